Source: an optimization exercise on an open RTL-to-GDS flow (aim: small area, a short achievable clock period and few clock cycles). Production flows keep margins and buffers that such runs may drop.
Function was checked by simulation only, so behaviour that the tests miss may differ from the original.
Runs are listed by start time; runs that overlapped did not see each other's results, and the first one shown may already differ from the original design.
Some runs may be left out. An edit can pass the tests and still lose a function that they never use.
Power and IR drop assume default switching activity.

--- run.sh ---
#!/bin/bash
# synth_recipe.tcl (not shown) runs the flow's synth.tcl, then flattens the netlist and writes it again
# the make line also repeats each setting of config.mk as NAME=value (left out here)
make -C /OpenROAD-flow-scripts/flow DESIGN_CONFIG=/design/flow/config.mk WORK_HOME=/design/flow/orfs CLKGATE_MAP_FILE= SYNTH_SCRIPT=/design/flow/synth_recipe.tcl finish
--- config.mk ---
export PLATFORM = sky130hd
export DESIGN_NAME = RSA
export DESIGN_NICKNAME = RSA
export VERILOG_FILES = /design/flow/design.v
export SDC_FILE = /design/flow/constraint.sdc
export NUM_CORES = 8
export LEC_CHECK = 0
export CAP_MARGIN = 20
export CORE_MARGIN = 2
export CORE_UTILIZATION = 40
export SLEW_MARGIN = 20
export SYNTH_MEMORY_MAX_BITS = 8192
--- constraint.sdc ---
create_clock -name core_clock -period 14.0 [get_ports {CLK}]
set_input_delay 2.8000 -clock core_clock [delete_from_list [all_inputs] [get_ports {CLK}]]
set_output_delay 2.8000 -clock core_clock [all_outputs]
set_load 0.01 [all_outputs]
--- design.v ---
module RSA ( key_in, mod_in, data_in, data_out, key_ready, mod_ready, data_ready, resetn, CLK, finish, key_end, mod_end, data_out_ready,state );   
   input           CLK, resetn;
   input [31:0]    key_in, mod_in, data_in;
   input           key_ready, mod_ready, data_ready;
   output          finish;
   output [31:0]   data_out;
   output          key_end, mod_end, data_out_ready;
   output [2:0] state;
   reg [1023:0]    Krg;
   wire [4:0]      count;
   wire [1:0]      InOutMem;
   wire [2:0]      state;
   wire [31:0]     w_data, d_out, r_data_m, r_data_s, r_data0, r_data1, d_in;
   wire [30:16]    MBCon;
   wire [8:0]      MemCon_m, MemCon_s, MemCon0, MemCon1, MemCon_i, MemCon_o;
   wire            MemSel;
   wire [1:0]      DSel;
   wire            v, sign;
   wire            ENKey;
   wire            key_bit;
   parameter       INIT     = 3'h1;
   parameter       IDLE     = 3'h2;
   parameter       KEY_GET  = 3'h3;
   parameter       MOD_GET  = 3'h4;
   parameter       DATA_GET = 3'h5;
   parameter       DATA_OUT = 3'h6;
   parameter       EnCRYPT  = 3'h7;
   always @(posedge CLK) begin
      if (resetn == 1'b0)                  
    Krg <= 1024'h0;
      else if (state == KEY_GET)     
    Krg <= {key_in, Krg[1023:32]};
      else if (ENKey == 1'b1)       
        Krg <= {Krg[1022:0], Krg[1023]}; 
   end
   assign key_bit = Krg[1023]; 
   assign data_out = r_data_m;           
   function [31:0] mux2_1_32;
      input [31:0] a, b;
      input Sel;
      case (Sel)
        1'b0: mux2_1_32 = a;
        1'b1: mux2_1_32 = b;
      endcase
   endfunction  
   function [8:0] mux3_1_9;
      input [8:0] a, b, c, d;
      input [2:0] Sel;
      case (Sel)
        3'b000: mux3_1_9 = a;
        3'b100: mux3_1_9 = b;
    3'b010: mux3_1_9 = c;
    3'b110: mux3_1_9 = c;
    3'b001: mux3_1_9 = d;
    3'b101: mux3_1_9 = d;
        default: mux3_1_9 = a;
      endcase
   endfunction  
   function [31:0] mux3_1_32;
      input [31:0] a, b, c;
      input [1:0] Sel;
      case (Sel)
        2'b00: mux3_1_32 = a;
        2'b01: mux3_1_32 = b;
        2'b10: mux3_1_32 = c;
        default: mux3_1_32 = a;
      endcase
   endfunction  
   assign d_in = (state == MOD_GET) ? mod_in : data_in;
   assign w_data = mux3_1_32(d_out, r_data_m, d_in, DSel);
   assign v = r_data_s[0];
   RSA_MultiplicationBlock  MULT_BLK     (CLK, resetn, MBCon, r_data_m, r_data_s, d_out, sign);
   RSA_SequencerBlock       SEQ_BLK    
     (CLK, resetn, 1'b1, key_ready, mod_ready, data_ready, key_bit, sign, v, MBCon, MemCon_m, MemCon_s, ENKey, MemSel, DSel, count, InOutMem, state, finish, key_end, mod_end, data_out_ready);
   assign MemCon_i = (state == MOD_GET) ? {2'b11, 2'b10, count}:{2'b11, 2'b01, count};
   assign MemCon_o = {2'b01, 2'b00, count};
   assign MemCon0 = mux3_1_9(MemCon_m, MemCon_s, MemCon_i, MemCon_o, {MemSel, InOutMem});
   assign MemCon1 = mux3_1_9(MemCon_s, MemCon_m, MemCon_i, MemCon_o, {MemSel, InOutMem});
   assign r_data_m = mux2_1_32(r_data0, r_data1, MemSel);
   assign r_data_s = mux2_1_32(r_data1, r_data0, MemSel);
   RSA_Memory MEM0 (r_data0, CLK, ~MemCon0[7], ~MemCon0[8], MemCon0[6:0], w_data);
   RSA_Memory MEM1 (r_data1, CLK, ~MemCon1[7], ~MemCon1[8], MemCon1[6:0], w_data);
endmodule  
module RSA_Memory ( Q, CLK, CEN, WEN, A, D);   
   input         CLK;
   input  [31:0] D;          
   input  [6:0]  A;          
   input     CEN, WEN;   
   output [31:0] Q;          
   reg [31:0]    mem [0:127];
   reg [31:0]    Q;
   wire      MemW, MemR;   
   assign MemW = (WEN == 0) & (CEN == 0);
   assign MemR = (WEN == 1) & (CEN == 0);
   always @(posedge CLK) begin
      if (MemW) begin
     mem[A] <= D;
      end
      else if (MemR)
    Q <= mem[A];
   end
endmodule  
module RSA_SequencerBlock (CLK, resetn, enable, key_ready, mod_ready, data_ready, key_bit, sign, v, MBCon, MemCon_m, MemCon_s, EnKey, MemSel, DSel, count, InOutMem, state, finish, key_end, mod_end, data_out_ready);
   input          CLK, resetn, enable, key_ready, mod_ready, data_ready;   
   input          key_bit;
   input      sign;
   input      v;
   output [30:16] MBCon;
   output [8:0]   MemCon_m, MemCon_s;
   output     EnKey;
   output     MemSel;
   output [1:0]   DSel;
   output [4:0]   count;
   output [1:0]   InOutMem;
   output [2:0]   state;
   output     finish, key_end, mod_end, data_out_ready;
   wire [30:0]    Con, Con_MM, Con_MR, Con_IN, Con_C, Con_O;  
   wire [9:0]     i;
   wire [4:0]     j, jj, jp1;
   wire       Cy_mr, Cy_m, Cy_r, sign;
   wire       Hlt_MM, Hlt_MR, Hlt_IN, Hlt_C, Hlt_O;  
   wire       Start_MM, Start_MR, Start_IN, Start_C, Start_O;  
   wire [6:0]     ad_m, ad_s;
   wire [11:0]    Pc;
   wire       Pc_MM, Fin, Hlt;
   reg        exp, msb, s;
   reg [4:0]      count;
   reg        Rst, key_endrg, data_out_readyrg, mod_endrg, Start;
   reg        key_endrg_tmp, mod_endrg_tmp;
   reg [1:0]      InOutMem;
   reg [2:0]      state;
   parameter       INIT     = 3'h1;   
   parameter       IDLE     = 3'h2; 
   parameter       KEY_GET  = 3'h3; 
   parameter       MOD_GET  = 3'h4;  
   parameter       DATA_GET = 3'h5; 
   parameter       DATA_OUT = 3'h6; 
   parameter       ENCRYPT  = 3'h7; 
   always @(posedge CLK) begin
      if (resetn == 1'b0) begin 
         state <= INIT; 
         Rst <= 1'b0;         
         data_out_readyrg <= 1'b0;
         key_endrg <= 1'b0;
         mod_endrg <= 1'b0;
         key_endrg_tmp <= 1'b0;
         mod_endrg_tmp <= 1'b0;
         count <= 5'b00000;
         InOutMem <= 2'b00;
         Start <= 1'b0;                                 
      end
      else if (enable == 1'b1) begin                    
     case(state)                                        
           INIT:                                        
         if (key_ready ==  1'b1)
           state <= KEY_GET; 
         else if (mod_ready == 1'b1) begin
           state <= MOD_GET;
           InOutMem <= 2'b10;                              
         end
       KEY_GET: begin                     
          if (count == 5'b11111) begin    
             state <= IDLE;                   
             key_endrg <= 1'b1;               
             key_endrg_tmp <= 1'b1;           
             count <= 5'b00000;               
          end
          else 
            count <= count + 1;               
       end
       MOD_GET: begin                   
          if (count == 5'b11111) begin  
            state <= IDLE;                 
            mod_endrg <= 1'b1;             
            mod_endrg_tmp <= 1'b1;         
            InOutMem <= 2'b00;             
            count <= 5'b00000;             
          end
          else
        count <= count + 1;             
       end
       DATA_GET: begin                  
          if (count == 5'b11111) begin  
         state <= ENCRYPT;              
         InOutMem <= 2'b00;             
         count <= 5'b00000;             
         Start <= 1'b1;                 
          end
          else
        count <= count + 1;              
       end
       ENCRYPT: begin                
          if (Hlt == 1'b1) begin     
         state <= DATA_OUT;          
         data_out_readyrg <= 1'b1;   
         InOutMem <= 2'b01;          
         count <= 5'b00000;          
          end
          else
        Start <= 1'b0;               
       end
       DATA_OUT: begin                        
          if (data_out_readyrg == 1'b1) begin 
         data_out_readyrg <= 1'b0;            
         count <= count + 1;                  
          end
          else if (count == 5'b11111) begin  
         state <= IDLE;                       
         InOutMem <= 2'b00;                   
         count <= 5'b00000;                   
         Rst <= 1'b1;                         
          end
          else
        count <= count + 1;                   
       end
       IDLE: begin                           
          if (key_ready == 1'b1) begin      
             state <= KEY_GET;                  
             data_out_readyrg <= 1'b0;          
             key_endrg_tmp <= 1'b0;             
             mod_endrg_tmp <= 1'b0;             
             Rst <= 1'b0;                       
          end
          else if (mod_ready == 1'b1) begin 
            state <= MOD_GET;                  
            InOutMem <= 2'b10;                 
            data_out_readyrg <= 1'b0;          
            key_endrg_tmp <= 1'b0;             
            mod_endrg_tmp <= 1'b0;             
            Rst <= 1'b0;                      
          end
          else if (mod_endrg == 1'b1 && key_endrg == 1'b1 && data_ready == 1'b1) begin  
            state <= DATA_GET;              
            InOutMem <= 2'b10;               
            data_out_readyrg <= 1'b0;                  
            key_endrg_tmp <= 1'b0;              
            mod_endrg_tmp <= 1'b0;              
            Rst <= 1'b0;                     
          end
          else begin                   
            data_out_readyrg <= 1'b0;                  
            key_endrg_tmp <= 1'b0;              
            mod_endrg_tmp <= 1'b0;              
            Rst <= 1'b0;                       
          end 
       end 
       default: state <= IDLE;          
     endcase
     end 
   end 
   assign finish = ~(state == INIT || state == IDLE);
   assign key_end = key_endrg_tmp;
   assign mod_end = mod_endrg_tmp;
   assign data_out_ready = data_out_readyrg;
   always @(posedge CLK) begin       
     if (resetn == 1'b0)                
       s <= 1'b0;                     
     else if (Pc[0] == 1'b1)          
       s <= 1'b0;                     
     else if (Hlt_MM == 1'b1)         
       s <= ~((sign ^ v) ^ s);       
   end
   assign MemSel = s | Pc[3];         
   always @(posedge CLK) begin       
     if (resetn == 1'b0)                
       exp <= 1'b0;                   
     else if (Pc[0] == 1'b1)          
       exp <= 1'b0;                   
     else if (Pc[4] == 1'b1)          
       exp <= key_bit;                
   end
   always @(posedge CLK) begin       
     if (resetn == 1'b0)                
       msb <= 1'b0;                   
     else if (Pc[0] == 1'b1)          
       msb <= 1'b0;                   
     else if (Pc[7] == 1'b1)          
       msb <= exp;                    
   end
   function [30:0] mux5_1;           
      input [30:0] a, b, c, d, e;
      input [4:0] Sel;
      case (Sel)
    5'b00000: mux5_1 = 31'b0000000000000000000000000000000;
    5'b00001: mux5_1 = a;                      
    5'b00010: mux5_1 = b;                      
    5'b00100: mux5_1 = c;                      
    5'b01000: mux5_1 = d;                      
    5'b10000: mux5_1 = e;                      
    default: mux5_1 = 31'b0000000000000000000000000000000;
      endcase
   endfunction 
   assign Pc_MM = Pc[5] | Pc[6] | Pc[10];
   assign Con = mux5_1(Con_MM, Con_MR, Con_IN, Con_C, Con_O,
                       {Pc[9], Pc[3], Pc[1], Pc[2], Pc_MM});
   assign Fin = Hlt_MM | Hlt_MR | Hlt_IN | Hlt_C | Hlt_O | Start;
   RSA_MemoryAddressController MEM_CON      (i[4:0], j, jj, jp1, Pc[5], Con[5:0], ad_m, ad_s);
   RSA_LoopController          LOOP_CON     (CLK, resetn, Con[11:6], {Pc[8],Pc[0]}, i, j, jj, jp1, Cy_mr, Cy_m, Cy_r);
   RSA_ModExpSequencer         MODEXP_SEQ   (CLK, resetn, Rst, msb, exp, Cy_mr, Fin, Pc);
   RSA_StartGen               START_MM     (CLK, resetn, Rst, Hlt_MM, Pc_MM, Start_MM);   
   RSA_MontMultSequencer       MONTMULT_SEQ (CLK, resetn, Start_MM, i, Cy_m, Pc[5], Con_MM, Hlt_MM);
   RSA_StartGen               START_MR     (CLK, resetn, Rst, Hlt_MR, Pc[2], Start_MR);
   RSA_MontRedcSequencer       MONTREDC_SEQ (CLK, resetn, Start_MR, i, sign, Cy_m, Cy_mr, Con_MR, Hlt_MR);
   RSA_StartGen                START_IN     (CLK, resetn, Rst, Hlt_IN, Pc[1], Start_IN);
   RSA_InvNSequencer           INVN_SEQ     (CLK, resetn, Start_IN, Cy_r, Con_IN, Hlt_IN);
   RSA_StartGen                START_C      (CLK, resetn, Rst, Hlt_C, Pc[3], Start_C);
   RSA_CpSequencer             Cp_SEQ       (CLK, resetn, Start_C, Cy_m, Con_C, Hlt_C);
   RSA_StartGen                START_O      (CLK, resetn, Rst, Hlt_O, Pc[9], Start_O);
   RSA_OneSequencer            ONE_SEQ      (CLK, resetn, Start_O, Cy_m, Con_O, Hlt_O);
   assign MBCon = Con[30:16];
   assign MemCon_m = {Con[15:14], ad_m};
   assign MemCon_s = {Con[13:12], ad_s};
   assign Hlt = Pc[11];
   assign DSel = {Pc[0], Pc[3]};
   assign EnKey = Pc[8];
endmodule  
module RSA_StartGen (CLK, resetn, Rst, Hlt, Pc, Start);
   input  CLK, resetn, Rst, Hlt, Pc;
   output Start;
   reg    rgt;
   always @(posedge CLK) begin       
     if (resetn == 1'b0)                
       rgt <= 1'b0;                   
     else if (Rst == 1'b1)            
       rgt <= 1'b0;                   
     else if (Hlt == 1'b1)            
       rgt <= 1'b0;                   
     else
       rgt <= rgt | Pc;           
   end
   assign Start = ~rgt & Pc;           
endmodule  
module RSA_ModExpSequencer (CLK, resetn, Rst, Msb, Exp, Cy_mr, Fin, pc);
   input         CLK, resetn, Rst;
   input     Msb, Exp;
   input         Cy_mr;
   input     Fin;    
   output [11:0] pc;
   reg    [11:0] pc;
   always @(posedge CLK) begin                   
     if (resetn == 1'b0)                            
       pc <= 12'b000000000001;
     else if (Rst == 1'b1)
       pc <= 12'b000000000001;
     else if (pc[0])
       if (Fin == 1) pc <= {pc[10:0],1'b0};       
       else       pc <= pc;                       
     else if (pc[1] || pc[2] || pc[3] || pc[9] || pc[10])  
       if (Fin == 1) pc <= {pc[10:0],1'b0};       
       else          pc <= pc;                    
     else if (pc[4])
       if (Msb == 1) pc <= {pc[10:0],1'b0};       
       else          pc <= 12'b000010000000;      
     else if (pc[5])
       if (Fin == 1) 
     if (Exp == 1) pc <= {pc[10:0],1'b0};     
     else          pc <= 12'b000100000000;    
       else            pc <= pc;                  
     else if (pc[6])
       if (Fin == 1) pc <= 12'b000100000000;      
       else          pc <= pc;                    
     else if (pc[8])
       if (Cy_mr == 1) pc <= {pc[10:0],1'b0};     
       else            pc <= 12'b000000010000;    
     else
       pc <= {pc[10:0],1'b0};                     
   end
endmodule  
module RSA_MontMultSequencer (CLK, resetn, Start, i, Cy_m, Sel, Con, Hlt);
   input         CLK, resetn, Start;
   input  [9:0]  i;        
   input     Cy_m, Sel;     
   output [30:0] Con;
   output    Hlt;
   reg    [27:0] pc;
   wire      zero;
   assign zero = ~(|(i ^ 10'b0000000000));
   always @(posedge CLK) begin
     if (resetn == 1'b0)
       pc <= 28'b0000000000000000000000000000;
     else if(Start == 1'b1)
       pc <= 28'b0000000000000000000000000001;
     else if (pc[1])
       pc <= 28'b0000000000000000000000001000;       
     else if (pc[5])
       if (zero == 1'b1)
     pc <= {pc[26:0],1'b0};                      
       else 
     pc <= 28'b0000000000000000000100000000;     
     else if (pc[7])
       if (Cy_m == 1'b1)
     pc <= 28'b0000000000000001000000000000;     
       else
     pc <= 28'b0000000000000000000001000000;     
     else if (pc[9])
       pc <= 28'b0000000000000000100000000000;
     else if (pc[11])
       if (Cy_m == 1'b1)
     pc <= {pc[26:0],1'b0};                      
       else
     pc <= 28'b0000000000000000010000000000;     
     else if (pc[17])
       if (Cy_m == 1'b1)
     pc <= {pc[26:0],1'b0};                      
       else
     pc <= 28'b0000000000010000000000000000;     
     else if (pc[21])
       if (Cy_m == 1'b1)
     pc <= {pc[26:0],1'b0};                      
       else
     pc <= 28'b0000000000000000000000000100;     
     else if (pc[23])
       pc <= 28'b0010000000000000000000000000;       
     else if (pc[25])
       if (Cy_m == 1'b1)
     pc <= {pc[26:0],1'b0};                      
       else
     pc <= 28'b0000010000000000000000000000;     
     else
       pc <= {pc[26:0],1'b0};
   end
   function [30:0] decoder;
      input [27:0] pc;
      input Sel, zero;
      case(pc)
    28'b0000000000000000000000000001: if (Sel == 1'b0) decoder = {15'b010100000000000, 4'b0100, 6'b010100, 6'b001000};  
                                     else             decoder = {15'b010100000000000, 4'b0100, 6'b010100, 6'b100000};  
    28'b0000000000000000000000000010: decoder = {15'b000010100001000, 4'b0111, 6'b000000, 6'b000101};  
    28'b0000000000000000000000000100: decoder = {15'b000000000000000, 4'b0101, 6'b000000, 6'b000000};  
    28'b0000000000000000000000001000: if (zero == 1'b1) decoder = {15'b010110000000000, 4'b0100, 6'b000000, 6'b011000};  
                                      else              decoder = {15'b011010000000000, 4'b0100, 6'b000000, 6'b011000};  
    28'b0000000000000000000000010000: decoder = {15'b000110100100000, 4'b0100, 6'b000000, 6'b000000};  
    28'b0000000000000000000000100000: if (Sel == 1'b0) decoder = {15'b000010000000000, 4'b0111, 6'b000100, 6'b001100};  
                                     else              decoder = {15'b000010000000000, 4'b0111, 6'b000100, 6'b100100};  
    28'b0000000000000000000001000000: decoder = {15'b000100100000000, 4'b0000, 6'b000000, 6'b000000};  
    28'b0000000000000000000010000000: decoder = {15'b100000000000000, 4'b0111, 6'b001000, 6'b101000};  
    28'b0000000000000000000100000000: if (Sel == 1'b0) decoder = {15'b000000000000000, 4'b0101, 6'b000000, 6'b001000};  
                                     else              decoder = {15'b000000000000000, 4'b0101, 6'b000000, 6'b100000};  
    28'b0000000000000000001000000000: decoder = {15'b001000100000000, 4'b0001, 6'b000000, 6'b000110};  
    28'b0000000000000000010000000000: decoder = {15'b000000100000000, 4'b0001, 6'b000000, 6'b000110};  
    28'b0000000000000000100000000000: decoder = {15'b101000000000000, 4'b0111, 6'b001000, 6'b101000};  
    28'b0000000000000001000000000000: decoder = {15'b000000000001000, 4'b1101, 6'b000100, 6'b110100};  
    28'b0000000000000010000000000000: decoder = {15'b010010001100000, 4'b0101, 6'b000000, 6'b010000};  
    28'b0000000000000100000000000000: decoder = {15'b011000100000000, 4'b0001, 6'b000000, 6'b000110};  
    28'b0000000000001000000000000000: decoder = {15'b101000000000000, 4'b0100, 6'b001000, 6'b111000};  
    28'b0000000000010000000000000000: decoder = {15'b000000100000000, 4'b0001, 6'b000000, 6'b000110};  
    28'b0000000000100000000000000000: decoder = {15'b101000000000000, 4'b0111, 6'b001000, 6'b111111};  
    28'b0000000001000000000000000000: decoder = {15'b000000000000000, 4'b0101, 6'b000100, 6'b110101};  
    28'b0000000010000000000000000000: decoder = {15'b001010101000000, 4'b0000, 6'b000000, 6'b000000};  
    28'b0000000100000000000000000000: if (Sel == 1'b0) decoder = {15'b100000000000000, 4'b0111, 6'b000000, 6'b001111};  
                                     else              decoder = {15'b100000000000000, 4'b0111, 6'b000000, 6'b100111};  
    28'b0000001000000000000000000000: decoder = {15'b100000100011000, 4'b0011, 6'b100101, 6'b000101};  
    28'b0000010000000000000000000000: decoder = {15'b000000000000000, 4'b0101, 6'b000000, 6'b010000};  
    28'b0000100000000000000000000000: decoder = {15'b001010101000001, 4'b0000, 6'b000000, 6'b000000};  
    28'b0001000000000000000000000000: decoder = {15'b001010001000000, 4'b0100, 6'b000000, 6'b111000};  
    28'b0010000000000000000000000000: decoder = {15'b100000100000001, 4'b1101, 6'b001000, 6'b100110};  
    28'b0100000000000000000000000000: decoder = {15'b000000000000000, 4'b0001, 6'b010100, 6'b000101};  
    28'b0100000000000000000000000000: decoder = {15'b000000000000000, 4'b0000, 6'b000000, 6'b000000};  
    default: decoder = 31'b0000000000000000000000000000000;
      endcase
   endfunction
   assign Con = decoder(pc, Sel, zero);
   assign Hlt = pc[27];
endmodule  
module RSA_MontRedcSequencer (CLK, resetn, Start, i, sign, Cy_m, Cy_mr, Con, Hlt);
   input         CLK, resetn, Start;
   input  [9:0]  i;  
   input     sign;   
   input     Cy_m, Cy_mr;     
   output [30:0] Con;
   output    Hlt;
   reg    [10:0] pc;
   reg      op;
   wire     a;
   wire  [32:0] Contmp;
   assign a = ~(op ^ sign);
   always @(posedge CLK) begin
     if (resetn == 1'b0)
       op <= 1'b0;
     else if(Contmp[31] == 1'b1)
       op <= 1'b0;
     else if (Contmp[32] == 1'b1)
       op <= a;
   end
   always @(posedge CLK) begin
     if (resetn == 1'b0)
       pc <= 11'b00000000000;
     else if (Start == 1'b1)
       pc <= 11'b00000000001;
     else if (pc[2])
       if (op == 1'b0)
     pc <= {pc[9:0],1'b0};         
       else
     pc <= 11'b00000010000;        
     else if (pc[3] || pc[4])  
       pc <= 11'b00000100000;          
     else if (pc[5]) begin
       if (Cy_m == 1'b1) 
     pc <= {pc[9:0],1'b0};         
       else 
     pc <= 10'b0000000100;         
     end
     else if (pc[6]) begin
       if (Cy_mr == 1'b1)
     if (a == 1'b0)
       pc <= {pc[9:0],1'b0};       
     else
       pc <= 11'b10000000000;      
       else
     pc <= 11'b00000000100;        
     end
     else if (pc[9]) begin
       if (Cy_m == 1'b1)
     pc <= {pc[9:0],1'b0};         
       else
     pc <= 11'b00010000000;        
     end
     else
       pc <= {pc[9:0],1'b0};           
   end
   function [32:0] decoder;
      input [10:0] pc;
      input a;
      case(pc)
    11'b00000000001: decoder = {2'b01, 15'b010101010000000, 4'b0000, 6'b010100, 6'b000000};  
    11'b00000000010: decoder = {2'b10, 15'b100000000010000, 4'b0101, 6'b000000, 6'b010001};  
    11'b00000000100: decoder = {2'b00, 15'b000000000000000, 4'b0101, 6'b000000, 6'b010001};  
    11'b00000001000: decoder = {2'b00, 15'b001010101000000, 4'b0000, 6'b000000, 6'b000000};  
    11'b00000010000: decoder = {2'b00, 15'b001010101010001, 4'b0000, 6'b000000, 6'b000000};  
    11'b00000100000: decoder = {2'b00, 15'b100000000000010, 4'b1111, 6'b001000, 6'b001001};  
    11'b00001000000:
      if (a == 1'b0)
        decoder = {2'b10, 15'b010000000000000, 4'b0000, 6'b100101, 6'b000000};  
      else
        decoder = {2'b10, 15'b100000000010000, 4'b0000, 6'b100101, 6'b000000};  
    11'b00010000000: decoder = {2'b00, 15'b000000000000000, 4'b0101, 6'b000000, 6'b010001};  
    11'b00100000000: decoder = {2'b00, 15'b001010101000000, 4'b0000, 6'b000000, 6'b000000};  
    11'b01000000000: decoder = {2'b00, 15'b100000000000000, 4'b1111, 6'b001000, 6'b001001};  
    11'b10000000000: decoder = {2'b00, 15'b000000000000000, 4'b0000, 6'b010100, 6'b000000};  
    default: decoder = 33'b000000000000000000000000000000000;
      endcase
   endfunction
   assign Contmp = decoder(pc, a);
   assign Con = Contmp[30:0];
   assign Hlt = pc[10];
endmodule  
module RSA_InvNSequencer (CLK, resetn, Start, Cy_r, Con, Hlt);
   input         CLK, resetn, Start;
   input     Cy_r;     
   output [30:0] Con;
   output    Hlt;
   reg    [6:0] pc;
   always @(posedge CLK) begin
     if (resetn == 1'b0)
       pc <= 7'b0000000;
     else if (Start == 1'b1)
       pc <= 7'b0000001;
     else if (pc[3])
       if (Cy_r == 1'b1) pc <= {pc[5:0],1'b0};    
       else              pc <=  7'b0000100;       
     else
       pc <= {pc[5:0],1'b0};    
   end
   function [30:0] decoder;  
      input [6:0] pc;
      case(pc)
    7'b0000001: decoder = {15'b010100000000000, 4'b0100, 6'b010100, 6'b010000};  
    7'b0000010: decoder = {15'b000010100000000, 4'b0001, 6'b100001, 6'b000010};  
    7'b0000100: decoder = {15'b000010101100100, 4'b0000, 6'b000000, 6'b000000};  
    7'b0001000: decoder = {15'b000010100100100, 4'b1101, 6'b100001, 6'b011010};  
    7'b0010000: decoder = {15'b000000000000000, 4'b0100, 6'b000000, 6'b011000};  
    7'b0100000: decoder = {15'b100110101010001, 4'b0000, 6'b000000, 6'b000000};  
    7'b1000000: decoder = {15'b000000000000000, 4'b1111, 6'b010100, 6'b011011};  
    default: decoder = 31'b0000000000000000000000000000000;
      endcase
   endfunction
   assign Con = decoder(pc);
   assign Hlt = pc[6];
endmodule  
module RSA_CpSequencer (CLK, resetn, Start, Cy_m, Con, Hlt);
   input         CLK, resetn, Start;
   input         Cy_m;
   output [30:0] Con;
   output        Hlt;
   reg    [3:0] pc;
   always @(posedge CLK) begin
     if (resetn == 1'b0)
       pc <= 4'b0000;
     else if (Start == 1'b1)
       pc <= 4'b0001;
     else if (pc[2])
       if (Cy_m == 1'b1) pc <= {pc[2:0],1'b0};
       else              pc <= 4'b0010;
     else 
       pc <= {pc[2:0],1'b0};   
   end
   function [30:0] decoder;
      input [3:0] pc;
      case(pc)
    4'b0001: decoder = {15'b000000000000000, 4'b0000, 6'b010100, 6'b000000};  
    4'b0010: decoder = {15'b000000000000000, 4'b0100, 6'b000000, 6'b001000};  
    4'b0100: decoder = {15'b000000000000000, 4'b0011, 6'b101000, 6'b000000};  
    4'b1000: decoder = {15'b000000000000000, 4'b0000, 6'b010100, 6'b000000};  
    default: decoder = 31'b0000000000000000000000000000000;
      endcase
   endfunction
   assign Con = decoder(pc);
   assign Hlt = pc[3];
endmodule  
module RSA_OneSequencer (CLK, resetn, Start, Cy_m, Con, Hlt);
   input         CLK, resetn, Start;
   input         Cy_m;
   output [30:0] Con;
   output        Hlt;
   reg    [4:0] pc;
   always @(posedge CLK) begin
     if (resetn == 1'b0)
       pc <= 5'b00000;
     else if (Start == 1'b1) 
       pc <= 5'b00001;
     else if (pc[3])
       if (Cy_m == 1'b1) pc <= {pc[3:0],1'b0};
       else              pc <= pc;
     else 
       pc <= {pc[3:0],1'b0};   
   end
   function [30:0] decoder;
      input [4:0] pc;
      case(pc)
    5'b00001: decoder = {15'b100000000010000, 4'b0000, 6'b000100, 6'b000000};  
    5'b00010: decoder = {15'b000000000001000, 4'b1100, 6'b001000, 6'b001000};  
    5'b00100: decoder = {15'b010000000000000, 4'b0000, 6'b000000, 6'b000000};  
    5'b01000: decoder = {15'b000000000001000, 4'b1100, 6'b001000, 6'b001000};  
    5'b10000: decoder = {15'b000000000000000, 4'b0000, 6'b000000, 6'b000000};  
    default: decoder = 31'b0000000000000000000000000000000;
      endcase
   endfunction
   assign Con = decoder(pc);
   assign Hlt = pc[4];
endmodule  
module RSA_LoopController (CLK, resetn, Con, Pc, i, j, jj, jp1, Cy_mr, Cy_m, Cy_r);
   input        CLK, resetn; 
   input  [5:0] Con;
   input  [1:0] Pc;
   output [9:0] i;
   output [4:0] j, jj, jp1;
   output   Cy_mr, Cy_m, Cy_r;
   reg [9:0]    i, i_me;
   reg [4:0]    j, jj;
   wire [9:0]   add_in;
   wire [10:0]  q;
   function [9:0] mux3_1;
      input [4:0] a;
      input [9:0] b, c;
      input [1:0] Sel;
      case (Sel)
        2'b00: mux3_1 = {5'b00000, a};
        2'b01: mux3_1 = b;
    2'b10: mux3_1 = c;
    default: mux3_1 = c;
      endcase
   endfunction
   assign add_in = mux3_1(j, i, i_me, {Pc[1], Con[0]});      
   assign q = add_in + 10'b0000000001;
   assign Cy_r = q[5];
   assign Cy_m = q[5];
   assign Cy_mr = q[10];           
   always @(posedge CLK) begin
     if (resetn == 1'b0)
       i <= 10'b0000000000;
     else if (Con[4] == 1'b1)
       i <= 10'b0000000000;
     else if (Con[5] == 1'b1)
       i <= q;
   end
   always @(posedge CLK) begin
     if (resetn == 1'b0)
       j <= 5'b00000;
     else if (Con[2] == 1'b1)
       j <= 5'b00000;
     else if (Con[3] == 1'b1)
       j <= q[4:0];
   end
   always @(posedge CLK) begin
     if (resetn == 1'b0)
       jj <= 5'b00000;
     else if (Con[3] == 1'b1)
       jj <= j;
   end
   always @(posedge CLK) begin
     if (resetn == 1'b0)
       i_me <= 10'b0000000000;
     else if (Pc[0] == 1'b1)
       i_me <= 10'b0000000000;
     else if (Pc[1] == 1'b1)
       i_me <= q;      
   end
   assign jp1 = q[4:0];
endmodule  
module RSA_MemoryAddressController (i, j, jj, jp1, Sel, Con, ad_m, ad_s);
   input  [4:0] i, j, jj, jp1;
   input    Sel;
   input  [5:0] Con;
   output [6:0] ad_m;
   output [6:0] ad_s;
   function [6:0] adg_m;
      input [4:0] i, j, jp1;
      input [2:0] Con;
      input Sel;
      case (Con)
        3'b000: adg_m = {2'b00, i};     
        3'b001: adg_m = {2'b01, j};     
        3'b010: adg_m = {2'b10, j};     
    3'b011: adg_m = 7'b1100000;     
        3'b100: adg_m = {2'b00, j};     
        3'b101: adg_m = (Sel == 1'b0)? {2'b01, jp1} : {2'b00, jp1};   
        3'b110: adg_m = 7'b1100011;     
        3'b111: adg_m = {2'b10, jp1};   
        default: adg_m = 7'b0000000;
      endcase
   endfunction
   assign ad_m = adg_m(i, j, jp1, Con[5:3], Sel);
   function [6:0] adg_s;
      input [4:0] i, j, jj, jp1;
      input [2:0] Con;
      case (Con)
        3'b000: adg_s = {2'b00, j};     
        3'b001: adg_s = {2'b01, j};     
        3'b010: adg_s = {2'b10, j};     
    3'b011: adg_s = 7'b1100000;     
        3'b100: adg_s = 7'b1100001;     
        3'b101: adg_s = 7'b1100010;     
        3'b110: adg_s = {2'b00, jp1};   
        3'b111: adg_s = {2'b00, jj};    
        default: adg_s = 7'b0000000;
      endcase
   endfunction
   assign ad_s = adg_s(i, j, jj, jp1, Con[2:0]);
endmodule  
module RSA_MultiplicationBlock (CLK, resetn, Con, d_in0, d_in1, d_out, sign);
   input          CLK, resetn;
   input  [30:16] Con;             
   input  [31:0]  d_in0, d_in1;    
   output [31:0]  d_out;           
   output         sign;            
   wire [31:0]  c, x, y;
   wire [32:0]  z;
   wire [31:0]  regc_in, regx_in, regy_in, regz_out;
   wire [63:0]  q;
   function [31:0] mux4_1;
      input [31:0] a, b, c, d;
      input [1:0] Sel;
      case (Sel)
        2'b00: mux4_1 = a;
        2'b01: mux4_1 = b;
        2'b10: mux4_1 = c;
    2'b11: mux4_1 = d;
      endcase
   endfunction  
   function [31:0] mux3_1;
      input [31:0] a, b, c;
      input [1:0] Sel;
      case (Sel)
        2'b00: mux3_1 = a;
        2'b01: mux3_1 = b;
        2'b10: mux3_1 = c;
        default: mux3_1 = a;
      endcase
   endfunction  
   function [31:0] mux2_1;
      input [31:0] a, b;
      input Sel;
      case (Sel)
        1'b0: mux2_1 = a;
        1'b1: mux2_1 = b;
      endcase
   endfunction  
   function [32:0] mux2_1_shift;
      input [31:0] a;
      input Sel;
      case (Sel)
        1'b0: mux2_1_shift = {1'b0,a};      
        1'b1: mux2_1_shift = {a,1'b0};       
      endcase
   endfunction  
   function  [31:0] exor;
      input [31:0] d;
      input Inv;
      integer i;
      for (i = 0; i <= 31; i = i + 1) begin
        exor[i] = d[i] ^ Inv;
      end
   endfunction  
   assign regx_in = mux4_1(d_in0, q[31:0], 32'h00000001, d_in1, Con[22:21]);
   assign d_out = mux2_1(q[31:0], c, Con[19]);
   assign regc_in = mux2_1(q[63:32], 32'h00000001, Con[20]);
   assign regy_in = mux2_1(exor(d_in0, Con[16]), q[31:0], Con[18]);
   assign z = mux2_1_shift(regz_out, Con[17]);
   assign sign = c[0];
   RSA_Register32 REG_C (CLK, resetn, Con[30], Con[29], regc_in, c);
   RSA_Register32 REG_Z (CLK, resetn, Con[28], Con[27], d_in1, regz_out);
   RSA_Register32 REG_X (CLK, resetn, Con[26], Con[25], regx_in, x);
   RSA_Register32 REG_Y (CLK, resetn, Con[24], Con[23], regy_in, y);
   RSA_ArithCore ArithCore (x, y, z, c, q);
endmodule  
module RSA_Register32 (CLK, resetn, enable, Rst, d, q);
   input  CLK, resetn, enable, Rst;
   input  [31:0] d;
   output [31:0] q;
   reg    [31:0] q;
   always @(posedge CLK) begin
     if (resetn == 1'b0)
       q <= 32'h00000000;
     else if (Rst == 1'b1)
       q <= 32'h00000000;
     else if (enable == 1'b1)
       q <= d;
   end
endmodule  
module RSA_ArithCore (x, y, z, c, q);
   input  [31:0] x, y, c;
   input  [32:0] z;
   output [63:0] q;
   assign q = z + c + x * y;
endmodule  
==> results of run 1 <==
## final cells by class
cell class                 instances  area share [%]
clock buffer                    1216            5.46
tap                            13700            3.65
sequential                      9531            58.5
clock inverter                   577            1.26
antenna                           99          0.0530
inverter                        1000           0.804
multi-input combinational      16800            27.7
timing repair buffer            1343            2.61
## worst max path at each step
stage                          startpoint                    to  cells after the start  slack [ns]
2_1_floorplan    SEQ_BLK.MODEXP_SEQ.pc[5]       MEM0.mem[0][17]                     42       -3.54
3_3_place_gp   SEQ_BLK.MONTREDC_SEQ.pc[7]  MULT_BLK.REG_C.q[30]                     55        0.13
3_5_place_dp   SEQ_BLK.MONTREDC_SEQ.pc[7]  MULT_BLK.REG_C.q[30]                     54        0.43
4_1_cts        SEQ_BLK.MONTREDC_SEQ.pc[7]  MULT_BLK.REG_C.q[30]                     54        0.29
5_1_grt        SEQ_BLK.MONTREDC_SEQ.pc[7]  MULT_BLK.REG_C.q[28]                     53        0.03
6_report       SEQ_BLK.MONTREDC_SEQ.pc[7]  MULT_BLK.REG_C.q[28]                     54        0.70
## per-stage QoR
stage	total power, mW	hold WS, ns	setup TNS, ns
5_1_grt	80.4	0.417	0
4_1_cts	78.0	0.405	0
2_1_floorplan	43.4	0.416	-9975.75
6_report	78.9	0.424	0
3_3_place_gp	52.3	0.449	0
3_5_place_dp	52.4	0.462	0
## cells by family (layout without fill, tap and decap cells)
| family | Yosys count | in the layout | synth area share [%] |
|---|---|---|---|
| muxes | 2651 | 2651 | 6.97 |
| AOI/OAI and AO/OA | 6387 | 6387 | 11.3 |
| other | 0 | 99 | 0 |
| adders and majority gates | 1239 | 1239 | 5.46 |
| DFF | 9531 | 9531 | 66.4 |
| and+or+nand+nor | 6344 | 6344 | 6.49 |
| buffers and inverters | 3153 | 4136 | 3.05 |
| xor gates and xnor gates | 158 | 158 | 0.336 |
## worst reg2reg max path: cells and delay by family, from the launching register on
family                     cells  cell delay [ns]
and+or+nand+nor                9             1.85
buffers and inverters         11             1.21
AOI/OAI and AO/OA             22             4.75
xor gates and xnor gates       2             0.35
DFF                            1             0.32
adders and majority gates     10             4.69
## placed cells by master, fill, tap and decap left out, types with 130 or more instances in the layout
master,count
clkinv_2,190
and2_1,284
clkbuf_1,215
a222oi_1,182
buf_4,1049
o21ai_0,471
edfxtp_1,8256
dfxtp_1,1242
a221oi_1,597
nand2_1,3093
inv_1,996
o2bb2ai_1,408
a22oi_1,412
mux2_2,685
clkdlybuf4s50_1,139
fa_1,931
buf_12,130
nor3_1,141
clkbuf_16,973
nand3_1,376
o22ai_1,227
a221o_1,414
a21oi_1,1326
nor2_1,1596
ha_1,307
a211oi_1,1373
nor2_4,274
clkinv_1,204
mux2i_1,1820
## power by group
part / internal, mW / switching [mW]
logic: 4.88 / 13.6
registers: 32.9 / 1.45
clock network: 14.6 / 11.5
total: 52.4 / 26.5
## routing by layer
metal | GRT usage, % | vias up | part of all wire, % | routed length, um
met4 | 13.4 | 66 | 5.6 | 87100
met2 | 42.4 | 20400 | 42 | 663000
met1 | 39.9 | 144000 | 38 | 594000
li1 | - | 113000 | - | -
met5 | 0 | - | 0.044 | 685
met3 | 9.57 | 3443 | 14 | 224000
## what timing repair did
item / 4_1_cts / 5_1_grt
buffers inserted: 0 / 0
hold buffers: 0 / 0
setup endpoints to repair: 0 / 89
gates resized for setup: 0 / 9
==> results.py, run 1 <==
metrics = {
    "yosys": {
        "ys_types": 104,
        "ys_seq_area_share_pct": 66.4,
        "ys_ff_latch": 9531,
        "synth.most_common_cell": "edfxtp_1",
        "yosys_most_used_dff": "edfxtp_1",
        "yosysWarnings": 14,
        "netlist_area_um2": 412000,
        "syn_area_per_cell_um2": 14.0,
        "synth_common_cells": "8,256 x edfxtp_1, 3,135 x nand2_1, 1,876 x nor2_1",
        "synth_enable_flop_cells": 8256,
        "async_flop_share_pct": 0,
        "synth_area_leaders": "edfxtp_1 60%, dfxtp_1 6.2%, fa_1 4.5%",
        "yosys.area.top_type": "edfxtp_1",
        "netlist.area_leader.share_pct": 60.2,
        "synth_cells": 29500,
    },
    "finish": {
        "reg_top3": "MEM0.mem x4096, MEM1.mem x4096, Krg x1024",
        "fin_area_um2": 468000,
        "utilization_pct": 45.6,
        "multi_input_area_um2": 129000,
        "nets": 31000,
        "regArea_um2": 273000,
        "layout-drive-gt1-share_pct": 13.0,
        "finalNonFillerCells": 44200,
        "fill_cells": 90400,
        "area_growth_pct": 13.6,
    },
    "place": {
        "placed_cells": 42300,
        "pre_cts_slack_ns": 0.431,
        "hpwl_mm": 941,
        "placed_area_um2": 435000,
        "place.gp.congestion": 0.954,
        "port_buffers": 139,
    },
    "power": {
        "power.density_nw_per_um2": 169,
        "irDropWorstVdd_mv": 0.160,
        "p_leak_nw": 154,
    },
    "routing": {
        "vias_per_cell": 6.36,
        "drtAntennaViolNets": 0,
        "drt_wl_total_mm": 1570,
        "avgRoutedWirePerCell_um": 35.5,
        "drc": 0,
        "vias": 281000,
        "first_pass_iters": 9,
        "drtIter0Drc": 44600,
    },
    "critical_path": {
        "arrival_ns": 14.34,
        "path_common_cell": "fa_1",
        "crit_path_max_incr_delay_ns": 0.56,
        "timing.rr.end": "MULT_BLK.REG_C.q[28]",
        "path_max_fanout": 5,
        "required_ns": 15.04,
        "worst_setup_path_end_kind": "flip-flop",
        "cp_slowest_cell": "fa_1",
        "critPathTopFamily": "compound AO/OA/AOI/OAI gates",
        "rrSetupSlack_ns": 0.70,
        "regToRegStartpoint": "SEQ_BLK.MONTREDC_SEQ.pc[7]",
        "critPathKind": "flip-flop to flip-flop",
        "path_buf_inv": 11,
        "worstRegToRegCells": 54,
        "setup.worst_path.start_class": "flip-flop",
    },
    "die": {
        "rows": 372,
        "die_y_mm": 1.02,
        "die_w_mm": 1.02,
        "dieArea_um2": 1040000,
        "coreArea_um2": 1030000,
        "io_pins": 140,
        "initial_core_util_pct": 40.1,
    },
    "sta": {
        "finalCritPeriodShare_pct": 95.0,
        "fin_ws_ns": 0.701,
        "slew-limit-headroom_pct": 4.64,
        "setup_viol": 0,
        "fmax_mhz": 75.2,
        "hold_viol": 0,
        "skew_ns": 0.242,
        "rsz0062_at_grt": "no",
        "worst_pin_slew_ns": 1.43,
        "min_period_ns": 13.30,
        "drv_slew": 0,
    },
    "grt": {
        "grt-ovfl-total": 0,
        "antenna_found_initial": 149,
        "grt_pass1_vias": 265000,
        "grt_pass1_wl_mm": 2160,
        "grt_usage_pct": 29.2,
        "grt_max_degree": 243,
    },
    "clock_network": {
        "h-tree-depth": 6,
        "clock-sinks": 9531,
        "path_clk_slew_ns": 0.06,
        "cts_root_buf": "clkbuf_16",
        "cts_tree": "yes",
        "cts_buffers": 968,
        "clk_latency_ns": 1.40,
        "clockBufferDepth": 5,
    },
    "worst_hold_path": {
        "holdCritStartpoint": "Krg[103]",
        "hold_end": "Krg[71]",
        "hold_class": "flip-flop to flip-flop",
        "holdPathStages": 2,
    },
    "status": {
        "status": "no timing/DRC/antenna violations",
    },
    "run": {
        "timing.max_cap.violations": 0,
    },
}
Testbench counts, summed over its fixed seeds: cycles 29,961,241.
==> run 2, diff against run 1 <==
==> design.v (replaced) <==
module RSA ( key_in, mod_in, data_in, data_out, key_ready, mod_ready, data_ready, resetn, CLK, finish, key_end, mod_end, data_out_ready,state );
   input           CLK, resetn;
   input [31:0]    key_in, mod_in, data_in;
   input           key_ready, mod_ready, data_ready;
   output          finish;
   output [31:0]   data_out;
   output          key_end, mod_end, data_out_ready;
   output [2:0]    state;
   localparam [2:0] INIT     = 3'h1;
   localparam [2:0] IDLE     = 3'h2;
   localparam [2:0] KEY_GET  = 3'h3;
   localparam [2:0] MOD_GET  = 3'h4;
   localparam [2:0] DATA_GET = 3'h5;
   localparam [2:0] DATA_OUT = 3'h6;
   localparam [2:0] ENCRYPT  = 3'h7;
   localparam [3:0] EG_IDLE = 4'd0;
   localparam [3:0] EG_INIT = 4'd1;    
   localparam [3:0] EG_WS1  = 4'd2;    
   localparam [3:0] EG_WS2  = 4'd3;    
   localparam [3:0] EG_PRE  = 4'd4;    
   localparam [3:0] EG_RUN  = 4'd5;    
   localparam [3:0] EG_RES  = 4'd6;    
   localparam [3:0] EG_NEXT = 4'd7;    
   localparam [3:0] EG_DONE = 4'd8;
   localparam [3:0] PH_DBLA  = 4'd0;
   localparam [3:0] PH_SQ    = 4'd1;
   localparam [3:0] PH_CONV  = 4'd2;
   localparam [3:0] PH_RED   = 4'd3;
   localparam [3:0] PH_DBLB  = 4'd4;
   localparam [3:0] PH_LOOP  = 4'd5;
   localparam [3:0] PH_FINAL = 4'd6;
   localparam [3:0] PH_FRED  = 4'd7;
   localparam [3:0] PH_END   = 4'd8;
   localparam [1:0] SRC_A   = 2'd0;
   localparam [1:0] SRC_X   = 2'd1;
   localparam [1:0] SRC_ONE = 2'd2;
   reg [2:0]  st, st_n;
   reg [4:0]  cnt;
   reg        fin_r, kend_r, mend_r, dor_r, keyok, modok;
   reg [3:0]  eg;
   wire       eng_start = (st == DATA_GET) && (cnt == 5'd31);
   always @(*) begin
      st_n = st;
      case (st)
        INIT, IDLE:
          if (key_ready) st_n = KEY_GET;
          else if (mod_ready) st_n = MOD_GET;
          else if (st == IDLE && keyok && modok && data_ready) st_n = DATA_GET;
        KEY_GET, MOD_GET:
          if (cnt == 5'd31) st_n = IDLE;
        DATA_GET:
          if (cnt == 5'd31) st_n = ENCRYPT;
        ENCRYPT:
          if (eg == EG_DONE) st_n = DATA_OUT;
        DATA_OUT:
          if (!dor_r && cnt == 5'd31) st_n = IDLE;
        default: st_n = IDLE;
      endcase
   end
   always @(posedge CLK) begin
      if (resetn == 1'b0) begin
         st     <= INIT;
         fin_r  <= 1'b0;
         cnt    <= 5'd0;
         kend_r <= 1'b0;
         mend_r <= 1'b0;
         dor_r  <= 1'b0;
         keyok  <= 1'b0;
         modok  <= 1'b0;
      end
      else begin
         st    <= st_n;
         fin_r <= !(st_n == INIT || st_n == IDLE);
         kend_r <= (st == KEY_GET) && (cnt == 5'd31);
         mend_r <= (st == MOD_GET) && (cnt == 5'd31);
         if (st == KEY_GET && cnt == 5'd31) keyok <= 1'b1;
         if (st == MOD_GET && cnt == 5'd31) modok <= 1'b1;
         case (st)
           KEY_GET, MOD_GET, DATA_GET: cnt <= cnt + 5'd1;
           ENCRYPT: begin
              cnt <= 5'd0;
              if (eg == EG_DONE) dor_r <= 1'b1;
           end
           DATA_OUT: begin
              dor_r <= 1'b0;
              cnt <= cnt + 5'd1;
           end
           default: cnt <= 5'd0;
         endcase
      end
   end
   assign state          = st;
   assign finish         = fin_r;
   assign key_end        = kend_r;
   assign mod_end        = mend_r;
   assign data_out_ready = dor_r;
   reg [1023:0] E;           
   reg [1023:0] N;           
   reg [1027:0] X;           
   reg [1024:0] A;           
   reg [1025:0] S, C;        
   reg          cin;         
   reg [3:0]    Np;          
   reg [4:0]    topw_idx;    
   reg [4:0]    topw_msb;    
   reg          mexam;
   reg [4:0]    mexam_idx;
   assign data_out = A[31:0];
   reg [3:0]    phase;
   reg [1:0]    src;
   reg [10:0]   dcnt;
   reg [2:0]    sqcnt;
   reg [4:0]    wcnt;
   reg          wsdbl, bor, pmsb, ge;
   reg [8:0]    di;
   reg [3:0]    a_reg;
   reg          res_first;
   reg [10:0]   ebits;
   reg          scan_act, found, first, sqd, mld;
   localparam integer W = 1030;
   wire [W-1:0] Sx = {4'b0, S};
   wire [W-1:0] Cx = {4'b0, C};
   wire [W-1:0] Bx = {5'b0, A};
   wire [W-1:0] Nx = {6'b0, N};
   wire [3:0] P  = a_reg * A[3:0];
   wire [3:0] T  = S[3:0] + C[3:0] + P + {3'b0, cin};
   wire [3:0] q  = T * Np;
   wire [W-1:0] r2 = a_reg[0] ? Bx        : {W{1'b0}};
   wire [W-1:0] r3 = a_reg[1] ? (Bx << 1) : {W{1'b0}};
   wire [W-1:0] r4 = a_reg[2] ? (Bx << 2) : {W{1'b0}};
   wire [W-1:0] r5 = a_reg[3] ? (Bx << 3) : {W{1'b0}};
   wire [W-1:0] n0 = q[0] ? Nx        : {W{1'b0}};
   wire [W-1:0] n1 = q[1] ? (Nx << 1) : {W{1'b0}};
   wire [W-1:0] n2 = q[2] ? (Nx << 2) : {W{1'b0}};
   wire [W-1:0] n3 = q[3] ? (Nx << 3) : {W{1'b0}};
   wire [W-1:0] s1a = Sx ^ Cx ^ r2;
   wire [W-1:0] c1a = {((Sx & Cx) | (Sx & r2) | (Cx & r2)), cin} ;
   wire [W-1:0] s1b = r3 ^ r4 ^ r5;
   wire [W-1:0] c1b = {((r3 & r4) | (r3 & r5) | (r4 & r5)), 1'b0};
   wire [W-1:0] s2  = s1a ^ c1a ^ s1b;
   wire [W-1:0] c2  = {((s1a & c1a) | (s1a & s1b) | (c1a & s1b)), 1'b0};
   wire [W-1:0] e0  = s2 ^ c2 ^ c1b;
   wire [W-1:0] e1  = {((s2 & c2) | (s2 & c1b) | (c2 & c1b)), 1'b0};
   wire [W-1:0] s4  = e0 ^ e1 ^ n0;
   wire [W-1:0] c4  = {((e0 & e1) | (e0 & n0) | (e1 & n0)), 1'b0};
   wire [W-1:0] s5  = n1 ^ n2 ^ n3;
   wire [W-1:0] c5  = {((n1 & n2) | (n1 & n3) | (n2 & n3)), 1'b0};
   wire [W-1:0] s6  = s4 ^ c4 ^ s5;
   wire [W-1:0] c6  = {((s4 & c4) | (s4 & s5) | (c4 & s5)), 1'b0};
   wire [W-1:0] s7  = s6 ^ c6 ^ c5;
   wire [W-1:0] c7  = {((s6 & c6) | (s6 & c5) | (c6 & c5)), 1'b0};
   wire [1025:0] S_mm   = s7[W-1:4];
   wire [1025:0] C_mm   = c7[W-1:4];
   wire          cin_mm = |{s7[3:0], c7[3:0]};
   wire [1026:0] rc;
   wire [1025:0] rsum;
   wire [1025:0] C_res;
   wire [128:0]  cbound;
   genvar gp;
   generate
      for (gp = 0; gp < 1026; gp = gp + 1) begin : g_res
         wire ci;
         if (gp == 0) begin : g_c0
            assign ci = cin;
         end else if (gp % 8 == 0) begin : g_cb
            assign ci = 1'b0;
         end else begin : g_cr
            assign ci = rc[gp];
         end
         assign rsum[gp]  = S[gp] ^ C[gp] ^ ci;
         assign rc[gp+1]  = (S[gp] & C[gp]) | (S[gp] & ci) | (C[gp] & ci);
         if (gp % 8 == 0 && gp > 0) begin : g_cout
            assign C_res[gp] = rc[gp];
            assign cbound[gp/8] = C[gp];
         end else begin : g_cz
            assign C_res[gp] = 1'b0;
         end
      end
   endgenerate
   assign rc[0] = 1'b0;
   assign cbound[0] = 1'b0;
   wire c_zero = ~|cbound;
   wire [1027:0] Aext = {3'b0, A};
   wire [4*512-1:0] lv0;
   genvar gl, gi;
   generate
      for (gi = 0; gi < 512; gi = gi + 1) begin : g_leaf
         if (gi < 257) begin : g_l
            assign lv0[4*gi +: 4] = Aext[4*gi +: 4];
         end else begin : g_z
            assign lv0[4*gi +: 4] = 4'b0;
         end
      end
   endgenerate
   wire [4*256-1:0] lv1;
   wire [4*128-1:0] lv2;
   wire [4*64-1:0]  lv3;
   wire [4*32-1:0]  lv4;
   wire [4*16-1:0]  lv5;
   wire [4*8-1:0]   lv6;
   wire [4*4-1:0]   lv7;
   wire [4*2-1:0]   lv8;
   wire [3:0]       lv9;
   generate
      for (gi = 0; gi < 256; gi = gi + 1) begin : g_t1
         assign lv1[4*gi +: 4] = di[0] ? lv0[4*(2*gi+1) +: 4] : lv0[4*(2*gi) +: 4];
      end
      for (gi = 0; gi < 128; gi = gi + 1) begin : g_t2
         assign lv2[4*gi +: 4] = di[1] ? lv1[4*(2*gi+1) +: 4] : lv1[4*(2*gi) +: 4];
      end
      for (gi = 0; gi < 64; gi = gi + 1) begin : g_t3
         assign lv3[4*gi +: 4] = di[2] ? lv2[4*(2*gi+1) +: 4] : lv2[4*(2*gi) +: 4];
      end
      for (gi = 0; gi < 32; gi = gi + 1) begin : g_t4
         assign lv4[4*gi +: 4] = di[3] ? lv3[4*(2*gi+1) +: 4] : lv3[4*(2*gi) +: 4];
      end
      for (gi = 0; gi < 16; gi = gi + 1) begin : g_t5
         assign lv5[4*gi +: 4] = di[4] ? lv4[4*(2*gi+1) +: 4] : lv4[4*(2*gi) +: 4];
      end
      for (gi = 0; gi < 8; gi = gi + 1) begin : g_t6
         assign lv6[4*gi +: 4] = di[5] ? lv5[4*(2*gi+1) +: 4] : lv5[4*(2*gi) +: 4];
      end
      for (gi = 0; gi < 4; gi = gi + 1) begin : g_t7
         assign lv7[4*gi +: 4] = di[6] ? lv6[4*(2*gi+1) +: 4] : lv6[4*(2*gi) +: 4];
      end
      for (gi = 0; gi < 2; gi = gi + 1) begin : g_t8
         assign lv8[4*gi +: 4] = di[7] ? lv7[4*(2*gi+1) +: 4] : lv7[4*(2*gi) +: 4];
      end
   endgenerate
   assign lv9 = di[8] ? lv8[7:4] : lv8[3:0];
   wire [3:0] dig_next = (src == SRC_A) ? lv9 :
                         (src == SRC_X) ? X[3:0] :
                         ((di == 9'd0) ? 4'd1 : 4'd0);
   wire [31:0] aw  = A[31:0];
   wire [31:0] nw  = N[31:0];
   wire [31:0] opa = wsdbl ? {aw[30:0], pmsb} : aw;
   wire [32:0] dif = {1'b0, opa} - {1'b0, nw} - {32'b0, bor};
   wire        bout = dif[32];
   wire [31:0] initw = (wcnt == topw_idx) ? (32'd1 << topw_msb) : 32'd0;
   wire [11:0] m_dbl = 12'd1036 - {2'b0, topw_idx, 5'b0} - {7'b0, topw_msb};
   wire [31:0] ntop = N[1023:992];
   reg  [4:0]  ntop_msb;
   integer k;
   always @(*) begin
      ntop_msb = 5'd0;
      for (k = 0; k < 32; k = k + 1)
        if (ntop[k]) ntop_msb = k[4:0];
   end
   reg [3:0] np_f;
   always @(*) begin
      case (ntop[3:0])
        4'd1:  np_f = 4'd15;
        4'd3:  np_f = 4'd5;
        4'd5:  np_f = 4'd3;
        4'd7:  np_f = 4'd9;
        4'd9:  np_f = 4'd7;
        4'd11: np_f = 4'd13;
        4'd13: np_f = 4'd11;
        4'd15: np_f = 4'd1;
        default: np_f = 4'd0;
      endcase
   end
   wire etop = E[1023];
   reg rotE_cmd;        
   reg copyX;           
   always @(posedge CLK) begin
      if (resetn == 1'b0) begin
         eg <= EG_IDLE;
         scan_act <= 1'b0;
         rotE_cmd <= 1'b0;
         copyX <= 1'b0;
      end
      else begin
         rotE_cmd <= 1'b0;
         copyX <= 1'b0;
         if (eng_start) begin
            ebits <= 11'd0;
            scan_act <= 1'b1;
            found <= 1'b0;
         end
         else if (scan_act) begin
            if (etop) begin
               found <= 1'b1;
               scan_act <= 1'b0;
            end
            else if (ebits[10]) begin
               scan_act <= 1'b0;
            end
            else
              ebits <= ebits + 11'd1;
         end
         else if (rotE_cmd)
           ebits <= ebits + 11'd1;
         case (eg)
           EG_IDLE: begin
              if (eng_start) begin
                 eg <= EG_INIT;
                 wcnt <= 5'd0;
                 phase <= PH_DBLA;
                 dcnt <= m_dbl[10:0];
                 first <= 1'b1;
                 sqd <= 1'b0;
                 mld <= 1'b0;
              end
           end
           EG_INIT: begin
              wcnt <= wcnt + 5'd1;
              if (wcnt == 5'd31) eg <= EG_NEXT;
           end
           EG_WS1: begin
              wcnt <= wcnt + 5'd1;
              bor <= bout;
              pmsb <= aw[31];
              if (wcnt == 5'd31) begin
                 ge <= (wsdbl ? aw[31] : A[1024]) | ~bout;
                 eg <= EG_WS2;
                 bor <= 1'b0;
                 pmsb <= 1'b0;
              end
           end
           EG_WS2: begin
              wcnt <= wcnt + 5'd1;
              bor <= bout;
              pmsb <= aw[31];
              if (wcnt == 5'd31) eg <= EG_NEXT;
           end
           EG_PRE: begin
              di <= di + 9'd1;
              eg <= EG_RUN;
           end
           EG_RUN: begin
              di <= di + 9'd1;
              if (di == 9'd257) begin
                 eg <= EG_RES;
                 res_first <= 1'b1;
              end
           end
           EG_RES: begin
              res_first <= 1'b0;
              if (!res_first && c_zero) eg <= EG_NEXT;
           end
           EG_NEXT: begin
              case (phase)
                PH_DBLA:
                  if (dcnt != 11'd0) begin
                     dcnt <= dcnt - 11'd1;
                     wsdbl <= 1'b1;
                     wcnt <= 5'd0; bor <= 1'b0; pmsb <= 1'b0;
                     eg <= EG_WS1;
                  end
                  else begin
                     phase <= PH_SQ;
                     sqcnt <= 3'd7;
                  end
                PH_SQ:
                  if (sqcnt != 3'd0) begin
                     sqcnt <= sqcnt - 3'd1;
                     src <= SRC_A;
                     di <= 9'd0;
                     eg <= EG_PRE;
                  end
                  else begin
                     phase <= PH_CONV;
                  end
                PH_CONV: begin
                   src <= SRC_X;
                   di <= 9'd0;
                   eg <= EG_PRE;
                   phase <= PH_RED;
                end
                PH_RED: begin
                   wsdbl <= 1'b0;
                   wcnt <= 5'd0; bor <= 1'b0; pmsb <= 1'b0;
                   eg <= EG_WS1;
                   phase <= PH_DBLB;
                   dcnt <= 11'd4;
                end
                PH_DBLB:
                  if (dcnt != 11'd0) begin
                     dcnt <= dcnt - 11'd1;
                     wsdbl <= 1'b1;
                     wcnt <= 5'd0; bor <= 1'b0; pmsb <= 1'b0;
                     eg <= EG_WS1;
                  end
                  else begin
                     copyX <= 1'b1;
                     phase <= PH_LOOP;
                  end
                PH_LOOP:
                  if (scan_act || copyX) begin
                  end
                  else if (!found) begin
                     phase <= PH_FINAL;
                  end
                  else if (first) begin
                     first <= 1'b0;
                     rotE_cmd <= 1'b1;
                  end
                  else if (rotE_cmd) begin
                  end
                  else if (ebits[10]) begin
                     phase <= PH_FINAL;
                  end
                  else if (!sqd) begin
                     sqd <= 1'b1;
                     src <= SRC_A;
                     di <= 9'd0;
                     eg <= EG_PRE;
                  end
                  else if (etop && !mld) begin
                     mld <= 1'b1;
                     src <= SRC_X;
                     di <= 9'd0;
                     eg <= EG_PRE;
                  end
                  else begin
                     sqd <= 1'b0;
                     mld <= 1'b0;
                     rotE_cmd <= 1'b1;
                  end
                PH_FINAL: begin
                   src <= SRC_ONE;
                   di <= 9'd0;
                   eg <= EG_PRE;
                   phase <= PH_FRED;
                end
                PH_FRED: begin
                   wsdbl <= 1'b0;
                   wcnt <= 5'd0; bor <= 1'b0; pmsb <= 1'b0;
                   eg <= EG_WS1;
                   phase <= PH_END;
                end
                PH_END: eg <= EG_DONE;
                default: ;
              endcase
           end
           EG_DONE: eg <= EG_IDLE;
           default: eg <= EG_IDLE;
         endcase
      end
   end
   wire wordop = (eg == EG_INIT) || (eg == EG_WS1) || (eg == EG_WS2) ||
                 (st == DATA_OUT && !dor_r);
   wire [31:0] topword = (eg == EG_INIT) ? initw :
                         (eg == EG_WS2)  ? (ge ? dif[31:0] : opa) : aw;
   always @(posedge CLK) begin
      if (st == KEY_GET)
        E <= {key_in, E[1023:32]};
      else if ((scan_act && !etop && !ebits[10]) || rotE_cmd)
        E <= {E[1022:0], E[1023]};
      if (st == MOD_GET)
        N <= {mod_in, N[1023:32]};
      else if (eg == EG_WS1 || eg == EG_WS2)
        N <= {N[31:0], N[1023:32]};
      mexam <= (st == MOD_GET);
      mexam_idx <= cnt;
      if (mexam) begin
         if (mexam_idx == 5'd0) begin
            Np <= np_f;
            topw_idx <= 5'd0;
            topw_msb <= ntop_msb;
         end
         else if (ntop != 32'd0) begin
            topw_idx <= mexam_idx;
            topw_msb <= ntop_msb;
         end
      end
      if (st == DATA_GET)
        X <= {4'b0, data_in, X[1023:32]};
      else if (copyX)
        X <= {3'b0, A};
      else if (src == SRC_X && (eg == EG_PRE || (eg == EG_RUN && di != 9'd257)))
        X <= {X[3:0], X[1027:4]};
      if (eg == EG_RES)
        A <= rsum[1024:0];
      else if (wordop) begin
         A[1023:0] <= {topword, A[1023:32]};
         if (eg == EG_INIT || eg == EG_WS2) A[1024] <= 1'b0;
      end
      if (eg == EG_RES) begin
         S <= rsum;
         C <= C_res;
      end
      else if (eg == EG_PRE) begin
         S <= 1026'd0;
         C <= 1026'd0;
      end
      else begin
         S <= S_mm;
         C <= C_mm;
      end
      cin <= (eg == EG_RUN) ? cin_mm : 1'b0;
      a_reg <= dig_next;
   end
endmodule
==> run 2 against run 1 <==
Against the previous run:
- still clean on timing, DRC and antenna
- first-iteration DRC count down 27%
- critical path depth down 32
- via count up 18%
- worst hold slack worse by 0.069 ns
- cell count up 42%
- die area up 22%
- fmax up 61%
- core utilization down 2.0 points
- sequential cell count down 3278
- area after synthesis up 22%
- synthesized cell count up 56%
- critical path type unchanged
- largest cell class is now multi-input combinational cells
==> results.py, run 2 <==
metrics = {
    "clock_network": {
        "cts_root_buf": "clkbuf_16",
        "clock-sinks": 6253,
        "h-tree-depth": 6,
        "path_clk_slew_ns": 0.06,
        "post_cts_buffers": 0,
        "cts_buffers": 765,
        "ctsResizeCount": 0,
        "clockBufferDepth": 5,
        "clk_latency_ns": 1.20,
        "postCtsHoldBufs": 0,
        "cts_tree": "yes",
    },
    "grt": {
        "grt_pass1_vias": 365000,
        "grt_max_degree": 255,
        "antenna_found_initial": 135,
        "grt-ovfl-total": 0,
        "grt_pass1_wl_mm": 2460,
        "grt_usage_pct": 26.1,
    },
    "routing": {
        "avgRoutedWirePerCell_um": 26.2,
        "vias": 332000,
        "drt_wl_total_mm": 1640,
        "drtAntennaViolNets": 0,
        "drtIter0Drc": 32500,
        "first_pass_iters": 6,
        "vias_per_cell": 5.29,
        "drc": 0,
    },
    "die": {
        "die_w_mm": 1.12,
        "rows": 411,
        "dieArea_um2": 1260000,
        "io_pins": 140,
        "coreArea_um2": 1250000,
        "die_y_mm": 1.12,
        "initial_core_util_pct": 40.0,
    },
    "yosys": {
        "synth_cells": 46000,
        "synth_common_cells": "10,700 x nand2_1, 9,095 x fa_1, 7,068 x and2_1",
        "yosysWarnings": 1,
        "async_flop_share_pct": 0,
        "synth.most_common_cell": "nand2_1",
        "yosys_most_used_dff": "edfxtp_1",
        "ys_seq_area_share_pct": 33.3,
        "ys_types": 78,
        "synth_area_leaders": "fa_1 36%, edfxtp_1 25%, and2_1 8.8%",
        "ys_ff_latch": 6253,
        "yosys.area.top_type": "fa_1",
        "netlist.area_leader.share_pct": 36.4,
        "syn_area_per_cell_um2": 10.9,
        "synth_enable_flop_cells": 4165,
        "netlist_area_um2": 501000,
    },
    "sta": {
        "slew-limit-headroom_pct": 16.5,
        "worst_pin_slew_ns": 1.24,
        "fin_setup_tns_ns": 0,
        "min_period_ns": 8.25,
        "rsz0062_at_grt": "no",
        "finalCritPeriodShare_pct": 58.9,
        "fmax_mhz": 121,
        "setup_viol": 0,
        "drv_slew": 0,
        "skew_ns": 0.104,
        "hold_viol": 0,
    },
    "finish": {
        "layout_commonest_cell": "nand2_1",
        "nets": 54600,
        "reg_top3": "X x1028, C x1026, S x1026",
        "layout-drive-gt1-share_pct": 4.24,
        "fin_area_um2": 545000,
        "final_cell_mix": "10,700 x nand2_1, 9,095 x fa_1, 7,065 x and2_1, 6,782 x inv_1, 4,165 x edfxtp_1",
        "top_register": "X",
        "largest_reg_flops": 1028,
        "area_growth_pct": 8.91,
    },
    "critical_path": {
        "path_max_fanout": 116,
        "worstRegToRegCells": 22,
        "arrival_ns": 9.24,
        "worst_setup_path_end_kind": "flip-flop",
        "setup.worst_path.start_class": "flip-flop",
        "required_ns": 14.99,
        "critPathKind": "flip-flop to flip-flop",
    },
    "place": {
        "port_buffers": 139,
        "placed_area_um2": 519000,
        "place.gp.congestion": 0.911,
        "hpwl_mm": 1140,
    },
    "worst_hold_path": {
        "holdPathStages": 0,
        "hold_class": "flip-flop to flip-flop",
    },
    "status": {
        "status": "no timing/DRC/antenna violations",
    },
    "run": {
        "timing.max_cap.violations": 0,
    },
}
==> run 2: cell count changes after synthesis, sizes merged, moves of 695 or more <==
cell	change
a21oi	-1233
mux2i	-751
nor2	-1731
inv	+5785
dfxtp	+813
o21ai	+695
and2	+6781
fa	+8164
edfxtp	-4091
nand2	+7565
buf	-710
a211oi	-1374
==> run 2: final cells by class <==
type                       instances  area [um^2]
clock inverter                   387         4770
sequential                      6253       167000
tap                            16700        20900
inverter                        6783        25500
timing repair buffer             557         5560
antenna                           84          210
multi-input combinational      30800       300000
clock buffer                    1040        21100
fill                          117000       705000
==> run 2: cell families (layout without fill, tap and decap cells) <==
| logic type | after synthesis | after routing | share of synthesized area, % |
|---|---|---|---|
| DFF | 6253 | 6253 | 33.3 |
| buffers and inverters | 8916 | 8767 | 6.74 |
| muxes | 1380 | 1380 | 3.45 |
| xor gates and xnor gates | 82 | 82 | 0.145 |
| and+or+nand+nor | 18100 | 18100 | 17.3 |
| adders and majority gates | 9338 | 9338 | 37.0 |
| other | 0 | 84 | 0 |
| AOI/OAI and AO/OA | 1879 | 1879 | 2.11 |
==> run 2: worst paths after layout <==
kind,from,to,slack (ns)
max,A[0],S[719],5.75
min,cnt[4],mexam_idx[4],0.35
max reg2reg,A[0],S[719],5.75
min reg2reg,cnt[4],mexam_idx[4],0.35
==> run 2: per-stage QoR <==
stage	instances	worst slack [ns]	utilization, %	hold WS (ns)
after floorplan	46000	-36.86	-	0.337
after global placement	61100	5.75	41.5	0.344
after detailed placement	61100	5.76	41.5	0.345
after CTS	62600	5.77	43.6	0.355
after global routing	62600	5.71	43.6	0.360
final	62700	5.75	43.6	0.355
==> run 2: layer usage <==
metal | up-vias | track usage, % | part of all wire (%)
li1 | 138000 | - | -
met1 | 176000 | 35.3 | 40
met2 | 14800 | 40.5 | 45
met3 | 3189 | 5.98 | 9.4
met4 | 40 | 11.6 | 5.0
met5 | - | 0 | 0.019
==> run 2: worst max-delay path, stage by stage, from the launching register on <==
cell      delay, ns
edfxtp_1       0.73
and2_1         0.27
fa_1           0.43
ha_1           0.32
fa_1           0.48
and2_1         0.19
ha_1           0.28
ha_1           0.33
ha_4           0.16
xor2_1         0.16
xnor2_1        0.20
xnor2_1        0.16
xnor2_1        0.18
xnor2_4        0.47
buf_16         0.23
buf_12         0.44
buf_12         0.53
and2_1         0.28
fa_1           0.44
fa_1           0.60
inv_1          0.09
fa_1           0.49
o22ai_1        0.07
Testbench counts for the RTL of run 2, summed over its fixed seeds: cycles 1,706,047.
Power of run 2 is left out: the tool's default activity adds up to more than one toggle a clock period on the data nets, which glitch-free logic cannot reach.
==> run 3, diff against run 2 <==
--- a/design.v
+++ b/design.v
@@ -15,21 +15,21 @@
    localparam [2:0] ENCRYPT  = 3'h7;
    localparam [3:0] EG_IDLE = 4'd0;
    localparam [3:0] EG_INIT = 4'd1;    
-   localparam [3:0] EG_WS1  = 4'd2;    
-   localparam [3:0] EG_WS2  = 4'd3;    
-   localparam [3:0] EG_PRE  = 4'd4;    
-   localparam [3:0] EG_RUN  = 4'd5;    
-   localparam [3:0] EG_RES  = 4'd6;    
-   localparam [3:0] EG_NEXT = 4'd7;    
-   localparam [3:0] EG_DONE = 4'd8;
+   localparam [3:0] EG_WS   = 4'd2;    
+   localparam [3:0] EG_PRE1 = 4'd4;    
+   localparam [3:0] EG_PRE2 = 4'd5;    
+   localparam [3:0] EG_RUN  = 4'd6;    
+   localparam [3:0] EG_RES  = 4'd7;    
+   localparam [3:0] EG_NEXT = 4'd8;    
+   localparam [3:0] EG_DONE = 4'd9;
    localparam [3:0] PH_DBLA  = 4'd0;
    localparam [3:0] PH_SQ    = 4'd1;
    localparam [3:0] PH_CONV  = 4'd2;
-   localparam [3:0] PH_RED   = 4'd3;
+   localparam [3:0] PH_FIX1  = 4'd3;
    localparam [3:0] PH_DBLB  = 4'd4;
    localparam [3:0] PH_LOOP  = 4'd5;
    localparam [3:0] PH_FINAL = 4'd6;
-   localparam [3:0] PH_FRED  = 4'd7;
+   localparam [3:0] PH_FFIX  = 4'd7;
    localparam [3:0] PH_END   = 4'd8;
    localparam [1:0] SRC_A   = 2'd0;
    localparam [1:0] SRC_X   = 2'd1;
@@ -98,91 +98,143 @@
    reg [1023:0] N;           
    reg [1027:0] X;           
    reg [1024:0] A;           
-   reg [1025:0] S, C;        
-   reg          cin;         
+   reg [1026:0] nS, nC;      
    reg [3:0]    Np;          
    reg [4:0]    topw_idx;    
    reg [4:0]    topw_msb;    
    reg          mexam;
    reg [4:0]    mexam_idx;
-   assign data_out = A[31:0];
+   reg [31:0]   dout_r;
+   assign data_out = dout_r;
    reg [3:0]    phase;
    reg [1:0]    src;
    reg [10:0]   dcnt;
    reg [2:0]    sqcnt;
    reg [4:0]    wcnt;
-   reg          wsdbl, bor, pmsb, ge;
-   reg [8:0]    di;
-   reg [3:0]    a_reg;
+   reg          wsdbl, cy, pmsb;
+   reg [8:0]    di;          
+   reg [3:0]    a_pre;       
+   reg [3:0]    a_reg;       
+   reg          a_regm;      
+   reg [5:0]    PL;          
+   reg [2:0]    cin;         
    reg          res_first;
    reg [10:0]   ebits;
    reg          scan_act, found, first, sqd, mld;
-   localparam integer W = 1030;
-   wire [W-1:0] Sx = {4'b0, S};
-   wire [W-1:0] Cx = {4'b0, C};
-   wire [W-1:0] Bx = {5'b0, A};
-   wire [W-1:0] Nx = {6'b0, N};
-   wire [3:0] P  = a_reg * A[3:0];
-   wire [3:0] T  = S[3:0] + C[3:0] + P + {3'b0, cin};
-   wire [3:0] q  = T * Np;
-   wire [W-1:0] r2 = a_reg[0] ? Bx        : {W{1'b0}};
-   wire [W-1:0] r3 = a_reg[1] ? (Bx << 1) : {W{1'b0}};
-   wire [W-1:0] r4 = a_reg[2] ? (Bx << 2) : {W{1'b0}};
-   wire [W-1:0] r5 = a_reg[3] ? (Bx << 3) : {W{1'b0}};
-   wire [W-1:0] n0 = q[0] ? Nx        : {W{1'b0}};
-   wire [W-1:0] n1 = q[1] ? (Nx << 1) : {W{1'b0}};
-   wire [W-1:0] n2 = q[2] ? (Nx << 2) : {W{1'b0}};
-   wire [W-1:0] n3 = q[3] ? (Nx << 3) : {W{1'b0}};
-   wire [W-1:0] s1a = Sx ^ Cx ^ r2;
-   wire [W-1:0] c1a = {((Sx & Cx) | (Sx & r2) | (Cx & r2)), cin} ;
-   wire [W-1:0] s1b = r3 ^ r4 ^ r5;
-   wire [W-1:0] c1b = {((r3 & r4) | (r3 & r5) | (r4 & r5)), 1'b0};
-   wire [W-1:0] s2  = s1a ^ c1a ^ s1b;
-   wire [W-1:0] c2  = {((s1a & c1a) | (s1a & s1b) | (c1a & s1b)), 1'b0};
-   wire [W-1:0] e0  = s2 ^ c2 ^ c1b;
-   wire [W-1:0] e1  = {((s2 & c2) | (s2 & c1b) | (c2 & c1b)), 1'b0};
-   wire [W-1:0] s4  = e0 ^ e1 ^ n0;
-   wire [W-1:0] c4  = {((e0 & e1) | (e0 & n0) | (e1 & n0)), 1'b0};
-   wire [W-1:0] s5  = n1 ^ n2 ^ n3;
-   wire [W-1:0] c5  = {((n1 & n2) | (n1 & n3) | (n2 & n3)), 1'b0};
-   wire [W-1:0] s6  = s4 ^ c4 ^ s5;
-   wire [W-1:0] c6  = {((s4 & c4) | (s4 & s5) | (c4 & s5)), 1'b0};
-   wire [W-1:0] s7  = s6 ^ c6 ^ c5;
-   wire [W-1:0] c7  = {((s6 & c6) | (s6 & c5) | (c6 & c5)), 1'b0};
-   wire [1025:0] S_mm   = s7[W-1:4];
-   wire [1025:0] C_mm   = c7[W-1:4];
-   wire          cin_mm = |{s7[3:0], c7[3:0]};
-   wire [1026:0] rc;
-   wire [1025:0] rsum;
-   wire [1025:0] C_res;
+   function [2:0] booth;
+      input b2, b1, b0;
+      begin
+         booth[2] = b2 & ~(b1 & b0);
+         booth[1] = b1 ^ b0;
+         booth[0] = (b2 & ~b1 & ~b0) | (~b2 & b1 & b0);
+      end
+   endfunction
+   function [5:0] lowcols;
+      input [5:0] sel;      
+      input [3:0] m;
+      reg [3:0] r0;
+      reg [1:0] r1;
+      begin
+         r0[0] = (sel[1] & m[0]) ^ sel[2];
+         r0[1] = ((sel[1] & m[1]) | (sel[0] & m[0])) ^ sel[2];
+         r0[2] = ((sel[1] & m[2]) | (sel[0] & m[1])) ^ sel[2];
+         r0[3] = ((sel[1] & m[3]) | (sel[0] & m[2])) ^ sel[2];
+         r1[0] = (sel[4] & m[0]) ^ sel[5];
+         r1[1] = ((sel[4] & m[1]) | (sel[3] & m[0])) ^ sel[5];
+         lowcols = {2'b0, r0} + {2'b0, r1, 2'b0} + {5'b0, sel[2]} + {3'b0, sel[5], 2'b0};
+      end
+   endfunction
+   localparam integer W = 1031;
+   wire [2:0] sa0 = booth(a_reg[1], a_reg[0], a_regm);
+   wire [2:0] sa1 = booth(a_reg[3], a_reg[2], a_reg[1]);
+   wire [6:0] e_lo = {3'b0, ~nS[3:0]} + {3'b0, ~nC[3:0]} + {1'b0, PL} + {4'b0, cin};
+   wire [3:0] t_lo = e_lo[3:0];
+   reg  [5:0] qsel;
+   reg  [5:0] qz;
+   reg  [3:0] qv;
+   reg  [5:0] qs_t [0:15];
+   reg  [5:0] qz_t [0:15];
+   integer ti;
+   always @(*) begin
+      for (ti = 0; ti < 16; ti = ti + 1) begin
+         qv = ti[3:0] * Np;
+         qs_t[ti] = {booth(qv[3], qv[2], qv[1]), booth(qv[1], qv[0], 1'b0)};
+         qz_t[ti] = lowcols(qs_t[ti], N[3:0]);
+      end
+      qsel = qs_t[t_lo];
+      qz   = qz_t[t_lo];
+   end
+   wire [6:0] l_sum = e_lo + {1'b0, qz};
+   wire [2:0] c4 = l_sum[6:4];         
+   wire [W-1:0] Bx  = {{(W-1025){A[1024]}}, A};
+   wire [W-1:0] Nx  = {{(W-1024){1'b0}}, N};
+   wire [W-1:0] na0 = ~((({W{sa0[1]}} & Bx) | ({W{sa0[0]}} & {Bx[W-2:0], 1'b0})) ^ {W{sa0[2]}});
+   wire [W-1:0] na1 = ~((({W{sa1[1]}} & {Bx[W-3:0], 2'b0}) | ({W{sa1[0]}} & {Bx[W-4:0], 3'b0})) ^ {W{sa1[2]}});
+   wire [W-1:0] nq0 = ~((({W{qsel[1]}} & Nx) | ({W{qsel[0]}} & {Nx[W-2:0], 1'b0})) ^ {W{qsel[2]}});
+   wire [W-1:0] nq1 = ~((({W{qsel[4]}} & {Nx[W-3:0], 2'b0}) | ({W{qsel[3]}} & {Nx[W-4:0], 3'b0})) ^ {W{qsel[5]}});
+   wire [1:0] s_t = ~nS[1026:1025];
+   wire [1:0] c_t = ~nC[1026:1025];
+   wire ext_s = |{s_t, c_t};
+   wire ext_c = &{s_t, c_t};
+   wire [W-1:0] nSx = {{(W-1027){~ext_s}}, nS};
+   wire [W-1:0] nCx = {{(W-1027){~ext_c}}, nC};
+   wire [1030:0] cs_s1, cs_c1;
+   rsa_fav #(1027) cs_f1_4 (nSx[1030:4], nCx[1030:4], na0[1030:4], cs_s1[1030:4], cs_c1[1030:4]);
+   wire [1030:0] cs_s2, cs_c2;
+   rsa_haiv #(1) cs_h2_4 (cs_s1[4], na1[4], cs_s2[4:4], cs_c2[4:4]);
+   rsa_fav #(1026) cs_f2_5 (cs_s1[1030:5], cs_c1[1029:4], na1[1030:5], cs_s2[1030:5], cs_c2[1030:5]);
+   wire [1030:0] cs_s3, cs_c3;
+   rsa_haiv #(1) cs_h3_4 (cs_s2[4], nq0[4], cs_s3[4:4], cs_c3[4:4]);
+   rsa_fav #(1026) cs_f3_5 (cs_s2[1030:5], cs_c2[1029:4], nq0[1030:5], cs_s3[1030:5], cs_c3[1030:5]);
+   wire [1030:0] cs_s4, cs_c4;
+   rsa_haiv #(1) cs_h4_4 (cs_s3[4], nq1[4], cs_s4[4:4], cs_c4[4:4]);
+   rsa_fav #(1026) cs_f4_5 (cs_s3[1030:5], cs_c3[1029:4], nq1[1030:5], cs_s4[1030:5], cs_c4[1030:5]);
+   wire [1030:0] ncsa_s = {cs_s4[1030:4], {4{1'b1}}};
+   wire [1030:0] ncsa_c = {cs_c4[1029:4], {5{1'b1}}};
+   wire [1026:0] nS_mm = ncsa_s[W-1:4];
+   wire [1026:0] nC_mm = ncsa_c[W-1:4];
+   wire [5:0] sp0 = {booth(a_pre[3], a_pre[2], a_pre[1]),
+                     booth(a_pre[1], a_pre[0], (eg == EG_PRE2) ? 1'b0 : a_reg[3])};
+   wire [5:0] pl_nx = lowcols(sp0, A[3:0]);
+   wire [9:0] rs0 = {2'b0, ~nS[7:0]} + {2'b0, ~nC[7:0]} + {7'b0, cin};
+   wire [1027:0] nrc;
+   wire [1026:0] nrsum;
+   wire [1026:0] nC_res;
    wire [128:0]  cbound;
    genvar gp;
    generate
-      for (gp = 0; gp < 1026; gp = gp + 1) begin : g_res
+      for (gp = 0; gp < 1027; gp = gp + 1) begin : g_res
          wire ci;
-         if (gp == 0) begin : g_c0
-            assign ci = cin;
-         end else if (gp % 8 == 0) begin : g_cb
-            assign ci = 1'b0;
-         end else begin : g_cr
-            assign ci = rc[gp];
+         if (gp < 8) begin : g_b0
+            assign nrsum[gp] = ~rs0[gp];
+            assign nrc[gp+1] = 1'b1;
+         end else begin : g_bk
+            if (gp % 8 == 0) begin : g_cb
+               assign ci = 1'b1;
+            end else begin : g_cr
+               assign ci = nrc[gp];
+            end
+            rsa_fa FA (nS[gp], nC[gp], ci, nrsum[gp], nrc[gp+1]);
          end
-         assign rsum[gp]  = S[gp] ^ C[gp] ^ ci;
-         assign rc[gp+1]  = (S[gp] & C[gp]) | (S[gp] & ci) | (C[gp] & ci);
-         if (gp % 8 == 0 && gp > 0) begin : g_cout
-            assign C_res[gp] = rc[gp];
-            assign cbound[gp/8] = C[gp];
+         if (gp == 8 || gp == 9) begin : g_c8
+            assign nC_res[gp] = ~rs0[gp];
+            if (gp == 8) begin : g_cb8
+               assign cbound[1] = ~nC[8];
+            end
+         end else if (gp % 8 == 0 && gp > 0) begin : g_cout
+            assign nC_res[gp] = nrc[gp];
+            assign cbound[gp/8] = ~nC[gp];
          end else begin : g_cz
-            assign C_res[gp] = 1'b0;
+            assign nC_res[gp] = 1'b1;
          end
       end
    endgenerate
-   assign rc[0] = 1'b0;
+   assign nrc[0] = 1'b1;
    assign cbound[0] = 1'b0;
    wire c_zero = ~|cbound;
-   wire [1027:0] Aext = {3'b0, A};
+   wire [1027:0] Aext = {{3{A[1024]}}, A};
    wire [4*512-1:0] lv0;
-   genvar gl, gi;
+   genvar gi;
    generate
       for (gi = 0; gi < 512; gi = gi + 1) begin : g_leaf
          if (gi < 257) begin : g_l
@@ -228,14 +280,19 @@
       end
    endgenerate
    assign lv9 = di[8] ? lv8[7:4] : lv8[3:0];
-   wire [3:0] dig_next = (src == SRC_A) ? lv9 :
-                         (src == SRC_X) ? X[3:0] :
-                         ((di == 9'd0) ? 4'd1 : 4'd0);
-   wire [31:0] aw  = A[31:0];
-   wire [31:0] nw  = N[31:0];
-   wire [31:0] opa = wsdbl ? {aw[30:0], pmsb} : aw;
-   wire [32:0] dif = {1'b0, opa} - {1'b0, nw} - {32'b0, bor};
-   wire        bout = dif[32];
+   wire [3:0] dig_fetch = (src == SRC_A) ? lv9 :
+                          (src == SRC_X) ? X[3:0] :
+                          ((di == 9'd0) ? 4'd1 : 4'd0);
+   wire fetch = (eg == EG_PRE1) || (eg == EG_PRE2) || (eg == EG_RUN);
+   wire        sgn  = A[1024];
+   wire [31:0] aw   = A[31:0];
+   wire [31:0] nw   = N[31:0];
+   wire        wsub = wsdbl & ~sgn;
+   wire        wadd = sgn;
+   wire [31:0] opa  = wsdbl ? {aw[30:0], pmsb} : aw;
+   wire [31:0] opn  = wsub ? ~nw : (wadd ? nw : 32'd0);
+   wire [32:0] wsum = {1'b0, opa} + {1'b0, opn} + {32'b0, cy};
+   wire        wsgn = (wsdbl ? aw[31] : sgn) ^ wsub ^ wsum[32];
    wire [31:0] initw = (wcnt == topw_idx) ? (32'd1 << topw_msb) : 32'd0;
    wire [11:0] m_dbl = 12'd1036 - {2'b0, topw_idx, 5'b0} - {7'b0, topw_msb};
    wire [31:0] ntop = N[1023:992];
@@ -307,30 +364,23 @@
               wcnt <= wcnt + 5'd1;
               if (wcnt == 5'd31) eg <= EG_NEXT;
            end
-           EG_WS1: begin
-              wcnt <= wcnt + 5'd1;
-              bor <= bout;
-              pmsb <= aw[31];
-              if (wcnt == 5'd31) begin
-                 ge <= (wsdbl ? aw[31] : A[1024]) | ~bout;
-                 eg <= EG_WS2;
-                 bor <= 1'b0;
-                 pmsb <= 1'b0;
-              end
-           end
-           EG_WS2: begin
+           EG_WS: begin
               wcnt <= wcnt + 5'd1;
-              bor <= bout;
+              cy <= wsum[32];
               pmsb <= aw[31];
               if (wcnt == 5'd31) eg <= EG_NEXT;
            end
-           EG_PRE: begin
+           EG_PRE1: begin
+              di <= di + 9'd1;
+              eg <= EG_PRE2;
+           end
+           EG_PRE2: begin
               di <= di + 9'd1;
               eg <= EG_RUN;
            end
            EG_RUN: begin
               di <= di + 9'd1;
-              if (di == 9'd257) begin
+              if (di == 9'd258) begin
                  eg <= EG_RES;
                  res_first <= 1'b1;
               end
@@ -345,8 +395,9 @@
                   if (dcnt != 11'd0) begin
                      dcnt <= dcnt - 11'd1;
                      wsdbl <= 1'b1;
-                     wcnt <= 5'd0; bor <= 1'b0; pmsb <= 1'b0;
-                     eg <= EG_WS1;
+                     wcnt <= 5'd0; pmsb <= 1'b0;
+                     cy <= ~A[1024];
+                     eg <= EG_WS;
                   end
                   else begin
                      phase <= PH_SQ;
@@ -357,7 +408,7 @@
                      sqcnt <= sqcnt - 3'd1;
                      src <= SRC_A;
                      di <= 9'd0;
-                     eg <= EG_PRE;
+                     eg <= EG_PRE1;
                   end
                   else begin
                      phase <= PH_CONV;
@@ -365,13 +416,13 @@
                 PH_CONV: begin
                    src <= SRC_X;
                    di <= 9'd0;
-                   eg <= EG_PRE;
-                   phase <= PH_RED;
+                   eg <= EG_PRE1;
+                   phase <= PH_FIX1;
                 end
-                PH_RED: begin
+                PH_FIX1: begin
                    wsdbl <= 1'b0;
-                   wcnt <= 5'd0; bor <= 1'b0; pmsb <= 1'b0;
-                   eg <= EG_WS1;
+                   wcnt <= 5'd0; pmsb <= 1'b0; cy <= 1'b0;
+                   eg <= EG_WS;
                    phase <= PH_DBLB;
                    dcnt <= 11'd4;
                 end
@@ -379,8 +430,9 @@
                   if (dcnt != 11'd0) begin
                      dcnt <= dcnt - 11'd1;
                      wsdbl <= 1'b1;
-                     wcnt <= 5'd0; bor <= 1'b0; pmsb <= 1'b0;
-                     eg <= EG_WS1;
+                     wcnt <= 5'd0; pmsb <= 1'b0;
+                     cy <= ~A[1024];
+                     eg <= EG_WS;
                   end
                   else begin
                      copyX <= 1'b1;
@@ -405,13 +457,13 @@
                      sqd <= 1'b1;
                      src <= SRC_A;
                      di <= 9'd0;
-                     eg <= EG_PRE;
+                     eg <= EG_PRE1;
                   end
                   else if (etop && !mld) begin
                      mld <= 1'b1;
                      src <= SRC_X;
                      di <= 9'd0;
-                     eg <= EG_PRE;
+                     eg <= EG_PRE1;
                   end
                   else begin
                      sqd <= 1'b0;
@@ -421,13 +473,13 @@
                 PH_FINAL: begin
                    src <= SRC_ONE;
                    di <= 9'd0;
-                   eg <= EG_PRE;
-                   phase <= PH_FRED;
+                   eg <= EG_PRE1;
+                   phase <= PH_FFIX;
                 end
-                PH_FRED: begin
+                PH_FFIX: begin
                    wsdbl <= 1'b0;
-                   wcnt <= 5'd0; bor <= 1'b0; pmsb <= 1'b0;
-                   eg <= EG_WS1;
+                   wcnt <= 5'd0; pmsb <= 1'b0; cy <= 1'b0;
+                   eg <= EG_WS;
                    phase <= PH_END;
                 end
                 PH_END: eg <= EG_DONE;
@@ -439,18 +491,19 @@
          endcase
       end
    end
-   wire wordop = (eg == EG_INIT) || (eg == EG_WS1) || (eg == EG_WS2) ||
-                 (st == DATA_OUT && !dor_r);
+   wire wordop = (eg == EG_INIT) || (eg == EG_WS) ||
+                 (st == DATA_OUT && cnt != 5'd31);
    wire [31:0] topword = (eg == EG_INIT) ? initw :
-                         (eg == EG_WS2)  ? (ge ? dif[31:0] : opa) : aw;
+                         (eg == EG_WS)   ? wsum[31:0] : aw;
    always @(posedge CLK) begin
+      dout_r <= A[31:0];
       if (st == KEY_GET)
         E <= {key_in, E[1023:32]};
       else if ((scan_act && !etop && !ebits[10]) || rotE_cmd)
         E <= {E[1022:0], E[1023]};
       if (st == MOD_GET)
         N <= {mod_in, N[1023:32]};
-      else if (eg == EG_WS1 || eg == EG_WS2)
+      else if (eg == EG_WS)
         N <= {N[31:0], N[1023:32]};
       mexam <= (st == MOD_GET);
       mexam_idx <= cnt;
@@ -468,28 +521,62 @@
       if (st == DATA_GET)
         X <= {4'b0, data_in, X[1023:32]};
       else if (copyX)
-        X <= {3'b0, A};
-      else if (src == SRC_X && (eg == EG_PRE || (eg == EG_RUN && di != 9'd257)))
+        X <= {{3{A[1024]}}, A};
+      else if (src == SRC_X && fetch && di < 9'd257)
         X <= {X[3:0], X[1027:4]};
       if (eg == EG_RES)
-        A <= rsum[1024:0];
+        A <= ~nrsum[1024:0];
       else if (wordop) begin
          A[1023:0] <= {topword, A[1023:32]};
-         if (eg == EG_INIT || eg == EG_WS2) A[1024] <= 1'b0;
+         if (eg == EG_INIT) A[1024] <= 1'b0;
+         if (eg == EG_WS && wcnt == 5'd31) A[1024] <= wsgn;
       end
       if (eg == EG_RES) begin
-         S <= rsum;
-         C <= C_res;
+         nS <= nrsum;
+         nC <= nC_res;
       end
-      else if (eg == EG_PRE) begin
-         S <= 1026'd0;
-         C <= 1026'd0;
+      else if (eg == EG_PRE2) begin
+         nS <= {1027{1'b1}};
+         nC <= {1027{1'b1}};
       end
       else begin
-         S <= S_mm;
-         C <= C_mm;
+         nS <= nS_mm;
+         nC <= nC_mm;
       end
-      cin <= (eg == EG_RUN) ? cin_mm : 1'b0;
-      a_reg <= dig_next;
+      a_pre  <= dig_fetch;
+      a_reg  <= a_pre;
+      a_regm <= (eg == EG_PRE2) ? 1'b0 : a_reg[3];
+      PL     <= pl_nx;
+      cin    <= (eg == EG_RUN) ? c4 : 3'd0;
    end
 endmodule
+module rsa_fa (a, b, c, s, co);
+   input  a, b, c;
+   output s, co;
+   assign s  = a ^ b ^ c;
+   assign co = (a & b) | (a & c) | (b & c);
+endmodule
+module rsa_hai (a, b, s, co);
+   input  a, b;
+   output s, co;
+   assign s  = ~(a ^ b);
+   assign co = a | b;
+endmodule
+module rsa_fav (a, b, c, s, co);
+   parameter integer W = 8;
+   input  [W-1:0] a, b, c;
+   output [W-1:0] s, co;
+   genvar i;
+   generate
+      for (i = 0; i < W; i = i + 1) begin : g
+         rsa_fa FA (a[i], b[i], c[i], s[i], co[i]);
+      end
+   endgenerate
+endmodule
+module rsa_haiv (a, b, s, co);
+   parameter integer W = 8;
+   input  [W-1:0] a, b;
+   output [W-1:0] s, co;
+   assign s  = ~(a ^ b);
+   assign co = a | b;
+endmodule
--- a/config.mk
+++ b/config.mk
@@ -9,4 +9,5 @@
 export CORE_MARGIN = 2
 export CORE_UTILIZATION = 40
 export SLEW_MARGIN = 20
+export SYNTH_HIERARCHICAL = 1
 export SYNTH_MEMORY_MAX_BITS = 8192
==> run 3 against run 2 <==
Against the previous run:
- clock skew fell by 0.014 ns
- highest routed layer unchanged
- core utilization rose by 0.19 points
- still clean on timing, DRC and antenna
- via count fell by 11%
==> results.py, run 3 <==
metrics = {
    "yosys": {
        "synth_cells": 34800,
        "synth_common_cells": "5,257 x nand2_1, 5,142 x fa_1, 4,187 x xnor2_1",
        "synth_enable_flop_cells": 4164,
        "synth.most_common_cell": "nand2_1",
        "netlist_area_um2": 422000,
        "synth_area_leaders": "edfxtp_1 30%, fa_1 24%, dfxtp_1 10%",
        "ys_types": 83,
        "ys_ff_latch": 6298,
        "ys_seq_area_share_pct": 39.8,
        "async_flop_share_pct": 0,
        "netlist.area_leader.share_pct": 29.6,
        "yosys.area.top_type": "edfxtp_1",
        "yosysWarnings": 9,
        "yosys_most_used_dff": "edfxtp_1",
        "syn_area_per_cell_um2": 12.1,
    },
    "routing": {
        "first_pass_iters": 7,
        "drtIter0Drc": 40100,
        "drt_wl_total_mm": 1520,
        "drc": 0,
        "avgRoutedWirePerCell_um": 31.3,
        "vias_per_cell": 6.12,
        "vias": 296000,
        "drtAntennaViolNets": 0,
    },
    "critical_path": {
        "path_common_cell": "fa_1",
        "path_max_fanout": 121,
        "arrival_ns": 8.90,
        "crit_path_max_incr_delay_ns": 1.02,
        "critPathKind": "flip-flop to flip-flop",
        "setup.worst_path.start_class": "flip-flop",
        "worst_setup_path_end_kind": "flip-flop",
        "required_ns": 15.03,
        "cp_slowest_cell": "fa_1",
        "path_cells": "inv_1 > fa_1 > inv_1 > fa_1 > ha_1 > fa_1 > nand2_1 > nor2_1 > a211oi_1 > o221ai_4 > buf_4 > buf_12 > buf_4 > a22oi_1 > xnor2_1 > fa_1 > o22a_1",
    },
    "sta": {
        "hold_viol": 0,
        "rsz0062_at_grt": "no",
        "setup_viol": 0,
        "fmax_mhz": 127,
        "skew_ns": 0.0904,
        "drv_slew": 0,
        "min_period_ns": 7.87,
        "slew-limit-headroom_pct": 9.76,
        "worst_pin_slew_ns": 1.35,
        "fin_setup_tns_ns": 0,
        "finalCritPeriodShare_pct": 56.2,
    },
    "place": {
        "port_buffers": 139,
        "hpwl_mm": 1000,
        "place.gp.congestion": 0.929,
    },
    "finish": {
        "final_cell_mix": "5,257 x nand2_1, 5,142 x fa_1, 4,186 x xnor2_1, 4,164 x edfxtp_1, 4,122 x a22oi_1",
        "layout-drive-gt1-share_pct": 6.02,
        "fill_cells": 96600,
        "top_register": "X",
        "largest_reg_flops": 1028,
        "reg_top3": "X x1028, nS x1027, nC x1026",
        "area_growth_pct": 9.29,
        "layout_commonest_cell": "nand2_1",
        "nets": 38900,
    },
    "die": {
        "die_y_mm": 1.03,
        "die_w_mm": 1.03,
        "rows": 377,
        "initial_core_util_pct": 40.1,
        "coreArea_um2": 1050000,
        "io_pins": 140,
        "dieArea_um2": 1060000,
    },
    "run": {
        "timing.max_cap.violations": 0,
    },
    "worst_hold_path": {
        "hold_class": "flip-flop to flip-flop",
    },
    "clock_network": {
        "path_clk_slew_ns": 0.07,
        "h-tree-depth": 6,
        "cts_tree": "yes",
        "cts_buffers": 746,
        "clk_latency_ns": 1.22,
        "postCtsHoldBufs": 0,
        "ctsResizeCount": 0,
        "clock-sinks": 6298,
        "cts_root_buf": "clkbuf_16",
        "clockBufferDepth": 5,
        "post_cts_buffers": 0,
    },
    "grt": {
        "grt-ovfl-total": 0,
        "grt_usage_pct": 27.9,
        "grt_pass1_wl_mm": 2210,
        "grt_pass1_vias": 307000,
        "grt_max_degree": 246,
        "antenna_found_initial": 119,
    },
    "status": {
        "status": "no timing/DRC/antenna violations",
    },
}
==> run 3: routing by layer <==
layer  routed length (um)  vias up  GRT usage [%]  part of all wire (%)
li1                     -   120000              -                     -
met1               578000   154000           36.9                    38
met2               664000    18700           41.5                    44
met3               183000     3536           8.51                    12
met4                90500       72           14.5                   6.0
met5                  777        -          0.152                 0.051
==> run 3: path summary, 6_finish.rpt <==
| kind | cells after the start | slack (ns) | endpoint | startpoint |
|---|---|---|---|---|
| max reg2reg | 17 | 6.13 | nS[947] | cin[2] |
| min | 0 | 0.38 | mexam_idx[3] | cnt[3] |
| min reg2reg | 0 | 0.38 | mexam_idx[3] | cnt[3] |
| max | 17 | 6.13 | nS[947] | cin[2] |
==> run 3: Yosys stat by module (local to each module, per instance), a selection <==
module	area, um^2	flops+latches	cells
RSA	319000	6298	29600
rsa_fa	20.0	0	1
==> run 3: logic make-up after synthesis <==
logic type,synth area share (%)
DFF,39.8
AOI/OAI and AO/OA,12.7
and+or+nand+nor,6.71
other,0.000889
buffers and inverters,2.78
xor gates and xnor gates,8.81
adders and majority gates,24.9
muxes,4.37
==> run 3: critical path, delay by kind of cell, from the launching register on <==
kind,cells,cell delay (ns)
adders and majority gates,5,2.61
buffers and inverters,5,2.07
AOI/OAI and AO/OA,4,0.97
and+or+nand+nor,2,0.79
DFF,1,0.36
xor gates and xnor gates,1,0.26
==> run 3: final cells by class <==
cell class / count / area [um^2] / area share (%)
multi-input combinational: 25600 / 243000 / 52.7
sequential: 6298 / 168000 / 36.4
clock buffer: 977 / 20400 / 4.42
tap: 14000 / 17500 / 3.80
timing repair buffer: 627 / 6370 / 1.38
clock inverter: 421 / 4490 / 0.974
inverter: 255 / 972 / 0.211
antenna: 154 / 385 / 0.0836
==> run 3: metrics by stage <==
| stage | setup slack, ns | hold slack (ns) | utilization, % | instances | instance area [um^2] |
|---|---|---|---|---|---|
| 4_1_cts | 6.37 | 0.386 | 43.8 | 48200 | 461000 |
| 6_report | 6.13 | 0.384 | 43.8 | 48400 | 461000 |
| 3_5_place_dp | 6.40 | 0.377 | 41.4 | 46800 | 436000 |
| 2_1_floorplan | -37.01 | 0.342 | - | 34900 | 423000 |
| 3_3_place_gp | 6.58 | 0.373 | 41.4 | 46800 | 436000 |
| 5_1_grt | 5.99 | 0.389 | 43.8 | 48300 | 461000 |
Testbench counts for the RTL of run 3, summed over its fixed seeds: cycles 1,705,681.
Power of run 3 is left out for the same reason.
==> run 4, diff against run 3 <==
==> flow/run.sh (new file) <==
#!/bin/bash
# Layout flow: the standard ORFS flow (standard.sh), run with a setup
# repair margin aimed well below the 14 ns clock, so that repair_timing
# keeps sizing and buffering the critical paths (on the worst 5 % of the
# endpoints) after the 14 ns constraint is met.  The constraints, the
# synthesis and every step are the standard ones.
set -euo pipefail
bash standard.sh SETUP_SLACK_MARGIN=9.3 TNS_END_PERCENT=5 finish > standard_flow.log 2>&1
==> standard.sh (new file) <==
#!/bin/bash
# synth_recipe.tcl (not shown) runs the flow's synth.tcl, then flattens the netlist and writes it again
# the make line also repeats each setting of config.mk as NAME=value (left out here)
make -C /OpenROAD-flow-scripts/flow DESIGN_CONFIG=/design/flow/config.mk WORK_HOME=/design/flow/orfs CLKGATE_MAP_FILE= SYNTH_SCRIPT=/design/flow/synth_recipe.tcl "${@:-finish}"
removed: run.sh
==> run 4 against run 3 <==
Against the previous run:
- via count rose by 3.3%
- sequential cell count unchanged
- non-clock buffer count is 410 higher
- die area stayed put
- wire length up 8.3%
- still clean
- first-iteration DRC count rose by 12%
- fmax grew 42%
==> results.py, run 4 <==
metrics = {
    "critical_path": {
        "timing.rr.end": "X[901]",
        "critPathKind": "flip-flop to flip-flop",
        "worst_setup_path_end_kind": "flip-flop",
        "setup.worst_path.start_class": "flip-flop",
        "arrival_ns": 6.42,
        "required_ns": 14.88,
        "regToRegStartpoint": "st[0]",
        "rrSetupSlack_ns": 8.46,
        "path_max_fanout": 188,
        "worstRegToRegCells": 8,
    },
    "place": {
        "port_buffers": 139,
        "place.gp.congestion": 0.929,
        "placed_cells": 46800,
        "hpwl_mm": 1000,
        "placed_area_um2": 436000,
    },
    "yosys": {
        "synth_cells": 34800,
        "syn_area_per_cell_um2": 12.1,
        "ys_seq_area_share_pct": 39.8,
        "synth.most_common_cell": "nand2_1",
        "yosysWarnings": 9,
        "synth_enable_flop_cells": 4164,
        "synth_area_leaders": "edfxtp_1 30%, fa_1 24%, dfxtp_1 10%",
        "yosys_most_used_dff": "edfxtp_1",
        "ys_ff_latch": 6298,
        "netlist.area_leader.share_pct": 29.6,
        "ys_types": 83,
        "netlist_area_um2": 422000,
        "yosys.area.top_type": "edfxtp_1",
        "async_flop_share_pct": 0,
        "synth_common_cells": "5,257 x nand2_1, 5,142 x fa_1, 4,187 x xnor2_1",
    },
    "clock_network": {
        "clockBufferDepth": 5,
        "path_clk_slew_ns": 0.06,
        "clock-sinks": 6298,
        "h-tree-depth": 6,
        "cts_tree": "yes",
        "cts_buffers": 746,
        "postCtsHoldBufs": 0,
        "clk_latency_ns": 1.23,
        "cts_root_buf": "clkbuf_16",
    },
    "sta": {
        "fmax_mhz": 180,
        "fin_setup_tns_ns": 0,
        "drv_slew": 0,
        "min_period_ns": 5.54,
        "rsz0062_at_grt": "yes",
        "finalCritPeriodShare_pct": 39.6,
        "hold_viol": 0,
        "setup_viol": 0,
        "worst_pin_slew_ns": 1.40,
        "slew-limit-headroom_pct": 6.78,
        "skew_ns": 0.0941,
    },
    "finish": {
        "final_cell_mix": "5,253 x nand2_1, 5,137 x fa_1, 4,164 x edfxtp_1, 4,108 x xnor2_1, 3,957 x a22oi_1",
        "nets": 39400,
        "regArea_um2": 168000,
        "utilization_pct": 44.9,
        "area_growth_pct": 12.1,
        "multi_input_area_um2": 245000,
        "largest_reg_flops": 1028,
        "layout_commonest_cell": "nand2_1",
        "layout-drive-gt1-share_pct": 8.05,
        "fin_area_um2": 473000,
        "fill_cells": 95400,
        "reg_top3": "X x1028, nS x1027, nC x1026",
        "top_register": "X",
        "finalNonFillerCells": 48800,
    },
    "worst_hold_path": {
        "hold_class": "flip-flop to flip-flop",
        "hold_end": "mexam_idx[3]",
        "holdPathStages": 0,
        "holdCritStartpoint": "cnt[3]",
    },
    "die": {
        "dieArea_um2": 1060000,
        "io_pins": 140,
        "die_y_mm": 1.03,
        "initial_core_util_pct": 40.1,
        "die_w_mm": 1.03,
        "rows": 377,
        "coreArea_um2": 1050000,
    },
    "grt": {
        "grt_pass1_wl_mm": 2310,
        "grt_usage_pct": 29.6,
        "grt_max_degree": 246,
        "grt_pass1_vias": 313000,
        "grt-ovfl-total": 0,
        "antenna_found_initial": 129,
    },
    "routing": {
        "drtAntennaViolNets": 0,
        "avgRoutedWirePerCell_um": 33.6,
        "drt_wl_total_mm": 1640,
        "vias": 306000,
        "drc": 0,
        "vias_per_cell": 6.26,
        "drtIter0Drc": 44800,
        "first_pass_iters": 10,
    },
    "run": {
        "timing.max_cap.violations": 0,
    },
    "status": {
        "status": "no timing/DRC/antenna violations",
    },
}
## run 4: cell counts after synthesis
No cell type changed its count.
## run 4: per-layer routing
layer | vias up | GRT usage [%] | share of wire [%]
met5 | - | 0.300 | 0.096
met4 | 80 | 16.8 | 6.8
met3 | 4518 | 10.3 | 14
met1 | 158000 | 38.5 | 37
met2 | 22000 | 43.0 | 43
li1 | 121000 | - | -
## run 4: how the worst max path moves through the flow
stage                 from       end  slack, ns  cells past startpoint
floorplan           cnt[0]      A[0]     -37.01                      4
global placement    cin[2]   nS[532]       6.58                     19
detailed placement  cin[2]   nS[492]       6.40                     17
CTS                 cin[2]    nS[58]       8.66                     18
global route        cin[2]  nS[1007]       8.47                     22
finish               st[0]    X[901]       8.46                      8
## run 4: through the flow
| step | setup WS (ns) | hold WS, ns |
|---|---|---|
| floorplan | -37.01 | 0.342 |
| global placement | 6.58 | 0.373 |
| detailed placement | 6.40 | 0.377 |
| CTS | 8.66 | 0.386 |
| global route | 8.47 | 0.389 |
| finish | 8.46 | 0.384 |
## run 4: cells by family (layout without fill, tap and decap cells)
family	count (synthesis)	in the layout	synth area share [%]
xor+xnor	4243	4243	8.81
simple gates	6768	6774	6.71
buf+inv	2975	2694	2.78
flops	6298	6298	39.8
compound gates	7745	7746	12.7
fa+ha+maj	5297	5297	24.9
other cells	1	338	0.000889
mux	1432	1432	4.37
## run 4: per-module statistics from Yosys, one instance, submodules excluded, a selection
| module | times used | cell area [um^2] | cells |
|---|---|---|---|
| RSA | 1 | 319000 | 29600 |
| rsa_fa | 5124 | 20.0 | 1 |
## run 4: area by class of cell
class,count,share of cell area (%)
Antenna cell,210,0.111
Clock buffer,977,4.31
Clock inverter,421,0.950
Inverter,255,0.214
Multi-Input combinational cell,25600,51.8
Sequential cell,6298,35.5
Tap cell,14000,3.71
Timing Repair Buffer,1037,3.42
Timing Repair inverter,4,0.00846
## run 4: critical path: stages, from the launching register on
cell	delay [ns]
dfxtp_1	0.39
buf_4	0.40
nor2b_2	0.64
and2_4	0.69
buf_4	0.81
buf_12	0.45
buf_4	0.79
nand2_1	0.29
o21ai_0	0.26
## run 4: what timing repair did
| item | CTS | global route |
|---|---|---|
| setup buffers | 104 | 95 |
| endpoints found under the setup margin | 5349 | 4543 |
| pin swaps | 102 | 190 |
| gates resized for setup | 519 | 344 |
| cloned | 149 | 72 |
Power of run 4 is left out for the same reason.
==> run 5, diff against run 4 <==
--- a/design.v
+++ b/design.v
@@ -13,15 +13,24 @@
    localparam [2:0] DATA_GET = 3'h5;
    localparam [2:0] DATA_OUT = 3'h6;
    localparam [2:0] ENCRYPT  = 3'h7;
-   localparam [3:0] EG_IDLE = 4'd0;
-   localparam [3:0] EG_INIT = 4'd1;    
-   localparam [3:0] EG_WS   = 4'd2;    
-   localparam [3:0] EG_PRE1 = 4'd4;    
-   localparam [3:0] EG_PRE2 = 4'd5;    
-   localparam [3:0] EG_RUN  = 4'd6;    
-   localparam [3:0] EG_RES  = 4'd7;    
-   localparam [3:0] EG_NEXT = 4'd8;    
-   localparam [3:0] EG_DONE = 4'd9;
+   localparam integer I_IDLE = 0;
+   localparam integer I_INIT = 1;      
+   localparam integer I_WS   = 2;      
+   localparam integer I_PRE1 = 3;      
+   localparam integer I_PRE2 = 4;      
+   localparam integer I_RUN  = 5;      
+   localparam integer I_RES  = 6;      
+   localparam integer I_NEXT = 7;      
+   localparam integer I_DONE = 8;
+   localparam [8:0] EG_IDLE = 9'b000000001;
+   localparam [8:0] EG_INIT = 9'b000000010;
+   localparam [8:0] EG_WS   = 9'b000000100;
+   localparam [8:0] EG_PRE1 = 9'b000001000;
+   localparam [8:0] EG_PRE2 = 9'b000010000;
+   localparam [8:0] EG_RUN  = 9'b000100000;
+   localparam [8:0] EG_RES  = 9'b001000000;
+   localparam [8:0] EG_NEXT = 9'b010000000;
+   localparam [8:0] EG_DONE = 9'b100000000;
    localparam [3:0] PH_DBLA  = 4'd0;
    localparam [3:0] PH_SQ    = 4'd1;
    localparam [3:0] PH_CONV  = 4'd2;
@@ -37,7 +46,8 @@
    reg [2:0]  st, st_n;
    reg [4:0]  cnt;
    reg        fin_r, kend_r, mend_r, dor_r, keyok, modok;
-   reg [3:0]  eg;
+   reg [8:0]  eg;
+   reg        st_key, st_mod, st_dget, st_dout;    
    wire       eng_start = (st == DATA_GET) && (cnt == 5'd31);
    always @(*) begin
       st_n = st;
@@ -51,7 +61,7 @@
         DATA_GET:
           if (cnt == 5'd31) st_n = ENCRYPT;
         ENCRYPT:
-          if (eg == EG_DONE) st_n = DATA_OUT;
+          if (eg[I_DONE]) st_n = DATA_OUT;
         DATA_OUT:
           if (!dor_r && cnt == 5'd31) st_n = IDLE;
         default: st_n = IDLE;
@@ -60,6 +70,10 @@
    always @(posedge CLK) begin
       if (resetn == 1'b0) begin
          st     <= INIT;
+         st_key <= 1'b0;
+         st_mod <= 1'b0;
+         st_dget <= 1'b0;
+         st_dout <= 1'b0;
          fin_r  <= 1'b0;
          cnt    <= 5'd0;
          kend_r <= 1'b0;
@@ -70,6 +84,10 @@
       end
       else begin
          st    <= st_n;
+         st_key  <= (st_n == KEY_GET);
+         st_mod  <= (st_n == MOD_GET);
+         st_dget <= (st_n == DATA_GET);
+         st_dout <= (st_n == DATA_OUT);
          fin_r <= !(st_n == INIT || st_n == IDLE);
          kend_r <= (st == KEY_GET) && (cnt == 5'd31);
          mend_r <= (st == MOD_GET) && (cnt == 5'd31);
@@ -79,7 +97,7 @@
            KEY_GET, MOD_GET, DATA_GET: cnt <= cnt + 5'd1;
            ENCRYPT: begin
               cnt <= 5'd0;
-              if (eg == EG_DONE) dor_r <= 1'b1;
+              if (eg[I_DONE]) dor_r <= 1'b1;
            end
            DATA_OUT: begin
               dor_r <= 1'b0;
@@ -113,10 +131,13 @@
    reg [4:0]    wcnt;
    reg          wsdbl, cy, pmsb;
    reg [8:0]    di;          
+   reg [63:0]   blk;         
+   reg [4:0]    bs;          
+   reg          xrot;        
    reg [3:0]    a_pre;       
-   reg [3:0]    a_reg;       
-   reg          a_regm;      
-   reg [5:0]    PL;          
+   reg          a_top;       
+   reg [5:0]    asel;        
+   reg [6:0]    elo;         
    reg [2:0]    cin;         
    reg          res_first;
    reg [10:0]   ebits;
@@ -145,27 +166,33 @@
       end
    endfunction
    localparam integer W = 1031;
-   wire [2:0] sa0 = booth(a_reg[1], a_reg[0], a_regm);
-   wire [2:0] sa1 = booth(a_reg[3], a_reg[2], a_reg[1]);
-   wire [6:0] e_lo = {3'b0, ~nS[3:0]} + {3'b0, ~nC[3:0]} + {1'b0, PL} + {4'b0, cin};
-   wire [3:0] t_lo = e_lo[3:0];
-   reg  [5:0] qsel;
-   reg  [5:0] qz;
+   wire [2:0] sa0 = asel[2:0];
+   wire [2:0] sa1 = asel[5:3];
+   wire [3:0] t_lo = elo[3:0];
+   reg  [5:0] qtab [0:15];
+   reg  [1:0] ktab [0:15];
    reg  [3:0] qv;
-   reg  [5:0] qs_t [0:15];
-   reg  [5:0] qz_t [0:15];
+   reg  [5:0] qtab_nx [0:15];
+   reg  [6:0] kv;
+   reg  [1:0] ktab_nx [0:15];
    integer ti;
    always @(*) begin
       for (ti = 0; ti < 16; ti = ti + 1) begin
          qv = ti[3:0] * Np;
-         qs_t[ti] = {booth(qv[3], qv[2], qv[1]), booth(qv[1], qv[0], 1'b0)};
-         qz_t[ti] = lowcols(qs_t[ti], N[3:0]);
+         qtab_nx[ti] = {booth(qv[3], qv[2], qv[1]), booth(qv[1], qv[0], 1'b0)};
+         kv = {3'b0, ti[3:0]} + {1'b0, lowcols(qtab_nx[ti], N[3:0])};
+         ktab_nx[ti] = kv[5:4];
       end
-      qsel = qs_t[t_lo];
-      qz   = qz_t[t_lo];
    end
-   wire [6:0] l_sum = e_lo + {1'b0, qz};
-   wire [2:0] c4 = l_sum[6:4];         
+   always @(posedge CLK) begin
+      if (eng_start)
+        for (ti = 0; ti < 16; ti = ti + 1) begin
+           qtab[ti] <= qtab_nx[ti];
+           ktab[ti] <= ktab_nx[ti];
+        end
+   end
+   wire [5:0] qsel = qtab[t_lo];
+   wire [2:0] c4 = elo[6:4] + {1'b0, ktab[t_lo]};
    wire [W-1:0] Bx  = {{(W-1025){A[1024]}}, A};
    wire [W-1:0] Nx  = {{(W-1024){1'b0}}, N};
    wire [W-1:0] na0 = ~((({W{sa0[1]}} & Bx) | ({W{sa0[0]}} & {Bx[W-2:0], 1'b0})) ^ {W{sa0[2]}});
@@ -194,8 +221,10 @@
    wire [1026:0] nS_mm = ncsa_s[W-1:4];
    wire [1026:0] nC_mm = ncsa_c[W-1:4];
    wire [5:0] sp0 = {booth(a_pre[3], a_pre[2], a_pre[1]),
-                     booth(a_pre[1], a_pre[0], (eg == EG_PRE2) ? 1'b0 : a_reg[3])};
+                     booth(a_pre[1], a_pre[0], eg[I_PRE2] ? 1'b0 : a_top)};
    wire [5:0] pl_nx = lowcols(sp0, A[3:0]);
+   wire [6:0] elo_nx = eg[I_PRE2] ? {1'b0, pl_nx} :
+                       ({3'b0, ~nS_mm[3:0]} + {3'b0, ~nC_mm[3:0]} + {1'b0, pl_nx} + {4'b0, c4});
    wire [9:0] rs0 = {2'b0, ~nS[7:0]} + {2'b0, ~nC[7:0]} + {7'b0, cin};
    wire [1027:0] nrc;
    wire [1026:0] nrsum;
@@ -232,58 +261,61 @@
    assign nrc[0] = 1'b1;
    assign cbound[0] = 1'b0;
    wire c_zero = ~|cbound;
-   wire [1027:0] Aext = {{3{A[1024]}}, A};
-   wire [4*512-1:0] lv0;
+   wire [1087:0] Aext = {{63{A[1024]}}, A};
+   wire [8:0] di_p2 = di + 9'd2;
+   wire [4:0] bsel = bs;
+   wire [64*32-1:0] bl0;
    genvar gi;
    generate
-      for (gi = 0; gi < 512; gi = gi + 1) begin : g_leaf
-         if (gi < 257) begin : g_l
-            assign lv0[4*gi +: 4] = Aext[4*gi +: 4];
+      for (gi = 0; gi < 32; gi = gi + 1) begin : g_bl
+         if (gi < 17) begin : g_l
+            assign bl0[64*gi +: 64] = Aext[64*gi +: 64];
          end else begin : g_z
-            assign lv0[4*gi +: 4] = 4'b0;
+            assign bl0[64*gi +: 64] = 64'd0;
          end
       end
    endgenerate
-   wire [4*256-1:0] lv1;
-   wire [4*128-1:0] lv2;
-   wire [4*64-1:0]  lv3;
-   wire [4*32-1:0]  lv4;
-   wire [4*16-1:0]  lv5;
-   wire [4*8-1:0]   lv6;
-   wire [4*4-1:0]   lv7;
-   wire [4*2-1:0]   lv8;
-   wire [3:0]       lv9;
+   wire [64*16-1:0] bl1;
+   wire [64*8-1:0]  bl2;
+   wire [64*4-1:0]  bl3;
+   wire [64*2-1:0]  bl4;
+   wire [63:0]      bl5;
    generate
-      for (gi = 0; gi < 256; gi = gi + 1) begin : g_t1
-         assign lv1[4*gi +: 4] = di[0] ? lv0[4*(2*gi+1) +: 4] : lv0[4*(2*gi) +: 4];
-      end
-      for (gi = 0; gi < 128; gi = gi + 1) begin : g_t2
-         assign lv2[4*gi +: 4] = di[1] ? lv1[4*(2*gi+1) +: 4] : lv1[4*(2*gi) +: 4];
+      for (gi = 0; gi < 16; gi = gi + 1) begin : g_b1
+         assign bl1[64*gi +: 64] = bsel[0] ? bl0[64*(2*gi+1) +: 64] : bl0[64*(2*gi) +: 64];
       end
-      for (gi = 0; gi < 64; gi = gi + 1) begin : g_t3
-         assign lv3[4*gi +: 4] = di[2] ? lv2[4*(2*gi+1) +: 4] : lv2[4*(2*gi) +: 4];
+      for (gi = 0; gi < 8; gi = gi + 1) begin : g_b2
+         assign bl2[64*gi +: 64] = bsel[1] ? bl1[64*(2*gi+1) +: 64] : bl1[64*(2*gi) +: 64];
       end
-      for (gi = 0; gi < 32; gi = gi + 1) begin : g_t4
-         assign lv4[4*gi +: 4] = di[3] ? lv3[4*(2*gi+1) +: 4] : lv3[4*(2*gi) +: 4];
+      for (gi = 0; gi < 4; gi = gi + 1) begin : g_b3
+         assign bl3[64*gi +: 64] = bsel[2] ? bl2[64*(2*gi+1) +: 64] : bl2[64*(2*gi) +: 64];
       end
-      for (gi = 0; gi < 16; gi = gi + 1) begin : g_t5
-         assign lv5[4*gi +: 4] = di[4] ? lv4[4*(2*gi+1) +: 4] : lv4[4*(2*gi) +: 4];
+      for (gi = 0; gi < 2; gi = gi + 1) begin : g_b4
+         assign bl4[64*gi +: 64] = bsel[3] ? bl3[64*(2*gi+1) +: 64] : bl3[64*(2*gi) +: 64];
       end
-      for (gi = 0; gi < 8; gi = gi + 1) begin : g_t6
-         assign lv6[4*gi +: 4] = di[5] ? lv5[4*(2*gi+1) +: 4] : lv5[4*(2*gi) +: 4];
+   endgenerate
+   assign bl5 = bsel[4] ? bl4[127:64] : bl4[63:0];
+   wire [4*8-1:0] dg1;
+   wire [4*4-1:0] dg2;
+   wire [4*2-1:0] dg3;
+   wire [3:0]     dg4;
+   generate
+      for (gi = 0; gi < 8; gi = gi + 1) begin : g_d1
+         assign dg1[4*gi +: 4] = di[0] ? blk[4*(2*gi+1) +: 4] : blk[4*(2*gi) +: 4];
       end
-      for (gi = 0; gi < 4; gi = gi + 1) begin : g_t7
-         assign lv7[4*gi +: 4] = di[6] ? lv6[4*(2*gi+1) +: 4] : lv6[4*(2*gi) +: 4];
+      for (gi = 0; gi < 4; gi = gi + 1) begin : g_d2
+         assign dg2[4*gi +: 4] = di[1] ? dg1[4*(2*gi+1) +: 4] : dg1[4*(2*gi) +: 4];
       end
-      for (gi = 0; gi < 2; gi = gi + 1) begin : g_t8
-         assign lv8[4*gi +: 4] = di[7] ? lv7[4*(2*gi+1) +: 4] : lv7[4*(2*gi) +: 4];
+      for (gi = 0; gi < 2; gi = gi + 1) begin : g_d3
+         assign dg3[4*gi +: 4] = di[2] ? dg2[4*(2*gi+1) +: 4] : dg2[4*(2*gi) +: 4];
       end
    endgenerate
-   assign lv9 = di[8] ? lv8[7:4] : lv8[3:0];
+   assign dg4 = di[3] ? dg3[7:4] : dg3[3:0];
+   wire [3:0] lv9 = dg4;
    wire [3:0] dig_fetch = (src == SRC_A) ? lv9 :
                           (src == SRC_X) ? X[3:0] :
                           ((di == 9'd0) ? 4'd1 : 4'd0);
-   wire fetch = (eg == EG_PRE1) || (eg == EG_PRE2) || (eg == EG_RUN);
+   wire fetch = eg[I_PRE1] | eg[I_PRE2] | eg[I_RUN];
    wire        sgn  = A[1024];
    wire [31:0] aw   = A[31:0];
    wire [31:0] nw   = N[31:0];
@@ -326,10 +358,13 @@
          scan_act <= 1'b0;
          rotE_cmd <= 1'b0;
          copyX <= 1'b0;
+         xrot <= 1'b0;
       end
       else begin
          rotE_cmd <= 1'b0;
          copyX <= 1'b0;
+         if (eg[I_NEXT]) xrot <= 1'b0;
+         if (eg[I_RUN] && di == 9'd256) xrot <= 1'b0;
          if (eng_start) begin
             ebits <= 11'd0;
             scan_act <= 1'b1;
@@ -348,8 +383,8 @@
          end
          else if (rotE_cmd)
            ebits <= ebits + 11'd1;
-         case (eg)
-           EG_IDLE: begin
+         case (1'b1)
+           eg[I_IDLE]: begin
               if (eng_start) begin
                  eg <= EG_INIT;
                  wcnt <= 5'd0;
@@ -360,36 +395,36 @@
                  mld <= 1'b0;
               end
            end
-           EG_INIT: begin
+           eg[I_INIT]: begin
               wcnt <= wcnt + 5'd1;
               if (wcnt == 5'd31) eg <= EG_NEXT;
            end
-           EG_WS: begin
+           eg[I_WS]: begin
               wcnt <= wcnt + 5'd1;
               cy <= wsum[32];
               pmsb <= aw[31];
               if (wcnt == 5'd31) eg <= EG_NEXT;
            end
-           EG_PRE1: begin
+           eg[I_PRE1]: begin
               di <= di + 9'd1;
               eg <= EG_PRE2;
            end
-           EG_PRE2: begin
+           eg[I_PRE2]: begin
               di <= di + 9'd1;
               eg <= EG_RUN;
            end
-           EG_RUN: begin
+           eg[I_RUN]: begin
               di <= di + 9'd1;
               if (di == 9'd258) begin
                  eg <= EG_RES;
                  res_first <= 1'b1;
               end
            end
-           EG_RES: begin
+           eg[I_RES]: begin
               res_first <= 1'b0;
               if (!res_first && c_zero) eg <= EG_NEXT;
            end
-           EG_NEXT: begin
+           eg[I_NEXT]: begin
               case (phase)
                 PH_DBLA:
                   if (dcnt != 11'd0) begin
@@ -415,6 +450,7 @@
                   end
                 PH_CONV: begin
                    src <= SRC_X;
+                   xrot <= 1'b1;
                    di <= 9'd0;
                    eg <= EG_PRE1;
                    phase <= PH_FIX1;
@@ -462,6 +498,7 @@
                   else if (etop && !mld) begin
                      mld <= 1'b1;
                      src <= SRC_X;
+                     xrot <= 1'b1;
                      di <= 9'd0;
                      eg <= EG_PRE1;
                   end
@@ -486,26 +523,25 @@
                 default: ;
               endcase
            end
-           EG_DONE: eg <= EG_IDLE;
+           eg[I_DONE]: eg <= EG_IDLE;
            default: eg <= EG_IDLE;
          endcase
       end
    end
-   wire wordop = (eg == EG_INIT) || (eg == EG_WS) ||
-                 (st == DATA_OUT && cnt != 5'd31);
-   wire [31:0] topword = (eg == EG_INIT) ? initw :
-                         (eg == EG_WS)   ? wsum[31:0] : aw;
+   wire wordop = eg[I_INIT] | eg[I_WS] | (st_dout & (cnt != 5'd31));
+   wire [31:0] topword = eg[I_INIT] ? initw :
+                         eg[I_WS]   ? wsum[31:0] : aw;
    always @(posedge CLK) begin
       dout_r <= A[31:0];
-      if (st == KEY_GET)
+      if (st_key)
         E <= {key_in, E[1023:32]};
       else if ((scan_act && !etop && !ebits[10]) || rotE_cmd)
         E <= {E[1022:0], E[1023]};
-      if (st == MOD_GET)
+      if (st_mod)
         N <= {mod_in, N[1023:32]};
-      else if (eg == EG_WS)
+      else if (eg[I_WS])
         N <= {N[31:0], N[1023:32]};
-      mexam <= (st == MOD_GET);
+      mexam <= st_mod;
       mexam_idx <= cnt;
       if (mexam) begin
          if (mexam_idx == 5'd0) begin
@@ -518,24 +554,24 @@
             topw_msb <= ntop_msb;
          end
       end
-      if (st == DATA_GET)
+      if (st_dget)
         X <= {4'b0, data_in, X[1023:32]};
       else if (copyX)
         X <= {{3{A[1024]}}, A};
-      else if (src == SRC_X && fetch && di < 9'd257)
+      else if (xrot)
         X <= {X[3:0], X[1027:4]};
-      if (eg == EG_RES)
+      if (eg[I_RES])
         A <= ~nrsum[1024:0];
       else if (wordop) begin
          A[1023:0] <= {topword, A[1023:32]};
-         if (eg == EG_INIT) A[1024] <= 1'b0;
-         if (eg == EG_WS && wcnt == 5'd31) A[1024] <= wsgn;
+         if (eg[I_INIT]) A[1024] <= 1'b0;
+         if (eg[I_WS] && wcnt == 5'd31) A[1024] <= wsgn;
       end
-      if (eg == EG_RES) begin
+      if (eg[I_RES]) begin
          nS <= nrsum;
          nC <= nC_res;
       end
-      else if (eg == EG_PRE2) begin
+      else if (eg[I_PRE2]) begin
          nS <= {1027{1'b1}};
          nC <= {1027{1'b1}};
       end
@@ -543,11 +579,13 @@
          nS <= nS_mm;
          nC <= nC_mm;
       end
-      a_pre  <= dig_fetch;
-      a_reg  <= a_pre;
-      a_regm <= (eg == EG_PRE2) ? 1'b0 : a_reg[3];
-      PL     <= pl_nx;
-      cin    <= (eg == EG_RUN) ? c4 : 3'd0;
+      blk   <= bl5;
+      bs    <= fetch ? di_p2[8:4] : 5'd0;
+      a_pre <= dig_fetch;
+      a_top <= a_pre[3];
+      asel  <= sp0;
+      elo   <= elo_nx;
+      cin   <= eg[I_RUN] ? c4 : 3'd0;
    end
 endmodule
 module rsa_fa (a, b, c, s, co);
==> flow/run.sh (replaced) <==
#!/bin/bash
# Layout flow: the standard ORFS flow (standard.sh), run with a setup
# repair margin aimed well below the 14 ns clock, so that repair_timing
# keeps sizing and buffering the critical paths after the 14 ns
# constraint is met.  The constraints, the synthesis and every step are
# the standard ones.
set -euo pipefail
bash standard.sh SETUP_SLACK_MARGIN=9.3 TNS_END_PERCENT=100 finish > standard_flow.log 2>&1
==> run 5 against run 4 <==
Against the previous run:
- synthesized cell count down 6.1%
- setup slack better by 0.53 ns
- area after synthesis up 0.83%
- first-iteration DRC count up 2.0%
- sequential cell count up 144
==> results.py, run 5 <==
metrics = {
    "die": {
        "io_pins": 140,
        "rows": 378,
        "coreArea_um2": 1060000,
        "die_y_mm": 1.04,
        "initial_core_util_pct": 40.1,
        "dieArea_um2": 1070000,
        "die_w_mm": 1.04,
    },
    "sta": {
        "worst_pin_slew_ns": 1.36,
        "slew-limit-headroom_pct": 7.08,
        "hold_viol": 0,
        "rsz0062_at_grt": "yes",
        "fmax_mhz": 200,
        "drv_slew": 0,
        "setup_viol": 0,
        "fin_setup_tns_ns": 0,
        "skew_ns": 0.124,
        "min_period_ns": 5.01,
        "finalCritPeriodShare_pct": 35.8,
    },
    "critical_path": {
        "path_max_fanout": 131,
        "critPathKind": "flip-flop to flip-flop",
        "path_cells": "clkbuf_8 > or2_4 > buf_16 > buf_12 > buf_6 > o22a_1",
        "crit_path_max_incr_delay_ns": 0.73,
        "worstRegToRegCells": 6,
        "worst_setup_path_end_kind": "flip-flop",
        "timing.rr.end": "nC[392]",
        "required_ns": 15.12,
        "critPathTopFamily": "buffers and inverters",
        "rrSetupSlack_ns": 8.99,
        "regToRegStartpoint": "eg[4]",
        "arrival_ns": 6.12,
        "path_buf_inv": 4,
        "setup.worst_path.start_class": "flip-flop",
        "cp_slowest_cell": "dfxtp_4",
    },
    "run": {
        "timing.max_cap.violations": 0,
    },
    "place": {
        "port_buffers": 139,
        "place.gp.congestion": 0.979,
        "hpwl_mm": 1120,
    },
    "yosys": {
        "netlist.area_leader.share_pct": 29.8,
        "async_flop_share_pct": 0,
        "netlist_area_um2": 426000,
        "ys_types": 79,
        "synth_cells": 32700,
        "yosysWarnings": 11,
        "synth_common_cells": "5,146 x fa_1, 4,226 x edfxtp_1, 4,112 x a22oi_1",
        "synth_enable_flop_cells": 4226,
        "syn_area_per_cell_um2": 13.0,
        "synth.most_common_cell": "fa_1",
        "yosys_most_used_dff": "edfxtp_1",
        "synth_area_leaders": "edfxtp_1 30%, fa_1 24%, dfxtp_1 10%",
        "ys_seq_area_share_pct": 40.2,
        "ys_ff_latch": 6442,
        "yosys.area.top_type": "edfxtp_1",
    },
    "clock_network": {
        "clockBufferDepth": 5,
        "clock-sinks": 6442,
        "clk_latency_ns": 1.23,
        "h-tree-depth": 6,
        "cts_buffers": 764,
        "cts_tree": "yes",
        "path_clk_slew_ns": 0.06,
        "cts_root_buf": "clkbuf_16",
    },
    "worst_hold_path": {
        "holdPathStages": 0,
        "holdCritStartpoint": "cnt[4]",
        "hold_end": "mexam_idx[4]",
        "hold_class": "flip-flop to flip-flop",
    },
    "finish": {
        "largest_reg_flops": 1028,
        "top_register": "X",
        "nets": 37100,
        "final_cell_mix": "5,133 x fa_1, 4,226 x edfxtp_1, 4,108 x a22oi_1, 2,187 x dfxtp_1, 2,133 x xnor2_1",
        "layout-drive-gt1-share_pct": 10.4,
        "reg_top3": "X x1028, nS x1027, nC x1026",
        "layout_commonest_cell": "fa_1",
        "fill_cells": 95000,
        "area_growth_pct": 10.7,
    },
    "routing": {
        "drtAntennaViolNets": 0,
        "drtIter0Drc": 45700,
        "drc": 0,
        "vias": 302000,
        "vias_per_cell": 6.47,
        "avgRoutedWirePerCell_um": 37.3,
        "drt_wl_total_mm": 1740,
        "first_pass_iters": 9,
    },
    "grt": {
        "grt_max_degree": 220,
        "grt-ovfl-total": 0,
        "grt_pass1_wl_mm": 2420,
        "antenna_found_initial": 302,
        "grt_usage_pct": 31.3,
        "grt_pass1_vias": 304000,
    },
    "status": {
        "status": "no timing/DRC/antenna violations",
    },
}
## run 5: cell count changes after synthesis, moves of 137 or more
cell,before,now
xor2_1,55,2097
o21ai_0,2095,1121
xnor2_1,4187,2135
clkbuf_1,2100,1945
mux2_2,69,1108
nand2b_1,931,25
nor2_1,321,1148
nand2_1,5257,1192
a31oi_1,169,15
a21oi_1,135,1093
o22a_1,993,1130
or3_1,12,909
## run 5: area by class of cell
| type | count | area, um^2 | share of cell area [%] |
|---|---|---|---|
| Sequential cell | 6442 | 171000 | 36.4 |
| Timing Repair Buffer | 843 | 11800 | 2.50 |
| Clock inverter | 324 | 3530 | 0.748 |
| Timing Repair inverter | 2 | 17.5 | 0.00372 |
| Multi-Input combinational cell | 23400 | 244000 | 51.7 |
| Inverter | 218 | 842 | 0.179 |
| Antenna cell | 280 | 701 | 0.149 |
| Clock buffer | 1103 | 21800 | 4.62 |
| Tap cell | 14100 | 17600 | 3.73 |
## run 5: logic make-up after synthesis
group | Yosys count | share of synthesized area [%]
compound gates | 7724 | 12.6
other cells | 2 | 0.00176
mux | 2500 | 7.22
xor+xnor | 4232 | 8.71
flops | 6442 | 40.2
fa+ha+maj | 5299 | 24.7
buf+inv | 2930 | 2.73
simple gates | 3524 | 3.79
## run 5: Yosys stat by module (local to each module, per instance), a selection
module	copies in the design	flops+latches
rsa_fa	5124	0
RSA	1	6442
## run 5: worst max-delay path by stage
stage                     startpoint       to  slack (ns)  cells after the start
final                          eg[4]  nC[392]        8.99                      6
after global routing         asel[0]   elo[5]        8.95                     17
after CTS                    asel[0]  nC[454]        9.07                     12
after detailed placement      elo[3]  nC[453]        7.28                     14
after global placement        elo[3]  nC[517]        7.34                     14
after floorplan                eg[2]     N[0]        5.53                      3
## run 5: routing by layer
layer / track usage, % / wire, um
met1: 40.5 / 636000
met2: 44.6 / 734000
met3: 12.9 / 259000
met4: 16.8 / 111000
met5: 0.159 / 1900
## run 5: per-stage QoR
stage	setup slack [ns]	utilization (%)	cell area, um^2	instances	hold slack [ns]
after global placement	7.34	41.5	439000	44800	0.345
after floorplan	5.53	-	426000	32800	0.337
after global routing	8.95	44.4	471000	46400	0.359
final	8.99	44.4	471000	46700	0.357
after detailed placement	7.28	41.5	439000	44800	0.348
after CTS	9.07	44.3	469000	46400	0.358
## run 5: repair_timing
action                     4_1_cts  5_1_grt
pin swaps                       33        4
buffers inserted                64       14
cloned                          65       29
hold buffers                     0        0
setup endpoints to repair     3446     1707
gates resized for setup        419      122
## run 5: worst register-to-register path: stages (launching register included)
cell and delay [ns]:
dfxtp_4 0.73, clkbuf_8 0.70, or2_4 0.66, buf_16 0.58, buf_12 0.71, buf_6 1.14
o22a_1 0.42
Testbench counts for the RTL of run 5, summed over its fixed seeds: cycles 1,705,681.
Power of run 5 is not shown: the default activity estimate is doubtful for this run.
==> run 6, diff against run 5 <==
--- a/design.v
+++ b/design.v
@@ -16,7 +16,6 @@
    localparam integer I_IDLE = 0;
    localparam integer I_INIT = 1;      
    localparam integer I_WS   = 2;      
-   localparam integer I_PRE1 = 3;      
    localparam integer I_PRE2 = 4;      
    localparam integer I_RUN  = 5;      
    localparam integer I_RES  = 6;      
@@ -25,7 +24,6 @@
    localparam [8:0] EG_IDLE = 9'b000000001;
    localparam [8:0] EG_INIT = 9'b000000010;
    localparam [8:0] EG_WS   = 9'b000000100;
-   localparam [8:0] EG_PRE1 = 9'b000001000;
    localparam [8:0] EG_PRE2 = 9'b000010000;
    localparam [8:0] EG_RUN  = 9'b000100000;
    localparam [8:0] EG_RES  = 9'b001000000;
@@ -34,7 +32,7 @@
    localparam [3:0] PH_DBLA  = 4'd0;
    localparam [3:0] PH_SQ    = 4'd1;
    localparam [3:0] PH_CONV  = 4'd2;
-   localparam [3:0] PH_FIX1  = 4'd3;
+   localparam [3:0] PH_COPY  = 4'd3;
    localparam [3:0] PH_DBLB  = 4'd4;
    localparam [3:0] PH_LOOP  = 4'd5;
    localparam [3:0] PH_FINAL = 4'd6;
@@ -137,11 +135,11 @@
    reg [3:0]    a_pre;       
    reg          a_top;       
    reg [5:0]    asel;        
+   reg [5:0]    pl_pre;      
    reg [6:0]    elo;         
    reg [2:0]    cin;         
-   reg          res_first;
    reg [10:0]   ebits;
-   reg          scan_act, found, first, sqd, mld;
+   reg          scan_act, found, cbit;
    function [2:0] booth;
       input b2, b1, b0;
       begin
@@ -222,14 +220,14 @@
    wire [1026:0] nC_mm = ncsa_c[W-1:4];
    wire [5:0] sp0 = {booth(a_pre[3], a_pre[2], a_pre[1]),
                      booth(a_pre[1], a_pre[0], eg[I_PRE2] ? 1'b0 : a_top)};
-   wire [5:0] pl_nx = lowcols(sp0, A[3:0]);
+   wire [5:0] pl_nx = pl_pre;
    wire [6:0] elo_nx = eg[I_PRE2] ? {1'b0, pl_nx} :
                        ({3'b0, ~nS_mm[3:0]} + {3'b0, ~nC_mm[3:0]} + {1'b0, pl_nx} + {4'b0, c4});
    wire [9:0] rs0 = {2'b0, ~nS[7:0]} + {2'b0, ~nC[7:0]} + {7'b0, cin};
    wire [1027:0] nrc;
+   wire [128:0]  cbound;
    wire [1026:0] nrsum;
    wire [1026:0] nC_res;
-   wire [128:0]  cbound;
    genvar gp;
    generate
       for (gp = 0; gp < 1027; gp = gp + 1) begin : g_res
@@ -259,8 +257,10 @@
       end
    endgenerate
    assign nrc[0] = 1'b1;
-   assign cbound[0] = 1'b0;
+   assign cbound[0] = ~nC[9];
    wire c_zero = ~|cbound;
+   reg  res_first;      
+   wire nx = eg[I_NEXT] | (eg[I_RES] & c_zero & ~res_first);
    wire [1087:0] Aext = {{63{A[1024]}}, A};
    wire [8:0] di_p2 = di + 9'd2;
    wire [4:0] bsel = bs;
@@ -315,7 +315,10 @@
    wire [3:0] dig_fetch = (src == SRC_A) ? lv9 :
                           (src == SRC_X) ? X[3:0] :
                           ((di == 9'd0) ? 4'd1 : 4'd0);
-   wire fetch = eg[I_PRE1] | eg[I_PRE2] | eg[I_RUN];
+   wire fetch = eg[I_PRE2] | eg[I_RUN];
+   wire [3:0] dig_f = nx ? dig0 : dig_fetch;
+   wire [5:0] spf = {booth(dig_f[3], dig_f[2], dig_f[1]),
+                     booth(dig_f[1], dig_f[0], nx ? 1'b0 : a_pre[3])};
    wire        sgn  = A[1024];
    wire [31:0] aw   = A[31:0];
    wire [31:0] nw   = N[31:0];
@@ -350,49 +353,128 @@
       endcase
    end
    wire etop = E[1023];
-   reg rotE_cmd;        
    reg copyX;           
+   reg        n_mm;         
+   reg [1:0]  n_src;        
+   reg        n_ws;         
+   reg        n_wsdbl;      
+   reg        n_rot;        
+   reg        n_copy;       
+   reg        n_done;
+   reg [3:0]  n_phase;
+   reg [10:0] n_dcnt;
+   reg [2:0]  n_sqcnt;
+   reg        n_cbit;
+   always @(*) begin
+      n_mm = 1'b0; n_src = SRC_A; n_ws = 1'b0; n_wsdbl = 1'b1;
+      n_rot = 1'b0; n_copy = 1'b0; n_done = 1'b0;
+      n_phase = phase; n_dcnt = dcnt; n_sqcnt = sqcnt; n_cbit = cbit;
+      case (phase)
+        PH_DBLA:
+          if (dcnt != 11'd0) begin
+             n_dcnt = dcnt - 11'd1;
+             n_ws = 1'b1;
+          end
+          else begin
+             n_phase = PH_SQ;
+             n_sqcnt = 3'd6;
+             n_mm = 1'b1;
+          end
+        PH_SQ:
+          if (sqcnt != 3'd0) begin
+             n_sqcnt = sqcnt - 3'd1;
+             n_mm = 1'b1;
+          end
+          else begin
+             n_phase = PH_DBLB;
+             n_dcnt = 11'd3;
+             n_ws = 1'b1;
+          end
+        PH_DBLB:
+          if (dcnt != 11'd0) begin
+             n_dcnt = dcnt - 11'd1;
+             n_ws = 1'b1;
+          end
+          else begin
+             n_phase = PH_COPY;
+             n_mm = 1'b1;
+             n_src = SRC_X;
+          end
+        PH_COPY: begin
+           n_copy = 1'b1;
+           n_phase = PH_LOOP;
+        end
+        PH_LOOP:
+          if (scan_act || copyX) begin
+          end
+          else if (!found) begin
+             n_phase = PH_FFIX;
+             n_mm = 1'b1;
+             n_src = SRC_ONE;
+          end
+          else if (cbit) begin
+             n_cbit = 1'b0;
+             n_mm = 1'b1;
+             n_src = SRC_X;
+          end
+          else if (ebits[10]) begin
+             n_phase = PH_FFIX;
+             n_mm = 1'b1;
+             n_src = SRC_ONE;
+          end
+          else begin
+             n_cbit = etop;
+             n_rot = 1'b1;
+             n_mm = 1'b1;
+          end
+        PH_FFIX: begin
+           n_ws = 1'b1;
+           n_wsdbl = 1'b0;
+           n_phase = PH_END;
+        end
+        PH_END: n_done = 1'b1;
+        default: ;
+      endcase
+   end
+   wire start_x = nx & n_mm & (n_src == SRC_X);
+   wire [3:0] dig0 = (n_src == SRC_A) ? A[3:0] :
+                     (n_src == SRC_X) ? X[3:0] : 4'd1;
+   wire rotE = (scan_act & ~ebits[10]) | (nx & n_rot);
    always @(posedge CLK) begin
       if (resetn == 1'b0) begin
          eg <= EG_IDLE;
          scan_act <= 1'b0;
-         rotE_cmd <= 1'b0;
          copyX <= 1'b0;
          xrot <= 1'b0;
       end
       else begin
-         rotE_cmd <= 1'b0;
          copyX <= 1'b0;
-         if (eg[I_NEXT]) xrot <= 1'b0;
          if (eg[I_RUN] && di == 9'd256) xrot <= 1'b0;
          if (eng_start) begin
             ebits <= 11'd0;
             scan_act <= 1'b1;
             found <= 1'b0;
          end
-         else if (scan_act) begin
-            if (etop) begin
-               found <= 1'b1;
-               scan_act <= 1'b0;
+         else begin
+            if (rotE) ebits <= ebits + 11'd1;
+            if (scan_act) begin
+               if (ebits[10])
+                 scan_act <= 1'b0;
+               else if (etop) begin
+                  found <= 1'b1;
+                  scan_act <= 1'b0;
+               end
             end
-            else if (ebits[10]) begin
-               scan_act <= 1'b0;
-            end
-            else
-              ebits <= ebits + 11'd1;
          end
-         else if (rotE_cmd)
-           ebits <= ebits + 11'd1;
          case (1'b1)
            eg[I_IDLE]: begin
               if (eng_start) begin
+                 copyX <= 1'b1;
                  eg <= EG_INIT;
                  wcnt <= 5'd0;
                  phase <= PH_DBLA;
                  dcnt <= m_dbl[10:0];
-                 first <= 1'b1;
-                 sqd <= 1'b0;
-                 mld <= 1'b0;
+                 cbit <= 1'b0;
               end
            end
            eg[I_INIT]: begin
@@ -405,10 +487,6 @@
               pmsb <= aw[31];
               if (wcnt == 5'd31) eg <= EG_NEXT;
            end
-           eg[I_PRE1]: begin
-              di <= di + 9'd1;
-              eg <= EG_PRE2;
-           end
            eg[I_PRE2]: begin
               di <= di + 9'd1;
               eg <= EG_RUN;
@@ -420,122 +498,44 @@
                  res_first <= 1'b1;
               end
            end
-           eg[I_RES]: begin
-              res_first <= 1'b0;
-              if (!res_first && c_zero) eg <= EG_NEXT;
-           end
-           eg[I_NEXT]: begin
-              case (phase)
-                PH_DBLA:
-                  if (dcnt != 11'd0) begin
-                     dcnt <= dcnt - 11'd1;
-                     wsdbl <= 1'b1;
-                     wcnt <= 5'd0; pmsb <= 1'b0;
-                     cy <= ~A[1024];
-                     eg <= EG_WS;
-                  end
-                  else begin
-                     phase <= PH_SQ;
-                     sqcnt <= 3'd7;
-                  end
-                PH_SQ:
-                  if (sqcnt != 3'd0) begin
-                     sqcnt <= sqcnt - 3'd1;
-                     src <= SRC_A;
-                     di <= 9'd0;
-                     eg <= EG_PRE1;
-                  end
-                  else begin
-                     phase <= PH_CONV;
-                  end
-                PH_CONV: begin
-                   src <= SRC_X;
-                   xrot <= 1'b1;
-                   di <= 9'd0;
-                   eg <= EG_PRE1;
-                   phase <= PH_FIX1;
-                end
-                PH_FIX1: begin
-                   wsdbl <= 1'b0;
-                   wcnt <= 5'd0; pmsb <= 1'b0; cy <= 1'b0;
-                   eg <= EG_WS;
-                   phase <= PH_DBLB;
-                   dcnt <= 11'd4;
-                end
-                PH_DBLB:
-                  if (dcnt != 11'd0) begin
-                     dcnt <= dcnt - 11'd1;
-                     wsdbl <= 1'b1;
-                     wcnt <= 5'd0; pmsb <= 1'b0;
-                     cy <= ~A[1024];
-                     eg <= EG_WS;
-                  end
-                  else begin
-                     copyX <= 1'b1;
-                     phase <= PH_LOOP;
-                  end
-                PH_LOOP:
-                  if (scan_act || copyX) begin
-                  end
-                  else if (!found) begin
-                     phase <= PH_FINAL;
-                  end
-                  else if (first) begin
-                     first <= 1'b0;
-                     rotE_cmd <= 1'b1;
-                  end
-                  else if (rotE_cmd) begin
-                  end
-                  else if (ebits[10]) begin
-                     phase <= PH_FINAL;
-                  end
-                  else if (!sqd) begin
-                     sqd <= 1'b1;
-                     src <= SRC_A;
-                     di <= 9'd0;
-                     eg <= EG_PRE1;
-                  end
-                  else if (etop && !mld) begin
-                     mld <= 1'b1;
-                     src <= SRC_X;
-                     xrot <= 1'b1;
-                     di <= 9'd0;
-                     eg <= EG_PRE1;
-                  end
-                  else begin
-                     sqd <= 1'b0;
-                     mld <= 1'b0;
-                     rotE_cmd <= 1'b1;
-                  end
-                PH_FINAL: begin
-                   src <= SRC_ONE;
-                   di <= 9'd0;
-                   eg <= EG_PRE1;
-                   phase <= PH_FFIX;
-                end
-                PH_FFIX: begin
-                   wsdbl <= 1'b0;
-                   wcnt <= 5'd0; pmsb <= 1'b0; cy <= 1'b0;
-                   eg <= EG_WS;
-                   phase <= PH_END;
-                end
-                PH_END: eg <= EG_DONE;
-                default: ;
-              endcase
+           nx: begin
+              phase <= n_phase;
+              dcnt <= n_dcnt;
+              sqcnt <= n_sqcnt;
+              cbit <= n_cbit;
+              if (n_copy) copyX <= 1'b1;
+              if (n_mm) begin
+                 src <= n_src;
+                 xrot <= (n_src == SRC_X);
+                 di <= 9'd1;
+                 eg <= EG_PRE2;
+              end
+              else if (n_ws) begin
+                 wsdbl <= n_wsdbl;
+                 wcnt <= 5'd0; pmsb <= 1'b0;
+                 cy <= n_wsdbl & ~A[1024];
+                 eg <= EG_WS;
+              end
+              else if (n_done)
+                eg <= EG_DONE;
+              else
+                eg <= EG_NEXT;
            end
+           eg[I_RES]: res_first <= 1'b0;
            eg[I_DONE]: eg <= EG_IDLE;
            default: eg <= EG_IDLE;
          endcase
       end
    end
-   wire wordop = eg[I_INIT] | eg[I_WS] | (st_dout & (cnt != 5'd31));
+   wire wordop = eg[I_INIT] | eg[I_WS] | st_dget | (st_dout & (cnt != 5'd31));
    wire [31:0] topword = eg[I_INIT] ? initw :
-                         eg[I_WS]   ? wsum[31:0] : aw;
+                         eg[I_WS]   ? wsum[31:0] :
+                         st_dget    ? data_in : aw;
    always @(posedge CLK) begin
       dout_r <= A[31:0];
       if (st_key)
         E <= {key_in, E[1023:32]};
-      else if ((scan_act && !etop && !ebits[10]) || rotE_cmd)
+      else if (rotE)
         E <= {E[1022:0], E[1023]};
       if (st_mod)
         N <= {mod_in, N[1023:32]};
@@ -554,17 +554,15 @@
             topw_msb <= ntop_msb;
          end
       end
-      if (st_dget)
-        X <= {4'b0, data_in, X[1023:32]};
-      else if (copyX)
+      if (copyX)
         X <= {{3{A[1024]}}, A};
-      else if (xrot)
+      else if (xrot | start_x)
         X <= {X[3:0], X[1027:4]};
       if (eg[I_RES])
         A <= ~nrsum[1024:0];
       else if (wordop) begin
          A[1023:0] <= {topword, A[1023:32]};
-         if (eg[I_INIT]) A[1024] <= 1'b0;
+         if (eg[I_INIT] | st_dget) A[1024] <= 1'b0;
          if (eg[I_WS] && wcnt == 5'd31) A[1024] <= wsgn;
       end
       if (eg[I_RES]) begin
@@ -581,9 +579,10 @@
       end
       blk   <= bl5;
       bs    <= fetch ? di_p2[8:4] : 5'd0;
-      a_pre <= dig_fetch;
+      a_pre <= dig_f;
       a_top <= a_pre[3];
       asel  <= sp0;
+      pl_pre <= lowcols(spf, A[3:0]);
       elo   <= elo_nx;
       cin   <= eg[I_RUN] ? c4 : 3'd0;
    end
==> flow/run.sh (replaced) <==
#!/bin/bash
# Layout flow: the standard ORFS flow (standard.sh), run with a setup
# repair margin aimed well below the 14 ns clock, so that repair_timing
# keeps sizing and buffering the critical paths after the 14 ns
# constraint is met, and with cell resizing not limited to cells of the
# same footprint.  The constraints, the synthesis and every step are the
# standard ones.
set -euo pipefail
bash standard.sh SETUP_SLACK_MARGIN=9.3 TNS_END_PERCENT=100 MATCH_CELL_FOOTPRINT=0 finish > standard_flow.log 2>&1
==> run 6 against run 5 <==
Against the previous run:
- sequential share of layout area increased by 0.19 points
- register-to-register slack improved by 0.19 ns
- design area decreased by 0.45%
- first-iteration DRC count decreased by 10%
- die area decreased by 1.3%
- area after synthesis decreased by 1.3%
- largest cell class unchanged
- worst hold slack got worse by 0.015 ns
- core utilization increased by 0.31 points
==> results.py, run 6 <==
metrics = {
    "status": {
        "status": "no timing/DRC/antenna violations",
    },
    "critical_path": {
        "worst_setup_path_end_kind": "flip-flop",
        "required_ns": 14.86,
        "arrival_ns": 5.68,
        "path_max_fanout": 53,
        "worstRegToRegCells": 11,
        "critPathKind": "flip-flop to flip-flop",
        "rrSetupSlack_ns": 9.18,
        "setup.worst_path.start_class": "flip-flop",
    },
    "clock_network": {
        "h-tree-depth": 6,
        "path_clk_slew_ns": 0.06,
        "clockBufferDepth": 5,
        "cts_tree": "yes",
        "clk_latency_ns": 1.35,
        "cts_buffers": 762,
        "cts_root_buf": "clkbuf_16",
        "clock-sinks": 6444,
    },
    "grt": {
        "grt_pass1_vias": 294000,
        "grt_usage_pct": 29.8,
        "grt_pass1_wl_mm": 2280,
        "grt_max_degree": 196,
        "antenna_found_initial": 298,
        "grt-ovfl-total": 0,
    },
    "finish": {
        "top_register": "X",
        "layout-drive-gt1-share_pct": 14.4,
        "final_cell_mix": "5,141 x fa_1, 4,228 x edfxtp_1, 4,109 x a22oi_1, 2,140 x dfxtp_1, 2,139 x mux2_2",
        "fin_area_um2": 469000,
        "finalNonFillerCells": 46100,
        "reg_top3": "X x1028, nS x1027, nC x1026",
        "nets": 36500,
        "area_growth_pct": 11.6,
        "largest_reg_flops": 1028,
        "layout_commonest_cell": "fa_1",
    },
    "die": {
        "initial_core_util_pct": 40.1,
        "io_pins": 140,
        "die_w_mm": 1.03,
        "die_y_mm": 1.03,
        "dieArea_um2": 1060000,
        "rows": 376,
        "coreArea_um2": 1050000,
    },
    "yosys": {
        "yosysWarnings": 11,
        "netlist.area_leader.share_pct": 30.2,
        "ys_types": 81,
        "async_flop_share_pct": 0,
        "synth.most_common_cell": "fa_1",
        "synth_common_cells": "5,146 x fa_1, 4,228 x edfxtp_1, 4,112 x a22oi_1",
        "syn_area_per_cell_um2": 13.2,
        "ys_seq_area_share_pct": 40.8,
        "ys_ff_latch": 6444,
        "synth_area_leaders": "edfxtp_1 30%, fa_1 25%, dfxtp_1 11%",
        "yosys_most_used_dff": "edfxtp_1",
        "yosys.area.top_type": "edfxtp_1",
        "netlist_area_um2": 420000,
        "synth_cells": 31800,
        "synth_enable_flop_cells": 4228,
    },
    "place": {
        "placed_area_um2": 435000,
        "placed_cells": 44000,
        "port_buffers": 139,
        "hpwl_mm": 1060,
        "place.gp.congestion": 0.950,
    },
    "worst_hold_path": {
        "hold_class": "flip-flop to flip-flop",
        "holdPathStages": 0,
    },
    "routing": {
        "drtIter0Drc": 40900,
        "avgRoutedWirePerCell_um": 35.6,
        "drc": 0,
        "vias_per_cell": 6.24,
        "drt_wl_total_mm": 1640,
        "drtAntennaViolNets": 0,
        "vias": 288000,
        "first_pass_iters": 8,
    },
    "sta": {
        "rsz0062_at_grt": "yes",
        "hold_viol": 0,
        "finalCritPeriodShare_pct": 34.4,
        "worst_pin_slew_ns": 1.40,
        "skew_ns": 0.169,
        "drv_slew": 0,
        "min_period_ns": 4.82,
        "slew-limit-headroom_pct": 6.84,
        "setup_viol": 0,
        "fmax_mhz": 208,
    },
    "run": {
        "timing.max_cap.violations": 0,
    },
}
run 6: final cells by class:
cell class / count / area [um^2]
well taps: 14000 / 17500
fillers: 93700 / 579000
clock buffers: 994 / 20600
diodes: 323 / 808
inverters: 221 / 833
multi-input cells: 22700 / 240000
flip-flops and latches: 6444 / 171000
repair buffers: 925 / 13600
clock inverters: 425 / 4580
run 6: logic make-up after synthesis:
logic type / synth area share, %
AO/OA/AOI/OAI: 11.2
flip-flops: 40.8
adder cells (fa/ha/maj): 25.0
XOR/XNOR: 8.84
AND/OR/NAND/NOR: 4.09
buffers and inverters: 2.46
multiplexers: 7.62
other: 0.00179
run 6: path summary, 6_finish.rpt:
path	from	end
setup / recovery	nC[704]	X[430]
hold / removal	cnt[4]	mexam_idx[4]
setup reg to reg	nC[704]	X[430]
hold reg to reg	cnt[4]	mexam_idx[4]
run 6: through the flow:
stage / utilization [%] / hold WS (ns) / setup WS [ns] / TNS [ns]
finish: 44.8 / 0.342 / 9.18 / 0
global route: 44.7 / 0.351 / 9.08 / 0
CTS: 44.5 / 0.337 / 9.24 / 0
detailed placement: 41.5 / 0.374 / 6.76 / 0
global placement: 41.5 / 0.375 / 6.84 / 0
floorplan: - / 0.329 / -3.79 / -5042.29
run 6: what timing repair did:
action	in CTS	in global routing
cloned	115	46
hold buffers	0	0
buffers inserted	90	26
setup endpoints to repair	4897	2191
pin swaps	49	26
gates resized for setup	734	193
run 6: worst max-delay path, stage by stage, from the launching register on:
cell and delay, ns:
dfxtp_4 0.50, nand4_1 0.61, nor4_4 0.55, buf_4 0.21, nand4_1 0.14, o41ai_4 0.45
buf_12 0.17, buf_12 0.14, a21boi_4 0.37, a211o_4 0.32, buf_16 0.25, buf_16 0.33
run 6: modules after synthesis, one instance, submodules excluded, a selection:
| module | cells | flops+latches | cell area (um^2) | times used |
|---|---|---|---|---|
| rsa_fa | 1 | 0 | 20.0 | 5124 |
| RSA | 26600 | 6444 | 317000 | 1 |
run 6: routing by layer:
layer	track usage (%)	vias up	part of all wire (%)
li1	-	113000	-
met1	38.6	150000	37
met2	44.0	20200	43
met3	8.64	4235	12
met4	19.3	120	7.7
met5	0	-	0.049
Testbench counts for the RTL of run 6, summed over its fixed seeds: cycles 1,683,961.
Power of run 6 is not shown: the default activity estimate is doubtful for this run.
==> run 7, diff against run 6 <==
--- a/design.v
+++ b/design.v
@@ -44,7 +44,7 @@
    reg [2:0]  st, st_n;
    reg [4:0]  cnt;
    reg        fin_r, kend_r, mend_r, dor_r, keyok, modok;
-   reg [8:0]  eg;
+   reg [8:0]  eg, eg_n;
    reg        st_key, st_mod, st_dget, st_dout;    
    wire       eng_start = (st == DATA_GET) && (cnt == 5'd31);
    always @(*) begin
@@ -111,10 +111,16 @@
    assign mod_end        = mend_r;
    assign data_out_ready = dor_r;
    reg [1023:0] E;           
+   reg [31:0]   ew;          
+   reg          ewv;         
+   reg [5:0]    ewl;         
+   reg [4:0]    erc;         
    reg [1023:0] N;           
-   reg [1027:0] X;           
-   reg [1024:0] A;           
-   reg [1026:0] nS, nC;      
+   reg [1023:0] X;           
+   reg          xsign;       
+   wire [1024:0] A;          
+   reg          a_sign;      
+   wire [1026:0] nS, nC;     
    reg [3:0]    Np;          
    reg [4:0]    topw_idx;    
    reg [4:0]    topw_msb;    
@@ -131,10 +137,9 @@
    reg [8:0]    di;          
    reg [63:0]   blk;         
    reg [4:0]    bs;          
-   reg          xrot;        
+   reg          xstream;     
    reg [3:0]    a_pre;       
    reg          a_top;       
-   reg [5:0]    asel;        
    reg [5:0]    pl_pre;      
    reg [6:0]    elo;         
    reg [2:0]    cin;         
@@ -164,8 +169,7 @@
       end
    endfunction
    localparam integer W = 1031;
-   wire [2:0] sa0 = asel[2:0];
-   wire [2:0] sa1 = asel[5:3];
+   wire [W-1:0] one0_v, two0_v, neg0_v, one1_v, two1_v, neg1_v;
    wire [3:0] t_lo = elo[3:0];
    reg  [5:0] qtab [0:15];
    reg  [1:0] ktab [0:15];
@@ -193,8 +197,8 @@
    wire [2:0] c4 = elo[6:4] + {1'b0, ktab[t_lo]};
    wire [W-1:0] Bx  = {{(W-1025){A[1024]}}, A};
    wire [W-1:0] Nx  = {{(W-1024){1'b0}}, N};
-   wire [W-1:0] na0 = ~((({W{sa0[1]}} & Bx) | ({W{sa0[0]}} & {Bx[W-2:0], 1'b0})) ^ {W{sa0[2]}});
-   wire [W-1:0] na1 = ~((({W{sa1[1]}} & {Bx[W-3:0], 2'b0}) | ({W{sa1[0]}} & {Bx[W-4:0], 3'b0})) ^ {W{sa1[2]}});
+   wire [W-1:0] na0 = ~(((one0_v & Bx) | (two0_v & {Bx[W-2:0], 1'b0})) ^ neg0_v);
+   wire [W-1:0] na1 = ~(((one1_v & {Bx[W-3:0], 2'b0}) | (two1_v & {Bx[W-4:0], 3'b0})) ^ neg1_v);
    wire [W-1:0] nq0 = ~((({W{qsel[1]}} & Nx) | ({W{qsel[0]}} & {Nx[W-2:0], 1'b0})) ^ {W{qsel[2]}});
    wire [W-1:0] nq1 = ~((({W{qsel[4]}} & {Nx[W-3:0], 2'b0}) | ({W{qsel[3]}} & {Nx[W-4:0], 3'b0})) ^ {W{qsel[5]}});
    wire [1:0] s_t = ~nS[1026:1025];
@@ -221,8 +225,9 @@
    wire [5:0] sp0 = {booth(a_pre[3], a_pre[2], a_pre[1]),
                      booth(a_pre[1], a_pre[0], eg[I_PRE2] ? 1'b0 : a_top)};
    wire [5:0] pl_nx = pl_pre;
+   wire [6:0] w_lo = {1'b0, pl_nx} + {4'b0, c4};       
    wire [6:0] elo_nx = eg[I_PRE2] ? {1'b0, pl_nx} :
-                       ({3'b0, ~nS_mm[3:0]} + {3'b0, ~nC_mm[3:0]} + {1'b0, pl_nx} + {4'b0, c4});
+                       ({3'b0, ~nS_mm[3:0]} + {3'b0, ~nC_mm[3:0]} + w_lo);
    wire [9:0] rs0 = {2'b0, ~nS[7:0]} + {2'b0, ~nC[7:0]} + {7'b0, cin};
    wire [1027:0] nrc;
    wire [128:0]  cbound;
@@ -312,13 +317,17 @@
    endgenerate
    assign dg4 = di[3] ? dg3[7:4] : dg3[3:0];
    wire [3:0] lv9 = dg4;
+   wire [3:0] xdig = di[8] ? {4{xsign}} : X[4*di[2:0] +: 4];
    wire [3:0] dig_fetch = (src == SRC_A) ? lv9 :
-                          (src == SRC_X) ? X[3:0] :
+                          (src == SRC_X) ? xdig :
                           ((di == 9'd0) ? 4'd1 : 4'd0);
    wire fetch = eg[I_PRE2] | eg[I_RUN];
-   wire [3:0] dig_f = nx ? dig0 : dig_fetch;
+   wire shift_x = st_dget | (fetch & (di[2:0] == 3'd7) & ~di[8] & ((src == SRC_X) | xstream));
+   wire [31:0] xtop = st_dget ? data_in : (xstream ? blk[32*di[3] +: 32] : X[31:0]);
+   wire nxs = eg[I_NEXT] | eg[I_RES];
+   wire [3:0] dig_f = nxs ? dig0 : dig_fetch;
    wire [5:0] spf = {booth(dig_f[3], dig_f[2], dig_f[1]),
-                     booth(dig_f[1], dig_f[0], nx ? 1'b0 : a_pre[3])};
+                     booth(dig_f[1], dig_f[0], nxs ? 1'b0 : a_pre[3])};
    wire        sgn  = A[1024];
    wire [31:0] aw   = A[31:0];
    wire [31:0] nw   = N[31:0];
@@ -352,8 +361,7 @@
         default: np_f = 4'd0;
       endcase
    end
-   wire etop = E[1023];
-   reg copyX;           
+   wire etop = ew[31];
    reg        n_mm;         
    reg [1:0]  n_src;        
    reg        n_ws;         
@@ -405,7 +413,7 @@
            n_phase = PH_LOOP;
         end
         PH_LOOP:
-          if (scan_act || copyX) begin
+          if (scan_act) begin
           end
           else if (!found) begin
              n_phase = PH_FFIX;
@@ -422,6 +430,8 @@
              n_mm = 1'b1;
              n_src = SRC_ONE;
           end
+          else if (!ewv) begin
+          end
           else begin
              n_cbit = etop;
              n_rot = 1'b1;
@@ -436,31 +446,65 @@
         default: ;
       endcase
    end
-   wire start_x = nx & n_mm & (n_src == SRC_X);
    wire [3:0] dig0 = (n_src == SRC_A) ? A[3:0] :
                      (n_src == SRC_X) ? X[3:0] : 4'd1;
-   wire rotE = (scan_act & ~ebits[10]) | (nx & n_rot);
+   reg  rot_pend;
+   wire rotE = (scan_act & ewv & ~ebits[10]) | rot_pend;
+   always @(*) begin
+      eg_n = eg;
+      case (1'b1)
+        eg[I_IDLE]: if (eng_start) eg_n = EG_INIT;
+        eg[I_INIT]: if (wcnt == 5'd31) eg_n = EG_NEXT;
+        eg[I_WS]:   if (wcnt == 5'd31) eg_n = EG_NEXT;
+        eg[I_PRE2]: eg_n = EG_RUN;
+        eg[I_RUN]:  if (di == 9'd258) eg_n = EG_RES;
+        nx:
+          if (n_mm)        eg_n = EG_PRE2;
+          else if (n_ws)   eg_n = EG_WS;
+          else if (n_done) eg_n = EG_DONE;
+          else             eg_n = EG_NEXT;
+        eg[I_RES]: ;
+        eg[I_DONE]: eg_n = EG_IDLE;
+        default: eg_n = EG_IDLE;
+      endcase
+      if (resetn == 1'b0) eg_n = EG_IDLE;
+   end
+   always @(posedge CLK) eg <= eg_n;
    always @(posedge CLK) begin
       if (resetn == 1'b0) begin
-         eg <= EG_IDLE;
          scan_act <= 1'b0;
-         copyX <= 1'b0;
-         xrot <= 1'b0;
+         xstream <= 1'b0;
+         rot_pend <= 1'b0;
+         erc <= 5'd0;
       end
       else begin
-         copyX <= 1'b0;
-         if (eg[I_RUN] && di == 9'd256) xrot <= 1'b0;
+         rot_pend <= nx & n_rot;
+         if (eg[I_RUN] && di == 9'd256) xstream <= 1'b0;
          if (eng_start) begin
             ebits <= 11'd0;
             scan_act <= 1'b1;
             found <= 1'b0;
+            ewv <= 1'b0;
+            ewl <= 6'd32;
+            erc <= 5'd31;
          end
          else begin
-            if (rotE) ebits <= ebits + 11'd1;
+            if (erc != 5'd0) erc <= erc - 5'd1;
+            if (rotE) begin
+               ebits <= ebits + 11'd1;
+               ew <= {ew[30:0], 1'b0};
+               if (ebits[4:0] == 5'd31) ewv <= 1'b0;
+            end
+            else if (!ewv && erc == 5'd0 && ewl != 6'd0) begin
+               ew <= E[31:0];
+               ewv <= 1'b1;
+               ewl <= ewl - 6'd1;
+               if (ewl != 6'd1) erc <= 5'd31;
+            end
             if (scan_act) begin
                if (ebits[10])
                  scan_act <= 1'b0;
-               else if (etop) begin
+               else if (ewv && etop) begin
                   found <= 1'b1;
                   scan_act <= 1'b0;
                end
@@ -469,8 +513,6 @@
          case (1'b1)
            eg[I_IDLE]: begin
               if (eng_start) begin
-                 copyX <= 1'b1;
-                 eg <= EG_INIT;
                  wcnt <= 5'd0;
                  phase <= PH_DBLA;
                  dcnt <= m_dbl[10:0];
@@ -479,64 +521,49 @@
            end
            eg[I_INIT]: begin
               wcnt <= wcnt + 5'd1;
-              if (wcnt == 5'd31) eg <= EG_NEXT;
            end
            eg[I_WS]: begin
               wcnt <= wcnt + 5'd1;
               cy <= wsum[32];
               pmsb <= aw[31];
-              if (wcnt == 5'd31) eg <= EG_NEXT;
            end
            eg[I_PRE2]: begin
               di <= di + 9'd1;
-              eg <= EG_RUN;
            end
            eg[I_RUN]: begin
               di <= di + 9'd1;
-              if (di == 9'd258) begin
-                 eg <= EG_RES;
-                 res_first <= 1'b1;
-              end
+              if (di == 9'd258) res_first <= 1'b1;
            end
            nx: begin
               phase <= n_phase;
               dcnt <= n_dcnt;
               sqcnt <= n_sqcnt;
               cbit <= n_cbit;
-              if (n_copy) copyX <= 1'b1;
+              if (n_copy) xstream <= 1'b1;
               if (n_mm) begin
                  src <= n_src;
-                 xrot <= (n_src == SRC_X);
                  di <= 9'd1;
-                 eg <= EG_PRE2;
               end
               else if (n_ws) begin
                  wsdbl <= n_wsdbl;
                  wcnt <= 5'd0; pmsb <= 1'b0;
                  cy <= n_wsdbl & ~A[1024];
-                 eg <= EG_WS;
               end
-              else if (n_done)
-                eg <= EG_DONE;
-              else
-                eg <= EG_NEXT;
            end
            eg[I_RES]: res_first <= 1'b0;
-           eg[I_DONE]: eg <= EG_IDLE;
-           default: eg <= EG_IDLE;
+           default: ;
          endcase
       end
    end
-   wire wordop = eg[I_INIT] | eg[I_WS] | st_dget | (st_dout & (cnt != 5'd31));
+   wire wordop = eg[I_INIT] | eg[I_WS] | (st_dout & (cnt != 5'd31));
    wire [31:0] topword = eg[I_INIT] ? initw :
-                         eg[I_WS]   ? wsum[31:0] :
-                         st_dget    ? data_in : aw;
+                         eg[I_WS]   ? wsum[31:0] : aw;
    always @(posedge CLK) begin
       dout_r <= A[31:0];
       if (st_key)
         E <= {key_in, E[1023:32]};
-      else if (rotE)
-        E <= {E[1022:0], E[1023]};
+      else if (erc != 5'd0)
+        E <= {E[31:0], E[1023:32]};
       if (st_mod)
         N <= {mod_in, N[1023:32]};
       else if (eg[I_WS])
@@ -554,38 +581,82 @@
             topw_msb <= ntop_msb;
          end
       end
-      if (copyX)
-        X <= {{3{A[1024]}}, A};
-      else if (xrot | start_x)
-        X <= {X[3:0], X[1027:4]};
+      if (shift_x)
+        X <= {xtop, X[1023:32]};
+      if (st_dget)
+        xsign <= 1'b0;
+      else if (xstream)
+        xsign <= A[1024];
       if (eg[I_RES])
-        A <= ~nrsum[1024:0];
-      else if (wordop) begin
-         A[1023:0] <= {topword, A[1023:32]};
-         if (eg[I_INIT] | st_dget) A[1024] <= 1'b0;
-         if (eg[I_WS] && wcnt == 5'd31) A[1024] <= wsgn;
-      end
-      if (eg[I_RES]) begin
-         nS <= nrsum;
-         nC <= nC_res;
-      end
-      else if (eg[I_PRE2]) begin
-         nS <= {1027{1'b1}};
-         nC <= {1027{1'b1}};
-      end
-      else begin
-         nS <= nS_mm;
-         nC <= nC_mm;
-      end
+        a_sign <= ~nrsum[1024];
+      else if (eg[I_INIT])
+        a_sign <= 1'b0;
+      else if (eg[I_WS] && wcnt == 5'd31)
+        a_sign <= wsgn;
       blk   <= bl5;
       bs    <= fetch ? di_p2[8:4] : 5'd0;
       a_pre <= dig_f;
       a_top <= a_pre[3];
-      asel  <= sp0;
       pl_pre <= lowcols(spf, A[3:0]);
       elo   <= elo_nx;
       cin   <= eg[I_RUN] ? c4 : 3'd0;
    end
+   wire dout_rot_n = (st == ENCRYPT && eg[I_DONE]) ||
+                     (st == DATA_OUT && cnt != 5'd30 && cnt != 5'd31);
+   wire c_res_n = eg_n[I_RES];
+   wire c_rp_n  = eg_n[I_RES] | eg_n[I_PRE2];
+   wire c_wop_n = resetn & (eg_n[I_INIT] | eg_n[I_WS] | dout_rot_n);
+   wire [1023:0] A_sh = {topword, A[1023:32]};
+   assign A[1024] = a_sign;
+   genvar gs;
+   generate
+      for (gs = 0; gs < 8; gs = gs + 1) begin : g_sl
+         localparam integer LO  = 128 * gs;
+         localparam integer HA  = (gs == 7) ? 1023 : 128 * gs + 127;    
+         localparam integer HS  = (gs == 7) ? 1026 : 128 * gs + 127;    
+         localparam integer HW  = (gs == 7) ? W - 1 : 128 * gs + 127;   
+         wire c_res, c_rp, c_wop;
+         wire [5:0] as;
+         rsa_rep #(9) CTL (CLK, {c_res_n, c_rp_n, c_wop_n, sp0}, {c_res, c_rp, c_wop, as});
+         reg [HA-LO:0] a_q;
+         reg [HS-LO:0] ns_q, nc_q;
+         always @(posedge CLK) begin
+            if (c_res)
+              a_q <= ~nrsum[HA:LO];
+            else if (c_wop)
+              a_q <= A_sh[HA:LO];
+            if (c_res) begin
+               ns_q <= nrsum[HS:LO];
+               nc_q <= nC_res[HS:LO];
+            end
+            else if (c_rp) begin
+               ns_q <= {(HS-LO+1){1'b1}};
+               nc_q <= {(HS-LO+1){1'b1}};
+            end
+            else begin
+               ns_q <= nS_mm[HS:LO];
+               nc_q <= nC_mm[HS:LO];
+            end
+         end
+         assign A[HA:LO]  = a_q;
+         assign nS[HS:LO] = ns_q;
+         assign nC[HS:LO] = nc_q;
+         assign one0_v[HW:LO] = {(HW-LO+1){as[1]}};
+         assign two0_v[HW:LO] = {(HW-LO+1){as[0]}};
+         assign neg0_v[HW:LO] = {(HW-LO+1){as[2]}};
+         assign one1_v[HW:LO] = {(HW-LO+1){as[4]}};
+         assign two1_v[HW:LO] = {(HW-LO+1){as[3]}};
+         assign neg1_v[HW:LO] = {(HW-LO+1){as[5]}};
+      end
+   endgenerate
+endmodule
+module rsa_rep (CLK, d, q);
+   parameter integer W = 1;
+   input          CLK;
+   input  [W-1:0] d;
+   output [W-1:0] q;
+   reg    [W-1:0] q;
+   always @(posedge CLK) q <= d;
 endmodule
 module rsa_fa (a, b, c, s, co);
    input  a, b, c;
==> run 7 against run 6 <==
Against the previous run:
- design area decreased by 4.8%
- critical path type unchanged
- area after synthesis decreased by 4.2%
- setup slack worse by 0.092 ns
- sequential cell count is 106 higher
- sequential share of layout area increased by 2.4 points
- now fails the layout checks on antenna violations
- cell count is 4.9% lower
- via count down 8.4%
- global-route usage down 1.9 points
- core utilization down 0.25 points
- wire length shrank 12%
- fmax is 1.9% lower
- synthesized cell count is 6.3% lower
==> results.py, run 7 <==
metrics = {
    "status": {
        "status": "failed layout checks",
        "so_faults": "antenna violations",
    },
    "finish": {
        "largest_reg_flops": 1027,
        "layout_commonest_cell": "fa_1",
        "area_growth_pct": 11.0,
        "final_cell_mix": "5,138 x fa_1, 4,263 x edfxtp_1, 4,106 x a22oi_1, 2,171 x dfxtp_1, 2,137 x xnor2_1",
        "reg_top3": "g_sl.ns_q x1027, g_sl.nc_q x1026",
        "nets": 34600,
        "fill_cells": 89500,
        "top_register": "g_sl.ns_q",
        "layout-drive-gt1-share_pct": 7.90,
    },
    "sta": {
        "setup_viol": 0,
        "fin_setup_tns_ns": 0,
        "skew_ns": 0.160,
        "drv_slew": 0,
        "fmax_mhz": 204,
        "rsz0062_at_grt": "yes",
        "min_period_ns": 4.91,
        "worst_pin_slew_ns": 1.32,
        "finalCritPeriodShare_pct": 35.1,
        "slew-limit-headroom_pct": 10.1,
        "hold_viol": 0,
    },
    "die": {
        "coreArea_um2": 1000000,
        "initial_core_util_pct": 40.1,
        "dieArea_um2": 1010000,
        "rows": 368,
        "die_w_mm": 1.01,
        "die_y_mm": 1.01,
        "io_pins": 140,
    },
    "yosys": {
        "ys_seq_area_share_pct": 43.2,
        "synth_enable_flop_cells": 4263,
        "yosysWarnings": 12,
        "ys_ff_latch": 6550,
        "netlist_area_um2": 402000,
        "synth_adder_area_share_pct": 26.1,
        "ys_types": 74,
        "async_flop_share_pct": 0,
        "synth-simple-area-share_pct": 4.14,
        "synthMuxAreaShare_pct": 2.48,
        "synth.most_common_cell": "fa_1",
        "synth_xor_area_share_pct": 9.23,
        "synth_top_family_by_area": "adder cells",
        "synth_compound_area_share_pct": 11.7,
        "syn_area_per_cell_um2": 13.5,
        "synth_common_cells": "5,146 x fa_1, 4,263 x edfxtp_1, 4,114 x a22oi_1",
        "yosys.area.top_type": "edfxtp_1",
        "synth_cells": 29800,
        "yosys_most_used_dff": "edfxtp_1",
        "synth_area_leaders": "edfxtp_1 32%, fa_1 26%, dfxtp_1 11%",
        "netlist.area_leader.share_pct": 31.8,
    },
    "grt": {
        "grt-ovfl-total": 0,
        "grt_max_degree": 222,
        "grt_pass1_wl_mm": 2050,
        "grt_pass1_vias": 271000,
        "antenna_found_initial": 334,
        "grt_usage_pct": 28.0,
    },
    "clock_network": {
        "cts_root_buf": "clkbuf_16",
        "clock-sinks": 6550,
        "cts_tree": "yes",
        "clk_latency_ns": 1.19,
        "h-tree-depth": 6,
        "clockBufferDepth": 5,
        "postCtsHoldBufs": 0,
        "path_clk_slew_ns": 0.06,
        "cts_buffers": 758,
    },
    "critical_path": {
        "path_depth": 14,
        "cp_slowest_cell": "fa_2",
        "crit_path_max_incr_delay_ns": 0.61,
        "setup.worst_path.start_class": "flip-flop",
        "required_ns": 14.91,
        "path_buf_inv": 1,
        "arrival_ns": 5.82,
        "path_max_fanout": 6,
        "critPathTopFamily": "adder cells",
        "critPathKind": "flip-flop to flip-flop",
        "path_cells": "a22oi_2 > xor2_1 > fa_1 > fa_1 > fa_1 > fa_2 > inv_2 > fa_1 > ha_4 > ha_1 > a21o_1 > a21oi_2 > xor2_1 > o21ai_1",
        "worstRegToRegCells": 14,
        "path_common_cell": "fa_1",
        "worst_setup_path_end_kind": "flip-flop",
    },
    "routing": {
        "drc": 0,
        "vias_per_cell": 6.01,
        "drt_wl_total_mm": 1450,
        "first_pass_iters": 8,
        "drtAntennaViolNets": 1,
        "drtIter0Drc": 33000,
        "vias": 263000,
        "avgRoutedWirePerCell_um": 33.1,
    },
    "place": {
        "port_buffers": 139,
        "place.gp.congestion": 0.955,
        "hpwl_mm": 957,
    },
    "run": {
        "timing.max_cap.violations": 0,
    },
    "worst_hold_path": {
        "holdPathStages": 0,
        "hold_class": "flip-flop to flip-flop",
    },
}
==> run 7: cell count changes after synthesis, moves of 58 or more <==
cell      previous run  this run
clkbuf_1          2011      1675
dfxtp_1           2216      2287
nand2_1           1306       461
inv_1              219      1198
nand2b_1            14       993
mux2_2            2140       145
buf_2               61         3
nor2_1            1309       352
==> run 7: timing repair <==
item	CTS	global route
cloned	29	10
gates resized for setup	371	75
setup buffers	46	29
setup endpoints to repair	2609	1385
pin swaps	37	13
==> run 7: final timing paths <==
check	start	endpoint	slack [ns]
setup / recovery	g_sl[0].CTL.q[1]	elo[5]	9.09
hold / removal	E[505]	E[473]	0.36
setup reg to reg	g_sl[0].CTL.q[1]	elo[5]	9.09
hold reg to reg	E[505]	E[473]	0.36
==> run 7: cell families after synthesis <==
kind of cell,count (synthesis)
compound gates,6780
flops,6550
other cells,2
fa+ha+maj,5304
simple gates,2996
xor+xnor,4240
buf+inv,3354
mux,545
==> run 7: metrics by stage <==
step / instance area, um^2 / std cells / utilization [%] / setup slack (ns) / hold slack, ns
finish: 447000 / 43800 / 44.5 / 9.09 / 0.360
global route: 446000 / 43500 / 44.4 / 8.97 / 0.365
CTS: 444000 / 43100 / 44.3 / 9.07 / 0.352
detailed placement: 417000 / 41600 / 41.6 / 7.12 / 0.373
global placement: 417000 / 41600 / 41.5 / 7.17 / 0.365
floorplan: 403000 / 29900 / - / 5.45 / 0.330
==> run 7: layout make-up <==
type,count,area (um^2),share of cell area (%)
antenna,695,1740,0.389
clock buffer,1048,21200,4.74
clock inverter,338,3670,0.822
inverter,1201,4550,1.02
multi-input combinational,20000,217000,48.6
sequential,6550,174000,39.0
tap,13300,16700,3.73
timing repair buffer,633,7420,1.66
timing repair inverter,2,17.5,0.00392
==> run 7: Yosys stat by module (local to each module, per instance), a selection <==
| module | flops+latches | area (um^2) |
|---|---|---|
| RSA | 6478 | 298000 |
| rsa_fa | 0 | 20.0 |
==> run 7: metal layers <==
| metal | part of all wire (%) | vias up | track usage (%) |
|---|---|---|---|
| met3 | 12 | 3278 | 9.58 |
| li1 | - | 105000 | - |
| met5 | 0.072 | - | 0 |
| met2 | 43 | 17000 | 40.7 |
| met1 | 38 | 138000 | 36.2 |
| met4 | 6.7 | 139 | 16.8 |
Testbench counts for the RTL of run 7, summed over its fixed seeds: cycles 1,683,949.
Power of run 7 is not shown: the default activity estimate is doubtful for this run.
==> run 8, diff against run 7 <==
==> config.mk (replaced) <==
export PLATFORM = sky130hd
export DESIGN_NAME = RSA
export DESIGN_NICKNAME = RSA
export VERILOG_FILES = /design/flow/design.v
export SDC_FILE = /design/flow/constraint.sdc
export NUM_CORES = 8
export LEC_CHECK = 0
export CAP_MARGIN = 40
export CORE_MARGIN = 2
export CORE_UTILIZATION = 55
export SLEW_MARGIN = 40
export SYNTH_HIERARCHICAL = 1
export SYNTH_MEMORY_MAX_BITS = 8192
==> run 8 against run 7 <==
Against the previous run:
- now clean on timing, DRC and antenna
- design area down 0.93%
- register-to-register slack improved by 0.04 ns
- area after synthesis stayed put
- worst hold slack improved by 0.023 ns
- fmax rose by 0.87%
- sequential cell count is the same
- critical path depth is 4 lower
- synthesized cell count unchanged
- non-clock buffer count increased by 114
- highest routed layer unchanged
==> results.py, run 8 <==
metrics = {
    "sta": {
        "min_period_ns": 4.87,
        "drv_slew": 0,
        "setup_viol": 0,
        "worst_pin_slew_ns": 1.09,
        "fin_setup_tns_ns": 0,
        "slew-limit-headroom_pct": 27.2,
        "hold_viol": 0,
        "finalCritPeriodShare_pct": 34.8,
        "holdWs_ns": 0.383,
        "skew_ns": 0.104,
        "rsz0062_at_grt": "yes",
        "fmax_mhz": 205,
    },
    "die": {
        "die_w_um": 859,
        "dieArea_um2": 739000,
        "io_pins": 140,
        "initial_core_util_pct": 55.1,
        "coreArea_um2": 730000,
        "rows": 314,
        "die_y_um": 859,
    },
    "finish": {
        "layout_commonest_cell": "fa_1",
        "final_cell_mix": "5,140 x fa_1, 4,263 x edfxtp_1, 4,110 x a22oi_1, 2,203 x dfxtp_1, 2,139 x xnor2_1",
        "layout-drive-gt1-share_pct": 7.98,
        "largest_reg_flops": 1027,
        "nets": 34600,
        "fin_area_um2": 442000,
        "area_growth_pct": 9.94,
        "fill_cells": 57000,
        "reg_top3": "g_sl.ns_q x1027, g_sl.nc_q x1026",
        "top_register": "g_sl.ns_q",
    },
    "yosys": {
        "ys_seq_area_share_pct": 43.2,
        "synth.most_common_cell": "fa_1",
        "async_flop_share_pct": 0,
        "yosys.area.top_type": "edfxtp_1",
        "synth_enable_flop_cells": 4263,
        "synth_area_leaders": "edfxtp_1 32%, fa_1 26%, dfxtp_1 11%",
        "yosys_most_used_dff": "edfxtp_1",
        "netlist.area_leader.share_pct": 31.8,
        "synth_cells": 29800,
        "ys_types": 74,
        "syn_area_per_cell_um2": 13.5,
        "netlist_area_um2": 402000,
        "yosysWarnings": 12,
        "ys_ff_latch": 6550,
        "synth_common_cells": "5,146 x fa_1, 4,263 x edfxtp_1, 4,114 x a22oi_1",
    },
    "place": {
        "placed_area_um2": 414000,
        "port_buffers": 139,
        "place.gp.congestion": 0.962,
        "hpwl_mm": 985,
    },
    "clock_network": {
        "postCtsHoldBufs": 0,
        "cts_buffers": 728,
        "path_clk_slew_ns": 0.06,
        "clk_latency_ns": 1.21,
        "clock-sinks": 6550,
        "h-tree-depth": 6,
        "cts_root_buf": "clkbuf_16",
        "clockBufferDepth": 4,
        "cts_tree": "yes",
    },
    "critical_path": {
        "critical_path.endpoint": "g_sl[3].CTL.q[7]",
        "regToRegStartpoint": "g_sl[1].nc_q[96]",
        "timing.rr.end": "g_sl[3].CTL.q[7]",
        "rrSetupSlack_ns": 9.13,
        "worstRegToRegCells": 10,
        "worst_setup_path_end_kind": "flip-flop",
        "arrival_ns": 5.73,
        "crit_start": "g_sl[1].nc_q[96]",
        "path_max_fanout": 14,
        "setup.worst_path.start_class": "flip-flop",
        "required_ns": 14.86,
        "critPathKind": "flip-flop to flip-flop",
    },
    "routing": {
        "drt_wl_total_mm": 1460,
        "vias_per_cell": 6.61,
        "drtIter0Drc": 35400,
        "avgRoutedWirePerCell_um": 36.5,
        "drc": 0,
        "first_pass_iters": 7,
        "vias": 264000,
        "drtAntennaViolNets": 0,
    },
    "grt": {
        "grt_max_degree": 203,
        "grt-ovfl-total": 0,
        "grt_pass1_vias": 268000,
        "grt_pass1_wl_mm": 2060,
        "antenna_found_initial": 250,
        "grt_usage_pct": 39.0,
    },
    "run": {
        "timing.max_cap.violations": 0,
    },
    "status": {
        "status": "no timing/DRC/antenna violations",
    },
    "worst_hold_path": {
        "hold_class": "flip-flop to flip-flop",
    },
}
[run 8: layer usage]
layer,global-route usage [%],routed length [um],part of all wire [%]
met4,22.7,103000,7.0
met1,53.6,553000,38
met2,55.2,619000,42
met3,11.7,181000,12
met5,0,874,0.060
[run 8: kinds of logic (layout without fill, tap and decap cells)]
logic type,count (synthesis),in the layout,share of synthesized area [%]
multiplexers,545,545,2.48
other,2,507,0.00187
buffers and inverters,3354,3304,3.13
XOR/XNOR,4240,4240,9.23
flip-flops,6550,6550,43.2
AO/OA/AOI/OAI,6780,6781,11.7
AND/OR/NAND/NOR,2996,2997,4.14
adder cells (fa/ha/maj),5304,5304,26.1
[run 8: modules after synthesis (local to each module, per instance), excerpt]
module | area (um^2) | flops+latches
RSA | 298000 | 6478
rsa_fa | 20.0 | 0
[run 8: how the worst min path moves through the flow]
stage,start,endpoint,cells after the start,slack [ns]
final,cnt[4],mexam_idx[4],0,0.38
after global routing,cnt[4],mexam_idx[4],0,0.40
after CTS,cnt[4],mexam_idx[4],0,0.37
after detailed placement,cnt[4],mexam_idx[4],0,0.37
after global placement,cnt[4],mexam_idx[4],0,0.37
after floorplan,st_mod,mexam,0,0.33
[run 8: per-stage QoR]
step / utilization [%] / std cells / worst slack (ns)
global route: 60.6 / 39700 / 9.00
global placement: 56.5 / 38000 / 7.31
floorplan: - / 29900 / 5.45
finish: 60.6 / 39900 / 9.13
CTS: 60.3 / 39400 / 9.12
detailed placement: 56.7 / 38000 / 7.53
[run 8: worst max-delay path, stage by stage (launching register included)]
cell	delay, ns
dfxtp_1	0.63
nand4_1	0.76
or4_4	0.85
nor3_2	0.36
nand4_1	0.21
o21bai_4	0.32
or2_2	0.20
nand2_1	0.06
a22o_2	0.23
buf_4	0.32
or2_4	0.52
[run 8: layout make-up]
class                   instances  area, um^2  share of cell area [%]
multi-input cells           20000      217000                    49.1
flip-flops and latches       6550      174000                    39.3
clock buffers                 959       19800                    4.48
well taps                    9638       12100                    2.73
repair buffers                747        9490                    2.15
inverters                    1201        4540                    1.03
clock inverters               396        4410                   0.997
diodes                        378         946                   0.214
repair inverters                1        8.76                 0.00198
[run 8: what timing repair did]
action	in CTS	in global routing
resized for setup	333	76
setup endpoints to repair	2344	1371
endpoints found under the hold margin	0	0
cloned	26	10
pin swaps	29	17
buffers inserted	45	13
Power of run 8 is not shown: the default activity estimate is doubtful for this run.
==> run 9, diff against run 8 <==
--- a/config.mk
+++ b/config.mk
@@ -7,7 +7,7 @@
 export LEC_CHECK = 0
 export CAP_MARGIN = 40
 export CORE_MARGIN = 2
-export CORE_UTILIZATION = 55
+export CORE_UTILIZATION = 65
 export SLEW_MARGIN = 40
 export SYNTH_HIERARCHICAL = 1
 export SYNTH_MEMORY_MAX_BITS = 8192
==> run 9 against run 8 <==
Against the previous run:
- still clean
- setup slack worse by 0.043 ns
- clock skew fell by 0.0069 ns
- count of clock-buffer cells in the layout decreased by 10
- design area down 0.45%
- sequential cell count did not move
- cell count decreased by 3.5%
- worst hold slack worse by 0.0073 ns
- critical path depth rose by 5
- via count is essentially flat
- non-clock buffer count decreased by 20
- highest routed layer unchanged
==> results.py, run 9 <==
metrics = {
    "critical_path": {
        "timing.rr.end": "elo[5]",
        "rrSetupSlack_ns": 9.09,
        "worst_setup_path_end_kind": "flip-flop",
        "required_ns": 15.02,
        "worstRegToRegCells": 15,
        "critPathKind": "flip-flop to flip-flop",
        "regToRegStartpoint": "g_sl[0].a_q[6]",
        "path_max_fanout": 2,
        "setup.worst_path.start_class": "flip-flop",
        "arrival_ns": 5.93,
    },
    "yosys": {
        "synth.most_common_cell": "fa_1",
        "yosys_most_used_dff": "edfxtp_1",
        "ys_seq_area_share_pct": 43.2,
        "synth_common_cells": "5,146 x fa_1, 4,263 x edfxtp_1, 4,114 x a22oi_1",
        "ys_ff_latch": 6550,
        "yosysWarnings": 12,
        "synth_cells": 29800,
        "netlist_area_um2": 402000,
        "yosys.area.top_type": "edfxtp_1",
        "synth_area_leaders": "edfxtp_1 32%, fa_1 26%, dfxtp_1 11%",
        "async_flop_share_pct": 0,
        "syn_area_per_cell_um2": 13.5,
        "ys_types": 74,
        "synth_enable_flop_cells": 4263,
        "netlist.area_leader.share_pct": 31.8,
    },
    "routing": {
        "avgRoutedWirePerCell_um": 35.8,
        "vias_per_cell": 6.85,
        "drtIter0Drc": 37700,
        "drtAntennaViolNets": 0,
        "drc": 0,
        "first_pass_iters": 9,
        "vias": 263000,
        "drt_wl_total_mm": 1380,
    },
    "grt": {
        "grt-ovfl-total": 0,
        "grt_max_degree": 204,
        "grt_pass1_vias": 267000,
        "grt_pass1_wl_mm": 1960,
        "antenna_found_initial": 261,
        "grt_usage_pct": 43.7,
    },
    "clock_network": {
        "cts_tree": "yes",
        "clk_latency_ns": 1.20,
        "clock-sinks": 6550,
        "clockBufferDepth": 4,
        "h-tree-depth": 6,
        "path_clk_slew_ns": 0.07,
        "cts_root_buf": "clkbuf_16",
        "cts_buffers": 708,
    },
    "place": {
        "place.gp.congestion": 1.01,
        "hpwl_mm": 915,
        "port_buffers": 139,
        "placed_cells": 36500,
        "pre_cts_slack_ns": 7.29,
    },
    "worst_hold_path": {
        "hold_end": "X[771]",
        "holdPathStages": 0,
        "holdCritStartpoint": "X[803]",
        "hold_class": "flip-flop to flip-flop",
    },
    "sta": {
        "fin_setup_tns_ns": 0,
        "fmax_mhz": 204,
        "min_period_ns": 4.91,
        "fin_ws_ns": 9.09,
        "finalCritPeriodShare_pct": 35.1,
        "drv_slew": 0,
        "slew-limit-headroom_pct": 28.9,
        "worst_pin_slew_ns": 1.06,
        "skew_ns": 0.0967,
        "hold_viol": 0,
        "rsz0062_at_grt": "yes",
        "setup_viol": 0,
    },
    "finish": {
        "top_register": "g_sl.ns_q",
        "final_cell_mix": "5,139 x fa_1, 4,263 x edfxtp_1, 4,109 x a22oi_1, 2,202 x dfxtp_1, 2,138 x xnor2_1",
        "area_growth_pct": 9.44,
        "reg_top3": "g_sl.ns_q x1027, g_sl.nc_q x1026",
        "layout-drive-gt1-share_pct": 7.81,
        "finalNonFillerCells": 38500,
        "utilization_pct": 71.3,
        "nets": 34600,
        "layout_commonest_cell": "fa_1",
        "largest_reg_flops": 1027,
        "fill_cells": 41900,
    },
    "die": {
        "dieArea_um2": 625000,
        "coreArea_um2": 618000,
        "initial_core_util_pct": 65.1,
        "die_w_um": 791,
        "rows": 289,
        "die_y_um": 791,
        "io_pins": 140,
    },
    "status": {
        "status": "no timing/DRC/antenna violations",
    },
    "run": {
        "timing.max_cap.violations": 0,
    },
}
[run 9: cell types whose count changed in the layout (fill, tap and decap cells not counted), sizes merged, moves of 3 or more]
cell,previous run,this run
clkinvlp,25,33
inv,1222,1210
diode,378,501
clkbuf,996,987
bufinv,59,56
buf,575,554
clkinv,292,283
[run 9: per-stage QoR]
stage          hold slack, ns  instance area (um^2)
5_1_grt                 0.378                440000
3_5_place_dp            0.384                412000
6_report                0.376                440000
3_3_place_gp            0.378                410000
2_1_floorplan           0.330                403000
4_1_cts                 0.349                438000
[run 9: logic make-up (layout without fill, tap and decap cells)]
group | count (synthesis) | after routing | share of synthesized area (%)
buf+inv | 3354 | 3258 | 3.13
flops | 6550 | 6550 | 43.2
mux | 545 | 545 | 2.48
compound gates | 6780 | 6782 | 11.7
xor+xnor | 4240 | 4240 | 9.23
fa+ha+maj | 5304 | 5304 | 26.1
simple gates | 2996 | 2996 | 4.14
other cells | 2 | 630 | 0.00187
[run 9: area by class of cell]
cell class	count	area, um^2	area share, %
antenna	501	1250	0.285
clock buffer	949	19300	4.39
clock inverter	380	4360	0.989
inverter	1201	4540	1.03
multi-input combinational	20000	217000	49.3
sequential	6550	174000	39.5
tap	8148	10200	2.31
timing repair buffer	727	9670	2.19
timing repair inverter	1	8.76	0.00199
[run 9: repair_timing]
action	in CTS	in global routing
pin swaps	28	18
hold endpoints to repair	0	0
endpoints found under the setup margin	1946	1213
resized for setup	262	57
gates cloned	27	19
hold buffers	0	0
setup buffers	42	17
[run 9: worst max-delay path, stage by stage (launching register included)]
cell,delay [ns]
edfxtp_1,0.44
buf_6,0.15
a22oi_2,0.16
xor2_2,0.18
fa_1,0.49
fa_1,0.54
fa_1,0.54
fa_1,0.60
inv_2,0.07
fa_1,0.56
ha_4,0.22
ha_1,0.27
a21o_1,0.19
a21oi_2,0.15
xor2_1,0.17
o21ai_1,0.07
[run 9: worst max path at each step]
stage,to,from,slack [ns]
after CTS,elo[5],g_sl[0].a_q[6],9.07
after detailed placement,g_sl[3].nc_q[43],elo[1],7.29
after global routing,elo[5],g_sl[0].a_q[6],8.96
final,elo[5],g_sl[0].a_q[6],9.09
after global placement,g_sl[5].nc_q[61],elo[1],6.99
after floorplan,X[0],di[1],5.45
[run 9: Yosys stat by module, one instance, submodules excluded, a selection]
module  flops+latches  area [um^2]  cells inside
rsa_fa              0         20.0             1
RSA              6478       298000         24600
[run 9: per-layer routing]
metal / wire (um) / up-vias / global-route usage [%]
met5: 1560 / - / 0.732
met4: 89400 / 146 / 23.8
met3: 214000 / 3157 / 18.8
met2: 569000 / 20000 / 58.8
met1: 503000 / 136000 / 59.9
li1: - / 104000 / -
Power of run 9 is not shown: the default activity estimate is doubtful for this run.
==> run 10, diff against run 9 <==
--- a/design.v
+++ b/design.v
@@ -263,7 +263,8 @@
    endgenerate
    assign nrc[0] = 1'b1;
    assign cbound[0] = ~nC[9];
-   wire c_zero = ~|cbound;
+   wire [7:0] zsv;
+   wire c_zero = &zsv;
    reg  res_first;      
    wire nx = eg[I_NEXT] | (eg[I_RES] & c_zero & ~res_first);
    wire [1087:0] Aext = {{63{A[1024]}}, A};
@@ -620,6 +621,7 @@
          rsa_rep #(9) CTL (CLK, {c_res_n, c_rp_n, c_wop_n, sp0}, {c_res, c_rp, c_wop, as});
          reg [HA-LO:0] a_q;
          reg [HS-LO:0] ns_q, nc_q;
+         reg zs_q;
          always @(posedge CLK) begin
             if (c_res)
               a_q <= ~nrsum[HA:LO];
@@ -637,7 +639,9 @@
                ns_q <= nS_mm[HS:LO];
                nc_q <= nC_mm[HS:LO];
             end
+            zs_q <= &nC_res[HS:LO];
          end
+         assign zsv[gs] = zs_q;
          assign A[HA:LO]  = a_q;
          assign nS[HS:LO] = ns_q;
          assign nC[HS:LO] = nc_q;
--- a/config.mk
+++ b/config.mk
@@ -7,7 +7,7 @@
 export LEC_CHECK = 0
 export CAP_MARGIN = 40
 export CORE_MARGIN = 2
-export CORE_UTILIZATION = 65
+export CORE_UTILIZATION = 55
 export SLEW_MARGIN = 40
 export SYNTH_HIERARCHICAL = 1
 export SYNTH_MEMORY_MAX_BITS = 8192
==> run 10 against run 9 <==
Against the previous run:
- the layout now fails its checks (antenna violations)
- register-to-register slack got worse by 0.13 ns
- die area is 18% higher
- design area rose by 0.86%
- clock skew decreased by 0.016 ns
- global-route usage shrank 5.3 points
- synthesized cell count fell by 0.13%
- critical path type unchanged
==> results.py, run 10 <==
metrics = {
    "status": {
        "status": "failed layout checks",
        "so_faults": "antenna violations",
    },
    "finish": {
        "finalNonFillerCells": 40000,
        "reg_top3": "g_sl.ns_q x1027, g_sl.nc_q x1026",
        "top_register": "g_sl.ns_q",
        "layout_commonest_cell": "fa_1",
        "final_cell_mix": "5,130 x fa_1, 4,263 x edfxtp_1, 4,116 x a22oi_1, 2,198 x dfxtp_1, 2,133 x xnor2_1",
        "layout-drive-gt1-share_pct": 8.21,
        "nets": 34600,
        "area_growth_pct": 10.3,
        "largest_reg_flops": 1027,
    },
    "place": {
        "hpwl_mm": 972,
        "port_buffers": 139,
        "place.gp.congestion": 0.998,
        "placed_cells": 37900,
    },
    "yosys": {
        "synth_enable_flop_cells": 4263,
        "netlist.area_leader.share_pct": 31.8,
        "yosys.area.top_type": "edfxtp_1",
        "netlist_area_um2": 403000,
        "yosys_most_used_dff": "edfxtp_1",
        "ys_seq_area_share_pct": 43.2,
        "yosysWarnings": 12,
        "synth_common_cells": "5,146 x fa_1, 4,263 x edfxtp_1, 4,122 x a22oi_1",
        "synth.most_common_cell": "fa_1",
        "async_flop_share_pct": 0,
        "ys_types": 79,
        "ys_ff_latch": 6558,
        "synth_area_leaders": "edfxtp_1 32%, fa_1 26%, dfxtp_1 11%",
        "synth_cells": 29700,
        "syn_area_per_cell_um2": 13.5,
    },
    "sta": {
        "worst_pin_slew_ns": 1.04,
        "fin_setup_tns_ns": 0,
        "skew_ns": 0.0812,
        "rsz0062_at_grt": "yes",
        "finalCritPeriodShare_pct": 36.0,
        "fmax_mhz": 198,
        "setup_viol": 0,
        "min_period_ns": 5.04,
        "hold_viol": 0,
        "slew-limit-headroom_pct": 30.5,
        "drv_slew": 0,
    },
    "routing": {
        "first_pass_iters": 6,
        "drtAntennaViolNets": 1,
        "drtIter0Drc": 33900,
        "avgRoutedWirePerCell_um": 35.9,
        "vias_per_cell": 6.55,
        "drt_wl_total_mm": 1440,
        "drc": 0,
        "vias": 262000,
    },
    "critical_path": {
        "rrSetupSlack_ns": 8.96,
        "path_max_fanout": 2,
        "path_cells": "buf_6 > a22oi_2 > xor2_2 > fa_1 > fa_1 > fa_1 > fa_2 > fa_1 > fa_1 > inv_1 > ha_4 > inv_2 > fa_2 > o21ai_4",
        "cp_slowest_cell": "fa_1",
        "setup.worst_path.start_class": "flip-flop",
        "critPathKind": "flip-flop to flip-flop",
        "crit_path_max_incr_delay_ns": 0.56,
        "arrival_ns": 6.07,
        "required_ns": 15.03,
        "worst_setup_path_end_kind": "flip-flop",
        "path_common_cell": "fa_1",
    },
    "die": {
        "rows": 314,
        "coreArea_um2": 730000,
        "initial_core_util_pct": 55.2,
        "dieArea_um2": 739000,
        "die_w_um": 860,
        "die_y_um": 860,
        "io_pins": 140,
    },
    "grt": {
        "antenna_found_initial": 301,
        "grt_max_degree": 178,
        "grt_pass1_wl_mm": 2030,
        "grt_usage_pct": 38.3,
        "grt_pass1_vias": 267000,
        "grt-ovfl-total": 0,
    },
    "clock_network": {
        "cts_tree": "yes",
        "clk_latency_ns": 1.20,
        "cts_root_buf": "clkbuf_16",
        "clockBufferDepth": 4,
        "h-tree-depth": 6,
        "path_clk_slew_ns": 0.06,
        "clock-sinks": 6558,
        "postCtsHoldBufs": 0,
        "cts_buffers": 731,
    },
    "worst_hold_path": {
        "hold_class": "flip-flop to flip-flop",
    },
    "run": {
        "timing.max_cap.violations": 0,
    },
}
run 10: stage by stage:
| step | setup WS (ns) | hold WS (ns) | util [%] | instance area, um^2 |
|---|---|---|---|---|
| 3_3_place_gp | 6.82 | 0.400 | 56.5 | 412000 |
| 2_1_floorplan | 5.49 | 0.330 | - | 403000 |
| 5_1_grt | 8.87 | 0.369 | 60.7 | 443000 |
| 6_report | 8.96 | 0.369 | 60.8 | 444000 |
| 3_5_place_dp | 6.96 | 0.405 | 56.7 | 414000 |
| 4_1_cts | 8.97 | 0.363 | 60.5 | 442000 |
run 10: layout make-up:
type                            count  area, um^2
Clock buffer                      969       19900
Sequential cell                  6558      174000
Inverter                         1190        4470
Multi-Input combinational cell  20000      217000
Antenna cell                      564        1410
Tap cell                         9638       12100
Timing Repair Buffer              726        9590
Clock inverter                    409        5090
Fill cell                       56900      286000
run 10: worst paths after layout:
kind                  startpoint      to  depth (start not counted)
setup reg to reg  g_sl[0].a_q[5]  elo[3]                         14
hold / removal            X[509]  X[477]                          0
hold reg to reg           X[509]  X[477]                          0
setup / recovery  g_sl[0].a_q[5]  elo[3]                         14
run 10: kinds of logic after synthesis:
kind of cell	after synthesis	share of synthesized area, %
simple gates	2952	4.11
mux	553	2.48
compound gates	6779	11.8
other cells	2	0.00186
fa+ha+maj	5304	26.1
buf+inv	3343	3.13
xor+xnor	4240	9.22
flops	6558	43.2
run 10: critical path, delay by kind of cell (launching register included):
kind / cells / cell delay, ns
compound gates: 2 / 0.53
xor+xnor: 1 / 0.18
fa+ha+maj: 8 / 3.53
flops: 1 / 0.41
buf+inv: 3 / 0.29
run 10: repair_timing:
item	CTS	global route
gates cloned	34	14
setup endpoints to repair	2509	1325
setup buffers	54	18
pin swaps	34	19
resized for setup	349	81
run 10: layer usage:
| metal | routed length [um] | part of all wire, % | track usage [%] | vias up |
|---|---|---|---|---|
| li1 | - | - | - | 105000 |
| met1 | 548000 | 38 | 52.3 | 137000 |
| met2 | 610000 | 42 | 54.1 | 16900 |
| met3 | 181000 | 13 | 12.9 | 3193 |
| met4 | 97100 | 6.8 | 21.6 | 120 |
| met5 | 1130 | 0.078 | 0 | - |
run 10: Yosys stat by module, one instance, submodules excluded, a selection:
| module | area [um^2] | flip-flops and latches | cells inside | times used |
|---|---|---|---|---|
| RSA | 299000 | 6486 | 24500 | 1 |
| rsa_fa | 20.0 | 0 | 1 | 5124 |
Testbench counts for the RTL of run 10, summed over its fixed seeds: cycles 1,683,949.
Power of run 10 is not shown: the default activity estimate is doubtful for this run.
==> run 11, diff against run 10 <==
--- a/design.v
+++ b/design.v
@@ -111,10 +111,10 @@
    assign mod_end        = mend_r;
    assign data_out_ready = dor_r;
    reg [1023:0] E;           
+   reg [4:0]    epos;        
    reg [31:0]   ew;          
    reg          ewv;         
    reg [5:0]    ewl;         
-   reg [4:0]    erc;         
    reg [1023:0] N;           
    reg [1023:0] X;           
    reg          xsign;       
@@ -476,7 +476,6 @@
          scan_act <= 1'b0;
          xstream <= 1'b0;
          rot_pend <= 1'b0;
-         erc <= 5'd0;
       end
       else begin
          rot_pend <= nx & n_rot;
@@ -487,20 +486,17 @@
             found <= 1'b0;
             ewv <= 1'b0;
             ewl <= 6'd32;
-            erc <= 5'd31;
          end
          else begin
-            if (erc != 5'd0) erc <= erc - 5'd1;
             if (rotE) begin
                ebits <= ebits + 11'd1;
                ew <= {ew[30:0], 1'b0};
                if (ebits[4:0] == 5'd31) ewv <= 1'b0;
             end
-            else if (!ewv && erc == 5'd0 && ewl != 6'd0) begin
+            else if (!ewv && ewl != 6'd0 && epos == ewl[4:0] - 5'd1) begin
                ew <= E[31:0];
                ewv <= 1'b1;
                ewl <= ewl - 6'd1;
-               if (ewl != 6'd1) erc <= 5'd31;
             end
             if (scan_act) begin
                if (ebits[10])
@@ -561,10 +557,8 @@
                          eg[I_WS]   ? wsum[31:0] : aw;
    always @(posedge CLK) begin
       dout_r <= A[31:0];
-      if (st_key)
-        E <= {key_in, E[1023:32]};
-      else if (erc != 5'd0)
-        E <= {E[31:0], E[1023:32]};
+      E <= {st_key ? key_in : E[31:0], E[1023:32]};
+      epos <= (st_key && cnt == 5'd31) ? 5'd0 : epos + 5'd1;
       if (st_mod)
         N <= {mod_in, N[1023:32]};
       else if (eg[I_WS])
--- a/config.mk
+++ b/config.mk
@@ -7,7 +7,7 @@
 export LEC_CHECK = 0
 export CAP_MARGIN = 40
 export CORE_MARGIN = 2
-export CORE_UTILIZATION = 55
+export CORE_UTILIZATION = 65
 export SLEW_MARGIN = 40
 export SYNTH_HIERARCHICAL = 1
 export SYNTH_MEMORY_MAX_BITS = 8192
==> run 11 against run 10 <==
Against the previous run:
- the run now finishes clean
- cell count is 4.3% lower
- die area is 17% lower
- sequential share of layout area down 1.2 points
- register-to-register slack gained 0.04 ns
- first-iteration DRC count rose by 3.5%
- count of clock-buffer cells in the layout grew 10
- wire length shrank 6.1%
- synthesized cell count increased by 0.21%
- critical endpoint unchanged
- largest cell class unchanged
==> results.py, run 11 <==
metrics = {
    "status": {
        "status": "no timing/DRC/antenna violations",
    },
    "die": {
        "rows": 285,
        "dieArea_um2": 610000,
        "io_pins": 140,
        "coreArea_um2": 602000,
        "initial_core_util_pct": 65.2,
        "die_y_um": 781,
        "die_w_um": 781,
    },
    "worst_hold_path": {
        "hold_class": "flip-flop to flip-flop",
    },
    "routing": {
        "vias_per_cell": 6.84,
        "drtIter0Drc": 35100,
        "avgRoutedWirePerCell_um": 35.2,
        "drc": 0,
        "drt_wl_total_mm": 1350,
        "drtAntennaViolNets": 0,
        "first_pass_iters": 8,
        "vias": 262000,
    },
    "finish": {
        "largest_reg_flops": 1027,
        "regArea_um2": 164000,
        "layout-drive-gt1-share_pct": 7.97,
        "area_growth_pct": 9.79,
        "top_register": "g_sl.ns_q",
        "reg_top3": "g_sl.ns_q x1027, g_sl.nc_q x1026",
        "fill_cells": 40800,
        "multi_input_area_um2": 217000,
        "nets": 34600,
        "layout_commonest_cell": "fa_1",
        "final_cell_mix": "5,137 x fa_1, 4,105 x a22oi_1, 3,239 x edfxtp_1, 3,226 x dfxtp_1, 2,131 x xnor2_1",
    },
    "sta": {
        "setup_viol": 0,
        "worst_pin_slew_ns": 0.986,
        "fin_setup_tns_ns": 0,
        "rsz0062_at_grt": "yes",
        "drv_slew": 0,
        "slew-limit-headroom_pct": 34.1,
        "hold_viol": 0,
        "fmax_mhz": 200,
        "skew_ns": 0.106,
        "finalCritPeriodShare_pct": 35.7,
        "min_period_ns": 5.00,
    },
    "clock_network": {
        "clk_latency_ns": 1.19,
        "clock-sinks": 6558,
        "path_clk_slew_ns": 0.07,
        "h-tree-depth": 6,
        "clockBufferDepth": 4,
        "cts_buffers": 705,
        "cts_root_buf": "clkbuf_16",
        "cts_tree": "yes",
    },
    "grt": {
        "grt_pass1_wl_mm": 1940,
        "grt_busiest_layer": "met2",
        "grt_use_met2_pct": 64.3,
        "grt-ovfl-total": 0,
        "grt_pass1_vias": 270000,
        "met1_usage_pct": 57.7,
        "grt_usage_pct": 43.9,
        "antenna_found_initial": 267,
        "grt_max_degree": 205,
        "met3_usage_pct": 13.8,
    },
    "place": {
        "hpwl_mm": 889,
        "port_buffers": 139,
        "place.gp.congestion": 1.02,
    },
    "yosys": {
        "syn_area_per_cell_um2": 13.2,
        "synth_common_cells": "5,146 x fa_1, 4,109 x a22oi_1, 3,319 x dfxtp_1",
        "yosys.area.top_type": "fa_1",
        "netlist.area_leader.share_pct": 26.2,
        "ys_seq_area_share_pct": 41.7,
        "netlist_area_um2": 393000,
        "ys_ff_latch": 6558,
        "synth_cells": 29800,
        "synth.most_common_cell": "fa_1",
        "synth_enable_flop_cells": 3239,
        "async_flop_share_pct": 0,
        "yosysWarnings": 12,
        "synth_area_leaders": "fa_1 26%, edfxtp_1 25%, dfxtp_1 17%",
        "yosys_most_used_dff": "dfxtp_1",
        "ys_types": 83,
    },
    "critical_path": {
        "cp_slowest_cell": "fa_1",
        "arrival_ns": 6.06,
        "critPathKind": "flip-flop to flip-flop",
        "critPathTopFamily": "adder cells",
        "crit_path_max_incr_delay_ns": 0.58,
        "rrSetupSlack_ns": 9.00,
        "path_buf_inv": 4,
        "path_cells": "buf_16 > a22oi_2 > xor2_1 > fa_1 > fa_1 > fa_1 > fa_2 > fa_1 > fa_1 > inv_2 > ha_4 > inv_2 > fa_2 > o21ai_2 > buf_6",
        "worst_setup_path_end_kind": "flip-flop",
        "path_common_cell": "fa_1",
        "required_ns": 15.06,
        "setup.worst_path.start_class": "flip-flop",
        "path_max_fanout": 5,
    },
    "run": {
        "timing.max_cap.violations": 0,
    },
}
## run 11: changes by cell type in the layout (fill, tap and decap cells not counted), moves of 15 or more
| cell | previous run | this run |
|---|---|---|
| a21oi_1 | 102 | 117 |
| buf_4 | 211 | 235 |
| buf_6 | 155 | 118 |
| clkbuf_8 | 72 | 101 |
| clkinv_1 | 95 | 72 |
| clkinv_2 | 138 | 111 |
| dfxtp_1 | 2198 | 3226 |
| diode_2 | 564 | 478 |
| edfxtp_1 | 4263 | 3239 |
| nand2_1 | 421 | 455 |
| nor2_1 | 315 | 350 |
| o21ai_0 | 1287 | 1326 |
| o22a_1 | 44 | 0 |
## run 11: worst reg2reg max path: stages, from the launching register on
cell     delay (ns)
dfxtp_4        0.38
buf_16         0.16
a22oi_2        0.15
xor2_1         0.21
fa_1           0.47
fa_1           0.51
fa_1           0.53
fa_2           0.39
fa_1           0.50
fa_1           0.58
inv_2          0.06
ha_4           0.16
inv_2          0.05
fa_2           0.42
o21ai_2        0.16
buf_6          0.17
## run 11: through the flow
stage                     hold WS, ns  instances  area (um^2)  worst slack [ns]  util (%)
final                           0.296      38300       431000              9.00      71.6
after global routing            0.307      38100       431000              8.88      71.5
after CTS                       0.305      37800       429000              9.10      71.2
after detailed placement        0.312      36400       402000              7.46      66.7
after global placement          0.310      36300       400000              6.99      66.4
after floorplan                 0.310      29900       393000              5.45         -
## run 11: cell type report
cell class / instances / share of cell area (%)
Tap cell: 8036 / 2.33
Clock buffer: 979 / 4.65
Antenna cell: 478 / 0.277
Inverter: 1184 / 1.03
Timing Repair Buffer: 726 / 2.26
Sequential cell: 6558 / 38.0
Multi-Input combinational cell: 20000 / 50.4
Clock inverter: 338 / 1.01
## run 11: cell families (layout without fill, tap and decap cells)
logic type / after synthesis / after routing / synth area share [%]
AO/OA/AOI/OAI: 6771 / 6772 / 12.0
XOR/XNOR: 4241 / 4241 / 9.46
adder cells (fa/ha/maj): 5305 / 5305 / 26.7
buffers and inverters: 3348 / 3227 / 3.22
flip-flops: 6558 / 6558 / 41.7
multiplexers: 554 / 554 / 2.56
other: 2 / 607 / 0.00191
AND/OR/NAND/NOR: 3014 / 3014 / 4.29
## run 11: repair_timing
item	CTS	global route
pin swaps	29	21
cloned	43	11
gates resized for setup	312	57
buffers inserted	47	36
hold buffers	0	0
setup endpoints to repair	2046	1024
## run 11: path summary, 6_finish.rpt
path / startpoint / end / cells past startpoint
setup reg to reg: g_sl[0].CTL.q[0] / elo[3] / 15
hold reg to reg: E[668] / E[636] / 0
hold / removal: E[668] / E[636] / 0
setup / recovery: g_sl[0].CTL.q[0] / elo[3] / 15
## run 11: modules after synthesis, one instance, submodules excluded, a selection
module  flip-flops and latches  cell area, um^2  cells inside
RSA                       6486           289000         24600
rsa_fa                       0             20.0             1
## run 11: metal layers
metal  vias to the layer above  wire [um]  part of all wire, %
met2                     19800     594000                   44
li1                     103000          -                    -
met5                         -        979                0.073
met4                       124     100000                  7.4
met1                    135000     474000                   35
met3                      3873     179000                   13
Testbench counts for the RTL of run 11, summed over its fixed seeds: cycles 1,683,949.
Power of run 11 is not shown: the default activity estimate is doubtful for this run.
==> run 12, diff against run 11 <==
--- a/design.v
+++ b/design.v
@@ -141,8 +141,8 @@
    reg [3:0]    a_pre;       
    reg          a_top;       
    reg [5:0]    pl_pre;      
-   reg [6:0]    elo;         
-   reg [2:0]    cin;         
+   reg [7:0]    elo;         
+   reg [6:0]    cin;         
    reg [10:0]   ebits;
    reg          scan_act, found, cbit;
    function [2:0] booth;
@@ -153,6 +153,19 @@
          booth[0] = (b2 & ~b1 & ~b0) | (~b2 & b1 & b0);
       end
    endfunction
+   function [4:0] midcols;
+      input [5:0] sel;      
+      input [7:0] m;
+      reg [3:0] r0, r1;
+      integer j;
+      begin
+         for (j = 4; j < 8; j = j + 1) begin
+            r0[j-4] = ((sel[1] & m[j]) | (sel[0] & m[j-1])) ^ sel[2];
+            r1[j-4] = ((sel[4] & m[j-2]) | (sel[3] & m[j-3])) ^ sel[5];
+         end
+         midcols = {1'b0, r0} + {1'b0, r1};
+      end
+   endfunction
    function [5:0] lowcols;
       input [5:0] sel;      
       input [3:0] m;
@@ -172,29 +185,35 @@
    wire [W-1:0] one0_v, two0_v, neg0_v, one1_v, two1_v, neg1_v;
    wire [3:0] t_lo = elo[3:0];
    reg  [5:0] qtab [0:15];
-   reg  [1:0] ktab [0:15];
-   reg  [3:0] qv;
-   reg  [5:0] qtab_nx [0:15];
-   reg  [6:0] kv;
-   reg  [1:0] ktab_nx [0:15];
+   reg  [5:0] ktab [0:15];
+   reg  [3:0] tcnt, tcnt_d;
+   reg        tfill, tfill_d;
+   reg  [5:0] qlast;
+   wire [3:0] qv = tcnt * Np;
+   wire [5:0] qf = {booth(qv[3], qv[2], qv[1]), booth(qv[1], qv[0], 1'b0)};
+   wire [6:0] kv = {3'b0, tcnt_d} + {1'b0, lowcols(qlast, N[3:0])};
+   wire [5:0] kf = {4'b0, kv[5:4]} + {1'b0, midcols(qlast, N[7:0])};
    integer ti;
-   always @(*) begin
+   always @(posedge CLK) begin
+      if (eng_start) begin
+         tcnt  <= 4'd0;
+         tfill <= 1'b1;
+      end
+      else begin
+         tcnt <= tcnt + 4'd1;
+         if (tcnt == 4'd15) tfill <= 1'b0;
+      end
+      tcnt_d  <= tcnt;
+      tfill_d <= tfill & ~eng_start;
+      qlast   <= qf;
       for (ti = 0; ti < 16; ti = ti + 1) begin
-         qv = ti[3:0] * Np;
-         qtab_nx[ti] = {booth(qv[3], qv[2], qv[1]), booth(qv[1], qv[0], 1'b0)};
-         kv = {3'b0, ti[3:0]} + {1'b0, lowcols(qtab_nx[ti], N[3:0])};
-         ktab_nx[ti] = kv[5:4];
+         if (tfill && !eng_start && tcnt == ti) qtab[ti] <= qf;
+         if (tfill_d && tcnt_d == ti) ktab[ti] <= kf;
       end
    end
-   always @(posedge CLK) begin
-      if (eng_start)
-        for (ti = 0; ti < 16; ti = ti + 1) begin
-           qtab[ti] <= qtab_nx[ti];
-           ktab[ti] <= ktab_nx[ti];
-        end
-   end
    wire [5:0] qsel = qtab[t_lo];
-   wire [2:0] c4 = elo[6:4] + {1'b0, ktab[t_lo]};
+   wire [6:0] c4 = {3'b0, elo[7:4]} + {1'b0, ktab[t_lo]};
+   reg  [4:0] a47;
    wire [W-1:0] Bx  = {{(W-1025){A[1024]}}, A};
    wire [W-1:0] Nx  = {{(W-1024){1'b0}}, N};
    wire [W-1:0] na0 = ~(((one0_v & Bx) | (two0_v & {Bx[W-2:0], 1'b0})) ^ neg0_v);
@@ -208,27 +227,26 @@
    wire [W-1:0] nSx = {{(W-1027){~ext_s}}, nS};
    wire [W-1:0] nCx = {{(W-1027){~ext_c}}, nC};
    wire [1030:0] cs_s1, cs_c1;
-   rsa_fav #(1027) cs_f1_4 (nSx[1030:4], nCx[1030:4], na0[1030:4], cs_s1[1030:4], cs_c1[1030:4]);
+   rsa_fav #(1023) cs_f1_8 (nSx[1030:8], nCx[1030:8], na0[1030:8], cs_s1[1030:8], cs_c1[1030:8]);
    wire [1030:0] cs_s2, cs_c2;
-   rsa_haiv #(1) cs_h2_4 (cs_s1[4], na1[4], cs_s2[4:4], cs_c2[4:4]);
-   rsa_fav #(1026) cs_f2_5 (cs_s1[1030:5], cs_c1[1029:4], na1[1030:5], cs_s2[1030:5], cs_c2[1030:5]);
+   rsa_fav #(1022) cs_f2_9 (cs_s1[1030:9], cs_c1[1029:8], na1[1030:9], cs_s2[1030:9], cs_c2[1030:9]);
    wire [1030:0] cs_s3, cs_c3;
-   rsa_haiv #(1) cs_h3_4 (cs_s2[4], nq0[4], cs_s3[4:4], cs_c3[4:4]);
-   rsa_fav #(1026) cs_f3_5 (cs_s2[1030:5], cs_c2[1029:4], nq0[1030:5], cs_s3[1030:5], cs_c3[1030:5]);
+   rsa_fav #(1) cs_f3_8 (cs_s1[8], na1[8], nq0[8], cs_s3[8:8], cs_c3[8:8]);
+   rsa_haiv #(1) cs_h3_9 (cs_s2[9], nq0[9], cs_s3[9:9], cs_c3[9:9]);
+   rsa_fav #(1021) cs_f3_10 (cs_s2[1030:10], cs_c2[1029:9], nq0[1030:10], cs_s3[1030:10], cs_c3[1030:10]);
    wire [1030:0] cs_s4, cs_c4;
-   rsa_haiv #(1) cs_h4_4 (cs_s3[4], nq1[4], cs_s4[4:4], cs_c4[4:4]);
-   rsa_fav #(1026) cs_f4_5 (cs_s3[1030:5], cs_c3[1029:4], nq1[1030:5], cs_s4[1030:5], cs_c4[1030:5]);
-   wire [1030:0] ncsa_s = {cs_s4[1030:4], {4{1'b1}}};
-   wire [1030:0] ncsa_c = {cs_c4[1029:4], {5{1'b1}}};
+   rsa_fav #(1022) cs_f4_9 (cs_s3[1030:9], cs_c3[1029:8], nq1[1030:9], cs_s4[1030:9], cs_c4[1030:9]);
+   wire [1030:0] ncsa_s = {cs_s4[1030:9], cs_s3[8], nSx[7:4], {4{1'b1}}};
+   wire [1030:0] ncsa_c = {cs_c4[1029:9], {1{1'b1}}, nq1[8], nCx[7:4], {4{1'b1}}};
    wire [1026:0] nS_mm = ncsa_s[W-1:4];
    wire [1026:0] nC_mm = ncsa_c[W-1:4];
    wire [5:0] sp0 = {booth(a_pre[3], a_pre[2], a_pre[1]),
                      booth(a_pre[1], a_pre[0], eg[I_PRE2] ? 1'b0 : a_top)};
    wire [5:0] pl_nx = pl_pre;
-   wire [6:0] w_lo = {1'b0, pl_nx} + {4'b0, c4};       
-   wire [6:0] elo_nx = eg[I_PRE2] ? {1'b0, pl_nx} :
-                       ({3'b0, ~nS_mm[3:0]} + {3'b0, ~nC_mm[3:0]} + w_lo);
-   wire [9:0] rs0 = {2'b0, ~nS[7:0]} + {2'b0, ~nC[7:0]} + {7'b0, cin};
+   wire [7:0] elo_early = {4'b0, ~nS[7:4]} + {4'b0, ~nC[7:4]} + {2'b0, pl_nx} +
+                          {3'b0, a47} + {4'b0, elo[7:4]};
+   wire [7:0] elo_nx = eg[I_PRE2] ? {2'b0, pl_nx} : (elo_early + {2'b0, ktab[t_lo]});
+   wire [9:0] rs0 = {2'b0, ~nS[7:0]} + {2'b0, ~nC[7:0]} + {3'b0, cin};
    wire [1027:0] nrc;
    wire [128:0]  cbound;
    wire [1026:0] nrsum;
@@ -594,7 +612,8 @@
       a_top <= a_pre[3];
       pl_pre <= lowcols(spf, A[3:0]);
       elo   <= elo_nx;
-      cin   <= eg[I_RUN] ? c4 : 3'd0;
+      cin   <= eg[I_RUN] ? (c4 + {2'b0, a47}) : 7'd0;
+      a47   <= midcols(sp0, A[7:0]);
    end
    wire dout_rot_n = (st == ENCRYPT && eg[I_DONE]) ||
                      (st == DATA_OUT && cnt != 5'd30 && cnt != 5'd31);
==> flow/run.sh (replaced) <==
#!/bin/bash
# Layout flow: the standard ORFS flow (standard.sh), run with a setup
# repair margin aimed well below the 14 ns clock, so that repair_timing
# keeps sizing and buffering the critical paths after the 14 ns
# constraint is met, with cell resizing not limited to cells of the same
# footprint, and with more antenna repair iterations after detailed
# routing.  The constraints, the synthesis and every step are the
# standard ones.
set -euo pipefail
bash standard.sh SETUP_SLACK_MARGIN=9.3 TNS_END_PERCENT=100 MATCH_CELL_FOOTPRINT=0 \
  MAX_REPAIR_ANTENNAS_ITER_DRT=12 MAX_REPAIR_ANTENNAS_ITER_GRT=8 finish > standard_flow.log 2>&1
==> run 12 against run 11 <==
Against the previous run:
- still clean
- synthesized cell count rose by 0.39%
- wire length rose by 5.9%
- global-route usage rose by 2.0 points
- sequential share of layout area rose by 0.64 points
- setup slack improved by 0.21 ns
- register-to-register slack improved by 0.21 ns
- area after synthesis rose by 0.97%
- design area rose by 0.96%
- count of clock-buffer cells in the layout rose by 5
- first-iteration DRC count rose by 11%
- worst hold slack got worse by 0.0094 ns
- die area rose by 0.97%
==> results.py, run 12 <==
metrics = {
    "yosys": {
        "synth_cells": 29900,
        "ys_ff_latch": 6713,
        "synth-simple-area-share_pct": 4.26,
        "synth_xor_area_share_pct": 9.30,
        "synthMuxAreaShare_pct": 2.48,
        "async_flop_share_pct": 0,
        "synth_enable_flop_cells": 3369,
        "synth.most_common_cell": "fa_1",
        "synth_adder_area_share_pct": 26.4,
        "synth_top_family_by_area": "adder cells",
        "ys_seq_area_share_pct": 42.4,
        "netlist.area_leader.share_pct": 26.0,
        "yosys_most_used_dff": "edfxtp_1",
        "yosysWarnings": 10,
        "synth_area_leaders": "fa_1 26%, edfxtp_1 26%, dfxtp_1 17%",
        "ys_types": 73,
        "netlist_area_um2": 397000,
        "syn_area_per_cell_um2": 13.3,
        "synth_common_cells": "5,145 x fa_1, 4,167 x a22oi_1, 3,369 x edfxtp_1",
        "synth_compound_area_share_pct": 12.0,
        "yosys.area.top_type": "fa_1",
    },
    "critical_path": {
        "crit_start": "g_sl[5].CTL.q[0]",
        "timing.rr.end": "g_sl[5].ns_q[87]",
        "rrSetupSlack_ns": 9.21,
        "required_ns": 15.01,
        "setup.worst_path.start_class": "flip-flop",
        "worst_setup_path_end_kind": "flip-flop",
        "regToRegStartpoint": "g_sl[5].CTL.q[0]",
        "worstRegToRegCells": 9,
        "critPathKind": "flip-flop to flip-flop",
        "critical_path.endpoint": "g_sl[5].ns_q[87]",
        "path_max_fanout": 57,
        "arrival_ns": 5.80,
    },
    "sta": {
        "finalCritPeriodShare_pct": 34.2,
        "drv_slew": 0,
        "fmax_mhz": 209,
        "skew_ns": 0.0941,
        "fin_setup_tns_ns": 0,
        "min_period_ns": 4.79,
        "hold_viol": 0,
        "slew-limit-headroom_pct": 31.9,
        "setup_viol": 0,
        "rsz0062_at_grt": "yes",
        "worst_pin_slew_ns": 1.02,
    },
    "routing": {
        "vias_per_cell": 6.95,
        "drtAntennaViolNets": 0,
        "drtIter0Drc": 38900,
        "avgRoutedWirePerCell_um": 37.3,
        "drc": 0,
        "drt_wl_total_mm": 1430,
        "vias": 266000,
        "first_pass_iters": 9,
    },
    "die": {
        "die_y_um": 785,
        "coreArea_um2": 607000,
        "rows": 286,
        "io_pins": 140,
        "dieArea_um2": 616000,
        "die_w_um": 785,
        "initial_core_util_pct": 65.3,
    },
    "worst_hold_path": {
        "holdPathStages": 0,
        "hold_class": "flip-flop to flip-flop",
    },
    "grt": {
        "grt-ovfl-total": 0,
        "grt_pass1_vias": 271000,
        "grt_pass1_wl_mm": 2020,
        "antenna_found_initial": 219,
        "grt_max_degree": 186,
        "grt_usage_pct": 45.9,
    },
    "clock_network": {
        "clock-sinks": 6713,
        "path_clk_slew_ns": 0.06,
        "cts_root_buf": "clkbuf_16",
        "cts_buffers": 714,
        "clk_latency_ns": 1.20,
        "clockBufferDepth": 4,
        "postCtsHoldBufs": 0,
        "h-tree-depth": 6,
        "cts_tree": "yes",
    },
    "place": {
        "hpwl_mm": 936,
        "port_buffers": 139,
        "placed_area_um2": 406000,
        "place.gp.congestion": 1.01,
    },
    "status": {
        "status": "no timing/DRC/antenna violations",
    },
    "finish": {
        "nets": 34700,
        "layout-drive-gt1-share_pct": 8.01,
        "final_cell_mix": "5,138 x fa_1, 4,163 x a22oi_1, 3,369 x edfxtp_1, 3,263 x dfxtp_1, 2,121 x xnor2_1",
        "top_register": "g_sl.ns_q",
        "largest_reg_flops": 1027,
        "layout_commonest_cell": "fa_1",
        "fin_area_um2": 435000,
        "area_growth_pct": 9.77,
        "reg_top3": "g_sl.ns_q x1027, g_sl.nc_q x1025",
        "fill_cells": 41100,
    },
    "run": {
        "timing.max_cap.violations": 0,
    },
}
[run 12: cell types whose count changed in the layout (fill, tap and decap cells not counted), sizes merged, moves of 15 or more]
cell	previous run	this run
diode	478	276
clkinv	233	260
dfxtp	3319	3344
nand2	455	435
and2	27	43
nor3	24	42
a22oi	4109	4168
ha	159	121
o22a	0	29
a31oi	24	8
inv	1203	1218
o21a	1003	1021
xor2	2108	2086
edfxtp	3239	3369
[run 12: how the worst min path moves through the flow]
stage | end | startpoint
after floorplan | E[0] | E[32]
after global placement | E[196] | E[228]
after detailed placement | E[116] | E[148]
after CTS | E[638] | E[670]
after global routing | E[574] | E[606]
final | E[740] | E[772]
[run 12: kinds of logic (layout without fill, tap and decap cells)]
group                      count (synthesis)  after routing
AOI/OAI and AO/OA                       6825           6829
xor gates and xnor gates                4210           4210
adders and majority gates               5266           5266
buffers and inverters                   3338           3267
DFF                                     6713           6713
muxes                                    537            537
other                                      1            404
and+or+nand+nor                         3019           3019
[run 12: metrics by stage]
stage	setup slack (ns)	std cells	util, %	hold WS (ns)
final	9.21	38300	71.7	0.287
after detailed placement	7.68	36500	66.8	0.312
after global placement	7.68	36500	66.6	0.310
after floorplan	5.56	30000	-	0.310
after global routing	9.24	38100	71.6	0.286
after CTS	9.27	37900	71.3	0.277
[run 12: critical path: stages (launching register included)]
cell and delay (ns):
dfxtp_4 0.69, buf_8 0.48, buf_12 0.41, a22oi_1 0.15, xor2_1 0.25, fa_1 0.54, fa_1 0.57, fa_1 0.57
fa_1 0.55, o21a_1 0.22
[run 12: per-layer routing]
metal / track usage (%) / part of all wire [%] / vias to the layer above
li1: - / - / 104000
met1: 60.5 / 35 / 136000
met2: 62.8 / 41 / 22100
met3: 19.9 / 16 / 4190
met4: 28.3 / 7.5 / 126
met5: 0.0388 / 0.073 / -
[run 12: timing repair]
action,in CTS,in global routing
endpoints found under the setup margin,2338,1878
cloned,51,27
resized for setup,296,91
endpoints found under the hold margin,0,0
setup buffers,24,49
pin swaps,7,23
[run 12: modules after synthesis (local to each module, per instance), excerpt]
module  times used  area [um^2]  flip-flops and latches  cells inside
RSA              1       293000                    6641         24700
rsa_fa        5108         20.0                       0             1
[run 12: layout make-up]
type | count | area (um^2) | area share (%)
Multi-Input combinational cell | 20000 | 217000 | 49.8
Inverter | 1188 | 4460 | 1.02
Clock buffer | 984 | 20300 | 4.66
Tap cell | 8064 | 10100 | 2.32
Sequential cell | 6713 | 168000 | 38.7
Clock inverter | 357 | 4220 | 0.970
Antenna cell | 276 | 691 | 0.159
Timing Repair Buffer | 738 | 10300 | 2.36
Testbench counts for the RTL of run 12, summed over its fixed seeds: cycles 1,683,949.
Power of run 12 is not shown: default switching activity piles up to over one toggle a cycle in this logic, so the estimate is an artifact.
==> run 13, diff against run 12 <==
--- a/config.mk
+++ b/config.mk
@@ -8,6 +8,8 @@
 export CAP_MARGIN = 40
 export CORE_MARGIN = 2
 export CORE_UTILIZATION = 65
+export CTS_CLUSTER_DIAMETER = 100
+export CTS_CLUSTER_SIZE = 20
 export SLEW_MARGIN = 40
 export SYNTH_HIERARCHICAL = 1
 export SYNTH_MEMORY_MAX_BITS = 8192
==> run 13 against run 12 <==
Against the previous run:
- still clean on timing, DRC and antenna
- core utilization fell by 2.0 points
- critical path depth increased by 6
- first-iteration DRC count shrank 0.29%
- highest routed layer unchanged
==> results.py, run 13 <==
metrics = {
    "die": {
        "initial_core_util_pct": 65.3,
        "die_w_um": 785,
        "rows": 286,
        "die_y_um": 785,
        "coreArea_um2": 607000,
        "dieArea_um2": 616000,
        "io_pins": 140,
    },
    "routing": {
        "vias_per_cell": 7.00,
        "drt_wl_total_mm": 1410,
        "first_pass_iters": 7,
        "drc": 0,
        "vias": 264000,
        "drtIter0Drc": 38800,
        "drtAntennaViolNets": 0,
        "avgRoutedWirePerCell_um": 37.5,
    },
    "clock_network": {
        "h-tree-depth": 5,
        "cts_root_buf": "clkbuf_16",
        "postCtsHoldBufs": 0,
        "cts_tree": "yes",
        "clock-sinks": 6713,
        "path_clk_slew_ns": 0.09,
        "clk_latency_ns": 1.14,
        "cts_buffers": 374,
        "clockBufferDepth": 4,
    },
    "yosys": {
        "ys_seq_area_share_pct": 42.4,
        "yosys.area.top_type": "fa_1",
        "synth_area_leaders": "fa_1 26%, edfxtp_1 26%, dfxtp_1 17%",
        "syn_area_per_cell_um2": 13.3,
        "yosysWarnings": 10,
        "synth.most_common_cell": "fa_1",
        "ys_types": 73,
        "netlist.area_leader.share_pct": 26.0,
        "yosys_most_used_dff": "edfxtp_1",
        "synth_enable_flop_cells": 3369,
        "synth_common_cells": "5,145 x fa_1, 4,167 x a22oi_1, 3,369 x edfxtp_1",
        "synth_cells": 29900,
        "ys_ff_latch": 6713,
        "async_flop_share_pct": 0,
        "netlist_area_um2": 397000,
    },
    "finish": {
        "layout-drive-gt1-share_pct": 5.88,
        "largest_reg_flops": 1027,
        "top_register": "g_sl.ns_q",
        "final_cell_mix": "5,139 x fa_1, 4,152 x a22oi_1, 3,369 x edfxtp_1, 3,262 x dfxtp_1, 2,118 x xnor2_1",
        "fill_cells": 42600,
        "layout_commonest_cell": "fa_1",
        "finalNonFillerCells": 37700,
        "nets": 34400,
        "reg_top3": "g_sl.ns_q x1027, g_sl.nc_q x1025",
        "area_growth_pct": 6.66,
    },
    "critical_path": {
        "cp_slowest_cell": "fa_1",
        "crit_start": "elo[1]",
        "path_buf_inv": 5,
        "critPathKind": "flip-flop to flip-flop",
        "arrival_ns": 5.81,
        "setup.worst_path.start_class": "flip-flop",
        "critPathTopFamily": "adder cells",
        "path_cells": "nand2b_4 > nor2_1 > buf_6 > buf_12 > buf_4 > a221oi_2 > nand3_2 > o22a_4 > buf_16 > buf_16 > a22oi_1 > xnor2_1 > fa_1 > fa_1 > o21a_1",
        "regToRegStartpoint": "elo[1]",
        "required_ns": 14.95,
        "path_max_fanout": 66,
        "worst_setup_path_end_kind": "flip-flop",
        "crit_path_max_incr_delay_ns": 0.63,
    },
    "place": {
        "port_buffers": 139,
        "place.gp.congestion": 1.01,
        "hpwl_mm": 936,
        "placed_cells": 36500,
    },
    "grt": {
        "grt_max_degree": 186,
        "grt_pass1_vias": 265000,
        "grt-ovfl-total": 0,
        "grt_usage_pct": 45.2,
        "antenna_found_initial": 235,
        "grt_pass1_wl_mm": 1990,
    },
    "sta": {
        "hold_viol": 0,
        "rsz0062_at_grt": "yes",
        "min_period_ns": 4.85,
        "worst_pin_slew_ns": 1.03,
        "skew_ns": 0.141,
        "slew-limit-headroom_pct": 31.6,
        "drv_slew": 0,
        "setup_viol": 0,
        "fmax_mhz": 206,
        "holdWs_ns": 0.280,
        "finalCritPeriodShare_pct": 34.7,
        "fin_setup_tns_ns": 0,
    },
    "run": {
        "timing.max_cap.violations": 0,
    },
    "status": {
        "status": "no timing/DRC/antenna violations",
    },
    "worst_hold_path": {
        "hold_class": "flip-flop to flip-flop",
        "holdCritStartpoint": "E[976]",
    },
}
## run 13: final cells by class
type | count | area (um^2) | share of cell area (%)
multi-input cells | 20000 | 217000 | 51.3
flip-flops and latches | 6713 | 168000 | 39.8
repair buffers | 757 | 10900 | 2.57
clock buffers | 643 | 10400 | 2.46
well taps | 8064 | 10100 | 2.39
inverters | 1188 | 4460 | 1.05
diodes | 354 | 886 | 0.209
clock inverters | 30 | 845 | 0.200
## run 13: per-stage QoR
step / area (um^2) / util (%) / setup slack (ns)
global placement: 404000 / 66.6 / 7.68
finish: 423000 / 69.6 / 9.15
CTS: 420000 / 69.1 / 9.26
floorplan: 397000 / - / 5.56
detailed placement: 406000 / 66.8 / 7.68
global route: 422000 / 69.5 / 9.21
## run 13: cells by family after synthesis
group	count (synthesis)	synth area share, %
AOI/OAI and AO/OA	6825	12.0
DFF	6713	42.4
adders and majority gates	5266	26.4
xor gates and xnor gates	4210	9.30
buffers and inverters	3338	3.17
and+or+nand+nor	3019	4.26
muxes	537	2.48
other	1	0.000946
## run 13: Yosys stat by module (local to each module, per instance), a selection
module,cells inside,flops+latches
rsa_fa,1,0
RSA,24700,6641
## run 13: worst register-to-register path: stages (launching register included)
cell	delay, ns
dfxtp_4	0.40
nand2b_4	0.16
nor2_1	0.06
buf_6	0.13
buf_12	0.13
buf_4	0.13
a221oi_2	0.27
nand3_2	0.12
o22a_4	0.33
buf_16	0.23
buf_16	0.80
a22oi_1	0.36
xnor2_1	0.17
fa_1	0.52
fa_1	0.63
o21a_1	0.25
## run 13: timing repair
action,CTS,global route
cloned,56,40
gates resized for setup,304,135
pin swaps,10,33
setup buffers,31,41
endpoints found under the setup margin,2338,2101
## run 13: routing by layer
layer  global-route usage, %  vias up  share of wire (%)
li1                        -   103000                  -
met1                    60.1   135000                 35
met2                    61.4    22000                 41
met3                    19.6     3985                 16
met4                    27.7      142                7.3
met5                   0.497        -              0.096
## run 13: path summary, 6_finish.rpt
| path | to | slack (ns) | cells past startpoint |
|---|---|---|---|
| worst max register to register | g_sl[4].ns_q[25] | 9.15 | 15 |
| worst max-delay path | g_sl[4].ns_q[25] | 9.15 | 15 |
| worst min-delay path | E[944] | 0.28 | 0 |
| worst min register to register | E[944] | 0.28 | 0 |
Power of run 13 is left out for the same reason.
==> run 14, diff against run 13 <==
--- a/config.mk
+++ b/config.mk
@@ -7,7 +7,7 @@
 export LEC_CHECK = 0
 export CAP_MARGIN = 40
 export CORE_MARGIN = 2
-export CORE_UTILIZATION = 65
+export CORE_UTILIZATION = 72
 export CTS_CLUSTER_DIAMETER = 100
 export CTS_CLUSTER_SIZE = 20
 export SLEW_MARGIN = 40
==> run 14 against run 13 <==
Against the previous run:
- still clean
- cell count fell by 2.5%
- count of clock-buffer cells in the layout decreased by 3
- worst hold slack worse by 0.023 ns
- setup slack worse by 0.055 ns
- die area is 9.7% lower
- synthesized cell count did not move
- register-to-register slack worse by 0.05 ns
- sequential share of layout area is 0.24 points higher
- wire length fell by 0.91%
- core utilization rose by 7.0 points
- critical endpoint is now g_sl[4].ns_q[14]
==> results.py, run 14 <==
metrics = {
    "clock_network": {
        "clock-sinks": 6713,
        "cts_tree": "yes",
        "postCtsHoldBufs": 0,
        "h-tree-depth": 5,
        "path_clk_slew_ns": 0.09,
        "cts_buffers": 374,
        "clockBufferDepth": 4,
        "clk_latency_ns": 1.18,
        "cts_root_buf": "clkbuf_16",
    },
    "yosys": {
        "syn_area_per_cell_um2": 13.3,
        "yosys_most_used_dff": "edfxtp_1",
        "synth_common_cells": "5,145 x fa_1, 4,167 x a22oi_1, 3,369 x edfxtp_1",
        "netlist_area_um2": 397000,
        "synth-simple-area-share_pct": 4.26,
        "synth_xor_area_share_pct": 9.30,
        "synth_area_leaders": "fa_1 26%, edfxtp_1 26%, dfxtp_1 17%",
        "synthMuxAreaShare_pct": 2.48,
        "ys_ff_latch": 6713,
        "synth_enable_flop_cells": 3369,
        "synth.most_common_cell": "fa_1",
        "netlist.area_leader.share_pct": 26.0,
        "yosysWarnings": 10,
        "synth_compound_area_share_pct": 12.0,
        "ys_types": 73,
        "synth_cells": 29900,
        "async_flop_share_pct": 0,
        "ys_seq_area_share_pct": 42.4,
        "synth_top_family_by_area": "adder cells",
        "yosys.area.top_type": "fa_1",
        "synth_adder_area_share_pct": 26.4,
    },
    "routing": {
        "drtIter0Drc": 43800,
        "vias_per_cell": 7.30,
        "first_pass_iters": 10,
        "drt_wl_total_mm": 1400,
        "vias": 269000,
        "drtAntennaViolNets": 0,
        "drc": 0,
        "avgRoutedWirePerCell_um": 38.1,
    },
    "critical_path": {
        "worstRegToRegCells": 15,
        "setup.worst_path.start_class": "flip-flop",
        "regToRegStartpoint": "elo[2]",
        "critPathKind": "flip-flop to flip-flop",
        "arrival_ns": 5.83,
        "path_max_fanout": 102,
        "required_ns": 14.92,
        "worst_setup_path_end_kind": "flip-flop",
        "rrSetupSlack_ns": 9.09,
        "timing.rr.end": "g_sl[4].ns_q[14]",
    },
    "finish": {
        "final_cell_mix": "5,139 x fa_1, 4,164 x a22oi_1, 3,369 x edfxtp_1, 3,262 x dfxtp_1, 2,123 x xnor2_1",
        "area_growth_pct": 6.02,
        "largest_reg_flops": 1027,
        "layout_commonest_cell": "fa_1",
        "nets": 34300,
        "utilization_pct": 76.6,
        "top_register": "g_sl.ns_q",
        "layout-drive-gt1-share_pct": 5.63,
        "reg_top3": "g_sl.ns_q x1027, g_sl.nc_q x1025",
    },
    "grt": {
        "grt_max_degree": 194,
        "grt_usage_pct": 50.0,
        "grt_pass1_vias": 273000,
        "grt_pass1_wl_mm": 2000,
        "grt-ovfl-total": 0,
        "antenna_found_initial": 237,
    },
    "place": {
        "place.gp.congestion": 1.04,
        "hpwl_mm": 915,
        "port_buffers": 139,
        "pre_cts_slack_ns": 7.79,
    },
    "sta": {
        "holdWs_ns": 0.257,
        "min_period_ns": 4.91,
        "fin_setup_tns_ns": 0,
        "fmax_mhz": 204,
        "skew_ns": 0.176,
        "setup_viol": 0,
        "hold_viol": 0,
        "fin_ws_ns": 9.09,
        "rsz0062_at_grt": "yes",
        "finalCritPeriodShare_pct": 35.1,
        "slew-limit-headroom_pct": 26.2,
        "drv_slew": 0,
        "worst_pin_slew_ns": 1.08,
    },
    "status": {
        "status": "no timing/DRC/antenna violations",
    },
    "worst_hold_path": {
        "holdPathStages": 0,
        "hold_class": "flip-flop to flip-flop",
        "hold_end": "E[323]",
        "holdCritStartpoint": "E[355]",
    },
    "die": {
        "die_y_um": 746,
        "rows": 272,
        "initial_core_util_pct": 72.3,
        "dieArea_um2": 557000,
        "coreArea_um2": 549000,
        "io_pins": 140,
        "die_w_um": 746,
    },
    "run": {
        "timing.max_cap.violations": 0,
    },
}
-- run 14: cell counts after synthesis --
Identical to the previous run, type by type.
-- run 14: per-module statistics from Yosys (local to each module, per instance), a selection --
module,cells,area (um^2),flops+latches
rsa_fa,1,20.0,0
RSA,24700,293000,6641
-- run 14: what timing repair did --
item	CTS	global route
pin swaps	15	12
gates cloned	69	17
endpoints found under the setup margin	2308	1705
gates resized for setup	238	85
buffers inserted	38	21
-- run 14: worst max path at each step --
| stage | endpoint | depth (start not counted) | start | slack, ns |
|---|---|---|---|---|
| after floorplan | N[0] | 3 | eg[2] | 5.56 |
| after global placement | g_sl[6].nc_q[81] | 13 | elo[1] | 7.88 |
| after detailed placement | g_sl[4].nc_q[31] | 15 | elo[3] | 7.79 |
| after CTS | pl_pre[5] | 15 | di[0] | 9.29 |
| after global routing | g_sl[1].nc_q[79] | 15 | elo[3] | 9.20 |
| final | g_sl[4].ns_q[14] | 15 | elo[2] | 9.09 |
-- run 14: cells by family (layout without fill, tap and decap cells) --
family          Yosys count  in the layout
xor+xnor               4210           4210
flops                  6713           6713
other cells               1            428
simple gates           3019           3019
fa+ha+maj              5266           5266
compound gates         6825           6828
buf+inv                3338           2552
mux                     537            537
-- run 14: worst max-delay path: stages, from the launching register on --
cell      delay, ns
dfxtp_2        0.45
nand2b_4       0.24
nor3_1         0.10
buf_4          0.21
a221oi_1       0.42
nand3_4        0.36
o22a_4         0.34
buf_4          0.15
buf_12         0.14
buf_12         0.13
buf_16         0.21
buf_16         0.46
a22oi_1        0.25
xnor2_1        0.20
fa_1           0.47
o21a_1         0.19
-- run 14: per-stage QoR --
stage | instance area [um^2] | instances
floorplan | 397000 | 30000
global placement | 403000 | 35600
detailed placement | 404000 | 35700
CTS | 418000 | 36500
global route | 420000 | 36600
finish | 420000 | 36800
-- run 14: layout make-up --
type                       instances  area (um^2)
antenna                          300          751
clock buffer                     640        10400
clock inverter                    29          648
fill                           34200       128000
inverter                        1188         4460
multi-input combinational      20000       217000
sequential                      6713       168000
tap                             7261         9080
timing repair buffer             695         9760
-- run 14: metal layers --
metal | vias to the layer above | wire (um) | GRT usage (%)
li1 | 103000 | - | -
met1 | 136000 | 456000 | 63.7
met2 | 24800 | 575000 | 67.6
met3 | 5437 | 247000 | 24.0
met4 | 206 | 122000 | 34.4
met5 | - | 2230 | 1.17
Power of run 14 is left out for the same reason.
==> run 15, diff against run 14 <==
--- a/design.v
+++ b/design.v
@@ -183,7 +183,6 @@
    endfunction
    localparam integer W = 1031;
    wire [W-1:0] one0_v, two0_v, neg0_v, one1_v, two1_v, neg1_v;
-   wire [3:0] t_lo = elo[3:0];
    reg  [5:0] qtab [0:15];
    reg  [5:0] ktab [0:15];
    reg  [3:0] tcnt, tcnt_d;
@@ -211,15 +210,23 @@
          if (tfill_d && tcnt_d == ti) ktab[ti] <= kf;
       end
    end
-   wire [5:0] qsel = qtab[t_lo];
-   wire [6:0] c4 = {3'b0, elo[7:4]} + {1'b0, ktab[t_lo]};
+   reg  [15:0] t_oh;
+   reg  [5:0]  ktab_t;
+   integer oi;
+   always @(*) begin
+      ktab_t = 6'd0;
+      for (oi = 0; oi < 16; oi = oi + 1)
+        ktab_t = ktab_t | ({6{t_oh[oi]}} & ktab[oi]);
+   end
+   wire [6:0] c4 = {3'b0, elo[7:4]} + {1'b0, ktab_t};
    reg  [4:0] a47;
    wire [W-1:0] Bx  = {{(W-1025){A[1024]}}, A};
    wire [W-1:0] Nx  = {{(W-1024){1'b0}}, N};
    wire [W-1:0] na0 = ~(((one0_v & Bx) | (two0_v & {Bx[W-2:0], 1'b0})) ^ neg0_v);
    wire [W-1:0] na1 = ~(((one1_v & {Bx[W-3:0], 2'b0}) | (two1_v & {Bx[W-4:0], 3'b0})) ^ neg1_v);
-   wire [W-1:0] nq0 = ~((({W{qsel[1]}} & Nx) | ({W{qsel[0]}} & {Nx[W-2:0], 1'b0})) ^ {W{qsel[2]}});
-   wire [W-1:0] nq1 = ~((({W{qsel[4]}} & {Nx[W-3:0], 2'b0}) | ({W{qsel[3]}} & {Nx[W-4:0], 3'b0})) ^ {W{qsel[5]}});
+   wire [W-1:0] qtwo0_v, qone0_v, qneg0_v, qtwo1_v, qone1_v, qneg1_v;
+   wire [W-1:0] nq0 = ~(((qone0_v & Nx) | (qtwo0_v & {Nx[W-2:0], 1'b0})) ^ qneg0_v);
+   wire [W-1:0] nq1 = ~(((qone1_v & {Nx[W-3:0], 2'b0}) | (qtwo1_v & {Nx[W-4:0], 3'b0})) ^ qneg1_v);
    wire [1:0] s_t = ~nS[1026:1025];
    wire [1:0] c_t = ~nC[1026:1025];
    wire ext_s = |{s_t, c_t};
@@ -245,7 +252,8 @@
    wire [5:0] pl_nx = pl_pre;
    wire [7:0] elo_early = {4'b0, ~nS[7:4]} + {4'b0, ~nC[7:4]} + {2'b0, pl_nx} +
                           {3'b0, a47} + {4'b0, elo[7:4]};
-   wire [7:0] elo_nx = eg[I_PRE2] ? {2'b0, pl_nx} : (elo_early + {2'b0, ktab[t_lo]});
+   wire [7:0] elo_nx = eg[I_PRE2] ? {2'b0, pl_nx} : (elo_early + {2'b0, ktab_t});
+   wire [15:0] t_oh_nx = 16'd1 << elo_nx[3:0];
    wire [9:0] rs0 = {2'b0, ~nS[7:0]} + {2'b0, ~nC[7:0]} + {3'b0, cin};
    wire [1027:0] nrc;
    wire [128:0]  cbound;
@@ -612,6 +620,7 @@
       a_top <= a_pre[3];
       pl_pre <= lowcols(spf, A[3:0]);
       elo   <= elo_nx;
+      t_oh  <= t_oh_nx;
       cin   <= eg[I_RUN] ? (c4 + {2'b0, a47}) : 7'd0;
       a47   <= midcols(sp0, A[7:0]);
    end
@@ -632,6 +641,15 @@
          wire c_res, c_rp, c_wop;
          wire [5:0] as;
          rsa_rep #(9) CTL (CLK, {c_res_n, c_rp_n, c_wop_n, sp0}, {c_res, c_rp, c_wop, as});
+         wire [15:0] qoh;
+         rsa_rep #(16) QOH (CLK, t_oh_nx, qoh);
+         reg [5:0] qs;
+         integer qi;
+         always @(*) begin
+            qs = 6'd0;
+            for (qi = 0; qi < 16; qi = qi + 1)
+              qs = qs | ({6{qoh[qi]}} & qtab[qi]);
+         end
          reg [HA-LO:0] a_q;
          reg [HS-LO:0] ns_q, nc_q;
          reg zs_q;
@@ -664,6 +682,12 @@
          assign one1_v[HW:LO] = {(HW-LO+1){as[4]}};
          assign two1_v[HW:LO] = {(HW-LO+1){as[3]}};
          assign neg1_v[HW:LO] = {(HW-LO+1){as[5]}};
+         assign qtwo0_v[HW:LO] = {(HW-LO+1){qs[0]}};
+         assign qone0_v[HW:LO] = {(HW-LO+1){qs[1]}};
+         assign qneg0_v[HW:LO] = {(HW-LO+1){qs[2]}};
+         assign qtwo1_v[HW:LO] = {(HW-LO+1){qs[3]}};
+         assign qone1_v[HW:LO] = {(HW-LO+1){qs[4]}};
+         assign qneg1_v[HW:LO] = {(HW-LO+1){qs[5]}};
       end
    endgenerate
 endmodule
--- a/config.mk
+++ b/config.mk
@@ -7,7 +7,7 @@
 export LEC_CHECK = 0
 export CAP_MARGIN = 40
 export CORE_MARGIN = 2
-export CORE_UTILIZATION = 72
+export CORE_UTILIZATION = 65
 export CTS_CLUSTER_DIAMETER = 100
 export CTS_CLUSTER_SIZE = 20
 export SLEW_MARGIN = 40
==> run 15 against run 14 <==
Against the previous run:
- non-clock buffer count decreased by 30
- wire length increased by 0.95%
- synthesized cell count increased by 1.9%
- largest cell class unchanged
==> results.py, run 15 <==
metrics = {
    "status": {
        "status": "no timing/DRC/antenna violations",
    },
    "routing": {
        "drc": 0,
        "vias_per_cell": 7.02,
        "drt_wl_total_mm": 1420,
        "avgRoutedWirePerCell_um": 36.9,
        "first_pass_iters": 10,
        "drtIter0Drc": 39200,
        "vias": 269000,
        "drtAntennaViolNets": 0,
    },
    "finish": {
        "largest_reg_flops": 1027,
        "reg_top3": "g_sl.ns_q x1027, g_sl.nc_q x1025",
        "utilization_pct": 69.0,
        "layout_commonest_cell": "fa_1",
        "layout-drive-gt1-share_pct": 5.65,
        "top_register": "g_sl.ns_q",
        "fin_area_um2": 427000,
        "area_growth_pct": 5.97,
        "nets": 34800,
        "final_cell_mix": "5,129 x fa_1, 4,206 x a22oi_1, 3,378 x dfxtp_1, 3,369 x edfxtp_1, 2,122 x xnor2_1",
    },
    "critical_path": {
        "path_max_fanout": 41,
        "required_ns": 14.96,
        "worst_setup_path_end_kind": "flip-flop",
        "setup.worst_path.start_class": "flip-flop",
        "critPathKind": "flip-flop to flip-flop",
        "arrival_ns": 5.77,
    },
    "yosys": {
        "yosys_most_used_dff": "dfxtp_1",
        "yosysWarnings": 11,
        "synth_common_cells": "5,143 x fa_1, 4,209 x a22oi_1, 3,484 x dfxtp_1",
        "ys_seq_area_share_pct": 42.4,
        "async_flop_share_pct": 0,
        "synth.most_common_cell": "fa_1",
        "ys_ff_latch": 6853,
        "synth_cells": 30500,
        "netlist_area_um2": 403000,
        "synth_enable_flop_cells": 3369,
        "netlist.area_leader.share_pct": 25.6,
        "yosys.area.top_type": "fa_1",
        "ys_types": 85,
        "synth_area_leaders": "fa_1 26%, edfxtp_1 25%, dfxtp_1 17%",
        "syn_area_per_cell_um2": 13.2,
    },
    "sta": {
        "hold_viol": 0,
        "worst_pin_slew_ns": 1.09,
        "slew-limit-headroom_pct": 27.5,
        "setup_viol": 0,
        "fmax_mhz": 208,
        "skew_ns": 0.127,
        "finalCritPeriodShare_pct": 34.3,
        "rsz0062_at_grt": "yes",
        "drv_slew": 0,
        "fin_setup_tns_ns": 0,
        "min_period_ns": 4.80,
    },
    "clock_network": {
        "cts_buffers": 383,
        "clock-sinks": 6853,
        "h-tree-depth": 5,
        "clk_latency_ns": 1.17,
        "postCtsHoldBufs": 0,
        "cts_root_buf": "clkbuf_16",
        "clockBufferDepth": 4,
        "path_clk_slew_ns": 0.10,
        "cts_tree": "yes",
    },
    "grt": {
        "grt_usage_pct": 45.0,
        "grt_max_degree": 223,
        "grt_pass1_vias": 273000,
        "grt-ovfl-total": 0,
        "antenna_found_initial": 256,
        "grt_pass1_wl_mm": 2020,
    },
    "place": {
        "hpwl_mm": 970,
        "placed_area_um2": 412000,
        "port_buffers": 139,
        "place.gp.congestion": 1.00,
    },
    "worst_hold_path": {
        "hold_class": "flip-flop to flip-flop",
    },
    "die": {
        "coreArea_um2": 618000,
        "dieArea_um2": 626000,
        "die_w_um": 791,
        "initial_core_util_pct": 65.1,
        "die_y_um": 791,
        "rows": 289,
        "io_pins": 140,
    },
    "run": {
        "timing.max_cap.violations": 0,
    },
}
## run 15: cell types whose count changed in the layout (fill, tap and decap cells not counted), sizes merged, moves of 14 or more
| cell | previous run | this run |
|---|---|---|
| a221oi | 13 | 168 |
| buf | 489 | 522 |
| nand3 | 54 | 68 |
| diode | 300 | 519 |
| a22o | 10 | 163 |
| dfxtp | 3344 | 3484 |
| nand4 | 56 | 83 |
| clkbuf | 712 | 644 |
| nor2 | 347 | 366 |
| a22oi | 4168 | 4209 |
## run 15: cells by family after synthesis
logic type / share of synthesized area (%)
buffers and inverters: 3.16
multiplexers: 2.42
AO/OA/AOI/OAI: 12.5
other: 0.000931
flip-flops: 42.4
adder cells (fa/ha/maj): 26.0
AND/OR/NAND/NOR: 4.30
XOR/XNOR: 9.16
## run 15: critical path, cell delays in order, from the launching register on
cell     delay, ns
dfxtp_4       0.85
buf_4         0.62
buf_4         0.70
buf_4         0.67
mux4_2        0.65
mux4_2        0.56
inv_1         0.21
o21ai_0       0.16
## run 15: Yosys stat by module, one instance, submodules excluded, excerpt
module  cells inside  flops+latches  area (um^2)  copies in the design
RSA            25200           6653       296000                     1
rsa_fa             1              0         20.0                  5108
## run 15: layout make-up
class                   count  area (um^2)
clock buffers             639        10600
fillers                 43700       192000
diodes                    519         1300
clock inverters            34          773
inverters                1172         4400
repair buffers            665         7940
multi-input cells       20400       220000
well taps                8148        10200
flip-flops and latches   6853       171000
## run 15: stage by stage
| step | setup WS [ns] | hold slack [ns] | cells |
|---|---|---|---|
| after global routing | 9.26 | 0.299 | 38200 |
| final | 9.20 | 0.303 | 38400 |
| after floorplan | 5.38 | 0.310 | 30600 |
| after detailed placement | 8.50 | 0.312 | 37100 |
| after CTS | 9.12 | 0.294 | 37800 |
| after global placement | 8.22 | 0.310 | 37100 |
## run 15: path summary, 6_finish.rpt
path	startpoint	cells after the start	end	slack (ns)
min	E[261]	0	E[229]	0.30
min reg2reg	E[261]	0	E[229]	0.30
max reg2reg	bs[0]	7	blk[1]	9.20
max	bs[0]	7	blk[1]	9.20
## run 15: per-layer routing
layer / track usage (%) / routed length (um) / up-vias
li1: - / - / 105000
met1: 59.3 / 496000 / 139000
met2: 63.6 / 605000 / 21100
met3: 17.7 / 212000 / 3907
met4: 26.1 / 101000 / 138
met5: 0.229 / 926 / -
## run 15: timing repair
action / in CTS / in global routing
pin swaps: 6 / 11
setup buffers: 22 / 18
setup endpoints to repair: 1391 / 722
gates cloned: 0 / 2
hold endpoints to repair: 0 / 0
resized for setup: 194 / 85
Testbench counts for the RTL of run 15, summed over its fixed seeds: cycles 1,683,949.
Power of run 15 is not shown: the default activity estimate is doubtful for this run.
==> run 16, diff against run 15 <==
--- a/design.v
+++ b/design.v
@@ -220,6 +220,7 @@
    end
    wire [6:0] c4 = {3'b0, elo[7:4]} + {1'b0, ktab_t};
    reg  [4:0] a47;
+   reg  [6:0] pa;
    wire [W-1:0] Bx  = {{(W-1025){A[1024]}}, A};
    wire [W-1:0] Nx  = {{(W-1024){1'b0}}, N};
    wire [W-1:0] na0 = ~(((one0_v & Bx) | (two0_v & {Bx[W-2:0], 1'b0})) ^ neg0_v);
@@ -250,9 +251,11 @@
    wire [5:0] sp0 = {booth(a_pre[3], a_pre[2], a_pre[1]),
                      booth(a_pre[1], a_pre[0], eg[I_PRE2] ? 1'b0 : a_top)};
    wire [5:0] pl_nx = pl_pre;
-   wire [7:0] elo_early = {4'b0, ~nS[7:4]} + {4'b0, ~nC[7:4]} + {2'b0, pl_nx} +
-                          {3'b0, a47} + {4'b0, elo[7:4]};
-   wire [7:0] elo_nx = eg[I_PRE2] ? {2'b0, pl_nx} : (elo_early + {2'b0, ktab_t});
+   wire [7:0] elo_early = {4'b0, ~nS[7:4]} + {4'b0, ~nC[7:4]} + {1'b0, pa} +
+                          {4'b0, elo[7:4]};
+   wire [7:0] elo_k;
+   rsa_add8 ADDK (elo_early, {2'b0, ktab_t}, elo_k);
+   wire [7:0] elo_nx = eg[I_PRE2] ? {2'b0, pl_nx} : elo_k;
    wire [15:0] t_oh_nx = 16'd1 << elo_nx[3:0];
    wire [9:0] rs0 = {2'b0, ~nS[7:0]} + {2'b0, ~nC[7:0]} + {3'b0, cin};
    wire [1027:0] nrc;
@@ -623,6 +626,7 @@
       t_oh  <= t_oh_nx;
       cin   <= eg[I_RUN] ? (c4 + {2'b0, a47}) : 7'd0;
       a47   <= midcols(sp0, A[7:0]);
+      pa    <= {1'b0, lowcols(spf, A[3:0])} + {2'b0, midcols(sp0, A[7:0])};
    end
    wire dout_rot_n = (st == ENCRYPT && eg[I_DONE]) ||
                      (st == DATA_OUT && cnt != 5'd30 && cnt != 5'd31);
@@ -699,6 +703,11 @@
    reg    [W-1:0] q;
    always @(posedge CLK) q <= d;
 endmodule
+module rsa_add8 (a, b, s);
+   input  [7:0] a, b;
+   output [7:0] s;
+   assign s = a + b;
+endmodule
 module rsa_fa (a, b, c, s, co);
    input  a, b, c;
    output s, co;
==> run 16 against run 15 <==
Against the previous run:
- critical path depth grew 12
- design area grew 0.27%
- clock skew is 0.0042 ns higher
- critical path type unchanged
- still clean
- non-clock buffer count grew 89
- area after synthesis about the same
- highest routed layer unchanged
- first-iteration DRC count increased by 1.6%
- synthesized cell count grew 0.20%
- count of clock-buffer cells in the layout grew 3
==> results.py, run 16 <==
metrics = {
    "grt": {
        "grt_pass1_wl_mm": 2040,
        "met1_usage_pct": 59.6,
        "grt_pass1_vias": 274000,
        "grt-ovfl-total": 0,
        "grt_use_met2_pct": 62.4,
        "grt_max_degree": 205,
        "met3_usage_pct": 19.2,
        "grt_busiest_layer": "met2",
        "antenna_found_initial": 262,
        "grt_usage_pct": 45.6,
    },
    "run": {
        "timing.max_cap.violations": 0,
    },
    "yosys": {
        "synth_xor_area_share_pct": 9.17,
        "yosys.area.top_type": "fa_1",
        "synth-simple-area-share_pct": 4.26,
        "ys_seq_area_share_pct": 42.4,
        "synth_adder_area_share_pct": 25.9,
        "yosysWarnings": 11,
        "async_flop_share_pct": 0,
        "synth_compound_area_share_pct": 12.6,
        "ys_types": 77,
        "synth_top_family_by_area": "adder cells",
        "netlist.area_leader.share_pct": 25.5,
        "synth_cells": 30500,
        "synthMuxAreaShare_pct": 2.44,
        "yosys_most_used_dff": "dfxtp_1",
        "synth_area_leaders": "fa_1 26%, edfxtp_1 25%, dfxtp_1 17%",
        "syn_area_per_cell_um2": 13.2,
        "synth_common_cells": "5,137 x fa_1, 4,203 x a22oi_1, 3,491 x dfxtp_1",
        "netlist_area_um2": 403000,
        "ys_ff_latch": 6860,
        "synth_enable_flop_cells": 3369,
        "synth.most_common_cell": "fa_1",
    },
    "critical_path": {
        "worst_setup_path_end_kind": "flip-flop",
        "arrival_ns": 5.81,
        "path_buf_inv": 1,
        "path_cells": "buf_12 > mux4_2 > mux2_2 > o211ai_1 > a21oi_2 > o21bai_4 > ha_2 > or2_4 > a221oi_2 > a31oi_1 > nand2_1 > ha_1 > ha_4 > nand2_1 > o31a_1 > xnor2_2 > ha_4 > a21oi_4 > xnor2_1",
        "critPathTopFamily": "compound AO/OA/AOI/OAI gates",
        "timing.rr.end": "pa[5]",
        "rrSetupSlack_ns": 9.16,
        "path_max_fanout": 6,
        "required_ns": 14.98,
        "crit_start": "di[0]",
        "worstRegToRegCells": 19,
        "crit_path_max_incr_delay_ns": 0.50,
        "critPathKind": "flip-flop to flip-flop",
        "setup.worst_path.start_class": "flip-flop",
        "cp_slowest_cell": "mux4_2",
        "regToRegStartpoint": "di[0]",
    },
    "die": {
        "io_pins": 140,
        "die_w_um": 791,
        "coreArea_um2": 619000,
        "die_y_um": 791,
        "dieArea_um2": 626000,
        "initial_core_util_pct": 65.1,
        "rows": 289,
    },
    "sta": {
        "rsz0062_at_grt": "yes",
        "fin_setup_tns_ns": 0,
        "skew_ns": 0.131,
        "fmax_mhz": 207,
        "min_period_ns": 4.84,
        "hold_viol": 0,
        "drv_slew": 0,
        "holdWs_ns": 0.300,
        "finalCritPeriodShare_pct": 34.6,
        "worst_pin_slew_ns": 1.06,
        "slew-limit-headroom_pct": 29.5,
        "setup_viol": 0,
    },
    "finish": {
        "layout_commonest_cell": "fa_1",
        "nets": 35000,
        "layout-drive-gt1-share_pct": 5.87,
        "top_register": "g_sl.ns_q",
        "reg_top3": "g_sl.ns_q x1027, g_sl.nc_q x1025",
        "fill_cells": 43800,
        "largest_reg_flops": 1027,
        "fin_area_um2": 428000,
        "utilization_pct": 69.2,
        "area_growth_pct": 6.16,
        "final_cell_mix": "5,135 x fa_1, 4,203 x a22oi_1, 3,408 x dfxtp_1, 3,369 x edfxtp_1, 2,129 x xnor2_1",
    },
    "routing": {
        "first_pass_iters": 26,
        "drtIter0Drc": 39800,
        "avgRoutedWirePerCell_um": 37.2,
        "drt_wl_total_mm": 1430,
        "vias": 269000,
        "vias_per_cell": 6.99,
        "drtAntennaViolNets": 0,
        "drc": 0,
    },
    "worst_hold_path": {
        "hold_class": "flip-flop to flip-flop",
        "hold_end": "E[137]",
        "holdCritStartpoint": "E[169]",
        "holdPathStages": 0,
    },
    "place": {
        "hpwl_mm": 978,
        "placed_area_um2": 413000,
        "port_buffers": 139,
        "place.gp.congestion": 1.02,
    },
    "clock_network": {
        "h-tree-depth": 5,
        "cts_buffers": 383,
        "clock-sinks": 6860,
        "path_clk_slew_ns": 0.09,
        "clockBufferDepth": 4,
        "clk_latency_ns": 1.16,
        "cts_tree": "yes",
        "cts_root_buf": "clkbuf_16",
    },
    "status": {
        "status": "no timing/DRC/antenna violations",
    },
}
run 16: cell count changes in the layout (fill, tap and decap cells not counted), moves of 10 or more:
cell	before	now
nand2_1	438	452
dfxtp_1	3378	3408
fa_2	14	2
inv_1	1169	1180
a21oi_1	95	107
buf_6	148	134
buf_8	22	45
diode_2	519	347
buf_4	223	287
and2_1	43	26
dfxtp_4	92	71
buf_12	102	112
run 16: final cells by class:
cell class	instances	area [um^2]	share of cell area, %
antenna	347	868	0.203
clock buffer	642	10700	2.49
clock inverter	35	708	0.166
inverter	1183	4440	1.04
multi-input combinational	20400	220000	51.5
sequential	6860	171000	40.0
tap	8293	10400	2.43
timing repair buffer	754	8980	2.10
run 16: metal layers:
layer / part of all wire [%] / up-vias
met3: 15 / 3729
met5: 0.084 / -
li1: - / 105000
met2: 42 / 21300
met1: 35 / 139000
met4: 8.0 / 148
run 16: worst reg2reg max path, stage by stage, from the launching register on:
cell and delay, ns:
edfxtp_1 0.41, buf_12 0.16, mux4_2 0.51, mux2_2 0.31, o211ai_1 0.36, a21oi_2 0.15, o21bai_4 0.27, ha_2 0.23
or2_4 0.28, a221oi_2 0.24, a31oi_1 0.08, nand2_1 0.11, ha_1 0.26, ha_4 0.28, nand2_1 0.04, o31a_1 0.27
xnor2_2 0.21, ha_4 0.26, a21oi_4 0.12, xnor2_1 0.12
run 16: cells by family (layout without fill, tap and decap cells):
group | after synthesis | in the layout
AOI/OAI and AO/OA | 7179 | 7179
DFF | 6860 | 6860
adders and majority gates | 5266 | 5266
xor gates and xnor gates | 4218 | 4218
buffers and inverters | 3399 | 2614
and+or+nand+nor | 3080 | 3081
muxes | 535 | 535
other | 2 | 477
run 16: how the worst max path moves through the flow:
stage	endpoint	slack, ns	depth (start not counted)
3_3_place_gp	pa[5]	7.98	19
6_report	pa[5]	9.16	19
3_5_place_dp	pa[5]	8.32	20
5_1_grt	pa[5]	9.04	21
2_1_floorplan	X[0]	5.27	4
4_1_cts	pa[5]	9.26	21
run 16: per-module statistics from Yosys, one instance, submodules excluded, a selection:
module / flops+latches / times used
RSA: 6660 / 1
rsa_add8: 0 / 1
rsa_fa: 0 / 5108
run 16: what timing repair did:
action,CTS,global route
pin swaps,13,15
hold buffers,0,0
gates cloned,2,2
resized for setup,176,82
setup buffers,54,20
setup endpoints to repair,1511,953
run 16: metrics by stage:
step           worst slack, ns  instances
2_1_floorplan             5.27      30700
3_3_place_gp              7.98      37300
3_5_place_dp              8.32      37400
4_1_cts                   9.26      38100
5_1_grt                   9.04      38300
6_report                  9.16      38500
Testbench counts for the RTL of run 16, summed over its fixed seeds: cycles 1,683,949.
Power of run 16 is not shown: the default activity estimate is doubtful for this run.
==> run 17, diff against run 16 <==
--- a/design.v
+++ b/design.v
@@ -136,7 +136,7 @@
    reg          wsdbl, cy, pmsb;
    reg [8:0]    di;          
    reg [63:0]   blk;         
-   reg [4:0]    bs;          
+   wire [19:0]  bsq;         
    reg          xstream;     
    reg [3:0]    a_pre;       
    reg          a_top;       
@@ -292,15 +292,26 @@
    endgenerate
    assign nrc[0] = 1'b1;
    assign cbound[0] = ~nC[9];
-   wire [7:0] zsv;
+   wire [15:0] zsv;
    wire c_zero = &zsv;
    reg  res_first;      
    wire nx = eg[I_NEXT] | (eg[I_RES] & c_zero & ~res_first);
    wire [1087:0] Aext = {{63{A[1024]}}, A};
    wire [8:0] di_p2 = di + 9'd2;
-   wire [4:0] bsel = bs;
-   wire [64*32-1:0] bl0;
    genvar gi;
+   wire [4:0] bs_n = (eg[I_PRE2] | eg[I_RUN]) ? di_p2[8:4] : 5'd0;
+   wire [63:0] bsv0, bsv1, bsv2, bsv3, bsv4;
+   generate
+      for (gi = 0; gi < 4; gi = gi + 1) begin : g_bs
+         rsa_rep #(5) BS (CLK, bs_n, bsq[5*gi +: 5]);
+         assign bsv0[16*gi +: 16] = {16{bsq[5*gi]}};
+         assign bsv1[16*gi +: 16] = {16{bsq[5*gi+1]}};
+         assign bsv2[16*gi +: 16] = {16{bsq[5*gi+2]}};
+         assign bsv3[16*gi +: 16] = {16{bsq[5*gi+3]}};
+         assign bsv4[16*gi +: 16] = {16{bsq[5*gi+4]}};
+      end
+   endgenerate
+   wire [64*32-1:0] bl0;
    generate
       for (gi = 0; gi < 32; gi = gi + 1) begin : g_bl
          if (gi < 17) begin : g_l
@@ -317,19 +328,19 @@
    wire [63:0]      bl5;
    generate
       for (gi = 0; gi < 16; gi = gi + 1) begin : g_b1
-         assign bl1[64*gi +: 64] = bsel[0] ? bl0[64*(2*gi+1) +: 64] : bl0[64*(2*gi) +: 64];
+         assign bl1[64*gi +: 64] = (bsv0 & bl0[64*(2*gi+1) +: 64]) | (~bsv0 & bl0[64*(2*gi) +: 64]);
       end
       for (gi = 0; gi < 8; gi = gi + 1) begin : g_b2
-         assign bl2[64*gi +: 64] = bsel[1] ? bl1[64*(2*gi+1) +: 64] : bl1[64*(2*gi) +: 64];
+         assign bl2[64*gi +: 64] = (bsv1 & bl1[64*(2*gi+1) +: 64]) | (~bsv1 & bl1[64*(2*gi) +: 64]);
       end
       for (gi = 0; gi < 4; gi = gi + 1) begin : g_b3
-         assign bl3[64*gi +: 64] = bsel[2] ? bl2[64*(2*gi+1) +: 64] : bl2[64*(2*gi) +: 64];
+         assign bl3[64*gi +: 64] = (bsv2 & bl2[64*(2*gi+1) +: 64]) | (~bsv2 & bl2[64*(2*gi) +: 64]);
       end
       for (gi = 0; gi < 2; gi = gi + 1) begin : g_b4
-         assign bl4[64*gi +: 64] = bsel[3] ? bl3[64*(2*gi+1) +: 64] : bl3[64*(2*gi) +: 64];
+         assign bl4[64*gi +: 64] = (bsv3 & bl3[64*(2*gi+1) +: 64]) | (~bsv3 & bl3[64*(2*gi) +: 64]);
       end
    endgenerate
-   assign bl5 = bsel[4] ? bl4[127:64] : bl4[63:0];
+   assign bl5 = (bsv4 & bl4[127:64]) | (~bsv4 & bl4[63:0]);
    wire [4*8-1:0] dg1;
    wire [4*4-1:0] dg2;
    wire [4*2-1:0] dg3;
@@ -618,7 +629,6 @@
       else if (eg[I_WS] && wcnt == 5'd31)
         a_sign <= wsgn;
       blk   <= bl5;
-      bs    <= fetch ? di_p2[8:4] : 5'd0;
       a_pre <= dig_f;
       a_top <= a_pre[3];
       pl_pre <= lowcols(spf, A[3:0]);
@@ -637,11 +647,11 @@
    assign A[1024] = a_sign;
    genvar gs;
    generate
-      for (gs = 0; gs < 8; gs = gs + 1) begin : g_sl
-         localparam integer LO  = 128 * gs;
-         localparam integer HA  = (gs == 7) ? 1023 : 128 * gs + 127;    
-         localparam integer HS  = (gs == 7) ? 1026 : 128 * gs + 127;    
-         localparam integer HW  = (gs == 7) ? W - 1 : 128 * gs + 127;   
+      for (gs = 0; gs < 16; gs = gs + 1) begin : g_sl
+         localparam integer LO  = 64 * gs;
+         localparam integer HA  = (gs == 15) ? 1023 : 64 * gs + 63;    
+         localparam integer HS  = (gs == 15) ? 1026 : 64 * gs + 63;    
+         localparam integer HW  = (gs == 15) ? W - 1 : 64 * gs + 63;   
          wire c_res, c_rp, c_wop;
          wire [5:0] as;
          rsa_rep #(9) CTL (CLK, {c_res_n, c_rp_n, c_wop_n, sp0}, {c_res, c_rp, c_wop, as});
==> run 17 against run 16 <==
Against the previous run:
- critical endpoint is now g_sl[5].nc_q[14]
- wire length rose by 1.3%
- critical path depth fell by 8
- via count rose by 2.7%
- setup slack improved by 0.080 ns
- sequential cell count rose by 223
- synthesized cell count rose by 2.4%
- area after synthesis rose by 2.1%
- largest cell class unchanged
- count of clock-buffer cells in the layout rose by 19
- cell count rose by 2.0%
- still clean on timing, DRC and antenna
- core utilization fell by 0.21 points
- first-iteration DRC count rose by 0.69%
- highest routed layer unchanged
- sequential share of layout area rose by 0.36 points
==> results.py, run 17 <==
metrics = {
    "yosys": {
        "ys_ff_latch": 7083,
        "ys_seq_area_share_pct": 42.7,
        "synth_area_leaders": "fa_1 25%, edfxtp_1 25%, dfxtp_1 18%",
        "synthMuxAreaShare_pct": 2.38,
        "synth_enable_flop_cells": 3369,
        "netlist_area_um2": 411000,
        "async_flop_share_pct": 0,
        "synth_common_cells": "5,137 x fa_1, 4,293 x a22oi_1, 3,714 x dfxtp_1",
        "synth-simple-area-share_pct": 4.41,
        "yosys_most_used_dff": "dfxtp_1",
        "synth_top_family_by_area": "adder cells",
        "synth_cells": 31300,
        "netlist.area_leader.share_pct": 25.0,
        "yosys.area.top_type": "fa_1",
        "synth_xor_area_share_pct": 8.97,
        "synth_adder_area_share_pct": 25.4,
        "synth_compound_area_share_pct": 13.1,
        "syn_area_per_cell_um2": 13.2,
        "ys_types": 88,
        "yosysWarnings": 12,
        "synth.most_common_cell": "fa_1",
    },
    "sta": {
        "slew-limit-headroom_pct": 29.0,
        "drv_slew": 0,
        "skew_ns": 0.140,
        "min_period_ns": 4.76,
        "rsz0062_at_grt": "yes",
        "hold_viol": 0,
        "finalCritPeriodShare_pct": 34.0,
        "setup_viol": 0,
        "fmax_mhz": 210,
        "worst_pin_slew_ns": 1.07,
        "fin_setup_tns_ns": 0,
        "holdWs_ns": 0.249,
        "fin_ws_ns": 9.24,
    },
    "die": {
        "rows": 292,
        "coreArea_um2": 631000,
        "die_y_um": 800,
        "dieArea_um2": 639000,
        "die_w_um": 800,
        "initial_core_util_pct": 65.2,
        "io_pins": 140,
    },
    "clock_network": {
        "clk_latency_ns": 1.15,
        "path_clk_slew_ns": 0.09,
        "clockBufferDepth": 4,
        "cts_root_buf": "clkbuf_16",
        "cts_tree": "yes",
        "h-tree-depth": 5,
        "postCtsHoldBufs": 0,
        "cts_buffers": 393,
        "clock-sinks": 7083,
    },
    "critical_path": {
        "critPathKind": "flip-flop to flip-flop",
        "setup.worst_path.start_class": "flip-flop",
        "path_max_fanout": 39,
        "worst_setup_path_end_kind": "flip-flop",
        "required_ns": 15.00,
        "arrival_ns": 5.76,
    },
    "routing": {
        "vias_per_cell": 7.05,
        "drc": 0,
        "first_pass_iters": 14,
        "drt_wl_total_mm": 1450,
        "avgRoutedWirePerCell_um": 37.0,
        "drtAntennaViolNets": 0,
        "drtIter0Drc": 40000,
        "vias": 277000,
    },
    "place": {
        "port_buffers": 139,
        "pre_cts_slack_ns": 8.62,
        "hpwl_mm": 998,
        "placed_cells": 38300,
        "place.gp.congestion": 0.990,
    },
    "grt": {
        "grt-ovfl-total": 0,
        "grt_max_degree": 191,
        "antenna_found_initial": 301,
        "grt_pass1_wl_mm": 2070,
        "grt_usage_pct": 45.4,
        "grt_pass1_vias": 282000,
    },
    "finish": {
        "layout_commonest_cell": "fa_1",
        "fill_cells": 44600,
        "regArea_um2": 176000,
        "area_growth_pct": 5.79,
        "multi_input_area_um2": 224000,
        "largest_reg_flops": 1027,
        "final_cell_mix": "5,137 x fa_1, 4,293 x a22oi_1, 3,564 x dfxtp_1, 3,369 x edfxtp_1, 2,123 x xnor2_1",
        "finalNonFillerCells": 39300,
        "nets": 35700,
        "reg_top3": "g_sl.ns_q x1027, g_sl.nc_q x1025",
        "layout-drive-gt1-share_pct": 6.06,
        "top_register": "g_sl.ns_q",
    },
    "run": {
        "timing.max_cap.violations": 0,
    },
    "worst_hold_path": {
        "hold_class": "flip-flop to flip-flop",
    },
    "status": {
        "status": "no timing/DRC/antenna violations",
    },
}
## run 17: cell types whose count changed after synthesis, sizes merged, moves of 46 or more
cell	before	now
a22oi	4203	4293
nand4	82	128
a221oi	166	320
clkbuf	1715	1648
nor2	361	427
dfxtp	3491	3714
a22o	163	311
buf	501	564
## run 17: final cells by class
| cell class | count | share of cell area, % |
|---|---|---|
| antenna | 236 | 0.136 |
| clock buffer | 661 | 2.50 |
| clock inverter | 31 | 0.145 |
| inverter | 1166 | 1.01 |
| multi-input combinational | 20900 | 51.5 |
| sequential | 7083 | 40.4 |
| tap | 8379 | 2.41 |
| timing repair buffer | 796 | 1.88 |
## run 17: routing by layer
layer / up-vias / track usage, % / part of all wire [%]
met2: 21200 / 64.4 / 43
li1: 109000 / - / -
met5: - / 0.750 / 0.10
met1: 142000 / 57.1 / 34
met3: 4759 / 17.4 / 14
met4: 146 / 32.6 / 8.8
## run 17: modules after synthesis, one instance, submodules excluded, excerpt
module / cells inside / copies in the design
RSA: 25700 / 1
rsa_add8: 38 / 1
rsa_fa: 1 / 5108
## run 17: critical path, cell delays in order (launching register included)
cell      delay (ns)
edfxtp_1        0.79
buf_4           0.35
a22o_1          0.23
a221oi_1        0.07
nand4_1         0.15
buf_4           0.60
buf_4           0.61
a22oi_1         0.21
xnor2_1         0.23
fa_1            0.50
fa_1            0.43
or3_1           0.33
## run 17: per-stage QoR
step / util, % / instance area [um^2]
after global routing: 68.9 / 435000
after floorplan: - / 412000
after CTS: 68.7 / 434000
after global placement: 66.6 / 420000
after detailed placement: 66.9 / 422000
final: 68.9 / 435000
## run 17: cell families after synthesis
| logic type | count (synthesis) |
|---|---|
| AOI/OAI and AO/OA | 7538 |
| DFF | 7083 |
| adders and majority gates | 5265 |
| xor gates and xnor gates | 4215 |
| buffers and inverters | 3378 |
| and+or+nand+nor | 3259 |
| muxes | 532 |
| other | 2 |
## run 17: timing repair
item / in CTS / in global routing
setup endpoints to repair: 245 / 332
resized for setup: 60 / 25
pin swaps: 0 / 5
buffers inserted: 1 / 15
cloned: 0 / 3
## run 17: path summary, 6_finish.rpt
path                                  from          endpoint  slack, ns  depth (start not counted)
worst max-delay path            qtab[0][1]  g_sl[5].nc_q[14]       9.24                         11
worst min-delay path                 E[57]             E[25]       0.25                          0
worst max register to register  qtab[0][1]  g_sl[5].nc_q[14]       9.24                         11
worst min register to register       E[57]             E[25]       0.25                          0
Testbench counts for the RTL of run 17, summed over its fixed seeds: cycles 1,683,949.
Power of run 17 is not shown: the default activity estimate is doubtful for this run.
==> run 18, diff against run 17 <==
--- a/design.v
+++ b/design.v
@@ -257,6 +257,13 @@
    rsa_add8 ADDK (elo_early, {2'b0, ktab_t}, elo_k);
    wire [7:0] elo_nx = eg[I_PRE2] ? {2'b0, pl_nx} : elo_k;
    wire [15:0] t_oh_nx = 16'd1 << elo_nx[3:0];
+   reg  [5:0]  qs_nx;
+   integer oj;
+   always @(*) begin
+      qs_nx = 6'd0;
+      for (oj = 0; oj < 16; oj = oj + 1)
+        qs_nx = qs_nx | ({6{t_oh_nx[oj]}} & qtab[oj]);
+   end
    wire [9:0] rs0 = {2'b0, ~nS[7:0]} + {2'b0, ~nC[7:0]} + {3'b0, cin};
    wire [1027:0] nrc;
    wire [128:0]  cbound;
@@ -655,15 +662,8 @@
          wire c_res, c_rp, c_wop;
          wire [5:0] as;
          rsa_rep #(9) CTL (CLK, {c_res_n, c_rp_n, c_wop_n, sp0}, {c_res, c_rp, c_wop, as});
-         wire [15:0] qoh;
-         rsa_rep #(16) QOH (CLK, t_oh_nx, qoh);
-         reg [5:0] qs;
-         integer qi;
-         always @(*) begin
-            qs = 6'd0;
-            for (qi = 0; qi < 16; qi = qi + 1)
-              qs = qs | ({6{qoh[qi]}} & qtab[qi]);
-         end
+         wire [5:0] qs;
+         rsa_rep #(6) QSR (CLK, qs_nx, qs);
          reg [HA-LO:0] a_q;
          reg [HS-LO:0] ns_q, nc_q;
          reg zs_q;
==> run 18 against run 17 <==
Against the previous run:
- sequential cell count shrank 160
- non-clock buffer count decreased by 182
- critical path depth down 2
- first-iteration DRC count decreased by 12%
- die area is 2.6% lower
- sequential share of layout area increased by 0.35 points
- core utilization increased by 0.074 points
- global-route usage down 1.9 points
- critical path type unchanged
==> results.py, run 18 <==
metrics = {
    "sta": {
        "skew_ns": 0.153,
        "hold_viol": 0,
        "fin_setup_tns_ns": 0,
        "rsz0062_at_grt": "yes",
        "finalCritPeriodShare_pct": 33.5,
        "worst_pin_slew_ns": 0.989,
        "drv_slew": 0,
        "min_period_ns": 4.68,
        "setup_viol": 0,
        "fmax_mhz": 214,
        "slew-limit-headroom_pct": 34.1,
    },
    "clock_network": {
        "clockBufferDepth": 4,
        "cts_buffers": 385,
        "cts_tree": "yes",
        "path_clk_slew_ns": 0.09,
        "cts_root_buf": "clkbuf_16",
        "h-tree-depth": 5,
        "postCtsHoldBufs": 0,
        "clock-sinks": 6923,
        "clk_latency_ns": 1.15,
    },
    "place": {
        "port_buffers": 139,
        "place.gp.congestion": 0.995,
        "hpwl_mm": 956,
    },
    "routing": {
        "drtIter0Drc": 35300,
        "drt_wl_total_mm": 1360,
        "vias": 261000,
        "drc": 0,
        "avgRoutedWirePerCell_um": 35.9,
        "drtAntennaViolNets": 0,
        "vias_per_cell": 6.89,
        "first_pass_iters": 8,
    },
    "grt": {
        "grt-ovfl-total": 0,
        "met1_usage_pct": 55.9,
        "grt_pass1_vias": 266000,
        "met3_usage_pct": 15.1,
        "grt_use_met2_pct": 62.3,
        "grt_max_degree": 202,
        "antenna_found_initial": 318,
        "grt_usage_pct": 43.4,
        "grt_pass1_wl_mm": 1940,
        "grt_busiest_layer": "met2",
    },
    "die": {
        "die_y_um": 789,
        "io_pins": 140,
        "initial_core_util_pct": 65.2,
        "rows": 288,
        "die_w_um": 789,
        "dieArea_um2": 623000,
        "coreArea_um2": 615000,
    },
    "yosys": {
        "synth.most_common_cell": "fa_1",
        "netlist.area_leader.share_pct": 25.7,
        "synth_enable_flop_cells": 3369,
        "ys_ff_latch": 6923,
        "async_flop_share_pct": 0,
        "synth_common_cells": "5,137 x fa_1, 4,123 x a22oi_1, 3,991 x xor2_1",
        "yosys.area.top_type": "fa_1",
        "synth_cells": 30100,
        "ys_types": 91,
        "netlist_area_um2": 401000,
        "synth_area_leaders": "fa_1 26%, edfxtp_1 25%, dfxtp_1 18%",
        "yosys_most_used_dff": "dfxtp_1",
        "yosysWarnings": 12,
        "syn_area_per_cell_um2": 13.3,
        "ys_seq_area_share_pct": 43.0,
    },
    "critical_path": {
        "path_max_fanout": 16,
        "setup.worst_path.start_class": "flip-flop",
        "worst_setup_path_end_kind": "flip-flop",
        "critPathKind": "flip-flop to flip-flop",
        "arrival_ns": 5.54,
        "required_ns": 14.86,
    },
    "finish": {
        "largest_reg_flops": 1027,
        "top_register": "g_sl.ns_q",
        "final_cell_mix": "5,136 x fa_1, 4,122 x a22oi_1, 3,989 x xor2_1, 3,369 x edfxtp_1, 3,312 x dfxtp_1",
        "layout_commonest_cell": "fa_1",
        "layout-drive-gt1-share_pct": 6.02,
        "area_growth_pct": 5.90,
        "reg_top3": "g_sl.ns_q x1027, g_sl.nc_q x1025",
        "nets": 34500,
    },
    "worst_hold_path": {
        "hold_class": "flip-flop to flip-flop",
    },
    "status": {
        "status": "no timing/DRC/antenna violations",
    },
    "run": {
        "timing.max_cap.violations": 0,
    },
}
## run 18: cell count changes after synthesis, sizes merged, moves of 274 or more
| cell | delta |
|---|---|
| buf | +317 |
| clkbuf | -423 |
| xnor2 | -1898 |
| xor2 | +1902 |
| a221oi | -281 |
| a22o | -274 |
## run 18: path summary, 6_finish.rpt
kind                            end  cells after the start          from  slack [ns]
setup / recovery  g_sl[11].CTL.q[7]                      9  g_sl[4].zs_q        9.32
hold / removal                E[63]                      0         E[95]        0.29
setup reg to reg  g_sl[11].CTL.q[7]                      9  g_sl[4].zs_q        9.32
hold reg to reg               E[63]                      0         E[95]        0.29
## run 18: cell families (layout without fill, tap and decap cells)
family / Yosys count / in the layout / share of synthesized area [%]
compound gates: 6827 / 6827 / 12.0
xor+xnor: 4220 / 4220 / 9.23
simple gates: 3019 / 3021 / 4.23
mux: 530 / 530 / 2.45
fa+ha+maj: 5265 / 5265 / 26.1
flops: 6923 / 6923 / 43.0
other cells: 2 / 540 / 0.00187
buf+inv: 3277 / 2470 / 3.08
## run 18: critical path, stage by stage (launching register included)
cell,delay [ns]
dfxtp_1,0.66
nand4b_1,0.62
nor3_2,0.60
a41oi_1,0.36
nand2b_1,0.32
nor4_2,0.54
nand2_1,0.22
nor2_1,0.33
a31o_2,0.17
or2_2,0.55
## run 18: per-module statistics from Yosys (local to each module, per instance), a selection
| module | cells | copies in the design |
|---|---|---|
| RSA | 24700 | 1 |
| rsa_fa | 1 | 5108 |
| rsa_add8 | 38 | 1 |
## run 18: stage by stage
step,cells,cell area [um^2],setup slack (ns),utilization [%],hold slack [ns]
floorplan,30200,401000,5.49,-,0.310
global route,37600,424000,9.21,68.9,0.276
detailed placement,36800,410000,8.28,66.7,0.312
global placement,36700,408000,8.10,66.4,0.310
CTS,37500,422000,9.27,68.7,0.278
finish,37900,424000,9.32,69.0,0.292
## run 18: area by class of cell
type	instances	area, um^2
multi-input combinational	20000	217000
antenna	410	1030
tap	8120	10200
clock inverter	31	732
clock buffer	654	10700
timing repair buffer	614	7180
fill	43900	190000
sequential	6923	173000
inverter	1171	4400
## run 18: timing repair
action	4_1_cts	5_1_grt
hold endpoints to repair	0	0
buffers inserted	10	22
gates cloned	0	5
setup endpoints to repair	728	455
pin swaps	4	21
gates resized for setup	101	70
## run 18: routing by layer
metal	routed length, um	part of all wire [%]
met1	472000	35
met2	591000	43
met3	186000	14
met4	111000	8.1
met5	1090	0.080
Testbench counts for the RTL of run 18, summed over its fixed seeds: cycles 1,683,949.
Power of run 18 is not shown: the default activity estimate is doubtful for this run.
==> run 19, diff against run 18 <==
==> design.v: back to that of run 12 <==
--- a/flow/run.sh
+++ b/flow/run.sh
@@ -7,5 +7,5 @@
 # routing.  The constraints, the synthesis and every step are the
 # standard ones.
 set -euo pipefail
-bash standard.sh SETUP_SLACK_MARGIN=9.3 TNS_END_PERCENT=100 MATCH_CELL_FOOTPRINT=0 \
+bash standard.sh SETUP_SLACK_MARGIN=9.5 TNS_END_PERCENT=100 MATCH_CELL_FOOTPRINT=0 \
   MAX_REPAIR_ANTENNAS_ITER_DRT=12 MAX_REPAIR_ANTENNAS_ITER_GRT=8 finish > standard_flow.log 2>&1
==> run 19 against run 18 <==
Against the previous run:
- count of clock-buffer cells in the layout down 11
- core utilization up 0.98 points
- first-iteration DRC count up 9.7%
- cell count down 0.35%
- synthesized cell count down 0.51%
- area after synthesis down 1.0%
- clock skew down 0.0053 ns
- critical endpoint is now g_sl[2].nc_q[44]
==> results.py, run 19 <==
metrics = {
    "sta": {
        "hold_viol": 0,
        "fmax_mhz": 218,
        "skew_ns": 0.147,
        "min_period_ns": 4.59,
        "finalCritPeriodShare_pct": 32.8,
        "setup_viol": 0,
        "fin_setup_tns_ns": 0,
        "drv_slew": 0,
        "worst_pin_slew_ns": 1.06,
        "rsz0062_at_grt": "yes",
        "slew-limit-headroom_pct": 29.5,
    },
    "clock_network": {
        "h-tree-depth": 5,
        "cts_root_buf": "clkbuf_16",
        "cts_buffers": 374,
        "clk_latency_ns": 1.14,
        "clockBufferDepth": 4,
        "path_clk_slew_ns": 0.09,
        "clock-sinks": 6713,
        "postCtsHoldBufs": 0,
        "cts_tree": "yes",
    },
    "run": {
        "timing.max_cap.violations": 0,
    },
    "finish": {
        "multi_input_area_um2": 218000,
        "layout_commonest_cell": "fa_1",
        "area_growth_pct": 7.21,
        "fill_cells": 42300,
        "final_cell_mix": "5,064 x fa_1, 4,096 x a22oi_1, 3,369 x edfxtp_1, 3,262 x dfxtp_1, 2,109 x xnor2_1",
        "largest_reg_flops": 1027,
        "regArea_um2": 168000,
        "layout-drive-gt1-share_pct": 6.80,
        "top_register": "g_sl.ns_q",
        "reg_top3": "g_sl.ns_q x1027, g_sl.nc_q x1025",
        "nets": 34500,
    },
    "yosys": {
        "yosys.area.top_type": "fa_1",
        "ys_ff_latch": 6713,
        "syn_area_per_cell_um2": 13.3,
        "synth_enable_flop_cells": 3369,
        "ys_seq_area_share_pct": 42.4,
        "yosys_most_used_dff": "edfxtp_1",
        "synth_area_leaders": "fa_1 26%, edfxtp_1 26%, dfxtp_1 17%",
        "yosysWarnings": 10,
        "netlist.area_leader.share_pct": 26.0,
        "async_flop_share_pct": 0,
        "synth.most_common_cell": "fa_1",
        "ys_types": 73,
        "synth_common_cells": "5,145 x fa_1, 4,167 x a22oi_1, 3,369 x edfxtp_1",
        "synth_cells": 29900,
        "netlist_area_um2": 397000,
    },
    "die": {
        "io_pins": 140,
        "initial_core_util_pct": 65.3,
        "die_w_um": 785,
        "dieArea_um2": 616000,
        "coreArea_um2": 607000,
        "die_y_um": 785,
        "rows": 286,
    },
    "critical_path": {
        "worstRegToRegCells": 17,
        "setup.worst_path.start_class": "flip-flop",
        "critPathKind": "flip-flop to flip-flop",
        "rrSetupSlack_ns": 9.41,
        "path_max_fanout": 29,
        "arrival_ns": 5.57,
        "worst_setup_path_end_kind": "flip-flop",
        "required_ns": 14.99,
        "regToRegStartpoint": "elo[3]",
        "timing.rr.end": "g_sl[2].nc_q[44]",
    },
    "routing": {
        "vias_per_cell": 7.01,
        "avgRoutedWirePerCell_um": 37.9,
        "drtIter0Drc": 38700,
        "vias": 265000,
        "first_pass_iters": 8,
        "drt_wl_total_mm": 1430,
        "drtAntennaViolNets": 0,
        "drc": 0,
    },
    "place": {
        "place.gp.congestion": 1.01,
        "hpwl_mm": 936,
        "port_buffers": 139,
    },
    "worst_hold_path": {
        "hold_end": "E[756]",
        "hold_class": "flip-flop to flip-flop",
        "holdPathStages": 0,
        "holdCritStartpoint": "E[788]",
    },
    "status": {
        "status": "no timing/DRC/antenna violations",
    },
    "grt": {
        "grt-ovfl-total": 0,
        "grt_pass1_vias": 266000,
        "antenna_found_initial": 215,
        "grt_max_degree": 186,
        "grt_pass1_wl_mm": 2010,
        "grt_usage_pct": 45.9,
    },
}
[run 19: cell types whose count changed after synthesis, sizes merged, moves of 19 or more]
cell,previous run,this run
o21a,1002,1021
a22o,37,10
clkbuf,1225,1742
a221oi,39,13
o21ai,1311,1335
xor2,3991,2086
a22oi,4124,4168
dfxtp,3554,3344
xnor2,228,2123
inv,1165,1186
buf,881,408
[run 19: worst max-delay path by stage]
stage,startpoint,endpoint
finish,elo[3],g_sl[2].nc_q[44]
global route,elo[1],elo[7]
CTS,elo[1],g_sl[4].ns_q[41]
detailed placement,elo[0],g_sl[3].nc_q[52]
global placement,elo[1],g_sl[6].nc_q[85]
floorplan,eg[2],N[0]
[run 19: critical path, cell delays in order, from the launching register on]
cell       delay (ns)
dfxtp_4          0.38
buf_6            0.12
nand2b_4         0.09
nor3_1           0.05
buf_4            0.18
a22oi_2          0.21
nand4_1          0.22
o22a_4           0.37
buf_12           0.17
buf_16           0.17
buf_16           0.30
buf_12           0.16
clkbuf_16        0.22
a22oi_2          0.27
xnor2_2          0.16
fa_1             0.47
fa_1             0.41
or3_1            0.31
[run 19: area by class of cell]
| class | instances | share of cell area (%) |
|---|---|---|
| inverters | 1188 | 1.05 |
| diodes | 284 | 0.167 |
| clock inverters | 30 | 0.199 |
| well taps | 8064 | 2.37 |
| repair buffers | 870 | 2.96 |
| clock buffers | 643 | 2.45 |
| flip-flops and latches | 6713 | 39.6 |
| multi-input cells | 20000 | 51.2 |
[run 19: metrics by stage]
| stage | utilization [%] | setup slack [ns] | instances | cell area, um^2 | hold slack (ns) |
|---|---|---|---|---|---|
| after floorplan | - | 5.56 | 30000 | 397000 | 0.310 |
| after global placement | 66.6 | 7.68 | 36500 | 404000 | 0.310 |
| after detailed placement | 66.8 | 7.68 | 36500 | 406000 | 0.312 |
| after CTS | 69.4 | 9.45 | 37400 | 421000 | 0.271 |
| after global routing | 69.9 | 9.33 | 37600 | 425000 | 0.280 |
| final | 70.0 | 9.41 | 37800 | 425000 | 0.280 |
[run 19: what timing repair did]
action	4_1_cts	5_1_grt
cloned	94	42
setup buffers	70	78
setup endpoints to repair	2501	2031
endpoints found under the hold margin	0	0
pin swaps	30	100
gates resized for setup	452	245
[run 19: logic make-up (layout without fill, tap and decap cells)]
group           count (synthesis)  after routing  synth area share, %
compound gates               6825           6830                 12.0
flops                        6713           6713                 42.4
fa+ha+maj                    5266           5266                 26.4
xor+xnor                     4210           4210                 9.30
buf+inv                      3338           2731                 3.17
simple gates                 3019           3019                 4.26
mux                           537            537                 2.48
other cells                     1            412             0.000946
[run 19: per-layer routing]
layer	routed length (um)	up-vias	GRT usage [%]
met5	1410	-	0.00776
li1	-	103000	-
met4	110000	142	28.6
met2	586000	22100	62.0
met1	498000	135000	60.5
met3	237000	4291	20.7
[run 19: modules after synthesis (local to each module, per instance), excerpt]
module / copies in the design / cells
rsa_fa: 5108 / 1
RSA: 1 / 24700
Testbench counts for the RTL of run 19, summed over its fixed seeds: cycles 1,683,949.
Power of run 19 is left out: the tool's default activity adds up to more than one toggle a clock period on the data nets, which glitch-free logic cannot reach.
==> run 20, diff against run 19 <==
--- a/design.v
+++ b/design.v
@@ -119,6 +119,7 @@
    reg [1023:0] X;           
    reg          xsign;       
    wire [1024:0] A;          
+   wire [1023:0] nA;         
    reg          a_sign;      
    wire [1026:0] nS, nC;     
    reg [3:0]    Np;          
@@ -136,7 +137,7 @@
    reg          wsdbl, cy, pmsb;
    reg [8:0]    di;          
    reg [63:0]   blk;         
-   reg [4:0]    bs;          
+   wire [19:0]  bsq;         
    reg          xstream;     
    reg [3:0]    a_pre;       
    reg          a_top;       
@@ -183,7 +184,6 @@
    endfunction
    localparam integer W = 1031;
    wire [W-1:0] one0_v, two0_v, neg0_v, one1_v, two1_v, neg1_v;
-   wire [3:0] t_lo = elo[3:0];
    reg  [5:0] qtab [0:15];
    reg  [5:0] ktab [0:15];
    reg  [3:0] tcnt, tcnt_d;
@@ -211,15 +211,24 @@
          if (tfill_d && tcnt_d == ti) ktab[ti] <= kf;
       end
    end
-   wire [5:0] qsel = qtab[t_lo];
-   wire [6:0] c4 = {3'b0, elo[7:4]} + {1'b0, ktab[t_lo]};
+   reg  [15:0] t_oh;
+   reg  [5:0]  ktab_t;
+   integer oi;
+   always @(*) begin
+      ktab_t = 6'd0;
+      for (oi = 0; oi < 16; oi = oi + 1)
+        ktab_t = ktab_t | ({6{t_oh[oi]}} & ktab[oi]);
+   end
+   wire [6:0] c4 = {3'b0, elo[7:4]} + {1'b0, ktab_t};
    reg  [4:0] a47;
+   reg  [6:0] pa;
    wire [W-1:0] Bx  = {{(W-1025){A[1024]}}, A};
    wire [W-1:0] Nx  = {{(W-1024){1'b0}}, N};
    wire [W-1:0] na0 = ~(((one0_v & Bx) | (two0_v & {Bx[W-2:0], 1'b0})) ^ neg0_v);
    wire [W-1:0] na1 = ~(((one1_v & {Bx[W-3:0], 2'b0}) | (two1_v & {Bx[W-4:0], 3'b0})) ^ neg1_v);
-   wire [W-1:0] nq0 = ~((({W{qsel[1]}} & Nx) | ({W{qsel[0]}} & {Nx[W-2:0], 1'b0})) ^ {W{qsel[2]}});
-   wire [W-1:0] nq1 = ~((({W{qsel[4]}} & {Nx[W-3:0], 2'b0}) | ({W{qsel[3]}} & {Nx[W-4:0], 3'b0})) ^ {W{qsel[5]}});
+   wire [W-1:0] qtwo0_v, qone0_v, qneg0_v, qtwo1_v, qone1_v, qneg1_v;
+   wire [W-1:0] nq0 = ~(((qone0_v & Nx) | (qtwo0_v & {Nx[W-2:0], 1'b0})) ^ qneg0_v);
+   wire [W-1:0] nq1 = ~(((qone1_v & {Nx[W-3:0], 2'b0}) | (qtwo1_v & {Nx[W-4:0], 3'b0})) ^ qneg1_v);
    wire [1:0] s_t = ~nS[1026:1025];
    wire [1:0] c_t = ~nC[1026:1025];
    wire ext_s = |{s_t, c_t};
@@ -243,9 +252,19 @@
    wire [5:0] sp0 = {booth(a_pre[3], a_pre[2], a_pre[1]),
                      booth(a_pre[1], a_pre[0], eg[I_PRE2] ? 1'b0 : a_top)};
    wire [5:0] pl_nx = pl_pre;
-   wire [7:0] elo_early = {4'b0, ~nS[7:4]} + {4'b0, ~nC[7:4]} + {2'b0, pl_nx} +
-                          {3'b0, a47} + {4'b0, elo[7:4]};
-   wire [7:0] elo_nx = eg[I_PRE2] ? {2'b0, pl_nx} : (elo_early + {2'b0, ktab[t_lo]});
+   wire [7:0] elo_early = {4'b0, ~nS[7:4]} + {4'b0, ~nC[7:4]} + {1'b0, pa} +
+                          {4'b0, elo[7:4]};
+   wire [7:0] elo_k;
+   rsa_add8 ADDK (elo_early, {2'b0, ktab_t}, elo_k);
+   wire [7:0] elo_nx = eg[I_PRE2] ? {2'b0, pl_nx} : elo_k;
+   wire [15:0] t_oh_nx = 16'd1 << elo_nx[3:0];
+   reg  [5:0]  qs_nx;
+   integer oj;
+   always @(*) begin
+      qs_nx = 6'd0;
+      for (oj = 0; oj < 16; oj = oj + 1)
+        qs_nx = qs_nx | ({6{t_oh_nx[oj]}} & qtab[oj]);
+   end
    wire [9:0] rs0 = {2'b0, ~nS[7:0]} + {2'b0, ~nC[7:0]} + {3'b0, cin};
    wire [1027:0] nrc;
    wire [128:0]  cbound;
@@ -281,21 +300,32 @@
    endgenerate
    assign nrc[0] = 1'b1;
    assign cbound[0] = ~nC[9];
-   wire [7:0] zsv;
+   wire [15:0] zsv;
    wire c_zero = &zsv;
    reg  res_first;      
    wire nx = eg[I_NEXT] | (eg[I_RES] & c_zero & ~res_first);
-   wire [1087:0] Aext = {{63{A[1024]}}, A};
+   wire [1087:0] nAext = {{63{~A[1024]}}, nA};
    wire [8:0] di_p2 = di + 9'd2;
-   wire [4:0] bsel = bs;
-   wire [64*32-1:0] bl0;
    genvar gi;
+   wire [4:0] bs_n = (eg[I_PRE2] | eg[I_RUN]) ? di_p2[8:4] : 5'd0;
+   wire [63:0] bsv0, bsv1, bsv2, bsv3, bsv4;
+   generate
+      for (gi = 0; gi < 4; gi = gi + 1) begin : g_bs
+         rsa_rep #(5) BS (CLK, bs_n, bsq[5*gi +: 5]);
+         assign bsv0[16*gi +: 16] = {16{bsq[5*gi]}};
+         assign bsv1[16*gi +: 16] = {16{bsq[5*gi+1]}};
+         assign bsv2[16*gi +: 16] = {16{bsq[5*gi+2]}};
+         assign bsv3[16*gi +: 16] = {16{bsq[5*gi+3]}};
+         assign bsv4[16*gi +: 16] = {16{bsq[5*gi+4]}};
+      end
+   endgenerate
+   wire [64*32-1:0] bl0;
    generate
       for (gi = 0; gi < 32; gi = gi + 1) begin : g_bl
          if (gi < 17) begin : g_l
-            assign bl0[64*gi +: 64] = Aext[64*gi +: 64];
+            assign bl0[64*gi +: 64] = nAext[64*gi +: 64];
          end else begin : g_z
-            assign bl0[64*gi +: 64] = 64'd0;
+            assign bl0[64*gi +: 64] = {64{1'b1}};
          end
       end
    endgenerate
@@ -306,19 +336,19 @@
    wire [63:0]      bl5;
    generate
       for (gi = 0; gi < 16; gi = gi + 1) begin : g_b1
-         assign bl1[64*gi +: 64] = bsel[0] ? bl0[64*(2*gi+1) +: 64] : bl0[64*(2*gi) +: 64];
+         assign bl1[64*gi +: 64] = (bsv0 & bl0[64*(2*gi+1) +: 64]) | (~bsv0 & bl0[64*(2*gi) +: 64]);
       end
       for (gi = 0; gi < 8; gi = gi + 1) begin : g_b2
-         assign bl2[64*gi +: 64] = bsel[1] ? bl1[64*(2*gi+1) +: 64] : bl1[64*(2*gi) +: 64];
+         assign bl2[64*gi +: 64] = (bsv1 & bl1[64*(2*gi+1) +: 64]) | (~bsv1 & bl1[64*(2*gi) +: 64]);
       end
       for (gi = 0; gi < 4; gi = gi + 1) begin : g_b3
-         assign bl3[64*gi +: 64] = bsel[2] ? bl2[64*(2*gi+1) +: 64] : bl2[64*(2*gi) +: 64];
+         assign bl3[64*gi +: 64] = (bsv2 & bl2[64*(2*gi+1) +: 64]) | (~bsv2 & bl2[64*(2*gi) +: 64]);
       end
       for (gi = 0; gi < 2; gi = gi + 1) begin : g_b4
-         assign bl4[64*gi +: 64] = bsel[3] ? bl3[64*(2*gi+1) +: 64] : bl3[64*(2*gi) +: 64];
+         assign bl4[64*gi +: 64] = (bsv3 & bl3[64*(2*gi+1) +: 64]) | (~bsv3 & bl3[64*(2*gi) +: 64]);
       end
    endgenerate
-   assign bl5 = bsel[4] ? bl4[127:64] : bl4[63:0];
+   assign bl5 = (bsv4 & bl4[127:64]) | (~bsv4 & bl4[63:0]);
    wire [4*8-1:0] dg1;
    wire [4*4-1:0] dg2;
    wire [4*2-1:0] dg3;
@@ -606,40 +636,43 @@
         a_sign <= 1'b0;
       else if (eg[I_WS] && wcnt == 5'd31)
         a_sign <= wsgn;
-      blk   <= bl5;
-      bs    <= fetch ? di_p2[8:4] : 5'd0;
+      blk   <= ~bl5;
       a_pre <= dig_f;
       a_top <= a_pre[3];
       pl_pre <= lowcols(spf, A[3:0]);
       elo   <= elo_nx;
+      t_oh  <= t_oh_nx;
       cin   <= eg[I_RUN] ? (c4 + {2'b0, a47}) : 7'd0;
       a47   <= midcols(sp0, A[7:0]);
+      pa    <= {1'b0, lowcols(spf, A[3:0])} + {2'b0, midcols(sp0, A[7:0])};
    end
    wire dout_rot_n = (st == ENCRYPT && eg[I_DONE]) ||
                      (st == DATA_OUT && cnt != 5'd30 && cnt != 5'd31);
    wire c_res_n = eg_n[I_RES];
    wire c_rp_n  = eg_n[I_RES] | eg_n[I_PRE2];
    wire c_wop_n = resetn & (eg_n[I_INIT] | eg_n[I_WS] | dout_rot_n);
-   wire [1023:0] A_sh = {topword, A[1023:32]};
+   wire [1023:0] nA_sh = {~topword, nA[1023:32]};
    assign A[1024] = a_sign;
    genvar gs;
    generate
-      for (gs = 0; gs < 8; gs = gs + 1) begin : g_sl
-         localparam integer LO  = 128 * gs;
-         localparam integer HA  = (gs == 7) ? 1023 : 128 * gs + 127;    
-         localparam integer HS  = (gs == 7) ? 1026 : 128 * gs + 127;    
-         localparam integer HW  = (gs == 7) ? W - 1 : 128 * gs + 127;   
+      for (gs = 0; gs < 16; gs = gs + 1) begin : g_sl
+         localparam integer LO  = 64 * gs;
+         localparam integer HA  = (gs == 15) ? 1023 : 64 * gs + 63;    
+         localparam integer HS  = (gs == 15) ? 1026 : 64 * gs + 63;    
+         localparam integer HW  = (gs == 15) ? W - 1 : 64 * gs + 63;   
          wire c_res, c_rp, c_wop;
          wire [5:0] as;
          rsa_rep #(9) CTL (CLK, {c_res_n, c_rp_n, c_wop_n, sp0}, {c_res, c_rp, c_wop, as});
+         wire [5:0] qs;
+         rsa_rep #(6) QSR (CLK, qs_nx, qs);
          reg [HA-LO:0] a_q;
          reg [HS-LO:0] ns_q, nc_q;
          reg zs_q;
          always @(posedge CLK) begin
             if (c_res)
-              a_q <= ~nrsum[HA:LO];
+              a_q <= nrsum[HA:LO];
             else if (c_wop)
-              a_q <= A_sh[HA:LO];
+              a_q <= nA_sh[HA:LO];
             if (c_res) begin
                ns_q <= nrsum[HS:LO];
                nc_q <= nC_res[HS:LO];
@@ -655,7 +688,8 @@
             zs_q <= &nC_res[HS:LO];
          end
          assign zsv[gs] = zs_q;
-         assign A[HA:LO]  = a_q;
+         assign nA[HA:LO] = a_q;
+         assign A[HA:LO]  = ~a_q;
          assign nS[HS:LO] = ns_q;
          assign nC[HS:LO] = nc_q;
          assign one0_v[HW:LO] = {(HW-LO+1){as[1]}};
@@ -664,6 +698,12 @@
          assign one1_v[HW:LO] = {(HW-LO+1){as[4]}};
          assign two1_v[HW:LO] = {(HW-LO+1){as[3]}};
          assign neg1_v[HW:LO] = {(HW-LO+1){as[5]}};
+         assign qtwo0_v[HW:LO] = {(HW-LO+1){qs[0]}};
+         assign qone0_v[HW:LO] = {(HW-LO+1){qs[1]}};
+         assign qneg0_v[HW:LO] = {(HW-LO+1){qs[2]}};
+         assign qtwo1_v[HW:LO] = {(HW-LO+1){qs[3]}};
+         assign qone1_v[HW:LO] = {(HW-LO+1){qs[4]}};
+         assign qneg1_v[HW:LO] = {(HW-LO+1){qs[5]}};
       end
    endgenerate
 endmodule
@@ -675,6 +715,11 @@
    reg    [W-1:0] q;
    always @(posedge CLK) q <= d;
 endmodule
+module rsa_add8 (a, b, s);
+   input  [7:0] a, b;
+   output [7:0] s;
+   assign s = a + b;
+endmodule
 module rsa_fa (a, b, c, s, co);
    input  a, b, c;
    output s, co;
--- a/flow/run.sh
+++ b/flow/run.sh
@@ -7,5 +7,5 @@
 # routing.  The constraints, the synthesis and every step are the
 # standard ones.
 set -euo pipefail
-bash standard.sh SETUP_SLACK_MARGIN=9.5 TNS_END_PERCENT=100 MATCH_CELL_FOOTPRINT=0 \
+bash standard.sh SETUP_SLACK_MARGIN=9.3 TNS_END_PERCENT=100 MATCH_CELL_FOOTPRINT=0 \
   MAX_REPAIR_ANTENNAS_ITER_DRT=12 MAX_REPAIR_ANTENNAS_ITER_GRT=8 finish > standard_flow.log 2>&1
==> run 20 against run 19 <==
Against the previous run:
- still clean
- non-clock buffer count decreased by 256
- wire length fell by 7.2%
- fmax decreased by 2.5%
- critical path type unchanged
==> results.py, run 20 <==
metrics = {
    "die": {
        "coreArea_um2": 610000,
        "rows": 287,
        "die_y_um": 786,
        "io_pins": 140,
        "die_w_um": 786,
        "dieArea_um2": 618000,
        "initial_core_util_pct": 65.2,
    },
    "clock_network": {
        "cts_root_buf": "clkbuf_16",
        "cts_tree": "yes",
        "h-tree-depth": 5,
        "clock-sinks": 6923,
        "clk_latency_ns": 1.13,
        "cts_buffers": 385,
        "clockBufferDepth": 4,
        "path_clk_slew_ns": 0.10,
    },
    "place": {
        "port_buffers": 139,
        "hpwl_mm": 924,
        "place.gp.congestion": 1.03,
    },
    "yosys": {
        "synthMuxAreaShare_pct": 2.30,
        "yosys.area.top_type": "fa_1",
        "synth_area_leaders": "fa_1 26%, edfxtp_1 25%, dfxtp_1 18%",
        "synth_enable_flop_cells": 3369,
        "async_flop_share_pct": 0,
        "synth_compound_area_share_pct": 10.9,
        "synth.most_common_cell": "fa_1",
        "yosys_most_used_dff": "dfxtp_1",
        "synth_top_family_by_area": "adder cells",
        "synth_adder_area_share_pct": 26.3,
        "yosysWarnings": 12,
        "ys_seq_area_share_pct": 43.4,
        "synth_xor_area_share_pct": 9.28,
        "synth_common_cells": "5,137 x fa_1, 3,554 x dfxtp_1, 3,369 x edfxtp_1",
        "ys_ff_latch": 6923,
        "synth-simple-area-share_pct": 4.69,
        "syn_area_per_cell_um2": 12.7,
        "netlist.area_leader.share_pct": 25.9,
        "netlist_area_um2": 397000,
        "synth_cells": 31400,
        "ys_types": 93,
    },
    "worst_hold_path": {
        "hold_class": "flip-flop to flip-flop",
        "holdCritStartpoint": "E[227]",
    },
    "routing": {
        "drtIter0Drc": 34400,
        "vias_per_cell": 6.80,
        "drt_wl_total_mm": 1330,
        "first_pass_iters": 8,
        "vias": 265000,
        "drtAntennaViolNets": 0,
        "drc": 0,
        "avgRoutedWirePerCell_um": 34.1,
    },
    "sta": {
        "skew_ns": 0.131,
        "drv_slew": 0,
        "fmax_mhz": 213,
        "min_period_ns": 4.70,
        "worst_pin_slew_ns": 1.10,
        "hold_viol": 0,
        "fin_setup_tns_ns": 0,
        "setup_viol": 0,
        "rsz0062_at_grt": "yes",
        "finalCritPeriodShare_pct": 33.6,
        "slew-limit-headroom_pct": 26.1,
    },
    "finish": {
        "area_growth_pct": 5.78,
        "largest_reg_flops": 1027,
        "fill_cells": 44100,
        "top_register": "g_sl.ns_q",
        "layout-drive-gt1-share_pct": 5.55,
        "reg_top3": "g_sl.ns_q x1027, g_sl.nc_q x1025",
        "layout_commonest_cell": "fa_1",
        "final_cell_mix": "5,136 x fa_1, 3,376 x dfxtp_1, 3,369 x edfxtp_1, 2,243 x xnor2_1, 2,232 x o21ai_0",
        "nets": 35700,
    },
    "critical_path": {
        "setup.worst_path.start_class": "flip-flop",
        "required_ns": 14.93,
        "critPathKind": "flip-flop to flip-flop",
        "arrival_ns": 5.64,
        "worst_setup_path_end_kind": "flip-flop",
        "regToRegStartpoint": "di[0]",
        "path_max_fanout": 9,
        "crit_start": "di[0]",
    },
    "grt": {
        "antenna_found_initial": 247,
        "grt_pass1_vias": 269000,
        "grt-ovfl-total": 0,
        "grt_pass1_wl_mm": 1920,
        "grt_max_degree": 227,
        "grt_usage_pct": 43.0,
    },
    "status": {
        "status": "no timing/DRC/antenna violations",
    },
    "run": {
        "timing.max_cap.violations": 0,
    },
}
[run 20: what timing repair did]
| action | CTS | global route |
|---|---|---|
| setup buffers | 14 | 18 |
| cloned | 2 | 3 |
| hold buffers | 0 | 0 |
| endpoints found under the setup margin | 233 | 272 |
| gates resized for setup | 101 | 66 |
| pin swaps | 10 | 17 |
[run 20: through the flow]
step | hold slack, ns | utilization, % | worst slack [ns] | instances | area (um^2)
floorplan | 0.310 | - | 5.27 | 31500 | 398000
global placement | 0.309 | 66.3 | 7.78 | 37900 | 405000
detailed placement | 0.312 | 66.7 | 7.84 | 37900 | 407000
CTS | 0.315 | 68.6 | 9.26 | 38700 | 419000
global route | 0.318 | 68.8 | 9.18 | 38800 | 420000
finish | 0.315 | 68.9 | 9.30 | 39000 | 420000
[run 20: area by class of cell]
type / count / area, um^2 / area share [%]
Antenna cell: 279 / 698 / 0.166
Clock buffer: 661 / 10700 / 2.55
Timing Repair Buffer: 614 / 7010 / 1.67
Multi-Input combinational cell: 21200 / 214000 / 50.8
Sequential cell: 6923 / 173000 / 41.1
Inverter: 1218 / 4650 / 1.11
Tap cell: 8092 / 10100 / 2.41
Clock inverter: 31 / 758 / 0.180
[run 20: critical path: stages (launching register included)]
cell       delay, ns
edfxtp_1        0.40
buf_12          0.16
buf_4           0.13
mux4_2          0.52
mux2i_1         0.28
a2bb2oi_1       0.30
and3_2          0.30
nor2_4          0.10
a32oi_2         0.26
buf_4           0.22
o22ai_1         0.11
xor2_1          0.17
ha_1            0.24
ha_1            0.36
ha_1            0.34
a21o_1          0.22
a21oi_2         0.22
nor2b_1         0.07
o21a_1          0.16
[run 20: metal layers]
metal  routed length [um]  vias up  global-route usage, %
met4               108000      124                   28.9
met1               471000   136000                   56.3
met5                 1100        -                 0.0233
li1                     -   107000                      -
met3               174000     3645                   14.4
met2               575000    18200                   61.4
[run 20: worst paths after layout]
check,to,slack [ns],cells past startpoint
hold / removal,E[195],0.32,0
setup / recovery,pa[6],9.30,18
hold reg to reg,E[195],0.32,0
setup reg to reg,pa[6],9.30,18
[run 20: logic make-up (layout without fill, tap and decap cells)]
logic type / Yosys count / after routing
AOI/OAI and AO/OA: 6889 / 6889
other: 2 / 409
muxes: 527 / 527
adders and majority gates: 5267 / 5267
buffers and inverters: 3413 / 2524
xor gates and xnor gates: 4212 / 4212
DFF: 6923 / 6923
and+or+nand+nor: 4132 / 4133
[run 20: modules after synthesis, one instance, submodules excluded, a selection]
module,flip-flops and latches,cell area (um^2),cells inside
rsa_fa,0,20.0,1
RSA,6663,290000,26000
rsa_add8,0,310,38
Testbench counts for the RTL of run 20, summed over its fixed seeds: cycles 1,683,949.
Power of run 20 is not shown: the default activity estimate is doubtful for this run.
==> run 21, diff against run 20 <==
--- a/flow/run.sh
+++ b/flow/run.sh
@@ -7,5 +7,5 @@
 # routing.  The constraints, the synthesis and every step are the
 # standard ones.
 set -euo pipefail
-bash standard.sh SETUP_SLACK_MARGIN=9.3 TNS_END_PERCENT=100 MATCH_CELL_FOOTPRINT=0 \
+bash standard.sh SETUP_SLACK_MARGIN=9.7 TNS_END_PERCENT=100 MATCH_CELL_FOOTPRINT=0 \
   MAX_REPAIR_ANTENNAS_ITER_DRT=12 MAX_REPAIR_ANTENNAS_ITER_GRT=8 finish > standard_flow.log 2>&1
==> run 21 against run 20 <==
Against the previous run:
- area after synthesis unchanged
- clock skew down 0.0011 ns
- design area up 0.41%
- critical endpoint is now pa[5]
- global-route usage grew 0.26 points
- fmax is 1.7% higher
- first-iteration DRC count is 2.0% higher
- largest cell class unchanged
- highest routed layer unchanged
- the layout now fails its checks (antenna violations)
==> results.py, run 21 <==
metrics = {
    "status": {
        "status": "failed layout checks",
        "so_faults": "antenna violations",
    },
    "grt": {
        "antenna_found_initial": 255,
        "grt_max_degree": 227,
        "grt_pass1_wl_mm": 1930,
        "grt-ovfl-total": 0,
        "grt_pass1_vias": 269000,
        "grt_usage_pct": 43.3,
    },
    "clock_network": {
        "postCtsHoldBufs": 0,
        "h-tree-depth": 5,
        "clock-sinks": 6923,
        "clockBufferDepth": 4,
        "cts_buffers": 385,
        "clk_latency_ns": 1.13,
        "cts_root_buf": "clkbuf_16",
        "path_clk_slew_ns": 0.10,
        "cts_tree": "yes",
    },
    "routing": {
        "drt_wl_total_mm": 1340,
        "vias_per_cell": 6.80,
        "first_pass_iters": 7,
        "vias": 266000,
        "drtAntennaViolNets": 1,
        "drtIter0Drc": 35100,
        "avgRoutedWirePerCell_um": 34.2,
        "drc": 0,
    },
    "yosys": {
        "synth_area_leaders": "fa_1 26%, edfxtp_1 25%, dfxtp_1 18%",
        "yosys.area.top_type": "fa_1",
        "synth.most_common_cell": "fa_1",
        "synth_common_cells": "5,137 x fa_1, 3,554 x dfxtp_1, 3,369 x edfxtp_1",
        "netlist_area_um2": 397000,
        "netlist.area_leader.share_pct": 25.9,
        "syn_area_per_cell_um2": 12.7,
        "ys_types": 93,
        "yosysWarnings": 12,
        "ys_ff_latch": 6923,
        "synth_enable_flop_cells": 3369,
        "yosys_most_used_dff": "dfxtp_1",
        "async_flop_share_pct": 0,
        "synth_cells": 31400,
        "ys_seq_area_share_pct": 43.4,
    },
    "sta": {
        "finalCritPeriodShare_pct": 33.0,
        "rsz0062_at_grt": "yes",
        "min_period_ns": 4.62,
        "fin_ws_ns": 9.38,
        "skew_ns": 0.130,
        "slew-limit-headroom_pct": 28.7,
        "holdWs_ns": 0.311,
        "setup_viol": 0,
        "drv_slew": 0,
        "fin_setup_tns_ns": 0,
        "worst_pin_slew_ns": 1.06,
        "hold_viol": 0,
        "fmax_mhz": 216,
    },
    "critical_path": {
        "worstRegToRegCells": 19,
        "required_ns": 14.97,
        "arrival_ns": 5.59,
        "path_depth": 19,
        "critPathTopFamily": "adder cells",
        "path_max_fanout": 9,
        "worst_setup_path_end_kind": "flip-flop",
        "path_buf_inv": 4,
        "crit_path_max_incr_delay_ns": 0.51,
        "path_common_cell": "ha_1",
        "path_cells": "buf_12 > buf_4 > mux4_2 > mux2_2 > a2bb2oi_1 > and3_4 > nor2_4 > buf_12 > ha_1 > inv_1 > o22ai_1 > xor2_1 > ha_1 > ha_1 > ha_1 > a21oi_2 > o21bai_2 > a21oi_2 > xnor2_1",
        "critPathKind": "flip-flop to flip-flop",
        "cp_slowest_cell": "mux4_2",
        "setup.worst_path.start_class": "flip-flop",
    },
    "die": {
        "initial_core_util_pct": 65.2,
        "die_w_um": 786,
        "coreArea_um2": 610000,
        "dieArea_um2": 618000,
        "io_pins": 140,
        "die_y_um": 786,
        "rows": 287,
    },
    "finish": {
        "largest_reg_flops": 1027,
        "area_growth_pct": 6.21,
        "multi_input_area_um2": 214000,
        "layout-drive-gt1-share_pct": 6.63,
        "layout_commonest_cell": "fa_1",
        "regArea_um2": 173000,
        "final_cell_mix": "5,015 x fa_1, 3,369 x edfxtp_1, 3,346 x dfxtp_1, 2,242 x xnor2_1, 2,232 x o21ai_0",
        "utilization_pct": 69.2,
        "nets": 35800,
        "reg_top3": "g_sl.ns_q x1027, g_sl.nc_q x1025",
        "top_register": "g_sl.ns_q",
        "fill_cells": 43900,
    },
    "worst_hold_path": {
        "hold_class": "flip-flop to flip-flop",
        "holdPathStages": 0,
    },
    "place": {
        "hpwl_mm": 924,
        "pre_cts_slack_ns": 7.84,
        "place.gp.congestion": 1.03,
        "port_buffers": 139,
    },
    "run": {
        "timing.max_cap.violations": 0,
    },
}
[run 21: final timing paths]
path,from,to,slack (ns)
worst max register to register,di[0],pa[5],9.38
worst max-delay path,di[0],pa[5],9.38
worst min register to register,E[742],E[710],0.31
worst min-delay path,E[742],E[710],0.31
[run 21: logic make-up (layout without fill, tap and decap cells)]
group	Yosys count	after routing	synth area share, %
simple gates	4132	4133	4.69
mux	527	527	2.30
other cells	2	415	0.00189
compound gates	6889	6890	10.9
fa+ha+maj	5267	5267	26.3
xor+xnor	4212	4212	9.28
flops	6923	6923	43.4
buf+inv	3413	2608	3.23
[run 21: worst reg2reg max path, delay by kind of cell (launching register included)]
| family | cells | cell delay (ns) |
|---|---|---|
| adder cells (fa/ha/maj) | 4 | 1.25 |
| buffers and inverters | 4 | 0.57 |
| XOR/XNOR | 2 | 0.30 |
| flip-flops | 1 | 0.41 |
| multiplexers | 2 | 0.83 |
| AO/OA/AOI/OAI | 5 | 0.87 |
| AND/OR/NAND/NOR | 2 | 0.32 |
[run 21: cell type report]
cell class	instances	area share, %
repair buffers	698	1.89
clock buffers	661	2.54
multi-input cells	21200	50.8
flip-flops and latches	6923	41.0
inverters	1218	1.10
clock inverters	31	0.180
diodes	285	0.169
well taps	8092	2.40
[run 21: per-layer routing]
metal	GRT usage [%]	up-vias	share of wire, %
li1	-	107000	-
met1	56.2	136000	35
met2	61.5	18300	43
met3	15.1	3744	13
met4	29.4	116	8.1
met5	0.225	-	0.063
[run 21: what timing repair did]
item                                    4_1_cts  5_1_grt
pin swaps                                    50       44
buffers inserted                             77       32
cloned                                        9        3
gates resized for setup                     404      173
endpoints found under the setup margin      689      757
[run 21: Yosys stat by module (local to each module, per instance), excerpt]
module,cells inside,flops+latches,times used,cell area [um^2]
rsa_add8,38,0,1,310
RSA,26000,6663,1,290000
rsa_fa,1,0,5108,20.0
[run 21: through the flow]
step	instances	area [um^2]
6_report	39100	422000
5_1_grt	38900	422000
4_1_cts	38700	420000
3_5_place_dp	37900	407000
3_3_place_gp	37900	405000
2_1_floorplan	31500	398000
Power of run 21 is not shown: default switching activity piles up to over one toggle a cycle in this logic, so the estimate is an artifact.
==> run 22, diff against run 21 <==
--- a/flow/run.sh
+++ b/flow/run.sh
@@ -7,5 +7,5 @@
 # routing.  The constraints, the synthesis and every step are the
 # standard ones.
 set -euo pipefail
-bash standard.sh SETUP_SLACK_MARGIN=9.7 TNS_END_PERCENT=100 MATCH_CELL_FOOTPRINT=0 \
+bash standard.sh SETUP_SLACK_MARGIN=9.5 TNS_END_PERCENT=100 MATCH_CELL_FOOTPRINT=0 \
   MAX_REPAIR_ANTENNAS_ITER_DRT=12 MAX_REPAIR_ANTENNAS_ITER_GRT=8 finish > standard_flow.log 2>&1
==> run 22 against run 21 <==
Against the previous run:
- the run now finishes clean
- synthesized cell count unchanged
- fmax grew 0.91%
- cell count down 0.17%
- global-route usage fell by 0.17 points
- first-iteration DRC count about the same
- clock skew rose by 0.0045 ns
- design area down 0.31%
- setup slack improved by 0.042 ns
==> results.py, run 22 <==
metrics = {
    "finish": {
        "final_cell_mix": "5,132 x fa_1, 3,372 x dfxtp_1, 3,369 x edfxtp_1, 2,243 x xnor2_1, 2,232 x o21ai_0",
        "largest_reg_flops": 1027,
        "layout_commonest_cell": "fa_1",
        "top_register": "g_sl.ns_q",
        "finalNonFillerCells": 39000,
        "nets": 35700,
        "regArea_um2": 173000,
        "fin_area_um2": 421000,
        "reg_top3": "g_sl.ns_q x1027, g_sl.nc_q x1025",
        "fill_cells": 44000,
        "area_growth_pct": 5.88,
        "layout-drive-gt1-share_pct": 5.75,
        "multi_input_area_um2": 214000,
    },
    "sta": {
        "hold_viol": 0,
        "fin_setup_tns_ns": 0,
        "slew-limit-headroom_pct": 30.0,
        "min_period_ns": 4.58,
        "fmax_mhz": 218,
        "rsz0062_at_grt": "yes",
        "drv_slew": 0,
        "worst_pin_slew_ns": 1.04,
        "setup_viol": 0,
        "finalCritPeriodShare_pct": 32.7,
        "skew_ns": 0.134,
    },
    "routing": {
        "drtIter0Drc": 35100,
        "drc": 0,
        "avgRoutedWirePerCell_um": 34.1,
        "first_pass_iters": 9,
        "drt_wl_total_mm": 1330,
        "drtAntennaViolNets": 0,
        "vias_per_cell": 6.79,
        "vias": 265000,
    },
    "die": {
        "initial_core_util_pct": 65.2,
        "io_pins": 140,
        "die_y_um": 786,
        "rows": 287,
        "dieArea_um2": 618000,
        "die_w_um": 786,
        "coreArea_um2": 610000,
    },
    "yosys": {
        "async_flop_share_pct": 0,
        "ys_types": 93,
        "syn_area_per_cell_um2": 12.7,
        "ys_ff_latch": 6923,
        "synth_area_leaders": "fa_1 26%, edfxtp_1 25%, dfxtp_1 18%",
        "ys_seq_area_share_pct": 43.4,
        "yosys_most_used_dff": "dfxtp_1",
        "synth_common_cells": "5,137 x fa_1, 3,554 x dfxtp_1, 3,369 x edfxtp_1",
        "synth.most_common_cell": "fa_1",
        "netlist_area_um2": 397000,
        "synth_cells": 31400,
        "synth_enable_flop_cells": 3369,
        "netlist.area_leader.share_pct": 25.9,
        "yosys.area.top_type": "fa_1",
        "yosysWarnings": 12,
    },
    "worst_hold_path": {
        "holdCritStartpoint": "E[742]",
        "hold_class": "flip-flop to flip-flop",
        "hold_end": "E[710]",
        "holdPathStages": 0,
    },
    "place": {
        "placed_area_um2": 407000,
        "port_buffers": 139,
        "hpwl_mm": 924,
        "place.gp.congestion": 1.03,
        "placed_cells": 37900,
    },
    "critical_path": {
        "worstRegToRegCells": 21,
        "setup.worst_path.start_class": "flip-flop",
        "critPathKind": "flip-flop to flip-flop",
        "crit_start": "di[1]",
        "timing.rr.end": "pa[5]",
        "rrSetupSlack_ns": 9.42,
        "required_ns": 14.91,
        "arrival_ns": 5.50,
        "regToRegStartpoint": "di[1]",
        "path_max_fanout": 6,
        "worst_setup_path_end_kind": "flip-flop",
    },
    "status": {
        "status": "no timing/DRC/antenna violations",
    },
    "grt": {
        "grt_usage_pct": 43.1,
        "grt_pass1_vias": 269000,
        "grt_max_degree": 227,
        "grt_pass1_wl_mm": 1920,
        "antenna_found_initial": 229,
        "grt-ovfl-total": 0,
    },
    "clock_network": {
        "h-tree-depth": 5,
        "cts_tree": "yes",
        "cts_root_buf": "clkbuf_16",
        "clockBufferDepth": 4,
        "path_clk_slew_ns": 0.09,
        "clk_latency_ns": 1.14,
        "clock-sinks": 6923,
        "cts_buffers": 385,
        "postCtsHoldBufs": 0,
    },
    "run": {
        "timing.max_cap.violations": 0,
    },
}
[run 22: worst max path at each step]
| stage | to | cells after the start | slack (ns) |
|---|---|---|---|
| 2_1_floorplan | X[0] | 4 | 5.27 |
| 6_report | pa[5] | 21 | 9.42 |
| 3_5_place_dp | g_sl[8].CTL.q[7] | 9 | 7.84 |
| 3_3_place_gp | g_sl[7].CTL.q[7] | 9 | 7.78 |
| 4_1_cts | ktab[0][3] | 17 | 9.34 |
| 5_1_grt | pa[5] | 23 | 9.29 |
[run 22: stage by stage]
step	hold slack [ns]	setup slack, ns	util [%]
3_5_place_dp	0.312	7.84	66.7
3_3_place_gp	0.309	7.78	66.3
6_report	0.312	9.42	69.0
2_1_floorplan	0.310	5.27	-
5_1_grt	0.318	9.29	68.9
4_1_cts	0.315	9.34	68.7
[run 22: per-module statistics from Yosys, one instance, submodules excluded, excerpt]
module    copies in the design  flip-flops and latches
rsa_add8                     1                       0
RSA                          1                    6663
rsa_fa                    5108                       0
[run 22: final cells by class]
class | instances | share of cell area [%]
clock inverter | 31 | 0.180
tap | 8092 | 2.41
multi-input combinational | 21200 | 50.8
timing repair buffer | 634 | 1.72
inverter | 1218 | 1.11
clock buffer | 661 | 2.55
sequential | 6923 | 41.1
antenna | 285 | 0.169
[run 22: critical path, cell delays in order (launching register included)]
cell and delay, ns:
edfxtp_1 0.44, buf_6 0.17, buf_12 0.14, mux4_2 0.31, mux4_2 0.56, nand2b_4 0.10
a21oi_2 0.05, nand2_1 0.10, o21ai_2 0.08, buf_6 0.17, buf_4 0.18, nor3_1 0.26
o32a_1 0.22, o21ai_2 0.06, ha_1 0.32, ha_4 0.25, xor2_2 0.15, ha_1 0.35
inv_2 0.05, o21bai_2 0.15, a21oi_2 0.09, xnor2_1 0.12
[run 22: cells by family (layout without fill, tap and decap cells)]
| family | after synthesis | after routing | share of synthesized area [%] |
|---|---|---|---|
| xor gates and xnor gates | 4212 | 4212 | 9.28 |
| adders and majority gates | 5267 | 5267 | 26.3 |
| buffers and inverters | 3413 | 2544 | 3.23 |
| AOI/OAI and AO/OA | 6889 | 6889 | 10.9 |
| muxes | 527 | 527 | 2.30 |
| other | 2 | 415 | 0.00189 |
| and+or+nand+nor | 4132 | 4133 | 4.69 |
| DFF | 6923 | 6923 | 43.4 |
[run 22: timing repair]
item | 4_1_cts | 5_1_grt
setup endpoints to repair | 435 | 331
resized for setup | 150 | 77
gates cloned | 6 | 2
endpoints found under the hold margin | 0 | 0
buffers inserted | 22 | 28
pin swaps | 17 | 23
[run 22: layer usage]
| layer | routed length, um | global-route usage (%) |
|---|---|---|
| met5 | 887 | 1.02 |
| met4 | 108000 | 29.1 |
| met3 | 178000 | 14.7 |
| met2 | 575000 | 61.4 |
| met1 | 470000 | 56.1 |
Power of run 22 is not shown: the default activity estimate is doubtful for this run.
==> run 23, diff against run 22 <==
--- a/flow/run.sh
+++ b/flow/run.sh
@@ -7,5 +7,5 @@
 # routing.  The constraints, the synthesis and every step are the
 # standard ones.
 set -euo pipefail
-bash standard.sh SETUP_SLACK_MARGIN=9.5 TNS_END_PERCENT=100 MATCH_CELL_FOOTPRINT=0 \
+bash standard.sh SETUP_SLACK_MARGIN=9.6 TNS_END_PERCENT=100 MATCH_CELL_FOOTPRINT=0 \
   MAX_REPAIR_ANTENNAS_ITER_DRT=12 MAX_REPAIR_ANTENNAS_ITER_GRT=8 finish > standard_flow.log 2>&1
==> run 23 against run 22 <==
Against the previous run:
- setup slack worse by 0.0023 ns
- cell count about the same
- highest routed layer unchanged
- still clean
- count of clock-buffer cells in the layout is the same
==> results.py, run 23 <==
metrics = {
    "status": {
        "status": "no timing/DRC/antenna violations",
    },
    "clock_network": {
        "cts_buffers": 385,
        "clockBufferDepth": 4,
        "cts_tree": "yes",
        "clk_latency_ns": 1.13,
        "path_clk_slew_ns": 0.09,
        "cts_root_buf": "clkbuf_16",
        "postCtsHoldBufs": 0,
        "clock-sinks": 6923,
        "h-tree-depth": 5,
    },
    "yosys": {
        "ys_ff_latch": 6923,
        "yosysWarnings": 12,
        "synth_area_leaders": "fa_1 26%, edfxtp_1 25%, dfxtp_1 18%",
        "syn_area_per_cell_um2": 12.7,
        "netlist.area_leader.share_pct": 25.9,
        "synth_enable_flop_cells": 3369,
        "synth_cells": 31400,
        "synth_common_cells": "5,137 x fa_1, 3,554 x dfxtp_1, 3,369 x edfxtp_1",
        "synth.most_common_cell": "fa_1",
        "ys_types": 93,
        "yosys.area.top_type": "fa_1",
        "netlist_area_um2": 397000,
        "ys_seq_area_share_pct": 43.4,
        "async_flop_share_pct": 0,
        "yosys_most_used_dff": "dfxtp_1",
    },
    "finish": {
        "reg_top3": "g_sl.ns_q x1027, g_sl.nc_q x1025",
        "final_cell_mix": "5,116 x fa_1, 3,369 x edfxtp_1, 3,365 x dfxtp_1, 2,242 x xnor2_1, 2,232 x o21ai_0",
        "largest_reg_flops": 1027,
        "layout-drive-gt1-share_pct": 5.98,
        "finalNonFillerCells": 39000,
        "nets": 35700,
        "layout_commonest_cell": "fa_1",
        "top_register": "g_sl.ns_q",
        "fill_cells": 44000,
        "area_growth_pct": 5.95,
    },
    "grt": {
        "antenna_found_initial": 241,
        "grt_pass1_vias": 269000,
        "grt_max_degree": 227,
        "grt_usage_pct": 43.1,
        "grt-ovfl-total": 0,
        "grt_pass1_wl_mm": 1920,
    },
    "sta": {
        "rsz0062_at_grt": "yes",
        "fin_setup_tns_ns": 0,
        "min_period_ns": 4.59,
        "finalCritPeriodShare_pct": 32.8,
        "setup_viol": 0,
        "fmax_mhz": 218,
        "slew-limit-headroom_pct": 29.0,
        "skew_ns": 0.127,
        "drv_slew": 0,
        "hold_viol": 0,
        "worst_pin_slew_ns": 1.06,
    },
    "critical_path": {
        "setup.worst_path.start_class": "flip-flop",
        "critPathKind": "flip-flop to flip-flop",
        "cp_slowest_cell": "mux4_2",
        "path_max_fanout": 6,
        "worst_setup_path_end_kind": "flip-flop",
        "path_cells": "buf_6 > buf_12 > mux4_2 > mux4_2 > nand2b_4 > a21oi_2 > nand2_1 > o21ai_2 > buf_6 > buf_4 > nor3_1 > o32a_1 > o21ai_2 > ha_1 > ha_4 > xor2_2 > ha_1 > inv_2 > o21bai_2 > a21oi_2 > xnor2_1",
        "crit_path_max_incr_delay_ns": 0.56,
        "arrival_ns": 5.55,
        "required_ns": 14.96,
    },
    "die": {
        "die_y_um": 786,
        "initial_core_util_pct": 65.2,
        "dieArea_um2": 618000,
        "io_pins": 140,
        "die_w_um": 786,
        "rows": 287,
        "coreArea_um2": 610000,
    },
    "routing": {
        "first_pass_iters": 9,
        "vias_per_cell": 6.81,
        "drt_wl_total_mm": 1330,
        "drc": 0,
        "drtAntennaViolNets": 0,
        "vias": 266000,
        "drtIter0Drc": 34600,
        "avgRoutedWirePerCell_um": 34.2,
    },
    "place": {
        "hpwl_mm": 924,
        "place.gp.congestion": 1.03,
        "port_buffers": 139,
        "placed_cells": 37900,
    },
    "worst_hold_path": {
        "hold_class": "flip-flop to flip-flop",
    },
    "run": {
        "timing.max_cap.violations": 0,
    },
}
[run 23: layer usage]
metal	global-route usage [%]	vias to the layer above	wire length, um
li1	-	107000	-
met1	56.3	137000	475000
met2	61.5	18300	577000
met3	14.6	3795	175000
met4	29.2	126	107000
met5	0.101	-	1210
[run 23: final cells by class]
class	count	area [um^2]	share of cell area, %
clock buffers	661	10700	2.55
inverters	1218	4650	1.11
clock inverters	31	758	0.180
flip-flops and latches	6923	173000	41.1
multi-input cells	21200	214000	50.8
repair buffers	657	7430	1.77
well taps	8092	10100	2.40
diodes	271	678	0.161
[run 23: final timing paths]
| check | startpoint | to | depth (start not counted) | slack (ns) |
|---|---|---|---|---|
| max | di[1] | pa[5] | 21 | 9.41 |
| min | E[742] | E[710] | 0 | 0.31 |
| max reg2reg | di[1] | pa[5] | 21 | 9.41 |
| min reg2reg | E[742] | E[710] | 0 | 0.31 |
[run 23: per-stage QoR]
| stage | utilization, % | hold slack (ns) | setup slack (ns) | instance area (um^2) |
|---|---|---|---|---|
| 6_report | 69.0 | 0.308 | 9.41 | 421000 |
| 5_1_grt | 68.9 | 0.318 | 9.30 | 421000 |
| 4_1_cts | 68.7 | 0.315 | 9.37 | 419000 |
| 3_5_place_dp | 66.7 | 0.312 | 7.84 | 407000 |
| 3_3_place_gp | 66.3 | 0.309 | 7.78 | 405000 |
| 2_1_floorplan | - | 0.310 | 5.27 | 398000 |
[run 23: modules after synthesis (local to each module, per instance), excerpt]
module	flip-flops and latches	area (um^2)	cells	times used
rsa_fa	0	20.0	1	5108
RSA	6663	290000	26000	1
rsa_add8	0	310	38	1
[run 23: worst max-delay path, delay by kind of cell (launching register included)]
family                   cells  cell delay (ns)
AO/OA/AOI/OAI                6             0.66
multiplexers                 2             0.87
buffers and inverters        5             0.75
adder cells (fa/ha/maj)      3             0.93
flip-flops                   1             0.45
AND/OR/NAND/NOR              3             0.47
XOR/XNOR                     2             0.29
[run 23: what timing repair did]
action                                  in CTS  in global routing
cloned                                       7                  2
endpoints found under the setup margin     490                387
pin swaps                                   26                 33
resized for setup                          230                103
buffers inserted                            39                 32
[run 23: logic make-up (layout without fill, tap and decap cells)]
| family | Yosys count | in the layout | share of synthesized area (%) |
|---|---|---|---|
| DFF | 6923 | 6923 | 43.4 |
| and+or+nand+nor | 4132 | 4133 | 4.69 |
| buffers and inverters | 3413 | 2567 | 3.23 |
| AOI/OAI and AO/OA | 6889 | 6889 | 10.9 |
| adders and majority gates | 5267 | 5267 | 26.3 |
| muxes | 527 | 527 | 2.30 |
| other | 2 | 401 | 0.00189 |
| xor gates and xnor gates | 4212 | 4212 | 9.28 |
Power of run 23 is left out: the tool's default activity adds up to more than one toggle a clock period on the data nets, which glitch-free logic cannot reach.
==> run 24, diff against run 23 <==
--- a/design.v
+++ b/design.v
@@ -136,6 +136,7 @@
    reg [4:0]    wcnt;
    reg          wsdbl, cy, pmsb;
    reg [8:0]    di;          
+   reg [15:0]   doh;         
    reg [63:0]   blk;         
    wire [19:0]  bsq;         
    reg          xstream;     
@@ -349,24 +350,17 @@
       end
    endgenerate
    assign bl5 = (bsv4 & bl4[127:64]) | (~bsv4 & bl4[63:0]);
-   wire [4*8-1:0] dg1;
-   wire [4*4-1:0] dg2;
-   wire [4*2-1:0] dg3;
-   wire [3:0]     dg4;
-   generate
-      for (gi = 0; gi < 8; gi = gi + 1) begin : g_d1
-         assign dg1[4*gi +: 4] = di[0] ? blk[4*(2*gi+1) +: 4] : blk[4*(2*gi) +: 4];
-      end
-      for (gi = 0; gi < 4; gi = gi + 1) begin : g_d2
-         assign dg2[4*gi +: 4] = di[1] ? dg1[4*(2*gi+1) +: 4] : dg1[4*(2*gi) +: 4];
-      end
-      for (gi = 0; gi < 2; gi = gi + 1) begin : g_d3
-         assign dg3[4*gi +: 4] = di[2] ? dg2[4*(2*gi+1) +: 4] : dg2[4*(2*gi) +: 4];
+   reg  [3:0] lv9, xsel;
+   integer dk;
+   always @(*) begin
+      lv9 = 4'd0;
+      xsel = 4'd0;
+      for (dk = 0; dk < 16; dk = dk + 1) begin
+         lv9 = lv9 | ({4{doh[dk]}} & blk[4*dk +: 4]);
+         xsel = xsel | ({4{doh[dk]}} & X[4*(dk % 8) +: 4]);
       end
-   endgenerate
-   assign dg4 = di[3] ? dg3[7:4] : dg3[3:0];
-   wire [3:0] lv9 = dg4;
-   wire [3:0] xdig = di[8] ? {4{xsign}} : X[4*di[2:0] +: 4];
+   end
+   wire [3:0] xdig = di[8] ? {4{xsign}} : xsel;
    wire [3:0] dig_fetch = (src == SRC_A) ? lv9 :
                           (src == SRC_X) ? xdig :
                           ((di == 9'd0) ? 4'd1 : 4'd0);
@@ -574,9 +568,11 @@
            end
            eg[I_PRE2]: begin
               di <= di + 9'd1;
+              doh <= {doh[14:0], doh[15]};
            end
            eg[I_RUN]: begin
               di <= di + 9'd1;
+              doh <= {doh[14:0], doh[15]};
               if (di == 9'd258) res_first <= 1'b1;
            end
            nx: begin
@@ -588,6 +584,7 @@
               if (n_mm) begin
                  src <= n_src;
                  di <= 9'd1;
+                 doh <= 16'd2;
               end
               else if (n_ws) begin
                  wsdbl <= n_wsdbl;
--- a/flow/run.sh
+++ b/flow/run.sh
@@ -7,5 +7,5 @@
 # routing.  The constraints, the synthesis and every step are the
 # standard ones.
 set -euo pipefail
-bash standard.sh SETUP_SLACK_MARGIN=9.6 TNS_END_PERCENT=100 MATCH_CELL_FOOTPRINT=0 \
+bash standard.sh SETUP_SLACK_MARGIN=9.5 TNS_END_PERCENT=100 MATCH_CELL_FOOTPRINT=0 \
   MAX_REPAIR_ANTENNAS_ITER_DRT=12 MAX_REPAIR_ANTENNAS_ITER_GRT=8 finish > standard_flow.log 2>&1
==> run 24 against run 23 <==
Against the previous run:
- design area rose by 0.16%
- synthesized cell count is 0.27% higher
- via count barely moved
- still clean
- core utilization rose by 0.070 points
==> results.py, run 24 <==
metrics = {
    "status": {
        "status": "no timing/DRC/antenna violations",
    },
    "sta": {
        "min_period_ns": 4.63,
        "finalCritPeriodShare_pct": 33.1,
        "drv_slew": 0,
        "hold_viol": 0,
        "worst_pin_slew_ns": 1.02,
        "skew_ns": 0.0979,
        "fin_setup_tns_ns": 0,
        "setup_viol": 0,
        "slew-limit-headroom_pct": 31.2,
        "fmax_mhz": 216,
        "rsz0062_at_grt": "yes",
    },
    "routing": {
        "drtAntennaViolNets": 0,
        "vias": 266000,
        "first_pass_iters": 9,
        "vias_per_cell": 6.80,
        "drt_wl_total_mm": 1320,
        "avgRoutedWirePerCell_um": 33.8,
        "drtIter0Drc": 35400,
        "drc": 0,
    },
    "yosys": {
        "ys_ff_latch": 6939,
        "synth_compound_area_share_pct": 11.0,
        "synth.most_common_cell": "fa_1",
        "synth_adder_area_share_pct": 26.2,
        "synth_xor_area_share_pct": 9.29,
        "synth_area_leaders": "fa_1 26%, edfxtp_1 26%, dfxtp_1 18%",
        "synth_cells": 31500,
        "syn_area_per_cell_um2": 12.7,
        "synth_enable_flop_cells": 3385,
        "synth-simple-area-share_pct": 4.75,
        "netlist.area_leader.share_pct": 25.8,
        "synthMuxAreaShare_pct": 2.10,
        "ys_seq_area_share_pct": 43.4,
        "async_flop_share_pct": 0,
        "yosys_most_used_dff": "dfxtp_1",
        "netlist_area_um2": 398000,
        "yosysWarnings": 12,
        "synth_common_cells": "5,137 x fa_1, 3,554 x dfxtp_1, 3,385 x edfxtp_1",
        "synth_top_family_by_area": "adder cells",
        "ys_types": 89,
        "yosys.area.top_type": "fa_1",
    },
    "worst_hold_path": {
        "holdCritStartpoint": "E[89]",
        "hold_class": "flip-flop to flip-flop",
        "holdPathStages": 0,
        "hold_end": "E[57]",
    },
    "grt": {
        "antenna_found_initial": 293,
        "grt-ovfl-total": 0,
        "grt_max_degree": 228,
        "grt_usage_pct": 42.7,
        "grt_pass1_vias": 269000,
        "grt_pass1_wl_mm": 1910,
    },
    "critical_path": {
        "path_max_fanout": 9,
        "worst_setup_path_end_kind": "flip-flop",
        "worstRegToRegCells": 20,
        "critPathKind": "flip-flop to flip-flop",
        "setup.worst_path.start_class": "flip-flop",
        "rrSetupSlack_ns": 9.37,
        "arrival_ns": 5.58,
        "regToRegStartpoint": "doh[1]",
        "required_ns": 14.95,
        "timing.rr.end": "pa[5]",
    },
    "clock_network": {
        "clk_latency_ns": 1.15,
        "clock-sinks": 6939,
        "clockBufferDepth": 4,
        "path_clk_slew_ns": 0.10,
        "cts_root_buf": "clkbuf_16",
        "cts_tree": "yes",
        "h-tree-depth": 5,
        "cts_buffers": 385,
        "postCtsHoldBufs": 0,
    },
    "place": {
        "port_buffers": 139,
        "placed_cells": 38000,
        "place.gp.congestion": 1.01,
        "hpwl_mm": 915,
    },
    "die": {
        "die_y_um": 787,
        "dieArea_um2": 619000,
        "rows": 287,
        "coreArea_um2": 610000,
        "die_w_um": 787,
        "initial_core_util_pct": 65.2,
        "io_pins": 140,
    },
    "finish": {
        "layout-drive-gt1-share_pct": 5.66,
        "top_register": "g_sl.ns_q",
        "nets": 35800,
        "area_growth_pct": 5.98,
        "fill_cells": 44000,
        "utilization_pct": 69.1,
        "final_cell_mix": "5,128 x fa_1, 3,385 x edfxtp_1, 3,369 x dfxtp_1, 2,258 x xnor2_1, 2,237 x o21ai_0",
        "largest_reg_flops": 1027,
        "reg_top3": "g_sl.ns_q x1027, g_sl.nc_q x1025",
        "finalNonFillerCells": 39100,
        "layout_commonest_cell": "fa_1",
    },
    "run": {
        "timing.max_cap.violations": 0,
    },
}
[run 24: per-module statistics from Yosys, one instance, submodules excluded, excerpt]
module	area, um^2	cells inside
RSA	290000	26000
rsa_add8	309	38
rsa_fa	20.0	1
[run 24: area by class of cell]
| cell class | count | area, um^2 | area share (%) |
|---|---|---|---|
| flip-flops and latches | 6939 | 173000 | 41.1 |
| clock buffers | 669 | 10800 | 2.55 |
| inverters | 1215 | 4640 | 1.10 |
| diodes | 318 | 796 | 0.189 |
| well taps | 8092 | 10100 | 2.40 |
| multi-input cells | 21200 | 214000 | 50.7 |
| repair buffers | 639 | 7410 | 1.76 |
| clock inverters | 30 | 840 | 0.199 |
[run 24: critical path, stage by stage (launching register included)]
cell	delay [ns]
edfxtp_1	0.59
a22o_1	0.29
a221oi_1	0.24
nand4_1	0.32
a211oi_4	0.40
or2_4	0.21
inv_4	0.05
ha_4	0.26
nor2b_4	0.14
nor3_2	0.05
a21oi_1	0.13
o21ai_1	0.11
ha_1	0.36
ha_4	0.29
xor2_4	0.16
ha_4	0.30
buf_6	0.11
inv_2	0.04
o21bai_1	0.23
a21oi_2	0.10
xnor2_1	0.12
[run 24: what timing repair did]
item,CTS,global route
endpoints found under the hold margin,0,0
endpoints found under the setup margin,409,406
setup buffers,41,42
gates resized for setup,163,123
cloned,2,7
pin swaps,20,32
[run 24: how the worst max path moves through the flow]
stage / end / slack [ns] / depth (start not counted) / start
finish: pa[5] / 9.37 / 20 / doh[1]
global placement: pa[6] / 8.43 / 20 / doh[2]
global route: pa[5] / 9.25 / 23 / dcnt[1]
detailed placement: pa[4] / 8.69 / 20 / dcnt[0]
floorplan: X[0] / 5.44 / 5 / di[1]
CTS: pa[4] / 9.45 / 19 / dcnt[0]
[run 24: per-layer routing]
metal / wire, um / GRT usage (%)
met2: 561000 / 59.7
met5: 1110 / 0.186
met4: 102000 / 27.3
met1: 479000 / 57.0
met3: 179000 / 15.1
[run 24: per-stage QoR]
| stage | area [um^2] | hold WS (ns) | setup slack, ns |
|---|---|---|---|
| 2_1_floorplan | 399000 | 0.310 | 5.44 |
| 3_3_place_gp | 405000 | 0.310 | 8.43 |
| 3_5_place_dp | 407000 | 0.312 | 8.69 |
| 4_1_cts | 420000 | 0.304 | 9.45 |
| 5_1_grt | 421000 | 0.306 | 9.25 |
| 6_report | 422000 | 0.304 | 9.37 |
[run 24: cells by family (layout without fill, tap and decap cells)]
| logic type | after synthesis | in the layout |
|---|---|---|
| buf+inv | 3416 | 2553 |
| flops | 6939 | 6939 |
| xor+xnor | 4220 | 4220 |
| simple gates | 4153 | 4153 |
| fa+ha+maj | 5266 | 5266 |
| mux | 495 | 495 |
| compound gates | 6960 | 6961 |
| other cells | 2 | 448 |
Testbench counts for the RTL of run 24, summed over its fixed seeds: cycles 1,683,949.
Power of run 24 is not shown: the default activity estimate is doubtful for this run.
==> run 25, diff against run 24 <==
--- a/design.v
+++ b/design.v
@@ -259,13 +259,17 @@
    rsa_add8 ADDK (elo_early, {2'b0, ktab_t}, elo_k);
    wire [7:0] elo_nx = eg[I_PRE2] ? {2'b0, pl_nx} : elo_k;
    wire [15:0] t_oh_nx = 16'd1 << elo_nx[3:0];
-   reg  [5:0]  qs_nx;
-   integer oj;
-   always @(*) begin
-      qs_nx = 6'd0;
-      for (oj = 0; oj < 16; oj = oj + 1)
-        qs_nx = qs_nx | ({6{t_oh_nx[oj]}} & qtab[oj]);
-   end
+   wire [95:0] qtab_f;
+   wire [23:0] qs_nx;
+   genvar gq;
+   generate
+      for (gq = 0; gq < 16; gq = gq + 1) begin : g_qf
+         assign qtab_f[6*gq +: 6] = qtab[gq];
+      end
+      for (gq = 0; gq < 4; gq = gq + 1) begin : g_qs
+         rsa_qsel QSL (elo_nx[3:0], qtab_f, qs_nx[6*gq +: 6]);
+      end
+   endgenerate
    wire [9:0] rs0 = {2'b0, ~nS[7:0]} + {2'b0, ~nC[7:0]} + {3'b0, cin};
    wire [1027:0] nrc;
    wire [128:0]  cbound;
@@ -661,7 +665,7 @@
          wire [5:0] as;
          rsa_rep #(9) CTL (CLK, {c_res_n, c_rp_n, c_wop_n, sp0}, {c_res, c_rp, c_wop, as});
          wire [5:0] qs;
-         rsa_rep #(6) QSR (CLK, qs_nx, qs);
+         rsa_rep #(6) QSR (CLK, qs_nx[6*(gs/4) +: 6], qs);
          reg [HA-LO:0] a_q;
          reg [HS-LO:0] ns_q, nc_q;
          reg zs_q;
@@ -712,6 +716,12 @@
    reg    [W-1:0] q;
    always @(posedge CLK) q <= d;
 endmodule
+module rsa_qsel (e, tab, q);
+   input  [3:0]  e;
+   input  [95:0] tab;
+   output [5:0]  q;
+   assign q = tab[6*e +: 6];
+endmodule
 module rsa_add8 (a, b, s);
    input  [7:0] a, b;
    output [7:0] s;
==> run 25 against run 24 <==
Against the previous run:
- still clean
- setup slack lost 0.18 ns
- wire length grew 1.7%
- non-clock buffer count shrank 22
- fmax shrank 3.8%
- clock skew grew 0.018 ns
- register-to-register slack lost 0.18 ns
- critical path type unchanged
==> results.py, run 25 <==
metrics = {
    "yosys": {
        "async_flop_share_pct": 0,
        "ys_ff_latch": 6939,
        "synth.most_common_cell": "fa_1",
        "synth_cells": 31600,
        "synth_area_leaders": "fa_1 26%, edfxtp_1 25%, dfxtp_1 18%",
        "yosys.area.top_type": "fa_1",
        "ys_seq_area_share_pct": 43.1,
        "synth_enable_flop_cells": 3385,
        "syn_area_per_cell_um2": 12.7,
        "yosysWarnings": 12,
        "yosys_most_used_dff": "dfxtp_1",
        "synth_common_cells": "5,137 x fa_1, 3,554 x dfxtp_1, 3,385 x edfxtp_1",
        "netlist.area_leader.share_pct": 25.6,
        "ys_types": 94,
        "netlist_area_um2": 401000,
    },
    "place": {
        "port_buffers": 139,
        "place.gp.congestion": 0.994,
        "hpwl_mm": 945,
    },
    "sta": {
        "worst_pin_slew_ns": 1.02,
        "skew_ns": 0.116,
        "drv_slew": 0,
        "fmax_mhz": 208,
        "rsz0062_at_grt": "yes",
        "hold_viol": 0,
        "slew-limit-headroom_pct": 31.8,
        "setup_viol": 0,
        "min_period_ns": 4.81,
        "finalCritPeriodShare_pct": 34.4,
        "fin_setup_tns_ns": 0,
    },
    "die": {
        "rows": 288,
        "coreArea_um2": 615000,
        "die_y_um": 789,
        "io_pins": 140,
        "dieArea_um2": 623000,
        "die_w_um": 789,
        "initial_core_util_pct": 65.2,
    },
    "critical_path": {
        "regToRegStartpoint": "doh[10]",
        "timing.rr.end": "pa[6]",
        "critPathKind": "flip-flop to flip-flop",
        "setup.worst_path.start_class": "flip-flop",
        "worst_setup_path_end_kind": "flip-flop",
        "path_cells": "a22o_1 > a221oi_1 > nand4_1 > a221oi_4 > a21oi_4 > ha_4 > nor4b_4 > a31oi_1 > o221ai_1 > ha_1 > ha_4 > nand2_4 > nor3_4 > nand3_1 > a21oi_2 > a2111oi_4 > nand3_2 > ha_4 > nor2b_1 > o21a_1",
        "path_buf_inv": 0,
        "rrSetupSlack_ns": 9.19,
        "crit_path_max_incr_delay_ns": 0.63,
        "arrival_ns": 5.73,
        "required_ns": 14.92,
        "path_common_cell": "ha_4",
        "worstRegToRegCells": 20,
        "cp_slowest_cell": "edfxtp_1",
        "critPathTopFamily": "compound AO/OA/AOI/OAI gates",
        "path_max_fanout": 9,
    },
    "finish": {
        "layout-drive-gt1-share_pct": 5.69,
        "nets": 35900,
        "utilization_pct": 68.8,
        "top_register": "g_sl.ns_q",
        "reg_top3": "g_sl.ns_q x1027, g_sl.nc_q x1025",
        "final_cell_mix": "5,132 x fa_1, 3,385 x edfxtp_1, 3,376 x dfxtp_1, 2,255 x xnor2_1, 2,248 x o21ai_0",
        "area_growth_pct": 5.41,
        "layout_commonest_cell": "fa_1",
        "largest_reg_flops": 1027,
    },
    "routing": {
        "drtIter0Drc": 36100,
        "first_pass_iters": 10,
        "vias": 268000,
        "drtAntennaViolNets": 0,
        "vias_per_cell": 6.86,
        "drt_wl_total_mm": 1340,
        "avgRoutedWirePerCell_um": 34.4,
        "drc": 0,
    },
    "status": {
        "status": "no timing/DRC/antenna violations",
    },
    "clock_network": {
        "clk_latency_ns": 1.14,
        "clockBufferDepth": 4,
        "cts_root_buf": "clkbuf_16",
        "h-tree-depth": 5,
        "cts_buffers": 386,
        "clock-sinks": 6939,
        "path_clk_slew_ns": 0.09,
        "cts_tree": "yes",
    },
    "grt": {
        "grt_max_degree": 176,
        "grt_pass1_wl_mm": 1940,
        "antenna_found_initial": 209,
        "grt_pass1_vias": 271000,
        "grt-ovfl-total": 0,
        "grt_usage_pct": 43.0,
    },
    "run": {
        "timing.max_cap.violations": 0,
    },
    "worst_hold_path": {
        "hold_end": "E[389]",
        "holdCritStartpoint": "E[421]",
        "hold_class": "flip-flop to flip-flop",
        "holdPathStages": 0,
    },
}
run 25: stage by stage:
| stage | setup slack [ns] | area [um^2] | hold WS, ns | std cells |
|---|---|---|---|---|
| after floorplan | 5.22 | 401000 | 0.310 | 31700 |
| after global routing | 9.00 | 422000 | 0.319 | 39000 |
| final | 9.19 | 423000 | 0.310 | 39100 |
| after detailed placement | 8.60 | 409000 | 0.312 | 38200 |
| after global placement | 8.43 | 408000 | 0.310 | 38200 |
| after CTS | 9.26 | 421000 | 0.315 | 38900 |
run 25: layer usage:
metal  global-route usage, %  part of all wire, %
met2                    61.4                   43
met1                    56.8                   35
met5                  0.0915                0.067
met3                    13.8                   13
met4                    28.9                  8.3
run 25: timing repair:
item                       4_1_cts  5_1_grt
pin swaps                       18       13
setup endpoints to repair      288      341
hold buffers                     0        0
buffers inserted                36       11
cloned                           0        3
resized for setup              132       61
run 25: worst register-to-register path: cells and delay by family (launching register included):
family / cells / cell delay, ns
compound gates: 9 / 1.98
fa+ha+maj: 4 / 1.09
flops: 1 / 0.63
simple gates: 7 / 1.01
run 25: cells by family after synthesis:
group,after synthesis,synth area share (%)
mux,593,2.74
buf+inv,3453,3.28
other cells,2,0.00187
compound gates,6938,10.9
xor+xnor,4212,9.20
flops,6939,43.1
simple gates,4216,4.77
fa+ha+maj,5265,26.0
run 25: Yosys stat by module (local to each module, per instance), excerpt:
| module | area (um^2) | cells |
|---|---|---|
| rsa_qsel | 782 | 53 |
| RSA | 290000 | 26000 |
| rsa_add8 | 310 | 38 |
| rsa_fa | 20.0 | 1 |
run 25: area by class of cell:
| cell class | count | area (um^2) |
|---|---|---|
| clock buffer | 652 | 10700 |
| multi-input combinational | 21400 | 216000 |
| antenna | 144 | 360 |
| sequential | 6939 | 173000 |
| inverter | 1221 | 4680 |
| clock inverter | 34 | 828 |
| fill | 44000 | 192000 |
| tap | 8120 | 10200 |
| timing repair buffer | 617 | 6400 |
run 25: worst max path at each step:
stage	from	end	cells past startpoint
6_report	doh[10]	pa[6]	20
5_1_grt	dcnt[0]	pa[6]	23
4_1_cts	dcnt[1]	pa[6]	22
3_5_place_dp	resetn	g_sl[9].CTL.q[7]	4
3_3_place_gp	dcnt[0]	pa[5]	22
2_1_floorplan	di[1]	X[0]	4
Testbench counts for the RTL of run 25, summed over its fixed seeds: cycles 1,683,949.
Power of run 25 is not shown: the default activity estimate is doubtful for this run.

-- re-timing with driven ports --
The results above use ideal ports. As a check the final layouts listed here were re-extracted and re-timed, cells and wires unchanged. Step 1 assumes that a clkbuf_16 drives the clock port and a buf_2 every other input. Step 2 also shifts input and output timing later by t, the mid clock arrival at the registers, as if the neighbouring blocks saw the same clock. Three values: ideal, step 1, step 2; two values: the first two.
| run | t (ns) | setup WS [ns] | latest minus earliest clock arrival (ns) | pins driven straight from the clock port |
|---|---|---|---|---|
| run 1 | 1.395 | 0.701 / 0.701 / 0.701 | 0.242 / 0.242 | 1 |
| run 2 | 1.353 | 5.750 / 5.750 / 5.750 | 0.149 / 0.149 | 1 |
| run 3 | 1.319 | 6.130 / 6.130 / 6.130 | 0.104 / 0.103 | 1 |
| run 4 | 1.331 | 8.460 / 8.460 / 8.460 | 0.109 / 0.110 | 1 |
| run 5 | 1.356 | 8.995 / 8.995 / 8.995 | 0.168 / 0.168 | 1 |
| run 6 | 1.369 | 9.183 / 9.169 / 8.512 | 0.191 / 0.191 | 1 |
| run 7 | 1.262 | 9.091 / 9.091 / 8.811 | 0.163 / 0.164 | 1 |
| run 8 | 1.312 | 9.133 / 9.133 / 8.115 | 0.129 / 0.129 | 1 |
| run 9 | 1.288 | 9.090 / 9.090 / 8.436 | 0.118 / 0.118 | 1 |
| run 10 | 1.321 | 8.962 / 8.962 / 8.756 | 0.089 / 0.089 | 1 |
| run 11 | 1.308 | 8.997 / 8.997 / 8.123 | 0.141 / 0.141 | 1 |
| run 12 | 1.314 | 9.209 / 9.209 / 8.745 | 0.113 / 0.114 | 1 |
| run 13 | 1.212 | 9.146 / 9.146 / 8.752 | 0.145 / 0.145 | 1 |
| run 14 | 1.249 | 9.092 / 9.092 / 8.802 | 0.201 / 0.202 | 1 |
| run 15 | 1.253 | 9.197 / 9.142 / 8.591 | 0.129 / 0.130 | 1 |
| run 16 | 1.256 | 9.161 / 9.144 / 8.315 | 0.137 / 0.137 | 1 |
| run 17 | 1.244 | 9.241 / 9.093 / 8.378 | 0.145 / 0.145 | 1 |
| run 18 | 1.232 | 9.317 / 9.317 / 8.532 | 0.156 / 0.157 | 1 |
| run 19 | 1.205 | 9.414 / 9.407 / 8.600 | 0.154 / 0.155 | 1 |
| run 20 | 1.214 | 9.296 / 9.281 / 8.541 | 0.137 / 0.137 | 1 |
| run 21 | 1.216 | 9.376 / 9.376 / 8.748 | 0.133 / 0.133 | 1 |
| run 22 | 1.219 | 9.417 / 9.378 / 8.532 | 0.138 / 0.139 | 1 |
| run 23 | 1.218 | 9.415 / 9.415 / 8.558 | 0.132 / 0.133 | 1 |
| run 24 | 1.241 | 9.372 / 9.366 / 8.690 | 0.098 / 0.098 | 1 |
| run 25 | 1.222 | 9.190 / 9.190 / 8.463 | 0.127 / 0.126 | 1 |
For run 8, which loses most, drivers alone change the setup slack by 0.000 ns; drivers and shift together by -1.018 ns.
